Context: an optimization exercise on an open-source flow, tuned for small area. The choices shown serve that exercise and are no tape-out recipe.
In this exercise RTL edits were held to simulation tests only and were not proved equivalent to the original.
The runs stand in the order in which they began. Some may have run side by side, so a run need not build on the results above it, and the first need not be the original design.
Not every run is shown, and edits may drop behaviour that the tests do not exercise.
No activity file was given, so power comes from the tool's default toggle rates.

[design/flow/design.v]
module DivFreq(clk, rst, tick, con);
input clk;
input rst;
input [28:0]con;
output reg tick;
reg newCLK;
reg [28:0] contador;
always @(posedge clk) begin
	if(rst) begin
		contador <= 0;
		newCLK   <= 0;
		tick     <= 0;
	end else begin
		if(contador + 1'b1 == con) begin
			contador <= 0;
			newCLK   <= !newCLK;
			tick     <= !newCLK;
		end else begin
			contador <= contador + 1'b1;
			tick     <= 0;
		end
	end
end
endmodule
module Cronometro(clk, rst, en, tiempo);
input clk;
input rst;
input en; 
output reg [23:0] tiempo;
reg [3:0] seg1;
reg [3:0] seg2;
reg [3:0] min1;
reg [3:0] min2;
reg [3:0] hora1;
reg [3:0] hora2;
reg [3:0] dia1;
reg [3:0] dia2;
reg [13:0] contador;
always @(posedge clk) begin
if(rst) begin
	seg1 = 0; seg2 = 0; min1 = 0; min2 = 0;
	hora1 = 0; hora2 = 0; dia1 = 0; dia2 = 0;
	contador = 0;
	tiempo <= 0;
end else if(en) begin
tiempo <= {dia2, dia1, hora2, hora1, min2, min1};
contador = contador+1;
if(contador == 'd10)begin
		seg1 = seg1+1;
		contador = 0;
	end 
	if(seg1 == 4'b1010)begin
		seg1 = 0;
		seg2 = seg2+1;
	end 
	if(seg2 == 4'b0110)begin
		seg2 = 0;
		min1 = min1+1;
	end 
	if(min1 == 4'b1010)begin
		min1 = 0;
		min2 = min2+1;
	end 
	if(min2 == 4'b0110)begin
		min2 = 0;
		hora1 = hora1+1;
	end 
	if(hora1 == 4'b1010)begin
		hora1 = 0;
		hora2 = hora2+1;
	end 
	if(hora1 == 4'b0100 && hora2 == 4'b0010)begin
	hora1 = 0;
	hora2 = 0;
	dia1 = dia1 + 1;
	end
	if(dia1 == 4'b1010)begin
		dia1 = 0;
		dia2 = dia2+1;
	end 
end
end
endmodule
module Barrido(clk, rst, en, columnas);
input clk;
input rst;
input en;
output reg [3:0] columnas;
reg [1:0]selector;
always @(posedge clk)
begin
if(rst) begin
columnas <= 0;
selector = 0;
end else if(en) begin
selector = selector + 1; 
	case (selector)
		2'b00: begin columnas <= 4'b0001; end
		2'b01: begin columnas <= 4'b0010; end
		2'b10: begin columnas <= 4'b0100; end
		2'b11: begin columnas <= 4'b1000; end
		default:
		begin columnas <= 4'b0000; end
	endcase
end
end
endmodule
module Comparador(clk, rst, en, filas, columnas, numeros);
input [3:0]columnas;
input [3:0]filas;
input clk;
input rst;
input en;
output reg [4:0]numeros;
reg [4:0]num;
reg [4:0]shift_num;
reg env;
reg [13:0]delay;
always @(posedge clk)
begin
if(rst) begin
num = 0;
shift_num = 0;
env = 0;
delay = 0;
numeros <= 0;
end else if(en) begin
if(env == 1) numeros <= shift_num;
else numeros <= 5'h00;
delay = delay + 1;
env = 0;
case(columnas)
	4'b0001:
		case(filas)
		4'b0001: begin num = 5'h11; if(shift_num == num) env = 0; else begin shift_num = num; delay = 0; env = 1; end end
		4'b0010: begin num = 5'h12; if(shift_num == num) env = 0; else begin shift_num = num; delay = 0; env = 1; end end
		4'b0100: begin num = 5'h13; if(shift_num == num) env = 0; else begin shift_num = num; delay = 0; env = 1; end end
		4'b1000: begin num = 5'h1A; if(shift_num == num) env = 0; else begin shift_num = num; delay = 0; env = 1; end end
		endcase
	4'b0010:
		case(filas)
		4'b0001: begin num = 5'h14; if(shift_num == num) env = 0; else begin shift_num = num; delay = 0; env = 1; end end
		4'b0010: begin num = 5'h15; if(shift_num == num) env = 0; else begin shift_num = num; delay = 0; env = 1; end end
		4'b0100: begin num = 5'h16; if(shift_num == num) env = 0; else begin shift_num = num; delay = 0; env = 1; end end
		4'b1000: begin num = 5'h1B; if(shift_num == num) env = 0; else begin shift_num = num; delay = 0; env = 1; end end
		endcase
	4'b0100:
		case(filas)
		4'b0001: begin num = 5'h17; if(shift_num == num) env = 0; else begin shift_num = num; delay = 0; env = 1; end end
		4'b0010: begin num = 5'h18; if(shift_num == num) env = 0; else begin shift_num = num; delay = 0; env = 1; end end
		4'b0100: begin num = 5'h19; if(shift_num == num) env = 0; else begin shift_num = num; delay = 0; env = 1; end end
		4'b1000: begin num = 5'h1C; if(shift_num == num) env = 0; else begin shift_num = num; delay = 0; env = 1; end end
		endcase
	4'b1000:
		case(filas)
		4'b0001: begin num = 5'h1F; if(shift_num == num) env = 0; else begin shift_num = num; delay = 0; env = 1; end end
		4'b0010: begin num = 5'h10; if(shift_num == num) env = 0; else begin shift_num = num; delay = 0; env = 1; end end
		4'b0100: begin num = 5'h1E; if(shift_num == num) env = 0; else begin shift_num = num; delay = 0; env = 1; end end
		4'b1000: begin num = 5'h1D; if(shift_num == num) env = 0; else begin shift_num = num; delay = 0; env = 1; end end 
		endcase	
endcase	
if(delay == 'd100) shift_num = 5'h00;
end
end
endmodule
module UART(clk, rst, RX, TX, RST, tag, done);
input clk;
input rst;
input RX;
input RST;
output reg TX;
output reg done;
output reg [0:31]tag;
reg TX_v;
reg done_v;
reg [0:31]tag_v;
reg [4:0]contador;
reg [4:0]delayTX;
reg [5:0]espacio;
reg lector;
reg empezar;
wire baud;
DivFreq div1(clk, rst, baud, 'd2);
always@(posedge clk)begin
TX_v = TX;
done_v = done;
tag_v = tag;
if(rst) begin
	tag_v = 0;
	contador = 0;
	delayTX = 0;
	espacio = 0;
	lector = 0;
	empezar = 0;
	TX_v = 0;
	done_v = 0;
end else if(baud) begin
contador = contador + 1;
delayTX = delayTX + 1;
	if(RST == 0 && lector == 0)begin
	lector = 1;
	delayTX = 0;
	TX_v = 1;
	done_v = 0;
	end
	if(delayTX == 'd31 && lector == 1)begin 
	TX_v = 0;
	end
	if(RX == 0 && empezar == 0)begin
		empezar = 1;
		contador = 'd0;
	end
	if(lector == 1 && empezar == 1 && contador == 'd25)begin
	contador='d0;
	if(espacio < 'd32) tag_v[espacio[4:0]]= RX;
	espacio = espacio + 1;
		if(espacio == 'd33) begin
		espacio = 0;
		empezar = 0;
		lector = 0;
		done_v = 1;
		end
	end
end
TX <= TX_v;
done <= done_v;
tag <= tag_v;
end
endmodule
module PWM(clk, rst, servo1, servo2, med);
input clk;
input rst;
input [3:0]med;
output reg servo1;
output servo2;
reg [21:0]contador;
assign servo2 = 1'b0;
always@(posedge clk)begin
	if(rst) begin
	contador = 0;
	servo1 <= 0;
	end else begin
	contador = contador + 1;
	if(contador =='d10_000) begin
	contador = 0;
	end
	case(med)
	4'h7: servo1 <= (contador < 'd1042) ? 1:0;
	4'h8: servo1 <= (contador < 'd486) ? 1:0;
	4'h9: servo1 <= (contador < 'd833) ? 1:0;
	4'hC: servo1 <= (contador < 'd1042) ? 1:0;
	default: servo1 <= (contador < 'd625) ? 1:0;
	endcase
	end
end
endmodule
module BCDSSeg(bcd, seg);
input [3:0] bcd;
output reg [6:0] seg;
always @(*) begin
	case(bcd)
		4'h0: seg = 7'b1000000;
		4'h1: seg = 7'b1111001;
		4'h2: seg = 7'b0100100;
		4'h3: seg = 7'b0110000;
		4'h4: seg = 7'b0011001;
		4'h5: seg = 7'b0010010;
		4'h6: seg = 7'b0000010;
		4'h7: seg = 7'b1111000;
		4'h8: seg = 7'b0000000;
		4'h9: seg = 7'b0010000;
		4'hA: seg = 7'b0001000;
		4'hB: seg = 7'b0000011;
		4'hC: seg = 7'b1000110;
		4'hD: seg = 7'b0100001;
		4'hE: seg = 7'b0000110;
		default: seg = 7'b0001110;
	endcase
end
endmodule
module LCD_Controller ( 
                        iDATA,iRS,
                        iStart,oDone,
                        iCLK,iRST_N,
                        LCD_DATA,
                        LCD_RW,
                        LCD_EN,
                        LCD_RS);
parameter CLK_Divide = 1;
input [7:0] iDATA;
input       iRS,iStart;
input       iCLK,iRST_N;
output reg  oDone;
output [7:0] LCD_DATA;
output reg   LCD_EN;
output       LCD_RW;
output       LCD_RS;
reg [4:0]    Cont;
reg [1:0]    ST;
reg preStart,mStart;
assign LCD_DATA= iDATA;
assign LCD_RW= 1'b0;
assign LCD_RS= iRS;
reg oDone_v, LCD_EN_v;
always@(posedge iCLK)
begin
    oDone_v  = oDone;
    LCD_EN_v = LCD_EN;
    if(!iRST_N)
    begin
        oDone_v = 1'b0;
        LCD_EN_v= 1'b0;
        preStart<= 1'b0;
        mStart  = 1'b0;
        Cont    = 0;
        ST      = 0;
    end
    else
    begin
        preStart <= iStart;
        if({preStart,iStart}==2'b01)   
        begin
            mStart   =    1'b1;
            oDone_v  =    1'b0;
        end
        if(mStart)   
        begin
            case(ST)
            0:    ST = 1;  
            1:    begin
                    LCD_EN_v = 1'b1;
                    ST     = 2;
                end
            2:    begin                   
                    if(Cont<CLK_Divide)
                    Cont  = Cont+1;
                    else
                    ST    = 3;
                end
            3:    begin
                    LCD_EN_v  =    1'b0;
                    mStart  =    1'b0;
                    oDone_v =    1'b1;
                    Cont    =    0;
                    ST      =    0;
                end
            endcase
        end
    end
    oDone  <= oDone_v;
    LCD_EN <= LCD_EN_v;
end
endmodule
module    LCD_TEXT (  
                    iCLK,iRST_N,
                    LCD_DATA,LCD_RW,LCD_EN,LCD_RS,
						  DATOS, DONE);
input [719:0]DATOS;
input  iCLK,iRST_N;
output [7:0] LCD_DATA;
output LCD_RW,LCD_EN,LCD_RS;
output reg DONE;
reg [6:0]  LUT_INDEX;
reg [8:0]  LUT_DATA;
reg [5:0]  mLCD_ST;
reg [17:0] mDLY;
reg        mLCD_Start;
reg [7:0]  mLCD_DATA;
reg        mLCD_RS;
wire       mLCD_Done;
reg [6:0]  LUT_INDEX_v;
reg [5:0]  mLCD_ST_v;
reg [17:0] mDLY_v;
reg        mLCD_Start_v;
reg [7:0]  mLCD_DATA_v;
reg        mLCD_RS_v;
reg        DONE_v;
parameter    LCD_INTIAL  = 0;
parameter    LCD_LINE1   = 5;
parameter    LCD_LINE2   = LCD_LINE1+20;
parameter    LCD_LINE3   = LCD_LINE1+40;
parameter    LCD_LINE4   = LCD_LINE1+60;
parameter    LUT_SIZE    = LCD_LINE1+80;
always@(posedge iCLK)
begin
    LUT_INDEX_v  = LUT_INDEX;
    mLCD_ST_v    = mLCD_ST;
    mDLY_v       = mDLY;
    mLCD_Start_v = mLCD_Start;
    mLCD_DATA_v  = mLCD_DATA;
    mLCD_RS_v    = mLCD_RS;
    DONE_v       = DONE;
    if(!iRST_N)
    begin
        LUT_INDEX_v  = 0;
        mLCD_ST_v    = 0;
        mDLY_v       = 0;
        mLCD_Start_v = 0;
        mLCD_DATA_v  = 0;
        mLCD_RS_v    = 0;
        DONE_v = 0;
    end
    else
    begin
        if(LUT_INDEX_v<LUT_SIZE)
        begin
            case(mLCD_ST_v)
            0:    begin
                    mLCD_DATA_v  = LUT_DATA[7:0];
                    mLCD_RS_v    = LUT_DATA[8];
                    mLCD_Start_v = 1;
                    mLCD_ST_v    = 1;
                end
            1:    begin
                    if(mLCD_Done)
                    begin
                    mLCD_Start_v = 0;
                    mLCD_ST_v    = 2;                   
                    end
                end
            2:    begin
                    if(mDLY_v < 18'h0003E)  
                    mDLY_v = mDLY_v+1;
                    else
                    begin
                       mDLY_v    = 0;
                       mLCD_ST_v = 3;
                    end
                end
            3:    begin
                    LUT_INDEX_v  = LUT_INDEX_v+1;
                    mLCD_ST_v    = 0;
                end
            endcase
        end
		  else DONE_v = 1;
    end
    LUT_INDEX  <= LUT_INDEX_v;
    mLCD_ST    <= mLCD_ST_v;
    mDLY       <= mDLY_v;
    mLCD_Start <= mLCD_Start_v;
    mLCD_DATA  <= mLCD_DATA_v;
    mLCD_RS    <= mLCD_RS_v;
    DONE       <= DONE_v;
end
always @(*)
begin
    case(LUT_INDEX)
    LCD_INTIAL+0:    LUT_DATA    =    9'h038;  
    LCD_INTIAL+1:    LUT_DATA    =    9'h00C;  
    LCD_INTIAL+2:    LUT_DATA    =    9'h001;  
    LCD_INTIAL+3:    LUT_DATA    =    9'h006;  
    LCD_INTIAL+4:    LUT_DATA    =    9'h080;  
    LCD_LINE1+0:     LUT_DATA    =    DATOS[8:0];	    
    LCD_LINE1+1:     LUT_DATA    =    DATOS[17:9];   
    LCD_LINE1+2:     LUT_DATA    =    DATOS[26:18];   
    LCD_LINE1+3:     LUT_DATA    =    DATOS[35:27];   
    LCD_LINE1+4:     LUT_DATA    =    DATOS[44:36];   
    LCD_LINE1+5:     LUT_DATA    =    DATOS[53:45];  
    LCD_LINE1+6:     LUT_DATA    =    DATOS[62:54];  
    LCD_LINE1+7:     LUT_DATA    =    DATOS[71:63];   
    LCD_LINE1+8:     LUT_DATA    =    DATOS[80:72];   
    LCD_LINE1+9:     LUT_DATA    =    DATOS[89:81];   
    LCD_LINE1+10:    LUT_DATA    =    DATOS[98:90];  
    LCD_LINE1+11:    LUT_DATA    =    DATOS[109:99];
    LCD_LINE1+12:    LUT_DATA    =    DATOS[116:108];
    LCD_LINE1+13:    LUT_DATA    =    DATOS[125:117];
    LCD_LINE1+14:    LUT_DATA    =    DATOS[134:126];
    LCD_LINE1+15:    LUT_DATA    =    DATOS[143:135];
	 LCD_LINE1+16:    LUT_DATA    =    DATOS[152:144];
	 LCD_LINE1+17:    LUT_DATA    =    DATOS[161:153];
    LCD_LINE1+18:    LUT_DATA    =    DATOS[170:162];
    LCD_LINE1+19:    LUT_DATA    =    DATOS[179:171]; 
    LCD_LINE3+0:     LUT_DATA    =    DATOS[188:180];  
    LCD_LINE3+1:     LUT_DATA    =    DATOS[197:189];  
    LCD_LINE3+2:     LUT_DATA    =    DATOS[206:198];  
    LCD_LINE3+3:     LUT_DATA    =    DATOS[215:207];  
    LCD_LINE3+4:     LUT_DATA    =    DATOS[224:216];  
    LCD_LINE3+5:     LUT_DATA    =    DATOS[233:225];  
    LCD_LINE3+6:     LUT_DATA    =    DATOS[242:234];  
    LCD_LINE3+7:     LUT_DATA    =    DATOS[251:243];  
    LCD_LINE3+8:     LUT_DATA    =    DATOS[260:252];  
    LCD_LINE3+9:    LUT_DATA    =    DATOS[269:261];  
    LCD_LINE3+10:    LUT_DATA    =    DATOS[278:270];  
    LCD_LINE3+11:    LUT_DATA    =    DATOS[287:279];  
    LCD_LINE3+12:    LUT_DATA    =    DATOS[296:288];  
    LCD_LINE3+13:    LUT_DATA    =    DATOS[305:297];  
    LCD_LINE3+14:    LUT_DATA    =    DATOS[314:306];
    LCD_LINE3+15:    LUT_DATA    =    DATOS[323:315];
	 LCD_LINE3+16:    LUT_DATA    =    DATOS[332:324]; 
	 LCD_LINE3+17:    LUT_DATA    =    DATOS[341:333];  
    LCD_LINE3+18:    LUT_DATA    =    DATOS[350:342];  
    LCD_LINE3+19:     LUT_DATA    =    DATOS[359:351];  
    LCD_LINE2+0:     LUT_DATA    =    DATOS[368:360];  
    LCD_LINE2+1:     LUT_DATA    =    DATOS[377:369];  
    LCD_LINE2+2:     LUT_DATA    =    DATOS[386:378];  
    LCD_LINE2+3:     LUT_DATA    =    DATOS[395:387];  
    LCD_LINE2+4:     LUT_DATA    =    DATOS[404:396];  
    LCD_LINE2+5:     LUT_DATA    =    DATOS[413:405];  
    LCD_LINE2+6:     LUT_DATA    =    DATOS[422:414];  
    LCD_LINE2+7:     LUT_DATA    =    DATOS[431:423];  
    LCD_LINE2+8:     LUT_DATA    =    DATOS[440:432];  
    LCD_LINE2+9:     LUT_DATA    =    DATOS[449:441];  
    LCD_LINE2+10:    LUT_DATA    =    DATOS[458:450];  
    LCD_LINE2+11:    LUT_DATA    =    DATOS[467:459];  
    LCD_LINE2+12:    LUT_DATA    =    DATOS[476:468];  
    LCD_LINE2+13:    LUT_DATA    =    DATOS[485:477];  
    LCD_LINE2+14:    LUT_DATA    =    DATOS[494:486];
    LCD_LINE2+15:    LUT_DATA    =    DATOS[503:495];
	 LCD_LINE2+16:    LUT_DATA    =    DATOS[512:504]; 
	 LCD_LINE2+17:    LUT_DATA    =    DATOS[521:513];  
    LCD_LINE2+18:    LUT_DATA    =    DATOS[530:522];  
    LCD_LINE2+19:    LUT_DATA    =    DATOS[539:531];  
    LCD_LINE4+0:     LUT_DATA    =    DATOS[548:540];  
    LCD_LINE4+1:     LUT_DATA    =    DATOS[557:549];  
    LCD_LINE4+2:     LUT_DATA    =    DATOS[566:558];  
    LCD_LINE4+3:     LUT_DATA    =    DATOS[575:567];  
    LCD_LINE4+4:     LUT_DATA    =    DATOS[584:576];  
    LCD_LINE4+5:     LUT_DATA    =    DATOS[593:585];  
    LCD_LINE4+6:     LUT_DATA    =    DATOS[602:594];  
    LCD_LINE4+7:     LUT_DATA    =    DATOS[611:603];  
    LCD_LINE4+8:     LUT_DATA    =    DATOS[620:612];  
    LCD_LINE4+9:     LUT_DATA    =    DATOS[629:621];  
    LCD_LINE4+10:    LUT_DATA    =    DATOS[638:630];  
    LCD_LINE4+11:    LUT_DATA    =    DATOS[647:639];  
    LCD_LINE4+12:    LUT_DATA    =    DATOS[656:648];  
    LCD_LINE4+13:    LUT_DATA    =    DATOS[665:657];  
    LCD_LINE4+14:    LUT_DATA    =    DATOS[674:666];
    LCD_LINE4+15:    LUT_DATA    =    DATOS[683:675];
	 LCD_LINE4+16:    LUT_DATA    =    DATOS[692:684]; 
	 LCD_LINE4+17:    LUT_DATA    =    DATOS[701:693];  
    LCD_LINE4+18:    LUT_DATA    =    DATOS[710:702];  
    LCD_LINE4+19:    LUT_DATA    =    DATOS[719:711];  
    default:         LUT_DATA    =    9'h000;
    endcase
end
LCD_Controller u0 (  
                   .iDATA(mLCD_DATA),
                   .iRS(mLCD_RS),
                   .iStart(mLCD_Start),
                   .oDone(mLCD_Done),
                   .iCLK(iCLK),
                   .iRST_N(iRST_N),
                   .LCD_DATA(LCD_DATA),
                   .LCD_RW(LCD_RW),
                   .LCD_EN(LCD_EN),
                   .LCD_RS(LCD_RS));
endmodule
module    Reset_Delay(iCLK, rst, oRESET, DONE, DATOS);
input        iCLK;
input        rst;
input DONE;
output reg    oRESET;
input [719:0] DATOS;
reg [719:0] shift_DATA;
reg [19:0]Cont;
reg oRESET_v;
always@(posedge iCLK)
begin
    oRESET_v = oRESET;
    if(rst) begin
        Cont = 0;
        oRESET_v = 1'b0;
    end else begin
    if(Cont!=20'h000FF)
    begin
        Cont    =    Cont+1;
        oRESET_v    =    1'b0;
    end
    else begin
	 oRESET_v    =    1'b1;
	 end
	 if(DONE==1 && shift_DATA!=DATOS) Cont = 0;
    end
	 shift_DATA = DATOS;
    oRESET <= oRESET_v;
end
endmodule
module Pantallas(clk, en, DATOS, state, Usuarios, user, posi, posiH, in, validate, tiempo);
input clk;
input en;
input [2:0]state;
input [128:0]Usuarios;
input [3:0]user;
output reg [719:0]DATOS;
input validate;
input [1:0]posi;
input [2:0]posiH;
input in;
input [15:0]tiempo;
reg [3:0]x;
reg [3:0]shift;
reg [719:0]DATOS_v;
parameter MenuPrin = 0;
parameter NewUser1 = 1;
parameter NewUser2 = 2;
parameter RFID1    = 3; 
parameter RFID2    = 4;
always@(posedge clk)begin
DATOS_v = DATOS;
if(en) begin
case(state)
	MenuPrin:	begin
						DATOS_v[8:0]    =9'h120;
						DATOS_v[17:9]   =9'h120;
						DATOS_v[26:18]  =9'h120;
						DATOS_v[35:27]  =9'h120;
						DATOS_v[44:36]  =9'h120;
						DATOS_v[53:45]  =9'h120;
						DATOS_v[62:54]  =9'h150; 
						DATOS_v[71:63]  =9'h149; 
						DATOS_v[80:72]  =9'h14C; 
						DATOS_v[89:81]  =9'h14C; 
						DATOS_v[98:90]  =9'h120;
						DATOS_v[109:99] =9'h14F; 
						DATOS_v[116:108]=9'h155; 
						DATOS_v[125:117]=9'h154; 
						DATOS_v[134:126]=9'h120;
						DATOS_v[143:135]=9'h120;
						DATOS_v[152:144]=9'h120;
						DATOS_v[161:153]=9'h120;
						DATOS_v[170:162]=9'h120;
						DATOS_v[179:171]=9'h120;
						DATOS_v[188:180]=9'h120;
						DATOS_v[197:189]=9'h131; 
						DATOS_v[206:198]=9'h12E; 
						DATOS_v[215:207]=9'h14E; 
						DATOS_v[224:216]=9'h175; 
						DATOS_v[233:225]=9'h165; 
						DATOS_v[242:234]=9'h176; 
						DATOS_v[251:243]=9'h16F; 
						DATOS_v[260:252]=9'h120;
						DATOS_v[269:261]=9'h120;				
						DATOS_v[278:270]=9'h120;
						DATOS_v[287:279]=9'h132; 
						DATOS_v[296:288]=9'h12E; 
						DATOS_v[305:297]=9'h145; 
						DATOS_v[314:306]=9'h164; 
						DATOS_v[323:315]=9'h169; 
						DATOS_v[332:324]=9'h174; 
						DATOS_v[341:333]=9'h161; 
						DATOS_v[350:342]=9'h172; 
						DATOS_v[359:351]=9'h120;
						DATOS_v[368:360]=9'h120;
						DATOS_v[377:369]=9'h120;
						DATOS_v[386:378]=9'h175; 
						DATOS_v[395:387]=9'h173; 
						DATOS_v[404:396]=9'h175; 
						DATOS_v[413:405]=9'h161; 
						DATOS_v[422:414]=9'h172; 
						DATOS_v[431:423]=9'h169; 
						DATOS_v[440:432]=9'h16F; 
						DATOS_v[449:441]=9'h120;
						DATOS_v[458:450]=9'h120;
						DATOS_v[467:459]=9'h120;
						DATOS_v[476:468]=9'h120;
						DATOS_v[485:477]=9'h120;
						DATOS_v[494:486]=9'h120;
						DATOS_v[503:495]=9'h120;
						DATOS_v[512:504]=9'h120;
						DATOS_v[521:513]=9'h120;
						DATOS_v[530:522]=9'h120;
						DATOS_v[539:531]=9'h120;
						DATOS_v[548:540]=9'h120;
						DATOS_v[557:549]=9'h120;
						DATOS_v[566:558]=9'h120;
						DATOS_v[575:567]=9'h120;
						DATOS_v[584:576]=9'h120;
						DATOS_v[593:585]=9'h148;
						DATOS_v[602:594]=9'h16F;
						DATOS_v[611:603]=9'h172;
						DATOS_v[620:612]=9'h161;
						DATOS_v[629:621]=9'h120;
						DATOS_v[638:630]={5'h13, tiempo[15:12]}; 
						DATOS_v[647:639]={5'h13, tiempo[11:8]}; 
						DATOS_v[656:648]=9'h13A; 
						DATOS_v[665:657]={5'h13, tiempo[7:4]}; 
						DATOS_v[674:666]={5'h13, tiempo[3:0]}; 
						DATOS_v[683:675]=9'h120;
						DATOS_v[692:684]=9'h120;
						DATOS_v[701:693]=9'h120;
						DATOS_v[710:702]=9'h120;
						DATOS_v[719:711]=9'h120;
				end
	NewUser1:begin
						DATOS_v[8:0]    =9'h155; 
						DATOS_v[17:9]   =9'h173; 
						DATOS_v[26:18]  =9'h175; 
						DATOS_v[35:27]  =9'h161; 
						DATOS_v[44:36]  =9'h172; 
						DATOS_v[53:45]  =9'h169; 
						DATOS_v[62:54]  =9'h16F; 
						DATOS_v[71:63]  =9'h120;
						DATOS_v[80:72]  ={5'h13, user[3:0]}; 
						DATOS_v[89:81]  =9'h120;
						DATOS_v[98:90]  =9'h120;
						DATOS_v[125:117]=9'h120;
						DATOS_v[152:144]=9'h120;
						DATOS_v[179:171]=9'h120;
						DATOS_v[109:99] =9'h144;
						DATOS_v[116:108]=9'h144;
						DATOS_v[134:126]=9'h148;
						DATOS_v[143:135]=9'h148;
						DATOS_v[161:153]=9'h14D;
						DATOS_v[170:162]=9'h14D;	
						DATOS_v[188:180]=9'h120;
						DATOS_v[197:189]=9'h14D; 
						DATOS_v[206:198]=9'h165; 
						DATOS_v[215:207]=9'h164; 
						DATOS_v[224:216]=9'h12E; 
						DATOS_v[233:225]=9'h131; 
						DATOS_v[242:234]=9'h120;
						DATOS_v[251:243]=9'h120;
						DATOS_v[260:252]=9'h120;
						DATOS_v[269:261]=9'h120;				
						DATOS_v[278:270]=9'h120;
						DATOS_v[287:279]={5'h13, Usuarios[4:1]};
						DATOS_v[296:288]={5'h13, Usuarios[8:5]};
						DATOS_v[305:297]=9'h13A;  
						DATOS_v[314:306]={5'h13, Usuarios[12:9]};
						DATOS_v[323:315]={5'h13, Usuarios[16:13]};
						DATOS_v[332:324]=9'h13A;  
						DATOS_v[341:333]={5'h13, Usuarios[20:17]};
						DATOS_v[350:342]={5'h13, Usuarios[24:21]};
						DATOS_v[359:351]=9'h120; 
						DATOS_v[368:360]=9'h120;
						DATOS_v[377:369]=9'h14D; 
						DATOS_v[386:378]=9'h165; 
						DATOS_v[395:387]=9'h164; 
						DATOS_v[404:396]=9'h12E; 
						DATOS_v[413:405]=9'h132; 
						DATOS_v[422:414]=9'h120;
						DATOS_v[431:423]=9'h120;
						DATOS_v[440:432]=9'h120;
						DATOS_v[449:441]=9'h120;
						DATOS_v[458:450]=9'h120;
						DATOS_v[467:459]={5'h13, Usuarios[28:25]};
						DATOS_v[476:468]={5'h13, Usuarios[32:29]};
						DATOS_v[485:477]=9'h13A;  
						DATOS_v[494:486]={5'h13, Usuarios[36:33]};
						DATOS_v[503:495]={5'h13, Usuarios[40:37]};
						DATOS_v[512:504]=9'h13A;  
						DATOS_v[521:513]={5'h13, Usuarios[44:41]};
						DATOS_v[530:522]={5'h13, Usuarios[48:45]};
						DATOS_v[539:531]=9'h120; 
						DATOS_v[548:540]=9'h120;
						DATOS_v[557:549]=9'h153; 
						DATOS_v[566:558]=9'h169; 
						DATOS_v[575:567]=9'h167; 
						DATOS_v[584:576]=9'h12E; 
						DATOS_v[593:585]=9'h150; 
						DATOS_v[602:594]=9'h161; 
						DATOS_v[611:603]=9'h167; 
						DATOS_v[620:612]=9'h120;
						DATOS_v[629:621]=9'h120;
						DATOS_v[638:630]=9'h120;
						DATOS_v[647:639]=9'h143; 
						DATOS_v[656:648]=9'h161; 
						DATOS_v[665:657]=9'h16E; 
						DATOS_v[674:666]=9'h163; 
						DATOS_v[683:675]=9'h165; 
						DATOS_v[692:684]=9'h16C; 
						DATOS_v[701:693]=9'h161; 
						DATOS_v[710:702]=9'h172; 
						DATOS_v[719:711]=9'h120;
					if(posi == 2'b01)DATOS_v[188:180]=9'h12A;
					if(posi == 2'b10)DATOS_v[368:360]=9'h12A;
					if(posi == 2'b11)DATOS_v[548:540]=9'h12A;
					if(in)begin
						if(posiH == 3'b000) DATOS_v[109:99] =9'h121; 
						if(posiH == 3'b001) DATOS_v[116:108]=9'h121; 
						if(posiH == 3'b010) DATOS_v[134:126]=9'h121; 
						if(posiH == 3'b011) DATOS_v[143:135]=9'h121; 
						if(posiH == 3'b100) DATOS_v[161:153]=9'h121; 
						if(posiH == 3'b101) DATOS_v[170:162]=9'h121; 
					end		
					if(validate == 1)begin
						DATOS_v[647:639]=9'h120;
						DATOS_v[656:648]=9'h147; 
						DATOS_v[665:657]=9'h175; 
						DATOS_v[674:666]=9'h161; 
						DATOS_v[683:675]=9'h172; 
						DATOS_v[692:684]=9'h164; 
						DATOS_v[701:693]=9'h161; 
						DATOS_v[710:702]=9'h172; 
						DATOS_v[719:711]=9'h120;
					end
				end
	NewUser2:begin
						DATOS_v[8:0]    =9'h120;
						DATOS_v[17:9]   =9'h150; 
						DATOS_v[26:18]  =9'h161; 
						DATOS_v[35:27]  =9'h167; 
						DATOS_v[44:36]  =9'h12E; 
						DATOS_v[53:45]  =9'h161; 
						DATOS_v[62:54]  =9'h16E; 
						DATOS_v[71:63]  =9'h174; 
						DATOS_v[80:72]  =9'h120;
						DATOS_v[89:81]  =9'h120;
						DATOS_v[98:90]  =9'h120;
						DATOS_v[125:117]=9'h120;
						DATOS_v[152:144]=9'h120;
						DATOS_v[179:171]=9'h120;
						DATOS_v[109:99] =9'h144;
						DATOS_v[116:108]=9'h144;
						DATOS_v[134:126]=9'h148;
						DATOS_v[143:135]=9'h148;
						DATOS_v[161:153]=9'h14D;
						DATOS_v[170:162]=9'h14D;	
						DATOS_v[188:180]=9'h120;
						DATOS_v[197:189]=9'h14D; 
						DATOS_v[206:198]=9'h165; 
						DATOS_v[215:207]=9'h164; 
						DATOS_v[224:216]=9'h12E; 
						DATOS_v[233:225]=9'h133; 
						DATOS_v[242:234]=9'h120;
						DATOS_v[251:243]=9'h120;
						DATOS_v[260:252]=9'h120;
						DATOS_v[269:261]=9'h120;				
						DATOS_v[278:270]=9'h120;
						DATOS_v[287:279]={5'h13, Usuarios[52:49]};
						DATOS_v[296:288]={5'h13, Usuarios[56:53]};
						DATOS_v[305:297]=9'h13A;  
						DATOS_v[314:306]={5'h13, Usuarios[60:57]};
						DATOS_v[323:315]={5'h13, Usuarios[64:61]};
						DATOS_v[332:324]=9'h13A;  
						DATOS_v[341:333]={5'h13, Usuarios[68:65]};
						DATOS_v[350:342]={5'h13, Usuarios[72:69]};
						DATOS_v[359:351]=9'h120; 
						DATOS_v[368:360]=9'h120;
						DATOS_v[377:369]=9'h14D; 
						DATOS_v[386:378]=9'h165; 
						DATOS_v[395:387]=9'h164; 
						DATOS_v[404:396]=9'h12E; 
						DATOS_v[413:405]=9'h134; 
						DATOS_v[422:414]=9'h120;
						DATOS_v[431:423]=9'h120;
						DATOS_v[440:432]=9'h120;
						DATOS_v[449:441]=9'h120;
						DATOS_v[458:450]=9'h120;
						DATOS_v[467:459]={5'h13, Usuarios[76:73]};
						DATOS_v[476:468]={5'h13, Usuarios[80:77]};
						DATOS_v[485:477]=9'h13A;  
						DATOS_v[494:486]={5'h13, Usuarios[84:81]};
						DATOS_v[503:495]={5'h13, Usuarios[88:85]};
						DATOS_v[512:504]=9'h13A;  
						DATOS_v[521:513]={5'h13, Usuarios[92:89]};
						DATOS_v[530:522]={5'h13, Usuarios[96:93]};
						DATOS_v[539:531]=9'h120; 
						DATOS_v[548:540]=9'h120;
						DATOS_v[557:549]=9'h143; 
						DATOS_v[566:558]=9'h16F; 
						DATOS_v[575:567]=9'h16E; 
						DATOS_v[584:576]=9'h166; 
						DATOS_v[593:585]=9'h169; 
						DATOS_v[602:594]=9'h172; 
						DATOS_v[611:603]=9'h16D; 
						DATOS_v[620:612]=9'h161; 
						DATOS_v[629:621]=9'h172; 
						DATOS_v[638:630]=9'h120;
						DATOS_v[647:639]=9'h143; 
						DATOS_v[656:648]=9'h161; 
						DATOS_v[665:657]=9'h16E; 
						DATOS_v[674:666]=9'h163; 
						DATOS_v[683:675]=9'h165; 
						DATOS_v[692:684]=9'h16C; 
						DATOS_v[701:693]=9'h161; 
						DATOS_v[710:702]=9'h172; 
						DATOS_v[719:711]=9'h120;
					if(posi == 2'b00)DATOS_v[8:0]=9'h12A;
					if(posi == 2'b01)DATOS_v[188:180]=9'h12A;
					if(posi == 2'b10)DATOS_v[368:360]=9'h12A;
					if(posi == 2'b11)DATOS_v[548:540]=9'h12A;
					if(in)begin
						if(posiH == 3'b000) DATOS_v[109:99] =9'h121; 
						if(posiH == 3'b001) DATOS_v[116:108]=9'h121; 
						if(posiH == 3'b010) DATOS_v[134:126]=9'h121; 
						if(posiH == 3'b011) DATOS_v[143:135]=9'h121; 
						if(posiH == 3'b100) DATOS_v[161:153]=9'h121; 
						if(posiH == 3'b101) DATOS_v[170:162]=9'h121; 
					end
					if(validate == 1)begin
						DATOS_v[548:540]=9'h120;
						DATOS_v[557:549]=9'h120;
						DATOS_v[566:558]=9'h120;
						DATOS_v[575:567]=9'h120;
						DATOS_v[584:576]=9'h120;
						DATOS_v[593:585]=9'h120;
						DATOS_v[602:594]=9'h120;
						DATOS_v[611:603]=9'h120;
						DATOS_v[620:612]=9'h120;
						DATOS_v[629:621]=9'h120;
						DATOS_v[638:630]=9'h120;
						DATOS_v[647:639]=9'h120;
						DATOS_v[656:648]=9'h147; 
						DATOS_v[665:657]=9'h175; 
						DATOS_v[674:666]=9'h161; 
						DATOS_v[683:675]=9'h172; 
						DATOS_v[692:684]=9'h164; 
						DATOS_v[701:693]=9'h161; 
						DATOS_v[710:702]=9'h172; 
						DATOS_v[719:711]=9'h120;
					end
				end
	RFID1:begin
						DATOS_v[8:0]    =9'h155; 
						DATOS_v[17:9]   =9'h173; 
						DATOS_v[26:18]  =9'h175; 
						DATOS_v[35:27]  =9'h161; 
						DATOS_v[44:36]  =9'h172; 
						DATOS_v[53:45]  =9'h169; 
						DATOS_v[62:54]  =9'h16F; 
						DATOS_v[71:63]  =9'h120;
						DATOS_v[80:72]  ={5'h13, user[3:0]}; 
						DATOS_v[89:81]  =9'h120;
						DATOS_v[98:90]  =9'h120;
						DATOS_v[109:99] =9'h120;
						DATOS_v[116:108]=9'h120;
						DATOS_v[125:117]=9'h156; 
						DATOS_v[134:126]=9'h16F; 
						DATOS_v[143:135]=9'h16C; 
						DATOS_v[152:144]=9'h176; 
						DATOS_v[161:153]=9'h165; 
						DATOS_v[170:162]=9'h172; 
						DATOS_v[179:171]=9'h120; 
						DATOS_v[188:180]=9'h120;
						DATOS_v[197:189]=9'h150; 
						DATOS_v[206:198]=9'h161; 
						DATOS_v[215:207]=9'h173; 
						DATOS_v[224:216]=9'h165; 
						DATOS_v[233:225]=9'h120;
						DATOS_v[242:234]=9'h16C; 
						DATOS_v[251:243]=9'h161; 
						DATOS_v[260:252]=9'h120;
						DATOS_v[269:261]=9'h174; 
						DATOS_v[278:270]=9'h161; 
						DATOS_v[287:279]=9'h172; 
						DATOS_v[296:288]=9'h16A; 
						DATOS_v[305:297]=9'h165; 
						DATOS_v[314:306]=9'h174; 
						DATOS_v[323:315]=9'h161; 
						DATOS_v[332:324]=9'h120;
						DATOS_v[341:333]=9'h120;
						DATOS_v[350:342]=9'h120;
						DATOS_v[359:351]=9'h120;
						DATOS_v[368:360]=9'h120;
						DATOS_v[377:369]=9'h120;
						DATOS_v[386:378]=9'h120;
						DATOS_v[395:387]=9'h120;
						DATOS_v[404:396]=9'h120;
						DATOS_v[413:405]=9'h128; 
						DATOS_v[422:414]=9'h128; 
						DATOS_v[431:423]=9'h128; 
						DATOS_v[440:432]=9'h128; 
						DATOS_v[449:441]=9'h12D; 
						DATOS_v[458:450]=9'h12D; 
						DATOS_v[467:459]=9'h129; 
						DATOS_v[476:468]=9'h129; 
						DATOS_v[485:477]=9'h129; 
						DATOS_v[494:486]=9'h129; 
						DATOS_v[503:495]=9'h120;
						DATOS_v[512:504]=9'h120;
						DATOS_v[521:513]=9'h120;
						DATOS_v[530:522]=9'h120;
						DATOS_v[539:531]=9'h120;
						DATOS_v[548:540]=9'h120;
						DATOS_v[557:549]=9'h149; 
						DATOS_v[566:558]=9'h144; 
						DATOS_v[575:567]=9'h13A; 
						DATOS_v[584:576]=9'h120;
						DATOS_v[593:585]=9'h120;
						DATOS_v[602:594]=9'h120;
						DATOS_v[611:603]=9'h120;
						DATOS_v[620:612]=9'h120;
						DATOS_v[629:621]=9'h120;
						DATOS_v[638:630]=9'h120;
						DATOS_v[647:639]=9'h120;
						DATOS_v[656:648]=9'h120;
						DATOS_v[665:657]=9'h120;
						DATOS_v[674:666]=9'h120;
						DATOS_v[683:675]=9'h120;
						DATOS_v[692:684]=9'h120;
						DATOS_v[701:693]=9'h120;
						DATOS_v[710:702]=9'h120;
						DATOS_v[719:711]=9'h120;	
						if(in == 1)begin
						DATOS_v[197:189]=9'h147; 
						DATOS_v[206:198]=9'h172; 
						DATOS_v[215:207]=9'h161; 
						DATOS_v[224:216]=9'h163; 
						DATOS_v[233:225]=9'h169; 
						DATOS_v[242:234]=9'h161; 
						DATOS_v[251:243]=9'h173; 
						DATOS_v[260:252]=9'h121; 
						DATOS_v[269:261]=9'h120;
						DATOS_v[278:270]=9'h120;
						DATOS_v[287:279]=9'h120;
						DATOS_v[296:288]=9'h120;
						DATOS_v[305:297]=9'h120;
						DATOS_v[314:306]=9'h120;
						DATOS_v[323:315]=9'h120;
						if(Usuarios[100:97] > 4'h9)  begin x = 4'h4; shift = Usuarios[100:97]  - 9; end else begin x=4'h3; shift = Usuarios[100:97];  end	
						DATOS_v[584:576]={1'h1, x, shift};
						if(Usuarios[104:101] > 4'h9) begin x = 4'h4; shift = Usuarios[104:101] - 9; end else begin x=4'h3; shift = Usuarios[104:101]; end
						DATOS_v[593:585]={1'h1, x, shift}; 
						if(Usuarios[108:105] > 4'h9) begin x = 4'h4; shift = Usuarios[108:105] - 9; end else begin x=4'h3; shift = Usuarios[108:105]; end
						DATOS_v[602:594]={1'h1, x, shift};
						if(Usuarios[112:109] > 4'h9) begin x = 4'h4; shift = Usuarios[112:109] - 9; end else begin x=4'h3; shift = Usuarios[112:109]; end
						DATOS_v[611:603]={1'h1, x, shift}; 
						if(Usuarios[116:113] > 4'h9) begin x = 4'h4; shift = Usuarios[116:113] - 9; end else begin x=4'h3; shift = Usuarios[116:113]; end
						DATOS_v[620:612]={1'h1, x, shift};
						if(Usuarios[120:117] > 4'h9) begin x = 4'h4; shift = Usuarios[120:117] - 9; end else begin x=4'h3; shift = Usuarios[120:117]; end
						DATOS_v[629:621]={1'h1, x, shift};
						if(Usuarios[124:121] > 4'h9) begin x = 4'h4; shift = Usuarios[124:121] - 9; end else begin x=4'h3; shift = Usuarios[124:121]; end
						DATOS_v[638:630]={1'h1, x, shift};
						if(Usuarios[128:125] > 4'h9) begin x = 4'h4; shift = Usuarios[128:125] - 9; end else begin x=4'h3; shift = Usuarios[128:125]; end
						DATOS_v[647:639]={1'h1, x, shift}; 
						end
			end
	RFID2:begin
				DATOS_v[8:0]    =9'h120;
				DATOS_v[17:9]   =9'h120; 
				DATOS_v[26:18]  =9'h120; 
				DATOS_v[35:27]  =9'h120; 
				DATOS_v[44:36]  =9'h120; 
				DATOS_v[53:45]  =9'h120; 
				DATOS_v[62:54]  =9'h120; 
				DATOS_v[71:63]  =9'h120; 
				DATOS_v[80:72]  =9'h120;
				DATOS_v[89:81]  =9'h120;
				DATOS_v[98:90]  =9'h120;
				DATOS_v[109:99] =9'h120;
				DATOS_v[116:108]=9'h120;
				DATOS_v[125:117]=9'h156; 
				DATOS_v[134:126]=9'h16F; 
				DATOS_v[143:135]=9'h16C; 
				DATOS_v[152:144]=9'h176; 
				DATOS_v[161:153]=9'h165; 
				DATOS_v[170:162]=9'h172; 
				DATOS_v[179:171]=9'h120; 
				DATOS_v[188:180]=9'h120;
				DATOS_v[197:189]=9'h150; 
				DATOS_v[206:198]=9'h161; 
				DATOS_v[215:207]=9'h173; 
				DATOS_v[224:216]=9'h165; 
				DATOS_v[233:225]=9'h120;
				DATOS_v[242:234]=9'h16C; 
				DATOS_v[251:243]=9'h161; 
				DATOS_v[260:252]=9'h120;
				DATOS_v[269:261]=9'h174; 
				DATOS_v[278:270]=9'h161; 
				DATOS_v[287:279]=9'h172; 
				DATOS_v[296:288]=9'h16A; 
				DATOS_v[305:297]=9'h165; 
				DATOS_v[314:306]=9'h174; 
				DATOS_v[323:315]=9'h161; 
				DATOS_v[332:324]=9'h120;
				DATOS_v[341:333]=9'h120;
				DATOS_v[350:342]=9'h120;
				DATOS_v[359:351]=9'h120;
				DATOS_v[368:360]=9'h120;
				DATOS_v[377:369]=9'h120;
				DATOS_v[386:378]=9'h120;
				DATOS_v[395:387]=9'h120;
				DATOS_v[404:396]=9'h120;
				DATOS_v[413:405]=9'h128; 
				DATOS_v[422:414]=9'h128; 
				DATOS_v[431:423]=9'h128; 
				DATOS_v[440:432]=9'h128; 
				DATOS_v[449:441]=9'h12D; 
				DATOS_v[458:450]=9'h12D; 
				DATOS_v[467:459]=9'h129; 
				DATOS_v[476:468]=9'h129; 
				DATOS_v[485:477]=9'h129; 
				DATOS_v[494:486]=9'h129; 
				DATOS_v[503:495]=9'h120;
				DATOS_v[512:504]=9'h120;
				DATOS_v[521:513]=9'h120;
				DATOS_v[530:522]=9'h120;
				DATOS_v[539:531]=9'h120;
				DATOS_v[548:540]=9'h120;
				DATOS_v[557:549]=9'h120;
				DATOS_v[566:558]=9'h120;
				DATOS_v[575:567]=9'h120;
				DATOS_v[584:576]=9'h120;
				DATOS_v[593:585]=9'h120;
				DATOS_v[602:594]=9'h120;
				DATOS_v[611:603]=9'h120;
				DATOS_v[620:612]=9'h120;
				DATOS_v[629:621]=9'h120;
				DATOS_v[638:630]=9'h120;
				DATOS_v[647:639]=9'h120;
				DATOS_v[656:648]=9'h120;
				DATOS_v[665:657]=9'h120;
				DATOS_v[674:666]=9'h120;
				DATOS_v[683:675]=9'h120;
				DATOS_v[692:684]=9'h120;
				DATOS_v[701:693]=9'h120;
				DATOS_v[710:702]=9'h120;
				DATOS_v[719:711]=9'h120;	
				if(in == 1)begin
				DATOS_v[17:9]   =9'h145; 
				DATOS_v[26:18]  =9'h172; 
				DATOS_v[35:27]  =9'h172; 
				DATOS_v[44:36]  =9'h16F; 
				DATOS_v[53:45]  =9'h172; 
				DATOS_v[62:54]  =9'h121; 
				DATOS_v[71:63]  =9'h121; 
				end
			end
endcase
end
DATOS <= DATOS_v;
end
endmodule
module PILLOUT(clk,
					rst,
					filas,
					columnas,
					RX,
					TX,
					Servo1,
					Servo2,
					Bocina,
					HEX0,
					dis,
					LCD_RW, 
					LCD_EN, 
					LCD_RS, 
					LCD_DATA);
input	clk;
input	rst;
input  [3:0]filas;
output [3:0]columnas;
input RX;
output TX;
output Servo1;
output Servo2;
output Bocina;
output dis;
output [6:0] HEX0;
output  [7:0] LCD_DATA;
output LCD_RW;
output LCD_EN;
output LCD_RS;
wire  [719:0] DATOS;  
wire [4:0]num;
wire Done;
wire [23:0]tiempo;
wire DLY_RST;
wire clk_10k;
wire [31:0]tag;
wire done;
reg [2:0]state_q;
reg [1:0]posi_q;
reg [2:0]posiH_q;
reg in_q;
reg [15:0]contador_q;
reg RST_q;
reg [3:0]med_q;
reg [514:0]Usuarios_q;
reg [128:0]info_q;
reg [3:0]user_q;
reg validate_q;
reg [2:0]state;
reg [1:0]posi;
reg [2:0]posiH;
reg in;
reg [15:0]contador;
reg RST;
reg [3:0]med;
reg [514:0]Usuarios;
reg [128:0]info;
reg [3:0]user;
reg validate;
assign Bocina = 1'b0;
assign dis    = 1'b0;
DivFreq 		div0 (clk, rst, clk_10k, 'd4);
Cronometro cronometro1(clk, rst, clk_10k, tiempo);
LCD_TEXT    LCD1(clk, DLY_RST & ~rst, LCD_DATA, LCD_RW, LCD_EN, LCD_RS, DATOS, Done);
Reset_Delay r0 (clk, rst, DLY_RST, Done, DATOS);
Pantallas   dis1(clk, clk_10k, DATOS, state_q, info_q, user_q, posi_q, posiH_q, in_q, validate_q, tiempo[15:0]);
Barrido 		bar  (clk, rst, clk_10k, columnas);
Comparador  comp (clk, rst, clk_10k, filas, columnas, num);
UART RFID(clk, rst, RX, TX, RST_q, tag, done);
PWM servos(clk, rst, Servo1, Servo2, med_q);
BCDSSeg sseg(num[3:0], HEX0);
parameter MenuPrin 	 = 0;
parameter NewUser1 	 = 1;
parameter NewUser2 	 = 2;
parameter RFID1    	 = 3; 
parameter RFID2    	 = 4;
parameter Medicamento = 5;
always@(posedge clk)begin
state = state_q;
posi = posi_q;
posiH = posiH_q;
in = in_q;
contador = contador_q;
RST = RST_q;
med = med_q;
Usuarios = Usuarios_q;
info = info_q;
user = user_q;
validate = validate_q;
if(rst) begin
state = 0;
posi = 0;
posiH = 0;
in = 0;
contador = 0;
RST = 1;
med = 0;
Usuarios = 0;
info = 0;
user = 0;
validate = 0;
end else if(clk_10k) begin
if(state == 0) med = num;
info = 0;
case(user)
		4'h0:   info = Usuarios[128:0];  
		4'h1:   info = Usuarios[257:129];
		4'h2:   info = Usuarios[386:258];
		4'h3:   info = Usuarios[514:387];
endcase
case(state)
	MenuPrin:begin
					if(num == 5'h11) begin
						state = 1;
						info[0] = 1;  
					if(Usuarios[0]   == 0) begin user=4'h0; end
					else if(Usuarios[129] == 0) begin user=4'h1; end
					else if(Usuarios[258] == 0) begin user=4'h2; end
					else if(Usuarios[387] == 0) begin user=4'h3; end
					else state = 0;
					end
					if(num == 5'h12) begin state = 4; RST = 0; end
			end
	NewUser1:begin
				if(in == 0 && num == 5'h1B) begin
					state = 0; 
					posi = 0; 
					posiH = 0; 
					if( validate == 0)info = 0;
					else validate = 0;
				end
				if(in == 0)begin
					if(posi == 0 || (num == 5'h1C && posi == 2'b10)) posi = 2'b01;
					else if((num == 5'h1D && posi == 2'b01) || (num == 5'h1c && posi == 2'b11)) posi = 2'b10;
					else if(num == 5'h1D && posi == 2'b10) posi = 2'b11;
				end
				if((num == 5'h1A && (posi == 2'b01 || posi == 2'b10))|| in == 1)begin
				in = 1;
					if((num == 5'h1E && posiH == 3'b000) || (num == 5'h1F && posiH == 3'b010)) posiH = 3'b001;
					else if((num == 5'h1E && posiH == 3'b001) || (num == 5'h1F && posiH == 3'b011)) posiH = 3'b010;
					else if((num == 5'h1E && posiH == 3'b010) || (num == 5'h1F && posiH == 3'b100)) posiH = 3'b011;
					else if((num == 5'h1E && posiH == 3'b011) || (num == 5'h1F && posiH == 3'b101)) posiH = 3'b100;
					else if((num == 5'h1E && posiH == 3'b100)) posiH = 3'b101;			
					else if(num == 5'h1F && posiH == 3'b001) posiH = 3'b000;		
					if(posi == 2'b01 && num[4]==1'b1 && num[3:0] <= 4'h9)begin
						case(posiH)
							3'b000: info[4:1] = num[3:0];
							3'b001: info[8:5] = num[3:0];
							3'b010: if(num[3:0] < 4'h3 && info[16:13] < 4'h4)info[12:9] = num[3:0];
							3'b011: begin 
									  if(info[12:9] != 4'h2) info[16:13] = num[3:0];
										else if(num[3:0] < 4'h4) info[16:13] = num[3:0];
									  end
							3'b100: if(num[3:0] < 4'h6)info[20:17] = num[3:0];		
							3'b101: info[24:21] = num[3:0];				
						endcase						
					end
					if(posi == 2'b10 && num[4]==1'b1 && num[3:0] <= 4'h9)begin
					case(posiH)
						3'b000: info[28:25] = num[3:0];
						3'b001: info[32:29] = num[3:0];
						3'b010: if(num[3:0] < 4'h3 && info[40:37] < 4'h4)info[36:33] = num[3:0];
						3'b011: begin 
									if(info[36:33] != 4'h2) info[40:37] = num[3:0];
									else if(num[3:0] < 4'h4)info[40:37] = num[3:0];
								  end
						3'b100: if(num[3:0] < 4'h6)info[44:41] = num[3:0];
						3'b101: info[48:45] = num[3:0];				
					endcase
					end
					if(num == 5'h1B)begin in=0; posiH = 3'b000; end
				end	
				if(in == 0 && posi==2'b11 && num == 5'h1A)  begin state = 2; posi = 0; posiH = 0;end	
				end
	NewUser2:begin
				if(in == 0 && num == 5'h1B) begin
					state = 0; 
					posi = 0; 
					posiH = 0; 
					if( validate == 0)begin
					info = 0;
					end else validate = 0;
				end
				if(in ==	0)begin
					if(num == 5'h1C && posi == 2'b01) posi = 2'b00;
					if((num == 5'h1D && posi == 2'b00) || (num == 5'h1C && posi == 2'b10)) posi = 2'b01;
					else if((num == 5'h1D && posi == 2'b01) || (num == 5'h1c && posi == 2'b11)) posi = 2'b10;
					else if(num == 5'h1D && posi == 2'b10 && validate == 0) posi = 2'b11;
				end
				if((num == 5'h1A && (posi == 2'b01 || posi == 2'b10)) || in == 1)begin
				in = 1;
					if((num == 5'h1E && posiH == 3'b000) || (num == 5'h1F && posiH == 3'b010)) posiH = 3'b001;
					else if((num == 5'h1E && posiH == 3'b001) || (num == 5'h1F && posiH == 3'b011)) posiH = 3'b010;
					else if((num == 5'h1E && posiH == 3'b010) || (num == 5'h1F && posiH == 3'b100)) posiH = 3'b011;
					else if((num == 5'h1E && posiH == 3'b011) || (num == 5'h1F && posiH == 3'b101)) posiH = 3'b100;
					else if((num == 5'h1E && posiH == 3'b100)) posiH = 3'b101;			
					else if(num == 5'h1F && posiH == 3'b001) posiH = 3'b000;		
					if(posi == 2'b01 && num[4]==1'b1 && num[3:0] <= 4'h9)begin
						case(posiH)
							3'b000: info[52:49] = num[3:0];
							3'b001: info[56:53] = num[3:0];
							3'b010: if(num[3:0] < 4'h3 && info[64:61] < 4'h4)info[60:57] = num[3:0];
							3'b011: begin 
									  if(info[60:57] != 4'h2) info[64:61] = num[3:0];
										else if(num[3:0] < 4'h4) info[64:61] = num[3:0];
									  end
							3'b100: if(num[3:0] < 4'h6)info[68:65] = num[3:0];		
							3'b101: info[72:69] = num[3:0];				
						endcase
					end
					if(posi == 2'b10 && num[4]==1'b1 && num[3:0] <= 4'h9)begin
					case(posiH)
						3'b000: info[76:73] = num[3:0];
						3'b001: info[80:77] = num[3:0];
						3'b010: if(num[3:0] < 4'h3 && info[88:85] < 4'h4)info[84:81] = num[3:0];
						3'b011: begin 
									if(info[84:81] != 4'h2) info[88:85] = num[3:0];
									else if(num[3:0] < 4'h4)info[88:85] = num[3:0];
								  end
						3'b100: if(num[3:0] < 4'h6)info[92:89] = num[3:0];
						3'b101: info[96:93] = num[3:0];				
					endcase
					end
				end
				if(num == 5'h1B)begin in=0; posiH = 3'b000; end
				if(in == 0 && num == 5'h1A)begin
					if(posi==2'b11)begin
					state = 3; 
					RST = 0;
					end else if(posi == 2'b00) state = 1;
					posi = 0; posiH = 0;
				end
				end
	RFID1: 	begin
					RST = 1;
					if(num == 5'h1b) state = 2;					
					info[128:97] = tag[31:0];
					in = done;
						if(in == 1)begin
						contador = contador + 1;
							if(contador == 'd500) begin 
							state = 0; 
							contador = 0;
							in = 0;
							end
						end
				end
	RFID2:	begin
					RST = 1;
					if(num == 5'h1b) state = 0;	
					if(done)begin
						case(tag)
							Usuarios[128:97]:  begin user = 4'h0; state = 1; in = 0; validate = 1; info[128:97] = tag[31:0];end
							Usuarios[257:226]: begin user = 4'h1; state = 1; in = 0; validate = 1; info[128:97] = tag[31:0];end
							Usuarios[386:355]: begin user = 4'h2; state = 1; in = 0; validate = 1; info[128:97] = tag[31:0];end
							Usuarios[514:483]: begin user = 4'h3; state = 1; in = 0; validate = 1; info[128:97] = tag[31:0];end
							default: begin
								in = 1;
								RST = 0;
							end
						endcase
					end
				end
endcase
case(user)
	4'h0: Usuarios[128:0]   = info;
	4'h1: Usuarios[257:129] = info;
	4'h2: Usuarios[386:258] = info;
	4'h3: Usuarios[514:387] = info;
endcase
end	
state_q <= state;
posi_q <= posi;
posiH_q <= posiH;
in_q <= in;
contador_q <= contador;
RST_q <= RST;
med_q <= med;
Usuarios_q <= Usuarios;
info_q <= info;
user_q <= user;
validate_q <= validate;
end
endmodule
[design/flow/run.sh]
#!/bin/bash
# synth_recipe.tcl (not shown) runs the flow's synth.tcl, then flattens the netlist and writes it again
# the make line also repeats each setting of config.mk as NAME=value (left out here)
make -C /OpenROAD-flow-scripts/flow DESIGN_CONFIG=/design/flow/config.mk WORK_HOME=/design/flow/orfs CLKGATE_MAP_FILE= SYNTH_SCRIPT=/design/flow/synth_recipe.tcl finish
[design/flow/config.mk]
export PLATFORM = sky130hd
export DESIGN_NAME = PILLOUT
export DESIGN_NICKNAME = PILLOUT
export VERILOG_FILES = /design/flow/design.v
export SDC_FILE = /design/flow/constraint.sdc
export NUM_CORES = 4
export LEC_CHECK = 0
export CAP_MARGIN = 20
export CORE_MARGIN = 2
export CORE_UTILIZATION = 45
export SLEW_MARGIN = 20
[design/flow/constraint.sdc]
create_clock -name core_clock -period 10.0 [get_ports {clk}]
set_input_delay 2.0000 -clock core_clock [delete_from_list [all_inputs] [get_ports {clk}]]
set_output_delay 2.0000 -clock core_clock [all_outputs]
set_load 0.01 [all_outputs]
==> results of run 1 <==
-- cell usage in the layout, fill, tap and decap left out, drive strengths merged, types with 15 or more instances in the layout --
cell | synthesis | routed
clkinv | 6 | 41
nand3 | 152 | 152
a32oi | 17 | 17
o21ai | 288 | 288
xnor2 | 239 | 239
a22o | 56 | 56
mux2 | 21 | 21
nor4 | 74 | 74
and3 | 74 | 74
nor2b | 42 | 42
nand4b | 28 | 28
nor4b | 17 | 17
mux4 | 101 | 101
o2bb2ai | 21 | 21
or2 | 18 | 18
ha | 68 | 68
a221o | 19 | 19
clkdlybuf4s50 | 0 | 28
and2 | 49 | 49
nand2b | 25 | 25
o21a | 22 | 22
clkbuf | 444 | 229
a211oi | 330 | 330
or3 | 38 | 38
nand2 | 444 | 444
mux2i | 351 | 351
a22oi | 116 | 116
buf | 71 | 95
nand4 | 101 | 101
o22ai | 89 | 89
nor3b | 15 | 15
xor2 | 174 | 174
nor3 | 138 | 138
a221oi | 34 | 34
edfxtp | 212 | 212
a21oi | 310 | 310
a31oi | 166 | 166
dfxtp | 1189 | 1189
nor2 | 1062 | 1062
inv | 226 | 237
-- report_power, final --
part | switching [mW] | internal (mW) | total [mW]
clock | 2.50 | 3.43 | 5.93
combinational | 0.128 | 0.0494 | 0.177
sequential | 0.0297 | 5.72 | 5.75
-- layout make-up --
type                    count  area share [%]
multi-input cells        4879            44.5
well taps                1903            3.32
repair buffers            123            1.52
diodes                      1         0.00349
clock buffers             229            6.29
inverters                 232            1.22
flip-flops and latches   1401            42.1
clock inverters            62            1.11
-- through the flow --
| stage | cell area (µm²) | hold WS [ns] | power [mW] |
|---|---|---|---|
| floorplan | 64700 | 0.346 | 6.00 |
| global placement | 66400 | 0.397 | 6.05 |
| detailed placement | 66400 | 0.400 | 6.05 |
| CTS | 71700 | 0.413 | 11.9 |
| global route | 71700 | 0.428 | 12.2 |
| finish | 71700 | 0.411 | 11.9 |
-- per-layer routing --
layer | global-route usage (%) | wire length, µm | vias to the layer above | share of wire [%]
met5 | 0 | 0 | - | 0
met4 | 15.7 | 13000 | 0 | 5.8
met3 | 5.30 | 18300 | 567 | 8.2
met2 | 44.8 | 97000 | 2443 | 44
met1 | 40.0 | 94000 | 25902 | 42
li1 | - | - | 24807 | -
-- flip-flops by register name, summed over array words and instances (netlist names), 6 cells and up --
| signal | cells |
|---|---|
| LCD1.LUT_INDEX | 7 |
| contador_q | 16 |
| HEX0 | 7 |
| LCD1.mLCD_DATA | 8 |
| servos.contador | 22 |
| r0.Cont | 20 |
| r0.shift_DATA | 212 |
| Usuarios_q | 515 |
| RFID.div1.contador | 29 |
| cronometro1.tiempo | 16 |
| div0.contador | 29 |
| LCD1.mDLY | 18 |
| dis1.DATOS | 212 |
| RFID.espacio | 6 |
| cronometro1.contador | 14 |
| RFID.tag | 32 |
| comp.delay | 14 |
| info_q | 128 |
-- logic make-up (layout without fill, tap and decap cells) --
| group | count (synthesis) | in the layout | share of synthesized area, % |
|---|---|---|---|
| simple gates | 2330 | 2330 | 16.6 |
| compound gates | 1591 | 1591 | 16.2 |
| flops | 1401 | 1401 | 46.6 |
| buf+inv | 747 | 646 | 4.42 |
| mux | 473 | 473 | 9.31 |
| xor+xnor | 413 | 413 | 5.59 |
| fa+ha+maj | 68 | 68 | 1.31 |
| other cells | 1 | 5 | 0.00579 |
-- path summary, 6_finish.rpt --
path | end | slack [ns] | cells past startpoint
setup / recovery | Usuarios_q[139] | 4.24 | 12
hold / removal | r0.shift_DATA[321] | 0.41 | 0
setup reg to reg | Usuarios_q[139] | 4.24 | 12
hold reg to reg | r0.shift_DATA[321] | 0.41 | 0
==> reports/results.ini, run 1 <==
[drt]
drc_errors = 0
initialDrtViolationCount = 6362
postRouteAntennaNets = 0
routed-via-count = 53719
detail_route.first_pass.iterations = 9
routedWlPerCell_um = 25.2
post_drt_via_cell_ratio = 6.08
routed_wirelength_mm = 222

[sta]
setup_viol = 0
timing.slew.headroom_pct = 11.9
grt_setup_unrepaired = false
fmaxAchievable_mhz = 173
hold_viol_final = 0
setup_slack_ns = 4.24
report.final.slew_viol_count = 0
tns_ns = 0
setup_skew_after_layout_ns = 0.0468
fin_crit_sh_pct = 57.6
final.min_clock_period_ns = 5.76
tightest_slew_ns = 1.32

[power_and_ir_drop]
p_leak_nw = 25.1
power_per_cell_area_nw_per_um2 = 165
power.ir.vdd_worst_uv = 128

[flow_run]
cap_viol_max_count = 0

[worst_setup_path]
r2r-start = RFID.tag[30]
crit_top_cell = sky130_fd_sc_hd__buf_4
timing.critical_path.required_ns = 10.66
critical_path.startpoint = RFID.tag[30]
path_max_fanout = 92
cp_data_arrival_time_ns = 6.42
worst_path_largest_cell_delay_ns = 0.95
cp_cell_sequence = xnor2_1, nand4_1, nor4_1, a21oi_1, o21ai_0, a31oi_1, o21ai_4, buf_4, nand3_4, buf_4, mux2i_1, nor2_1
critPathSlowestCell = sky130_fd_sc_hd__buf_4
cp_launch_type = flip-flop
worst_path_dominant_cell_family = buffers and inverters
critPathCaptureType = flip-flop
timing.critical_path.buf_inv = 2
timing.setup.critical_path_class = reg2reg

[placed_design]
gp_routability_congestion = 1.04
buffer_ports.inserted = 29
dp_hpwl_mm = 152
preCtsSetupSlack_ns = 4.35
dp_cells = 8536

[finish]
post_route_cells_drive_above_1_share_pct = 7.67
n_fill_cell = 13275
layout.nets = 6868
regArea_um2 = 30200
syn2layout_area_growth_pct = 10.8
multiInputGateArea_um2 = 31900
postLayoutCoreUtil_pct = 50.1
post_layout_nonfiller_instances = 8830

[hold_path]
min_from = dis1.DATOS[321]
hp-class = reg2reg

[clocking]
cts-root-buf = sky130_fd_sc_hd__clkbuf_16
cts_tree = yes
clk_pin_slew_ns = 0.06
post_cts_resize_count = 0
number_of_post_cts_setup_repair_buffers = 0
cts-htree-levels = 4
clkSinkCount = 1401
hold_buffers_post_cts = 0
cts_made_buffers = 156
clkLatencyLatePin_ns = 0.83
cts_buffer_depth = 3

[floorplanning]
die-height_um = 383
design.die.area_um2 = 147000
rows = 139
placeableCoreArea_um2 = 143000
floorplan.io_pins = 34
initial_core_util_pct = 45.2
dieWidth_um = 383

[synth]
synth_most_common_cell = sky130_fd_sc_hd__dfxtp_1
synth_edf_count = 212
ys_top_cells_by_area = sky130_fd_sc_hd__dfxtp_1, sky130_fd_sc_hd__edfxtp_1, sky130_fd_sc_hd__nor2_1
synth.distinct_cells = 88
synthesis.area_um2 = 64700
synth-main-ff-cell = sky130_fd_sc_hd__dfxtp_1
post-synth-top-area-fraction_pct = 36.8
netlist_top_cells_count = sky130_fd_sc_hd__dfxtp_1, sky130_fd_sc_hd__nor2_1, sky130_fd_sc_hd__clkbuf_1, sky130_fd_sc_hd__nand2_1, sky130_fd_sc_hd__mux2i_1
yosysWarningCount = 12
synth_sequential_area_ratio_pct = 46.6
synth_async_sr_flop_share_pct = 0
synth.avg_cell_area_um2 = 9.22
ys_ff_latch = 1401
synth_top_cell_by_area = sky130_fd_sc_hd__dfxtp_1
synthesis.instances = 7024

[global_route]
grt_max_degree = 232
number_of_antenna_violations_at_the_first_check_in_global_routing = 4
global_route.overflow_total = 0
grt_pass1_vias = 50373
first_pass_grt_wire_length_mm = 331
grt_util_all_layers_pct = 29.6

[outcome]
run_status = complete, no violations

==> inputs of run 2 (changes only) <==
--- a/design/flow/design.v
+++ b/design/flow/design.v
@@ -1,83 +1,51 @@
-module DivFreq(clk, rst, tick, con);
+module DivFreq(clk, rst, cnt, tick, baud);
 input clk;
 input rst;
-input [28:0]con;
-output reg tick;
-reg newCLK;
-reg [28:0] contador;
+output reg [2:0] cnt;
+output tick;
+output baud;
 always @(posedge clk) begin
-	if(rst) begin
-		contador <= 0;
-		newCLK   <= 0;
-		tick     <= 0;
-	end else begin
-		if(contador + 1'b1 == con) begin
-			contador <= 0;
-			newCLK   <= !newCLK;
-			tick     <= !newCLK;
-		end else begin
-			contador <= contador + 1'b1;
-			tick     <= 0;
-		end
-	end
+	if(rst) cnt <= 3'd0;
+	else    cnt <= cnt + 3'd1;
 end
+assign tick = (cnt == 3'd4);
+assign baud = (cnt[1:0] == 2'd2);
 endmodule
-module Cronometro(clk, rst, en, tiempo);
+module Cronometro(clk, rst, en, tiempo, carry);
 input clk;
 input rst;
-input en; 
-output reg [23:0] tiempo;
-reg [3:0] seg1;
-reg [3:0] seg2;
+input en;
+output [15:0] tiempo;
+output carry;
+reg [9:0] ticks;
 reg [3:0] min1;
-reg [3:0] min2;
+reg [2:0] min2;
 reg [3:0] hora1;
-reg [3:0] hora2;
-reg [3:0] dia1;
-reg [3:0] dia2;
-reg [13:0] contador;
+reg [1:0] hora2;
+assign carry  = en && (ticks == 10'd601);
+assign tiempo = {2'b00, hora2, hora1, 1'b0, min2, min1};
 always @(posedge clk) begin
 if(rst) begin
-	seg1 = 0; seg2 = 0; min1 = 0; min2 = 0;
-	hora1 = 0; hora2 = 0; dia1 = 0; dia2 = 0;
-	contador = 0;
-	tiempo <= 0;
+	ticks <= 10'd0;
+	min1 <= 4'd0; min2 <= 3'd0; hora1 <= 4'd0; hora2 <= 2'd0;
 end else if(en) begin
-tiempo <= {dia2, dia1, hora2, hora1, min2, min1};
-contador = contador+1;
-if(contador == 'd10)begin
-		seg1 = seg1+1;
-		contador = 0;
-	end 
-	if(seg1 == 4'b1010)begin
-		seg1 = 0;
-		seg2 = seg2+1;
-	end 
-	if(seg2 == 4'b0110)begin
-		seg2 = 0;
-		min1 = min1+1;
-	end 
-	if(min1 == 4'b1010)begin
-		min1 = 0;
-		min2 = min2+1;
-	end 
-	if(min2 == 4'b0110)begin
-		min2 = 0;
-		hora1 = hora1+1;
-	end 
-	if(hora1 == 4'b1010)begin
-		hora1 = 0;
-		hora2 = hora2+1;
-	end 
-	if(hora1 == 4'b0100 && hora2 == 4'b0010)begin
-	hora1 = 0;
-	hora2 = 0;
-	dia1 = dia1 + 1;
-	end
-	if(dia1 == 4'b1010)begin
-		dia1 = 0;
-		dia2 = dia2+1;
-	end 
+	if(ticks == 10'd601) begin
+		ticks <= 10'd2;
+		if(min1 != 4'd9) min1 <= min1 + 4'd1;
+		else begin
+			min1 <= 4'd0;
+			if(min2 != 3'd5) min2 <= min2 + 3'd1;
+			else begin
+				min2 <= 3'd0;
+				if(hora2 == 2'd2 && hora1 == 4'd3) begin
+					hora1 <= 4'd0; hora2 <= 2'd0;
+				end else if(hora1 == 4'd9) begin
+					hora1 <= 4'd0; hora2 <= hora2 + 2'd1;
+				end else hora1 <= hora1 + 4'd1;
+			end
+		end
+	end else
+		ticks <= ticks + 10'd1;
 end
 end
 endmodule
@@ -85,25 +53,20 @@
 input clk;
 input rst;
 input en;
-output reg [3:0] columnas;
-reg [1:0]selector;
+output [3:0] columnas;
+reg [1:0] selector;
+reg       started;
 always @(posedge clk)
 begin
 if(rst) begin
-columnas <= 0;
-selector = 0;
+	selector <= 2'd0;
+	started  <= 1'b0;
 end else if(en) begin
-selector = selector + 1; 
-	case (selector)
-		2'b00: begin columnas <= 4'b0001; end
-		2'b01: begin columnas <= 4'b0010; end
-		2'b10: begin columnas <= 4'b0100; end
-		2'b11: begin columnas <= 4'b1000; end
-		default:
-		begin columnas <= 4'b0000; end
-	endcase
+	selector <= selector + 2'd1;
+	started  <= 1'b1;
 end
 end
+assign columnas = started ? (4'b0001 << selector) : 4'b0000;
 endmodule
 module Comparador(clk, rst, en, filas, columnas, numeros);
 input [3:0]columnas;
@@ -112,145 +75,179 @@
 input rst;
 input en;
 output reg [4:0]numeros;
-reg [4:0]num;
 reg [4:0]shift_num;
 reg env;
-reg [13:0]delay;
-always @(posedge clk)
-begin
-if(rst) begin
-num = 0;
-shift_num = 0;
-env = 0;
-delay = 0;
-numeros <= 0;
-end else if(en) begin
-if(env == 1) numeros <= shift_num;
-else numeros <= 5'h00;
-delay = delay + 1;
-env = 0;
-case(columnas)
+reg [6:0]delay;
+reg [4:0] num;
+reg       hit;
+reg [4:0] sn;
+reg [6:0] d;
+reg       e;
+always @(*) begin
+	hit = 1'b1;
+	num = 5'h00;
+	case(columnas)
 	4'b0001:
 		case(filas)
-		4'b0001: begin num = 5'h11; if(shift_num == num) env = 0; else begin shift_num = num; delay = 0; env = 1; end end
-		4'b0010: begin num = 5'h12; if(shift_num == num) env = 0; else begin shift_num = num; delay = 0; env = 1; end end
-		4'b0100: begin num = 5'h13; if(shift_num == num) env = 0; else begin shift_num = num; delay = 0; env = 1; end end
-		4'b1000: begin num = 5'h1A; if(shift_num == num) env = 0; else begin shift_num = num; delay = 0; env = 1; end end
+		4'b0001: num = 5'h11;
+		4'b0010: num = 5'h12;
+		4'b0100: num = 5'h13;
+		4'b1000: num = 5'h1A;
+		default: hit = 1'b0;
 		endcase
 	4'b0010:
 		case(filas)
-		4'b0001: begin num = 5'h14; if(shift_num == num) env = 0; else begin shift_num = num; delay = 0; env = 1; end end
-		4'b0010: begin num = 5'h15; if(shift_num == num) env = 0; else begin shift_num = num; delay = 0; env = 1; end end
-		4'b0100: begin num = 5'h16; if(shift_num == num) env = 0; else begin shift_num = num; delay = 0; env = 1; end end
-		4'b1000: begin num = 5'h1B; if(shift_num == num) env = 0; else begin shift_num = num; delay = 0; env = 1; end end
+		4'b0001: num = 5'h14;
+		4'b0010: num = 5'h15;
+		4'b0100: num = 5'h16;
+		4'b1000: num = 5'h1B;
+		default: hit = 1'b0;
 		endcase
 	4'b0100:
 		case(filas)
-		4'b0001: begin num = 5'h17; if(shift_num == num) env = 0; else begin shift_num = num; delay = 0; env = 1; end end
-		4'b0010: begin num = 5'h18; if(shift_num == num) env = 0; else begin shift_num = num; delay = 0; env = 1; end end
-		4'b0100: begin num = 5'h19; if(shift_num == num) env = 0; else begin shift_num = num; delay = 0; env = 1; end end
-		4'b1000: begin num = 5'h1C; if(shift_num == num) env = 0; else begin shift_num = num; delay = 0; env = 1; end end
+		4'b0001: num = 5'h17;
+		4'b0010: num = 5'h18;
+		4'b0100: num = 5'h19;
+		4'b1000: num = 5'h1C;
+		default: hit = 1'b0;
 		endcase
 	4'b1000:
 		case(filas)
-		4'b0001: begin num = 5'h1F; if(shift_num == num) env = 0; else begin shift_num = num; delay = 0; env = 1; end end
-		4'b0010: begin num = 5'h10; if(shift_num == num) env = 0; else begin shift_num = num; delay = 0; env = 1; end end
-		4'b0100: begin num = 5'h1E; if(shift_num == num) env = 0; else begin shift_num = num; delay = 0; env = 1; end end
-		4'b1000: begin num = 5'h1D; if(shift_num == num) env = 0; else begin shift_num = num; delay = 0; env = 1; end end 
-		endcase	
-endcase	
-if(delay == 'd100) shift_num = 5'h00;
+		4'b0001: num = 5'h1F;
+		4'b0010: num = 5'h10;
+		4'b0100: num = 5'h1E;
+		4'b1000: num = 5'h1D;
+		default: hit = 1'b0;
+		endcase
+	default: hit = 1'b0;
+	endcase
+	sn = shift_num;
+	d  = (delay == 7'd101) ? delay : delay + 7'd1;
+	e  = 1'b0;
+	if(hit && shift_num != num) begin
+		sn = num;
+		d  = 7'd0;
+		e  = 1'b1;
+	end
+	if(d == 7'd100) sn = 5'h00;
+end
+always @(posedge clk)
+begin
+if(rst) begin
+	shift_num <= 5'h00;
+	env       <= 1'b0;
+	delay     <= 7'd0;
+	numeros   <= 5'h00;
+end else if(en) begin
+	numeros   <= env ? shift_num : 5'h00;
+	shift_num <= sn;
+	env       <= e;
+	delay     <= d;
 end
 end
 endmodule
-module UART(clk, rst, RX, TX, RST, tag, done);
+module UART(clk, rst, baud, en, RX, TX, RST, tag, done);
 input clk;
 input rst;
+input baud;
+input en;
 input RX;
 input RST;
-output reg TX;
+output TX;
 output reg done;
-output reg [0:31]tag;
-reg TX_v;
-reg done_v;
-reg [0:31]tag_v;
+output reg [31:0]tag;
 reg [4:0]contador;
 reg [4:0]delayTX;
 reg [5:0]espacio;
 reg lector;
 reg empezar;
-wire baud;
-DivFreq div1(clk, rst, baud, 'd2);
-always@(posedge clk)begin
-TX_v = TX;
-done_v = done;
-tag_v = tag;
-if(rst) begin
-	tag_v = 0;
-	contador = 0;
-	delayTX = 0;
-	espacio = 0;
-	lector = 0;
-	empezar = 0;
-	TX_v = 0;
-	done_v = 0;
-end else if(baud) begin
-contador = contador + 1;
-delayTX = delayTX + 1;
-	if(RST == 0 && lector == 0)begin
-	lector = 1;
-	delayTX = 0;
-	TX_v = 1;
-	done_v = 0;
-	end
-	if(delayTX == 'd31 && lector == 1)begin 
-	TX_v = 0;
-	end
-	if(RX == 0 && empezar == 0)begin
-		empezar = 1;
-		contador = 'd0;
-	end
-	if(lector == 1 && empezar == 1 && contador == 'd25)begin
-	contador='d0;
-	if(espacio < 'd32) tag_v[espacio[4:0]]= RX;
-	espacio = espacio + 1;
-		if(espacio == 'd33) begin
-		espacio = 0;
-		empezar = 0;
-		lector = 0;
-		done_v = 1;
+reg pend;
+reg pbit;
+assign TX = lector && (delayTX != 5'd31);
+reg [4:0] c_v, d_v;
+reg [5:0] e_v;
+reg l_v, s_v, done_v, pend_v, pbit_v;
+always @(*) begin
+	c_v = contador; d_v = delayTX; e_v = espacio; l_v = lector; s_v = empezar;
+	done_v = done; pend_v = pend; pbit_v = pbit;
+	if(baud) begin
+		c_v = contador + 5'd1;
+		if(delayTX != 5'd31) d_v = delayTX + 5'd1;
+		if(RST == 1'b0 && lector == 1'b0) begin
+			l_v = 1'b1;
+			d_v = 5'd0;
+			done_v = 1'b0;
+		end
+		if(RX == 1'b0 && empezar == 1'b0) begin
+			s_v = 1'b1;
+			c_v = 5'd0;
+		end
+		if(l_v && s_v && c_v == 5'd25) begin
+			c_v = 5'd0;
+			if(espacio < 6'd32) begin pend_v = 1'b1; pbit_v = RX; end
+			e_v = espacio + 6'd1;
+			if(e_v == 6'd33) begin
+				e_v = 6'd0;
+				s_v = 1'b0;
+				l_v = 1'b0;
+				done_v = 1'b1;
+			end
 		end
 	end
+	if(en) pend_v = 1'b0;
 end
-TX <= TX_v;
-done <= done_v;
-tag <= tag_v;
+always@(posedge clk)begin
+	if(rst) begin
+		tag <= 32'd0;
+		contador <= 5'd0;
+		delayTX <= 5'd0;
+		espacio <= 6'd0;
+		lector <= 1'b0;
+		empezar <= 1'b0;
+		done <= 1'b0;
+		pend <= 1'b0;
+		pbit <= 1'b0;
+	end else begin
+		contador <= c_v;
+		delayTX <= d_v;
+		espacio <= e_v;
+		lector <= l_v;
+		empezar <= s_v;
+		done <= done_v;
+		pend <= pend_v;
+		pbit <= pbit_v;
+		if(en && pend) tag[5'd31 - (espacio[4:0] - 5'd1)] <= pbit;
+	end
 end
 endmodule
-module PWM(clk, rst, servo1, servo2, med);
+module PWM(clk, rst, cnt, servo1, servo2, med);
 input clk;
 input rst;
+input [2:0] cnt;
 input [3:0]med;
 output reg servo1;
 output servo2;
-reg [21:0]contador;
+reg [10:0] hi;
 assign servo2 = 1'b0;
+wire wrap = (hi == 11'd1249) && (cnt == 3'd7);
+wire [13:0] cur = {hi, cnt};
+reg lt;
+always @(*) begin
+	case(med)
+	4'h7:    lt = (cur < 14'd1041);
+	4'h8:    lt = (cur < 14'd485);
+	4'h9:    lt = (cur < 14'd832);
+	4'hC:    lt = (cur < 14'd1041);
+	default: lt = (cur < 14'd624);
+	endcase
+end
 always@(posedge clk)begin
 	if(rst) begin
-	contador = 0;
-	servo1 <= 0;
+		hi     <= 11'd0;
+		servo1 <= 1'b0;
 	end else begin
-	contador = contador + 1;
-	if(contador =='d10_000) begin
-	contador = 0;
-	end
-	case(med)
-	4'h7: servo1 <= (contador < 'd1042) ? 1:0;
-	4'h8: servo1 <= (contador < 'd486) ? 1:0;
-	4'h9: servo1 <= (contador < 'd833) ? 1:0;
-	4'hC: servo1 <= (contador < 'd1042) ? 1:0;
-	default: servo1 <= (contador < 'd625) ? 1:0;
-	endcase
+		if(cnt == 3'd7) hi <= wrap ? 11'd0 : hi + 11'd1;
+		servo1 <= lt | wrap;
 	end
 end
 endmodule
@@ -278,15 +275,7 @@
 	endcase
 end
 endmodule
-module LCD_Controller ( 
-                        iDATA,iRS,
-                        iStart,oDone,
-                        iCLK,iRST_N,
-                        LCD_DATA,
-                        LCD_RW,
-                        LCD_EN,
-                        LCD_RS);
-parameter CLK_Divide = 1;
+module LCD_Controller (iDATA,iRS,iStart,oDone,iCLK,iRST_N,LCD_DATA,LCD_RW,LCD_EN,LCD_RS);
 input [7:0] iDATA;
 input       iRS,iStart;
 input       iCLK,iRST_N;
@@ -295,60 +284,67 @@
 output reg   LCD_EN;
 output       LCD_RW;
 output       LCD_RS;
-reg [4:0]    Cont;
+reg          Cont;
 reg [1:0]    ST;
 reg preStart,mStart;
 assign LCD_DATA= iDATA;
 assign LCD_RW= 1'b0;
 assign LCD_RS= iRS;
-reg oDone_v, LCD_EN_v;
+reg oDone_v, LCD_EN_v, mStart_v, Cont_v;
+reg [1:0] ST_v;
 always@(posedge iCLK)
 begin
     oDone_v  = oDone;
     LCD_EN_v = LCD_EN;
+    mStart_v = mStart;
+    Cont_v   = Cont;
+    ST_v     = ST;
     if(!iRST_N)
     begin
         oDone_v = 1'b0;
         LCD_EN_v= 1'b0;
         preStart<= 1'b0;
-        mStart  = 1'b0;
-        Cont    = 0;
-        ST      = 0;
+        mStart_v  = 1'b0;
+        Cont_v    = 1'b0;
+        ST_v      = 2'd0;
     end
     else
     begin
         preStart <= iStart;
-        if({preStart,iStart}==2'b01)   
+        if({preStart,iStart}==2'b01)
         begin
-            mStart   =    1'b1;
+            mStart_v =    1'b1;
             oDone_v  =    1'b0;
         end
-        if(mStart)   
+        if(mStart_v)
         begin
-            case(ST)
-            0:    ST = 1;  
-            1:    begin
+            case(ST_v)
+            2'd0:    ST_v = 2'd1;
+            2'd1:    begin
                     LCD_EN_v = 1'b1;
-                    ST     = 2;
+                    ST_v     = 2'd2;
                 end
-            2:    begin                   
-                    if(Cont<CLK_Divide)
-                    Cont  = Cont+1;
+            2'd2:    begin
+                    if(!Cont_v)
+                    Cont_v  = 1'b1;
                     else
-                    ST    = 3;
+                    ST_v    = 2'd3;
                 end
-            3:    begin
+            2'd3:    begin
                     LCD_EN_v  =    1'b0;
-                    mStart  =    1'b0;
-                    oDone_v =    1'b1;
-                    Cont    =    0;
-                    ST      =    0;
+                    mStart_v  =    1'b0;
+                    oDone_v   =    1'b1;
+                    Cont_v    =    1'b0;
+                    ST_v      =    2'd0;
                 end
             endcase
         end
     end
     oDone  <= oDone_v;
     LCD_EN <= LCD_EN_v;
+    mStart <= mStart_v;
+    Cont   <= Cont_v;
+    ST     <= ST_v;
 end
 endmodule
 module    LCD_TEXT (  
@@ -362,15 +358,15 @@
 output reg DONE;
 reg [6:0]  LUT_INDEX;
 reg [8:0]  LUT_DATA;
-reg [5:0]  mLCD_ST;
-reg [17:0] mDLY;
+reg [1:0]  mLCD_ST;
+reg [5:0]  mDLY;
 reg        mLCD_Start;
 reg [7:0]  mLCD_DATA;
 reg        mLCD_RS;
 wire       mLCD_Done;
 reg [6:0]  LUT_INDEX_v;
-reg [5:0]  mLCD_ST_v;
-reg [17:0] mDLY_v;
+reg [1:0]  mLCD_ST_v;
+reg [5:0]  mDLY_v;
 reg        mLCD_Start_v;
 reg [7:0]  mLCD_DATA_v;
 reg        mLCD_RS_v;
@@ -419,7 +415,7 @@
                     end
                 end
             2:    begin
-                    if(mDLY_v < 18'h0003E)  
+                    if(mDLY_v < 6'h3E)  
                     mDLY_v = mDLY_v+1;
                     else
                     begin
@@ -546,39 +542,26 @@
                    .LCD_EN(LCD_EN),
                    .LCD_RS(LCD_RS));
 endmodule
-module    Reset_Delay(iCLK, rst, oRESET, DONE, DATOS);
+module    Reset_Delay(iCLK, rst, oRESET, DONE, chg);
 input        iCLK;
 input        rst;
-input DONE;
-output reg    oRESET;
-input [719:0] DATOS;
-reg [719:0] shift_DATA;
-reg [19:0]Cont;
-reg oRESET_v;
+input        DONE;
+input        chg;
+output reg   oRESET;
+reg [7:0] Cont;
 always@(posedge iCLK)
 begin
-    oRESET_v = oRESET;
     if(rst) begin
-        Cont = 0;
-        oRESET_v = 1'b0;
+        Cont   <= 8'd0;
+        oRESET <= 1'b0;
     end else begin
-    if(Cont!=20'h000FF)
-    begin
-        Cont    =    Cont+1;
-        oRESET_v    =    1'b0;
-    end
-    else begin
-	 oRESET_v    =    1'b1;
-	 end
-	 if(DONE==1 && shift_DATA!=DATOS) Cont = 0;
+        oRESET <= (Cont == 8'hFF);
+        if(DONE && chg) Cont <= 8'd0;
+        else if(Cont != 8'hFF) Cont <= Cont + 8'd1;
     end
-	 shift_DATA = DATOS;
-    oRESET <= oRESET_v;
 end
 endmodule
-module Pantallas(clk, en, DATOS, state, Usuarios, user, posi, posiH, in, validate, tiempo);
-input clk;
-input en;
+module Pantallas(DATOS, state, Usuarios, user, posi, posiH, in, validate, tiempo);
 input [2:0]state;
 input [128:0]Usuarios;
 input [3:0]user;
@@ -596,9 +579,10 @@
 parameter NewUser2 = 2;
 parameter RFID1    = 3; 
 parameter RFID2    = 4;
-always@(posedge clk)begin
-DATOS_v = DATOS;
-if(en) begin
+always@(*)begin
+DATOS_v = 720'd0;
+x = 4'd0; shift = 4'd0;
+begin
 case(state)
 	MenuPrin:	begin
 						DATOS_v[8:0]    =9'h120;
@@ -1110,8 +1094,35 @@
 			end
 endcase
 end
-DATOS <= DATOS_v;
+DATOS = DATOS_v;
+end
+endmodule
+module Cambio(chg, st_s, info_s, user_s, posi_s, posiH_s, in_s, val_s, tcarry,
+              st_l, info_l, user_l, posi_l, posiH_l, in_l, val_l);
+output chg;
+input [2:0] st_s, st_l;
+input [128:0] info_s, info_l;
+input [1:0] user_s, user_l;
+input [1:0] posi_s, posi_l;
+input [2:0] posiH_s, posiH_l;
+input in_s, in_l, val_s, val_l, tcarry;
+wire [2:0] mark_s = (in_s && posiH_s < 3'd6) ? posiH_s : 3'd7;
+wire [2:0] mark_l = (in_l && posiH_l < 3'd6) ? posiH_l : 3'd7;
+wire d_user = user_s != user_l;
+wire d_form = (posi_s != posi_l) || (mark_s != mark_l) || (val_s != val_l);
+wire d_in   = in_s != in_l;
+reg c;
+always @(*) begin
+	case(st_s)
+	3'd0: c = tcarry;
+	3'd1: c = d_user || d_form || (info_s[48:1] != info_l[48:1]);
+	3'd2: c = d_form || (info_s[96:49] != info_l[96:49]);
+	3'd3: c = d_user || d_in || (in_s && info_s[128:97] != info_l[128:97]);
+	3'd4: c = d_in;
+	default: c = 1'b0;
+	endcase
 end
+assign chg = (st_s != st_l) || c;
 endmodule
 module PILLOUT(clk,
 					rst,
@@ -1143,102 +1154,97 @@
 output LCD_RW;
 output LCD_EN;
 output LCD_RS;
-wire  [719:0] DATOS;  
 wire [4:0]num;
 wire Done;
-wire [23:0]tiempo;
+wire [15:0]tiempo;
+wire tcarry;
 wire DLY_RST;
 wire clk_10k;
+wire baud;
+wire [2:0]cnt;
 wire [31:0]tag;
 wire done;
-reg [2:0]state_q;
-reg [1:0]posi_q;
-reg [2:0]posiH_q;
-reg in_q;
-reg [15:0]contador_q;
-reg RST_q;
-reg [3:0]med_q;
-reg [514:0]Usuarios_q;
-reg [128:0]info_q;
-reg [3:0]user_q;
-reg validate_q;
-reg [2:0]state;
-reg [1:0]posi;
-reg [2:0]posiH;
-reg in;
-reg [15:0]contador;
-reg RST;
-reg [3:0]med;
-reg [514:0]Usuarios;
-reg [128:0]info;
-reg [3:0]user;
-reg validate;
+wire [719:0] DATOS;
+wire chg;
 assign Bocina = 1'b0;
 assign dis    = 1'b0;
-DivFreq 		div0 (clk, rst, clk_10k, 'd4);
-Cronometro cronometro1(clk, rst, clk_10k, tiempo);
-LCD_TEXT    LCD1(clk, DLY_RST & ~rst, LCD_DATA, LCD_RW, LCD_EN, LCD_RS, DATOS, Done);
-Reset_Delay r0 (clk, rst, DLY_RST, Done, DATOS);
-Pantallas   dis1(clk, clk_10k, DATOS, state_q, info_q, user_q, posi_q, posiH_q, in_q, validate_q, tiempo[15:0]);
-Barrido 		bar  (clk, rst, clk_10k, columnas);
-Comparador  comp (clk, rst, clk_10k, filas, columnas, num);
-UART RFID(clk, rst, RX, TX, RST_q, tag, done);
-PWM servos(clk, rst, Servo1, Servo2, med_q);
-BCDSSeg sseg(num[3:0], HEX0);
 parameter MenuPrin 	 = 0;
 parameter NewUser1 	 = 1;
 parameter NewUser2 	 = 2;
 parameter RFID1    	 = 3; 
 parameter RFID2    	 = 4;
 parameter Medicamento = 5;
-always@(posedge clk)begin
-state = state_q;
-posi = posi_q;
-posiH = posiH_q;
-in = in_q;
-contador = contador_q;
-RST = RST_q;
-med = med_q;
-Usuarios = Usuarios_q;
-info = info_q;
-user = user_q;
-validate = validate_q;
-if(rst) begin
-state = 0;
-posi = 0;
-posiH = 0;
-in = 0;
-contador = 0;
-RST = 1;
-med = 0;
-Usuarios = 0;
-info = 0;
-user = 0;
-validate = 0;
-end else if(clk_10k) begin
-if(state == 0) med = num;
-info = 0;
-case(user)
-		4'h0:   info = Usuarios[128:0];  
-		4'h1:   info = Usuarios[257:129];
-		4'h2:   info = Usuarios[386:258];
-		4'h3:   info = Usuarios[514:387];
-endcase
+function [116:0] pack(input [128:0] i);
+	pack = {i[128:93], i[91:85], i[82:69], i[67:61], i[58:45], i[43:37], i[34:21], i[19:13], i[10:0]};
+endfunction
+function [128:0] unpack(input [116:0] p);
+	unpack = {p[116:81], 1'b0, p[80:74], 2'b00, p[73:60], 1'b0, p[59:53], 2'b00,
+	          p[52:39], 1'b0, p[38:32], 2'b00, p[31:18], 1'b0, p[17:11], 2'b00, p[10:0]};
+endfunction
+reg [2:0]state_s;
+reg [1:0]posi_s;
+reg [2:0]posiH_s;
+reg in_s;
+reg [8:0]contador_s;
+reg RST_s;
+reg [3:0]med_s;
+reg [1:0]user_s;
+reg validate_s;
+reg info128_s;       
+reg [116:0] U0_s, U1_s, U2_s;
+reg [115:0] U3_s;
+reg [4:0] num_i;
+reg done_i;
+reg rstd;
+wire [128:0] U3_full = unpack({1'b0, U3_s});
+wire [514:0] Usuarios = {U3_full[127:0], unpack(U2_s), unpack(U1_s), unpack(U0_s)};
+reg [128:0] info_rd;
+always @(*) begin
+	case(user_s)
+		2'h0: info_rd = Usuarios[128:0];
+		2'h1: info_rd = Usuarios[257:129];
+		2'h2: info_rd = Usuarios[386:258];
+		default: info_rd = {1'b0, Usuarios[514:387]};
+	endcase
+end
+wire [128:0] info_show = {info128_s, info_rd[127:0]};
+reg [2:0]state;
+reg [1:0]posi;
+reg [2:0]posiH;
+reg in;
+reg [8:0]contador;
+reg RST;
+reg [3:0]med;
+reg [128:0]info;
+reg [1:0]user;
+reg validate;
+always @(*) begin
+state = state_s;
+posi = posi_s;
+posiH = posiH_s;
+in = in_s;
+contador = contador_s;
+RST = RST_s;
+med = med_s;
+user = user_s;
+validate = validate_s;
+if(state == 0) med = num_i;
+info = info_rd;
 case(state)
 	MenuPrin:begin
-					if(num == 5'h11) begin
+					if(num_i == 5'h11) begin
 						state = 1;
 						info[0] = 1;  
-					if(Usuarios[0]   == 0) begin user=4'h0; end
-					else if(Usuarios[129] == 0) begin user=4'h1; end
-					else if(Usuarios[258] == 0) begin user=4'h2; end
-					else if(Usuarios[387] == 0) begin user=4'h3; end
+					if(Usuarios[0]   == 0) begin user=2'h0; end
+					else if(Usuarios[129] == 0) begin user=2'h1; end
+					else if(Usuarios[258] == 0) begin user=2'h2; end
+					else if(Usuarios[387] == 0) begin user=2'h3; end
 					else state = 0;
 					end
-					if(num == 5'h12) begin state = 4; RST = 0; end
+					if(num_i == 5'h12) begin state = 4; RST = 0; end
 			end
 	NewUser1:begin
-				if(in == 0 && num == 5'h1B) begin
+				if(in == 0 && num_i == 5'h1B) begin
 					state = 0; 
 					posi = 0; 
 					posiH = 0; 
@@ -1246,50 +1252,50 @@
 					else validate = 0;
 				end
 				if(in == 0)begin
-					if(posi == 0 || (num == 5'h1C && posi == 2'b10)) posi = 2'b01;
-					else if((num == 5'h1D && posi == 2'b01) || (num == 5'h1c && posi == 2'b11)) posi = 2'b10;
-					else if(num == 5'h1D && posi == 2'b10) posi = 2'b11;
+					if(posi == 0 || (num_i == 5'h1C && posi == 2'b10)) posi = 2'b01;
+					else if((num_i == 5'h1D && posi == 2'b01) || (num_i == 5'h1c && posi == 2'b11)) posi = 2'b10;
+					else if(num_i == 5'h1D && posi == 2'b10) posi = 2'b11;
 				end
-				if((num == 5'h1A && (posi == 2'b01 || posi == 2'b10))|| in == 1)begin
+				if((num_i == 5'h1A && (posi == 2'b01 || posi == 2'b10))|| in == 1)begin
 				in = 1;
-					if((num == 5'h1E && posiH == 3'b000) || (num == 5'h1F && posiH == 3'b010)) posiH = 3'b001;
-					else if((num == 5'h1E && posiH == 3'b001) || (num == 5'h1F && posiH == 3'b011)) posiH = 3'b010;
-					else if((num == 5'h1E && posiH == 3'b010) || (num == 5'h1F && posiH == 3'b100)) posiH = 3'b011;
-					else if((num == 5'h1E && posiH == 3'b011) || (num == 5'h1F && posiH == 3'b101)) posiH = 3'b100;
-					else if((num == 5'h1E && posiH == 3'b100)) posiH = 3'b101;			
-					else if(num == 5'h1F && posiH == 3'b001) posiH = 3'b000;		
-					if(posi == 2'b01 && num[4]==1'b1 && num[3:0] <= 4'h9)begin
+					if((num_i == 5'h1E && posiH == 3'b000) || (num_i == 5'h1F && posiH == 3'b010)) posiH = 3'b001;
+					else if((num_i == 5'h1E && posiH == 3'b001) || (num_i == 5'h1F && posiH == 3'b011)) posiH = 3'b010;
+					else if((num_i == 5'h1E && posiH == 3'b010) || (num_i == 5'h1F && posiH == 3'b100)) posiH = 3'b011;
+					else if((num_i == 5'h1E && posiH == 3'b011) || (num_i == 5'h1F && posiH == 3'b101)) posiH = 3'b100;
+					else if((num_i == 5'h1E && posiH == 3'b100)) posiH = 3'b101;			
+					else if(num_i == 5'h1F && posiH == 3'b001) posiH = 3'b000;		
+					if(posi == 2'b01 && num_i[4]==1'b1 && num_i[3:0] <= 4'h9)begin
 						case(posiH)
-							3'b000: info[4:1] = num[3:0];
-							3'b001: info[8:5] = num[3:0];
-							3'b010: if(num[3:0] < 4'h3 && info[16:13] < 4'h4)info[12:9] = num[3:0];
+							3'b000: info[4:1] = num_i[3:0];
+							3'b001: info[8:5] = num_i[3:0];
+							3'b010: if(num_i[3:0] < 4'h3 && info[16:13] < 4'h4)info[12:9] = num_i[3:0];
 							3'b011: begin 
-									  if(info[12:9] != 4'h2) info[16:13] = num[3:0];
-										else if(num[3:0] < 4'h4) info[16:13] = num[3:0];
+									  if(info[12:9] != 4'h2) info[16:13] = num_i[3:0];
+										else if(num_i[3:0] < 4'h4) info[16:13] = num_i[3:0];
 									  end
-							3'b100: if(num[3:0] < 4'h6)info[20:17] = num[3:0];		
-							3'b101: info[24:21] = num[3:0];				
+							3'b100: if(num_i[3:0] < 4'h6)info[20:17] = num_i[3:0];		
+							3'b101: info[24:21] = num_i[3:0];				
 						endcase						
 					end
-					if(posi == 2'b10 && num[4]==1'b1 && num[3:0] <= 4'h9)begin
+					if(posi == 2'b10 && num_i[4]==1'b1 && num_i[3:0] <= 4'h9)begin
 					case(posiH)
-						3'b000: info[28:25] = num[3:0];
-						3'b001: info[32:29] = num[3:0];
-						3'b010: if(num[3:0] < 4'h3 && info[40:37] < 4'h4)info[36:33] = num[3:0];
+						3'b000: info[28:25] = num_i[3:0];
+						3'b001: info[32:29] = num_i[3:0];
+						3'b010: if(num_i[3:0] < 4'h3 && info[40:37] < 4'h4)info[36:33] = num_i[3:0];
 						3'b011: begin 
-									if(info[36:33] != 4'h2) info[40:37] = num[3:0];
-									else if(num[3:0] < 4'h4)info[40:37] = num[3:0];
+									if(info[36:33] != 4'h2) info[40:37] = num_i[3:0];
+									else if(num_i[3:0] < 4'h4)info[40:37] = num_i[3:0];
 								  end
-						3'b100: if(num[3:0] < 4'h6)info[44:41] = num[3:0];
-						3'b101: info[48:45] = num[3:0];				
+						3'b100: if(num_i[3:0] < 4'h6)info[44:41] = num_i[3:0];
+						3'b101: info[48:45] = num_i[3:0];				
 					endcase
 					end
-					if(num == 5'h1B)begin in=0; posiH = 3'b000; end
+					if(num_i == 5'h1B)begin in=0; posiH = 3'b000; end
 				end	
-				if(in == 0 && posi==2'b11 && num == 5'h1A)  begin state = 2; posi = 0; posiH = 0;end	
+				if(in == 0 && posi==2'b11 && num_i == 5'h1A)  begin state = 2; posi = 0; posiH = 0;end	
 				end
 	NewUser2:begin
-				if(in == 0 && num == 5'h1B) begin
+				if(in == 0 && num_i == 5'h1B) begin
 					state = 0; 
 					posi = 0; 
 					posiH = 0; 
@@ -1298,48 +1304,48 @@
 					end else validate = 0;
 				end
 				if(in ==	0)begin
-					if(num == 5'h1C && posi == 2'b01) posi = 2'b00;
-					if((num == 5'h1D && posi == 2'b00) || (num == 5'h1C && posi == 2'b10)) posi = 2'b01;
-					else if((num == 5'h1D && posi == 2'b01) || (num == 5'h1c && posi == 2'b11)) posi = 2'b10;
-					else if(num == 5'h1D && posi == 2'b10 && validate == 0) posi = 2'b11;
+					if(num_i == 5'h1C && posi == 2'b01) posi = 2'b00;
+					if((num_i == 5'h1D && posi == 2'b00) || (num_i == 5'h1C && posi == 2'b10)) posi = 2'b01;
+					else if((num_i == 5'h1D && posi == 2'b01) || (num_i == 5'h1c && posi == 2'b11)) posi = 2'b10;
+					else if(num_i == 5'h1D && posi == 2'b10 && validate == 0) posi = 2'b11;
 				end
-				if((num == 5'h1A && (posi == 2'b01 || posi == 2'b10)) || in == 1)begin
+				if((num_i == 5'h1A && (posi == 2'b01 || posi == 2'b10)) || in == 1)begin
 				in = 1;
-					if((num == 5'h1E && posiH == 3'b000) || (num == 5'h1F && posiH == 3'b010)) posiH = 3'b001;
-					else if((num == 5'h1E && posiH == 3'b001) || (num == 5'h1F && posiH == 3'b011)) posiH = 3'b010;
-					else if((num == 5'h1E && posiH == 3'b010) || (num == 5'h1F && posiH == 3'b100)) posiH = 3'b011;
-					else if((num == 5'h1E && posiH == 3'b011) || (num == 5'h1F && posiH == 3'b101)) posiH = 3'b100;
-					else if((num == 5'h1E && posiH == 3'b100)) posiH = 3'b101;			
-					else if(num == 5'h1F && posiH == 3'b001) posiH = 3'b000;		
-					if(posi == 2'b01 && num[4]==1'b1 && num[3:0] <= 4'h9)begin
+					if((num_i == 5'h1E && posiH == 3'b000) || (num_i == 5'h1F && posiH == 3'b010)) posiH = 3'b001;
+					else if((num_i == 5'h1E && posiH == 3'b001) || (num_i == 5'h1F && posiH == 3'b011)) posiH = 3'b010;
+					else if((num_i == 5'h1E && posiH == 3'b010) || (num_i == 5'h1F && posiH == 3'b100)) posiH = 3'b011;
+					else if((num_i == 5'h1E && posiH == 3'b011) || (num_i == 5'h1F && posiH == 3'b101)) posiH = 3'b100;
+					else if((num_i == 5'h1E && posiH == 3'b100)) posiH = 3'b101;			
+					else if(num_i == 5'h1F && posiH == 3'b001) posiH = 3'b000;		
+					if(posi == 2'b01 && num_i[4]==1'b1 && num_i[3:0] <= 4'h9)begin
 						case(posiH)
-							3'b000: info[52:49] = num[3:0];
-							3'b001: info[56:53] = num[3:0];
-							3'b010: if(num[3:0] < 4'h3 && info[64:61] < 4'h4)info[60:57] = num[3:0];
+							3'b000: info[52:49] = num_i[3:0];
+							3'b001: info[56:53] = num_i[3:0];
+							3'b010: if(num_i[3:0] < 4'h3 && info[64:61] < 4'h4)info[60:57] = num_i[3:0];
 							3'b011: begin 
-									  if(info[60:57] != 4'h2) info[64:61] = num[3:0];
-										else if(num[3:0] < 4'h4) info[64:61] = num[3:0];
+									  if(info[60:57] != 4'h2) info[64:61] = num_i[3:0];
+										else if(num_i[3:0] < 4'h4) info[64:61] = num_i[3:0];
 									  end
-							3'b100: if(num[3:0] < 4'h6)info[68:65] = num[3:0];		
-							3'b101: info[72:69] = num[3:0];				
+							3'b100: if(num_i[3:0] < 4'h6)info[68:65] = num_i[3:0];		
+							3'b101: info[72:69] = num_i[3:0];				
 						endcase
 					end
-					if(posi == 2'b10 && num[4]==1'b1 && num[3:0] <= 4'h9)begin
+					if(posi == 2'b10 && num_i[4]==1'b1 && num_i[3:0] <= 4'h9)begin
 					case(posiH)
-						3'b000: info[76:73] = num[3:0];
-						3'b001: info[80:77] = num[3:0];
-						3'b010: if(num[3:0] < 4'h3 && info[88:85] < 4'h4)info[84:81] = num[3:0];
+						3'b000: info[76:73] = num_i[3:0];
+						3'b001: info[80:77] = num_i[3:0];
+						3'b010: if(num_i[3:0] < 4'h3 && info[88:85] < 4'h4)info[84:81] = num_i[3:0];
 						3'b011: begin 
-									if(info[84:81] != 4'h2) info[88:85] = num[3:0];
-									else if(num[3:0] < 4'h4)info[88:85] = num[3:0];
+									if(info[84:81] != 4'h2) info[88:85] = num_i[3:0];
+									else if(num_i[3:0] < 4'h4)info[88:85] = num_i[3:0];
 								  end
-						3'b100: if(num[3:0] < 4'h6)info[92:89] = num[3:0];
-						3'b101: info[96:93] = num[3:0];				
+						3'b100: if(num_i[3:0] < 4'h6)info[92:89] = num_i[3:0];
+						3'b101: info[96:93] = num_i[3:0];				
 					endcase
 					end
 				end
-				if(num == 5'h1B)begin in=0; posiH = 3'b000; end
-				if(in == 0 && num == 5'h1A)begin
+				if(num_i == 5'h1B)begin in=0; posiH = 3'b000; end
+				if(in == 0 && num_i == 5'h1A)begin
 					if(posi==2'b11)begin
 					state = 3; 
 					RST = 0;
@@ -1349,9 +1355,9 @@
 				end
 	RFID1: 	begin
 					RST = 1;
-					if(num == 5'h1b) state = 2;					
+					if(num_i == 5'h1b) state = 2;					
 					info[128:97] = tag[31:0];
-					in = done;
+					in = done_i;
 						if(in == 1)begin
 						contador = contador + 1;
 							if(contador == 'd500) begin 
@@ -1363,13 +1369,13 @@
 				end
 	RFID2:	begin
 					RST = 1;
-					if(num == 5'h1b) state = 0;	
-					if(done)begin
+					if(num_i == 5'h1b) state = 0;	
+					if(done_i)begin
 						case(tag)
-							Usuarios[128:97]:  begin user = 4'h0; state = 1; in = 0; validate = 1; info[128:97] = tag[31:0];end
-							Usuarios[257:226]: begin user = 4'h1; state = 1; in = 0; validate = 1; info[128:97] = tag[31:0];end
-							Usuarios[386:355]: begin user = 4'h2; state = 1; in = 0; validate = 1; info[128:97] = tag[31:0];end
-							Usuarios[514:483]: begin user = 4'h3; state = 1; in = 0; validate = 1; info[128:97] = tag[31:0];end
+							Usuarios[128:97]:  begin user = 2'h0; state = 1; in = 0; validate = 1; info[128:97] = tag[31:0];end
+							Usuarios[257:226]: begin user = 2'h1; state = 1; in = 0; validate = 1; info[128:97] = tag[31:0];end
+							Usuarios[386:355]: begin user = 2'h2; state = 1; in = 0; validate = 1; info[128:97] = tag[31:0];end
+							Usuarios[514:483]: begin user = 2'h3; state = 1; in = 0; validate = 1; info[128:97] = tag[31:0];end
 							default: begin
 								in = 1;
 								RST = 0;
@@ -1378,23 +1384,56 @@
 					end
 				end
 endcase
-case(user)
-	4'h0: Usuarios[128:0]   = info;
-	4'h1: Usuarios[257:129] = info;
-	4'h2: Usuarios[386:258] = info;
-	4'h3: Usuarios[514:387] = info;
-endcase
-end	
-state_q <= state;
-posi_q <= posi;
-posiH_q <= posiH;
-in_q <= in;
-contador_q <= contador;
-RST_q <= RST;
-med_q <= med;
-Usuarios_q <= Usuarios;
-info_q <= info;
-user_q <= user;
-validate_q <= validate;
+if(rstd) begin
+state = 0;
+posi = 0;
+posiH = 0;
+in = 0;
+contador = 0;
+RST = 1;
+med = 0;
+info = 0;
+user = 0;
+validate = 0;
 end
+end
+wire [116:0] info_pk = pack(info);
+wire chg_now;
+always @(posedge clk) begin
+	if(rst) rstd <= 1'b1;
+	else if(clk_10k) rstd <= 1'b0;
+	if(clk_10k) begin
+		state_s <= state;
+		posi_s <= posi;
+		posiH_s <= posiH;
+		in_s <= in;
+		contador_s <= contador;
+		RST_s <= RST;
+		med_s <= med;
+		user_s <= user;
+		validate_s <= validate;
+		info128_s <= info[128];
+		num_i <= num;
+		done_i <= done;
+		if(rstd || user == 2'h0) U0_s <= pack(info);
+		if(rstd || user == 2'h1) U1_s <= pack(info);
+		if(rstd || user == 2'h2) U2_s <= pack(info);
+		if(rstd || user == 2'h3) U3_s <= info_pk[115:0];
+	end
+end
+DivFreq 	div0 (clk, rst, cnt, clk_10k, baud);
+Cronometro cronometro1(clk, rst, clk_10k, tiempo, tcarry);
+Pantallas  dis1(DATOS, state_s, info_show, {2'b00, user_s}, posi_s, posiH_s, in_s, validate_s, tiempo);
+Cambio     cmb (chg_now, state_s, info_show, user_s, posi_s, posiH_s, in_s, validate_s, tcarry,
+                state, info, user, posi, posiH, in, validate);
+reg chg_q;
+always @(posedge clk) chg_q <= clk_10k & chg_now;
+assign chg = chg_q;
+LCD_TEXT    LCD1(clk, DLY_RST & ~rst, LCD_DATA, LCD_RW, LCD_EN, LCD_RS, DATOS, Done);
+Reset_Delay r0 (clk, rst, DLY_RST, Done, chg);
+Barrido 	bar  (clk, rst, clk_10k, columnas);
+Comparador  comp (clk, rst, clk_10k, filas, columnas, num);
+UART RFID(clk, rst, baud, clk_10k, RX, TX, RST, tag, done);
+PWM servos(clk, rst, cnt, Servo1, Servo2, med);
+BCDSSeg sseg(num[3:0], HEX0);
 endmodule
==> run 2 against run 1 <==
  * Still clean on timing, DRC and antenna
  * Register-to-register slack worse by 0.52 ns
  * Sequential power is 47% lower
  * Cell area is 39% lower
  * Cell count is 41% lower
  * Sequential share of layout area is 0.50 points lower
  * Synthesized cell count is 42% lower
  * Fmax is 8.3% lower
  * Combinational power is 120% higher
  * Count of clock-buffer cells in the layout is 133 lower
  * Power is 48% lower
==> reports/results.ini, run 2 <==
[outcome]
run_status = complete, no violations

[power_and_ir_drop]
finalPower_mw = 6.11  ; -48%
power_per_cell_area_nw_per_um2 = 139  ; -16%
p_leak_nw = 14.4  ; -43%
power.ir.vdd_worst_uv = 131  ; +2.9%

[worst_setup_path]
crit_top_cell = sky130_fd_sc_hd__o311ai_1
timing.setup.critical_path_class = reg2reg
cp_cell_sequence = nand4bb_1, nor2_1, o311ai_1, ha_1, nor2b_1, a21oi_1, o22ai_1, a32o_1, a21boi_1, or4_1, a2111oi_0, o311ai_1, nor3_1, o311ai_1
cp_data_arrival_time_ns = 6.79  ; +0.37 ns
path_max_fanout = 25  ; -73%
critPathSlowestCell = sky130_fd_sc_hd__edfxtp_1
timing.critical_path.required_ns = 10.50  ; -0.16 ns
worst_path_largest_cell_delay_ns = 1.01  ; +0.06 ns
critPathCaptureType = flip-flop
cp_launch_type = flip-flop

[drt]
drc_errors = 0  ; unchanged
initialDrtViolationCount = 5566  ; -13%
post_drt_via_cell_ratio = 6.93  ; +14%
routed-via-count = 35899  ; -33%
routed_wirelength_mm = 161  ; -27%
postRouteAntennaNets = 0  ; unchanged
routedWlPerCell_um = 31.2  ; +24%
detail_route.first_pass.iterations = 8  ; -1

[placed_design]
gp_routability_congestion = 1.06  ; +1.9%
placed_cell_area_um2 = 41600  ; -37%
dp_hpwl_mm = 113  ; -26%
buffer_ports.inserted = 29  ; unchanged

[floorplanning]
dieWidth_um = 304  ; -21%
die-height_um = 304  ; -21%
floorplan.io_pins = 34  ; unchanged
rows = 109  ; -22%
initial_core_util_pct = 45.6  ; +0.34 points
placeableCoreArea_um2 = 88800  ; -38%
design.die.area_um2 = 92300  ; -37%

[finish]
post_route_cells_drive_above_1_share_pct = 9.89  ; +2.2 points
final_cell_mix = sky130_fd_sc_hd__edfxtp_1, sky130_fd_sc_hd__nor2_1, sky130_fd_sc_hd__nand2_1
layout.nets = 4039  ; -41%
postLayoutCoreUtil_pct = 49.5  ; -0.59 points
n_fill_cell = 8132  ; -39%
insertedDiodeCount = 0  ; -1
final_common_cell = sky130_fd_sc_hd__edfxtp_1
layout.cell_area.non_filler_um2 = 44000  ; -39%
syn2layout_area_growth_pct = 8.68

[clocking]
cts_made_buffers = 75  ; -52%
number_of_post_cts_setup_repair_buffers = 0  ; unchanged
cts_buffer_depth = 3  ; unchanged
clk_pin_slew_ns = 0.07  ; about the same
cts-root-buf = sky130_fd_sc_hd__clkbuf_16
clkSinkCount = 663  ; -53%
hold_buffers_post_cts = 0  ; unchanged
post_cts_resize_count = 0  ; unchanged
clkLatencyLatePin_ns = 0.67  ; -0.16 ns
cts-htree-levels = 3  ; -1
cts_tree = yes

[global_route]
grt_util_all_layers_pct = 34.1  ; +4.6 points
global_route.overflow_total = 0  ; unchanged
grt_max_degree = 106  ; -54%
first_pass_grt_wire_length_mm = 235  ; -29%
number_of_antenna_violations_at_the_first_check_in_global_routing = 3  ; -1
grt_pass1_vias = 33751  ; -33%

[synth]
synth_sequential_area_ratio_pct = 45.2  ; -1.4 points
synth_top_cell_by_area = sky130_fd_sc_hd__edfxtp_1
synth_async_sr_flop_share_pct = 0  ; unchanged
synth.avg_cell_area_um2 = 9.94  ; +7.9%
netlist_top_cells_count = sky130_fd_sc_hd__edfxtp_1, sky130_fd_sc_hd__nor2_1, sky130_fd_sc_hd__nand2_1
synthesis.instances = 4069  ; -42%
synth-main-ff-cell = sky130_fd_sc_hd__edfxtp_1
synth_edf_count = 500  ; +140%
yosysWarningCount = 13  ; +1
ys_ff_latch = 663  ; -53%
synth_most_common_cell = sky130_fd_sc_hd__edfxtp_1
post-synth-top-area-fraction_pct = 37.1  ; +0.34 points
ys_top_cells_by_area = sky130_fd_sc_hd__edfxtp_1, sky130_fd_sc_hd__dfxtp_1, sky130_fd_sc_hd__mux4_2
synthesis.area_um2 = 40500  ; -37%
synth.distinct_cells = 111  ; +26%

[sta]
tightest_slew_ns = 1.15  ; -0.175 ns
setup_skew_after_layout_ns = 0.0359  ; -0.0108 ns
hold_ws_ns = 0.438  ; +0.0263 ns
fmaxAchievable_mhz = 159  ; -8.3%
grt_setup_unrepaired = false
tns_ns = 0  ; unchanged
setup_viol = 0  ; unchanged
fin_crit_sh_pct = 62.9  ; +5.2 points
timing.slew.headroom_pct = 21.6  ; +9.7 points
final.min_clock_period_ns = 6.29  ; +0.521 ns
report.final.slew_viol_count = 0  ; unchanged
hold_viol_final = 0  ; unchanged

[flow_run]
cap_viol_max_count = 0  ; unchanged

[hold_path]
hp-class = reg2reg

run 2: kinds of logic (layout without fill, tap and decap cells):
| group | after synthesis | in the layout | share of synthesized area [%] |
|---|---|---|---|
| other | 1 | 4 | 0.00927 |
| xor gates and xnor gates | 198 | 198 | 4.29 |
| and+or+nand+nor | 1360 | 1360 | 16.8 |
| buffers and inverters | 442 | 385 | 4.77 |
| muxes | 163 | 163 | 7.85 |
| adders and majority gates | 72 | 72 | 2.23 |
| DFF | 663 | 663 | 45.2 |
| AOI/OAI and AO/OA | 1170 | 1170 | 18.8 |
run 2: worst paths after layout:
path,from,end,slack (ns),cells past startpoint
worst min register to register,comp.numeros[1],num_i[1],0.44,0
worst max-delay path,num_i[3],chg_q,3.71,14
worst max register to register,num_i[3],chg_q,3.71,14
worst min-delay path,comp.numeros[1],num_i[1],0.44,0
run 2: worst max-delay path, delay by kind of cell (launching register included):
family,cells,cell delay (ns)
AND/OR/NAND/NOR,5,2.44
AO/OA/AOI/OAI,8,2.30
flip-flops,1,1.01
adder cells (fa/ha/maj),1,0.37
run 2: metal layers:
metal  wire length [µm]  global-route usage [%]  vias up
met4               9960                    18.1        6
met2              66600                    48.8     2359
met3              18000                    8.04      551
met1              66900                    47.9    17614
li1                   -                       -    15369
met5                 38                       0        -
run 2: layout make-up:
cell class | instances | area (µm²) | share of cell area [%]
Multi-Input combinational cell | 2967 | 20400 | 46.3
Sequential cell | 663 | 18300 | 41.6
Clock buffer | 96 | 2020 | 4.59
Tap cell | 1165 | 1460 | 3.32
Timing Repair Buffer | 126 | 1050 | 2.38
Inverter | 127 | 477 | 1.08
Clock inverter | 36 | 337 | 0.765
run 2: stage by stage:
stage,worst slack [ns],instances
finish,3.71,5180
global placement,4.22,5047
CTS,4.02,5180
global route,3.59,5180
detailed placement,4.06,5048
floorplan,1.42,4072
run 2: power breakdown:
group,switching [mW],internal (mW)
combinational,0.282,0.109
sequential,0.0290,3.00
clock,1.14,1.56
total,1.45,4.66
==> inputs of run 3 (changes only) <==
--- a/design/flow/design.v
+++ b/design/flow/design.v
@@ -1190,24 +1190,26 @@
 reg [3:0]med_s;
 reg [1:0]user_s;
 reg validate_s;
-reg info128_s;       
-reg [116:0] U0_s, U1_s, U2_s;
-reg [115:0] U3_s;
+reg [116:0] rec_s;
+reg [3:0] used_s;
+reg [31:0] tag0_s, tag1_s, tag2_s, tag3_s;
 reg [4:0] num_i;
 reg done_i;
 reg rstd;
-wire [128:0] U3_full = unpack({1'b0, U3_s});
-wire [514:0] Usuarios = {U3_full[127:0], unpack(U2_s), unpack(U1_s), unpack(U0_s)};
-reg [128:0] info_rd;
+wire [128:0] info_show = unpack(rec_s);
+wire [128:0] info_rd = {info_show[128] & (user_s != 2'h3), info_show[127:0]};
+reg [514:0] Usuarios;
 always @(*) begin
-	case(user_s)
-		2'h0: info_rd = Usuarios[128:0];
-		2'h1: info_rd = Usuarios[257:129];
-		2'h2: info_rd = Usuarios[386:258];
-		default: info_rd = {1'b0, Usuarios[514:387]};
-	endcase
+	Usuarios = 515'd0;
+	Usuarios[0]       = used_s[0];
+	Usuarios[128:97]  = tag0_s;
+	Usuarios[129]     = used_s[1];
+	Usuarios[257:226] = tag1_s;
+	Usuarios[258]     = used_s[2];
+	Usuarios[386:355] = tag2_s;
+	Usuarios[387]     = used_s[3];
+	Usuarios[514:483] = tag3_s;
 end
-wire [128:0] info_show = {info128_s, info_rd[127:0]};
 reg [2:0]state;
 reg [1:0]posi;
 reg [2:0]posiH;
@@ -1397,7 +1399,6 @@
 validate = 0;
 end
 end
-wire [116:0] info_pk = pack(info);
 wire chg_now;
 always @(posedge clk) begin
 	if(rst) rstd <= 1'b1;
@@ -1412,13 +1413,13 @@
 		med_s <= med;
 		user_s <= user;
 		validate_s <= validate;
-		info128_s <= info[128];
 		num_i <= num;
 		done_i <= done;
-		if(rstd || user == 2'h0) U0_s <= pack(info);
-		if(rstd || user == 2'h1) U1_s <= pack(info);
-		if(rstd || user == 2'h2) U2_s <= pack(info);
-		if(rstd || user == 2'h3) U3_s <= info_pk[115:0];
+		rec_s <= pack(info);
+		if(rstd || user == 2'h0) begin used_s[0] <= info[0]; tag0_s <= info[128:97]; end
+		if(rstd || user == 2'h1) begin used_s[1] <= info[0]; tag1_s <= info[128:97]; end
+		if(rstd || user == 2'h2) begin used_s[2] <= info[0]; tag2_s <= info[128:97]; end
+		if(rstd || user == 2'h3) begin used_s[3] <= info[0]; tag3_s <= info[127:96]; end
 	end
 end
 DivFreq 	div0 (clk, rst, cnt, clk_10k, baud);
==> run 3 against run 2 <==
  * Die area shrank 25%
  * Critical path depth grew 2
  * Cell area shrank 25%
  * Largest power group unchanged
  * Highest routed layer is now met4
==> reports/results.ini, run 3 <==
[synth]
ys_ff_latch = 444  ; -33%
synth.avg_cell_area_um2 = 8.31  ; -16%
synth-main-ff-cell = sky130_fd_sc_hd__edfxtp_1
synth_edf_count = 281  ; -44%
netlist_top_cells_count = sky130_fd_sc_hd__nor2_1, sky130_fd_sc_hd__nand2_1, sky130_fd_sc_hd__edfxtp_1
synth_most_common_cell = sky130_fd_sc_hd__nor2_1
synthesis.instances = 3654  ; -10%
synth_top_cell_by_area = sky130_fd_sc_hd__edfxtp_1
synthesis.area_um2 = 30400  ; -25%
synth_sequential_area_ratio_pct = 38.5  ; -6.6 points
synth.distinct_cells = 100  ; -9.9%
yosysWarningCount = 13  ; unchanged
synth_async_sr_flop_share_pct = 0  ; unchanged
post-synth-top-area-fraction_pct = 27.8  ; -9.3 points
ys_top_cells_by_area = sky130_fd_sc_hd__edfxtp_1, sky130_fd_sc_hd__dfxtp_1, sky130_fd_sc_hd__nor2_1

[worst_setup_path]
worst_path_largest_cell_delay_ns = 0.95  ; -0.06 ns
critPathCaptureType = flip-flop
worst_path_dominant_cell_family = simple AND/OR/NAND/NOR gates
timing.critical_path.required_ns = 10.55  ; +0.05 ns
r2r-start = num_i[2]
cp_launch_type = flip-flop
timing.critical_path.buf_inv = 0  ; unchanged
reg2regPathDepth = 16  ; +2
critPathSlowestCell = sky130_fd_sc_hd__nor4_1
critical_path.reg2reg.endpoint = chg_q
ff2ff_setup_slack_ns = 4.04  ; +0.33 ns
timing.setup.critical_path_class = reg2reg
path_max_fanout = 21  ; -16%
cp_data_arrival_time_ns = 6.51  ; -0.28 ns
cp_cell_sequence = nand3_1, nor2_1, a21o_1, a21boi_0, or2_2, ha_1, a31oi_1, nor4_1, nand3_1, a22oi_1, o21ai_1, nand4b_1, nor4_1, and3_1, a41oi_1, o31a_1

[drt]
routed_wirelength_mm = 141  ; -13%
met3_length_mm = 16.2  ; -9.8%
initialDrtViolationCount = 4652  ; -16%
routedWlPerCell_um = 31.7  ; +1.7%
drc_errors = 0  ; unchanged
highest-signal-layer = met4
postRouteAntennaNets = 0  ; unchanged
post_drt_via_cell_ratio = 7.09  ; +2.2%
met2_length_mm = 60.1  ; -9.8%
detail_route.wirelength.met1_mm = 55.9  ; -16%
routed-via-count = 31532  ; -12%
detail_route.first_pass.iterations = 9  ; +1

[floorplanning]
die-height_um = 264  ; -13%
floorplan.io_pins = 34  ; unchanged
dieWidth_um = 264  ; -13%
initial_core_util_pct = 45.3  ; -0.28 points
rows = 95  ; -13%
placeableCoreArea_um2 = 67000  ; -24%
design.die.area_um2 = 69600  ; -25%

[clocking]
number_of_post_cts_setup_repair_buffers = 0  ; unchanged
clkLatencyLatePin_ns = 0.67  ; about the same
cts-htree-levels = 2  ; -1
cts-root-buf = sky130_fd_sc_hd__clkbuf_16
clkSinkCount = 444  ; -33%
post_cts_resize_count = 0  ; unchanged
clk_pin_slew_ns = 0.07  ; about the same
cts_made_buffers = 51  ; -32%
cts_tree = yes
cts_buffer_depth = 3  ; unchanged
hold_buffers_post_cts = 0  ; unchanged

[global_route]
grt_util_all_layers_pct = 39.1  ; +5.0 points
grt_max_degree = 72  ; -32%
first_pass_grt_wire_length_mm = 204  ; -13%
grt_pass1_vias = 29772  ; -12%
number_of_antenna_violations_at_the_first_check_in_global_routing = 4  ; +1
global_route.overflow_total = 0  ; unchanged

[sta]
fin_crit_sh_pct = 59.6  ; -3.3 points
tns_ns = 0  ; unchanged
report.final.slew_viol_count = 0  ; unchanged
hold_viol_final = 0  ; unchanged
setup_slack_ns = 4.04  ; +0.330 ns
tightest_slew_ns = 1.27  ; +0.121 ns
grt_setup_unrepaired = false
setup_skew_after_layout_ns = 0.0645  ; +0.0286 ns
timing.slew.headroom_pct = 15.2  ; -6.4 points
hold_ws_ns = 0.436  ; -0.00128 ns
final.min_clock_period_ns = 5.96  ; -0.330 ns
setup_viol = 0  ; unchanged
fmaxAchievable_mhz = 168  ; +5.5%

[placed_design]
placed_cell_area_um2 = 31300  ; -25%
buffer_ports.inserted = 29  ; unchanged
dp_cells = 4352  ; -14%
preCtsSetupSlack_ns = 4.22  ; +0.161 ns
gp_routability_congestion = 1.06  ; -0.55%
dp_hpwl_mm = 100  ; -11%

[power_and_ir_drop]
netsw_mw = 1.06  ; -27%
switching_share_pct = 25.1  ; +1.4 points
power.ir.vdd_worst_uv = 164  ; +25%
pwr-share-clk_pct = 46.5  ; +2.4 points
power_per_cell_area_nw_per_um2 = 127  ; -8.5%
pwr-share-comb_pct = 5.6  ; -0.8 points
p_leak_nw = 11.3  ; -22%
power.share.sequential_pct = 48.0  ; -1.5 points
finalPower_mw = 4.20  ; -31%
p_int_mw = 3.15  ; -32%

[outcome]
run_status = complete, no violations

[finish]
largest_register_ffs = 117
final_common_cell = sky130_fd_sc_hd__nand2_1
postLayoutCoreUtil_pct = 49.3  ; -0.22 points
post_route_cells_drive_above_1_share_pct = 6.40  ; -3.5 points
post_layout_nonfiller_instances = 4450  ; -14%
top_register = rec_s
final_cell_mix = sky130_fd_sc_hd__nand2_1, sky130_fd_sc_hd__nor2_1, sky130_fd_sc_hd__edfxtp_1
syn2layout_area_growth_pct = 8.87
layout.nets = 3612  ; -11%
layout.cell_area.non_filler_um2 = 33100  ; -25%
n_fill_cell = 6431  ; -21%

[hold_path]
whs_path_depth = 1  ; +1
min_from = div0.cnt[0]
hp-class = reg2reg
hold_end = div0.cnt[0]

[flow_run]
cap_viol_max_count = 0  ; unchanged

[run 3: cell count changes in the layout (fill, tap and decap cells not counted), sizes merged, moves of 25 or more]
cell / before / now
mux4: 115 / 0
clkbuf: 96 / 64
xor2: 124 / 165
o21ai: 306 / 269
a21oi: 271 / 240
xnor2: 74 / 36
nand2: 325 / 399
a22oi: 90 / 127
edfxtp: 500 / 281
buf: 98 / 73
[run 3: how the worst max path moves through the flow]
stage | from | to | slack [ns] | cells after the start
floorplan | div0.cnt[0] | tag2_s[0] | 2.36 | 8
global placement | num_i[2] | chg_q | 4.32 | 15
detailed placement | num_i[2] | chg_q | 4.22 | 15
CTS | num_i[2] | chg_q | 4.20 | 15
global route | num_i[2] | chg_q | 3.85 | 18
finish | num_i[2] | chg_q | 4.04 | 16
[run 3: final cells by class]
type | instances | area (µm²) | share of cell area (%)
sequential | 444 | 11700 | 35.4
multi-input combinational | 2830 | 17300 | 52.3
clock buffer | 64 | 1370 | 4.13
antenna | 1 | 2.50 | 0.00757
clock inverter | 32 | 374 | 1.13
inverter | 105 | 399 | 1.21
timing repair buffer | 101 | 841 | 2.54
tap | 873 | 1090 | 3.30
[run 3: kinds of logic after synthesis]
family,share of synthesized area [%]
flops,38.5
simple gates,22.0
fa+ha+maj,3.00
other cells,0.0124
compound gates,24.8
mux,0.841
xor+xnor,5.80
buf+inv,5.01
[run 3: per-layer routing]
metal  global-route usage, %  up-vias
met3                    9.70      523
met5                       0        -
li1                        -    13469
met1                    52.3    15276
met4                    20.5        0
met2                    58.5     2264
[run 3: power by group through the flow]
| stage | clock, mW | sequential (mW) | combinational [mW] |
|---|---|---|---|
| after floorplan | 0 | 2.03 | 0.151 |
| after CTS | 1.98 | 2.01 | 0.225 |
| after detailed placement | 0 | 2.05 | 0.224 |
| after global routing | 2.04 | 2.02 | 0.247 |
| final | 1.95 | 2.02 | 0.235 |
| after global placement | 0 | 2.05 | 0.219 |
==> inputs of run 4 (changes only) <==
--- a/design/flow/config.mk
+++ b/design/flow/config.mk
@@ -8,4 +8,5 @@
 export CAP_MARGIN = 20
 export CORE_MARGIN = 2
 export CORE_UTILIZATION = 45
+export CTS_BUF_LIST = sky130_fd_sc_hd__clkbuf_2 sky130_fd_sc_hd__clkbuf_4
 export SLEW_MARGIN = 20
==> run 4 against run 3 <==
  * Still clean
  * Count of clock-buffer cells in the layout rose by 106
  * Wire length up 0.33%
  * Clock power shrank 11%
  * Die area did not move
  * Power decreased by 5.4%
  * Sequential power about the same
  * First-iteration DRC count is 1.1% higher
  * Synthesized area is the same
  * Utilization shrank 0.11 points
  * Critical path type unchanged
  * Largest power group unchanged
==> reports/results.ini, run 4 <==
[worst_setup_path]
timing.setup.critical_path_class = reg2reg
worst_path_largest_cell_delay_ns = 0.95  ; about the same
ff2ff_setup_slack_ns = 4.06  ; +0.02 ns
cp_launch_type = flip-flop
timing.critical_path.buf_inv = 0  ; unchanged
cp_cell_sequence = nand3_1, nor2_1, a21o_1, a21boi_0, or2_2, ha_1, a31oi_1, nor4_1, nand3_1, a22oi_1, o21ai_1, nand4b_1, nor4_1, and3_1, a41oi_1, o31a_1
worst_path_dominant_cell_family = simple AND/OR/NAND/NOR gates
critical_path.reg2reg.endpoint = chg_q
critPathSlowestCell = sky130_fd_sc_hd__nor4_1
critPathCaptureType = flip-flop
r2r-start = num_i[2]
cp_data_arrival_time_ns = 6.79  ; +0.28 ns
path_max_fanout = 21  ; unchanged
timing.critical_path.required_ns = 10.86  ; +0.31 ns
reg2regPathDepth = 16  ; unchanged

[hold_path]
whs_path_depth = 1  ; unchanged
hp-class = reg2reg
min_from = div0.cnt[0]
hold_end = div0.cnt[0]

[power_and_ir_drop]
switching_share_pct = 26.8  ; +1.7 points
p_leak_nw = 11.4  ; +1.0%
power.share.sequential_pct = 50.7  ; +2.7 points
pwr-share-clk_pct = 43.4  ; -3.1 points
power_per_cell_area_nw_per_um2 = 121  ; -5.2%
p_int_mw = 2.91  ; -7.6%
pwr-share-comb_pct = 5.9  ; +0.3 points
power.ir.vdd_worst_uv = 136  ; -17%
netsw_mw = 1.07  ; +1.1%

[floorplanning]
die-height_um = 264  ; unchanged
rows = 95  ; unchanged
initial_core_util_pct = 45.3  ; unchanged
design.die.area_um2 = 69600  ; unchanged
dieWidth_um = 264  ; unchanged
placeableCoreArea_um2 = 67000  ; unchanged
floorplan.io_pins = 34  ; unchanged

[sta]
final.min_clock_period_ns = 5.94  ; -0.0180 ns
report.final.slew_viol_count = 0  ; unchanged
fmaxAchievable_mhz = 168  ; +0.30%
tns_ns = 0  ; unchanged
fin_crit_sh_pct = 59.4  ; -0.18 points
setup_viol = 0  ; unchanged
hold_viol_final = 0  ; unchanged
timing.slew.headroom_pct = 18.4  ; +3.2 points
grt_setup_unrepaired = false
setup_skew_after_layout_ns = 0.0919  ; +0.0274 ns
hold_ws_ns = 0.438  ; +0.00109 ns
tightest_slew_ns = 1.22  ; -0.0481 ns

[finish]
post_layout_nonfiller_instances = 4586  ; +3.1%
postLayoutCoreUtil_pct = 49.2  ; -0.11 points
post_route_cells_drive_above_1_share_pct = 9.16  ; +2.8 points
largest_register_ffs = 117  ; unchanged
final_common_cell = sky130_fd_sc_hd__nand2_1
top_register = rec_s
syn2layout_area_growth_pct = 8.62
n_fill_cell = 6515  ; +1.3%
layout.cell_area.non_filler_um2 = 33000  ; -0.23%
final_cell_mix = sky130_fd_sc_hd__nand2_1, sky130_fd_sc_hd__nor2_1, sky130_fd_sc_hd__edfxtp_1
layout.nets = 3678  ; +1.8%

[global_route]
grt_pass1_vias = 30235  ; +1.6%
grt_max_degree = 72  ; unchanged
number_of_antenna_violations_at_the_first_check_in_global_routing = 7  ; +3
grt_util_all_layers_pct = 39.3  ; +0.19 points
first_pass_grt_wire_length_mm = 205  ; +0.34%
global_route.overflow_total = 0  ; unchanged

[clocking]
number_of_post_cts_setup_repair_buffers = 0  ; unchanged
clkSinkCount = 444  ; unchanged
cts-root-buf = sky130_fd_sc_hd__clkbuf_4
clk_pin_slew_ns = 0.07  ; about the same
cts_tree = yes
cts-htree-levels = 3  ; +1
cts_buffer_depth = 3  ; unchanged
clkLatencyLatePin_ns = 1.00  ; +0.33 ns
post_cts_resize_count = 0  ; unchanged
hold_buffers_post_cts = 0  ; unchanged
cts_made_buffers = 116  ; +130%

[synth]
post-synth-top-area-fraction_pct = 27.8  ; unchanged
netlist_top_cells_count = sky130_fd_sc_hd__nor2_1, sky130_fd_sc_hd__nand2_1, sky130_fd_sc_hd__edfxtp_1
yosysWarningCount = 13  ; unchanged
ys_ff_latch = 444  ; unchanged
synthesis.area_um2 = 30400  ; unchanged
synth_async_sr_flop_share_pct = 0  ; unchanged
synth.avg_cell_area_um2 = 8.31  ; unchanged
synth_most_common_cell = sky130_fd_sc_hd__nor2_1
synth.distinct_cells = 100  ; unchanged
synth_top_cell_by_area = sky130_fd_sc_hd__edfxtp_1
synth_sequential_area_ratio_pct = 38.5  ; unchanged
synth-main-ff-cell = sky130_fd_sc_hd__edfxtp_1
synthesis.instances = 3654  ; unchanged
ys_top_cells_by_area = sky130_fd_sc_hd__edfxtp_1, sky130_fd_sc_hd__dfxtp_1, sky130_fd_sc_hd__nor2_1
synth_edf_count = 281  ; unchanged

[placed_design]
buffer_ports.inserted = 29  ; unchanged
gp_routability_congestion = 1.06  ; unchanged
dp_hpwl_mm = 100  ; unchanged
dp_cells = 4352  ; unchanged
placed_cell_area_um2 = 31300  ; unchanged

[drt]
postRouteAntennaNets = 0  ; unchanged
met2_length_mm = 60.2  ; +0.16%
routed-via-count = 32032  ; +1.6%
detail_route.wirelength.met1_mm = 55.1  ; -1.5%
routed_wirelength_mm = 142  ; +0.33%
highest-signal-layer = met5
drc_errors = 0  ; unchanged
routedWlPerCell_um = 30.9  ; -2.6%
initialDrtViolationCount = 4701  ; +1.1%
post_drt_via_cell_ratio = 6.98  ; -1.4%
detail_route.first_pass.iterations = 9  ; unchanged
met3_length_mm = 16.8  ; +3.8%

[outcome]
run_status = complete, no violations

[flow_run]
cap_viol_max_count = 0  ; unchanged

run 4: cell counts after synthesis:
No cell type changed its count.
run 4: how the worst max path moves through the flow:
stage	startpoint	endpoint	depth (start not counted)
floorplan	div0.cnt[0]	tag2_s[0]	8
global placement	num_i[2]	chg_q	15
detailed placement	num_i[2]	chg_q	15
CTS	num_i[2]	chg_q	15
global route	num_i[2]	chg_q	18
finish	num_i[2]	chg_q	16
run 4: through the flow:
stage          setup WS, ns  power [mW]
3_5_place_dp           4.22        2.28
4_1_cts                4.21        3.99
6_report               4.06        3.98
5_1_grt                3.80        4.10
3_3_place_gp           4.32        2.27
2_1_floorplan          2.36        2.18
run 4: cell type report:
cell class / instances / area (µm²) / share of cell area [%]
Antenna cell: 13 / 32.5 / 0.0986
Clock buffer: 170 / 1280 / 3.87
Clock inverter: 49 / 330 / 1.00
Inverter: 105 / 399 / 1.21
Multi-Input combinational cell: 2830 / 17300 / 52.4
Sequential cell: 444 / 11700 / 35.5
Tap cell: 873 / 1090 / 3.31
Timing Repair Buffer: 102 / 868 / 2.63
run 4: power groups by stage:
stage | clock network, mW | registers, mW | logic, mW
2_1_floorplan | 0 | 2.03 | 0.151
3_3_place_gp | 0 | 2.05 | 0.219
3_5_place_dp | 0 | 2.05 | 0.224
4_1_cts | 1.76 | 2.01 | 0.224
5_1_grt | 1.84 | 2.02 | 0.248
6_report | 1.73 | 2.02 | 0.235
run 4: cell families after synthesis:
logic type      Yosys count  synth area share (%)
xor+xnor                201                  5.80
mux                      25                 0.841
fa+ha+maj                73                  3.00
compound gates         1134                  24.8
simple gates           1393                  22.0
other cells               1                0.0124
flops                   444                  38.5
buf+inv                 383                  5.01
run 4: layer usage:
metal  GRT usage, %  vias up
met5              0        -
met4           21.2        4
met3           10.6      566
met2           58.7     2400
met1           51.9    15387
li1               -    13675
run 4: worst reg2reg max path, cell delays in order (launching register included):
cell	delay (ns)
sky130_fd_sc_hd__edfxtp_1	0.91
sky130_fd_sc_hd__nand3_1	0.48
sky130_fd_sc_hd__nor2_1	0.35
sky130_fd_sc_hd__a21o_1	0.16
sky130_fd_sc_hd__a21boi_0	0.12
sky130_fd_sc_hd__or2_2	0.36
sky130_fd_sc_hd__ha_1	0.38
sky130_fd_sc_hd__a31oi_1	0.27
sky130_fd_sc_hd__nor4_1	0.95
sky130_fd_sc_hd__nand3_1	0.22
sky130_fd_sc_hd__a22oi_1	0.23
sky130_fd_sc_hd__o21ai_1	0.07
sky130_fd_sc_hd__nand4b_1	0.20
sky130_fd_sc_hd__nor4_1	0.46
sky130_fd_sc_hd__and3_1	0.24
sky130_fd_sc_hd__a41oi_1	0.17
sky130_fd_sc_hd__o31a_1	0.30
==> inputs of run 5 (changes only) <==
==> design/flow/design.v (replaced) <==
module DivFreq(clk, rst, cnt, tick, baud);
input clk;
input rst;
output reg [2:0] cnt;
output tick;
output baud;
always @(posedge clk) begin
	if(rst) cnt <= 3'd0;
	else    cnt <= cnt + 3'd1;
end
assign tick = (cnt == 3'd4);
assign baud = (cnt[1:0] == 2'd2);
endmodule
module Cronometro(clk, rst, en, tiempo, carry);
input clk;
input rst;
input en;
output [15:0] tiempo;
output carry;
reg [9:0] ticks;
reg [3:0] min1;
reg [2:0] min2;
reg [3:0] hora1;
reg [1:0] hora2;
assign carry  = en && (ticks == 10'd601);
assign tiempo = {2'b00, hora2, hora1, 1'b0, min2, min1};
always @(posedge clk) begin
if(rst) begin
	ticks <= 10'd0;
	min1 <= 4'd0; min2 <= 3'd0; hora1 <= 4'd0; hora2 <= 2'd0;
end else if(en) begin
	if(ticks == 10'd601) begin
		ticks <= 10'd2;
		if(min1 != 4'd9) min1 <= min1 + 4'd1;
		else begin
			min1 <= 4'd0;
			if(min2 != 3'd5) min2 <= min2 + 3'd1;
			else begin
				min2 <= 3'd0;
				if(hora2 == 2'd2 && hora1 == 4'd3) begin
					hora1 <= 4'd0; hora2 <= 2'd0;
				end else if(hora1 == 4'd9) begin
					hora1 <= 4'd0; hora2 <= hora2 + 2'd1;
				end else hora1 <= hora1 + 4'd1;
			end
		end
	end else
		ticks <= ticks + 10'd1;
end
end
endmodule
module Barrido(clk, rst, en, columnas);
input clk;
input rst;
input en;
output [3:0] columnas;
reg [1:0] selector;
reg       started;
always @(posedge clk)
begin
if(rst) begin
	selector <= 2'd0;
	started  <= 1'b0;
end else if(en) begin
	selector <= selector + 2'd1;
	started  <= 1'b1;
end
end
assign columnas = started ? (4'b0001 << selector) : 4'b0000;
endmodule
module Comparador(clk, rst, en, filas, columnas, numeros);
input [3:0]columnas;
input [3:0]filas;
input clk;
input rst;
input en;
output reg [4:0]numeros;
reg [4:0]shift_num;
reg env;
reg [6:0]delay;
reg [4:0] num;
reg       hit;
reg [4:0] sn;
reg [6:0] d;
reg       e;
always @(*) begin
	hit = 1'b1;
	num = 5'h00;
	case(columnas)
	4'b0001:
		case(filas)
		4'b0001: num = 5'h11;
		4'b0010: num = 5'h12;
		4'b0100: num = 5'h13;
		4'b1000: num = 5'h1A;
		default: hit = 1'b0;
		endcase
	4'b0010:
		case(filas)
		4'b0001: num = 5'h14;
		4'b0010: num = 5'h15;
		4'b0100: num = 5'h16;
		4'b1000: num = 5'h1B;
		default: hit = 1'b0;
		endcase
	4'b0100:
		case(filas)
		4'b0001: num = 5'h17;
		4'b0010: num = 5'h18;
		4'b0100: num = 5'h19;
		4'b1000: num = 5'h1C;
		default: hit = 1'b0;
		endcase
	4'b1000:
		case(filas)
		4'b0001: num = 5'h1F;
		4'b0010: num = 5'h10;
		4'b0100: num = 5'h1E;
		4'b1000: num = 5'h1D;
		default: hit = 1'b0;
		endcase
	default: hit = 1'b0;
	endcase
	sn = shift_num;
	d  = (delay == 7'd101) ? delay : delay + 7'd1;
	e  = 1'b0;
	if(hit && shift_num != num) begin
		sn = num;
		d  = 7'd0;
		e  = 1'b1;
	end
	if(d == 7'd100) sn = 5'h00;
end
always @(posedge clk)
begin
if(rst) begin
	shift_num <= 5'h00;
	env       <= 1'b0;
	delay     <= 7'd0;
	numeros   <= 5'h00;
end else if(en) begin
	numeros   <= env ? shift_num : 5'h00;
	shift_num <= sn;
	env       <= e;
	delay     <= d;
end
end
endmodule
module UART(clk, rst, baud, en, RX, TX, RST, tag, done);
input clk;
input rst;
input baud;
input en;
input RX;
input RST;
output TX;
output reg done;
output reg [31:0]tag;
reg [4:0]contador;
reg [4:0]delayTX;
reg [5:0]espacio;
reg lector;
reg empezar;
reg pend;
reg pbit;
assign TX = lector && (delayTX != 5'd31);
reg [4:0] c_v, d_v;
reg [5:0] e_v;
reg l_v, s_v, done_v, pend_v, pbit_v;
always @(*) begin
	c_v = contador; d_v = delayTX; e_v = espacio; l_v = lector; s_v = empezar;
	done_v = done; pend_v = pend; pbit_v = pbit;
	if(baud) begin
		c_v = contador + 5'd1;
		if(delayTX != 5'd31) d_v = delayTX + 5'd1;
		if(RST == 1'b0 && lector == 1'b0) begin
			l_v = 1'b1;
			d_v = 5'd0;
			done_v = 1'b0;
		end
		if(RX == 1'b0 && empezar == 1'b0) begin
			s_v = 1'b1;
			c_v = 5'd0;
		end
		if(l_v && s_v && c_v == 5'd25) begin
			c_v = 5'd0;
			if(espacio < 6'd32) begin pend_v = 1'b1; pbit_v = RX; end
			e_v = espacio + 6'd1;
			if(e_v == 6'd33) begin
				e_v = 6'd0;
				s_v = 1'b0;
				l_v = 1'b0;
				done_v = 1'b1;
			end
		end
	end
	if(en) pend_v = 1'b0;
end
always@(posedge clk)begin
	if(rst) begin
		tag <= 32'd0;
		contador <= 5'd0;
		delayTX <= 5'd0;
		espacio <= 6'd0;
		lector <= 1'b0;
		empezar <= 1'b0;
		done <= 1'b0;
		pend <= 1'b0;
		pbit <= 1'b0;
	end else begin
		contador <= c_v;
		delayTX <= d_v;
		espacio <= e_v;
		lector <= l_v;
		empezar <= s_v;
		done <= done_v;
		pend <= pend_v;
		pbit <= pbit_v;
		if(en && pend) tag[5'd31 - (espacio[4:0] - 5'd1)] <= pbit;
	end
end
endmodule
module PWM(clk, rst, cnt, servo1, servo2, med);
input clk;
input rst;
input [2:0] cnt;
input [3:0]med;
output reg servo1;
output servo2;
reg [10:0] hi;
assign servo2 = 1'b0;
wire wrap = (hi == 11'd1249) && (cnt == 3'd7);
wire [13:0] cur = {hi, cnt};
reg lt;
always @(*) begin
	case(med)
	4'h7:    lt = (cur < 14'd1041);
	4'h8:    lt = (cur < 14'd485);
	4'h9:    lt = (cur < 14'd832);
	4'hC:    lt = (cur < 14'd1041);
	default: lt = (cur < 14'd624);
	endcase
end
always@(posedge clk)begin
	if(rst) begin
		hi     <= 11'd0;
		servo1 <= 1'b0;
	end else begin
		if(cnt == 3'd7) hi <= wrap ? 11'd0 : hi + 11'd1;
		servo1 <= lt | wrap;
	end
end
endmodule
module BCDSSeg(bcd, seg);
input [3:0] bcd;
output reg [6:0] seg;
always @(*) begin
	case(bcd)
		4'h0: seg = 7'b1000000;
		4'h1: seg = 7'b1111001;
		4'h2: seg = 7'b0100100;
		4'h3: seg = 7'b0110000;
		4'h4: seg = 7'b0011001;
		4'h5: seg = 7'b0010010;
		4'h6: seg = 7'b0000010;
		4'h7: seg = 7'b1111000;
		4'h8: seg = 7'b0000000;
		4'h9: seg = 7'b0010000;
		4'hA: seg = 7'b0001000;
		4'hB: seg = 7'b0000011;
		4'hC: seg = 7'b1000110;
		4'hD: seg = 7'b0100001;
		4'hE: seg = 7'b0000110;
		default: seg = 7'b0001110;
	endcase
end
endmodule
module LCD_Controller (iDATA,iRS,iStart,oDone,iCLK,iRST_N,LCD_DATA,LCD_RW,LCD_EN,LCD_RS);
input [7:0] iDATA;
input       iRS,iStart;
input       iCLK,iRST_N;
output reg  oDone;
output [7:0] LCD_DATA;
output reg   LCD_EN;
output       LCD_RW;
output       LCD_RS;
reg          Cont;
reg [1:0]    ST;
reg preStart,mStart;
assign LCD_DATA= iDATA;
assign LCD_RW= 1'b0;
assign LCD_RS= iRS;
reg oDone_v, LCD_EN_v, mStart_v, Cont_v;
reg [1:0] ST_v;
always@(posedge iCLK)
begin
    oDone_v  = oDone;
    LCD_EN_v = LCD_EN;
    mStart_v = mStart;
    Cont_v   = Cont;
    ST_v     = ST;
    if(!iRST_N)
    begin
        oDone_v = 1'b0;
        LCD_EN_v= 1'b0;
        preStart<= 1'b0;
        mStart_v  = 1'b0;
        Cont_v    = 1'b0;
        ST_v      = 2'd0;
    end
    else
    begin
        preStart <= iStart;
        if({preStart,iStart}==2'b01)
        begin
            mStart_v =    1'b1;
            oDone_v  =    1'b0;
        end
        if(mStart_v)
        begin
            case(ST_v)
            2'd0:    ST_v = 2'd1;
            2'd1:    begin
                    LCD_EN_v = 1'b1;
                    ST_v     = 2'd2;
                end
            2'd2:    begin
                    if(!Cont_v)
                    Cont_v  = 1'b1;
                    else
                    ST_v    = 2'd3;
                end
            2'd3:    begin
                    LCD_EN_v  =    1'b0;
                    mStart_v  =    1'b0;
                    oDone_v   =    1'b1;
                    Cont_v    =    1'b0;
                    ST_v      =    2'd0;
                end
            endcase
        end
    end
    oDone  <= oDone_v;
    LCD_EN <= LCD_EN_v;
    mStart <= mStart_v;
    Cont   <= Cont_v;
    ST     <= ST_v;
end
endmodule
module    LCD_TEXT (  
                    iCLK,iRST_N,
                    LCD_DATA,LCD_RW,LCD_EN,LCD_RS,
						  LUT_LINE, LUT_COL, LUT_DATA, DONE);
output reg [1:0] LUT_LINE;
output reg [4:0] LUT_COL;
input [8:0] LUT_DATA;
input  iCLK,iRST_N;
output [7:0] LCD_DATA;
output LCD_RW,LCD_EN,LCD_RS;
output reg DONE;
reg [1:0]  mLCD_ST;
reg [5:0]  mDLY;
reg        mLCD_Start;
reg [7:0]  mLCD_DATA;
reg        mLCD_RS;
wire       mLCD_Done;
reg [1:0]  LUT_LINE_v;
reg [4:0]  LUT_COL_v;
reg [1:0]  mLCD_ST_v;
reg [5:0]  mDLY_v;
reg        mLCD_Start_v;
reg [7:0]  mLCD_DATA_v;
reg        mLCD_RS_v;
reg        DONE_v;
always@(posedge iCLK)
begin
    LUT_LINE_v   = LUT_LINE;
    LUT_COL_v    = LUT_COL;
    mLCD_ST_v    = mLCD_ST;
    mDLY_v       = mDLY;
    mLCD_Start_v = mLCD_Start;
    mLCD_DATA_v  = mLCD_DATA;
    mLCD_RS_v    = mLCD_RS;
    DONE_v       = DONE;
    if(!iRST_N)
    begin
        LUT_LINE_v   = 2'd3;
        LUT_COL_v    = 5'd20;
        mLCD_ST_v    = 0;
        mDLY_v       = 0;
        mLCD_Start_v = 0;
        mLCD_DATA_v  = 0;
        mLCD_RS_v    = 0;
        DONE_v = 0;
    end
    else
    begin
        if(LUT_COL_v != 5'd25)
        begin
            case(mLCD_ST_v)
            0:    begin
                    mLCD_DATA_v  = LUT_DATA[7:0];
                    mLCD_RS_v    = LUT_DATA[8];
                    mLCD_Start_v = 1;
                    mLCD_ST_v    = 1;
                end
            1:    begin
                    if(mLCD_Done)
                    begin
                    mLCD_Start_v = 0;
                    mLCD_ST_v    = 2;                   
                    end
                end
            2:    begin
                    if(mDLY_v < 6'h3E)  
                    mDLY_v = mDLY_v+1;
                    else
                    begin
                       mDLY_v    = 0;
                       mLCD_ST_v = 3;
                    end
                end
            3:    begin
                    if(LUT_COL_v == 5'd19 && LUT_LINE_v == 2'd3) LUT_COL_v = 5'd25;
                    else if(LUT_COL_v == 5'd19 || LUT_COL_v == 5'd24) begin
                        LUT_COL_v  = 5'd0;
                        LUT_LINE_v = LUT_LINE_v + 2'd1;
                    end
                    else LUT_COL_v = LUT_COL_v + 5'd1;
                    mLCD_ST_v    = 0;
                end
            endcase
        end
		  else DONE_v = 1;
    end
    LUT_LINE   <= LUT_LINE_v;
    LUT_COL    <= LUT_COL_v;
    mLCD_ST    <= mLCD_ST_v;
    mDLY       <= mDLY_v;
    mLCD_Start <= mLCD_Start_v;
    mLCD_DATA  <= mLCD_DATA_v;
    mLCD_RS    <= mLCD_RS_v;
    DONE       <= DONE_v;
end
LCD_Controller u0 (  
                   .iDATA(mLCD_DATA),
                   .iRS(mLCD_RS),
                   .iStart(mLCD_Start),
                   .oDone(mLCD_Done),
                   .iCLK(iCLK),
                   .iRST_N(iRST_N),
                   .LCD_DATA(LCD_DATA),
                   .LCD_RW(LCD_RW),
                   .LCD_EN(LCD_EN),
                   .LCD_RS(LCD_RS));
endmodule
module    Reset_Delay(iCLK, rst, oRESET, DONE, chg);
input        iCLK;
input        rst;
input        DONE;
input        chg;
output reg   oRESET;
reg [7:0] Cont;
always@(posedge iCLK)
begin
    if(rst) begin
        Cont   <= 8'd0;
        oRESET <= 1'b0;
    end else begin
        oRESET <= (Cont == 8'hFF);
        if(DONE && chg) Cont <= 8'd0;
        else if(Cont != 8'hFF) Cont <= Cont + 8'd1;
    end
end
endmodule
module Pantalla(line, col, state, info, user, posi, posiH, in, validate, tiempo, c);
input [1:0] line;
input [4:0] col;
input [2:0] state;
input [128:1] info;
input [1:0] user;
input [1:0] posi;
input [2:0] posiH;
input in, validate;
input [15:0] tiempo;
output reg [8:0] c;
wire v = (state == 3'd1 || state == 3'd2) ? validate : in;
wire l_0 = (~line[0] & line[1]) |
		(line[1] & state[0] & state[1]) |
		(line[1] & state[2]) |
		(~line[0] & v & state[2]) |
		(line[0] & ~line[1] & ~state[1] & ~state[2]) |
		(line[0] & ~line[1] & ~state[0] & state[1]) |
		(line[1] & ~v & state[1]);
wire l_1 = (~line[0] & line[1] & ~state[0] & ~state[1] & ~state[2]) |
		(line[0] & line[1] & state[2]) |
		(~line[0] & ~line[1] & state[0]) |
		(line[0] & line[1] & state[0] & ~state[1]) |
		(~line[0] & ~line[1] & state[1]) |
		(line[0] & line[1] & v & ~state[0] & state[1]) |
		(~line[0] & v & state[0] & state[1]);
wire l_2 = (line[0] & ~state[0]) |
		(line[0] & ~line[1]) |
		(~line[0] & line[1] & state[0] & ~state[1]) |
		(~state[0] & state[1]) |
		(line[1] & state[2]) |
		(line[0] & ~v & ~state[1]) |
		(~line[0] & line[1] & ~v & state[0]);
wire l_3 = (~line[0] & ~line[1] & ~state[1] & ~state[2]) |
		(~line[0] & state[0] & ~state[1]) |
		(line[0] & state[1]) |
		(line[1] & ~state[0] & state[1]) |
		(line[0] & ~line[1] & state[2]) |
		(line[1] & v & state[0]) |
		(~line[1] & state[0] & ~state[1]);
wire l_4 = (line[1] & ~state[0] & ~state[1] & ~state[2]) |
		(~line[0] & ~line[1] & state[0]) |
		(~line[0] & ~line[1] & state[1]) |
		(~v & state[0] & state[1]) |
		(line[0] & state[0] & state[1]) |
		(line[0] & ~line[1] & state[2]) |
		(~line[0] & ~v & state[2]) |
		(~line[0] & line[1] & state[2]) |
		(line[0] & line[1] & ~v & state[1]);
wire [4:0] lid = {l_4, l_3, l_2, l_1, l_0};
wire r_0, r_1, r_2, r_3, r_4, r_5, r_6, r_7, r_8, r_9;
PantallaRom rom(col[0], col[1], col[2], col[3], col[4], lid[0], lid[1], lid[2], lid[3], lid[4],
                r_0, r_1, r_2, r_3, r_4, r_5, r_6, r_7, r_8, r_9);
wire [7:0] ch = {r_7, r_6, r_5, r_4, r_3, r_2, r_1, r_0};
wire dig = r_8 & ~r_9;
wire hex = r_9 & ~r_8;
wire med = r_9 & r_8;
reg [2:0] pos;
always @(*) begin
	case(col)
	5'd11: pos = 3'd0;
	5'd12: pos = 3'd1;
	5'd14: pos = 3'd2;
	5'd15: pos = 3'd3;
	5'd17: pos = 3'd4;
	5'd18: pos = 3'd5;
	default: pos = 3'd7;
	endcase
end
wire [1:0] grp = {state == 3'd2, line == 2'd1};
reg [23:0] g;
always @(*) begin
	case(grp)
	2'd0: g = info[24:1];
	2'd1: g = info[48:25];
	2'd2: g = info[72:49];
	default: g = info[96:73];
	endcase
end
reg [3:0] nmed;
always @(*) begin
	case(pos)
	3'd0: nmed = g[3:0];
	3'd1: nmed = g[7:4];
	3'd2: nmed = g[11:8];
	3'd3: nmed = g[15:12];
	3'd4: nmed = g[19:16];
	default: nmed = g[23:20];
	endcase
end
reg [3:0] ntag;
wire [2:0] tcol = col[2:0] - 3'd4;
always @(*) begin
	case(tcol)
	3'd0: ntag = info[100:97];
	3'd1: ntag = info[104:101];
	3'd2: ntag = info[108:105];
	3'd3: ntag = info[112:109];
	3'd4: ntag = info[116:113];
	3'd5: ntag = info[120:117];
	3'd6: ntag = info[124:121];
	default: ntag = info[128:125];
	endcase
end
reg [3:0] ntime;
always @(*) begin
	case(col[2:0])
	3'd2: ntime = tiempo[15:12];
	3'd3: ntime = tiempo[11:8];
	3'd5: ntime = tiempo[7:4];
	default: ntime = tiempo[3:0];
	endcase
end
wire [3:0] nd = (state == 3'd0) ? ntime : (line == 2'd0) ? {2'b00, user} : nmed;
wire [3:0] h9 = ntag - 4'd9;
wire form = (state == 3'd1 || state == 3'd2);
reg sline;
always @(*) begin
	case(posi)
	2'd0: sline = (state == 3'd2) && (line == 2'd0);
	2'd1: sline = form && (line == 2'd2);
	2'd2: sline = form && (line == 2'd1);
	default: sline = form && (line == 2'd3) && !(state == 3'd2 && validate);
	endcase
end
wire star = sline && (col == 5'd0);
wire mark = form && in && (line == 2'd0) && (pos == posiH) && (pos != 3'd7);
always @(*) begin
	if(col >= 5'd20) begin
		case(col[2:0])
		3'd4: c = 9'h038;
		3'd5: c = 9'h00C;
		3'd6: c = 9'h001;
		3'd7: c = 9'h006;
		default: c = 9'h080;
		endcase
	end
	else if(mark) c = 9'h121;
	else if(star) c = 9'h12A;
	else if(hex) c = !in ? 9'h120 : (ntag > 4'h9) ? {5'h14, h9} : {5'h13, ntag};
	else if(med) c = {7'b1001100, grp} + 9'd1;
	else if(dig) c = {5'h13, nd};
	else c = {1'b1, ch};
end
endmodule
module PantallaRom ( 
    c0, c1, c2, c3, c4, l0, l1, l2, l3, l4,
    r0, r1, r2, r3, r4, r5, r6, r7, r8, r9  );
  input  c0, c1, c2, c3, c4, l0, l1, l2, l3, l4;
  output r0, r1, r2, r3, r4, r5, r6, r7, r8, r9;
  wire new_n22, new_n23, new_n24, new_n25, new_n26, new_n27, new_n28,
    new_n29, new_n30, new_n31, new_n32, new_n33, new_n34, new_n35, new_n36,
    new_n37, new_n38, new_n39, new_n40, new_n41, new_n42, new_n43, new_n44,
    new_n45, new_n46, new_n47, new_n48, new_n49, new_n50, new_n51, new_n52,
    new_n53, new_n54, new_n55, new_n56, new_n57, new_n58, new_n59, new_n60,
    new_n61, new_n62, new_n63, new_n64, new_n65, new_n66, new_n67, new_n68,
    new_n69, new_n70, new_n71, new_n72, new_n73, new_n74, new_n75, new_n76,
    new_n77, new_n78, new_n79, new_n80, new_n81, new_n82, new_n83, new_n84,
    new_n85, new_n86, new_n87, new_n88, new_n89, new_n90, new_n91, new_n92,
    new_n93, new_n94, new_n95, new_n96, new_n97, new_n98, new_n99,
    new_n100, new_n101, new_n102, new_n103, new_n104, new_n105, new_n106,
    new_n107, new_n108, new_n109, new_n110, new_n111, new_n112, new_n113,
    new_n114, new_n115, new_n116, new_n117, new_n118, new_n119, new_n120,
    new_n121, new_n122, new_n123, new_n124, new_n125, new_n126, new_n127,
    new_n128, new_n129, new_n130, new_n131, new_n132, new_n133, new_n134,
    new_n135, new_n136, new_n137, new_n138, new_n139, new_n140, new_n141,
    new_n142, new_n143, new_n144, new_n145, new_n146, new_n147, new_n148,
    new_n149, new_n150, new_n151, new_n152, new_n153, new_n154, new_n155,
    new_n156, new_n157, new_n158, new_n159, new_n160, new_n161, new_n162,
    new_n163, new_n164, new_n165, new_n167, new_n168, new_n169, new_n170,
    new_n171, new_n172, new_n173, new_n174, new_n175, new_n176, new_n177,
    new_n178, new_n179, new_n180, new_n181, new_n182, new_n183, new_n184,
    new_n185, new_n186, new_n187, new_n188, new_n189, new_n190, new_n191,
    new_n192, new_n193, new_n194, new_n195, new_n196, new_n197, new_n198,
    new_n199, new_n200, new_n201, new_n202, new_n203, new_n204, new_n205,
    new_n206, new_n207, new_n208, new_n209, new_n210, new_n211, new_n212,
    new_n213, new_n214, new_n215, new_n216, new_n217, new_n218, new_n219,
    new_n220, new_n221, new_n222, new_n223, new_n224, new_n225, new_n226,
    new_n227, new_n228, new_n229, new_n230, new_n231, new_n232, new_n233,
    new_n234, new_n235, new_n236, new_n237, new_n238, new_n239, new_n240,
    new_n242, new_n243, new_n244, new_n245, new_n246, new_n247, new_n248,
    new_n249, new_n250, new_n251, new_n252, new_n253, new_n254, new_n255,
    new_n256, new_n257, new_n258, new_n259, new_n260, new_n261, new_n262,
    new_n263, new_n264, new_n265, new_n266, new_n267, new_n268, new_n269,
    new_n270, new_n271, new_n272, new_n273, new_n274, new_n275, new_n276,
    new_n277, new_n278, new_n279, new_n280, new_n281, new_n282, new_n283,
    new_n284, new_n285, new_n286, new_n287, new_n288, new_n289, new_n290,
    new_n291, new_n292, new_n293, new_n294, new_n295, new_n296, new_n297,
    new_n298, new_n299, new_n300, new_n301, new_n302, new_n303, new_n304,
    new_n305, new_n306, new_n307, new_n308, new_n309, new_n310, new_n311,
    new_n312, new_n313, new_n314, new_n315, new_n316, new_n317, new_n318,
    new_n319, new_n321, new_n322, new_n323, new_n324, new_n325, new_n326,
    new_n327, new_n328, new_n329, new_n330, new_n331, new_n332, new_n333,
    new_n334, new_n335, new_n336, new_n337, new_n338, new_n339, new_n340,
    new_n341, new_n342, new_n343, new_n344, new_n345, new_n346, new_n347,
    new_n348, new_n349, new_n350, new_n351, new_n352, new_n353, new_n354,
    new_n355, new_n356, new_n357, new_n358, new_n359, new_n360, new_n361,
    new_n362, new_n363, new_n364, new_n365, new_n366, new_n367, new_n368,
    new_n369, new_n370, new_n371, new_n372, new_n373, new_n374, new_n375,
    new_n376, new_n377, new_n378, new_n379, new_n381, new_n382, new_n383,
    new_n384, new_n385, new_n386, new_n387, new_n388, new_n389, new_n390,
    new_n391, new_n392, new_n393, new_n394, new_n395, new_n396, new_n397,
    new_n398, new_n399, new_n400, new_n401, new_n402, new_n403, new_n404,
    new_n405, new_n406, new_n407, new_n408, new_n409, new_n410, new_n411,
    new_n412, new_n413, new_n415, new_n416, new_n417, new_n418, new_n419,
    new_n420, new_n421, new_n422, new_n423, new_n424, new_n425, new_n426,
    new_n427, new_n428, new_n429, new_n430, new_n431, new_n432, new_n433,
    new_n434, new_n435, new_n436, new_n437, new_n438, new_n439, new_n440,
    new_n441, new_n442, new_n443, new_n444, new_n445, new_n446, new_n447,
    new_n448, new_n449, new_n450, new_n451, new_n452, new_n453, new_n454,
    new_n455, new_n456, new_n457, new_n458, new_n460, new_n461, new_n462,
    new_n463, new_n464, new_n465, new_n466, new_n467, new_n468, new_n469,
    new_n470, new_n471, new_n472, new_n473, new_n474, new_n475, new_n476,
    new_n477, new_n478, new_n479, new_n480, new_n481, new_n482, new_n483,
    new_n484, new_n485, new_n486, new_n487, new_n488, new_n489, new_n490,
    new_n491, new_n492, new_n493, new_n494, new_n495, new_n496, new_n497,
    new_n498, new_n499, new_n500, new_n501, new_n503, new_n504, new_n505,
    new_n506, new_n507, new_n508, new_n509, new_n510, new_n511, new_n512,
    new_n513, new_n514, new_n515, new_n516, new_n517, new_n519, new_n520;
  assign new_n22 = ~c2 & c3;
  assign new_n23 = ~l1 & l3;
  assign new_n24 = new_n22 & new_n23;
  assign new_n25 = ~l0 & new_n24;
  assign new_n26 = c0 & ~new_n25;
  assign new_n27 = ~l2 & ~l3;
  assign new_n28 = c0 & ~new_n27;
  assign new_n29 = ~l1 & l2;
  assign new_n30 = new_n22 & ~new_n29;
  assign new_n31 = new_n28 & new_n30;
  assign new_n32 = ~new_n26 & ~new_n31;
  assign new_n33 = ~l3 & ~l4;
  assign new_n34 = ~l0 & new_n33;
  assign new_n35 = ~c3 & new_n34;
  assign new_n36 = ~c2 & new_n35;
  assign new_n37 = c2 & ~l4;
  assign new_n38 = ~c3 & new_n37;
  assign new_n39 = new_n29 & new_n38;
  assign new_n40 = ~new_n36 & ~new_n39;
  assign new_n41 = c2 & l4;
  assign new_n42 = l0 & new_n41;
  assign new_n43 = ~l3 & new_n42;
  assign new_n44 = c3 & new_n43;
  assign new_n45 = ~c1 & ~new_n44;
  assign new_n46 = c4 & new_n27;
  assign new_n47 = ~c3 & ~c4;
  assign new_n48 = l0 & l3;
  assign new_n49 = new_n47 & new_n48;
  assign new_n50 = ~new_n46 & ~new_n49;
  assign new_n51 = ~c2 & ~l3;
  assign new_n52 = ~c3 & l0;
  assign new_n53 = ~l2 & new_n52;
  assign new_n54 = new_n51 & new_n53;
  assign new_n55 = c4 & l2;
  assign new_n56 = new_n48 & new_n55;
  assign new_n57 = ~new_n54 & ~new_n56;
  assign new_n58 = new_n50 & new_n57;
  assign new_n59 = new_n45 & new_n58;
  assign new_n60 = new_n40 & new_n59;
  assign new_n61 = ~l1 & ~l3;
  assign new_n62 = l2 & ~new_n61;
  assign new_n63 = new_n52 & ~new_n62;
  assign new_n64 = l2 & new_n63;
  assign new_n65 = ~new_n34 & ~new_n64;
  assign new_n66 = ~c4 & ~new_n65;
  assign new_n67 = ~l2 & l3;
  assign new_n68 = new_n42 & ~new_n67;
  assign new_n69 = c1 & ~new_n68;
  assign new_n70 = c2 & ~c3;
  assign new_n71 = ~l2 & ~l4;
  assign new_n72 = new_n70 & new_n71;
  assign new_n73 = ~new_n24 & ~new_n72;
  assign new_n74 = new_n69 & new_n73;
  assign new_n75 = ~new_n66 & new_n74;
  assign new_n76 = ~new_n60 & ~new_n75;
  assign new_n77 = ~new_n32 & ~new_n76;
  assign new_n78 = c3 & l2;
  assign new_n79 = l2 & ~l3;
  assign new_n80 = ~l0 & new_n79;
  assign new_n81 = new_n70 & new_n80;
  assign new_n82 = c1 & new_n81;
  assign new_n83 = ~c1 & new_n48;
  assign new_n84 = new_n22 & new_n83;
  assign new_n85 = ~new_n82 & ~new_n84;
  assign new_n86 = l4 & ~new_n85;
  assign new_n87 = ~l0 & ~l1;
  assign new_n88 = ~c1 & ~new_n51;
  assign new_n89 = new_n87 & ~new_n88;
  assign new_n90 = ~new_n86 & ~new_n89;
  assign new_n91 = new_n78 & ~new_n90;
  assign new_n92 = new_n22 & new_n29;
  assign new_n93 = new_n33 & new_n92;
  assign new_n94 = ~c1 & new_n93;
  assign new_n95 = ~new_n91 & ~new_n94;
  assign new_n96 = ~c4 & l0;
  assign new_n97 = l2 & l4;
  assign new_n98 = new_n96 & new_n97;
  assign new_n99 = new_n51 & new_n98;
  assign new_n100 = ~c2 & l1;
  assign new_n101 = ~l0 & ~l4;
  assign new_n102 = c3 & new_n101;
  assign new_n103 = ~new_n100 & new_n102;
  assign new_n104 = l1 & l3;
  assign new_n105 = new_n103 & new_n104;
  assign new_n106 = ~new_n99 & ~new_n105;
  assign new_n107 = ~c2 & ~c4;
  assign new_n108 = new_n52 & new_n107;
  assign new_n109 = new_n29 & new_n108;
  assign new_n110 = new_n106 & ~new_n109;
  assign new_n111 = c1 & ~new_n110;
  assign new_n112 = c2 & c3;
  assign new_n113 = new_n27 & new_n112;
  assign new_n114 = new_n69 & new_n113;
  assign new_n115 = ~c0 & ~new_n114;
  assign new_n116 = ~new_n63 & ~new_n102;
  assign new_n117 = ~c1 & c2;
  assign new_n118 = ~new_n72 & ~new_n117;
  assign new_n119 = ~new_n116 & ~new_n118;
  assign new_n120 = ~l1 & new_n82;
  assign new_n121 = l2 & l3;
  assign new_n122 = new_n112 & new_n121;
  assign new_n123 = ~new_n120 & ~new_n122;
  assign new_n124 = ~new_n119 & new_n123;
  assign new_n125 = new_n115 & new_n124;
  assign new_n126 = ~new_n111 & new_n125;
  assign new_n127 = new_n95 & new_n126;
  assign new_n128 = ~new_n77 & ~new_n127;
  assign new_n129 = ~l2 & new_n103;
  assign new_n130 = ~c3 & l3;
  assign new_n131 = ~new_n55 & ~new_n130;
  assign new_n132 = l4 & ~new_n131;
  assign new_n133 = ~l2 & new_n47;
  assign new_n134 = ~l0 & new_n133;
  assign new_n135 = ~new_n132 & ~new_n134;
  assign new_n136 = c1 & new_n135;
  assign new_n137 = ~c3 & new_n41;
  assign new_n138 = c4 & ~l0;
  assign new_n139 = c0 & ~new_n138;
  assign new_n140 = ~new_n137 & new_n139;
  assign new_n141 = ~new_n136 & ~new_n140;
  assign new_n142 = ~new_n129 & ~new_n141;
  assign new_n143 = c0 & c1;
  assign new_n144 = ~c0 & ~c1;
  assign new_n145 = ~new_n143 & ~new_n144;
  assign new_n146 = new_n22 & new_n48;
  assign new_n147 = ~new_n145 & ~new_n146;
  assign new_n148 = l1 & ~new_n147;
  assign new_n149 = ~new_n142 & new_n148;
  assign new_n150 = c3 & l3;
  assign new_n151 = new_n117 & new_n150;
  assign new_n152 = ~c3 & new_n107;
  assign new_n153 = c1 & ~l3;
  assign new_n154 = new_n152 & new_n153;
  assign new_n155 = ~new_n151 & ~new_n154;
  assign new_n156 = new_n62 & ~new_n155;
  assign new_n157 = new_n37 & new_n153;
  assign new_n158 = ~new_n156 & ~new_n157;
  assign new_n159 = ~l0 & ~new_n158;
  assign new_n160 = new_n100 & new_n133;
  assign new_n161 = ~l0 & l4;
  assign new_n162 = ~new_n28 & ~new_n161;
  assign new_n163 = new_n160 & ~new_n162;
  assign new_n164 = ~new_n159 & ~new_n163;
  assign new_n165 = ~new_n149 & new_n164;
  assign r0 = new_n128 | ~new_n165;
  assign new_n167 = l0 & new_n121;
  assign new_n168 = ~c1 & ~new_n167;
  assign new_n169 = ~c3 & ~l4;
  assign new_n170 = new_n61 & new_n169;
  assign new_n171 = ~c3 & l1;
  assign new_n172 = new_n97 & new_n171;
  assign new_n173 = l0 & l4;
  assign new_n174 = ~new_n172 & ~new_n173;
  assign new_n175 = ~new_n170 & new_n174;
  assign new_n176 = ~new_n168 & ~new_n175;
  assign new_n177 = new_n40 & ~new_n176;
  assign new_n178 = new_n107 & ~new_n177;
  assign new_n179 = ~new_n34 & ~new_n167;
  assign new_n180 = new_n112 & ~new_n179;
  assign new_n181 = ~l0 & new_n112;
  assign new_n182 = ~new_n37 & ~new_n181;
  assign new_n183 = new_n27 & ~new_n182;
  assign new_n184 = ~c1 & ~new_n183;
  assign new_n185 = ~new_n180 & new_n184;
  assign new_n186 = ~new_n115 & new_n185;
  assign new_n187 = ~new_n163 & new_n186;
  assign new_n188 = ~l0 & l1;
  assign new_n189 = new_n71 & new_n188;
  assign new_n190 = ~new_n35 & ~new_n189;
  assign new_n191 = c2 & ~new_n190;
  assign new_n192 = ~l4 & new_n122;
  assign new_n193 = ~new_n191 & ~new_n192;
  assign new_n194 = new_n47 & ~new_n190;
  assign new_n195 = ~l0 & new_n22;
  assign new_n196 = ~l4 & ~new_n104;
  assign new_n197 = new_n195 & new_n196;
  assign new_n198 = new_n48 & new_n70;
  assign new_n199 = ~l2 & new_n198;
  assign new_n200 = new_n143 & ~new_n199;
  assign new_n201 = ~new_n197 & new_n200;
  assign new_n202 = ~new_n194 & new_n201;
  assign new_n203 = new_n193 & new_n202;
  assign new_n204 = ~new_n187 & ~new_n203;
  assign new_n205 = ~new_n178 & ~new_n204;
  assign new_n206 = c4 & new_n188;
  assign new_n207 = ~l4 & new_n206;
  assign new_n208 = c1 & ~new_n54;
  assign new_n209 = ~new_n207 & new_n208;
  assign new_n210 = ~new_n180 & new_n209;
  assign new_n211 = ~new_n53 & ~new_n170;
  assign new_n212 = c2 & ~new_n211;
  assign new_n213 = ~new_n71 & new_n212;
  assign new_n214 = new_n97 & new_n130;
  assign new_n215 = ~new_n160 & ~new_n214;
  assign new_n216 = l0 & ~new_n215;
  assign new_n217 = ~new_n213 & ~new_n216;
  assign new_n218 = new_n210 & new_n217;
  assign new_n219 = new_n45 & ~new_n93;
  assign new_n220 = new_n193 & ~new_n198;
  assign new_n221 = new_n219 & new_n220;
  assign new_n222 = ~new_n218 & ~new_n221;
  assign new_n223 = new_n29 & new_n181;
  assign new_n224 = ~l3 & new_n223;
  assign new_n225 = c4 & ~l1;
  assign new_n226 = ~l4 & new_n48;
  assign new_n227 = new_n225 & new_n226;
  assign new_n228 = ~new_n224 & ~new_n227;
  assign new_n229 = ~new_n46 & new_n228;
  assign new_n230 = ~new_n173 & ~new_n229;
  assign new_n231 = new_n137 & new_n188;
  assign new_n232 = new_n115 & ~new_n231;
  assign new_n233 = ~new_n230 & new_n232;
  assign new_n234 = ~new_n222 & new_n233;
  assign new_n235 = ~new_n205 & ~new_n234;
  assign new_n236 = ~l2 & new_n42;
  assign new_n237 = c1 & ~new_n236;
  assign new_n238 = ~c3 & ~new_n237;
  assign new_n239 = ~new_n120 & ~new_n238;
  assign new_n240 = ~new_n184 & ~new_n239;
  assign r1 = new_n235 | new_n240;
  assign new_n242 = ~l4 & new_n152;
  assign new_n243 = ~new_n195 & ~new_n242;
  assign new_n244 = new_n29 & ~new_n243;
  assign new_n245 = l1 & l4;
  assign new_n246 = ~new_n135 & new_n245;
  assign new_n247 = ~new_n43 & ~new_n246;
  assign new_n248 = ~new_n244 & new_n247;
  assign new_n249 = ~new_n86 & new_n248;
  assign new_n250 = ~c0 & ~new_n249;
  assign new_n251 = ~c4 & new_n171;
  assign new_n252 = ~c0 & new_n133;
  assign new_n253 = ~new_n251 & ~new_n252;
  assign new_n254 = l0 & ~new_n253;
  assign new_n255 = c0 & c2;
  assign new_n256 = new_n167 & new_n255;
  assign new_n257 = ~new_n31 & ~new_n256;
  assign new_n258 = ~new_n254 & new_n257;
  assign new_n259 = l4 & ~new_n258;
  assign new_n260 = ~new_n71 & ~new_n80;
  assign new_n261 = new_n251 & ~new_n260;
  assign new_n262 = ~new_n113 & ~new_n261;
  assign new_n263 = l0 & l1;
  assign new_n264 = ~c0 & ~c3;
  assign new_n265 = ~new_n263 & ~new_n264;
  assign new_n266 = ~new_n262 & new_n265;
  assign new_n267 = new_n152 & new_n167;
  assign new_n268 = c1 & ~new_n267;
  assign new_n269 = ~new_n266 & new_n268;
  assign new_n270 = ~new_n259 & new_n269;
  assign new_n271 = ~new_n250 & new_n270;
  assign new_n272 = c3 & l0;
  assign new_n273 = new_n61 & new_n272;
  assign new_n274 = ~new_n29 & new_n138;
  assign new_n275 = ~new_n273 & ~new_n274;
  assign new_n276 = ~new_n180 & new_n275;
  assign new_n277 = l4 & ~new_n276;
  assign new_n278 = new_n27 & new_n169;
  assign new_n279 = new_n50 & ~new_n278;
  assign new_n280 = ~c2 & new_n169;
  assign new_n281 = ~new_n279 & new_n280;
  assign new_n282 = new_n26 & ~new_n113;
  assign new_n283 = ~new_n281 & new_n282;
  assign new_n284 = ~new_n277 & new_n283;
  assign new_n285 = new_n150 & new_n245;
  assign new_n286 = ~new_n93 & ~new_n285;
  assign new_n287 = ~c0 & ~new_n46;
  assign new_n288 = ~new_n207 & new_n287;
  assign new_n289 = l4 & new_n56;
  assign new_n290 = ~l1 & new_n70;
  assign new_n291 = l0 & new_n290;
  assign new_n292 = ~new_n289 & ~new_n291;
  assign new_n293 = new_n288 & new_n292;
  assign new_n294 = new_n286 & new_n293;
  assign new_n295 = ~new_n191 & new_n294;
  assign new_n296 = ~new_n284 & ~new_n295;
  assign new_n297 = ~c1 & ~new_n103;
  assign new_n298 = l1 & new_n180;
  assign new_n299 = ~new_n297 & ~new_n298;
  assign new_n300 = c0 & ~l0;
  assign new_n301 = l2 & new_n300;
  assign new_n302 = ~l1 & new_n41;
  assign new_n303 = ~new_n301 & ~new_n302;
  assign new_n304 = ~l0 & ~l2;
  assign new_n305 = new_n41 & ~new_n304;
  assign new_n306 = new_n303 & new_n305;
  assign new_n307 = ~new_n299 & ~new_n306;
  assign new_n308 = ~new_n296 & new_n307;
  assign new_n309 = ~new_n271 & ~new_n308;
  assign new_n310 = ~new_n47 & ~new_n70;
  assign new_n311 = ~new_n29 & ~new_n188;
  assign new_n312 = ~new_n310 & ~new_n311;
  assign new_n313 = ~l2 & l4;
  assign new_n314 = new_n312 & new_n313;
  assign new_n315 = ~c0 & ~new_n314;
  assign new_n316 = c0 & ~new_n103;
  assign new_n317 = c2 & ~new_n34;
  assign new_n318 = ~new_n316 & ~new_n317;
  assign new_n319 = ~new_n315 & new_n318;
  assign r2 = new_n309 | new_n319;
  assign new_n321 = ~new_n23 & new_n40;
  assign new_n322 = ~new_n48 & new_n70;
  assign new_n323 = c1 & new_n322;
  assign new_n324 = ~c2 & ~l2;
  assign new_n325 = new_n96 & new_n324;
  assign new_n326 = ~new_n137 & ~new_n195;
  assign new_n327 = ~new_n325 & new_n326;
  assign new_n328 = ~new_n323 & new_n327;
  assign new_n329 = ~new_n321 & ~new_n328;
  assign new_n330 = c0 & ~new_n329;
  assign new_n331 = ~new_n27 & ~new_n188;
  assign new_n332 = new_n70 & ~new_n331;
  assign new_n333 = ~new_n260 & new_n332;
  assign new_n334 = c4 & ~new_n179;
  assign new_n335 = ~new_n333 & ~new_n334;
  assign new_n336 = new_n219 & new_n335;
  assign new_n337 = ~c2 & new_n194;
  assign new_n338 = new_n97 & new_n322;
  assign new_n339 = c1 & ~new_n338;
  assign new_n340 = ~new_n337 & new_n339;
  assign new_n341 = ~new_n336 & ~new_n340;
  assign new_n342 = new_n24 & new_n161;
  assign new_n343 = ~c0 & ~new_n223;
  assign new_n344 = ~new_n342 & new_n343;
  assign new_n345 = ~new_n341 & new_n344;
  assign new_n346 = ~new_n330 & ~new_n345;
  assign new_n347 = ~new_n152 & ~new_n255;
  assign new_n348 = l1 & ~new_n347;
  assign new_n349 = c0 & new_n133;
  assign new_n350 = ~new_n267 & ~new_n349;
  assign new_n351 = ~new_n348 & new_n350;
  assign new_n352 = new_n173 & ~new_n351;
  assign new_n353 = new_n181 & new_n245;
  assign new_n354 = ~l1 & new_n113;
  assign new_n355 = c1 & ~new_n354;
  assign new_n356 = ~new_n353 & new_n355;
  assign new_n357 = ~new_n352 & new_n356;
  assign new_n358 = ~l0 & new_n255;
  assign new_n359 = ~new_n29 & ~new_n180;
  assign new_n360 = new_n358 & ~new_n359;
  assign new_n361 = ~c2 & ~new_n169;
  assign new_n362 = l3 & new_n29;
  assign new_n363 = ~new_n361 & new_n362;
  assign new_n364 = ~new_n198 & ~new_n363;
  assign new_n365 = c0 & ~new_n364;
  assign new_n366 = new_n37 & new_n167;
  assign new_n367 = ~l1 & ~l4;
  assign new_n368 = new_n195 & new_n367;
  assign new_n369 = ~c1 & ~new_n368;
  assign new_n370 = ~new_n366 & new_n369;
  assign new_n371 = ~new_n365 & new_n370;
  assign new_n372 = ~new_n360 & new_n371;
  assign new_n373 = ~new_n357 & ~new_n372;
  assign new_n374 = c4 & ~new_n27;
  assign new_n375 = new_n70 & new_n304;
  assign new_n376 = ~new_n374 & ~new_n375;
  assign new_n377 = new_n145 & new_n245;
  assign new_n378 = ~new_n376 & new_n377;
  assign new_n379 = ~new_n373 & ~new_n378;
  assign r3 = new_n346 | ~new_n379;
  assign new_n381 = ~new_n155 & new_n367;
  assign new_n382 = new_n107 & new_n263;
  assign new_n383 = ~new_n42 & ~new_n382;
  assign new_n384 = c3 & new_n79;
  assign new_n385 = ~l1 & new_n384;
  assign new_n386 = ~new_n130 & ~new_n385;
  assign new_n387 = ~new_n383 & ~new_n386;
  assign new_n388 = new_n67 & new_n290;
  assign new_n389 = ~new_n56 & ~new_n207;
  assign new_n390 = ~new_n388 & new_n389;
  assign new_n391 = ~new_n387 & new_n390;
  assign new_n392 = c1 & ~new_n391;
  assign new_n393 = ~new_n213 & new_n287;
  assign new_n394 = c1 & c2;
  assign new_n395 = new_n314 & ~new_n394;
  assign new_n396 = new_n228 & ~new_n395;
  assign new_n397 = new_n393 & new_n396;
  assign new_n398 = ~new_n392 & new_n397;
  assign new_n399 = c1 & ~new_n199;
  assign new_n400 = ~c3 & ~l1;
  assign new_n401 = new_n325 & new_n400;
  assign new_n402 = l4 & new_n22;
  assign new_n403 = new_n263 & new_n402;
  assign new_n404 = ~new_n401 & ~new_n403;
  assign new_n405 = new_n399 & new_n404;
  assign new_n406 = new_n152 & new_n245;
  assign new_n407 = new_n184 & ~new_n406;
  assign new_n408 = ~new_n194 & new_n407;
  assign new_n409 = ~new_n405 & ~new_n408;
  assign new_n410 = c0 & new_n106;
  assign new_n411 = ~new_n86 & new_n410;
  assign new_n412 = ~new_n409 & new_n411;
  assign new_n413 = ~new_n398 & ~new_n412;
  assign r4 = new_n381 | new_n413;
  assign new_n415 = ~c0 & c2;
  assign new_n416 = ~new_n143 & ~new_n415;
  assign new_n417 = c2 & ~l1;
  assign new_n418 = ~new_n27 & ~new_n417;
  assign new_n419 = ~new_n416 & new_n418;
  assign new_n420 = c3 & ~new_n419;
  assign new_n421 = ~l4 & new_n104;
  assign new_n422 = ~new_n46 & ~new_n61;
  assign new_n423 = ~new_n421 & new_n422;
  assign new_n424 = ~new_n312 & new_n423;
  assign new_n425 = c1 & ~new_n424;
  assign new_n426 = ~new_n420 & ~new_n425;
  assign new_n427 = ~l3 & ~new_n255;
  assign new_n428 = ~c1 & ~l2;
  assign new_n429 = ~new_n104 & new_n428;
  assign new_n430 = ~new_n427 & new_n429;
  assign new_n431 = ~new_n426 & ~new_n430;
  assign new_n432 = new_n145 & new_n161;
  assign new_n433 = new_n417 & new_n432;
  assign new_n434 = c2 & ~new_n101;
  assign new_n435 = ~new_n87 & ~new_n434;
  assign new_n436 = ~new_n394 & ~new_n435;
  assign new_n437 = ~new_n433 & new_n436;
  assign new_n438 = c0 & ~new_n313;
  assign new_n439 = ~c1 & ~new_n438;
  assign new_n440 = ~new_n48 & ~new_n439;
  assign new_n441 = ~c0 & new_n313;
  assign new_n442 = ~new_n83 & ~new_n374;
  assign new_n443 = ~new_n441 & new_n442;
  assign new_n444 = ~new_n440 & new_n443;
  assign new_n445 = ~new_n437 & ~new_n444;
  assign new_n446 = ~c3 & ~new_n445;
  assign new_n447 = l3 & ~new_n303;
  assign new_n448 = c0 & ~new_n394;
  assign new_n449 = ~new_n33 & ~new_n263;
  assign new_n450 = ~new_n448 & ~new_n449;
  assign new_n451 = ~new_n447 & ~new_n450;
  assign new_n452 = l2 & new_n33;
  assign new_n453 = ~new_n144 & ~new_n452;
  assign new_n454 = l0 & ~new_n453;
  assign new_n455 = c4 & ~new_n432;
  assign new_n456 = ~new_n454 & ~new_n455;
  assign new_n457 = new_n451 & new_n456;
  assign new_n458 = ~new_n446 & new_n457;
  assign r5 = new_n431 | ~new_n458;
  assign new_n460 = new_n161 & new_n171;
  assign new_n461 = new_n279 & ~new_n460;
  assign new_n462 = ~c1 & ~new_n461;
  assign new_n463 = c0 & ~new_n81;
  assign new_n464 = ~new_n70 & new_n98;
  assign new_n465 = ~new_n368 & ~new_n464;
  assign new_n466 = new_n463 & new_n465;
  assign new_n467 = new_n262 & new_n466;
  assign new_n468 = ~new_n462 & new_n467;
  assign new_n469 = new_n51 & ~new_n95;
  assign new_n470 = new_n181 & new_n418;
  assign new_n471 = ~new_n52 & ~new_n104;
  assign new_n472 = new_n41 & ~new_n471;
  assign new_n473 = new_n287 & ~new_n472;
  assign new_n474 = ~new_n470 & new_n473;
  assign new_n475 = ~new_n314 & new_n474;
  assign new_n476 = ~new_n469 & new_n475;
  assign new_n477 = ~new_n468 & ~new_n476;
  assign new_n478 = new_n188 & new_n384;
  assign new_n479 = ~new_n160 & ~new_n285;
  assign new_n480 = ~new_n478 & new_n479;
  assign new_n481 = c0 & ~new_n480;
  assign new_n482 = ~new_n79 & ~new_n101;
  assign new_n483 = new_n290 & ~new_n482;
  assign new_n484 = new_n69 & ~new_n483;
  assign new_n485 = new_n106 & new_n484;
  assign new_n486 = ~c4 & ~l4;
  assign new_n487 = c0 & ~new_n486;
  assign new_n488 = ~l1 & new_n108;
  assign new_n489 = ~new_n56 & ~new_n206;
  assign new_n490 = ~new_n488 & new_n489;
  assign new_n491 = ~new_n487 & ~new_n490;
  assign new_n492 = new_n262 & ~new_n491;
  assign new_n493 = new_n485 & new_n492;
  assign new_n494 = ~new_n481 & new_n493;
  assign new_n495 = ~new_n47 & new_n176;
  assign new_n496 = new_n42 & new_n78;
  assign new_n497 = ~new_n207 & ~new_n496;
  assign new_n498 = ~new_n212 & new_n497;
  assign new_n499 = new_n297 & new_n498;
  assign new_n500 = ~new_n495 & new_n499;
  assign new_n501 = ~new_n494 & ~new_n500;
  assign r6 = new_n477 | new_n501;
  assign new_n503 = ~new_n188 & ~new_n358;
  assign new_n504 = c1 & new_n91;
  assign new_n505 = new_n503 & ~new_n504;
  assign new_n506 = c1 & ~new_n503;
  assign new_n507 = new_n22 & new_n441;
  assign new_n508 = ~new_n385 & ~new_n507;
  assign new_n509 = ~new_n506 & ~new_n508;
  assign new_n510 = ~new_n505 & new_n509;
  assign new_n511 = new_n186 & new_n366;
  assign new_n512 = new_n272 & ~new_n416;
  assign new_n513 = new_n145 & new_n225;
  assign new_n514 = ~new_n512 & ~new_n513;
  assign new_n515 = ~l4 & new_n121;
  assign new_n516 = ~new_n514 & new_n515;
  assign new_n517 = ~new_n511 & ~new_n516;
  assign r8 = new_n510 | ~new_n517;
  assign new_n519 = ~new_n24 & ~new_n291;
  assign new_n520 = new_n313 & ~new_n519;
  assign r9 = new_n511 | new_n520;
  assign r7 = 1'b0;
endmodule
module Cambio(chg, st_s, info_s, user_s, posi_s, posiH_s, in_s, val_s, tcarry,
              st_l, info_l, user_l, posi_l, posiH_l, in_l, val_l);
output chg;
input [2:0] st_s, st_l;
input [128:0] info_s, info_l;
input [1:0] user_s, user_l;
input [1:0] posi_s, posi_l;
input [2:0] posiH_s, posiH_l;
input in_s, in_l, val_s, val_l, tcarry;
wire [2:0] mark_s = in_s ? posiH_s : 3'd7;    
wire [2:0] mark_l = in_l ? posiH_l : 3'd7;
wire d_form = (posi_s != posi_l) || (mark_s != mark_l) || (val_s != val_l);
wire d_in   = in_s != in_l;
reg c;
always @(*) begin
	case(st_s)
	3'd0: c = tcarry;
	3'd1: c = d_form || (info_s[48:1] != info_l[48:1]);
	3'd2: c = d_form || (info_s[96:49] != info_l[96:49]);
	3'd3: c = d_in;
	3'd4: c = d_in;
	default: c = 1'b0;
	endcase
end
assign chg = (st_s != st_l) || c;
endmodule
module PILLOUT(clk,
					rst,
					filas,
					columnas,
					RX,
					TX,
					Servo1,
					Servo2,
					Bocina,
					HEX0,
					dis,
					LCD_RW, 
					LCD_EN, 
					LCD_RS, 
					LCD_DATA);
input	clk;
input	rst;
input  [3:0]filas;
output [3:0]columnas;
input RX;
output TX;
output Servo1;
output Servo2;
output Bocina;
output dis;
output [6:0] HEX0;
output  [7:0] LCD_DATA;
output LCD_RW;
output LCD_EN;
output LCD_RS;
wire [4:0]num;
wire Done;
wire [15:0]tiempo;
wire tcarry;
wire DLY_RST;
wire clk_10k;
wire baud;
wire [2:0]cnt;
wire [31:0]tag;
wire done;
wire [1:0] LUT_LINE;
wire [4:0] LUT_COL;
wire [8:0] LUT_DATA;
wire chg;
assign Bocina = 1'b0;
assign dis    = 1'b0;
parameter MenuPrin 	 = 0;
parameter NewUser1 	 = 1;
parameter NewUser2 	 = 2;
parameter RFID1    	 = 3; 
parameter RFID2    	 = 4;
parameter Medicamento = 5;
function [116:0] pack(input [128:0] i);
	pack = {i[128:93], i[91:85], i[82:69], i[67:61], i[58:45], i[43:37], i[34:21], i[19:13], i[10:0]};
endfunction
function [128:0] unpack(input [116:0] p);
	unpack = {p[116:81], 1'b0, p[80:74], 2'b00, p[73:60], 1'b0, p[59:53], 2'b00,
	          p[52:39], 1'b0, p[38:32], 2'b00, p[31:18], 1'b0, p[17:11], 2'b00, p[10:0]};
endfunction
reg [2:0]state_s;
reg [1:0]posi_s;
reg [2:0]posiH_s;
reg in_s;
reg [8:0]contador_s;
reg RST_s;
reg [3:0]med_s;
reg [1:0]user_s;
reg validate_s;
reg [116:0] rec_s;
reg [3:0] used_s;
reg [31:0] tag0_s, tag1_s, tag2_s, tag3_s;
reg [4:0] num_i;
reg done_i;
reg rstd;
wire [128:0] info_show = unpack(rec_s);
wire [128:0] info_rd = {info_show[128] & (user_s != 2'h3), info_show[127:0]};
reg [514:0] Usuarios;
always @(*) begin
	Usuarios = 515'd0;
	Usuarios[0]       = used_s[0];
	Usuarios[128:97]  = tag0_s;
	Usuarios[129]     = used_s[1];
	Usuarios[257:226] = tag1_s;
	Usuarios[258]     = used_s[2];
	Usuarios[386:355] = tag2_s;
	Usuarios[387]     = used_s[3];
	Usuarios[514:483] = tag3_s;
end
reg [2:0]state;
reg [1:0]posi;
reg [2:0]posiH;
reg in;
reg [8:0]contador;
reg RST;
reg [3:0]med;
reg [128:0]info;
reg [1:0]user;
reg validate;
always @(*) begin
state = state_s;
posi = posi_s;
posiH = posiH_s;
in = in_s;
contador = contador_s;
RST = RST_s;
med = med_s;
user = user_s;
validate = validate_s;
if(state == 0) med = num_i;
info = info_rd;
case(state)
	MenuPrin:begin
					if(num_i == 5'h11) begin
						state = 1;
						info[0] = 1;  
					if(Usuarios[0]   == 0) begin user=2'h0; end
					else if(Usuarios[129] == 0) begin user=2'h1; end
					else if(Usuarios[258] == 0) begin user=2'h2; end
					else if(Usuarios[387] == 0) begin user=2'h3; end
					else state = 0;
					end
					if(num_i == 5'h12) begin state = 4; RST = 0; end
			end
	NewUser1:begin
				if(in == 0 && num_i == 5'h1B) begin
					state = 0; 
					posi = 0; 
					posiH = 0; 
					if( validate == 0)info = 0;
					else validate = 0;
				end
				if(in == 0)begin
					if(posi == 0 || (num_i == 5'h1C && posi == 2'b10)) posi = 2'b01;
					else if((num_i == 5'h1D && posi == 2'b01) || (num_i == 5'h1c && posi == 2'b11)) posi = 2'b10;
					else if(num_i == 5'h1D && posi == 2'b10) posi = 2'b11;
				end
				if((num_i == 5'h1A && (posi == 2'b01 || posi == 2'b10))|| in == 1)begin
				in = 1;
					if((num_i == 5'h1E && posiH == 3'b000) || (num_i == 5'h1F && posiH == 3'b010)) posiH = 3'b001;
					else if((num_i == 5'h1E && posiH == 3'b001) || (num_i == 5'h1F && posiH == 3'b011)) posiH = 3'b010;
					else if((num_i == 5'h1E && posiH == 3'b010) || (num_i == 5'h1F && posiH == 3'b100)) posiH = 3'b011;
					else if((num_i == 5'h1E && posiH == 3'b011) || (num_i == 5'h1F && posiH == 3'b101)) posiH = 3'b100;
					else if((num_i == 5'h1E && posiH == 3'b100)) posiH = 3'b101;			
					else if(num_i == 5'h1F && posiH == 3'b001) posiH = 3'b000;		
					if(posi == 2'b01 && num_i[4]==1'b1 && num_i[3:0] <= 4'h9)begin
						case(posiH)
							3'b000: info[4:1] = num_i[3:0];
							3'b001: info[8:5] = num_i[3:0];
							3'b010: if(num_i[3:0] < 4'h3 && info[16:13] < 4'h4)info[12:9] = num_i[3:0];
							3'b011: begin 
									  if(info[12:9] != 4'h2) info[16:13] = num_i[3:0];
										else if(num_i[3:0] < 4'h4) info[16:13] = num_i[3:0];
									  end
							3'b100: if(num_i[3:0] < 4'h6)info[20:17] = num_i[3:0];		
							3'b101: info[24:21] = num_i[3:0];				
						endcase						
					end
					if(posi == 2'b10 && num_i[4]==1'b1 && num_i[3:0] <= 4'h9)begin
					case(posiH)
						3'b000: info[28:25] = num_i[3:0];
						3'b001: info[32:29] = num_i[3:0];
						3'b010: if(num_i[3:0] < 4'h3 && info[40:37] < 4'h4)info[36:33] = num_i[3:0];
						3'b011: begin 
									if(info[36:33] != 4'h2) info[40:37] = num_i[3:0];
									else if(num_i[3:0] < 4'h4)info[40:37] = num_i[3:0];
								  end
						3'b100: if(num_i[3:0] < 4'h6)info[44:41] = num_i[3:0];
						3'b101: info[48:45] = num_i[3:0];				
					endcase
					end
					if(num_i == 5'h1B)begin in=0; posiH = 3'b000; end
				end	
				if(in == 0 && posi==2'b11 && num_i == 5'h1A)  begin state = 2; posi = 0; posiH = 0;end	
				end
	NewUser2:begin
				if(in == 0 && num_i == 5'h1B) begin
					state = 0; 
					posi = 0; 
					posiH = 0; 
					if( validate == 0)begin
					info = 0;
					end else validate = 0;
				end
				if(in ==	0)begin
					if(num_i == 5'h1C && posi == 2'b01) posi = 2'b00;
					if((num_i == 5'h1D && posi == 2'b00) || (num_i == 5'h1C && posi == 2'b10)) posi = 2'b01;
					else if((num_i == 5'h1D && posi == 2'b01) || (num_i == 5'h1c && posi == 2'b11)) posi = 2'b10;
					else if(num_i == 5'h1D && posi == 2'b10 && validate == 0) posi = 2'b11;
				end
				if((num_i == 5'h1A && (posi == 2'b01 || posi == 2'b10)) || in == 1)begin
				in = 1;
					if((num_i == 5'h1E && posiH == 3'b000) || (num_i == 5'h1F && posiH == 3'b010)) posiH = 3'b001;
					else if((num_i == 5'h1E && posiH == 3'b001) || (num_i == 5'h1F && posiH == 3'b011)) posiH = 3'b010;
					else if((num_i == 5'h1E && posiH == 3'b010) || (num_i == 5'h1F && posiH == 3'b100)) posiH = 3'b011;
					else if((num_i == 5'h1E && posiH == 3'b011) || (num_i == 5'h1F && posiH == 3'b101)) posiH = 3'b100;
					else if((num_i == 5'h1E && posiH == 3'b100)) posiH = 3'b101;			
					else if(num_i == 5'h1F && posiH == 3'b001) posiH = 3'b000;		
					if(posi == 2'b01 && num_i[4]==1'b1 && num_i[3:0] <= 4'h9)begin
						case(posiH)
							3'b000: info[52:49] = num_i[3:0];
							3'b001: info[56:53] = num_i[3:0];
							3'b010: if(num_i[3:0] < 4'h3 && info[64:61] < 4'h4)info[60:57] = num_i[3:0];
							3'b011: begin 
									  if(info[60:57] != 4'h2) info[64:61] = num_i[3:0];
										else if(num_i[3:0] < 4'h4) info[64:61] = num_i[3:0];
									  end
							3'b100: if(num_i[3:0] < 4'h6)info[68:65] = num_i[3:0];		
							3'b101: info[72:69] = num_i[3:0];				
						endcase
					end
					if(posi == 2'b10 && num_i[4]==1'b1 && num_i[3:0] <= 4'h9)begin
					case(posiH)
						3'b000: info[76:73] = num_i[3:0];
						3'b001: info[80:77] = num_i[3:0];
						3'b010: if(num_i[3:0] < 4'h3 && info[88:85] < 4'h4)info[84:81] = num_i[3:0];
						3'b011: begin 
									if(info[84:81] != 4'h2) info[88:85] = num_i[3:0];
									else if(num_i[3:0] < 4'h4)info[88:85] = num_i[3:0];
								  end
						3'b100: if(num_i[3:0] < 4'h6)info[92:89] = num_i[3:0];
						3'b101: info[96:93] = num_i[3:0];				
					endcase
					end
				end
				if(num_i == 5'h1B)begin in=0; posiH = 3'b000; end
				if(in == 0 && num_i == 5'h1A)begin
					if(posi==2'b11)begin
					state = 3; 
					RST = 0;
					end else if(posi == 2'b00) state = 1;
					posi = 0; posiH = 0;
				end
				end
	RFID1: 	begin
					RST = 1;
					if(num_i == 5'h1b) state = 2;					
					info[128:97] = tag[31:0];
					in = done_i;
						if(in == 1)begin
						contador = contador + 1;
							if(contador == 'd500) begin 
							state = 0; 
							contador = 0;
							in = 0;
							end
						end
				end
	RFID2:	begin
					RST = 1;
					if(num_i == 5'h1b) state = 0;	
					if(done_i)begin
						case(tag)
							Usuarios[128:97]:  begin user = 2'h0; state = 1; in = 0; validate = 1; info[128:97] = tag[31:0];end
							Usuarios[257:226]: begin user = 2'h1; state = 1; in = 0; validate = 1; info[128:97] = tag[31:0];end
							Usuarios[386:355]: begin user = 2'h2; state = 1; in = 0; validate = 1; info[128:97] = tag[31:0];end
							Usuarios[514:483]: begin user = 2'h3; state = 1; in = 0; validate = 1; info[128:97] = tag[31:0];end
							default: begin
								in = 1;
								RST = 0;
							end
						endcase
					end
				end
endcase
if(rstd) begin
state = 0;
posi = 0;
posiH = 0;
in = 0;
contador = 0;
RST = 1;
med = 0;
info = 0;
user = 0;
validate = 0;
end
end
wire chg_now;
always @(posedge clk) begin
	if(rst) rstd <= 1'b1;
	else if(clk_10k) rstd <= 1'b0;
	if(clk_10k) begin
		state_s <= state;
		posi_s <= posi;
		posiH_s <= posiH;
		in_s <= in;
		contador_s <= contador;
		RST_s <= RST;
		med_s <= med;
		user_s <= user;
		validate_s <= validate;
		num_i <= num;
		done_i <= done;
		rec_s <= pack(info);
		if(rstd || user == 2'h0) begin used_s[0] <= info[0]; tag0_s <= info[128:97]; end
		if(rstd || user == 2'h1) begin used_s[1] <= info[0]; tag1_s <= info[128:97]; end
		if(rstd || user == 2'h2) begin used_s[2] <= info[0]; tag2_s <= info[128:97]; end
		if(rstd || user == 2'h3) begin used_s[3] <= info[0]; tag3_s <= info[127:96]; end
	end
end
DivFreq 	div0 (clk, rst, cnt, clk_10k, baud);
Cronometro cronometro1(clk, rst, clk_10k, tiempo, tcarry);
Pantalla   dis1(LUT_LINE, LUT_COL, state_s, info_show[128:1], user_s, posi_s, posiH_s, in_s, validate_s, tiempo, LUT_DATA);
Cambio     cmb (chg_now, state_s, info_show, user_s, posi_s, posiH_s, in_s, validate_s, tcarry,
                state, info, user, posi, posiH, in, validate);
reg chg_q;
always @(posedge clk) chg_q <= clk_10k & chg_now;
assign chg = chg_q;
LCD_TEXT    LCD1(clk, DLY_RST & ~rst, LCD_DATA, LCD_RW, LCD_EN, LCD_RS, LUT_LINE, LUT_COL, LUT_DATA, Done);
Reset_Delay r0 (clk, rst, DLY_RST, Done, chg);
Barrido 	bar  (clk, rst, clk_10k, columnas);
Comparador  comp (clk, rst, clk_10k, filas, columnas, num);
UART RFID(clk, rst, baud, clk_10k, RX, TX, RST, tag, done);
PWM servos(clk, rst, cnt, Servo1, Servo2, med);
BCDSSeg sseg(num[3:0], HEX0);
endmodule
--- a/design/flow/config.mk
+++ b/design/flow/config.mk
@@ -8,5 +8,7 @@
 export CAP_MARGIN = 20
 export CORE_MARGIN = 2
 export CORE_UTILIZATION = 45
-export CTS_BUF_LIST = sky130_fd_sc_hd__clkbuf_2 sky130_fd_sc_hd__clkbuf_4
+export CTS_BUF_LIST = sky130_fd_sc_hd__clkbuf_16
+export CTS_CLUSTER_DIAMETER = 100
+export CTS_CLUSTER_SIZE = 20
 export SLEW_MARGIN = 20
==> run 5 against run 4 <==
  * Still clean on timing, DRC and antenna
  * Register-to-register slack worse by 0.14 ns
  * Flip-flop and latch count unchanged
  * Cell area down 6.7%
  * Sequential power about the same
  * Wire length down 21%
  * Critical path depth down 2
  * Count of clock-buffer cells in the layout down 136
  * Setup slack worse by 0.14 ns
  * Fmax down 2.2%
  * Utilization down 0.40 points
  * Cell count down 11%
  * Die area down 5.3%
  * Largest cell class unchanged
  * Largest power group unchanged
==> reports/results.ini, run 5 <==
[sta]
timing.slew.headroom_pct = 24.6  ; +6.1 points
report.final.slew_viol_count = 0  ; unchanged
tightest_slew_ns = 1.13  ; -0.0877 ns
hold_viol_final = 0  ; unchanged
hold_ws_ns = 0.437  ; -0.000556 ns
fin_crit_sh_pct = 60.7  ; +1.4 points
setup_viol = 0  ; unchanged
final.min_clock_period_ns = 6.07  ; +0.136 ns
tns_ns = 0  ; unchanged
fmaxAchievable_mhz = 165  ; -2.2%
setup_skew_after_layout_ns = 0.0488  ; -0.0431 ns
grt_setup_unrepaired = false

[clocking]
cts-htree-levels = 2  ; -1
hold_buffers_post_cts = 0  ; unchanged
cts_buffer_depth = 3  ; unchanged
cts-root-buf = sky130_fd_sc_hd__clkbuf_16
clkLatencyLatePin_ns = 0.60  ; -0.40 ns
clkSinkCount = 444  ; unchanged
cts_tree = yes
clk_pin_slew_ns = 0.08  ; about the same
number_of_post_cts_setup_repair_buffers = 0  ; unchanged
cts_made_buffers = 34  ; -71%
post_cts_resize_count = 0  ; unchanged

[synth]
synth_area_in_compound_gates_pct = 23.2  ; -1.6 points
synth_top_cell_by_area = sky130_fd_sc_hd__edfxtp_1
synth-main-ff-cell = sky130_fd_sc_hd__edfxtp_1
synth_async_sr_flop_share_pct = 0  ; unchanged
synthesis.instances = 3305  ; -9.6%
synthesis.area_um2 = 28700  ; -5.4%
synth_area_in_xor_xnor_pct = 5.76  ; -0.036 points
synth.avg_cell_area_um2 = 8.69  ; +4.6%
synth.distinct_cells = 115  ; +15%
ys_top_cells_by_area = sky130_fd_sc_hd__edfxtp_1, sky130_fd_sc_hd__dfxtp_1, sky130_fd_sc_hd__nor2_1
synth.mux.area_fraction_pct = 1.51  ; +0.67 points
synth_sequential_area_ratio_pct = 40.7  ; +2.2 points
synth_top_family_by_area = compound AO/OA/AOI/OAI gates
synth_edf_count = 281  ; unchanged
adder_and_majority_gate_portion_of_the_synthesized_area_pct = 3.18  ; +0.18 points
post-synth-top-area-fraction_pct = 29.4  ; +1.6 points
yosysWarningCount = 13  ; unchanged
ys_ff_latch = 444  ; unchanged
post_synth_and_or_nand_nor_area_fraction_pct = 20.8  ; -1.2 points
synth_most_common_cell = sky130_fd_sc_hd__nor2_1
netlist_top_cells_count = sky130_fd_sc_hd__nor2_1, sky130_fd_sc_hd__nand2_1, sky130_fd_sc_hd__edfxtp_1

[power_and_ir_drop]
power.ir.vdd_worst_uv = 171  ; +26%
p_leak_nw = 10.2  ; -11%
power_per_cell_area_nw_per_um2 = 121  ; about the same

[drt]
routed-via-count = 27394  ; -14%
post_drt_via_cell_ratio = 6.74  ; -3.5%
postRouteAntennaNets = 0  ; unchanged
routed_wirelength_mm = 112  ; -21%
detail_route.first_pass.iterations = 10  ; +1
initialDrtViolationCount = 3959  ; -16%
routedWlPerCell_um = 27.7  ; -10%
drc_errors = 0  ; unchanged

[outcome]
run_status = complete, no violations

[finish]
post_layout_nonfiller_instances = 4063  ; -11%
syn2layout_area_growth_pct = 7.15
multiInputGateArea_um2 = 15700  ; -8.9%
n_fill_cell = 6096  ; -6.4%
post_route_cells_drive_above_1_share_pct = 6.41  ; -2.8 points
final_common_cell = sky130_fd_sc_hd__nor2_1
final_cell_mix = sky130_fd_sc_hd__nor2_1, sky130_fd_sc_hd__nand2_1, sky130_fd_sc_hd__edfxtp_1
regArea_um2 = 11700  ; about the same
largest_register_ffs = 117  ; unchanged
layout.nets = 3270  ; -11%
postLayoutCoreUtil_pct = 48.8  ; -0.40 points
top_register = rec_s

[placed_design]
buffer_ports.inserted = 29  ; unchanged
dp_hpwl_mm = 79.5  ; -21%
dp_cells = 3999  ; -8.1%
gp_routability_congestion = 1.00  ; -5.1%

[worst_setup_path]
path_max_fanout = 21  ; unchanged
timing.setup.critical_path_class = reg2reg
timing.critical_path.required_ns = 10.44  ; -0.42 ns
cp_launch_type = flip-flop
cp_data_arrival_time_ns = 6.51  ; -0.28 ns
critPathCaptureType = flip-flop

[floorplanning]
rows = 92  ; -3.2%
placeableCoreArea_um2 = 63100  ; -5.9%
initial_core_util_pct = 45.5  ; +0.25 points
floorplan.io_pins = 34  ; unchanged
die-height_um = 257  ; -2.7%
design.die.area_um2 = 65900  ; -5.3%
dieWidth_um = 257  ; -2.7%

[hold_path]
hp-class = reg2reg

[global_route]
grt_pass1_vias = 25062  ; -17%
global_route.overflow_total = 0  ; unchanged
grt_util_all_layers_pct = 33.0  ; -6.4 points
number_of_antenna_violations_at_the_first_check_in_global_routing = 1  ; -6
grt_max_degree = 73  ; +1.4%
first_pass_grt_wire_length_mm = 166  ; -19%

[flow_run]
cap_viol_max_count = 0  ; unchanged

run 5: path summary, 6_finish.rpt:
check | from | to | slack, ns | cells after the start
hold / removal | comp.numeros[1] | num_i[1] | 0.44 | 0
hold reg to reg | comp.numeros[1] | num_i[1] | 0.44 | 0
setup / recovery | num_i[3] | chg_q | 3.93 | 14
setup reg to reg | num_i[3] | chg_q | 3.93 | 14
run 5: cell type report:
type / instances / area share (%)
clock buffers: 34 / 2.76
repair buffers: 95 / 2.61
well taps: 846 / 3.44
diodes: 1 / 0.00813
multi-input cells: 2523 / 51.1
flip-flops and latches: 444 / 38.0
clock inverters: 28 / 0.907
inverters: 92 / 1.14
run 5: layer usage:
| layer | wire [µm] | up-vias | GRT usage, % |
|---|---|---|---|
| met4 | 4590 | 0 | 11.9 |
| met1 | 47300 | 13403 | 46.2 |
| met2 | 48800 | 1566 | 50.1 |
| met5 | 0 | - | 0 |
| met3 | 11700 | 285 | 6.94 |
| li1 | - | 12140 | - |
run 5: cell families (layout without fill, tap and decap cells):
kind of cell,Yosys count,after routing
muxes,37,37
other,1,5
DFF,444,444
xor gates and xnor gates,189,189
AOI/OAI and AO/OA,987,987
adders and majority gates,73,73
buffers and inverters,341,249
and+or+nand+nor,1233,1233
run 5: where the power goes:
| part | internal, mW | switching, mW | total [mW] |
|---|---|---|---|
| registers | 1.97 | 0.0319 | 2.00 |
| clock network | 0.707 | 0.756 | 1.46 |
| logic | 0.0703 | 0.178 | 0.248 |
| total | 2.74 | 0.965 | 3.71 |
run 5: metrics by stage:
step	power [mW]	setup slack, ns	instance area, µm²
2_1_floorplan	2.19	2.15	28700
3_3_place_gp	2.28	4.47	29600
3_5_place_dp	2.28	4.28	29600
4_1_cts	3.73	4.22	30700
5_1_grt	3.82	3.77	30800
6_report	3.71	3.93	30800
run 5: critical path, stage by stage (launching register included):
cell                        delay [ns]
sky130_fd_sc_hd__edfxtp_1         0.97
sky130_fd_sc_hd__nand3b_1         0.55
sky130_fd_sc_hd__nor2_1           0.41
sky130_fd_sc_hd__o41ai_1          0.10
sky130_fd_sc_hd__a31oi_1          0.45
sky130_fd_sc_hd__ha_1             0.35
sky130_fd_sc_hd__a31oi_4          0.30
sky130_fd_sc_hd__nor4_1           0.69
sky130_fd_sc_hd__a31oi_1          0.16
sky130_fd_sc_hd__a2111oi_0        0.48
sky130_fd_sc_hd__nand4_1          0.20
sky130_fd_sc_hd__nor4_1           0.46
sky130_fd_sc_hd__nand4_1          0.29
sky130_fd_sc_hd__a221oi_1         0.37
sky130_fd_sc_hd__a31oi_1          0.13
==> inputs of run 6 (changes only) <==
--- a/design/flow/design.v
+++ b/design/flow/design.v
@@ -1194,15 +1194,13 @@
   assign r9 = new_n511 | new_n520;
   assign r7 = 1'b0;
 endmodule
-module Cambio(chg, st_s, info_s, user_s, posi_s, posiH_s, in_s, val_s, tcarry,
-              st_l, info_l, user_l, posi_l, posiH_l, in_l, val_l);
+module Cambio(chg, st_s, posi_s, posiH_s, in_s, val_s, tcarry, dchg,
+              st_l, posi_l, posiH_l, in_l, val_l);
 output chg;
 input [2:0] st_s, st_l;
-input [128:0] info_s, info_l;
-input [1:0] user_s, user_l;
 input [1:0] posi_s, posi_l;
 input [2:0] posiH_s, posiH_l;
-input in_s, in_l, val_s, val_l, tcarry;
+input in_s, in_l, val_s, val_l, tcarry, dchg;
 wire [2:0] mark_s = in_s ? posiH_s : 3'd7;    
 wire [2:0] mark_l = in_l ? posiH_l : 3'd7;
 wire d_form = (posi_s != posi_l) || (mark_s != mark_l) || (val_s != val_l);
@@ -1211,8 +1209,8 @@
 always @(*) begin
 	case(st_s)
 	3'd0: c = tcarry;
-	3'd1: c = d_form || (info_s[48:1] != info_l[48:1]);
-	3'd2: c = d_form || (info_s[96:49] != info_l[96:49]);
+	3'd1: c = d_form || dchg;
+	3'd2: c = d_form || dchg;
 	3'd3: c = d_in;
 	3'd4: c = d_in;
 	default: c = 1'b0;
@@ -1308,6 +1306,7 @@
 	Usuarios[387]     = used_s[3];
 	Usuarios[514:483] = tag3_s;
 end
+reg wr;    
 reg [2:0]state;
 reg [1:0]posi;
 reg [2:0]posiH;
@@ -1319,6 +1318,7 @@
 reg [1:0]user;
 reg validate;
 always @(*) begin
+wr = 1'b0;
 state = state_s;
 posi = posi_s;
 posiH = posiH_s;
@@ -1366,28 +1366,28 @@
 					else if(num_i == 5'h1F && posiH == 3'b001) posiH = 3'b000;		
 					if(posi == 2'b01 && num_i[4]==1'b1 && num_i[3:0] <= 4'h9)begin
 						case(posiH)
-							3'b000: info[4:1] = num_i[3:0];
-							3'b001: info[8:5] = num_i[3:0];
-							3'b010: if(num_i[3:0] < 4'h3 && info[16:13] < 4'h4)info[12:9] = num_i[3:0];
+							3'b000: begin info[4:1] = num_i[3:0]; wr = 1'b1; end
+							3'b001: begin info[8:5] = num_i[3:0]; wr = 1'b1; end
+							3'b010: if(num_i[3:0] < 4'h3 && info[16:13] < 4'h4)begin info[12:9] = num_i[3:0]; wr = 1'b1; end
 							3'b011: begin 
-									  if(info[12:9] != 4'h2) info[16:13] = num_i[3:0];
-										else if(num_i[3:0] < 4'h4) info[16:13] = num_i[3:0];
+									  if(info[12:9] != 4'h2) begin info[16:13] = num_i[3:0]; wr = 1'b1; end
+										else if(num_i[3:0] < 4'h4) begin info[16:13] = num_i[3:0]; wr = 1'b1; end
 									  end
-							3'b100: if(num_i[3:0] < 4'h6)info[20:17] = num_i[3:0];		
-							3'b101: info[24:21] = num_i[3:0];				
+							3'b100: if(num_i[3:0] < 4'h6)begin info[20:17] = num_i[3:0]; wr = 1'b1; end		
+							3'b101: begin info[24:21] = num_i[3:0]; wr = 1'b1; end				
 						endcase						
 					end
 					if(posi == 2'b10 && num_i[4]==1'b1 && num_i[3:0] <= 4'h9)begin
 					case(posiH)
-						3'b000: info[28:25] = num_i[3:0];
-						3'b001: info[32:29] = num_i[3:0];
-						3'b010: if(num_i[3:0] < 4'h3 && info[40:37] < 4'h4)info[36:33] = num_i[3:0];
+						3'b000: begin info[28:25] = num_i[3:0]; wr = 1'b1; end
+						3'b001: begin info[32:29] = num_i[3:0]; wr = 1'b1; end
+						3'b010: if(num_i[3:0] < 4'h3 && info[40:37] < 4'h4)begin info[36:33] = num_i[3:0]; wr = 1'b1; end
 						3'b011: begin 
-									if(info[36:33] != 4'h2) info[40:37] = num_i[3:0];
-									else if(num_i[3:0] < 4'h4)info[40:37] = num_i[3:0];
+									if(info[36:33] != 4'h2) begin info[40:37] = num_i[3:0]; wr = 1'b1; end
+									else if(num_i[3:0] < 4'h4)begin info[40:37] = num_i[3:0]; wr = 1'b1; end
 								  end
-						3'b100: if(num_i[3:0] < 4'h6)info[44:41] = num_i[3:0];
-						3'b101: info[48:45] = num_i[3:0];				
+						3'b100: if(num_i[3:0] < 4'h6)begin info[44:41] = num_i[3:0]; wr = 1'b1; end
+						3'b101: begin info[48:45] = num_i[3:0]; wr = 1'b1; end				
 					endcase
 					end
 					if(num_i == 5'h1B)begin in=0; posiH = 3'b000; end
@@ -1419,28 +1419,28 @@
 					else if(num_i == 5'h1F && posiH == 3'b001) posiH = 3'b000;		
 					if(posi == 2'b01 && num_i[4]==1'b1 && num_i[3:0] <= 4'h9)begin
 						case(posiH)
-							3'b000: info[52:49] = num_i[3:0];
-							3'b001: info[56:53] = num_i[3:0];
-							3'b010: if(num_i[3:0] < 4'h3 && info[64:61] < 4'h4)info[60:57] = num_i[3:0];
+							3'b000: begin info[52:49] = num_i[3:0]; wr = 1'b1; end
+							3'b001: begin info[56:53] = num_i[3:0]; wr = 1'b1; end
+							3'b010: if(num_i[3:0] < 4'h3 && info[64:61] < 4'h4)begin info[60:57] = num_i[3:0]; wr = 1'b1; end
 							3'b011: begin 
-									  if(info[60:57] != 4'h2) info[64:61] = num_i[3:0];
-										else if(num_i[3:0] < 4'h4) info[64:61] = num_i[3:0];
+									  if(info[60:57] != 4'h2) begin info[64:61] = num_i[3:0]; wr = 1'b1; end
+										else if(num_i[3:0] < 4'h4) begin info[64:61] = num_i[3:0]; wr = 1'b1; end
 									  end
-							3'b100: if(num_i[3:0] < 4'h6)info[68:65] = num_i[3:0];		
-							3'b101: info[72:69] = num_i[3:0];				
+							3'b100: if(num_i[3:0] < 4'h6)begin info[68:65] = num_i[3:0]; wr = 1'b1; end		
+							3'b101: begin info[72:69] = num_i[3:0]; wr = 1'b1; end				
 						endcase
 					end
 					if(posi == 2'b10 && num_i[4]==1'b1 && num_i[3:0] <= 4'h9)begin
 					case(posiH)
-						3'b000: info[76:73] = num_i[3:0];
-						3'b001: info[80:77] = num_i[3:0];
-						3'b010: if(num_i[3:0] < 4'h3 && info[88:85] < 4'h4)info[84:81] = num_i[3:0];
+						3'b000: begin info[76:73] = num_i[3:0]; wr = 1'b1; end
+						3'b001: begin info[80:77] = num_i[3:0]; wr = 1'b1; end
+						3'b010: if(num_i[3:0] < 4'h3 && info[88:85] < 4'h4)begin info[84:81] = num_i[3:0]; wr = 1'b1; end
 						3'b011: begin 
-									if(info[84:81] != 4'h2) info[88:85] = num_i[3:0];
-									else if(num_i[3:0] < 4'h4)info[88:85] = num_i[3:0];
+									if(info[84:81] != 4'h2) begin info[88:85] = num_i[3:0]; wr = 1'b1; end
+									else if(num_i[3:0] < 4'h4)begin info[88:85] = num_i[3:0]; wr = 1'b1; end
 								  end
-						3'b100: if(num_i[3:0] < 4'h6)info[92:89] = num_i[3:0];
-						3'b101: info[96:93] = num_i[3:0];				
+						3'b100: if(num_i[3:0] < 4'h6)begin info[92:89] = num_i[3:0]; wr = 1'b1; end
+						3'b101: begin info[96:93] = num_i[3:0]; wr = 1'b1; end				
 					endcase
 					end
 				end
@@ -1498,6 +1498,38 @@
 end
 end
 wire chg_now;
+wire [4:0] fk = (state_s == 3'd2 ? 5'd12 : 5'd0) + (posi_s == 2'd2 ? 5'd6 : 5'd0) + {2'b00, posiH_s};
+reg [3:0] old_dig;
+always @(*) begin
+	case(fk)
+	5'd0: old_dig = info_rd[4:1];
+	5'd1: old_dig = info_rd[8:5];
+	5'd2: old_dig = info_rd[12:9];
+	5'd3: old_dig = info_rd[16:13];
+	5'd4: old_dig = info_rd[20:17];
+	5'd5: old_dig = info_rd[24:21];
+	5'd6: old_dig = info_rd[28:25];
+	5'd7: old_dig = info_rd[32:29];
+	5'd8: old_dig = info_rd[36:33];
+	5'd9: old_dig = info_rd[40:37];
+	5'd10: old_dig = info_rd[44:41];
+	5'd11: old_dig = info_rd[48:45];
+	5'd12: old_dig = info_rd[52:49];
+	5'd13: old_dig = info_rd[56:53];
+	5'd14: old_dig = info_rd[60:57];
+	5'd15: old_dig = info_rd[64:61];
+	5'd16: old_dig = info_rd[68:65];
+	5'd17: old_dig = info_rd[72:69];
+	5'd18: old_dig = info_rd[76:73];
+	5'd19: old_dig = info_rd[80:77];
+	5'd20: old_dig = info_rd[84:81];
+	5'd21: old_dig = info_rd[88:85];
+	5'd22: old_dig = info_rd[92:89];
+	5'd23: old_dig = info_rd[96:93];
+	default: old_dig = 4'd0;
+	endcase
+end
+wire dchg = wr && (old_dig != num_i[3:0]);
 always @(posedge clk) begin
 	if(rst) rstd <= 1'b1;
 	else if(clk_10k) rstd <= 1'b0;
@@ -1523,8 +1555,8 @@
 DivFreq 	div0 (clk, rst, cnt, clk_10k, baud);
 Cronometro cronometro1(clk, rst, clk_10k, tiempo, tcarry);
 Pantalla   dis1(LUT_LINE, LUT_COL, state_s, info_show[128:1], user_s, posi_s, posiH_s, in_s, validate_s, tiempo, LUT_DATA);
-Cambio     cmb (chg_now, state_s, info_show, user_s, posi_s, posiH_s, in_s, validate_s, tcarry,
-                state, info, user, posi, posiH, in, validate);
+Cambio     cmb (chg_now, state_s, posi_s, posiH_s, in_s, validate_s, tcarry, dchg,
+                state, posi, posiH, in, validate);
 reg chg_q;
 always @(posedge clk) chg_q <= clk_10k & chg_now;
 assign chg = chg_q;
==> run 6 against run 5 <==
  * Register-to-register slack worse by 0.22 ns
  * Cell area down 5.3%
  * Worst hold slack better by 0.0014 ns
  * Combinational power down 11%
  * Non-clock buffer count down 12
  * Largest power group unchanged
  * Highest routed layer unchanged
==> reports/results.ini, run 6 <==
[outcome]
run_status = complete, no violations

[floorplanning]
dieWidth_um = 252  ; -2.0%
placeableCoreArea_um2 = 60500  ; -4.1%
design.die.area_um2 = 63300  ; -3.9%
die-height_um = 252  ; -2.0%
initial_core_util_pct = 45.6  ; +0.060 points
rows = 90  ; -2.2%
floorplan.io_pins = 34  ; unchanged

[worst_setup_path]
cp_launch_type = flip-flop
r2r-start = state_s[1]
worst_path_largest_cell_delay_ns = 0.84  ; -0.13 ns
path_max_fanout = 25  ; +19%
reg2regPathDepth = 15  ; +1
cp-endpoint = chg_q
ff2ff_setup_slack_ns = 3.70  ; -0.22 ns
critical_path.startpoint = state_s[1]
critPathCaptureType = flip-flop
timing.critical_path.required_ns = 10.49  ; +0.05 ns
cp_data_arrival_time_ns = 6.79  ; +0.28 ns
timing.setup.critical_path_class = reg2reg
critical_path.reg2reg.endpoint = chg_q
critPathSlowestCell = sky130_fd_sc_hd__edfxtp_1
cp_cell_sequence = or3b_2, inv_1, fa_1, ha_1, inv_1, fa_1, nor2_1, a221oi_1, a21oi_1, a311o_1, a211oi_1, xor2_1, nand4_1, a221oi_1, o22ai_1

[finish]
top_register = rec_s
insertedDiodeCount = 0  ; -1
final_cell_mix = sky130_fd_sc_hd__nor2_1, sky130_fd_sc_hd__edfxtp_1, sky130_fd_sc_hd__nand2_1
largest_register_ffs = 117  ; unchanged
post_route_cells_drive_above_1_share_pct = 5.75  ; -0.66 points
final_common_cell = sky130_fd_sc_hd__nor2_1
layout.nets = 3022  ; -7.6%
syn2layout_area_growth_pct = 5.76
postLayoutCoreUtil_pct = 48.2  ; -0.57 points
post_layout_nonfiller_instances = 3741  ; -7.9%

[drt]
routedWlPerCell_um = 24.6  ; -11%
drc_errors = 0  ; unchanged
initialDrtViolationCount = 3270  ; -17%
postRouteAntennaNets = 0  ; unchanged
routed-via-count = 24712  ; -9.8%
detail_route.first_pass.iterations = 10  ; unchanged
post_drt_via_cell_ratio = 6.61  ; -2.0%
routed_wirelength_mm = 91.9  ; -18%

[synth]
ys_top_cells_by_area = sky130_fd_sc_hd__edfxtp_1, sky130_fd_sc_hd__dfxtp_1, sky130_fd_sc_hd__nor2_1
synth_most_common_cell = sky130_fd_sc_hd__nor2_1
synth_top_cell_by_area = sky130_fd_sc_hd__edfxtp_1
synth-main-ff-cell = sky130_fd_sc_hd__edfxtp_1
synth_async_sr_flop_share_pct = 0  ; unchanged
netlist_top_cells_count = sky130_fd_sc_hd__nor2_1, sky130_fd_sc_hd__edfxtp_1, sky130_fd_sc_hd__nand2_1
post-synth-top-area-fraction_pct = 30.6  ; +1.2 points
synth_sequential_area_ratio_pct = 42.4  ; +1.7 points
synth.avg_cell_area_um2 = 8.99  ; +3.5%
synth_edf_count = 281  ; unchanged
ys_ff_latch = 444  ; unchanged
synthesis.area_um2 = 27600  ; -4.0%
synthesis.instances = 3066  ; -7.2%
synth.distinct_cells = 110  ; -4.3%
yosysWarningCount = 13  ; unchanged

[global_route]
global_route.overflow_total = 0  ; unchanged
grt_util_all_layers_pct = 28.3  ; -4.7 points
first_pass_grt_wire_length_mm = 141  ; -15%
grt_pass1_vias = 23122  ; -7.7%
grt_max_degree = 93  ; +27%
number_of_antenna_violations_at_the_first_check_in_global_routing = 0  ; -1

[flow_run]
cap_viol_max_count = 0  ; unchanged

[clocking]
number_of_post_cts_setup_repair_buffers = 0  ; unchanged
clk_pin_slew_ns = 0.09  ; about the same
post_cts_resize_count = 0  ; unchanged
cts_made_buffers = 28  ; -18%
hold_buffers_post_cts = 0  ; unchanged
clkLatencyLatePin_ns = 0.64  ; +0.04 ns
cts_tree = yes
cts-htree-levels = 1  ; -1
cts_buffer_depth = 3  ; unchanged
cts-root-buf = sky130_fd_sc_hd__clkbuf_16
clkSinkCount = 444  ; unchanged

[placed_design]
dp_cells = 3690  ; -7.7%
preCtsSetupSlack_ns = 3.89  ; -0.389 ns
dp_hpwl_mm = 63.4  ; -20%
gp_routability_congestion = 0.944  ; -5.8%
buffer_ports.inserted = 29  ; unchanged

[power_and_ir_drop]
power.ir.vdd_worst_uv = 163  ; -4.6%
p_leak_nw = 9.75  ; -4.3%
power_per_cell_area_nw_per_um2 = 118  ; -2.3%
finalPower_mw = 3.43  ; -7.5%

[sta]
grt_setup_unrepaired = false
tightest_slew_ns = 1.07  ; -0.0609 ns
hold_viol_final = 0  ; unchanged
fin_crit_sh_pct = 63.0  ; +2.2 points
setup_skew_after_layout_ns = 0.0559  ; +0.00707 ns
fmaxAchievable_mhz = 159  ; -3.5%
tns_ns = 0  ; unchanged
timing.slew.headroom_pct = 28.6  ; +4.1 points
final.min_clock_period_ns = 6.30  ; +0.223 ns
report.final.slew_viol_count = 0  ; unchanged
setup_viol = 0  ; unchanged
setup_slack_ns = 3.70  ; -0.223 ns

[hold_path]
hp-class = reg2reg

run 6: cell types whose count changed after synthesis, sizes merged, moves of 18 or more:
| cell | delta |
|---|---|
| nor2 | +19 |
| nor4 | -23 |
| o21ai | -62 |
| a22oi | +24 |
| buf | +32 |
| xor2 | +36 |
| clkbuf | -37 |
| a32oi | +33 |
| nand2 | -87 |
| o31ai | -18 |
| xnor2 | -33 |
run 6: cell type report:
type	count	area, µm²
clock inverters	22	153
clock buffers	29	726
multi-input cells	2301	14600
repair buffers	83	697
flip-flops and latches	444	11700
fillers	5744	31300
well taps	782	978
inverters	80	302
run 6: power by group:
group | internal (mW) | switching, mW
clock network | 0.541 | 0.677
registers | 1.96 | 0.0290
logic | 0.0656 | 0.156
total | 2.57 | 0.861
run 6: metal layers:
layer | GRT usage, % | vias to the layer above | wire (µm)
met3 | 3.33 | 178 | 8640
met1 | 39.6 | 12002 | 37900
met4 | 8.28 | 0 | 2980
met2 | 45.9 | 1366 | 42400
met5 | 0 | - | 0
li1 | - | 11166 | -
run 6: logic make-up (layout without fill, tap and decap cells):
group           count (synthesis)  in the layout  share of synthesized area [%]
xor+xnor                      192            192                           6.10
compound gates                856            856                           21.1
simple gates                 1119           1119                           19.8
fa+ha+maj                      77             77                           3.55
other cells                     1              4                         0.0136
flops                         444            444                           42.4
buf+inv                       324            214                           4.86
mux                            53             53                           2.12
run 6: stage by stage:
| step | area, µm² | hold WS, ns |
|---|---|---|
| after floorplan | 27600 | 0.408 |
| after global placement | 28300 | 0.419 |
| after detailed placement | 28300 | 0.418 |
| after CTS | 29200 | 0.440 |
| after global routing | 29200 | 0.444 |
| final | 29200 | 0.438 |
run 6: worst min path at each step:
stage / to / cells after the start / from / slack (ns)
final: num_i[4] / 0 / comp.numeros[4] / 0.44
after global routing: num_i[4] / 0 / comp.numeros[4] / 0.44
after CTS: num_i[4] / 0 / comp.numeros[4] / 0.44
after detailed placement: num_i[4] / 0 / comp.numeros[4] / 0.42
after global placement: num_i[4] / 0 / comp.numeros[4] / 0.42
after floorplan: num_i[1] / 0 / comp.numeros[1] / 0.41
run 6: critical path: cells and delay by family, from the launching register on:
| family | cells | cell delay (ns) |
|---|---|---|
| fa+ha+maj | 3 | 1.44 |
| xor+xnor | 1 | 0.19 |
| flops | 1 | 0.84 |
| simple gates | 3 | 1.42 |
| buf+inv | 2 | 0.71 |
| compound gates | 6 | 1.56 |
==> inputs of run 7 (changes only) <==
--- a/design/flow/design.v
+++ b/design/flow/design.v
@@ -49,101 +49,36 @@
 end
 end
 endmodule
-module Barrido(clk, rst, en, columnas);
-input clk;
-input rst;
-input en;
-output [3:0] columnas;
-reg [1:0] selector;
-reg       started;
-always @(posedge clk)
-begin
-if(rst) begin
-	selector <= 2'd0;
-	started  <= 1'b0;
-end else if(en) begin
-	selector <= selector + 2'd1;
-	started  <= 1'b1;
-end
-end
-assign columnas = started ? (4'b0001 << selector) : 4'b0000;
-endmodule
 module Comparador(clk, rst, en, filas, columnas, numeros);
-input [3:0]columnas;
-input [3:0]filas;
-input clk;
-input rst;
-input en;
-output reg [4:0]numeros;
-reg [4:0]shift_num;
-reg env;
-reg [6:0]delay;
-reg [4:0] num;
-reg       hit;
-reg [4:0] sn;
-reg [6:0] d;
-reg       e;
+input clk, rst, en; input [3:0] filas; output [3:0] columnas; output reg [4:0] numeros;
+reg [1:0] selector; reg started;
+assign columnas = started ? (4'b0001 << selector) : 4'b0000;
+reg [4:0] shift_num; reg env; reg [6:0] delay;
+wire one = (filas == 4'b0001) | (filas == 4'b0010) | (filas == 4'b0100) | (filas == 4'b1000);
+wire [1:0] row = {filas[3] | filas[2], filas[3] | filas[1]};
+reg [3:0] code;
 always @(*) begin
-	hit = 1'b1;
-	num = 5'h00;
-	case(columnas)
-	4'b0001:
-		case(filas)
-		4'b0001: num = 5'h11;
-		4'b0010: num = 5'h12;
-		4'b0100: num = 5'h13;
-		4'b1000: num = 5'h1A;
-		default: hit = 1'b0;
-		endcase
-	4'b0010:
-		case(filas)
-		4'b0001: num = 5'h14;
-		4'b0010: num = 5'h15;
-		4'b0100: num = 5'h16;
-		4'b1000: num = 5'h1B;
-		default: hit = 1'b0;
-		endcase
-	4'b0100:
-		case(filas)
-		4'b0001: num = 5'h17;
-		4'b0010: num = 5'h18;
-		4'b0100: num = 5'h19;
-		4'b1000: num = 5'h1C;
-		default: hit = 1'b0;
-		endcase
-	4'b1000:
-		case(filas)
-		4'b0001: num = 5'h1F;
-		4'b0010: num = 5'h10;
-		4'b0100: num = 5'h1E;
-		4'b1000: num = 5'h1D;
-		default: hit = 1'b0;
-		endcase
-	default: hit = 1'b0;
+	case({selector, row})
+	4'h0: code = 4'h1; 4'h1: code = 4'h2; 4'h2: code = 4'h3; 4'h3: code = 4'hA;
+	4'h4: code = 4'h4; 4'h5: code = 4'h5; 4'h6: code = 4'h6; 4'h7: code = 4'hB;
+	4'h8: code = 4'h7; 4'h9: code = 4'h8; 4'hA: code = 4'h9; 4'hB: code = 4'hC;
+	4'hC: code = 4'hF; 4'hD: code = 4'h0; 4'hE: code = 4'hE; default: code = 4'hD;
 	endcase
-	sn = shift_num;
-	d  = (delay == 7'd101) ? delay : delay + 7'd1;
-	e  = 1'b0;
-	if(hit && shift_num != num) begin
-		sn = num;
-		d  = 7'd0;
-		e  = 1'b1;
-	end
-	if(d == 7'd100) sn = 5'h00;
-end
-always @(posedge clk)
-begin
-if(rst) begin
-	shift_num <= 5'h00;
-	env       <= 1'b0;
-	delay     <= 7'd0;
-	numeros   <= 5'h00;
-end else if(en) begin
-	numeros   <= env ? shift_num : 5'h00;
-	shift_num <= sn;
-	env       <= e;
-	delay     <= d;
 end
+wire hit = started & one;
+wire newkey = hit && (shift_num != {1'b1, code});
+wire [6:0] d = newkey ? 7'd0 : (delay == 7'd101) ? delay : delay + 7'd1;
+always @(posedge clk) begin
+	if(rst) begin
+		selector <= 2'd0; started <= 1'b0;
+		shift_num <= 5'h00; env <= 1'b0; delay <= 7'd0; numeros <= 5'h00;
+	end else if(en) begin
+		selector <= selector + 2'd1; started <= 1'b1;
+		numeros   <= env ? shift_num : 5'h00;
+		env       <= newkey;
+		delay     <= d;
+		shift_num <= (d == 7'd100) ? 5'h00 : newkey ? {1'b1, code} : shift_num;
+	end
 end
 endmodule
 module UART(clk, rst, baud, en, RX, TX, RST, tag, done);
@@ -275,82 +210,10 @@
 	endcase
 end
 endmodule
-module LCD_Controller (iDATA,iRS,iStart,oDone,iCLK,iRST_N,LCD_DATA,LCD_RW,LCD_EN,LCD_RS);
-input [7:0] iDATA;
-input       iRS,iStart;
-input       iCLK,iRST_N;
-output reg  oDone;
-output [7:0] LCD_DATA;
-output reg   LCD_EN;
-output       LCD_RW;
-output       LCD_RS;
-reg          Cont;
-reg [1:0]    ST;
-reg preStart,mStart;
-assign LCD_DATA= iDATA;
-assign LCD_RW= 1'b0;
-assign LCD_RS= iRS;
-reg oDone_v, LCD_EN_v, mStart_v, Cont_v;
-reg [1:0] ST_v;
-always@(posedge iCLK)
-begin
-    oDone_v  = oDone;
-    LCD_EN_v = LCD_EN;
-    mStart_v = mStart;
-    Cont_v   = Cont;
-    ST_v     = ST;
-    if(!iRST_N)
-    begin
-        oDone_v = 1'b0;
-        LCD_EN_v= 1'b0;
-        preStart<= 1'b0;
-        mStart_v  = 1'b0;
-        Cont_v    = 1'b0;
-        ST_v      = 2'd0;
-    end
-    else
-    begin
-        preStart <= iStart;
-        if({preStart,iStart}==2'b01)
-        begin
-            mStart_v =    1'b1;
-            oDone_v  =    1'b0;
-        end
-        if(mStart_v)
-        begin
-            case(ST_v)
-            2'd0:    ST_v = 2'd1;
-            2'd1:    begin
-                    LCD_EN_v = 1'b1;
-                    ST_v     = 2'd2;
-                end
-            2'd2:    begin
-                    if(!Cont_v)
-                    Cont_v  = 1'b1;
-                    else
-                    ST_v    = 2'd3;
-                end
-            2'd3:    begin
-                    LCD_EN_v  =    1'b0;
-                    mStart_v  =    1'b0;
-                    oDone_v   =    1'b1;
-                    Cont_v    =    1'b0;
-                    ST_v      =    2'd0;
-                end
-            endcase
-        end
-    end
-    oDone  <= oDone_v;
-    LCD_EN <= LCD_EN_v;
-    mStart <= mStart_v;
-    Cont   <= Cont_v;
-    ST     <= ST_v;
-end
-endmodule
 module    LCD_TEXT (  
                     iCLK,iRST_N,
                     LCD_DATA,LCD_RW,LCD_EN,LCD_RS,
-						  LUT_LINE, LUT_COL, LUT_DATA, DONE);
+                    LUT_LINE, LUT_COL, LUT_DATA, DONE);
 output reg [1:0] LUT_LINE;
 output reg [4:0] LUT_COL;
 input [8:0] LUT_DATA;
@@ -358,101 +221,48 @@
 output [7:0] LCD_DATA;
 output LCD_RW,LCD_EN,LCD_RS;
 output reg DONE;
-reg [1:0]  mLCD_ST;
-reg [5:0]  mDLY;
-reg        mLCD_Start;
+reg [6:0]  t;
 reg [7:0]  mLCD_DATA;
 reg        mLCD_RS;
-wire       mLCD_Done;
-reg [1:0]  LUT_LINE_v;
-reg [4:0]  LUT_COL_v;
-reg [1:0]  mLCD_ST_v;
-reg [5:0]  mDLY_v;
-reg        mLCD_Start_v;
-reg [7:0]  mLCD_DATA_v;
-reg        mLCD_RS_v;
-reg        DONE_v;
+wire first = (LUT_LINE == 2'd3) && (LUT_COL == 5'd20);
+wire last_clk = first ? (t == 7'd70) : (t == 7'd65);
+wire running = (LUT_COL != 5'd25);
+assign LCD_DATA = mLCD_DATA;
+assign LCD_RS   = mLCD_RS;
+assign LCD_RW   = 1'b0;
+assign LCD_EN   = (t >= 7'd3) && (t <= 7'd5);
 always@(posedge iCLK)
 begin
-    LUT_LINE_v   = LUT_LINE;
-    LUT_COL_v    = LUT_COL;
-    mLCD_ST_v    = mLCD_ST;
-    mDLY_v       = mDLY;
-    mLCD_Start_v = mLCD_Start;
-    mLCD_DATA_v  = mLCD_DATA;
-    mLCD_RS_v    = mLCD_RS;
-    DONE_v       = DONE;
     if(!iRST_N)
     begin
-        LUT_LINE_v   = 2'd3;
-        LUT_COL_v    = 5'd20;
-        mLCD_ST_v    = 0;
-        mDLY_v       = 0;
-        mLCD_Start_v = 0;
-        mLCD_DATA_v  = 0;
-        mLCD_RS_v    = 0;
-        DONE_v = 0;
+        LUT_LINE  <= 2'd3;
+        LUT_COL   <= 5'd20;
+        t         <= 7'd0;
+        mLCD_DATA <= 8'd0;
+        mLCD_RS   <= 1'b0;
+        DONE      <= 1'b0;
+    end
+    else if(!running) DONE <= 1'b1;
+    else if(t == 7'd0)
+    begin
+        mLCD_DATA <= LUT_DATA[7:0];
+        mLCD_RS   <= LUT_DATA[8];
+        t         <= 7'd1;
     end
-    else
+    else if(last_clk)
     begin
-        if(LUT_COL_v != 5'd25)
+        t <= 7'd0;
         begin
-            case(mLCD_ST_v)
-            0:    begin
-                    mLCD_DATA_v  = LUT_DATA[7:0];
-                    mLCD_RS_v    = LUT_DATA[8];
-                    mLCD_Start_v = 1;
-                    mLCD_ST_v    = 1;
-                end
-            1:    begin
-                    if(mLCD_Done)
-                    begin
-                    mLCD_Start_v = 0;
-                    mLCD_ST_v    = 2;                   
-                    end
-                end
-            2:    begin
-                    if(mDLY_v < 6'h3E)  
-                    mDLY_v = mDLY_v+1;
-                    else
-                    begin
-                       mDLY_v    = 0;
-                       mLCD_ST_v = 3;
-                    end
-                end
-            3:    begin
-                    if(LUT_COL_v == 5'd19 && LUT_LINE_v == 2'd3) LUT_COL_v = 5'd25;
-                    else if(LUT_COL_v == 5'd19 || LUT_COL_v == 5'd24) begin
-                        LUT_COL_v  = 5'd0;
-                        LUT_LINE_v = LUT_LINE_v + 2'd1;
-                    end
-                    else LUT_COL_v = LUT_COL_v + 5'd1;
-                    mLCD_ST_v    = 0;
-                end
-            endcase
+            if(LUT_COL == 5'd19 && LUT_LINE == 2'd3) LUT_COL <= 5'd25;
+            else if(LUT_COL == 5'd19 || LUT_COL == 5'd24) begin
+                LUT_COL  <= 5'd0;
+                LUT_LINE <= LUT_LINE + 2'd1;
+            end
+            else LUT_COL <= LUT_COL + 5'd1;
         end
-		  else DONE_v = 1;
     end
-    LUT_LINE   <= LUT_LINE_v;
-    LUT_COL    <= LUT_COL_v;
-    mLCD_ST    <= mLCD_ST_v;
-    mDLY       <= mDLY_v;
-    mLCD_Start <= mLCD_Start_v;
-    mLCD_DATA  <= mLCD_DATA_v;
-    mLCD_RS    <= mLCD_RS_v;
-    DONE       <= DONE_v;
-end
-LCD_Controller u0 (  
-                   .iDATA(mLCD_DATA),
-                   .iRS(mLCD_RS),
-                   .iStart(mLCD_Start),
-                   .oDone(mLCD_Done),
-                   .iCLK(iCLK),
-                   .iRST_N(iRST_N),
-                   .LCD_DATA(LCD_DATA),
-                   .LCD_RW(LCD_RW),
-                   .LCD_EN(LCD_EN),
-                   .LCD_RS(LCD_RS));
+    else t <= t + 7'd1;
+end
 endmodule
 module    Reset_Delay(iCLK, rst, oRESET, DONE, chg);
 input        iCLK;
@@ -1307,6 +1117,9 @@
 	Usuarios[514:483] = tag3_s;
 end
 reg wr;    
+reg [23:0] we;    
+reg clr;          
+reg twr;          
 reg [2:0]state;
 reg [1:0]posi;
 reg [2:0]posiH;
@@ -1319,6 +1132,9 @@
 reg validate;
 always @(*) begin
 wr = 1'b0;
+we = 24'd0;
+clr = 1'b0;
+twr = 1'b0;
 state = state_s;
 posi = posi_s;
 posiH = posiH_s;
@@ -1348,7 +1164,7 @@
 					state = 0; 
 					posi = 0; 
 					posiH = 0; 
-					if( validate == 0)info = 0;
+					if( validate == 0) begin info = 0; clr = 1'b1; end
 					else validate = 0;
 				end
 				if(in == 0)begin
@@ -1366,28 +1182,28 @@
 					else if(num_i == 5'h1F && posiH == 3'b001) posiH = 3'b000;		
 					if(posi == 2'b01 && num_i[4]==1'b1 && num_i[3:0] <= 4'h9)begin
 						case(posiH)
-							3'b000: begin info[4:1] = num_i[3:0]; wr = 1'b1; end
-							3'b001: begin info[8:5] = num_i[3:0]; wr = 1'b1; end
-							3'b010: if(num_i[3:0] < 4'h3 && info[16:13] < 4'h4)begin info[12:9] = num_i[3:0]; wr = 1'b1; end
+							3'b000: begin info[4:1] = num_i[3:0]; wr = 1'b1; we[0] = 1'b1; end
+							3'b001: begin info[8:5] = num_i[3:0]; wr = 1'b1; we[1] = 1'b1; end
+							3'b010: if(num_i[3:0] < 4'h3 && info[16:13] < 4'h4)begin info[12:9] = num_i[3:0]; wr = 1'b1; we[2] = 1'b1; end
 							3'b011: begin 
-									  if(info[12:9] != 4'h2) begin info[16:13] = num_i[3:0]; wr = 1'b1; end
-										else if(num_i[3:0] < 4'h4) begin info[16:13] = num_i[3:0]; wr = 1'b1; end
+									  if(info[12:9] != 4'h2) begin info[16:13] = num_i[3:0]; wr = 1'b1; we[3] = 1'b1; end
+										else if(num_i[3:0] < 4'h4) begin info[16:13] = num_i[3:0]; wr = 1'b1; we[3] = 1'b1; end
 									  end
-							3'b100: if(num_i[3:0] < 4'h6)begin info[20:17] = num_i[3:0]; wr = 1'b1; end		
-							3'b101: begin info[24:21] = num_i[3:0]; wr = 1'b1; end				
+							3'b100: if(num_i[3:0] < 4'h6)begin info[20:17] = num_i[3:0]; wr = 1'b1; we[4] = 1'b1; end		
+							3'b101: begin info[24:21] = num_i[3:0]; wr = 1'b1; we[5] = 1'b1; end				
 						endcase						
 					end
 					if(posi == 2'b10 && num_i[4]==1'b1 && num_i[3:0] <= 4'h9)begin
 					case(posiH)
-						3'b000: begin info[28:25] = num_i[3:0]; wr = 1'b1; end
-						3'b001: begin info[32:29] = num_i[3:0]; wr = 1'b1; end
-						3'b010: if(num_i[3:0] < 4'h3 && info[40:37] < 4'h4)begin info[36:33] = num_i[3:0]; wr = 1'b1; end
+						3'b000: begin info[28:25] = num_i[3:0]; wr = 1'b1; we[6] = 1'b1; end
+						3'b001: begin info[32:29] = num_i[3:0]; wr = 1'b1; we[7] = 1'b1; end
+						3'b010: if(num_i[3:0] < 4'h3 && info[40:37] < 4'h4)begin info[36:33] = num_i[3:0]; wr = 1'b1; we[8] = 1'b1; end
 						3'b011: begin 
-									if(info[36:33] != 4'h2) begin info[40:37] = num_i[3:0]; wr = 1'b1; end
-									else if(num_i[3:0] < 4'h4)begin info[40:37] = num_i[3:0]; wr = 1'b1; end
+									if(info[36:33] != 4'h2) begin info[40:37] = num_i[3:0]; wr = 1'b1; we[9] = 1'b1; end
+									else if(num_i[3:0] < 4'h4)begin info[40:37] = num_i[3:0]; wr = 1'b1; we[9] = 1'b1; end
 								  end
-						3'b100: if(num_i[3:0] < 4'h6)begin info[44:41] = num_i[3:0]; wr = 1'b1; end
-						3'b101: begin info[48:45] = num_i[3:0]; wr = 1'b1; end				
+						3'b100: if(num_i[3:0] < 4'h6)begin info[44:41] = num_i[3:0]; wr = 1'b1; we[10] = 1'b1; end
+						3'b101: begin info[48:45] = num_i[3:0]; wr = 1'b1; we[11] = 1'b1; end				
 					endcase
 					end
 					if(num_i == 5'h1B)begin in=0; posiH = 3'b000; end
@@ -1400,7 +1216,7 @@
 					posi = 0; 
 					posiH = 0; 
 					if( validate == 0)begin
-					info = 0;
+					info = 0; clr = 1'b1;
 					end else validate = 0;
 				end
 				if(in ==	0)begin
@@ -1419,28 +1235,28 @@
 					else if(num_i == 5'h1F && posiH == 3'b001) posiH = 3'b000;		
 					if(posi == 2'b01 && num_i[4]==1'b1 && num_i[3:0] <= 4'h9)begin
 						case(posiH)
-							3'b000: begin info[52:49] = num_i[3:0]; wr = 1'b1; end
-							3'b001: begin info[56:53] = num_i[3:0]; wr = 1'b1; end
-							3'b010: if(num_i[3:0] < 4'h3 && info[64:61] < 4'h4)begin info[60:57] = num_i[3:0]; wr = 1'b1; end
+							3'b000: begin info[52:49] = num_i[3:0]; wr = 1'b1; we[12] = 1'b1; end
+							3'b001: begin info[56:53] = num_i[3:0]; wr = 1'b1; we[13] = 1'b1; end
+							3'b010: if(num_i[3:0] < 4'h3 && info[64:61] < 4'h4)begin info[60:57] = num_i[3:0]; wr = 1'b1; we[14] = 1'b1; end
 							3'b011: begin 
-									  if(info[60:57] != 4'h2) begin info[64:61] = num_i[3:0]; wr = 1'b1; end
-										else if(num_i[3:0] < 4'h4) begin info[64:61] = num_i[3:0]; wr = 1'b1; end
+									  if(info[60:57] != 4'h2) begin info[64:61] = num_i[3:0]; wr = 1'b1; we[15] = 1'b1; end
+										else if(num_i[3:0] < 4'h4) begin info[64:61] = num_i[3:0]; wr = 1'b1; we[15] = 1'b1; end
 									  end
-							3'b100: if(num_i[3:0] < 4'h6)begin info[68:65] = num_i[3:0]; wr = 1'b1; end		
-							3'b101: begin info[72:69] = num_i[3:0]; wr = 1'b1; end				
+							3'b100: if(num_i[3:0] < 4'h6)begin info[68:65] = num_i[3:0]; wr = 1'b1; we[16] = 1'b1; end		
+							3'b101: begin info[72:69] = num_i[3:0]; wr = 1'b1; we[17] = 1'b1; end				
 						endcase
 					end
 					if(posi == 2'b10 && num_i[4]==1'b1 && num_i[3:0] <= 4'h9)begin
 					case(posiH)
-						3'b000: begin info[76:73] = num_i[3:0]; wr = 1'b1; end
-						3'b001: begin info[80:77] = num_i[3:0]; wr = 1'b1; end
-						3'b010: if(num_i[3:0] < 4'h3 && info[88:85] < 4'h4)begin info[84:81] = num_i[3:0]; wr = 1'b1; end
+						3'b000: begin info[76:73] = num_i[3:0]; wr = 1'b1; we[18] = 1'b1; end
+						3'b001: begin info[80:77] = num_i[3:0]; wr = 1'b1; we[19] = 1'b1; end
+						3'b010: if(num_i[3:0] < 4'h3 && info[88:85] < 4'h4)begin info[84:81] = num_i[3:0]; wr = 1'b1; we[20] = 1'b1; end
 						3'b011: begin 
-									if(info[84:81] != 4'h2) begin info[88:85] = num_i[3:0]; wr = 1'b1; end
-									else if(num_i[3:0] < 4'h4)begin info[88:85] = num_i[3:0]; wr = 1'b1; end
+									if(info[84:81] != 4'h2) begin info[88:85] = num_i[3:0]; wr = 1'b1; we[21] = 1'b1; end
+									else if(num_i[3:0] < 4'h4)begin info[88:85] = num_i[3:0]; wr = 1'b1; we[21] = 1'b1; end
 								  end
-						3'b100: if(num_i[3:0] < 4'h6)begin info[92:89] = num_i[3:0]; wr = 1'b1; end
-						3'b101: begin info[96:93] = num_i[3:0]; wr = 1'b1; end				
+						3'b100: if(num_i[3:0] < 4'h6)begin info[92:89] = num_i[3:0]; wr = 1'b1; we[22] = 1'b1; end
+						3'b101: begin info[96:93] = num_i[3:0]; wr = 1'b1; we[23] = 1'b1; end				
 					endcase
 					end
 				end
@@ -1456,7 +1272,7 @@
 	RFID1: 	begin
 					RST = 1;
 					if(num_i == 5'h1b) state = 2;					
-					info[128:97] = tag[31:0];
+					info[128:97] = tag[31:0]; twr = 1'b1;
 					in = done_i;
 						if(in == 1)begin
 						contador = contador + 1;
@@ -1472,10 +1288,10 @@
 					if(num_i == 5'h1b) state = 0;	
 					if(done_i)begin
 						case(tag)
-							Usuarios[128:97]:  begin user = 2'h0; state = 1; in = 0; validate = 1; info[128:97] = tag[31:0];end
-							Usuarios[257:226]: begin user = 2'h1; state = 1; in = 0; validate = 1; info[128:97] = tag[31:0];end
-							Usuarios[386:355]: begin user = 2'h2; state = 1; in = 0; validate = 1; info[128:97] = tag[31:0];end
-							Usuarios[514:483]: begin user = 2'h3; state = 1; in = 0; validate = 1; info[128:97] = tag[31:0];end
+							Usuarios[128:97]:  begin user = 2'h0; state = 1; in = 0; validate = 1; info[128:97] = tag[31:0]; twr = 1'b1;end
+							Usuarios[257:226]: begin user = 2'h1; state = 1; in = 0; validate = 1; info[128:97] = tag[31:0]; twr = 1'b1;end
+							Usuarios[386:355]: begin user = 2'h2; state = 1; in = 0; validate = 1; info[128:97] = tag[31:0]; twr = 1'b1;end
+							Usuarios[514:483]: begin user = 2'h3; state = 1; in = 0; validate = 1; info[128:97] = tag[31:0]; twr = 1'b1;end
 							default: begin
 								in = 1;
 								RST = 0;
@@ -1498,6 +1314,27 @@
 end
 end
 wire chg_now;
+reg [128:0] upd_en, upd_val;
+integer k;
+always @(*) begin
+	upd_en  = 129'd0;
+	upd_val = 129'd0;
+	upd_en[0]  = 1'b1;
+	upd_val[0] = info[0];
+	for (k = 0; k < 24; k = k + 1) begin
+		upd_en[4*k+1 +: 4]  = {4{we[k] | clr | rstd}};
+		upd_val[4*k+1 +: 4] = (we[k] & ~rstd) ? num_i[3:0] : 4'd0;
+	end
+	upd_en[128:97]  = {32{twr | clr | rstd}};
+	upd_val[128:97] = (twr & ~rstd) ? tag : 32'd0;
+	upd_en[128]     = twr | clr | rstd | (user_s == 2'h3);
+end
+wire [116:0] rec_en = pack(upd_en), rec_val = pack(upd_val);
+integer j;
+always @(posedge clk)
+	if(clk_10k)
+		for (j = 0; j < 117; j = j + 1)
+			if(rec_en[j]) rec_s[j] <= rec_val[j];
 wire [4:0] fk = (state_s == 3'd2 ? 5'd12 : 5'd0) + (posi_s == 2'd2 ? 5'd6 : 5'd0) + {2'b00, posiH_s};
 reg [3:0] old_dig;
 always @(*) begin
@@ -1545,7 +1382,6 @@
 		validate_s <= validate;
 		num_i <= num;
 		done_i <= done;
-		rec_s <= pack(info);
 		if(rstd || user == 2'h0) begin used_s[0] <= info[0]; tag0_s <= info[128:97]; end
 		if(rstd || user == 2'h1) begin used_s[1] <= info[0]; tag1_s <= info[128:97]; end
 		if(rstd || user == 2'h2) begin used_s[2] <= info[0]; tag2_s <= info[128:97]; end
@@ -1562,7 +1398,6 @@
 assign chg = chg_q;
 LCD_TEXT    LCD1(clk, DLY_RST & ~rst, LCD_DATA, LCD_RW, LCD_EN, LCD_RS, LUT_LINE, LUT_COL, LUT_DATA, Done);
 Reset_Delay r0 (clk, rst, DLY_RST, Done, chg);
-Barrido 	bar  (clk, rst, clk_10k, columnas);
 Comparador  comp (clk, rst, clk_10k, filas, columnas, num);
 UART RFID(clk, rst, baud, clk_10k, RX, TX, RST, tag, done);
 PWM servos(clk, rst, cnt, Servo1, Servo2, med);
==> run 7 against run 6 <==
  * Combinational power down 6%
  * Sequential power down 2%
  * Clock skew down 0.033 ns
  * Via count down 7.6%
  * Register-to-register slack better by 0.29 ns
  * Sequential share of layout area up 1.1 points
  * Cell area down 4.1%
  * Fmax up 4.7%
  * Count of clock-buffer cells in the layout down 2
  * Flip-flop and latch count down 9
  * Wire length down 7.2%
  * Critical endpoint unchanged
==> reports/results.ini, run 7 <==
[outcome]
run_status = complete, no violations

[hold_path]
whs_path_depth = 1  ; +1
min_from = div0.cnt[0]
hp-class = reg2reg

[floorplanning]
initial_core_util_pct = 45.8  ; +0.18 points
die-height_um = 247  ; -1.9%
design.die.area_um2 = 60900  ; -3.8%
placeableCoreArea_um2 = 57900  ; -4.2%
rows = 88  ; -2.2%
dieWidth_um = 247  ; -1.9%
floorplan.io_pins = 34  ; unchanged

[power_and_ir_drop]
power.ir.vdd_worst_uv = 115  ; -30%
power_per_cell_area_nw_per_um2 = 117  ; -0.25%
finalPower_mw = 3.28  ; -4.3%
p_leak_nw = 9.54  ; -2.1%

[sta]
setup_viol = 0  ; unchanged
grt_setup_unrepaired = false
setup_skew_after_layout_ns = 0.0231  ; -0.0328 ns
tightest_slew_ns = 1.11  ; +0.0435 ns
tns_ns = 0  ; unchanged
hold_ws_ns = 0.443  ; +0.00490 ns
fin_crit_sh_pct = 60.1  ; -2.9 points
fmaxAchievable_mhz = 166  ; +4.7%
hold_viol_final = 0  ; unchanged
timing.slew.headroom_pct = 25.7  ; -2.9 points
final.min_clock_period_ns = 6.01  ; -0.286 ns
report.final.slew_viol_count = 0  ; unchanged

[drt]
routed-via-count = 22831  ; -7.6%
post_drt_via_cell_ratio = 6.38  ; -3.4%
drc_errors = 0  ; unchanged
routed_wirelength_mm = 85.3  ; -7.2%
postRouteAntennaNets = 0  ; unchanged
routedWlPerCell_um = 23.8  ; -3.0%
detail_route.first_pass.iterations = 9  ; -1
initialDrtViolationCount = 3082  ; -5.7%

[placed_design]
buffer_ports.inserted = 29  ; unchanged
dp_cells = 3530  ; -4.3%
dp_hpwl_mm = 59.9  ; -5.6%
placed_cell_area_um2 = 27100  ; -4.0%
gp_routability_congestion = 0.978  ; +3.6%

[global_route]
number_of_antenna_violations_at_the_first_check_in_global_routing = 0  ; unchanged
grt_pass1_vias = 21655  ; -6.3%
grt_max_degree = 66  ; -29%
grt_util_all_layers_pct = 27.8  ; -0.42 points
first_pass_grt_wire_length_mm = 132  ; -6.4%
global_route.overflow_total = 0  ; unchanged

[worst_setup_path]
crit_top_cell = sky130_fd_sc_hd__inv_1
cp_data_arrival_time_ns = 6.49  ; -0.30 ns
timing.critical_path.required_ns = 10.48  ; about the same
r2r-start = state_s[0]
ff2ff_setup_slack_ns = 3.99  ; +0.29 ns
path_max_fanout = 31  ; +24%
worst_path_dominant_cell_family = adder cells
critical_path_cell_count = 17  ; +2
critPathCaptureType = flip-flop
critical_path.startpoint = state_s[0]
timing.critical_path.buf_inv = 3  ; +1
cp_cell_sequence = inv_1, nand2_1, inv_1, fa_1, ha_1, inv_1, fa_1, nor2b_1, and2_1, nand2_1, o21ai_0, a22oi_1, o211ai_1, xnor2_1, nand4_1, a211oi_1, a21oi_1
critPathSlowestCell = sky130_fd_sc_hd__edfxtp_1
timing.setup.critical_path_class = reg2reg
cp_launch_type = flip-flop
worst_path_largest_cell_delay_ns = 0.99  ; +0.15 ns
reg2regPathDepth = 17  ; +2

[synth]
ys_ff_latch = 435  ; -2.0%
synthesis.area_um2 = 26500  ; -3.9%
synth_top_cell_by_area = sky130_fd_sc_hd__edfxtp_1
synth_most_common_cell = sky130_fd_sc_hd__nor2_1
ys_top_cells_by_area = sky130_fd_sc_hd__edfxtp_1, sky130_fd_sc_hd__dfxtp_1, sky130_fd_sc_hd__nor2_1
post-synth-top-area-fraction_pct = 31.8  ; +1.2 points
synth_edf_count = 281  ; unchanged
synth_sequential_area_ratio_pct = 43.5  ; +1.0 points
synth_async_sr_flop_share_pct = 0  ; unchanged
synth-main-ff-cell = sky130_fd_sc_hd__edfxtp_1
netlist_top_cells_count = sky130_fd_sc_hd__nor2_1, sky130_fd_sc_hd__edfxtp_1, sky130_fd_sc_hd__nand2_1
synthesis.instances = 2925  ; -4.6%
yosysWarningCount = 11  ; -2
synth.avg_cell_area_um2 = 9.06  ; +0.78%
synth.distinct_cells = 110  ; unchanged

[clocking]
cts_made_buffers = 26  ; -7.1%
number_of_post_cts_setup_repair_buffers = 0  ; unchanged
hold_buffers_post_cts = 0  ; unchanged
clkSinkCount = 435  ; -2.0%
cts-htree-levels = 1  ; unchanged
cts_tree = yes
clkLatencyLatePin_ns = 0.61  ; -0.03 ns
post_cts_resize_count = 0  ; unchanged
clk_pin_slew_ns = 0.10  ; about the same
cts_buffer_depth = 3  ; unchanged
cts-root-buf = sky130_fd_sc_hd__clkbuf_16

[finish]
insertedDiodeCount = 0  ; unchanged
layout.nets = 2874  ; -4.9%
final_cell_mix = sky130_fd_sc_hd__nor2_1, sky130_fd_sc_hd__edfxtp_1, sky130_fd_sc_hd__nand2_1
largest_register_ffs = 117  ; unchanged
n_fill_cell = 5524  ; -3.8%
post_layout_nonfiller_instances = 3579  ; -4.3%
final_common_cell = sky130_fd_sc_hd__nor2_1
top_register = rec_s
post_route_cells_drive_above_1_share_pct = 5.08  ; -0.66 points
layout.cell_area.non_filler_um2 = 28000  ; -4.1%
syn2layout_area_growth_pct = 5.48

[flow_run]
cap_viol_max_count = 0  ; unchanged

-- run 7: worst paths after layout --
check / to
setup / recovery: chg_q
hold / removal: div0.cnt[0]
setup reg to reg: chg_q
hold reg to reg: div0.cnt[0]
-- run 7: power by group --
part / internal, mW / switching, mW / total (mW)
Clock: 0.497 / 0.624 / 1.12
Sequential: 1.93 / 0.0252 / 1.95
Combinational: 0.0643 / 0.143 / 0.208
Total: 2.49 / 0.793 / 3.28
-- run 7: kinds of logic (layout without fill, tap and decap cells) --
kind of cell	Yosys count	count (layout)	share of synthesized area (%)
other	1	4	0.0141
and+or+nand+nor	1110	1110	20.6
adders and majority gates	74	74	3.54
AOI/OAI and AO/OA	756	756	19.3
DFF	435	435	43.5
xor gates and xnor gates	188	188	6.21
buffers and inverters	312	198	5.03
muxes	49	49	1.88
-- run 7: layout make-up --
type	instances	area, µm²	share of cell area, %
inverters	73	274	0.980
repair buffers	77	688	2.46
flip-flops and latches	435	11500	41.2
multi-input cells	2181	13700	49.1
clock inverters	21	118	0.421
well taps	765	957	3.42
clock buffers	27	676	2.42
-- run 7: worst reg2reg max path: cells and delay by family (launching register included) --
kind / cells / cell delay, ns
and+or+nand+nor: 5 / 1.55
DFF: 1 / 0.99
xor gates and xnor gates: 1 / 0.15
adders and majority gates: 3 / 1.70
buffers and inverters: 3 / 0.66
AOI/OAI and AO/OA: 5 / 0.81
-- run 7: metrics by stage --
stage	utilization [%]	setup WS (ns)
2_1_floorplan	-	5.47
3_3_place_gp	46.8	4.27
3_5_place_dp	46.9	4.17
4_1_cts	48.2	4.11
5_1_grt	48.3	3.52
6_report	48.3	3.99
-- run 7: per-layer routing --
| layer | global-route usage [%] | part of all wire, % | wire length (µm) |
|---|---|---|---|
| met1 | 38.6 | 42 | 35900 |
| met2 | 44.5 | 46 | 38900 |
| met3 | 4.29 | 8.7 | 7380 |
| met4 | 9.18 | 3.7 | 3170 |
| met5 | 0 | 0 | 0 |
==> inputs of run 8 (changes only) <==
--- a/design/flow/config.mk
+++ b/design/flow/config.mk
@@ -7,7 +7,7 @@
 export LEC_CHECK = 0
 export CAP_MARGIN = 20
 export CORE_MARGIN = 2
-export CORE_UTILIZATION = 45
+export CORE_UTILIZATION = 60
 export CTS_BUF_LIST = sky130_fd_sc_hd__clkbuf_16
 export CTS_CLUSTER_DIAMETER = 100
 export CTS_CLUSTER_SIZE = 20
==> run 8 against run 7 <==
  * Clock power is essentially flat
  * Largest cell class unchanged
  * Cell area decreased by 1.1%
  * Largest power group unchanged
  * Sequential share of layout area increased by 0.45 points
  * Combinational power hardly changed
  * Register-to-register slack better by 0.05 ns
==> reports/results.ini, run 8 <==
[outcome]
run_status = complete, no violations

[hold_path]
min_from = comp.numeros[3]
hp-class = reg2reg

[worst_setup_path]
r2r-start = state_s[0]
critical_path_cell_count = 17  ; unchanged
cp_cell_sequence = inv_1, nand2_1, inv_1, fa_1, ha_1, inv_1, fa_1, nor2b_1, and2_1, nand2_1, o21ai_0, a22oi_1, o211ai_1, xnor2_1, nand4_1, a211oi_1, a21oi_1
ff2ff_setup_slack_ns = 4.04  ; +0.05 ns
timing.setup.critical_path_class = reg2reg
worst_path_largest_cell_delay_ns = 0.98  ; about the same
critical_path.startpoint = state_s[0]
crit_top_cell = sky130_fd_sc_hd__inv_1
cp-endpoint = chg_q
critPathCaptureType = flip-flop
worst_path_dominant_cell_family = adder cells
timing.critical_path.required_ns = 10.48  ; about the same
critPathSlowestCell = sky130_fd_sc_hd__edfxtp_1
cp_launch_type = flip-flop
timing.critical_path.buf_inv = 3  ; unchanged
reg2regPathDepth = 17  ; unchanged
cp_data_arrival_time_ns = 6.44  ; -0.05 ns
path_max_fanout = 31  ; unchanged
critical_path.reg2reg.endpoint = chg_q

[global_route]
first_pass_grt_wire_length_mm = 128  ; -3.3%
grt_util_all_layers_pct = 35.0  ; +7.2 points
number_of_antenna_violations_at_the_first_check_in_global_routing = 0  ; unchanged
global_route.overflow_total = 0  ; unchanged
grt_pass1_vias = 21560  ; -0.44%
grt_max_degree = 76  ; +15%

[floorplanning]
dieWidth_um = 214  ; -13%
floorplan.io_pins = 34  ; unchanged
placeableCoreArea_um2 = 43900  ; -24%
design.die.area_um2 = 45900  ; -25%
rows = 77  ; -13%
die-height_um = 214  ; -13%
initial_core_util_pct = 60.3  ; +15 points

[power_and_ir_drop]
netsw_mw = 0.765  ; -3.5%
p_int_mw = 2.49  ; -0.13%
power.share.sequential_pct = 60.1  ; +0.6 points
switching_share_pct = 23.5  ; -0.62 points
power_per_cell_area_nw_per_um2 = 118  ; +0.15%
pwr-share-clk_pct = 33.6  ; -0.6 points
p_leak_nw = 9.49  ; -0.52%
power.ir.vdd_worst_uv = 148  ; +28%
pwr-share-comb_pct = 6.4  ; about the same

[drt]
post_drt_via_cell_ratio = 6.86  ; +7.5%
routedWlPerCell_um = 24.2  ; +1.7%
routed-via-count = 23305  ; +2.1%
postRouteAntennaNets = 0  ; unchanged
routed_wirelength_mm = 82.4  ; -3.4%
detail_route.first_pass.iterations = 11  ; +2
initialDrtViolationCount = 3651  ; +18%
drc_errors = 0  ; unchanged

[synth]
synth.avg_cell_area_um2 = 9.06  ; unchanged
ys_ff_latch = 435  ; unchanged
synth_edf_count = 281  ; unchanged
synth-main-ff-cell = sky130_fd_sc_hd__edfxtp_1
synth_most_common_cell = sky130_fd_sc_hd__nor2_1
netlist_top_cells_count = sky130_fd_sc_hd__nor2_1, sky130_fd_sc_hd__edfxtp_1, sky130_fd_sc_hd__nand2_1
ys_top_cells_by_area = sky130_fd_sc_hd__edfxtp_1, sky130_fd_sc_hd__dfxtp_1, sky130_fd_sc_hd__nor2_1
synth_sequential_area_ratio_pct = 43.5  ; unchanged
yosysWarningCount = 11  ; unchanged
synthesis.instances = 2925  ; unchanged
synth.distinct_cells = 110  ; unchanged
synthesis.area_um2 = 26500  ; unchanged
post-synth-top-area-fraction_pct = 31.8  ; unchanged
synth_top_cell_by_area = sky130_fd_sc_hd__edfxtp_1
synth_async_sr_flop_share_pct = 0  ; unchanged

[finish]
final_common_cell = sky130_fd_sc_hd__nor2_1
largest_register_ffs = 117  ; unchanged
post_layout_nonfiller_instances = 3399  ; -5.0%
syn2layout_area_growth_pct = 4.34
insertedDiodeCount = 0  ; unchanged
post_route_cells_drive_above_1_share_pct = 4.85  ; -0.24 points
layout.nets = 2869  ; -0.17%
top_register = rec_s
final_cell_mix = sky130_fd_sc_hd__nor2_1, sky130_fd_sc_hd__edfxtp_1, sky130_fd_sc_hd__nand2_1

[placed_design]
gp_routability_congestion = 0.988  ; +1.0%
dp_cells = 3353  ; -5.0%
buffer_ports.inserted = 29  ; unchanged
dp_hpwl_mm = 57.6  ; -3.8%

[sta]
report.final.slew_viol_count = 0  ; unchanged
setup_viol = 0  ; unchanged
hold_viol_final = 0  ; unchanged
final.min_clock_period_ns = 5.96  ; -0.0537 ns
setup_skew_after_layout_ns = 0.0243  ; +0.00120 ns
tightest_slew_ns = 1.13  ; +0.0128 ns
timing.slew.headroom_pct = 24.7  ; -1.0 points
fin_crit_sh_pct = 59.6  ; -0.54 points
fmaxAchievable_mhz = 168  ; +0.90%
tns_ns = 0  ; unchanged
grt_setup_unrepaired = false

[clocking]
cts-root-buf = sky130_fd_sc_hd__clkbuf_16
hold_buffers_post_cts = 0  ; unchanged
cts_tree = yes
cts-htree-levels = 1  ; unchanged
clkLatencyLatePin_ns = 0.59  ; -0.02 ns
post_cts_resize_count = 0  ; unchanged
cts_made_buffers = 25  ; -3.8%
clk_pin_slew_ns = 0.10  ; about the same
number_of_post_cts_setup_repair_buffers = 0  ; unchanged
clkSinkCount = 435  ; unchanged
cts_buffer_depth = 3  ; unchanged

[flow_run]
cap_viol_max_count = 0  ; unchanged

[run 8: worst min path at each step]
stage | to | slack, ns | depth (start not counted)
detailed placement | div0.cnt[0] | 0.43 | 1
finish | num_i[3] | 0.45 | 0
global route | LCD1.mLCD_DATA[7] | 0.46 | 2
global placement | div0.cnt[0] | 0.41 | 1
CTS | div0.cnt[0] | 0.45 | 1
floorplan | div0.cnt[0] | 0.40 | 1
[run 8: layout make-up]
class | count | area, µm²
Timing Repair Buffer | 73 | 631
Fill cell | 3714 | 16300
Tap cell | 592 | 741
Sequential cell | 435 | 11500
Clock buffer | 25 | 626
Clock inverter | 20 | 120
Inverter | 73 | 274
Multi-Input combinational cell | 2181 | 13700
[run 8: power groups by stage]
| stage | Combinational [mW] | Sequential (mW) | Clock, mW |
|---|---|---|---|
| CTS | 0.201 | 1.95 | 1.10 |
| floorplan | 0.147 | 1.98 | 0 |
| global placement | 0.197 | 1.99 | 0 |
| finish | 0.207 | 1.95 | 1.09 |
| global route | 0.223 | 1.96 | 1.16 |
| detailed placement | 0.200 | 1.99 | 0 |
[run 8: cell families after synthesis]
group                    share of synthesized area [%]
AO/OA/AOI/OAI                                     19.3
other                                           0.0141
AND/OR/NAND/NOR                                   20.6
buffers and inverters                             5.03
flip-flops                                        43.5
XOR/XNOR                                          6.21
adder cells (fa/ha/maj)                           3.54
multiplexers                                      1.88
[run 8: per-stage QoR]
step / hold WS [ns] / cell area (µm²) / utilization (%) / worst slack (ns) / power (mW)
final: 0.453 / 27700 / 63.0 / 4.04 / 3.25
after global routing: 0.465 / 27700 / 63.0 / 3.60 / 3.34
after CTS: 0.450 / 27600 / 62.9 / 4.17 / 3.26
after detailed placement: 0.430 / 26900 / 61.2 / 4.23 / 2.19
after global placement: 0.414 / 26900 / 61.2 / 4.23 / 2.19
after floorplan: 0.402 / 26500 / - / 5.47 / 2.13
[run 8: metal layers]
metal  global-route usage [%]  routed length (µm)
met1                     48.4               32400
met4                     12.9                3590
met5                        0                   0
met2                     55.9               37600
met3                     5.69                8760
==> inputs of run 9 (changes only) <==
--- a/design/flow/design.v
+++ b/design/flow/design.v
@@ -1096,14 +1096,13 @@
 reg [3:0]med_s;
 reg [1:0]user_s;
 reg validate_s;
-reg [116:0] rec_s;
+reg [84:0] rec_s;      
 reg [3:0] used_s;
 reg [31:0] tag0_s, tag1_s, tag2_s, tag3_s;
 reg [4:0] num_i;
 reg done_i;
 reg rstd;
-wire [128:0] info_show = unpack(rec_s);
-wire [128:0] info_rd = {info_show[128] & (user_s != 2'h3), info_show[127:0]};
+wire [128:0] info_rd = unpack({32'd0, rec_s});
 reg [514:0] Usuarios;
 always @(*) begin
 	Usuarios = 515'd0;
@@ -1325,15 +1324,12 @@
 		upd_en[4*k+1 +: 4]  = {4{we[k] | clr | rstd}};
 		upd_val[4*k+1 +: 4] = (we[k] & ~rstd) ? num_i[3:0] : 4'd0;
 	end
-	upd_en[128:97]  = {32{twr | clr | rstd}};
-	upd_val[128:97] = (twr & ~rstd) ? tag : 32'd0;
-	upd_en[128]     = twr | clr | rstd | (user_s == 2'h3);
 end
-wire [116:0] rec_en = pack(upd_en), rec_val = pack(upd_val);
+wire [116:0] rec_en = pack(upd_en), rec_val = pack(upd_val);    
 integer j;
 always @(posedge clk)
 	if(clk_10k)
-		for (j = 0; j < 117; j = j + 1)
+		for (j = 0; j < 85; j = j + 1)
 			if(rec_en[j]) rec_s[j] <= rec_val[j];
 wire [4:0] fk = (state_s == 3'd2 ? 5'd12 : 5'd0) + (posi_s == 2'd2 ? 5'd6 : 5'd0) + {2'b00, posiH_s};
 reg [3:0] old_dig;
@@ -1382,15 +1378,19 @@
 		validate_s <= validate;
 		num_i <= num;
 		done_i <= done;
-		if(rstd || user == 2'h0) begin used_s[0] <= info[0]; tag0_s <= info[128:97]; end
-		if(rstd || user == 2'h1) begin used_s[1] <= info[0]; tag1_s <= info[128:97]; end
-		if(rstd || user == 2'h2) begin used_s[2] <= info[0]; tag2_s <= info[128:97]; end
-		if(rstd || user == 2'h3) begin used_s[3] <= info[0]; tag3_s <= info[127:96]; end
+		if(rstd || user == 2'h0) used_s[0] <= info[0];
+		if(rstd || user == 2'h1) used_s[1] <= info[0];
+		if(rstd || user == 2'h2) used_s[2] <= info[0];
+		if(rstd || user == 2'h3) begin used_s[3] <= info[0]; tag3_s[0] <= info[96]; end
+		if(rstd || (user == 2'h0 && (twr || clr))) tag0_s <= (twr && !rstd) ? tag : 32'd0;
+		if(rstd || (user == 2'h1 && (twr || clr))) tag1_s <= (twr && !rstd) ? tag : 32'd0;
+		if(rstd || (user == 2'h2 && (twr || clr))) tag2_s <= (twr && !rstd) ? tag : 32'd0;
+		if(rstd || (user == 2'h3 && (twr || clr))) tag3_s[31:1] <= (twr && !rstd) ? tag[30:0] : 31'd0;
 	end
 end
 DivFreq 	div0 (clk, rst, cnt, clk_10k, baud);
 Cronometro cronometro1(clk, rst, clk_10k, tiempo, tcarry);
-Pantalla   dis1(LUT_LINE, LUT_COL, state_s, info_show[128:1], user_s, posi_s, posiH_s, in_s, validate_s, tiempo, LUT_DATA);
+Pantalla   dis1(LUT_LINE, LUT_COL, state_s, {tag, info_rd[96:1]}, user_s, posi_s, posiH_s, in_s, validate_s, tiempo, LUT_DATA);
 Cambio     cmb (chg_now, state_s, posi_s, posiH_s, in_s, validate_s, tcarry, dchg,
                 state, posi, posiH, in, validate);
 reg chg_q;
==> run 9 against run 8 <==
  * Cell area down 3.7%
  * Fmax up 13%
  * Still clean
  * Die area is 3.4% lower
  * Setup slack improved by 0.68 ns
  * Critical path type unchanged
  * Combinational power decreased by 2%
  * Critical endpoint unchanged
  * Count of clock-buffer cells in the layout stayed put
==> reports/results.ini, run 9 <==
[synth]
synth_top_cell_by_area = sky130_fd_sc_hd__edfxtp_1
synthesis.instances = 2848  ; -2.6%
netlist_top_cells_count = sky130_fd_sc_hd__nor2_1, sky130_fd_sc_hd__edfxtp_1, sky130_fd_sc_hd__nand2_1
synth_sequential_area_ratio_pct = 41.2  ; -2.2 points
ys_ff_latch = 403  ; -7.4%
ys_top_cells_by_area = sky130_fd_sc_hd__edfxtp_1, sky130_fd_sc_hd__dfxtp_1, sky130_fd_sc_hd__xnor2_1
synth.distinct_cells = 103  ; -6.4%
post-synth-top-area-fraction_pct = 29.2  ; -2.6 points
synth_edf_count = 249  ; -11%
synth_most_common_cell = sky130_fd_sc_hd__nor2_1
synth_async_sr_flop_share_pct = 0  ; unchanged
synth.avg_cell_area_um2 = 8.99  ; -0.82%
synthesis.area_um2 = 25600  ; -3.4%
synth-main-ff-cell = sky130_fd_sc_hd__edfxtp_1
yosysWarningCount = 11  ; unchanged

[global_route]
number_of_antenna_violations_at_the_first_check_in_global_routing = 0  ; unchanged
grt_pass1_vias = 20677  ; -4.1%
global_route.overflow_total = 0  ; unchanged
grt_max_degree = 76  ; unchanged
grt_util_all_layers_pct = 33.9  ; -1.1 points
first_pass_grt_wire_length_mm = 120  ; -6.4%

[worst_setup_path]
critPathCaptureType = flip-flop
crit_top_cell = sky130_fd_sc_hd__a31oi_1
critPathSlowestCell = sky130_fd_sc_hd__ha_1
critical_path.startpoint = state_s[1]
timing.critical_path.required_ns = 10.46  ; -0.02 ns
timing.setup.critical_path_class = reg2reg
worst_path_largest_cell_delay_ns = 0.92  ; -0.06 ns
timing.critical_path.buf_inv = 1  ; -2
cp_data_arrival_time_ns = 5.74  ; -0.70 ns
r2r-start = state_s[1]
worst_path_dominant_cell_family = simple AND/OR/NAND/NOR gates
ff2ff_setup_slack_ns = 4.72  ; +0.68 ns
cp_cell_sequence = or3b_1, inv_2, fa_1, ha_1, nand2b_1, or4b_2, o2111ai_1, nor4_1, xnor2_1, nor2_1, a31oi_1, a221oi_1, a31oi_1
cp_launch_type = flip-flop
path_max_fanout = 29  ; -6.5%

[sta]
timing.slew.headroom_pct = 32.1  ; +7.4 points
tns_ns = 0  ; unchanged
fmaxAchievable_mhz = 189  ; +13%
report.final.slew_viol_count = 0  ; unchanged
fin_crit_sh_pct = 52.8  ; -6.8 points
grt_setup_unrepaired = false
setup_skew_after_layout_ns = 0.0341  ; +0.00974 ns
final.min_clock_period_ns = 5.28  ; -0.676 ns
hold_ws_ns = 0.438  ; -0.0155 ns
tightest_slew_ns = 1.02  ; -0.111 ns
hold_viol_final = 0  ; unchanged
setup_viol = 0  ; unchanged

[finish]
post_route_cells_drive_above_1_share_pct = 5.14  ; +0.29 points
insertedDiodeCount = 0  ; unchanged
syn2layout_area_growth_pct = 4.04
layout.nets = 2790  ; -2.8%
largest_register_ffs = 85  ; -27%
top_register = rec_s
final_cell_mix = sky130_fd_sc_hd__nor2_1, sky130_fd_sc_hd__edfxtp_1, sky130_fd_sc_hd__nand2_1
postLayoutCoreUtil_pct = 63.4  ; +0.39 points
final_common_cell = sky130_fd_sc_hd__nor2_1

[placed_design]
dp_hpwl_mm = 52.6  ; -8.6%
buffer_ports.inserted = 29  ; unchanged
gp_routability_congestion = 1.02  ; +3.2%

[floorplanning]
floorplan.io_pins = 34  ; unchanged
die-height_um = 211  ; -1.7%
dieWidth_um = 211  ; -1.7%
initial_core_util_pct = 60.9  ; +0.55 points
placeableCoreArea_um2 = 42000  ; -4.3%
design.die.area_um2 = 44300  ; -3.4%
rows = 75  ; -2.6%

[clocking]
cts-root-buf = sky130_fd_sc_hd__clkbuf_16
number_of_post_cts_setup_repair_buffers = 0  ; unchanged
clkLatencyLatePin_ns = 0.57  ; -0.02 ns
hold_buffers_post_cts = 0  ; unchanged
cts_made_buffers = 24  ; -4.0%
post_cts_resize_count = 0  ; unchanged
clkSinkCount = 403  ; -7.4%
cts_buffer_depth = 3  ; unchanged
cts-htree-levels = 1  ; unchanged
clk_pin_slew_ns = 0.10  ; about the same
cts_tree = yes

[power_and_ir_drop]
pwr-share-comb_pct = 6.7  ; +0.3 points
power_per_cell_area_nw_per_um2 = 114  ; -3.5%
power.ir.vdd_worst_uv = 161  ; +9.3%
pwr-share-clk_pct = 33.5  ; about the same
p_leak_nw = 8.82  ; -7.1%
power.share.sequential_pct = 59.8  ; -0.3 points
switching_share_pct = 23.7  ; +0.19 points
p_int_mw = 2.31  ; -7.3%
netsw_mw = 0.717  ; -6.3%

[hold_path]
min_from = RFID.done
hp-class = reg2reg

[drt]
drc_errors = 0  ; unchanged
detail_route.first_pass.iterations = 8  ; -3
initialDrtViolationCount = 2951  ; -19%
routed-via-count = 22360  ; -4.1%
postRouteAntennaNets = 0  ; unchanged
routed_wirelength_mm = 76.4  ; -7.3%
post_drt_via_cell_ratio = 6.85  ; about the same
routedWlPerCell_um = 23.4  ; -3.5%

[outcome]
run_status = complete, no violations

[flow_run]
cap_viol_max_count = 0  ; unchanged

[run 9: changes by cell type after synthesis, moves of 29 or more]
cell,previous run,this run
sky130_fd_sc_hd__xnor2_1,95,156
sky130_fd_sc_hd__edfxtp_1,281,249
sky130_fd_sc_hd__a22oi_1,74,44
sky130_fd_sc_hd__nor2_1,331,276
sky130_fd_sc_hd__nand2_1,243,206
sky130_fd_sc_hd__xor2_1,93,26
sky130_fd_sc_hd__nor3_1,71,100
[run 9: metrics by stage]
stage                     instances  total power, mW  instance area, µm²  setup slack [ns]
final                          3264             3.02               26600              4.72
after global routing           3264             3.12               26600              4.42
after CTS                      3264             3.04               26600              4.83
after detailed placement       3223             2.04               25900              4.85
after global placement         3223             2.04               25900              4.99
after floorplan                2851             1.98               25600              5.40
[run 9: cell families after synthesis]
family | synth area share, %
AND/OR/NAND/NOR | 22.7
flip-flops | 41.2
AO/OA/AOI/OAI | 18.8
multiplexers | 2.30
other | 0.0146
adder cells (fa/ha/maj) | 3.63
buffers and inverters | 5.08
XOR/XNOR | 6.23
[run 9: final cells by class]
class | instances | area (µm²)
Timing Repair Buffer | 74 | 626
Fill cell | 3650 | 15400
Clock inverter | 16 | 85.1
Multi-Input combinational cell | 2135 | 13800
Tap cell | 539 | 674
Clock buffer | 25 | 626
Inverter | 72 | 270
Sequential cell | 403 | 10600
[run 9: worst register-to-register path, delay by kind of cell, from the launching register on]
family / cells / cell delay [ns]
xor gates and xnor gates: 1 / 0.14
DFF: 1 / 0.81
and+or+nand+nor: 5 / 1.81
AOI/OAI and AO/OA: 4 / 0.77
buffers and inverters: 1 / 0.28
adders and majority gates: 2 / 1.36
[run 9: final timing paths]
path / to / cells after the start
max: chg_q / 13
min: done_i / 0
max reg2reg: chg_q / 13
min reg2reg: done_i / 0
[run 9: power groups by stage]
stage               combinational [mW]  sequential (mW)  clock [mW]
detailed placement               0.198             1.85           0
floorplan                        0.151             1.83           0
global placement                 0.194             1.84           0
global route                     0.220             1.81        1.09
CTS                              0.199             1.81        1.03
finish                           0.203             1.81        1.01
[run 9: layer usage]
| metal | track usage [%] | wire, µm | vias to the layer above |
|---|---|---|---|
| met5 | 0 | 0 | - |
| met4 | 12.1 | 2890 | 0 |
| met3 | 4.72 | 7310 | 190 |
| met2 | 53.7 | 34700 | 1274 |
| met1 | 47.7 | 31400 | 10615 |
| li1 | - | - | 10281 |
==> inputs of run 10 (changes only) <==
--- a/design/flow/design.v
+++ b/design/flow/design.v
@@ -131,9 +131,14 @@
 	end
 	if(en) pend_v = 1'b0;
 end
+wire [4:0] widx = 5'd31 - (espacio[4:0] - 5'd1);
+wire tag_d = pbit & ~rst;
+integer i;
+always @(posedge clk)
+	for (i = 0; i < 32; i = i + 1)
+		if(rst || (en && pend && widx == i)) tag[i] <= tag_d;
 always@(posedge clk)begin
 	if(rst) begin
-		tag <= 32'd0;
 		contador <= 5'd0;
 		delayTX <= 5'd0;
 		espacio <= 6'd0;
@@ -151,7 +156,6 @@
 		done <= done_v;
 		pend <= pend_v;
 		pbit <= pbit_v;
-		if(en && pend) tag[5'd31 - (espacio[4:0] - 5'd1)] <= pbit;
 	end
 end
 endmodule
@@ -1322,7 +1326,7 @@
 	upd_val[0] = info[0];
 	for (k = 0; k < 24; k = k + 1) begin
 		upd_en[4*k+1 +: 4]  = {4{we[k] | clr | rstd}};
-		upd_val[4*k+1 +: 4] = (we[k] & ~rstd) ? num_i[3:0] : 4'd0;
+		upd_val[4*k+1 +: 4] = (clr | rstd) ? 4'd0 : num_i[3:0];    
 	end
 end
 wire [116:0] rec_en = pack(upd_en), rec_val = pack(upd_val);    
==> run 10 against run 9 <==
  * Global-route usage shrank 0.90 points
  * Die area shrank 3.4%
  * Count of clock-buffer cells in the layout is the same
  * Clock skew grew 0.0020 ns
  * Combinational power grew about 10%
  * Worst hold slack lost 0.0026 ns
  * Via count shrank 6.2%
  * Wire length shrank 6.3%
==> reports/results.ini, run 10 <==
[synth]
synth.distinct_cells = 109  ; +5.8%
netlist_top_cells_count = sky130_fd_sc_hd__edfxtp_1, sky130_fd_sc_hd__nor2_1, sky130_fd_sc_hd__nand2_1
synth_top_family_by_area = simple AND/OR/NAND/NOR gates
post-synth-top-area-fraction_pct = 34.1  ; +4.9 points
synth_async_sr_flop_share_pct = 0  ; unchanged
yosysWarningCount = 11  ; unchanged
synth_area_in_compound_gates_pct = 18.1  ; -0.70 points
synth_most_common_cell = sky130_fd_sc_hd__edfxtp_1
synth_area_in_xor_xnor_pct = 6.63  ; +0.40 points
synth-main-ff-cell = sky130_fd_sc_hd__edfxtp_1
adder_and_majority_gate_portion_of_the_synthesized_area_pct = 3.81  ; +0.18 points
synthesis.area_um2 = 24700  ; -3.5%
post_synth_and_or_nand_nor_area_fraction_pct = 20.5  ; -2.2 points
ys_ff_latch = 403  ; unchanged
synth_top_cell_by_area = sky130_fd_sc_hd__edfxtp_1
synth_sequential_area_ratio_pct = 44.0  ; +2.8 points
synth.avg_cell_area_um2 = 9.34  ; +3.9%
ys_top_cells_by_area = sky130_fd_sc_hd__edfxtp_1, sky130_fd_sc_hd__dfxtp_1, sky130_fd_sc_hd__xor2_1
synth.mux.area_fraction_pct = 2.12  ; -0.18 points
synth_edf_count = 281  ; +13%
synthesis.instances = 2647  ; -7.1%

[sta]
hold_ws_ns = 0.435  ; -0.00258 ns
setup_skew_after_layout_ns = 0.0360  ; +0.00198 ns
fin_crit_sh_pct = 59.2  ; +6.4 points
timing.slew.headroom_pct = 28.1  ; -4.0 points
tightest_slew_ns = 1.08  ; +0.0596 ns
tns_ns = 0  ; unchanged
fmaxAchievable_mhz = 169  ; -11%
hold_viol_final = 0  ; unchanged
final.min_clock_period_ns = 5.92  ; +0.642 ns
setup_viol = 0  ; unchanged
report.final.slew_viol_count = 0  ; unchanged
grt_setup_unrepaired = false

[global_route]
grt_use_met1_pct = 47.0  ; -0.74 points
grt_max_degree = 64  ; -16%
global_route.peak_usage_layer = met2
first_pass_grt_wire_length_mm = 111  ; -7.4%
global_route.overflow_total = 0  ; unchanged
grt_pass1_vias = 19500  ; -5.7%
grt_util_all_layers_pct = 33.0  ; -0.90 points
met2_usage_pct = 51.9  ; -1.9 points
groute.layer.met3.usage_pct = 5.81  ; +1.1 points
number_of_antenna_violations_at_the_first_check_in_global_routing = 0  ; unchanged

[drt]
detail_route.first_pass.iterations = 7  ; -1
routedWlPerCell_um = 23.1  ; -1.1%
initialDrtViolationCount = 2645  ; -10%
post_drt_via_cell_ratio = 6.78  ; -0.98%
routed_wirelength_mm = 71.6  ; -6.3%
routed-via-count = 20980  ; -6.2%
drc_errors = 0  ; unchanged
postRouteAntennaNets = 0  ; unchanged

[floorplanning]
design.die.area_um2 = 42800  ; -3.4%
floorplan.io_pins = 34  ; unchanged
rows = 74  ; -1.3%
initial_core_util_pct = 60.7  ; -0.24 points
dieWidth_um = 207  ; -1.7%
die-height_um = 207  ; -1.7%
placeableCoreArea_um2 = 40700  ; -3.1%

[worst_setup_path]
timing.critical_path.required_ns = 10.45  ; about the same
cp_cell_sequence = or3b_1, inv_2, fa_1, ha_1, inv_1, fa_1, nand3b_1, nor4_1, a211o_1, a2111oi_0, nand3_1, xor2_1, nor4_1, nor3_1, o41ai_1, a21oi_1
critPathSlowestCell = sky130_fd_sc_hd__fa_1
cp_data_arrival_time_ns = 6.37  ; +0.63 ns
cp_launch_type = flip-flop
critPathCaptureType = flip-flop
timing.setup.critical_path_class = reg2reg
path_max_fanout = 24  ; -17%
worst_path_largest_cell_delay_ns = 0.96  ; +0.04 ns

[clocking]
clkLatencyLatePin_ns = 0.59  ; +0.02 ns
cts_made_buffers = 24  ; unchanged
cts-htree-levels = 1  ; unchanged
cts_tree = yes
clkSinkCount = 403  ; unchanged
clk_pin_slew_ns = 0.10  ; about the same
number_of_post_cts_setup_repair_buffers = 0  ; unchanged
hold_buffers_post_cts = 0  ; unchanged
post_cts_resize_count = 0  ; unchanged
cts-root-buf = sky130_fd_sc_hd__clkbuf_16
cts_buffer_depth = 3  ; unchanged

[power_and_ir_drop]
p_leak_nw = 9.13  ; +3.5%
pwr-share-clk_pct = 32.8  ; -0.7 points
power.share.sequential_pct = 59.9  ; about the same
power_per_cell_area_nw_per_um2 = 120  ; +5.3%
netsw_mw = 0.747  ; +4.1%
power.ir.vdd_worst_uv = 168  ; +4.4%
p_int_mw = 2.34  ; +1.5%
switching_share_pct = 24.2  ; +0.46 points
pwr-share-comb_pct = 7.2  ; +0.5 points

[outcome]
run_status = complete, no violations

[finish]
largest_register_ffs = 85  ; unchanged
final_common_cell = sky130_fd_sc_hd__edfxtp_1
final_cell_mix = sky130_fd_sc_hd__edfxtp_1, sky130_fd_sc_hd__nor2_1, sky130_fd_sc_hd__nand2_1
top_register = rec_s
insertedDiodeCount = 0  ; unchanged
layout.nets = 2625  ; -5.9%
post_route_cells_drive_above_1_share_pct = 5.90  ; +0.76 points
syn2layout_area_growth_pct = 4.56

[placed_design]
dp_hpwl_mm = 49.7  ; -5.6%
gp_routability_congestion = 0.988  ; -3.1%
buffer_ports.inserted = 29  ; unchanged

[hold_path]
hp-class = reg2reg

[flow_run]
cap_viol_max_count = 0  ; unchanged

run 10: cell count changes after synthesis, moves of 19 or more:
| cell | before | now |
|---|---|---|
| sky130_fd_sc_hd__a21oi_1 | 157 | 180 |
| sky130_fd_sc_hd__xor2_1 | 26 | 127 |
| sky130_fd_sc_hd__nand4_1 | 69 | 48 |
| sky130_fd_sc_hd__nor3_1 | 100 | 60 |
| sky130_fd_sc_hd__a22oi_1 | 44 | 25 |
| sky130_fd_sc_hd__dfxtp_1 | 154 | 122 |
| sky130_fd_sc_hd__edfxtp_1 | 249 | 281 |
| sky130_fd_sc_hd__xnor2_1 | 156 | 60 |
| sky130_fd_sc_hd__nand2_1 | 206 | 229 |
| sky130_fd_sc_hd__nor2_1 | 276 | 244 |
| sky130_fd_sc_hd__clkbuf_1 | 147 | 104 |
| sky130_fd_sc_hd__o21ai_0 | 120 | 146 |
run 10: cell type report:
cell class / instances / area, µm²
clock buffers: 25 / 626
flip-flops and latches: 403 / 10900
well taps: 532 / 666
clock inverters: 18 / 83.8
inverters: 70 / 263
fillers: 3398 / 14900
multi-input cells: 1976 / 12700
repair buffers: 69 / 613
run 10: critical path: cells and delay by family (launching register included):
| family | cells | cell delay [ns] |
|---|---|---|
| AO/OA/AOI/OAI | 4 | 1.36 |
| flip-flops | 1 | 0.81 |
| buffers and inverters | 2 | 0.26 |
| XOR/XNOR | 1 | 0.19 |
| AND/OR/NAND/NOR | 6 | 1.49 |
| adder cells (fa/ha/maj) | 3 | 1.68 |
run 10: kinds of logic after synthesis:
family,count (synthesis)
AOI/OAI and AO/OA,665
xor gates and xnor gates,187
adders and majority gates,74
buffers and inverters,271
DFF,403
muxes,51
other,1
and+or+nand+nor,995
run 10: power groups by stage:
stage | Clock [mW] | Combinational (mW) | Sequential (mW)
3_3_place_gp | 0 | 0.213 | 1.89
2_1_floorplan | 0 | 0.172 | 1.86
5_1_grt | 1.08 | 0.242 | 1.85
6_report | 1.01 | 0.224 | 1.85
3_5_place_dp | 0 | 0.216 | 1.89
4_1_cts | 1.03 | 0.218 | 1.85
run 10: routing by layer:
layer / up-vias / routed length (µm)
met3: 150 / 6670
met4: 0 / 2070
met5: - / 0
met1: 10156 / 30300
li1: 9532 / -
met2: 1142 / 32600
run 10: worst paths after layout:
| path | startpoint | to | slack, ns | cells after the start |
|---|---|---|---|---|
| max | state_s[0] | chg_q | 4.08 | 16 |
| max reg2reg | state_s[0] | chg_q | 4.08 | 16 |
| min reg2reg | comp.numeros[4] | num_i[4] | 0.44 | 0 |
| min | comp.numeros[4] | num_i[4] | 0.44 | 0 |
run 10: through the flow:
| step | power, mW | utilization, % | area, µm² | worst slack [ns] | std cells |
|---|---|---|---|---|---|
| floorplan | 2.03 | - | 24700 | 4.86 | 2650 |
| global placement | 2.10 | 61.6 | 25100 | 4.26 | 3048 |
| detailed placement | 2.10 | 61.6 | 25100 | 4.22 | 3048 |
| CTS | 3.10 | 63.3 | 25800 | 4.16 | 3091 |
| finish | 3.09 | 63.4 | 25800 | 4.08 | 3093 |
| global route | 3.18 | 63.4 | 25800 | 3.80 | 3093 |
==> inputs of run 11 (changes only) <==
--- a/design/flow/design.v
+++ b/design/flow/design.v
@@ -287,7 +287,7 @@
     end
 end
 endmodule
-module Pantalla(line, col, state, info, user, posi, posiH, in, validate, tiempo, c);
+module Pantalla(line, col, state, info, user, posi, posiH, in, validate, tiempo, c, nmed);
 input [1:0] line;
 input [4:0] col;
 input [2:0] state;
@@ -298,6 +298,7 @@
 input in, validate;
 input [15:0] tiempo;
 output reg [8:0] c;
+output reg [3:0] nmed;
 wire v = (state == 3'd1 || state == 3'd2) ? validate : in;
 wire l_0 = (~line[0] & line[1]) |
 		(line[1] & state[0] & state[1]) |
@@ -366,7 +367,6 @@
 	default: g = info[96:73];
 	endcase
 end
-reg [3:0] nmed;
 always @(*) begin
 	case(pos)
 	3'd0: nmed = g[3:0];
@@ -1335,37 +1335,21 @@
 	if(clk_10k)
 		for (j = 0; j < 85; j = j + 1)
 			if(rec_en[j]) rec_s[j] <= rec_val[j];
-wire [4:0] fk = (state_s == 3'd2 ? 5'd12 : 5'd0) + (posi_s == 2'd2 ? 5'd6 : 5'd0) + {2'b00, posiH_s};
-reg [3:0] old_dig;
+wire lcd_idle = (LUT_COL == 5'd25);
+reg [4:0] fcol;
 always @(*) begin
-	case(fk)
-	5'd0: old_dig = info_rd[4:1];
-	5'd1: old_dig = info_rd[8:5];
-	5'd2: old_dig = info_rd[12:9];
-	5'd3: old_dig = info_rd[16:13];
-	5'd4: old_dig = info_rd[20:17];
-	5'd5: old_dig = info_rd[24:21];
-	5'd6: old_dig = info_rd[28:25];
-	5'd7: old_dig = info_rd[32:29];
-	5'd8: old_dig = info_rd[36:33];
-	5'd9: old_dig = info_rd[40:37];
-	5'd10: old_dig = info_rd[44:41];
-	5'd11: old_dig = info_rd[48:45];
-	5'd12: old_dig = info_rd[52:49];
-	5'd13: old_dig = info_rd[56:53];
-	5'd14: old_dig = info_rd[60:57];
-	5'd15: old_dig = info_rd[64:61];
-	5'd16: old_dig = info_rd[68:65];
-	5'd17: old_dig = info_rd[72:69];
-	5'd18: old_dig = info_rd[76:73];
-	5'd19: old_dig = info_rd[80:77];
-	5'd20: old_dig = info_rd[84:81];
-	5'd21: old_dig = info_rd[88:85];
-	5'd22: old_dig = info_rd[92:89];
-	5'd23: old_dig = info_rd[96:93];
-	default: old_dig = 4'd0;
+	case(posiH_s)
+	3'd0: fcol = 5'd11;
+	3'd1: fcol = 5'd12;
+	3'd2: fcol = 5'd14;
+	3'd3: fcol = 5'd15;
+	3'd4: fcol = 5'd17;
+	default: fcol = 5'd18;
 	endcase
 end
+wire [1:0] pan_line = lcd_idle ? ((posi_s == 2'd2) ? 2'd1 : 2'd2) : LUT_LINE;
+wire [4:0] pan_col  = lcd_idle ? fcol : LUT_COL;
+wire [3:0] old_dig;
 wire dchg = wr && (old_dig != num_i[3:0]);
 always @(posedge clk) begin
 	if(rst) rstd <= 1'b1;
@@ -1394,7 +1378,7 @@
 end
 DivFreq 	div0 (clk, rst, cnt, clk_10k, baud);
 Cronometro cronometro1(clk, rst, clk_10k, tiempo, tcarry);
-Pantalla   dis1(LUT_LINE, LUT_COL, state_s, {tag, info_rd[96:1]}, user_s, posi_s, posiH_s, in_s, validate_s, tiempo, LUT_DATA);
+Pantalla   dis1(pan_line, pan_col, state_s, {tag, info_rd[96:1]}, user_s, posi_s, posiH_s, in_s, validate_s, tiempo, LUT_DATA, old_dig);
 Cambio     cmb (chg_now, state_s, posi_s, posiH_s, in_s, validate_s, tcarry, dchg,
                 state, posi, posiH, in, validate);
 reg chg_q;
==> run 11 against run 10 <==
  * Cell area decreased by 2.9%
  * Register-to-register slack got worse by 0.06 ns
  * Wire length decreased by 6.5%
  * Setup slack got worse by 0.056 ns
  * Die area fell by 3.1%
  * Synthesized cell count decreased by 4.9%
  * Cell count shrank 4.0%
  * Fmax fell by 0.94%
  * Clock skew down 0.0070 ns
  * Synthesized area decreased by 3.1%
  * Power down 0.58%
  * Largest power group unchanged
  * Highest routed layer unchanged
==> reports/results.ini, run 11 <==
[outcome]
run_status = complete, no violations

[synth]
synth-main-ff-cell = sky130_fd_sc_hd__edfxtp_1
ys_ff_latch = 403  ; unchanged
synth_async_sr_flop_share_pct = 0  ; unchanged
synth.distinct_cells = 105  ; -3.7%
synth_area_in_xor_xnor_pct = 6.99  ; +0.36 points
synth_top_family_by_area = compound AO/OA/AOI/OAI gates
synthesis.instances = 2516  ; -4.9%
post-synth-top-area-fraction_pct = 35.3  ; +1.1 points
adder_and_majority_gate_portion_of_the_synthesized_area_pct = 3.50  ; -0.31 points
synth_most_common_cell = sky130_fd_sc_hd__edfxtp_1
synth.mux.area_fraction_pct = 1.30  ; -0.82 points
synth_top_cell_by_area = sky130_fd_sc_hd__edfxtp_1
synthesis.area_um2 = 23900  ; -3.1%
synth.avg_cell_area_um2 = 9.51  ; +1.9%
synth_edf_count = 281  ; unchanged
synth_area_in_compound_gates_pct = 19.3  ; +1.2 points
synth_sequential_area_ratio_pct = 45.5  ; +1.4 points
netlist_top_cells_count = sky130_fd_sc_hd__edfxtp_1, sky130_fd_sc_hd__nor2_1, sky130_fd_sc_hd__nand2_1
yosysWarningCount = 11  ; unchanged
post_synth_and_or_nand_nor_area_fraction_pct = 18.8  ; -1.7 points
ys_top_cells_by_area = sky130_fd_sc_hd__edfxtp_1, sky130_fd_sc_hd__dfxtp_1, sky130_fd_sc_hd__xor2_1

[global_route]
global_route.overflow_total = 0  ; unchanged
number_of_antenna_violations_at_the_first_check_in_global_routing = 0  ; unchanged
grt_pass1_vias = 18381  ; -5.7%
grt_max_degree = 68  ; +6.3%
first_pass_grt_wire_length_mm = 104  ; -5.9%
grt_util_all_layers_pct = 31.7  ; -1.3 points

[flow_run]
cap_viol_max_count = 0  ; unchanged

[floorplanning]
design.die.area_um2 = 41500  ; -3.1%
rows = 73  ; -1.4%
die-height_um = 204  ; -1.6%
dieWidth_um = 204  ; -1.6%
floorplan.io_pins = 34  ; unchanged
placeableCoreArea_um2 = 39500  ; -2.9%
initial_core_util_pct = 60.5  ; -0.14 points

[clocking]
post_cts_resize_count = 0  ; unchanged
cts_buffer_depth = 3  ; unchanged
number_of_post_cts_setup_repair_buffers = 0  ; unchanged
cts-root-buf = sky130_fd_sc_hd__clkbuf_16
cts-htree-levels = 1  ; unchanged
clkSinkCount = 403  ; unchanged
cts_made_buffers = 25  ; +4.2%
cts_tree = yes
hold_buffers_post_cts = 0  ; unchanged
clk_pin_slew_ns = 0.10  ; about the same
clkLatencyLatePin_ns = 0.60  ; about the same

[hold_path]
min_from = comp.numeros[1]
hp-class = reg2reg
whs_path_depth = 0  ; unchanged

[finish]
post_route_cells_drive_above_1_share_pct = 5.32  ; -0.57 points
n_fill_cell = 3286  ; -3.3%
layout.nets = 2499  ; -4.8%
largest_register_ffs = 85  ; unchanged
final_common_cell = sky130_fd_sc_hd__edfxtp_1
final_cell_mix = sky130_fd_sc_hd__edfxtp_1, sky130_fd_sc_hd__nor2_1, sky130_fd_sc_hd__nand2_1
syn2layout_area_growth_pct = 4.81
top_register = rec_s

[drt]
initialDrtViolationCount = 2292  ; -13%
routed-via-count = 19752  ; -5.9%
routedWlPerCell_um = 22.6  ; -2.5%
postRouteAntennaNets = 0  ; unchanged
drc_errors = 0  ; unchanged
routed_wirelength_mm = 67.0  ; -6.5%
post_drt_via_cell_ratio = 6.65  ; -1.9%
detail_route.first_pass.iterations = 8  ; +1

[sta]
hold_viol_final = 0  ; unchanged
fmaxAchievable_mhz = 167  ; -0.94%
hold_ws_ns = 0.431  ; -0.00391 ns
timing.slew.headroom_pct = 30.8  ; +2.7 points
setup_viol = 0  ; unchanged
setup_skew_after_layout_ns = 0.0290  ; -0.00699 ns
tightest_slew_ns = 1.04  ; -0.0373 ns
report.final.slew_viol_count = 0  ; unchanged
fin_crit_sh_pct = 59.8  ; +0.56 points
tns_ns = 0  ; unchanged
grt_setup_unrepaired = false
final.min_clock_period_ns = 5.98  ; +0.0562 ns

[worst_setup_path]
timing.critical_path.required_ns = 10.49  ; +0.04 ns
timing.setup.critical_path_class = reg2reg
critPathCaptureType = flip-flop
cp_launch_type = flip-flop
r2r-start = posiH_s[2]
critical_path.startpoint = posiH_s[2]
cp_data_arrival_time_ns = 6.47  ; +0.10 ns
reg2regPathDepth = 17  ; +1
path_max_fanout = 25  ; +4.2%

[placed_design]
dp_hpwl_mm = 45.3  ; -8.7%
buffer_ports.inserted = 29  ; unchanged
gp_routability_congestion = 0.981  ; -0.69%

[power_and_ir_drop]
p_leak_nw = 9.11  ; -0.26%
power.ir.vdd_worst_uv = 125  ; -26%
power_per_cell_area_nw_per_um2 = 122  ; +2.4%

-- run 11: metal layers --
layer / track usage, % / part of all wire (%)
met4: 11.0 / 3.2
met1: 44.3 / 42
met3: 4.43 / 8.3
met2: 50.8 / 46
met5: 0 / 0
-- run 11: cell families after synthesis --
kind of cell / Yosys count
AND/OR/NAND/NOR: 899
multiplexers: 29
other: 1
flip-flops: 403
AO/OA/AOI/OAI: 669
adder cells (fa/ha/maj): 67
XOR/XNOR: 191
buffers and inverters: 257
-- run 11: worst paths after layout --
path                             to  slack (ns)
setup reg to reg  LCD1.mLCD_DATA[1]        4.02
hold reg to reg            num_i[1]        0.43
setup / recovery  LCD1.mLCD_DATA[1]        4.02
hold / removal             num_i[1]        0.43
-- run 11: power by group --
| part | switching (mW) | internal, mW | leakage [nW] |
|---|---|---|---|
| sequential | 0.0363 | 1.80 | 3.72 |
| clock | 0.580 | 0.467 | 0.417 |
| combinational | 0.122 | 0.0614 | 4.97 |
-- run 11: area by class of cell --
type	count	area, µm²	area share, %
diodes	1	2.50	0.00997
multi-input cells	1859	12000	47.7
inverters	71	267	1.06
repair buffers	65	558	2.22
clock buffers	25	626	2.49
well taps	525	657	2.62
clock inverters	20	121	0.484
flip-flops and latches	403	10900	43.4
-- run 11: metrics by stage --
stage | utilization [%] | cells | setup slack (ns) | area (µm²) | total power [mW]
2_1_floorplan | - | 2519 | 5.16 | 23900 | 2.00
3_3_place_gp | 61.5 | 2923 | 4.38 | 24300 | 2.05
3_5_place_dp | 61.5 | 2923 | 4.24 | 24300 | 2.06
4_1_cts | 63.4 | 2968 | 4.20 | 25100 | 3.08
5_1_grt | 63.4 | 2968 | 3.73 | 25100 | 3.16
6_report | 63.4 | 2969 | 4.02 | 25100 | 3.07
-- run 11: worst max-delay path: stages (launching register included) --
cell and delay, ns:
sky130_fd_sc_hd__edfxtp_1 0.94, sky130_fd_sc_hd__nor2b_1 0.17, sky130_fd_sc_hd__a21oi_1 0.24, sky130_fd_sc_hd__a21o_1 0.83, sky130_fd_sc_hd__inv_1 0.57, sky130_fd_sc_hd__ha_1 0.70, sky130_fd_sc_hd__a222oi_1 0.44, sky130_fd_sc_hd__a21oi_1 0.12
sky130_fd_sc_hd__a21o_1 0.18, sky130_fd_sc_hd__mux2i_1 0.27, sky130_fd_sc_hd__ha_1 0.26, sky130_fd_sc_hd__nor2_1 0.06, sky130_fd_sc_hd__nor2_1 0.15, sky130_fd_sc_hd__nor2_2 0.08, sky130_fd_sc_hd__mux2i_1 0.15, sky130_fd_sc_hd__a32o_1 0.29
sky130_fd_sc_hd__a2111oi_2 0.28, sky130_fd_sc_hd__a21oi_1 0.12
==> inputs of run 12 (changes only) <==
--- a/design/flow/design.v
+++ b/design/flow/design.v
@@ -214,30 +214,34 @@
 	endcase
 end
 endmodule
-module    LCD_TEXT (  
-                    iCLK,iRST_N,
+module    LCD_TEXT (iCLK, rst, chg,
                     LCD_DATA,LCD_RW,LCD_EN,LCD_RS,
                     LUT_LINE, LUT_COL, LUT_DATA, DONE);
+input  iCLK, rst, chg;
 output reg [1:0] LUT_LINE;
 output reg [4:0] LUT_COL;
 input [8:0] LUT_DATA;
-input  iCLK,iRST_N;
 output [7:0] LCD_DATA;
 output LCD_RW,LCD_EN,LCD_RS;
 output reg DONE;
 reg [6:0]  t;
 reg [7:0]  mLCD_DATA;
 reg        mLCD_RS;
+reg        run;
+reg        win;
+wire [7:0] cont = (run && !win) ? 8'hFF : {LUT_LINE[0], t};
+wire       sat  = (cont == 8'hFF);
+wire [7:0] cont_n = (DONE && chg) ? 8'h00 : sat ? 8'hFF : cont + 8'd1;
 wire first = (LUT_LINE == 2'd3) && (LUT_COL == 5'd20);
 wire last_clk = first ? (t == 7'd70) : (t == 7'd65);
 wire running = (LUT_COL != 5'd25);
 assign LCD_DATA = mLCD_DATA;
 assign LCD_RS   = mLCD_RS;
 assign LCD_RW   = 1'b0;
-assign LCD_EN   = (t >= 7'd3) && (t <= 7'd5);
+assign LCD_EN   = run && !win && (t >= 7'd3) && (t <= 7'd5);
 always@(posedge iCLK)
 begin
-    if(!iRST_N)
+    if(rst || !run)
     begin
         LUT_LINE  <= 2'd3;
         LUT_COL   <= 5'd20;
@@ -256,34 +260,22 @@
     else if(last_clk)
     begin
         t <= 7'd0;
-        begin
-            if(LUT_COL == 5'd19 && LUT_LINE == 2'd3) LUT_COL <= 5'd25;
-            else if(LUT_COL == 5'd19 || LUT_COL == 5'd24) begin
-                LUT_COL  <= 5'd0;
-                LUT_LINE <= LUT_LINE + 2'd1;
-            end
-            else LUT_COL <= LUT_COL + 5'd1;
+        if(LUT_COL == 5'd19 && LUT_LINE == 2'd3) LUT_COL <= 5'd25;
+        else if(LUT_COL == 5'd19 || LUT_COL == 5'd24) begin
+            LUT_COL  <= 5'd0;
+            LUT_LINE <= LUT_LINE + 2'd1;
         end
+        else LUT_COL <= LUT_COL + 5'd1;
     end
     else t <= t + 7'd1;
-end
-endmodule
-module    Reset_Delay(iCLK, rst, oRESET, DONE, chg);
-input        iCLK;
-input        rst;
-input        DONE;
-input        chg;
-output reg   oRESET;
-reg [7:0] Cont;
-always@(posedge iCLK)
-begin
     if(rst) begin
-        Cont   <= 8'd0;
-        oRESET <= 1'b0;
+        run <= 1'b0;
+        win <= 1'b0;
+        {LUT_LINE[0], t} <= 8'd0;
     end else begin
-        oRESET <= (Cont == 8'hFF);
-        if(DONE && chg) Cont <= 8'd0;
-        else if(Cont != 8'hFF) Cont <= Cont + 8'd1;
+        run <= sat;
+        win <= sat && (cont_n != 8'hFF);
+        if(!sat || cont_n != 8'hFF) {LUT_LINE[0], t} <= cont_n;
     end
 end
 endmodule
@@ -1066,7 +1058,6 @@
 wire Done;
 wire [15:0]tiempo;
 wire tcarry;
-wire DLY_RST;
 wire clk_10k;
 wire baud;
 wire [2:0]cnt;
@@ -1384,8 +1375,7 @@
 reg chg_q;
 always @(posedge clk) chg_q <= clk_10k & chg_now;
 assign chg = chg_q;
-LCD_TEXT    LCD1(clk, DLY_RST & ~rst, LCD_DATA, LCD_RW, LCD_EN, LCD_RS, LUT_LINE, LUT_COL, LUT_DATA, Done);
-Reset_Delay r0 (clk, rst, DLY_RST, Done, chg);
+LCD_TEXT    LCD1(clk, rst, chg, LCD_DATA, LCD_RW, LCD_EN, LCD_RS, LUT_LINE, LUT_COL, LUT_DATA, Done);
 Comparador  comp (clk, rst, clk_10k, filas, columnas, num);
 UART RFID(clk, rst, baud, clk_10k, RX, TX, RST, tag, done);
 PWM servos(clk, rst, cnt, Servo1, Servo2, med);
==> run 12 against run 11 <==
  * Cell count unchanged
  * Synthesized cell count increased by 0.40%
  * Clock power down 4%
  * Sequential share of layout area fell by 0.41 points
  * Wire length increased by 2.6%
  * Critical path depth down 2
  * Sequential power about the same
==> reports/results.ini, run 12 <==
[synth]
synth_area_in_xor_xnor_pct = 6.72  ; -0.27 points
synth_most_common_cell = sky130_fd_sc_hd__edfxtp_1
synth_top_family_by_area = compound AO/OA/AOI/OAI gates
adder_and_majority_gate_portion_of_the_synthesized_area_pct = 3.52  ; +0.014 points
yosysWarningCount = 10  ; -1
synth.mux.area_fraction_pct = 1.21  ; -0.095 points
synth_area_in_compound_gates_pct = 20.1  ; +0.78 points
synth_edf_count = 281  ; unchanged
synth_sequential_area_ratio_pct = 45.0  ; -0.41 points
netlist_top_cells_count = sky130_fd_sc_hd__edfxtp_1, sky130_fd_sc_hd__nor2_1, sky130_fd_sc_hd__nand2_1
synth_async_sr_flop_share_pct = 0  ; unchanged
synth_top_cell_by_area = sky130_fd_sc_hd__edfxtp_1
post-synth-top-area-fraction_pct = 35.4  ; +0.14 points
synth.avg_cell_area_um2 = 9.44  ; -0.78%
synth.distinct_cells = 102  ; -2.9%
synthesis.area_um2 = 23800  ; -0.39%
ys_top_cells_by_area = sky130_fd_sc_hd__edfxtp_1, sky130_fd_sc_hd__dfxtp_1, sky130_fd_sc_hd__xor2_1
post_synth_and_or_nand_nor_area_fraction_pct = 18.9  ; +0.094 points
ys_ff_latch = 396  ; -1.7%
synthesis.instances = 2526  ; +0.40%
synth-main-ff-cell = sky130_fd_sc_hd__edfxtp_1

[finish]
top_register = rec_s
n_fill_cell = 3308  ; +0.67%
final_cell_mix = sky130_fd_sc_hd__edfxtp_1, sky130_fd_sc_hd__nor2_1, sky130_fd_sc_hd__nand2_1
layout.nets = 2500  ; +0.040%
syn2layout_area_growth_pct = 4.86  ; about the same
final_common_cell = sky130_fd_sc_hd__edfxtp_1
layout.cell_area.non_filler_um2 = 25000  ; -0.34%
postLayoutCoreUtil_pct = 63.4  ; -0.072 points
insertedDiodeCount = 0  ; -1
regArea_um2 = 10700  ; -1.3%
multiInputGateArea_um2 = 12100  ; +0.96%
post_route_cells_drive_above_1_share_pct = 5.07  ; -0.25 points
largest_register_ffs = 85  ; unchanged

[clocking]
clkLatencyLatePin_ns = 0.59  ; about the same
cts_made_buffers = 24  ; -4.0%
cts_buffer_depth = 3  ; unchanged
clkSinkCount = 396  ; -1.7%
hold_buffers_post_cts = 0  ; unchanged
cts-htree-levels = 1  ; unchanged
number_of_post_cts_setup_repair_buffers = 0  ; unchanged
clk_pin_slew_ns = 0.08  ; -0.02 ns
post_cts_resize_count = 0  ; unchanged
cts_tree = yes
cts-root-buf = sky130_fd_sc_hd__clkbuf_16

[worst_setup_path]
cp_data_arrival_time_ns = 6.69  ; +0.22 ns
path_max_fanout = 22  ; -12%
timing.setup.critical_path_class = reg2reg
critPathCaptureType = flip-flop
cp_launch_type = flip-flop
timing.critical_path.required_ns = 10.47  ; -0.02 ns

[power_and_ir_drop]
power_per_cell_area_nw_per_um2 = 121  ; -1.5%
p_leak_nw = 8.66  ; -4.9%
finalPower_mw = 3.01  ; -1.8%
power.ir.vdd_worst_uv = 141  ; +12%

[sta]
setup_skew_after_layout_ns = 0.0332  ; +0.00411 ns
setup_viol = 0  ; unchanged
report.final.slew_viol_count = 0  ; unchanged
setup_slack_ns = 3.78  ; -0.241 ns
hold_viol_final = 0  ; unchanged
grt_setup_unrepaired = false
tightest_slew_ns = 1.14  ; +0.102 ns
timing.slew.headroom_pct = 24.0  ; -6.8 points
fmaxAchievable_mhz = 161  ; -3.9%
tns_ns = 0  ; unchanged
fin_crit_sh_pct = 62.2  ; +2.4 points
final.min_clock_period_ns = 6.22  ; +0.241 ns

[global_route]
number_of_antenna_violations_at_the_first_check_in_global_routing = 0  ; unchanged
global_route.overflow_total = 0  ; unchanged
grt_util_all_layers_pct = 32.6  ; +0.88 points
grt_pass1_vias = 18508  ; +0.69%
grt_max_degree = 92  ; +35%
first_pass_grt_wire_length_mm = 106  ; +1.7%

[drt]
routedWlPerCell_um = 23.1  ; +2.6%
routed_wirelength_mm = 68.7  ; +2.6%
post_drt_via_cell_ratio = 6.74  ; +1.3%
postRouteAntennaNets = 0  ; unchanged
initialDrtViolationCount = 2632  ; +15%
routed-via-count = 20014  ; +1.3%
detail_route.first_pass.iterations = 13  ; +5
drc_errors = 0  ; unchanged

[placed_design]
dp_hpwl_mm = 47.2  ; +4.1%
gp_routability_congestion = 0.993  ; +1.3%
preCtsSetupSlack_ns = 4.06  ; -0.180 ns
placed_cell_area_um2 = 24300  ; -0.27%
buffer_ports.inserted = 29  ; unchanged

[hold_path]
hp-class = reg2reg

[outcome]
run_status = complete, no violations

[floorplanning]
dieWidth_um = 203  ; -0.19%
placeableCoreArea_um2 = 39500  ; -0.23%
initial_core_util_pct = 60.4  ; -0.095 points
die-height_um = 203  ; -0.19%
design.die.area_um2 = 41300  ; -0.38%
floorplan.io_pins = 34  ; unchanged
rows = 73  ; unchanged

[flow_run]
cap_viol_max_count = 0  ; unchanged

-- run 12: changes by cell type in the layout (fill, tap and decap cells not counted), sizes merged, moves of 14 or more --
cell    previous run  this run
o21bai            13        33
nor2             264       227
and3              34        20
a21o              30        10
nand2            193       215
-- run 12: critical path, stage by stage (launching register included) --
cell                        delay (ns)
sky130_fd_sc_hd__dfxtp_1          0.82
sky130_fd_sc_hd__and4b_1          0.83
sky130_fd_sc_hd__a21o_1           0.73
sky130_fd_sc_hd__inv_1            0.51
sky130_fd_sc_hd__ha_1             0.64
sky130_fd_sc_hd__a2111oi_1        0.71
sky130_fd_sc_hd__a22o_1           0.28
sky130_fd_sc_hd__inv_1            0.08
sky130_fd_sc_hd__ha_1             0.21
sky130_fd_sc_hd__or2_2            0.31
sky130_fd_sc_hd__a21boi_1         0.20
sky130_fd_sc_hd__xnor2_1          0.14
sky130_fd_sc_hd__a21oi_1          0.08
sky130_fd_sc_hd__nor3b_1          0.27
sky130_fd_sc_hd__o211ai_1         0.13
sky130_fd_sc_hd__o22ai_1          0.18
-- run 12: path summary, 6_finish.rpt --
path,startpoint,end,slack (ns),cells past startpoint
worst max-delay path,LCD1.LUT_COL[4],LCD1.mLCD_DATA[0],3.78,15
worst min-delay path,comp.numeros[3],num_i[3],0.44,0
worst max register to register,LCD1.LUT_COL[4],LCD1.mLCD_DATA[0],3.78,15
worst min register to register,comp.numeros[3],num_i[3],0.44,0
-- run 12: metal layers --
layer | up-vias | GRT usage (%) | wire length [µm]
met5 | - | 0 | 0
met4 | 0 | 12.2 | 2820
met3 | 187 | 4.75 | 6250
met2 | 1039 | 50.6 | 30500
met1 | 9623 | 46.5 | 29200
li1 | 9165 | - | -
-- run 12: area by class of cell --
| type | instances | share of cell area (%) |
|---|---|---|
| Sequential cell | 396 | 43.0 |
| Clock inverter | 20 | 0.485 |
| Inverter | 68 | 1.02 |
| Timing Repair Buffer | 62 | 2.14 |
| Clock buffer | 24 | 2.40 |
| Multi-Input combinational cell | 1874 | 48.4 |
| Tap cell | 525 | 2.63 |
-- run 12: cell families after synthesis --
family,count (synthesis)
and+or+nand+nor,896
other,1
adders and majority gates,67
AOI/OAI and AO/OA,698
buffers and inverters,259
muxes,26
DFF,396
xor gates and xnor gates,183
-- run 12: where the power goes --
group | switching (mW) | internal (mW) | total (mW) | leakage [nW]
clock network | 0.559 | 0.447 | 1.01 | 0.411
logic | 0.128 | 0.0637 | 0.191 | 4.68
registers | 0.0398 | 1.78 | 1.82 | 3.58
-- run 12: stage by stage --
step                      hold WS [ns]  std cells
after floorplan                  0.408       2529
after global placement           0.416       2925
after detailed placement         0.415       2925
after CTS                        0.440       2969
after global routing             0.448       2969
final                            0.437       2969
==> inputs of run 13 (changes only) <==
--- a/design/flow/config.mk
+++ b/design/flow/config.mk
@@ -10,5 +10,5 @@
 export CORE_UTILIZATION = 60
 export CTS_BUF_LIST = sky130_fd_sc_hd__clkbuf_16
 export CTS_CLUSTER_DIAMETER = 100
-export CTS_CLUSTER_SIZE = 20
+export CTS_CLUSTER_SIZE = 25
 export SLEW_MARGIN = 20
==> run 13 against run 12 <==
  * Flip-flop and latch count is the same
  * Count of clock-buffer cells in the layout fell by 3
  * Die area unchanged
  * Non-clock buffer count is the same
  * Clock power shrank 8%
  * Power fell by 2.7%
  * Cell area shrank 0.44%
  * Global-route usage about the same
  * Critical path depth unchanged
  * Still clean
  * Synthesized cell count unchanged
  * Highest routed layer unchanged
==> reports/results.ini, run 13 <==
[synth]
synth_most_common_cell = sky130_fd_sc_hd__edfxtp_1
synth_async_sr_flop_share_pct = 0  ; unchanged
synth-main-ff-cell = sky130_fd_sc_hd__edfxtp_1
ys_ff_latch = 396  ; unchanged
synth_top_cell_by_area = sky130_fd_sc_hd__edfxtp_1
ys_top_cells_by_area = sky130_fd_sc_hd__edfxtp_1, sky130_fd_sc_hd__dfxtp_1, sky130_fd_sc_hd__xor2_1
synthesis.area_um2 = 23800  ; unchanged
synth_sequential_area_ratio_pct = 45.0  ; unchanged
synth_edf_count = 281  ; unchanged
yosysWarningCount = 10  ; unchanged
synth.avg_cell_area_um2 = 9.44  ; unchanged
netlist_top_cells_count = sky130_fd_sc_hd__edfxtp_1, sky130_fd_sc_hd__nor2_1, sky130_fd_sc_hd__nand2_1
synth.distinct_cells = 102  ; unchanged
post-synth-top-area-fraction_pct = 35.4  ; unchanged
synthesis.instances = 2526  ; unchanged

[global_route]
grt_pass1_vias = 18466  ; -0.23%
global_route.overflow_total = 0  ; unchanged
grt_util_all_layers_pct = 32.6  ; about the same
number_of_antenna_violations_at_the_first_check_in_global_routing = 0  ; unchanged
grt_max_degree = 92  ; unchanged
first_pass_grt_wire_length_mm = 106  ; about the same

[finish]
post_layout_nonfiller_instances = 2961  ; -0.27%
final_cell_mix = sky130_fd_sc_hd__edfxtp_1, sky130_fd_sc_hd__nor2_1, sky130_fd_sc_hd__nand2_1
final_common_cell = sky130_fd_sc_hd__edfxtp_1
n_fill_cell = 3307  ; -0.030%
syn2layout_area_growth_pct = 4.40
largest_register_ffs = 85  ; unchanged
post_route_cells_drive_above_1_share_pct = 5.05  ; -0.022 points
top_register = rec_s
layout.nets = 2496  ; -0.16%

[clocking]
hold_buffers_post_cts = 0  ; unchanged
clkSinkCount = 396  ; unchanged
clkLatencyLatePin_ns = 0.57  ; -0.02 ns
cts-root-buf = sky130_fd_sc_hd__clkbuf_16
cts_tree = yes
clk_pin_slew_ns = 0.10  ; +0.02 ns
cts_buffer_depth = 3  ; unchanged
cts_made_buffers = 20  ; -17%
post_cts_resize_count = 0  ; unchanged
cts-htree-levels = 1  ; unchanged
number_of_post_cts_setup_repair_buffers = 0  ; unchanged

[drt]
drc_errors = 0  ; unchanged
post_drt_via_cell_ratio = 6.73  ; about the same
routed_wirelength_mm = 68.7  ; about the same
routedWlPerCell_um = 23.2  ; +0.19%
detail_route.first_pass.iterations = 8  ; -5
initialDrtViolationCount = 2685  ; +2.0%
routed-via-count = 19942  ; -0.36%
postRouteAntennaNets = 0  ; unchanged

[sta]
hold_viol_final = 0  ; unchanged
fmaxAchievable_mhz = 161  ; about the same
final.min_clock_period_ns = 6.22  ; -0.00120 ns
hold_ws_ns = 0.445  ; +0.00808 ns
setup_skew_after_layout_ns = 0.0296  ; -0.00355 ns
tightest_slew_ns = 1.13  ; -0.00692 ns
timing.slew.headroom_pct = 24.4  ; +0.46 points
setup_viol = 0  ; unchanged
report.final.slew_viol_count = 0  ; unchanged
grt_setup_unrepaired = false
fin_crit_sh_pct = 62.2  ; about the same
tns_ns = 0  ; unchanged

[placed_design]
gp_routability_congestion = 0.993  ; unchanged
dp_cells = 2925  ; unchanged
dp_hpwl_mm = 47.2  ; unchanged
buffer_ports.inserted = 29  ; unchanged

[floorplanning]
dieWidth_um = 203  ; unchanged
initial_core_util_pct = 60.4  ; unchanged
placeableCoreArea_um2 = 39500  ; unchanged
die-height_um = 203  ; unchanged
rows = 73  ; unchanged
design.die.area_um2 = 41300  ; unchanged
floorplan.io_pins = 34  ; unchanged

[worst_setup_path]
critPathSlowestCell = sky130_fd_sc_hd__dfxtp_1
path_max_fanout = 22  ; unchanged
critPathCaptureType = flip-flop
worst_path_largest_cell_delay_ns = 0.83  ; about the same
timing.critical_path.buf_inv = 2  ; unchanged
timing.critical_path.required_ns = 10.45  ; -0.02 ns
cp_data_arrival_time_ns = 6.67  ; -0.02 ns
cp_launch_type = flip-flop
cp_cell_sequence = and4b_1, a21o_1, inv_1, ha_1, a2111oi_1, a22o_1, inv_1, ha_1, or2_2, a21boi_1, xnor2_1, a21oi_1, nor3b_1, o211ai_1, o22ai_1
timing.setup.critical_path_class = reg2reg
worst_path_dominant_cell_family = compound AO/OA/AOI/OAI gates

[flow_run]
cap_viol_max_count = 0  ; unchanged

[hold_path]
hp-class = reg2reg

[power_and_ir_drop]
power.ir.vdd_worst_uv = 209  ; +49%
p_leak_nw = 8.58  ; -0.91%
power_per_cell_area_nw_per_um2 = 118  ; -2.2%

[outcome]
run_status = complete, no violations

-- run 13: power by group --
| group | total (mW) | internal [mW] | switching [mW] |
|---|---|---|---|
| Clock | 0.925 | 0.391 | 0.534 |
| Sequential | 1.82 | 1.78 | 0.0396 |
| Combinational | 0.192 | 0.0637 | 0.128 |
-- run 13: worst paths after layout --
check | start | to | slack, ns | cells past startpoint
setup / recovery | LCD1.LUT_COL[4] | LCD1.mLCD_DATA[0] | 3.78 | 15
hold / removal | comp.numeros[3] | num_i[3] | 0.45 | 0
setup reg to reg | LCD1.LUT_COL[4] | LCD1.mLCD_DATA[0] | 3.78 | 15
hold reg to reg | comp.numeros[3] | num_i[3] | 0.45 | 0
-- run 13: per-stage QoR --
step	setup WS (ns)	instance area, µm²	utilization [%]	total power, mW
6_report	3.78	24900	63.1	2.93
5_1_grt	3.53	24900	63.1	3.01
4_1_cts	4.05	24900	63.0	2.94
3_5_place_dp	4.06	24300	61.5	2.04
3_3_place_gp	4.36	24300	61.5	2.04
2_1_floorplan	4.95	23900	-	1.98
-- run 13: metal layers --
| layer | routed length [µm] | up-vias | share of wire (%) | track usage, % |
|---|---|---|---|---|
| li1 | - | 9152 | - | - |
| met1 | 28900 | 9531 | 42 | 46.4 |
| met2 | 30500 | 1082 | 44 | 51.2 |
| met3 | 6690 | 177 | 9.7 | 4.68 |
| met4 | 2640 | 0 | 3.8 | 11.3 |
| met5 | 0 | - | 0 | 0 |
-- run 13: layout make-up --
class                      instances  area (µm²)  share of cell area, %
timing repair buffer              62         536                   2.15
clock inverter                    14        77.6                  0.312
multi-input combinational       1874       12100                   48.6
antenna                            1        2.50                 0.0101
inverter                          68         255                   1.03
tap                              525         657                   2.64
sequential                       396       10700                   43.1
clock buffer                      21         526                   2.11
-- run 13: logic make-up (layout without fill, tap and decap cells) --
kind of cell | after synthesis | in the layout | share of synthesized area, %
and+or+nand+nor | 896 | 896 | 18.9
AOI/OAI and AO/OA | 698 | 698 | 20.1
DFF | 396 | 396 | 45.0
buffers and inverters | 259 | 165 | 4.55
xor gates and xnor gates | 183 | 183 | 6.72
adders and majority gates | 67 | 67 | 3.52
muxes | 26 | 26 | 1.21
other | 1 | 5 | 0.0157

-- re-timing with driven ports --
Ports are ideal in the flow. The routed layouts listed here were re-timed in OpenROAD. Step 1 (the two cells are an assumption about what drives the block):
set clk [get_ports {clk}]
set_driving_cell -lib_cell sky130_fd_sc_hd__clkbuf_16 $clk
set_driving_cell -lib_cell sky130_fd_sc_hd__buf_2 [delete_from_list [all_inputs] $clk]
Step 2 times the ports against the registers' clock, not the clock port: input delays grow and output delays shrink by t, the midpoint of the rising clock arrivals with the driver on. Three values: ideal, step 1, step 2; two values: the first two.
| run | t (ns) | slack for setup (ns) | worst setup path after step 2 | worst slew at a driven data input, ns |
|---|---|---|---|---|
| run 1 | 0.885 | 4.235 / 4.235 / 4.235 | register to register | 0.05 |
| run 2 | 0.721 | 3.714 / 3.714 / 3.714 | register to register | 0.04 |
| run 3 | 0.706 | 4.044 / 4.044 / 4.044 | register to register | 0.04 |
| run 4 | 1.020 | 4.062 / 4.062 / 4.062 | register to register | 0.04 |
| run 5 | 0.649 | 3.926 / 3.926 / 3.926 | register to register | 0.04 |
| run 6 | 0.677 | 3.703 / 3.703 / 3.703 | register to register | 0.03 |
| run 7 | 0.663 | 3.989 / 3.989 / 3.989 | register to register | 0.03 |
| run 8 | 0.639 | 4.042 / 4.042 / 4.042 | register to register | 0.04 |
| run 9 | 0.617 | 4.718 / 4.718 / 4.718 | register to register | 0.06 |
| run 10 | 0.618 | 4.076 / 4.076 / 4.076 | register to register | 0.03 |
| run 11 | 0.647 | 4.020 / 4.020 / 4.020 | register to register | 0.03 |
| run 12 | 0.633 | 3.779 / 3.779 / 3.779 | register to register | 0.03 |
| run 13 | 0.604 | 3.780 / 3.780 / 3.780 | register to register | 0.03 |
After both steps setup and hold are still met in every run listed.
